Background: an optimization exercise with open tools, aiming at small area, a short achievable clock period and few clock cycles. Do not read the settings as production practice.
At most, simulation tests tie the RTL to the original design; equivalence was not proved.
Order is by start time. A run may have started before the one above it ended, and the first run may already hold edits.
Not every run is shown, and edits may drop behaviour that the tests do not exercise.
The RTL of runs 2 to 8, 14, 16 to 22, 24, 30 to 32, 35, 37 to 40, 42, 45 to 47 and 49 was laid out without a check of its function.
Power is estimated from default activity; no workload was simulated.

## design.v

```verilog
module blank(clk,reset,x,y,clr_f);
input clk,reset;
output [7:0]x;
output [6:0]y;
output clr_f;
wire waste;
wire ofx,ofy;
wire [7:0]cx;
wire [6:0]cy;
counter8b horx(clk,reset,1'b1,cx,ofx);
counter8b #(120) hory(clk,reset,ofx,{waste,cy},ofy);
assign y = cy;
assign x = cx;
assign clr_f = ofy;
endmodule 
module counter8b #(parameter carret=160)(clk,reset,en,count,oflow);
input clk,reset,en;
output reg oflow;
output reg [7:0] count;
always @ (posedge clk, negedge reset)
begin 
	if (!reset)
		begin
		count <=0;
		oflow <=0;
		end
	else if (!en)
		begin
		end
	else if(count>=carret-1)
		begin
		count  <= 0;
		oflow <=1;
		end
	else
		begin
		oflow  <= 0;
		count <= count+1;
		end
end
endmodule 
	module bresen(xc,yc,r,xo,yo,CLK50,clearn,plot,done,idle);
	input [7:0]xc;
	input [5:0]r;
	input [6:0]yc;
	input CLK50,clearn,plot;
	output [7:0] xo;
	output [6:0] yo;
	output done;
	output idle;
	wire [10:0] x;
	wire  [7:0] y;
	reg signed [9:0] d,dn;
	reg [10:0] xn,xp;
	reg [7:0] yn,yp;
	reg [1:0] nst;
	reg [1:0] pst;
	reg enplot;
	wire holdn;
	parameter Ab=2'b00, Bb=2'b01,Cb=2'b10,Db=2'b11;
	setPixel pixplot(xc,yc,x[7:0],y[6:0],xo,yo,CLK50,clearn,enplot,holdn);
	always @(*)
	begin
	dn = d;
	xn = xp;
	yn = yp;
	enplot = 0;
	nst = Ab;
	case(pst)
	Ab: begin 
		 dn = 3 - (r << 1);
		 xn = 0;
		 yn = {2'b0,r};
		 enplot = 0;
		 if (plot) nst = Cb;
		 else nst = Ab;
		 end
	Bb: begin
	enplot = 1;
	if (xp>yp) nst = Ab;
		else 
		begin
		nst = Cb;
		xn = xp + 1;
			if (d < 0) dn = d + (xp <<< 2) + 6;
			else
				begin
					dn = d + ((xp-yp) <<< 2) + 10;
					yn = yp - 1;
				end			
	 	end
	end
	Cb:begin 
	enplot = 1;
		dn = d;
		xn = xp;
		yn = yp;
		if(holdn)
			nst = Bb;
		 else 
			nst = Cb;
		end
	default : nst=Ab;
	endcase
	end
	always @ (posedge CLK50, negedge clearn)
	begin
		if (!clearn)
		begin
		pst <= Ab;
		d <= 0;
		xp <= 0;
		yp <= 0;
		end
		else
		begin
		pst <= nst;
		d <= dn;
		xp <= xn;
		yp <= yn;	
		end
	end
	assign x = (pst == Ab) ?  0 : xp;
	assign y = (pst == Ab) ?  r : yp;
	assign done = (xn > yn);
	assign idle = (pst == Ab);
endmodule
module setPixel(xc,yc,x,y,xo,yo,CLK50,clearn,en,holdn);
input CLK50,clearn,en;
input [7:0]  xc,x;
input [6:0]  yc,y;
reg [2:0] p_state;
reg [2:0] n_state;
output reg holdn;
output reg [7:0] xo;
output reg [6:0] yo;
parameter A=3'd0,B=3'd1,C=3'd2,D=3'd3,E=3'd4,F=3'd5,G=3'd6,H=3'd7;
always @ (*)
begin
	case(p_state)
	A:
	begin
		xo = xc + x;
		yo = yc + y;
		holdn = 0;
		n_state = B;
	end
	B: 
	begin
		xo = xc - x;
		yo = yc + y;
		holdn = 0;
		n_state = C; 
	end
	C: 
	begin
		xo = xc + x;
		yo = yc - y;
		holdn = 0;
		n_state = D;
	end
	D: 
	begin
		xo = xc - x;
		yo = yc - y;
		holdn = 0;
		n_state = E; 
	end
	E: 
	begin
		xo = xc + y;
		yo = yc + x;
		holdn = 0;
		n_state = F; 
	end
	F: 
	begin
		xo = xc - y;
		yo = yc + x;
		holdn = 0;
		n_state = G; 
	end
	G: 
	begin
		xo = xc + y;
		yo = yc - x;
		holdn = 1;
		n_state = H; 
	end
	default: 
	begin
		xo = xc - y;
		yo = yc - x;
		holdn = 0;
		n_state = A;
	end
	endcase
end
always @ (posedge CLK50, negedge clearn)
begin
	if (!clearn)
		p_state <= A;
	else if (en)
		p_state<=n_state;	
end
endmodule
module circle_draw(xc,yc,rad,x,y,color,color_disp,CLK50,clearn,plot,wr,ready);
	input [7:0]xc;
	input [6:0]yc;
	input [5:0]rad;
	input CLK50,clearn,plot;
	input [2:0] color;
	output [7:0] x;
	output [6:0] y;
	output wr;
	output ready;
	output [2:0] color_disp;
	wire [7:0] xb,xf;
	wire [6:0] yb,yf;
	wire [5:0] r;
	reg [1:0] nst;
	reg [1:0] pst;
	parameter s0=2'd0,s1=2'd1,s2=2'd2;
	wire ofy;
	wire done;
	wire idle;
	assign r = ((rad > 59) || (rad == 0)) ? 59 : rad;
	blank emp(CLK50,clearn,xb,yb,ofy);
	bresen fill(xc,yc,r,xf,yf,CLK50,clearn,(pst == s2),done,idle);
	always @ (*)
	begin
		case (pst)
		s0: if(ofy) nst = s1;
			else nst = s0;
		s1: if(plot && idle) nst = s2;
			else nst = s1;
		s2: if(done) nst = s1;
			else nst = s2;
		default: nst = s0;
		endcase
	end
	always @ (posedge CLK50,negedge clearn)
	begin
	if(!clearn)
		pst <= s0;
	else 
		pst <= nst;
	end
	assign x = (pst == s0) ? xb : 
				  (pst == s1) ? 80 :
				  xf;
	assign y = (pst == s0) ? yb : 
				  (pst == s1) ? 60 :
				  yf;
	assign color_disp = (pst == s2) ? color : 0; 
	assign wr = (pst != s1);
	assign ready = (pst == s1) && idle;
endmodule
```

## run.sh

```bash
#!/bin/bash
# synth_recipe.tcl (not shown) runs the flow's synth.tcl, then flattens the netlist and writes it again
# the make line also repeats each setting of config.mk as NAME=value (left out here)
make -C /OpenROAD-flow-scripts/flow DESIGN_CONFIG=/design/flow/config.mk WORK_HOME=/design/flow/orfs CLKGATE_MAP_FILE= SYNTH_SCRIPT=/design/flow/synth_recipe.tcl finish
```

## config.mk

```make
export PLATFORM = sky130hd
export DESIGN_NAME = circle_draw
export DESIGN_NICKNAME = circle_draw
export VERILOG_FILES = /design/flow/design.v
export SDC_FILE = /design/flow/constraint.sdc
export NUM_CORES = 4
export LEC_CHECK = 0
export CAP_MARGIN = 20
export CORE_MARGIN = 2
export CORE_UTILIZATION = 40
export PLACE_DENSITY = 0.6
export SLEW_MARGIN = 20
```

## constraint.sdc

```tcl
create_clock -name core_clock -period 7.0 [get_ports {CLK50}]
set_input_delay 1.4000 -clock core_clock [delete_from_list [all_inputs] [get_ports {CLK50}]]
set_output_delay 1.4000 -clock core_clock [all_outputs]
set_load 0.01 [all_outputs]
```

==> flow_metrics.env, run 1 <==
export IMPL_fp_dieArea_um2=15500
export IMPL_finalMaxSlewViolations=0
export IMPL_timing_fmax_mhz=145
export IMPL_path_cells="clkdlybuf4s50_1 -> or4_4 -> nor2_2 -> nor3_2 -> a21oi_2 -> inv_1 -> ha_2 -> mux4_2 -> buf_4 -> ha_1 -> a21o_1 -> a21oi_1 -> o21bai_1 -> a21oi_1 -> xor2_1 -> a21oi_1 -> clkdlybuf4s50_1"
export IMPL_fin_skew_ns=0.0110
export IMPL_synth_edf_count=0
export IMPL_startpoint_type="primary input"
export IMPL_yosys_warnings=5
export IMPL_final_cell_mix="nand2_1 (66), ha_1 (66), nor2_1 (55), dfrtp_1 (53), inv_1 (43)"
export IMPL_row_count=44
export IMPL_clock_latency_ns=0.31
export IMPL_num_vias=5493
export IMPL_max_slew_worst_pin_slew_ns=0.772
export IMPL_crit_arrival_ns=5.51
export IMPL_core_area_um2=14400
export IMPL_synthArstFlopShare_pct=100
export IMPL_postCtsHoldBufs=0
export IMPL_cp_max_fo=3
export IMPL_r2r_end="pst[0]"
export IMPL_crit_path_end_kind="output pin"
export IMPL_cpPeakStageDelay_ns=0.57
export IMPL_hold_end="emp.hory.oflow"
export IMPL_die_width_um=125
export IMPL_die_height_um=125
export IMPL_antenna_cells=0
export IMPL_wirelength_um=17000
export IMPL_synthesis_area_um2=5830
export IMPL_setup_worst_path_class="primary input to output pin"
export IMPL_slowest_stage="clkdlybuf4s50_1"
export IMPL_grt_pass1_wl_um=28100
export IMPL_grt_pass1_vias=5578
export IMPL_reg2reg_setup_slack_ns=3.00
export IMPL_p_per_area_nw_per_um2=463
export IMPL_htreeDepth=2
export IMPL_antenna_left=0
export IMPL_initial_core_util_pct=40.6
export IMPL_r2r_start="fill.xp[4]"
export IMPL_finalSetupViolations=0
export IMPL_cts_tree="done"
export IMPL_cts_sinks=53
export IMPL_cap_violations=0
export IMPL_dp_worst_setup_slack_ns=-0.446
export IMPL_cpMostUsedCell="a21oi_1"
export IMPL_ioPinCount=47
export IMPL_instances_no_fill=946
export IMPL_synthCells=703
export IMPL_vias_per_cell=5.81
export IMPL_drt_iter0_markers=420
export IMPL_worst_slack_ns=0.0918
export IMPL_post_drt_wl_per_cell_um=18.0
export IMPL_cts_buffers_inserted=5
export IMPL_timing_reg2reg_worst_path_depth=13
export IMPL_finalCriticalPeriod_ns=6.91
export IMPL_relSlewSlack_pct=47.2
export IMPL_required_ns=5.60
export IMPL_io_buffers=46
export IMPL_finalPower_mw=3.19
export IMPL_min_path_type="flip-flop to flip-flop"
export IMPL_syn_area_per_cell_um2=8.29
export IMPL_holdCritStartpoint="emp.hory.oflow"
export IMPL_drive_gt1_share_pct=11.5
export IMPL_synthFlopType="dfrtp_1"
export IMPL_grt_use_total_pct=22.1
export IMPL_period_share_pct=98.7
export IMPL_cp_startpoint="rad[5]"
export IMPL_clk_pin_slew_ns=0.07
export IMPL_p_leak_nw=3.13
export IMPL_min_delay_path_depth=1
export IMPL_ys_seq_elements=53
export IMPL_synth_cell_types=83
export IMPL_status="finished clean"
export IMPL_num_nets_final=861
export IMPL_place_congestion=0.927
export IMPL_ir_worst_vdd_uv=489
export IMPL_ys_seq_area_share_pct=22.8
export IMPL_drtPass1Iterations=5
export IMPL_place_inst=935
export IMPL_hold_viol_final=0
export IMPL_cts_root_buf="clkbuf_16"
export IMPL_antenna_found_initial=0
export IMPL_syn2layout_area_growth_pct=18.2
export IMPL_grt_max_degree=54
export IMPL_hpwl_um=13100
export IMPL_globalRouteOverflowTotal=0
export IMPL_drc=0
export IMPL_ctsLongestPathBuffers=2
-- state kept, by name, summed over array words and instances, names as in the netlist, 2 cells and up --
| name | cells |
|---|---|
| emp.horx.count | 8 |
| fill.pst | 2 |
| emp.hory.count | 8 |
| pst | 2 |
| fill.d | 9 |
| fill.pixplot.p_state | 3 |
| fill.xp | 11 |
| fill.yp | 8 |
-- report_power, final --
group	switching [mW]	internal (mW)	leakage (nW)	total, mW
registers	0.127	0.367	0.676	0.494
clock network	0.132	0.136	0.0680	0.268
logic	1.31	1.11	2.39	2.43
total	1.57	1.62	3.13	3.19
-- timing repair --
action | in CTS | in global routing
setup buffers | 1 | 2
pin swaps | 1 | 5
cloned | 0 | 0
setup endpoints to repair | 3 | 6
resized for setup | 9 | 20
-- layer usage --
layer / routed length (um) / GRT usage, % / vias to the layer above
li1: - / - / 2679
met1: 7220 / 26.9 / 2643
met2: 8610 / 39.1 / 134
met3: 538 / 3.09 / 37
met4: 636 / 9.12 / 0
met5: 0 / 0 / -
-- worst max path at each step --
stage | to | slack, ns | cells after the start
after CTS | x[7] | 0.007 | 18
after global placement | y[6] | -0.30 | 19
after detailed placement | y[6] | -0.45 | 19
final | y[5] | 0.09 | 17
after global routing | y[6] | -0.08 | 19
after floorplan | x[7] | 0.61 | 17
-- synth_stat cells (4+ instances only) --
master    number  area share (%)
a211oi_1       8             1.0
a21o_1        10             1.3
a21oi_1       38             3.3
a22o_1         6            0.90
and2_1         8            0.86
and3_1        10             1.1
buf_2          6            0.52
clkbuf_1      19             1.2
dfrtp_1       53              23
fa_1           5             1.7
ha_1          68              15
inv_1         43             2.8
mux2i_1       20             3.4
mux4_2         6             2.3
nand2_1       66             4.3
nand2b_1       8            0.86
nand3_1       20             1.7
nand3b_1       5            0.64
nand4_1       12             1.3
nor2_1        56             3.6
nor2b_1       13             1.4
nor3_1        26             2.2
nor3b_1        4            0.52
o211ai_1       7            0.90
o21a_1        13             1.7
o21ai_0       42             3.6
o21ai_1        5            0.43
o21bai_1       4            0.52
o22ai_1        4            0.43
o31ai_1        4            0.52
or3_1          6            0.64
xnor2_1       17             2.6
xor2_1        17             2.6
-- cell type report --
cell class / count / area (um^2)
Fill cell: 1405 / 7480
Sequential cell: 53 / 1330
Timing Repair Buffer: 82 / 734
Clock inverter: 3 / 26.3
Inverter: 46 / 173
Multi-Input combinational cell: 573 / 4270
Tap cell: 184 / 230
Clock buffer: 5 / 125
-- through the flow --
step                cell area (um^2)  util, %  TNS, ns  hold WS [ns]
floorplan                       5830        -        0         0.459
global placement                6620     46.1   -0.578         0.483
detailed placement              6620     46.1   -0.933         0.501
CTS                             6810     47.4        0         0.518
global route                    6890     47.9   -0.116         0.552
finish                          6890     47.9        0         0.520
-- cell families after synthesis --
| logic type | Yosys count | share of synthesized area, % |
|---|---|---|
| compound gates | 179 | 21.0 |
| xor+xnor | 35 | 5.50 |
| fa+ha+maj | 73 | 16.3 |
| buf+inv | 77 | 5.41 |
| flops | 53 | 22.8 |
| mux | 29 | 6.40 |
| simple gates | 257 | 22.6 |
-- critical path: cells and delay by family --
kind	cells	cell delay, ns
buf+inv	4	1.24
xor+xnor	1	0.09
simple gates	3	0.73
fa+ha+maj	2	0.52
compound gates	6	1.00
mux	1	0.52
Testbench counts, summed over its fixed seeds: cycles 98,776.
==> run 2, diff against run 1 <==
==> design.v (replaced) <==
module circle_draw(xc,yc,rad,x,y,color,color_disp,CLK50,clearn,plot,wr,ready);
	input [7:0] xc;
	input [6:0] yc;
	input [5:0] rad;
	input CLK50,clearn,plot;
	input [2:0] color;
	output [7:0] x;
	output [6:0] y;
	output [2:0] color_disp;
	output wr;
	output ready;
	localparam IDLE = 2'b00, CLR = 2'b01, SET = 2'b10, DRW = 2'b11;
	reg [1:0] m;
	reg [7:0] xo;
	reg [6:0] yo;
	reg [2:0] col;
	reg [5:0] a, b;
	reg [7:0] e;
	reg [2:0] ph;
	wire [5:0] r = (rad == 6'd0 || rad > 6'd59) ? 6'd59 : rad;
	wire a0 = (a == 6'd0);
	wire dec = ~e[7];
	wire endpt = (ph == 3'd7) | (ph == 3'd5 & a0);
	wire done = (b < a);
	wire [5:0] xs = ph[2] ? b : a;
	wire xneg = ph[2] ? ph[0] : ph[1];
	wire [5:0] ys = ph[2] ? a : b;
	wire yneg = ph[2] ? ph[1] : ph[0];
	wire [7:0] gx = xneg ? xc - {2'b0, xs} : xc + {2'b0, xs};
	wire [6:0] gy = yneg ? yc - {1'b0, ys} : yc + {1'b0, ys};
	always @(posedge CLK50 or negedge clearn)
	begin
		if (!clearn) begin
			m <= CLR;
			xo <= 8'd0;
			yo <= 7'd0;
			col <= 3'd0;
		end else begin
			case (m)
			CLR: begin
				{yo, xo} <= {yo, xo} + 15'd1;
				if (&{yo, xo}) m <= IDLE;
			end
			IDLE: begin
				col <= color;
				if (plot) m <= SET;
			end
			SET: m <= DRW;
			default: if (done) m <= IDLE;
			endcase
			if (m[1]) begin
				xo <= gx;
				yo <= gy;
			end
		end
	end
	always @(posedge CLK50)
	begin
		if (m == IDLE) begin
			a <= 6'd0;
			b <= r;
			e <= 8'd1 - {2'b0, r};
			ph <= 3'd0;
		end else if (m[1]) begin
			if (endpt) begin
				ph <= 3'd0;
				a <= a + 6'd1;
				if (dec) begin
					b <= b - 6'd1;
					e <= e + {1'b0, a, 1'b0} - {1'b0, b, 1'b0} + 8'd5;
				end else
					e <= e + {1'b0, a, 1'b0} + 8'd3;
			end else if (ph == 3'd1 && a0)
				ph <= 3'd4;
			else
				ph <= ph + 3'd1;
		end
	end
	assign x = xo;
	assign y = yo;
	assign color_disp = col;
	assign wr = m[0];
	assign ready = ~m[1] & ~m[0];
endmodule
==> run 2 against run 1 <==
Compared with the run above: still clean; design area shrank 26%; core utilization down 1.1 points; register-to-register slack improved by 0.13 ns; routed wire length down 34%; global-route usage is 2.6 points lower; sequential share of layout area up 2.5 points; flip-flop and latch count fell by 10; area after synthesis down 24%; hold slack lost 0.0032 ns; via count down 29%; highest routed layer unchanged.
==> flow_metrics.env, run 2 <==
export IMPL_status="finished clean"
export IMPL_cts_setup_buffers=0
export IMPL_drive_gt1_share_pct=6.05
export IMPL_finalMaxSlewViolations=0
export IMPL_path_cells="ha_1 -> o21ai_0 -> nor4_1 -> nor3_1 -> inv_1 -> ha_1 -> ha_1 -> nor4bb_1 -> or3_1 -> a211oi_1 -> o41ai_2 -> xnor2_1 -> o21ai_1"
export IMPL_ctsResizeCount=0
export IMPL_top_regs="e: 8 flops, xo: 8 flops, yo: 7 flops"
export IMPL_finalCriticalPeriod_ns=3.87
export IMPL_io_buffers=46
export IMPL_postCtsHoldBufs=0
export IMPL_yosys_top_cells_area="ha_1 (15%), dfrtp_1 (11%), edfxtp_1 (9.4%)"
export IMPL_min_path_type="flip-flop to flip-flop"
export IMPL_initial_core_util_pct=41.0
export IMPL_worstPathBufferInverterCount=1
export IMPL_drtPass1Iterations=5
export IMPL_die_width_um=109
export IMPL_synthArstFlopShare_pct=46.5
export IMPL_grt_pass1_wl_um=18500
export IMPL_grt_setup_unrepaired="no"
export IMPL_multiInputGateArea_um2=3050
export IMPL_slowest_stage="dfxtp_1"
export IMPL_vias_per_cell=5.55
export IMPL_globalRouteOverflowTotal=0
export IMPL_num_vias=3898
export IMPL_cpMostUsedCell="ha_1"
export IMPL_yosys_warnings=1
export IMPL_ioPinCount=47
export IMPL_place_congestion=0.871
export IMPL_syn2layout_area_growth_pct=14.1
export IMPL_synth_cell_types=71
export IMPL_synth_top_area_share_pct=14.6
export IMPL_min_delay_path_depth=1
export IMPL_cts_buffers_inserted=5
export IMPL_yosysMostFrequentCell="ha_1"
export IMPL_setup_worst_path_class="flip-flop to flip-flop"
export IMPL_cp_max_fo=8
export IMPL_synthesis_area_um2=4450
export IMPL_synth_common_cells="ha_1 (52), nor2_1 (51), inv_1 (46)"
export IMPL_crit_arrival_ns=3.90
export IMPL_max_slew_worst_pin_slew_ns=0.979
export IMPL_cpPeakStageDelay_ns=0.53
export IMPL_row_count=38
export IMPL_antenna_cells=0
export IMPL_holdCritStartpoint="col[2]"
export IMPL_wirelength_um=11200
export IMPL_num_fill_cells=1055
export IMPL_required_ns=7.03
export IMPL_crit_family="simple AND/OR/NAND/NOR gates"
export IMPL_grt_pass1_vias=3784
export IMPL_syn_area_per_cell_um2=8.44
export IMPL_antenna_found_initial=0
export IMPL_drt_iter0_markers=305
export IMPL_finalSetupViolations=0
export IMPL_fp_dieArea_um2=12000
export IMPL_antenna_left=0
export IMPL_relSlewSlack_pct=34.5
export IMPL_cts_root_buf="clkbuf_8"
export IMPL_startpoint_type="flip-flop"
export IMPL_regArea_um2=1100
export IMPL_hpwl_um=8690
export IMPL_clock_latency_ns=0.31
export IMPL_crit_path_end_kind="flip-flop"
export IMPL_grt_use_total_pct=19.5
export IMPL_timing_fmax_mhz=259
export IMPL_grt_max_degree=38
export IMPL_reg2reg_setup_slack_ns=3.13
export IMPL_fin_tns_setup_ns=0
export IMPL_num_nets_final=644
export IMPL_core_area_um2=10800
export IMPL_drc=0
export IMPL_synth_top_area_cell="ha_1"
export IMPL_htreeDepth=2
export IMPL_mostFrequentLayoutCell="ha_1"
export IMPL_final_cell_mix="ha_1 (52), nor2_1 (51), inv_1 (46), clkdlybuf4s50_1 (46), a21oi_1 (37)"
export IMPL_ctsLongestPathBuffers=2
export IMPL_cap_violations=0
export IMPL_hold_viol_final=0
export IMPL_r2r_start="a[2]"
export IMPL_ys_seq_area_share_pct=24.8
export IMPL_synthFlopType="dfrtp_1"
export IMPL_synth_edf_count=14
export IMPL_post_drt_wl_per_cell_um=15.9
export IMPL_synthCells=527
export IMPL_cts_tree="done"
export IMPL_r2r_end="e[7]"
export IMPL_die_height_um=109
export IMPL_hold_end="col[2]"
export IMPL_ys_seq_elements=43
export IMPL_period_share_pct=55.2
export IMPL_timing_reg2reg_worst_path_depth=13
export IMPL_clk_pin_slew_ns=0.09
export IMPL_cts_sinks=43
export IMPL_fin_skew_ns=0.0171
==> run 2: cell types whose count changed after synthesis, sizes merged, moves of 14 or more <==
cell	delta
edfxtp	+14
dfrtp	-34
ha	-16
nand2	-37
xnor2	+19
o21ai	-16
==> run 2: worst reg2reg max path: cells and delay by family (launching register included) <==
family	cells	cell delay [ns]
compound gates	4	0.74
xor+xnor	1	0.17
fa+ha+maj	3	0.98
buf+inv	1	0.09
flops	1	0.53
simple gates	4	1.09
==> run 2: kinds of logic after synthesis <==
family / share of synthesized area (%)
adder cells (fa/ha/maj): 16.4
AO/OA/AOI/OAI: 20.2
XOR/XNOR: 8.46
buffers and inverters: 6.61
AND/OR/NAND/NOR: 18.5
multiplexers: 4.98
flip-flops: 24.8
==> run 2: final cells by class <==
cell class                      instances  area share [%]
Clock buffer                            6            1.43
Timing Repair Buffer                   49            9.51
Clock inverter                          2           0.271
Inverter                               47            3.48
Multi-Input combinational cell        415            60.1
Tap cell                              140            3.45
Sequential cell                        43            21.7
==> run 2: routing by layer <==
| layer | global-route usage (%) | vias to the layer above | part of all wire [%] |
|---|---|---|---|
| met3 | 2.49 | 14 | 4.2 |
| met4 | 5.70 | 0 | 1.9 |
| li1 | - | 1963 | - |
| met5 | 0 | - | 0 |
| met2 | 32.2 | 83 | 45 |
| met1 | 26.7 | 1838 | 49 |
==> run 2: worst max path at each step <==
stage / startpoint / end / cells past startpoint
after global placement: a[0] / e[7] / 15
after CTS: a[0] / e[7] / 15
after detailed placement: a[0] / e[7] / 15
after global routing: a[2] / e[7] / 13
after floorplan: a[0] / e[7] / 15
final: a[2] / e[7] / 13
==> run 2: stage by stage <==
stage | hold WS [ns] | utilization [%] | instance area [um^2] | setup WS (ns) | std cells
floorplan | 0.549 | - | 4450 | 3.53 | 527
global placement | 0.493 | 46.0 | 4990 | 3.30 | 694
detailed placement | 0.502 | 46.0 | 4990 | 3.20 | 694
CTS | 0.525 | 46.8 | 5080 | 3.17 | 702
global route | 0.548 | 46.8 | 5080 | 2.80 | 702
finish | 0.517 | 46.8 | 5080 | 3.13 | 702
Power of run 2 is not shown: the default activity estimate is doubtful for this run.
==> run 3, diff against run 2 <==
--- a/design.v
+++ b/design.v
@@ -11,2 +11,16 @@
 	output ready;
+	function [8:0] add8;
+		input [7:0] p, q;
+		input ci;
+		integer i;
+		reg c;
+		begin
+			c = ci;
+			for (i = 0; i < 8; i = i + 1) begin
+				add8[i] = p[i] ^ q[i] ^ c;
+				c = (p[i] & q[i]) | (c & (p[i] ^ q[i]));
+			end
+			add8[8] = c;
+		end
+	endfunction
 	localparam IDLE = 2'b00, CLR = 2'b01, SET = 2'b10, DRW = 2'b11;
@@ -19,3 +33,3 @@
 	reg [2:0] ph;
-	wire [5:0] r = (rad == 6'd0 || rad > 6'd59) ? 6'd59 : rad;
+	wire [5:0] r = (rad == 6'd0 || &rad[5:2]) ? 6'd59 : rad;
 	wire a0 = (a == 6'd0);
@@ -23,3 +37,4 @@
 	wire endpt = (ph == 3'd7) | (ph == 3'd5 & a0);
-	wire done = (b < a);
+	wire [8:0] bma = add8({2'b0, b}, {2'b11, ~a}, 1'b1);
+	wire done = ~bma[8];
 	wire [5:0] xs = ph[2] ? b : a;
@@ -28,4 +43,14 @@
 	wire yneg = ph[2] ? ph[1] : ph[0];
-	wire [7:0] gx = xneg ? xc - {2'b0, xs} : xc + {2'b0, xs};
-	wire [6:0] gy = yneg ? yc - {1'b0, ys} : yc + {1'b0, ys};
+	wire [8:0] gxs = add8(xc, {{2{xneg}}, xs ^ {6{xneg}}}, xneg);
+	wire [8:0] gys = add8({1'b0, yc}, {1'b0, yneg, ys ^ {6{yneg}}}, yneg);
+	wire [8:0] ai = add8({2'b0, a}, 8'd0, 1'b1);
+	wire [8:0] bd = add8({2'b0, b}, 8'hff, 1'b0);
+	wire [7:0] t1 = {1'b0, ai[5:0], 1'b1};
+	wire [7:0] t2 = dec ? {1'b1, ~bd[5:0], 1'b1} : 8'd0;
+	wire [7:0] cs_s = e ^ t1 ^ t2;
+	wire [7:0] cs_c = (e & t1) | (e & t2) | (t1 & t2);
+	wire [8:0] en = add8(cs_s, {cs_c[6:0], dec}, 1'b0);
+	wire [8:0] e0 = add8({2'b11, ~r}, 8'd1, 1'b1);
+	wire lfb = ~(yo[6] ^ yo[5]);
+	wire clr_end = ({yo, xo} == 15'h4000);
 	always @(posedge CLK50 or negedge clearn)
@@ -40,4 +65,5 @@
 			CLR: begin
-				{yo, xo} <= {yo, xo} + 15'd1;
-				if (&{yo, xo}) m <= IDLE;
+				xo <= {xo[6:0], lfb};
+				yo <= {yo[5:0], xo[7]};
+				if (clr_end) m <= IDLE;
 			end
@@ -51,4 +77,4 @@
 			if (m[1]) begin
-				xo <= gx;
-				yo <= gy;
+				xo <= gxs[7:0];
+				yo <= gys[6:0];
 			end
@@ -61,3 +87,3 @@
 			b <= r;
-			e <= 8'd1 - {2'b0, r};
+			e <= e0[7:0];
 			ph <= 3'd0;
@@ -66,8 +92,5 @@
 				ph <= 3'd0;
-				a <= a + 6'd1;
-				if (dec) begin
-					b <= b - 6'd1;
-					e <= e + {1'b0, a, 1'b0} - {1'b0, b, 1'b0} + 8'd5;
-				end else
-					e <= e + {1'b0, a, 1'b0} + 8'd3;
+				a <= ai[5:0];
+				if (dec) b <= bd[5:0];
+				e <= en[7:0];
 			end else if (ph == 3'd1 && a0)
==> run 3 against run 2 <==
Compared with the run above: sequential share of layout area increased by 5.3 points; core utilization increased by 2.6 points; die area decreased by 22%; count of clock-buffer cells in the layout unchanged; global-route usage decreased by 2.3 points; critical path depth increased by 3; register-to-register slack got worse by 0.53 ns; via count decreased by 35%.
==> flow_metrics.env, run 3 <==
export IMPL_fin_tns_setup_ns=0
export IMPL_ir_worst_vdd_uv=150
export IMPL_cts_setup_buffers=0
export IMPL_die_height_um=96.4
export IMPL_synth_cell_types=40
export IMPL_ctsResizeCount=0
export IMPL_cpMostUsedCell="fa_1"
export IMPL_final_area_um2=4080
export IMPL_htreeDepth=2
export IMPL_cts_root_buf="clkbuf_8"
export IMPL_drt_iter0_markers=86
export IMPL_startpoint_type="primary input"
export IMPL_antenna_found_initial=0
export IMPL_cts_tree="done"
export IMPL_synth_edf_count=14
export IMPL_final_cell_mix="inv_1 (47), clkdlybuf4s50_1 (46), nand2_1 (36), nor2_1 (31), ha_1 (28)"
export IMPL_ioPinCount=47
export IMPL_synth_top_area_share_pct=13.9
export IMPL_instances_no_fill=503
export IMPL_ys_seq_area_share_pct=32.2
export IMPL_dp_worst_setup_slack_ns=2.25
export IMPL_max_slew_worst_pin_slew_ns=0.986
export IMPL_row_count=33
export IMPL_worst_slack_ns=2.58
export IMPL_p_comb_share_pct=61.3
export IMPL_p_sw_mw=0.887
export IMPL_num_vias=2527
export IMPL_grt_setup_unrepaired="no"
export IMPL_yosysMostFrequentCell="inv_1"
export IMPL_pwr_share_seq_pct=28.2
export IMPL_finalSetupViolations=0
export IMPL_intPower_mw=1.15
export IMPL_period_share_pct=63.1
export IMPL_vias_per_cell=5.02
export IMPL_synthFlopType="dfrtp_1"
export IMPL_antenna_left=0
export IMPL_synth_common_cells="inv_1 (47), nand2_1 (36), nor2_1 (31)"
export IMPL_relSlewSlack_pct=34.1
export IMPL_path_cells="clkdlybuf4s50_1 -> o21ai_0 -> fa_1 -> fa_1 -> fa_1 -> inv_1 -> fa_1 -> inv_1 -> fa_1 -> inv_1 -> fa_1 -> xnor2_1 -> xnor2_1 -> nor2_1 -> a21oi_1 -> o21ai_0"
export IMPL_postCtsHoldBufs=0
export IMPL_yosys_warnings=1
export IMPL_globalRouteOverflowTotal=0
export IMPL_cts_sinks=43
export IMPL_whs_ns=0.520
export IMPL_synthesis_area_um2=3420
export IMPL_post_drt_wl_per_cell_um=14.8
export IMPL_core_area_um2=8260
export IMPL_die_width_um=96.4
export IMPL_r2r_start="ph[2]"
export IMPL_grt_use_total_pct=17.2
export IMPL_holdCritStartpoint="col[1]"
export IMPL_yosys_top_cells_area="dfrtp_1 (14%), fa_1 (13%), edfxtp_1 (12%)"
export IMPL_grt_pass1_vias=2538
export IMPL_ys_seq_elements=43
export IMPL_drive_gt1_share_pct=6.03
export IMPL_reg2reg_setup_slack_ns=2.60
export IMPL_hpwl_um=5800
export IMPL_clkPwrFrac_pct=10.5
export IMPL_hold_end="col[1]"
export IMPL_p_leak_nw=1.78
export IMPL_p_sw_share_pct=43.5
export IMPL_wirelength_um=7450
export IMPL_hold_viol_final=0
export IMPL_finalCriticalPeriod_ns=4.42
export IMPL_cp_max_fo=2
export IMPL_io_buffers=46
export IMPL_clock_latency_ns=0.32
export IMPL_num_nets_final=475
export IMPL_synthCells=358
export IMPL_crit_path_end_kind="flip-flop"
export IMPL_mostFrequentLayoutCell="inv_1"
export IMPL_finalMaxSlewViolations=0
export IMPL_grt_max_degree=40
export IMPL_place_congestion=0.821
export IMPL_setup_worst_path_class="primary input to flip-flop"
export IMPL_syn_area_per_cell_um2=9.55
export IMPL_drc=0
export IMPL_timing_reg2reg_worst_path_depth=16
export IMPL_cpPeakStageDelay_ns=0.50
export IMPL_min_path_type="flip-flop to flip-flop"
export IMPL_cts_buffers_inserted=5
export IMPL_drtPass1Iterations=4
export IMPL_synth_top_area_cell="dfrtp_1"
export IMPL_status="finished clean"
export IMPL_grt_pass1_wl_um=12100
export IMPL_slowest_stage="clkdlybuf4s50_1"
export IMPL_required_ns=7.16
export IMPL_cap_violations=0
export IMPL_top_regs="e: 8 flops, xo: 8 flops, yo: 7 flops"
export IMPL_p_per_area_nw_per_um2=500
export IMPL_fin_skew_ns=0.0169
export IMPL_syn2layout_area_growth_pct=19.4
export IMPL_initial_core_util_pct=41.4
export IMPL_r2r_end="xo[7]"
export IMPL_clk_pin_slew_ns=0.10
export IMPL_min_delay_path_depth=1
export IMPL_synthArstFlopShare_pct=46.5
export IMPL_fp_dieArea_um2=9300
export IMPL_dpl_cell_area_um2=3960
export IMPL_crit_arrival_ns=4.58
export IMPL_place_inst=495
export IMPL_antenna_cells=0
export IMPL_timing_fmax_mhz=226
export IMPL_ctsLongestPathBuffers=2
run 3: critical path: cells and delay by family:
kind / cells / cell delay, ns
adders and majority gates: 6 / 1.84
and+or+nand+nor: 1 / 0.05
buffers and inverters: 4 / 0.70
AOI/OAI and AO/OA: 3 / 0.34
xor gates and xnor gates: 2 / 0.26
run 3: metrics by stage:
stage / utilization [%] / power (mW)
after global routing: 49.4 / 2.28
after floorplan: - / 1.46
after global placement: 48.0 / 1.81
after detailed placement: 48.0 / 1.86
final: 49.4 / 2.04
after CTS: 49.4 / 2.08
run 3: cell type report:
type | count | area [um^2]
Inverter | 48 | 180
Sequential cell | 43 | 1100
Timing Repair Buffer | 48 | 475
Multi-Input combinational cell | 251 | 2070
Clock inverter | 2 | 38.8
Fill cell | 799 | 4180
Tap cell | 105 | 131
Clock buffer | 6 | 82.6
run 3: how the worst max path moves through the flow:
stage,endpoint,startpoint,cells past startpoint
final,xo[7],xc[0],16
after global routing,xo[7],ph[2],16
after CTS,xo[7],xc[0],16
after detailed placement,xo[7],xc[0],16
after global placement,xo[7],xc[0],16
after floorplan,xo[7],xc[0],15
run 3: per-layer routing:
layer | part of all wire (%) | GRT usage [%] | up-vias
li1 | - | - | 1255
met1 | 48 | 22.9 | 1217
met2 | 47 | 28.3 | 48
met3 | 4.3 | 3.34 | 7
met4 | 1.3 | 5.40 | 0
met5 | 0 | 0 | -
run 3: power groups by stage:
stage | Clock [mW] | Combinational, mW | Sequential (mW)
finish | 0.214 | 1.25 | 0.576
CTS | 0.220 | 1.28 | 0.576
global placement | 0 | 1.23 | 0.580
global route | 0.228 | 1.46 | 0.597
detailed placement | 0 | 1.28 | 0.583
floorplan | 0 | 0.918 | 0.543
run 3: cell families (layout without fill, tap and decap cells):
group | Yosys count | after routing | synth area share (%)
simple gates | 89 | 89 | 11.8
buf+inv | 64 | 104 | 7.17
compound gates | 55 | 55 | 8.75
fa+ha+maj | 51 | 51 | 23.7
flops | 43 | 43 | 32.2
xor+xnor | 28 | 28 | 7.17
mux | 28 | 28 | 9.11
==> run 4, diff against run 3 <==
==> design.v (replaced) <==
module circle_draw(xc,yc,rad,x,y,color,color_disp,CLK50,clearn,plot,wr,ready);
	input [7:0] xc;
	input [6:0] yc;
	input [5:0] rad;
	input CLK50,clearn,plot;
	input [2:0] color;
	output [7:0] x;
	output [6:0] y;
	output [2:0] color_disp;
	output wr;
	output ready;
	localparam IDLE = 2'b00, CLR = 2'b01, SET = 2'b10, DRW = 2'b11;
	reg [1:0] m;
	reg [7:0] xo;
	reg [6:0] yo;
	reg [2:0] col;
	reg [5:0] a, b;
	reg [7:0] e;
	reg [2:0] ph;
	wire [5:0] r = (rad == 6'd0 || rad > 6'd59) ? 6'd59 : rad;
	wire a0 = (a == 6'd0);
	wire dec = ~e[7];
	wire endpt = (ph == 3'd7) | (ph == 3'd5 & a0);
	wire done = (b < a);
	wire [7:0] edelta = dec ? (8'd4 - {1'b0, b, 1'b0}) : 8'd2;
	wire [5:0] xs = ph[2] ? b : a;
	wire xneg = ph[2] ? ph[0] : ph[1];
	wire [5:0] ys = ph[2] ? a : b;
	wire yneg = ph[2] ? ph[1] : ph[0];
	wire [8:0] gxs = {xc, 1'b1} + {{2'b0, xs} ^ {8{xneg}}, xneg};
	wire [7:0] gys = {yc, 1'b1} + {{1'b0, ys} ^ {7{yneg}}, yneg};
	wire [7:0] gx = gxs[8:1];
	wire [6:0] gy = gys[7:1];
	always @(posedge CLK50 or negedge clearn)
	begin
		if (!clearn) begin
			m <= CLR;
			xo <= 8'd0;
			yo <= 7'd0;
			col <= 3'd0;
		end else begin
			case (m)
			CLR: begin
				{yo, xo} <= {yo, xo} + 15'd1;
				if (&{yo, xo}) m <= IDLE;
			end
			IDLE: begin
				col <= color;
				if (plot) m <= SET;
			end
			SET: m <= DRW;
			default: if (done) m <= IDLE;
			endcase
			if (m[1]) begin
				xo <= gx;
				yo <= gy;
			end
		end
	end
	always @(posedge CLK50)
	begin
		if (m == IDLE) begin
			a <= 6'd0;
			b <= r;
			e <= 8'd1 - {2'b0, r};
			ph <= 3'd0;
		end else if (m[1]) begin
			if (endpt) begin
				ph <= 3'd0;
				a <= a + 6'd1;
				if (dec) b <= b - 6'd1;
				e <= e + {1'b0, a, 1'b1} + edelta;
			end else if (ph == 3'd1 && a0)
				ph <= 3'd4;
			else
				ph <= ph + 3'd1;
		end
	end
	assign x = xo;
	assign y = yo;
	assign color_disp = col;
	assign wr = m[0];
	assign ready = ~m[1] & ~m[0];
endmodule
==> run 4 against run 3 <==
Compared with the run above: still clean; final cell count rose by 27%; clock skew fell by 0.0071 ns; global-route usage rose by 1.1 points.
==> flow_metrics.env, run 4 <==
export IMPL_slowest_stage="dfrtp_1"
export IMPL_utilization_pct=47.6
export IMPL_antenna_found_initial=0
export IMPL_cts_sinks=43
export IMPL_cap_violations=0
export IMPL_top_regs="e: 8 flops, xo: 8 flops, yo: 7 flops"
export IMPL_place_inst=630
export IMPL_crit_family="buffers and inverters"
export IMPL_post_drt_wl_per_cell_um=15.3
export IMPL_path_cells="inv_1 -> ha_1 -> buf_4 -> clkdlybuf4s50_1"
export IMPL_instances_no_fill=638
export IMPL_syn2layout_area_growth_pct=15.8
export IMPL_hpwl_um=7430
export IMPL_synthArstFlopShare_pct=46.5
export IMPL_whs_ns=0.518
export IMPL_finalSetupViolations=0
export IMPL_clk_pin_slew_ns=0.09
export IMPL_synth_common_cells="nor2_1 (51), a21oi_1 (39), nand2_1 (39)"
export IMPL_synthesis_area_um2=4000
export IMPL_timing_fmax_mhz=249
export IMPL_wirelength_um=9770
export IMPL_grt_setup_unrepaired="no"
export IMPL_drc=0
export IMPL_required_ns=5.60
export IMPL_crit_path_end_kind="output pin"
export IMPL_io_buffers=46
export IMPL_synth_top_area_cell="dfrtp_1"
export IMPL_globalRouteOverflowTotal=0
export IMPL_mostFrequentLayoutCell="nor2_1"
export IMPL_cts_setup_buffers=0
export IMPL_die_height_um=104
export IMPL_grt_use_total_pct=18.2
export IMPL_synthFlopType="dfrtp_1"
export IMPL_ctsLongestPathBuffers=2
export IMPL_min_path_type="flip-flop to flip-flop"
export IMPL_num_nets_final=575
export IMPL_grt_pass1_wl_um=16000
export IMPL_fp_dieArea_um2=10800
export IMPL_vias_per_cell=5.28
export IMPL_cts_root_buf="clkbuf_8"
export IMPL_htreeDepth=2
export IMPL_grt_max_degree=32
export IMPL_ioPinCount=47
export IMPL_cts_buffers_inserted=5
export IMPL_startpoint_type="flip-flop"
export IMPL_drtPass1Iterations=4
export IMPL_worstPathBufferInverterCount=3
export IMPL_finalCriticalPeriod_ns=4.02
export IMPL_yosys_top_cells_area="dfrtp_1 (12%), ha_1 (12%), edfxtp_1 (11%)"
export IMPL_setup_worst_path_class="flip-flop to output pin"
export IMPL_cts_tree="done"
export IMPL_antenna_left=0
export IMPL_final_cell_mix="nor2_1 (51), clkdlybuf4s50_1 (46), nand2_1 (39), a21oi_1 (39), ha_1 (37)"
export IMPL_drt_iter0_markers=215
export IMPL_ctsResizeCount=0
export IMPL_place_congestion=0.876
export IMPL_initial_core_util_pct=41.1
export IMPL_crit_arrival_ns=2.62
export IMPL_num_vias=3371
export IMPL_synthCells=471
export IMPL_relSlewSlack_pct=38.3
export IMPL_die_width_um=104
export IMPL_ys_seq_elements=43
export IMPL_drive_gt1_share_pct=6.14
export IMPL_period_share_pct=57.4
export IMPL_yosysMostFrequentCell="nor2_1"
export IMPL_core_area_um2=9730
export IMPL_max_slew_worst_pin_slew_ns=0.917
export IMPL_yosys_warnings=1
export IMPL_synth_top_area_share_pct=11.9
export IMPL_cp_max_fo=31
export IMPL_antenna_cells=0
export IMPL_row_count=36
export IMPL_fin_tns_setup_ns=0
export IMPL_hold_viol_final=0
export IMPL_finalMaxSlewViolations=0
export IMPL_syn_area_per_cell_um2=8.49
export IMPL_ys_seq_area_share_pct=27.6
export IMPL_synth_edf_count=14
export IMPL_grt_pass1_vias=3148
export IMPL_status="finished clean"
export IMPL_clock_latency_ns=0.30
export IMPL_fin_skew_ns=0.00981
export IMPL_cpPeakStageDelay_ns=0.64
export IMPL_postCtsHoldBufs=0
export IMPL_synth_cell_types=61
-- run 4: cell families (layout without fill, tap and decap cells) --
kind of cell    Yosys count  count (layout)  share of synthesized area (%)
mux                      26              26                           7.10
compound gates          109             109                           16.6
buf+inv                  50              84                           4.94
xor+xnor                 50              50                           10.9
simple gates            149             149                           17.8
fa+ha+maj                44              44                           15.1
flops                    43              43                           27.6
-- run 4: final timing paths --
path                         from     end  slack [ns]  depth (start not counted)
setup / recovery             m[1]   ready        2.98                          4
hold / removal             col[2]  col[2]        0.52                          1
setup reg to reg             m[1]    b[5]        3.16                          6
hold reg to reg            col[2]  col[2]        0.52                          1
max in group asynchronous  clearn    m[1]        4.82                          1
min in group asynchronous  clearn   xo[5]        1.61                          1
-- run 4: layer usage --
layer,vias up,GRT usage (%),share of wire (%)
li1,1725,-,-
met1,1568,24.7,47
met2,72,30.8,48
met3,6,2.57,3.6
met4,0,4.25,0.93
met5,-,0,0
-- run 4: final cells by class --
class | instances | area [um^2]
Clock buffer | 6 | 72.6
Clock inverter | 2 | 11.3
Fill cell | 978 | 5100
Inverter | 28 | 105
Multi-Input combinational cell | 378 | 2700
Sequential cell | 43 | 1100
Tap cell | 133 | 166
Timing Repair Buffer | 48 | 475
-- run 4: per-stage QoR --
stage	area, um^2	setup WS [ns]
CTS	4630	2.97
floorplan	4000	4.00
finish	4630	2.98
global placement	4550	3.37
detailed placement	4550	3.13
global route	4630	2.79
Power of run 4 is not shown: the default activity estimate is doubtful for this run.
==> run 5, diff against run 4 <==
--- a/design.v
+++ b/design.v
@@ -11,2 +11,16 @@
 	output ready;
+	function [8:0] add8;
+		input [7:0] p, q;
+		input ci;
+		integer i;
+		reg c;
+		begin
+			c = ci;
+			for (i = 0; i < 8; i = i + 1) begin
+				add8[i] = p[i] ^ q[i] ^ c;
+				c = (p[i] & q[i]) | (c & (p[i] ^ q[i]));
+			end
+			add8[8] = c;
+		end
+	endfunction
 	localparam IDLE = 2'b00, CLR = 2'b01, SET = 2'b10, DRW = 2'b11;
@@ -19,3 +33,3 @@
 	reg [2:0] ph;
-	wire [5:0] r = (rad == 6'd0 || rad > 6'd59) ? 6'd59 : rad;
+	wire [5:0] r = (rad == 6'd0 || &rad[5:2]) ? 6'd59 : rad;
 	wire a0 = (a == 6'd0);
@@ -23,4 +37,4 @@
 	wire endpt = (ph == 3'd7) | (ph == 3'd5 & a0);
-	wire done = (b < a);
-	wire [7:0] edelta = dec ? (8'd4 - {1'b0, b, 1'b0}) : 8'd2;
+	wire [8:0] bma = add8({2'b0, b}, {2'b11, ~a}, 1'b1);
+	wire done = ~bma[8];
 	wire [5:0] xs = ph[2] ? b : a;
@@ -29,6 +43,14 @@
 	wire yneg = ph[2] ? ph[1] : ph[0];
-	wire [8:0] gxs = {xc, 1'b1} + {{2'b0, xs} ^ {8{xneg}}, xneg};
-	wire [7:0] gys = {yc, 1'b1} + {{1'b0, ys} ^ {7{yneg}}, yneg};
-	wire [7:0] gx = gxs[8:1];
-	wire [6:0] gy = gys[7:1];
+	wire [8:0] gxs = add8(xc, {{2{xneg}}, xs ^ {6{xneg}}}, xneg);
+	wire [8:0] gys = add8({1'b0, yc}, {1'b0, yneg, ys ^ {6{yneg}}}, yneg);
+	wire [8:0] ai = add8({2'b0, a}, 8'd0, 1'b1);
+	wire [8:0] bd = add8({2'b0, b}, 8'hff, 1'b0);
+	wire [7:0] t1 = {1'b0, ai[5:0], 1'b1};
+	wire [7:0] t2 = dec ? {1'b1, ~bd[5:0], 1'b1} : 8'd0;
+	wire [7:0] cs_s = e ^ t1 ^ t2;
+	wire [7:0] cs_c = (e & t1) | (e & t2) | (t1 & t2);
+	wire [8:0] en = add8(cs_s, {cs_c[6:0], dec}, 1'b0);
+	wire [8:0] e0 = add8({2'b11, ~r}, 8'd1, 1'b1);
+	wire lfb = ~(yo[6] ^ yo[5]);
+	wire clr_end = ({yo, xo} == 15'h4000);
 	always @(posedge CLK50 or negedge clearn)
@@ -43,4 +65,5 @@
 			CLR: begin
-				{yo, xo} <= {yo, xo} + 15'd1;
-				if (&{yo, xo}) m <= IDLE;
+				xo <= {xo[6:0], lfb};
+				yo <= {yo[5:0], xo[7]};
+				if (clr_end) m <= IDLE;
 			end
@@ -54,4 +77,4 @@
 			if (m[1]) begin
-				xo <= gx;
-				yo <= gy;
+				xo <= gxs[7:0];
+				yo <= gys[6:0];
 			end
@@ -64,3 +87,3 @@
 			b <= r;
-			e <= 8'd1 - {2'b0, r};
+			e <= e0[7:0];
 			ph <= 3'd0;
@@ -69,5 +92,5 @@
 				ph <= 3'd0;
-				a <= a + 6'd1;
-				if (dec) b <= b - 6'd1;
-				e <= e + {1'b0, a, 1'b1} + edelta;
+				a <= ai[5:0];
+				if (dec) b <= bd[5:0];
+				e <= en[7:0];
 			end else if (ph == 3'd1 && a0)
--- a/config.mk
+++ b/config.mk
@@ -7,2 +7,3 @@
 export LEC_CHECK = 0
+export ABC_CLOCK_PERIOD_IN_PS = 2500
 export CAP_MARGIN = 20
@@ -11,2 +12,3 @@
 export PLACE_DENSITY = 0.6
+export SETUP_SLACK_MARGIN = 3.5
 export SLEW_MARGIN = 20
==> run 5 against run 4 <==
Compared with the run above: still clean; via count decreased by 24%; core utilization increased by 4.6 points; final cell count decreased by 19%; clock skew about the same; synthesized cell count decreased by 24%; hold slack got worse by 0.0016 ns.
==> flow_metrics.env, run 5 <==
export IMPL_finalCriticalPeriod_ns=3.78
export IMPL_synth_top_area_cell="dfrtp_1"
export IMPL_required_ns=7.16
export IMPL_synth_top_area_share_pct=13.9
export IMPL_grt_setup_unrepaired="yes"
export IMPL_synthFlopType="dfrtp_1"
export IMPL_synth_edf_count=14
export IMPL_hpwl_um=5780
export IMPL_clk_pin_slew_ns=0.09
export IMPL_crit_end="xo[7]"
export IMPL_post_drt_wl_per_cell_um=14.7
export IMPL_ioPinCount=47
export IMPL_io_buffers=46
export IMPL_fp_dieArea_um2=9300
export IMPL_yosys_warnings=1
export IMPL_grt_pass1_vias=2553
export IMPL_timing_reg2reg_worst_path_depth=16
export IMPL_cts_root_buf="clkbuf_8"
export IMPL_ys_seq_area_share_pct=32.2
export IMPL_top_regs="e: 8 flops, xo: 8 flops, yo: 7 flops"
export IMPL_clock_latency_ns=0.30
export IMPL_antenna_cells=0
export IMPL_crit_arrival_ns=3.93
export IMPL_grt_max_degree=40
export IMPL_num_vias=2574
export IMPL_r2r_end="xo[7]"
export IMPL_min_path_type="flip-flop to flip-flop"
export IMPL_place_inst=495
export IMPL_row_count=33
export IMPL_syn_area_per_cell_um2=9.55
export IMPL_grt_use_total_pct=17.7
export IMPL_grt_pass1_wl_um=12500
export IMPL_final_cell_mix="nand2_1 (36), clkdlybuf4s50_1 (36), inv_1 (35), nor2_1 (30), ha_1 (25)"
export IMPL_wirelength_um=7600
export IMPL_timing_fmax_mhz=265
export IMPL_cp_startpoint="xc[0]"
export IMPL_synth_common_cells="inv_1 (47), nand2_1 (36), nor2_1 (31)"
export IMPL_die_width_um=96.4
export IMPL_setup_worst_path_class="primary input to flip-flop"
export IMPL_syn2layout_area_growth_pct=26.1
export IMPL_finalMaxSlewViolations=0
export IMPL_hold_viol_final=0
export IMPL_antenna_found_initial=0
export IMPL_globalRouteOverflowTotal=0
export IMPL_synthCells=358
export IMPL_synthSimpleGateAreaFrac_pct=11.8
export IMPL_synth_compound_area_share_pct=8.75
export IMPL_ctsLongestPathBuffers=2
export IMPL_ys_seq_elements=43
export IMPL_cp_max_fo=2
export IMPL_yosys_top_cells_area="dfrtp_1 (14%), fa_1 (13%), edfxtp_1 (12%)"
export IMPL_drt_iter0_markers=90
export IMPL_synth_xor_area_share_pct=7.17
export IMPL_fin_skew_ns=0.00944
export IMPL_die_height_um=96.4
export IMPL_yosysMostFrequentCell="inv_1"
export IMPL_finalSetupViolations=0
export IMPL_startpoint_type="primary input"
export IMPL_place_congestion=0.797
export IMPL_synthesis_area_um2=3420
export IMPL_drive_gt1_share_pct=20.6
export IMPL_drtPass1Iterations=4
export IMPL_r2r_start="ph[2]"
export IMPL_cts_sinks=43
export IMPL_cts_tree="done"
export IMPL_vias_per_cell=4.98
export IMPL_dp_worst_setup_slack_ns=2.35
export IMPL_initial_core_util_pct=41.4
export IMPL_synthArstFlopShare_pct=46.5
export IMPL_instances_no_fill=517
export IMPL_period_share_pct=54.0
export IMPL_synth_area_mux_share_pct=9.11
export IMPL_status="finished clean"
export IMPL_crit_path_end_kind="flip-flop"
export IMPL_drc=0
export IMPL_htreeDepth=2
export IMPL_worst_slack_ns=3.22
export IMPL_relSlewSlack_pct=37.8
export IMPL_synth_cell_types=40
export IMPL_cap_violations=0
export IMPL_synth_top_family_by_area="adder cells"
export IMPL_whs_ns=0.516
export IMPL_synthAdderAreaFrac_pct=23.7
export IMPL_core_area_um2=8260
export IMPL_num_nets_final=489
export IMPL_fin_tns_setup_ns=0
export IMPL_cts_buffers_inserted=5
export IMPL_reg2reg_setup_slack_ns=3.32
export IMPL_max_slew_worst_pin_slew_ns=0.931
export IMPL_antenna_left=0
## run 5: worst max-delay path, cell delays in order
cell     delay (ns)
buf_8          0.08
o21ai_4        0.05
fa_2           0.35
fa_2           0.35
fa_2           0.34
inv_2          0.06
fa_2           0.18
inv_2          0.04
fa_2           0.32
inv_2          0.07
fa_2           0.21
xnor2_2        0.12
xnor2_1        0.13
nor2_1         0.05
a21oi_1        0.12
o21ai_1        0.07
## run 5: area by class of cell
type | count | area [um^2]
well taps | 105 | 131
multi-input cells | 251 | 2180
flip-flops and latches | 43 | 1110
fillers | 757 | 3950
clock buffers | 5 | 68.8
inverters | 48 | 190
clock inverters | 3 | 43.8
repair buffers | 62 | 589
## run 5: layer usage
layer | wire [um] | part of all wire (%) | vias to the layer above | GRT usage [%]
met3 | 284 | 3.7 | 6 | 2.64
met1 | 3690 | 49 | 1244 | 24.5
li1 | - | - | 1283 | -
met4 | 73 | 0.96 | 0 | 4.34
met2 | 3550 | 47 | 41 | 29.4
met5 | 0 | 0 | - | 0
## run 5: logic make-up (layout without fill, tap and decap cells)
family	after synthesis	count (layout)
AO/OA/AOI/OAI	55	55
XOR/XNOR	28	28
adder cells (fa/ha/maj)	51	51
buffers and inverters	64	118
flip-flops	43	43
multiplexers	28	28
AND/OR/NAND/NOR	89	89
## run 5: repair_timing
item	CTS	global route
endpoints found under the hold margin	0	0
pin swaps	11	12
cloned	0	0
buffers inserted	6	8
resized for setup	37	25
setup endpoints to repair	12	9
hold buffers	0	0
## run 5: metrics by stage
| stage | instance area [um^2] | utilization [%] |
|---|---|---|
| after floorplan | 3490 | - |
| after global placement | 4030 | 48.8 |
| after detailed placement | 4030 | 48.8 |
| after CTS | 4210 | 50.9 |
| after global routing | 4310 | 52.2 |
| final | 4310 | 52.2 |
## run 5: how the worst min path moves through the flow
stage	startpoint	endpoint	slack [ns]	depth (start not counted)
final	col[1]	col[1]	0.52	1
after global routing	col[2]	col[2]	0.54	1
after CTS	col[1]	col[1]	0.52	1
after detailed placement	col[1]	col[1]	0.50	1
after global placement	col[1]	col[1]	0.49	1
after floorplan	a[1]	a[1]	0.49	2
Power of run 5 is not shown: the default activity estimate is doubtful for this run.
==> run 6, diff against run 5 <==
--- a/config.mk
+++ b/config.mk
@@ -7,3 +7,2 @@
 export LEC_CHECK = 0
-export ABC_CLOCK_PERIOD_IN_PS = 2500
 export CAP_MARGIN = 20
==> run 6 against run 5 <==
Compared with the run above: still clean on timing, DRC and antenna; final cell count did not move; critical path depth did not move; fmax did not move; routed wire length did not move; highest routed layer unchanged.
==> flow_metrics.env, run 6 <==
export IMPL_status="finished clean"
export IMPL_antenna_cells=0
export IMPL_synth_top_area_cell="dfrtp_1"
export IMPL_synthCells=358
export IMPL_num_nets_final=489
export IMPL_met1_usage_pct=24.5
export IMPL_ys_seq_elements=43
export IMPL_finalMaxSlewViolations=0
export IMPL_cpMostUsedCell="fa_2"
export IMPL_grt_setup_unrepaired="yes"
export IMPL_ys_seq_area_share_pct=32.2
export IMPL_finalSetupViolations=0
export IMPL_die_width_um=96.4
export IMPL_cts_sinks=43
export IMPL_gr_max_usage_layer="met2"
export IMPL_place_congestion=0.797
export IMPL_relSlewSlack_pct=37.8
export IMPL_multiInputGateArea_um2=2180
export IMPL_initial_core_util_pct=41.4
export IMPL_grt_use_total_pct=17.7
export IMPL_syn2layout_area_growth_pct=26.1
export IMPL_postCtsHoldBufs=0
export IMPL_grt_max_degree=40
export IMPL_hold_viol_final=0
export IMPL_yosys_warnings=1
export IMPL_instances_no_fill=517
export IMPL_timing_fmax_mhz=265
export IMPL_cpPeakStageDelay_ns=0.35
export IMPL_synthFlopType="dfrtp_1"
export IMPL_slowest_stage="fa_2"
export IMPL_synthArstFlopShare_pct=46.5
export IMPL_synth_common_cells="inv_1 (47), nand2_1 (36), nor2_1 (31)"
export IMPL_yosys_top_cells_area="dfrtp_1 (14%), fa_1 (13%), edfxtp_1 (12%)"
export IMPL_antenna_found_initial=0
export IMPL_antenna_left=0
export IMPL_cp_startpoint="xc[0]"
export IMPL_die_height_um=96.4
export IMPL_final_area_um2=4310
export IMPL_cts_buffers_inserted=5
export IMPL_io_buffers=46
export IMPL_globalRouteOverflowTotal=0
export IMPL_fin_skew_ns=0.00944
export IMPL_htreeDepth=2
export IMPL_synth_edf_count=14
export IMPL_holdCritStartpoint="col[1]"
export IMPL_synth_cell_types=40
export IMPL_top_regs="e: 8 flops, xo: 8 flops, yo: 7 flops"
export IMPL_row_count=33
export IMPL_syn_area_per_cell_um2=9.55
export IMPL_r2r_start="ph[2]"
export IMPL_cap_violations=0
export IMPL_drt_iter0_markers=90
export IMPL_max_slew_worst_pin_slew_ns=0.931
export IMPL_period_share_pct=54.0
export IMPL_crit_path_end_kind="flip-flop"
export IMPL_regArea_um2=1110
export IMPL_synth_top_area_share_pct=13.9
export IMPL_ctsLongestPathBuffers=2
export IMPL_cp_max_fo=2
export IMPL_drtPass1Iterations=4
export IMPL_vias_per_cell=4.98
export IMPL_dpl_cell_area_um2=4030
export IMPL_place_inst=495
export IMPL_synthesis_area_um2=3420
export IMPL_required_ns=7.16
export IMPL_wirelength_um=7600
export IMPL_drive_gt1_share_pct=20.6
export IMPL_setup_worst_path_class="primary input to flip-flop"
export IMPL_num_vias=2574
export IMPL_clk_pin_slew_ns=0.09
export IMPL_cts_tree="done"
export IMPL_grt_pass1_vias=2553
export IMPL_final_cell_mix="nand2_1 (36), clkdlybuf4s50_1 (36), inv_1 (35), nor2_1 (30), ha_1 (25)"
export IMPL_core_area_um2=8260
export IMPL_crit_arrival_ns=3.93
export IMPL_fp_dieArea_um2=9300
export IMPL_met2_usage_pct=29.4
export IMPL_finalCriticalPeriod_ns=3.78
export IMPL_path_cells="buf_8 -> o21ai_4 -> fa_2 -> fa_2 -> fa_2 -> inv_2 -> fa_2 -> inv_2 -> fa_2 -> inv_2 -> fa_2 -> xnor2_2 -> xnor2_1 -> nor2_1 -> a21oi_1 -> o21ai_1"
export IMPL_grt_pass1_wl_um=12500
export IMPL_num_fill_cells=757
export IMPL_startpoint_type="primary input"
export IMPL_min_path_type="flip-flop to flip-flop"
export IMPL_yosysMostFrequentCell="inv_1"
export IMPL_grt_use_met3_pct=2.64
export IMPL_drc=0
export IMPL_post_drt_wl_per_cell_um=14.7
export IMPL_ioPinCount=47
export IMPL_cts_root_buf="clkbuf_8"
export IMPL_clock_latency_ns=0.30
export IMPL_fin_tns_setup_ns=0
export IMPL_hpwl_um=5780
-- run 6: worst max-delay path, delay by kind of cell --
family | cells | cell delay, ns
AO/OA/AOI/OAI | 3 | 0.24
XOR/XNOR | 2 | 0.25
adder cells (fa/ha/maj) | 6 | 1.75
buffers and inverters | 4 | 0.25
AND/OR/NAND/NOR | 1 | 0.05
-- run 6: timing repair --
item | in CTS | in global routing
setup endpoints to repair | 12 | 9
resized for setup | 37 | 25
pin swaps | 11 | 12
buffers inserted | 6 | 8
-- run 6: path summary, 6_finish.rpt --
path / to / slack (ns) / depth (start not counted)
setup / recovery: xo[7] / 3.22 / 16
hold reg to reg: col[1] / 0.52 / 1
setup reg to reg: xo[7] / 3.32 / 16
hold / removal: col[1] / 0.52 / 1
max in group asynchronous: yo[4] / 4.82 / 1
min in group asynchronous: xo[2] / 1.61 / 1
-- run 6: kinds of logic after synthesis --
| kind of cell | after synthesis | synth area share [%] |
|---|---|---|
| and+or+nand+nor | 89 | 11.8 |
| DFF | 43 | 32.2 |
| AOI/OAI and AO/OA | 55 | 8.75 |
| adders and majority gates | 51 | 23.7 |
| buffers and inverters | 64 | 7.17 |
| muxes | 28 | 9.11 |
| xor gates and xnor gates | 28 | 7.17 |
-- run 6: metal layers --
metal  vias up  wire length (um)
met2        41              3550
met1      1244              3690
met5         -                 0
met3         6               284
met4         0                73
li1       1283                 -
-- run 6: layout make-up --
type / instances / area share, %
Multi-Input combinational cell: 251 / 50.6
Timing Repair Buffer: 62 / 13.7
Clock buffer: 5 / 1.60
Tap cell: 105 / 3.05
Inverter: 48 / 4.41
Clock inverter: 3 / 1.02
Sequential cell: 43 / 25.7
-- run 6: through the flow --
step / util, % / setup WS (ns) / hold WS, ns
2_1_floorplan: - / 3.10 / 0.488
3_3_place_gp: 48.8 / 2.40 / 0.490
3_5_place_dp: 48.8 / 2.35 / 0.500
4_1_cts: 50.9 / 3.12 / 0.522
5_1_grt: 52.2 / 3.12 / 0.544
6_report: 52.2 / 3.22 / 0.516
Power of run 6 is not shown: the default activity estimate is doubtful for this run.
==> run 7, diff against run 6 <==
--- a/design.v
+++ b/design.v
@@ -30,2 +30,3 @@
 	reg [2:0] col;
+	reg rdy;
 	reg [5:0] a, b;
@@ -43,4 +44,4 @@
 	wire yneg = ph[2] ? ph[1] : ph[0];
-	wire [8:0] gxs = add8(xc, {{2{xneg}}, xs ^ {6{xneg}}}, xneg);
-	wire [8:0] gys = add8({1'b0, yc}, {1'b0, yneg, ys ^ {6{yneg}}}, yneg);
+	wire [8:0] gxs = {xc, 1'b1} + {{2{xneg}}, xs ^ {6{xneg}}, xneg};
+	wire [7:0] gys = {yc, 1'b1} + {yneg, ys ^ {6{yneg}}, yneg};
 	wire [8:0] ai = add8({2'b0, a}, 8'd0, 1'b1);
@@ -51,3 +52,3 @@
 	wire [7:0] cs_c = (e & t1) | (e & t2) | (t1 & t2);
-	wire [8:0] en = add8(cs_s, {cs_c[6:0], dec}, 1'b0);
+	wire [7:0] en = cs_s + {cs_c[6:0], dec};
 	wire [8:0] e0 = add8({2'b11, ~r}, 8'd1, 1'b1);
@@ -59,2 +60,3 @@
 			m <= CLR;
+			rdy <= 1'b0;
 			xo <= 8'd0;
@@ -67,3 +69,6 @@
 				yo <= {yo[5:0], xo[7]};
-				if (clr_end) m <= IDLE;
+				if (clr_end) begin
+					m <= IDLE;
+					rdy <= 1'b1;
+				end
 			end
@@ -71,10 +76,16 @@
 				col <= color;
-				if (plot) m <= SET;
+				if (plot) begin
+					m <= SET;
+					rdy <= 1'b0;
+				end
 			end
 			SET: m <= DRW;
-			default: if (done) m <= IDLE;
+			default: if (done) begin
+				m <= IDLE;
+				rdy <= 1'b1;
+			end
 			endcase
 			if (m[1]) begin
-				xo <= gxs[7:0];
-				yo <= gys[6:0];
+				xo <= gxs[8:1];
+				yo <= gys[7:1];
 			end
@@ -105,3 +116,3 @@
 	assign wr = m[0];
-	assign ready = ~m[1] & ~m[0];
+	assign ready = rdy;
 endmodule
--- a/config.mk
+++ b/config.mk
@@ -11,3 +11,3 @@
 export PLACE_DENSITY = 0.6
-export SETUP_SLACK_MARGIN = 3.5
+export SETUP_SLACK_MARGIN = 4.0
 export SLEW_MARGIN = 20
==> run 7 against run 6 <==
Compared with the run above: still clean on timing, DRC and antenna; synthesized cell count rose by 17%; first-iteration DRC count rose by 23%; hold slack got worse by 0.0042 ns; largest cell class unchanged.
==> flow_metrics.env, run 7 <==
export IMPL_globalRouteOverflowTotal=0
export IMPL_cts_buffers_inserted=5
export IMPL_row_count=35
export IMPL_gr_max_usage_layer="met2"
export IMPL_crit_path_end_kind="flip-flop"
export IMPL_yosysMostFrequentCell="inv_1"
export IMPL_clk_pin_slew_ns=0.10
export IMPL_clock_latency_ns=0.31
export IMPL_ys_seq_elements=44
export IMPL_hpwl_um=6910
export IMPL_finalMaxSlewViolations=0
export IMPL_drt_iter0_markers=111
export IMPL_initial_core_util_pct=41.5
export IMPL_yosys_top_cells_area="ha_1 (15%), dfrtp_1 (13%), edfxtp_1 (11%)"
export IMPL_drtPass1Iterations=4
export IMPL_antenna_cells=0
export IMPL_max_slew_worst_pin_slew_ns=0.809
export IMPL_relSlewSlack_pct=45.0
export IMPL_io_buffers=46
export IMPL_htreeDepth=2
export IMPL_cts_sinks=44
export IMPL_grt_setup_unrepaired="yes"
export IMPL_hold_viol_final=0
export IMPL_yosys_warnings=1
export IMPL_place_inst=580
export IMPL_synth_cell_types=60
export IMPL_startpoint_type="flip-flop"
export IMPL_cts_tree="done"
export IMPL_core_area_um2=9330
export IMPL_syn_area_per_cell_um2=9.21
export IMPL_grt_pass1_wl_um=14500
export IMPL_drive_gt1_share_pct=21.5
export IMPL_cts_root_buf="clkbuf_8"
export IMPL_synthArstFlopShare_pct=47.7
export IMPL_num_vias=3137
export IMPL_synthCells=420
export IMPL_place_congestion=0.889
export IMPL_fp_dieArea_um2=10500
export IMPL_postCtsHoldBufs=0
export IMPL_wirelength_um=9230
export IMPL_crit_arrival_ns=3.04
export IMPL_period_share_pct=42.3
export IMPL_instances_no_fill=608
export IMPL_cp_max_fo=3
export IMPL_post_drt_wl_per_cell_um=15.2
export IMPL_drc=0
export IMPL_synthFlopType="dfrtp_1"
export IMPL_final_cell_mix="inv_1 (45), clkdlybuf4s50_1 (38), mux2i_1 (31), ha_1 (29), nand2_1 (28)"
export IMPL_vias_per_cell=5.16
export IMPL_grt_max_degree=36
export IMPL_finalSetupViolations=0
export IMPL_met2_usage_pct=29.6
export IMPL_final_area_um2=5060
export IMPL_status="finished clean"
export IMPL_fin_skew_ns=0.0139
export IMPL_antenna_left=0
export IMPL_antenna_found_initial=0
export IMPL_fin_tns_setup_ns=0
export IMPL_grt_use_met3_pct=2.33
export IMPL_cap_violations=0
export IMPL_finalCriticalPeriod_ns=2.96
export IMPL_synth_common_cells="inv_1 (49), ha_1 (47), mux2i_1 (32), nand2_1 (32), o21ai_0 (26)"
export IMPL_synthesis_area_um2=3870
export IMPL_die_height_um=102
export IMPL_top_regs="e: 8 flops, xo: 8 flops, yo: 7 flops"
export IMPL_dpl_cell_area_um2=4470
export IMPL_syn2layout_area_growth_pct=30.9
export IMPL_ctsLongestPathBuffers=2
export IMPL_ys_seq_area_share_pct=29.1
export IMPL_setup_worst_path_class="flip-flop to flip-flop"
export IMPL_synth_edf_count=14
export IMPL_num_fill_cells=839
export IMPL_mostFrequentLayoutCell="inv_1"
export IMPL_min_path_type="flip-flop to flip-flop"
export IMPL_die_width_um=102
export IMPL_regArea_um2=1130
export IMPL_grt_pass1_vias=2919
export IMPL_required_ns=7.07
export IMPL_timing_fmax_mhz=337
export IMPL_grt_use_total_pct=17.8
export IMPL_ioPinCount=47
export IMPL_met1_usage_pct=25.0
export IMPL_synth_top_area_cell="ha_1"
export IMPL_synth_top_area_share_pct=15.2
export IMPL_multiInputGateArea_um2=2860
export IMPL_num_nets_final=559
-- run 7: kinds of logic after synthesis --
family | after synthesis | synth area share, %
flops | 44 | 29.1
fa+ha+maj | 54 | 18.8
simple gates | 99 | 12.8
compound gates | 84 | 13.8
buf+inv | 66 | 7.15
xor+xnor | 35 | 7.92
mux | 38 | 10.4
-- run 7: final cells by class --
| cell class | count | share of cell area, % |
|---|---|---|
| Clock buffer | 5 | 1.36 |
| Tap cell | 129 | 3.19 |
| Clock inverter | 3 | 0.840 |
| Timing Repair Buffer | 67 | 12.1 |
| Multi-Input combinational cell | 310 | 56.4 |
| Sequential cell | 44 | 22.4 |
| Inverter | 50 | 3.71 |
-- run 7: critical path, stage by stage (launching register included) --
cell and delay (ns):
dfxtp_4 0.36, ha_1 0.20, ha_1 0.18, ha_1 0.18, ha_1 0.29, inv_1 0.06, fa_1 0.50, inv_1 0.06
ha_4 0.27, inv_2 0.04, o21ai_2 0.14, a31oi_4 0.11, xnor2_1 0.15, a21o_1 0.18
-- run 7: final timing paths --
check | start | to | slack [ns] | cells past startpoint
worst max-delay path | a[0] | e[7] | 4.04 | 13
worst min-delay path | col[2] | col[2] | 0.51 | 1
worst max register to register | a[0] | e[7] | 4.04 | 13
worst min register to register | col[2] | col[2] | 0.51 | 1
max in group asynchronous | clearn | m[1] | 5.61 | 1
min in group asynchronous | clearn | xo[3] | 1.04 | 1
-- run 7: routing by layer --
metal	routed length, um	up-vias	part of all wire [%]
met4	79	0	0.86
met3	262	8	2.8
met2	4440	58	48
met5	0	-	0
met1	4450	1493	48
li1	-	1578	-
-- run 7: timing repair --
| item | in CTS | in global routing |
|---|---|---|
| setup buffers | 16 | 3 |
| pin swaps | 10 | 14 |
| endpoints found under the setup margin | 31 | 19 |
| gates resized for setup | 47 | 37 |
-- run 7: per-stage QoR --
step | util [%] | hold WS, ns | worst slack [ns]
6_report | 54.3 | 0.512 | 4.04
4_1_cts | 52.4 | 0.517 | 3.96
5_1_grt | 54.3 | 0.538 | 3.91
3_5_place_dp | 47.9 | 0.495 | 2.63
2_1_floorplan | - | 0.529 | 3.99
3_3_place_gp | 47.9 | 0.494 | 2.83
Power of run 7 is not shown: the default activity estimate is doubtful for this run.
==> run 8, diff against run 7 <==
--- a/design.v
+++ b/design.v
@@ -30,3 +30,2 @@
 	reg [2:0] col;
-	reg rdy;
 	reg [5:0] a, b;
@@ -44,4 +43,4 @@
 	wire yneg = ph[2] ? ph[1] : ph[0];
-	wire [8:0] gxs = {xc, 1'b1} + {{2{xneg}}, xs ^ {6{xneg}}, xneg};
-	wire [7:0] gys = {yc, 1'b1} + {yneg, ys ^ {6{yneg}}, yneg};
+	wire [8:0] gxs = add8(xc, {{2{xneg}}, xs ^ {6{xneg}}}, xneg);
+	wire [8:0] gys = add8({1'b0, yc}, {1'b0, yneg, ys ^ {6{yneg}}}, yneg);
 	wire [8:0] ai = add8({2'b0, a}, 8'd0, 1'b1);
@@ -52,3 +51,3 @@
 	wire [7:0] cs_c = (e & t1) | (e & t2) | (t1 & t2);
-	wire [7:0] en = cs_s + {cs_c[6:0], dec};
+	wire [8:0] en = add8(cs_s, {cs_c[6:0], dec}, 1'b0);
 	wire [8:0] e0 = add8({2'b11, ~r}, 8'd1, 1'b1);
@@ -60,3 +59,2 @@
 			m <= CLR;
-			rdy <= 1'b0;
 			xo <= 8'd0;
@@ -69,6 +67,3 @@
 				yo <= {yo[5:0], xo[7]};
-				if (clr_end) begin
-					m <= IDLE;
-					rdy <= 1'b1;
-				end
+				if (clr_end) m <= IDLE;
 			end
@@ -76,16 +71,10 @@
 				col <= color;
-				if (plot) begin
-					m <= SET;
-					rdy <= 1'b0;
-				end
+				if (plot) m <= SET;
 			end
 			SET: m <= DRW;
-			default: if (done) begin
-				m <= IDLE;
-				rdy <= 1'b1;
-			end
+			default: if (done) m <= IDLE;
 			endcase
 			if (m[1]) begin
-				xo <= gxs[8:1];
-				yo <= gys[7:1];
+				xo <= gxs[7:0];
+				yo <= gys[6:0];
 			end
@@ -116,3 +105,3 @@
 	assign wr = m[0];
-	assign ready = rdy;
+	assign ready = ~m[1] & ~m[0];
 endmodule
==> run 8 against run 7 <==
Compared with the run above: still clean; clock skew down 0.0057 ns; setup slack lost 0.81 ns; synthesized cell count fell by 15%; final cell count decreased by 15%; area after synthesis is 12% lower; sequential share of layout area grew 2.8 points; count of clock-buffer cells in the layout up 1; routed wire length shrank 18%; design area down 13%; register-to-register slack worse by 0.74 ns; critical path depth grew 3; hold slack worse by 0.011 ns; largest cell class unchanged.
==> flow_metrics.env, run 8 <==
export IMPL_final_cell_mix="clkdlybuf4s50_1 (35), nand2_1 (34), inv_1 (33), nor2_1 (30), ha_1 (23)"
export IMPL_timing_fmax_mhz=265
export IMPL_hpwl_um=5760
export IMPL_clk_pin_slew_ns=0.09
export IMPL_finalSetupViolations=0
export IMPL_min_path_type="flip-flop to flip-flop"
export IMPL_multiInputGateArea_um2=2250
export IMPL_wirelength_um=7590
export IMPL_finalCriticalPeriod_ns=3.78
export IMPL_synthCells=358
export IMPL_row_count=33
export IMPL_required_ns=7.16
export IMPL_antenna_found_initial=0
export IMPL_io_buffers=46
export IMPL_synth_edf_count=14
export IMPL_hold_viol_final=0
export IMPL_syn_area_per_cell_um2=9.55
export IMPL_antenna_left=0
export IMPL_top_regs="e: 8 flops, xo: 8 flops, yo: 7 flops"
export IMPL_synthFlopType="dfrtp_1"
export IMPL_drc=0
export IMPL_relSlewSlack_pct=37.5
export IMPL_syn2layout_area_growth_pct=28.6
export IMPL_grt_setup_unrepaired="yes"
export IMPL_die_height_um=96.4
export IMPL_postCtsHoldBufs=0
export IMPL_fp_dieArea_um2=9300
export IMPL_drive_gt1_share_pct=22.6
export IMPL_grt_max_degree=40
export IMPL_ys_seq_elements=43
export IMPL_fin_skew_ns=0.00823
export IMPL_synthesis_area_um2=3420
export IMPL_post_drt_wl_per_cell_um=14.7
export IMPL_cp_max_fo=1
export IMPL_globalRouteOverflowTotal=0
export IMPL_grt_pass1_vias=2511
export IMPL_antenna_cells=0
export IMPL_place_congestion=0.777
export IMPL_num_fill_cells=759
export IMPL_grt_use_total_pct=17.8
export IMPL_status="finished clean"
export IMPL_cts_buffers_inserted=5
export IMPL_period_share_pct=53.9
export IMPL_drtPass1Iterations=4
export IMPL_ys_seq_area_share_pct=32.2
export IMPL_yosys_top_cells_area="dfrtp_1 (14%), fa_1 (13%), edfxtp_1 (12%)"
export IMPL_initial_core_util_pct=41.4
export IMPL_finalMaxSlewViolations=0
export IMPL_num_vias=2528
export IMPL_ctsLongestPathBuffers=2
export IMPL_cts_sinks=43
export IMPL_fin_tns_setup_ns=0
export IMPL_synth_common_cells="inv_1 (47), nand2_1 (36), nor2_1 (31)"
export IMPL_vias_per_cell=4.89
export IMPL_setup_worst_path_class="primary input to flip-flop"
export IMPL_yosys_warnings=1
export IMPL_cts_tree="done"
export IMPL_num_nets_final=489
export IMPL_max_slew_worst_pin_slew_ns=0.937
export IMPL_synth_top_area_cell="dfrtp_1"
export IMPL_drt_iter0_markers=80
export IMPL_startpoint_type="primary input"
export IMPL_yosysMostFrequentCell="inv_1"
export IMPL_regArea_um2=1110
export IMPL_die_width_um=96.4
export IMPL_cap_violations=0
export IMPL_cts_root_buf="clkbuf_8"
export IMPL_grt_pass1_wl_um=12600
export IMPL_crit_path_end_kind="flip-flop"
export IMPL_htreeDepth=2
export IMPL_synth_cell_types=40
export IMPL_core_area_um2=8260
export IMPL_ioPinCount=47
export IMPL_synthArstFlopShare_pct=46.5
export IMPL_clock_latency_ns=0.30
export IMPL_crit_arrival_ns=3.93
export IMPL_mostFrequentLayoutCell="clkdlybuf4s50_1"
export IMPL_synth_top_area_share_pct=13.9
## run 8: per-stage QoR
step	cell area (um^2)	hold slack [ns]	util, %	setup WS (ns)	cells
2_1_floorplan	3550	0.488	-	3.10	358
3_3_place_gp	4090	0.490	49.6	2.40	495
3_5_place_dp	4090	0.494	49.6	2.34	495
4_1_cts	4320	0.504	52.3	3.11	511
5_1_grt	4400	0.531	53.2	3.10	517
6_report	4400	0.501	53.2	3.22	517
## run 8: cell type report
class | instances | share of cell area (%)
inverters | 48 | 4.55
multi-input cells | 251 | 51.3
clock inverters | 2 | 0.256
clock buffers | 6 | 1.88
well taps | 105 | 2.99
repair buffers | 62 | 13.9
flip-flops and latches | 43 | 25.2
## run 8: critical path, stage by stage
cell	delay, ns
buf_8	0.08
inv_8	0.03
fa_2	0.38
fa_2	0.35
fa_2	0.34
inv_2	0.06
fa_2	0.18
inv_2	0.04
fa_2	0.32
inv_2	0.06
fa_2	0.21
xnor2_2	0.12
xnor2_1	0.13
nor2_1	0.05
a21oi_1	0.11
o21ai_1	0.07
## run 8: metal layers
metal / wire length [um] / GRT usage (%) / share of wire (%)
met1: 3670 / 24.5 / 48
met2: 3600 / 30.0 / 47
met3: 247 / 2.56 / 3.3
met4: 67 / 3.52 / 0.88
met5: 0 / 0 / 0
## run 8: worst paths after layout
path / start / to / slack, ns / cells past startpoint
max in group asynchronous: clearn / yo[6] / 4.82 / 1
min in group asynchronous: clearn / m[1] / 1.61 / 1
hold / removal: a[1] / a[1] / 0.50 / 2
setup / recovery: xc[1] / xo[7] / 3.22 / 16
setup reg to reg: b[0] / e[6] / 3.30 / 14
hold reg to reg: a[1] / a[1] / 0.50 / 2
## run 8: cells by family (layout without fill, tap and decap cells)
| kind of cell | count (synthesis) | in the layout | synth area share [%] |
|---|---|---|---|
| xor gates and xnor gates | 28 | 28 | 7.17 |
| muxes | 28 | 28 | 9.11 |
| adders and majority gates | 51 | 51 | 23.7 |
| AOI/OAI and AO/OA | 55 | 55 | 8.75 |
| and+or+nand+nor | 89 | 89 | 11.8 |
| buffers and inverters | 64 | 118 | 7.17 |
| DFF | 43 | 43 | 32.2 |
## run 8: timing repair
action	CTS	global route
setup buffers	8	6
endpoints found under the setup margin	17	12
pin swaps	10	11
gates resized for setup	58	8
Power of run 8 is not shown: the default activity estimate is doubtful for this run.
==> run 9, diff against run 8 <==
--- a/design.v
+++ b/design.v
@@ -27,2 +27,3 @@
 	reg [1:0] m;
+	reg rdy;
 	reg [7:0] xo;
@@ -33,6 +34,6 @@
 	reg [2:0] ph;
+	reg n1, n2, c3, c4;
 	wire [5:0] r = (rad == 6'd0 || &rad[5:2]) ? 6'd59 : rad;
 	wire a0 = (a == 6'd0);
-	wire dec = ~e[7];
-	wire endpt = (ph == 3'd7) | (ph == 3'd5 & a0);
+	wire dec = ~e[7] | (&e[6:1]);
 	wire [8:0] bma = add8({2'b0, b}, {2'b11, ~a}, 1'b1);
@@ -40,7 +41,30 @@
 	wire [5:0] xs = ph[2] ? b : a;
-	wire xneg = ph[2] ? ph[0] : ph[1];
 	wire [5:0] ys = ph[2] ? a : b;
-	wire yneg = ph[2] ? ph[1] : ph[0];
-	wire [8:0] gxs = add8(xc, {{2{xneg}}, xs ^ {6{xneg}}}, xneg);
-	wire [8:0] gys = add8({1'b0, yc}, {1'b0, yneg, ys ^ {6{yneg}}}, yneg);
+	wire xneg = ph[1];
+	wire yneg = ph[0];
+	wire [8:0] gxs = {xc, 1'b1} + {{2{xneg}}, xs ^ {6{xneg}}, xneg};
+	wire [7:0] gys = {yc, 1'b1} + {yneg, ys ^ {6{yneg}}, yneg};
+	wire [7:0] gx = gxs[8:1];
+	wire [6:0] gy = gys[7:1];
+	wire [7:0] mask = {c4 & ~a0, c4, c3 & ~a0, c3, {2{~n2 & ~a0}}, {2{~n1}}};
+	reg [2:0] nxt;
+	reg more;
+	integer k;
+	always @(*) begin
+		nxt = 3'd0;
+		more = 1'b0;
+		for (k = 7; k >= 0; k = k - 1)
+			if (k > ph && mask[k]) begin
+				nxt = k;
+				more = 1'b1;
+			end
+	end
+	wire set1 = (ph == 3'd1) & (gx == 8'd159);
+	wire set2 = ((ph == 3'd3) | ((ph == 3'd1) & a0)) & (gx == 8'd0);
+	wire xv = ~(xc[7] & (xc[6] | xc[5]));
+	wire [7:0] q = {~xc[7:5] + 3'd5, ~xc[4:0]};    
+	wire [8:0] qmb = add8(q, {2'b11, ~b}, 1'b1);
+	wire [8:0] xmb = add8(xc, {2'b11, ~b}, 1'b1);
+	wire v3 = ~xv | qmb[8];
+	wire v4 = ~xv | xmb[8];
 	wire [8:0] ai = add8({2'b0, a}, 8'd0, 1'b1);
@@ -51,4 +75,3 @@
 	wire [7:0] cs_c = (e & t1) | (e & t2) | (t1 & t2);
-	wire [8:0] en = add8(cs_s, {cs_c[6:0], dec}, 1'b0);
-	wire [8:0] e0 = add8({2'b11, ~r}, 8'd1, 1'b1);
+	wire [7:0] en = cs_s + {cs_c[6:0], dec};
 	wire lfb = ~(yo[6] ^ yo[5]);
@@ -59,2 +82,3 @@
 			m <= CLR;
+			rdy <= 1'b0;
 			xo <= 8'd0;
@@ -67,3 +91,6 @@
 				yo <= {yo[5:0], xo[7]};
-				if (clr_end) m <= IDLE;
+				if (clr_end) begin
+					m <= IDLE;
+					rdy <= 1'b1;
+				end
 			end
@@ -71,10 +98,18 @@
 				col <= color;
-				if (plot) m <= SET;
+				if (plot) begin
+					m <= SET;
+					rdy <= 1'b0;
+				end
 			end
-			SET: m <= DRW;
-			default: if (done) m <= IDLE;
+			SET: begin
+				m <= DRW;
+				end
+			default: if (done) begin
+				m <= IDLE;
+				rdy <= 1'b1;
+			end
 			endcase
 			if (m[1]) begin
-				xo <= gxs[7:0];
-				yo <= gys[6:0];
+				xo <= gx;
+				yo <= gy;
 			end
@@ -84,2 +119,4 @@
 	begin
+		c3 <= v3;
+		c4 <= v4;
 		if (m == IDLE) begin
@@ -87,14 +124,17 @@
 			b <= r;
-			e <= e0[7:0];
+			e <= {2'b11, ~r};
 			ph <= 3'd0;
+			n1 <= 1'b0;
+			n2 <= 1'b0;
 		end else if (m[1]) begin
-			if (endpt) begin
-				ph <= 3'd0;
+			if (set1) n1 <= 1'b1;
+			if (set2) n2 <= 1'b1;
+			if (more)
+				ph <= nxt;
+			else begin
+				ph <= (n1 | set1) ? 3'd2 : 3'd0;
 				a <= ai[5:0];
 				if (dec) b <= bd[5:0];
-				e <= en[7:0];
-			end else if (ph == 3'd1 && a0)
-				ph <= 3'd4;
-			else
-				ph <= ph + 3'd1;
+				e <= en;
+			end
 		end
@@ -105,3 +145,3 @@
 	assign wr = m[0];
-	assign ready = ~m[1] & ~m[0];
+	assign ready = rdy;
 endmodule
==> run 9 against run 8 <==
Compared with the run above: count of clock-buffer cells in the layout unchanged; critical path type is now flip-flop to flip-flop; flip-flop and latch count up 5; fmax grew 25%; sequential share of layout area down 3.1 points; setup slack gained 0.76 ns.
==> flow_metrics.env, run 9 <==
export IMPL_hold_viol_final=0
export IMPL_cts_tree="done"
export IMPL_crit_family="adder cells"
export IMPL_synth_edf_count=12
export IMPL_grt_max_degree=33
export IMPL_vias_per_cell=5.45
export IMPL_synth_area_mux_share_pct=8.92
export IMPL_place_congestion=0.851
export IMPL_grt_setup_unrepaired="yes"
export IMPL_grt_pass1_wl_um=17800
export IMPL_mostFrequentLayoutCell="inv_1"
export IMPL_fp_dieArea_um2=11300
export IMPL_crit_path_end_kind="flip-flop"
export IMPL_ys_seq_area_share_pct=28.3
export IMPL_finalCriticalPeriod_ns=3.02
export IMPL_globalRouteOverflowTotal=0
export IMPL_cts_sinks=48
export IMPL_die_width_um=106
export IMPL_htreeDepth=2
export IMPL_min_path_type="flip-flop to flip-flop"
export IMPL_crit_arrival_ns=3.21
export IMPL_slowest_stage="fa_1"
export IMPL_ioPinCount=47
export IMPL_post_drt_wl_per_cell_um=16.2
export IMPL_top_regs="e: 8 flops, xo: 8 flops, yo: 7 flops"
export IMPL_grt_pass1_vias=3658
export IMPL_regArea_um2=1200
export IMPL_syn2layout_area_growth_pct=29.9
export IMPL_cp_max_fo=2
export IMPL_synthArstFlopShare_pct=43.8
export IMPL_row_count=37
export IMPL_synth_top_area_cell="ha_1"
export IMPL_cts_buffers_inserted=5
export IMPL_ys_seq_elements=48
export IMPL_startpoint_type="flip-flop"
export IMPL_clock_latency_ns=0.31
export IMPL_status="finished clean"
export IMPL_whs_ns=0.487
export IMPL_num_fill_cells=956
export IMPL_max_slew_worst_pin_slew_ns=1.01
export IMPL_synth_compound_area_share_pct=17.3
export IMPL_worst_slack_ns=3.98
export IMPL_final_cell_mix="inv_1 (40), nor2_1 (38), clkdlybuf4s50_1 (37), a21oi_1 (32), ha_1 (29)"
export IMPL_dp_worst_setup_slack_ns=3.29
export IMPL_io_buffers=46
export IMPL_synthFlopType="dfrtp_1"
export IMPL_finalMaxSlewViolations=0
export IMPL_drt_iter0_markers=145
export IMPL_cap_violations=0
export IMPL_grt_use_total_pct=19.7
export IMPL_ctsLongestPathBuffers=2
export IMPL_drc=0
export IMPL_synth_common_cells="ha_1 (49), inv_1 (43), nor2_1 (40)"
export IMPL_yosys_warnings=1
export IMPL_num_vias=3653
export IMPL_fin_skew_ns=0.0117
export IMPL_multiInputGateArea_um2=3140
export IMPL_finalSetupViolations=0
export IMPL_postCtsHoldBufs=0
export IMPL_cpPeakStageDelay_ns=0.59
export IMPL_wirelength_um=10800
export IMPL_antenna_found_initial=0
export IMPL_die_height_um=106
export IMPL_synth_cell_types=63
export IMPL_syn_area_per_cell_um2=8.89
export IMPL_final_area_um2=5450
export IMPL_core_area_um2=10200
export IMPL_initial_core_util_pct=41.0
export IMPL_synthesis_area_um2=4190
export IMPL_worstPathBufferInverterCount=1
export IMPL_relSlewSlack_pct=32.5
export IMPL_synthAdderAreaFrac_pct=18.2
export IMPL_timing_fmax_mhz=331
export IMPL_cpMostUsedCell="ha_4"
export IMPL_synthSimpleGateAreaFrac_pct=14.1
export IMPL_num_nets_final=616
export IMPL_path_cells="inv_2 -> ha_4 -> ha_4 -> ha_4 -> ha_4 -> xor2_4 -> nor2_2 -> fa_1 -> ha_4 -> o21a_1 -> a21oi_2 -> xor2_2 -> mux2i_1 -> a21oi_1"
export IMPL_setup_worst_path_class="flip-flop to flip-flop"
export IMPL_fin_tns_setup_ns=0
export IMPL_synth_top_area_share_pct=14.6
export IMPL_antenna_cells=0
export IMPL_cts_root_buf="clkbuf_8"
export IMPL_yosysMostFrequentCell="ha_1"
export IMPL_clk_pin_slew_ns=0.11
export IMPL_dpl_cell_area_um2=4810
export IMPL_synthCells=472
export IMPL_required_ns=7.20
export IMPL_synth_top_family_by_area="adder cells"
export IMPL_period_share_pct=43.1
export IMPL_antenna_left=0
export IMPL_drive_gt1_share_pct=19.7
export IMPL_hpwl_um=7830
export IMPL_synth_xor_area_share_pct=7.49
export IMPL_yosys_top_cells_area="ha_1 (15%), dfrtp_1 (12%), edfxtp_1 (8.6%)"
export IMPL_drtPass1Iterations=4
[run 9: cell count changes after synthesis, sizes merged, moves of 8 or more]
| cell | delta |
|---|---|
| a21o | +11 |
| ha | +21 |
| a21oi | +17 |
| fa | -16 |
| nand2 | -9 |
| xnor2 | +8 |
| mux2i | +10 |
| nor2 | +9 |
[run 9: final timing paths]
check	startpoint	to	slack (ns)	depth (start not counted)
hold reg to reg	n2	n2	0.49	2
setup / recovery	b[1]	e[7]	3.98	14
hold / removal	n2	n2	0.49	2
setup reg to reg	b[1]	e[7]	3.98	14
max in group asynchronous	clearn	m[1]	5.57	1
min in group asynchronous	clearn	rdy	1.05	1
[run 9: through the flow]
step | instances | utilization [%]
after detailed placement | 638 | 47.0
after global routing | 670 | 53.3
final | 670 | 53.3
after global placement | 638 | 47.0
after floorplan | 472 | -
after CTS | 664 | 51.7
[run 9: kinds of logic after synthesis]
group | Yosys count
simple gates | 121
mux | 35
xor+xnor | 35
compound gates | 115
fa+ha+maj | 57
buf+inv | 61
flops | 48
[run 9: final cells by class]
type	count	area share, %
timing repair buffer	71	11.7
inverter	44	3.05
tap	136	3.12
multi-input combinational	363	57.7
clock inverter	2	0.712
clock buffer	6	1.72
sequential	48	22.1
[run 9: per-layer routing]
metal | up-vias | wire length [um] | track usage, %
met3 | 15 | 387 | 2.76
met1 | 1760 | 4830 | 25.0
met5 | - | 0 | 0
met2 | 89 | 5450 | 34.8
met4 | 0 | 168 | 5.26
li1 | 1789 | - | -
[run 9: repair_timing]
item	4_1_cts	5_1_grt
gates resized for setup	58	24
setup endpoints to repair	39	14
setup buffers	18	6
pin swaps	26	17
[run 9: worst reg2reg max path, cell delays in order, from the launching register on]
cell	delay, ns
edfxtp_1	0.39
inv_2	0.06
ha_4	0.16
ha_4	0.16
ha_4	0.16
ha_4	0.17
xor2_4	0.16
nor2_2	0.08
fa_1	0.59
ha_4	0.22
o21a_1	0.11
a21oi_2	0.18
xor2_2	0.21
mux2i_1	0.20
a21oi_1	0.07
Testbench counts for the RTL of run 9, summed over its fixed seeds: cycles 78,871.
Power of run 9 is not shown: the default activity estimate is doubtful for this run.
==> run 10, diff against run 9 <==
--- a/config.mk
+++ b/config.mk
@@ -11,3 +11,3 @@
 export PLACE_DENSITY = 0.6
-export SETUP_SLACK_MARGIN = 4.0
+export SETUP_SLACK_MARGIN = 4.3
 export SLEW_MARGIN = 20
==> run 10 against run 9 <==
Compared with the run above: via count grew 2.3%; register-to-register slack gained 0.03 ns; core utilization grew 4.3 points; die area is the same; flip-flop and latch count is the same; global-route usage shrank 0.13 points.
==> flow_metrics.env, run 10 <==
export IMPL_status="finished clean"
export IMPL_yosys_top_cells_area="ha_1 (15%), dfrtp_1 (12%), edfxtp_1 (8.6%)"
export IMPL_required_ns=7.20
export IMPL_slowest_stage="fa_1"
export IMPL_hpwl_um=8010
export IMPL_die_height_um=106
export IMPL_drtPass1Iterations=4
export IMPL_grt_pass1_wl_um=17900
export IMPL_drc=0
export IMPL_clk_pin_slew_ns=0.09
export IMPL_cp_max_fo=3
export IMPL_vias_per_cell=5.35
export IMPL_synth_top_area_share_pct=14.6
export IMPL_synthesis_area_um2=4190
export IMPL_cts_buffers_inserted=5
export IMPL_crit_path_end_kind="flip-flop"
export IMPL_fin_skew_ns=0.0131
export IMPL_synthArstFlopShare_pct=43.8
export IMPL_yosys_warnings=1
export IMPL_ioPinCount=47
export IMPL_synth_edf_count=12
export IMPL_globalRouteOverflowTotal=0
export IMPL_antenna_found_initial=0
export IMPL_period_share_pct=42.7
export IMPL_cts_tree="done"
export IMPL_synthCells=472
export IMPL_num_vias=3736
export IMPL_drive_gt1_share_pct=29.9
export IMPL_clock_latency_ns=0.31
export IMPL_antenna_cells=0
export IMPL_htreeDepth=2
export IMPL_synth_common_cells="ha_1 (49), inv_1 (43), nor2_1 (40)"
export IMPL_post_drt_wl_per_cell_um=15.9
export IMPL_startpoint_type="flip-flop"
export IMPL_max_slew_worst_pin_slew_ns=1.03
export IMPL_io_buffers=46
export IMPL_row_count=37
export IMPL_fp_dieArea_um2=11300
export IMPL_setup_worst_path_class="flip-flop to flip-flop"
export IMPL_synthFlopType="dfrtp_1"
export IMPL_grt_pass1_vias=3619
export IMPL_finalMaxSlewViolations=0
export IMPL_worst_slack_ns=4.01
export IMPL_cpPeakStageDelay_ns=0.52
export IMPL_syn2layout_area_growth_pct=40.4
export IMPL_relSlewSlack_pct=31.4
export IMPL_yosysMostFrequentCell="ha_1"
export IMPL_path_cells="inv_2 -> ha_4 -> ha_4 -> ha_4 -> ha_4 -> nand2_4 -> fa_1 -> inv_2 -> ha_4 -> o21a_1 -> a21oi_2 -> xor2_2 -> mux2i_1 -> a21oi_1"
export IMPL_finalSetupViolations=0
export IMPL_grt_setup_unrepaired="yes"
export IMPL_dp_worst_setup_slack_ns=3.37
export IMPL_top_regs="e: 8 flops, xo: 8 flops, yo: 7 flops"
export IMPL_cpMostUsedCell="ha_4"
export IMPL_fin_tns_setup_ns=0
export IMPL_ys_seq_area_share_pct=28.3
export IMPL_synth_cell_types=63
export IMPL_synth_top_area_cell="ha_1"
export IMPL_core_area_um2=10200
export IMPL_final_cell_mix="buf_4 (48), inv_1 (38), nor2_1 (35), clkdlybuf4s50_1 (28), a21oi_1 (27)"
export IMPL_hold_viol_final=0
export IMPL_place_congestion=0.799
export IMPL_min_path_type="flip-flop to flip-flop"
export IMPL_num_nets_final=644
export IMPL_ys_seq_elements=48
export IMPL_drt_iter0_markers=147
export IMPL_timing_fmax_mhz=334
export IMPL_ctsLongestPathBuffers=2
export IMPL_wirelength_um=11100
export IMPL_crit_arrival_ns=3.19
export IMPL_grt_max_degree=33
export IMPL_cts_root_buf="clkbuf_8"
export IMPL_cts_sinks=48
export IMPL_antenna_left=0
export IMPL_grt_use_total_pct=19.5
export IMPL_mostFrequentLayoutCell="buf_4"
export IMPL_finalCriticalPeriod_ns=2.99
export IMPL_syn_area_per_cell_um2=8.89
export IMPL_cap_violations=0
export IMPL_die_width_um=106
export IMPL_initial_core_util_pct=41.0
run 10: cell counts after synthesis:
No cell type changed its count.
run 10: critical path: cells and delay by family (launching register included):
family	cells	cell delay (ns)
buffers and inverters	2	0.12
XOR/XNOR	1	0.19
multiplexers	1	0.21
adder cells (fa/ha/maj)	6	1.47
AO/OA/AOI/OAI	3	0.44
flip-flops	1	0.40
AND/OR/NAND/NOR	1	0.05
run 10: area by class of cell:
cell class	count	area, um^2
clock buffers	6	72.6
clock inverters	2	11.3
fillers	925	4340
inverters	44	168
multi-input cells	363	3380
flip-flops and latches	48	1200
well taps	136	170
repair buffers	99	886
run 10: path summary, 6_finish.rpt:
kind | start | depth (start not counted) | slack, ns | to
min | n2 | 2 | 0.51 | n2
min reg2reg | n2 | 2 | 0.51 | n2
min in group asynchronous | clearn | 1 | 1.61 | yo[4]
max | b[0] | 14 | 4.01 | e[7]
max in group asynchronous | clearn | 1 | 4.75 | yo[5]
max reg2reg | b[0] | 14 | 4.01 | e[7]
run 10: kinds of logic (layout without fill, tap and decap cells):
kind of cell | Yosys count | in the layout | share of synthesized area (%)
DFF | 48 | 48 | 28.3
buffers and inverters | 61 | 151 | 5.70
muxes | 35 | 35 | 8.92
AOI/OAI and AO/OA | 115 | 115 | 17.3
adders and majority gates | 57 | 57 | 18.2
xor gates and xnor gates | 35 | 35 | 7.49
and+or+nand+nor | 121 | 121 | 14.1
run 10: per-stage QoR:
stage,instance area (um^2),hold slack (ns),utilization (%),cells
floorplan,4410,0.434,-,472
global placement,4980,0.477,48.7,639
detailed placement,4980,0.485,48.7,639
CTS,5500,0.510,53.8,678
global route,5890,0.529,57.5,698
finish,5890,0.506,57.5,698
run 10: timing repair:
action / CTS / global route
hold buffers: 0 / 0
pin swaps: 43 / 45
setup endpoints to repair: 41 / 39
buffers inserted: 31 / 20
resized for setup: 90 / 50
run 10: metal layers:
layer | track usage (%) | routed length (um)
met1 | 26.0 | 5160
met2 | 34.2 | 5370
met3 | 2.82 | 488
met4 | 2.82 | 70
met5 | 0 | 0
Power of run 10 is not shown: the default activity estimate is doubtful for this run.
==> run 11, diff against run 10 <==
--- a/config.mk
+++ b/config.mk
@@ -11,3 +11,3 @@
 export PLACE_DENSITY = 0.6
-export SETUP_SLACK_MARGIN = 4.3
+export SETUP_SLACK_MARGIN = 3.5
 export SLEW_MARGIN = 20
==> run 11 against run 10 <==
Compared with the run above: sequential share of layout area is 3.7 points higher; die area did not move; largest cell class unchanged; highest routed layer unchanged; critical path type is now primary input to flip-flop; first-iteration DRC count grew 12%; core utilization shrank 9.3 points; critical endpoint is now n1; flip-flop and latch count did not move; critical path depth is 5 lower; count of clock-buffer cells in the layout decreased by 1; register-to-register slack got worse by 0.30 ns.
==> flow_metrics.env, run 11 <==
export IMPL_status="finished clean"
export IMPL_wirelength_um=10100
export IMPL_die_width_um=106
export IMPL_final_cell_mix="ha_1 (46), inv_1 (43), clkdlybuf4s50_1 (43), nor2_1 (40), a21oi_1 (36)"
export IMPL_htreeDepth=2
export IMPL_crit_path_end_kind="flip-flop"
export IMPL_yosys_top_cells_area="ha_1 (15%), dfrtp_1 (12%), edfxtp_1 (8.6%)"
export IMPL_synthArstFlopShare_pct=43.8
export IMPL_synth_top_area_share_pct=14.6
export IMPL_io_buffers=46
export IMPL_synth_compound_area_share_pct=17.3
export IMPL_instances_no_fill=648
export IMPL_globalRouteOverflowTotal=0
export IMPL_vias_per_cell=5.27
export IMPL_grt_max_degree=33
export IMPL_grt_pass1_vias=3451
export IMPL_synthCells=472
export IMPL_synthesis_area_um2=4190
export IMPL_cts_root_buf="clkbuf_8"
export IMPL_finalCriticalPeriod_ns=3.34
export IMPL_fin_skew_ns=0.0154
export IMPL_ys_seq_area_share_pct=28.3
export IMPL_synth_area_mux_share_pct=8.92
export IMPL_grt_use_total_pct=19.0
export IMPL_wl_met1_um=5010
export IMPL_clock_latency_ns=0.32
export IMPL_synthFlopType="dfrtp_1"
export IMPL_synth_xor_area_share_pct=7.49
export IMPL_synth_top_area_cell="ha_1"
export IMPL_row_count=37
export IMPL_crit_arrival_ns=3.57
export IMPL_maxUsedRoutingLayer="met4"
export IMPL_hpwl_um=7740
export IMPL_cts_buffers_inserted=5
export IMPL_startpoint_type="primary input"
export IMPL_dr_wl_met3_um=256
export IMPL_initial_core_util_pct=41.0
export IMPL_finalSetupViolations=0
export IMPL_drc=0
export IMPL_antenna_cells=0
export IMPL_yosysMostFrequentCell="ha_1"
export IMPL_num_vias=3412
export IMPL_synth_top_family_by_area="adder cells"
export IMPL_synth_cell_types=63
export IMPL_place_congestion=0.869
export IMPL_syn2layout_area_growth_pct=17.6
export IMPL_core_area_um2=10200
export IMPL_synth_edf_count=12
export IMPL_required_ns=7.23
export IMPL_mostFrequentLayoutCell="ha_1"
export IMPL_antenna_left=0
export IMPL_yosys_warnings=1
export IMPL_max_slew_worst_pin_slew_ns=0.976
export IMPL_ioPinCount=47
export IMPL_grt_setup_unrepaired="yes"
export IMPL_grt_pass1_wl_um=17200
export IMPL_top_regs="e: 8 flops, xo: 8 flops, yo: 7 flops"
export IMPL_ys_seq_elements=48
export IMPL_drive_gt1_share_pct=7.42
export IMPL_timing_fmax_mhz=300
export IMPL_min_path_type="flip-flop to flip-flop"
export IMPL_cts_tree="done"
export IMPL_synthAdderAreaFrac_pct=18.2
export IMPL_syn_area_per_cell_um2=8.89
export IMPL_cts_sinks=48
export IMPL_die_height_um=106
export IMPL_finalMaxSlewViolations=0
export IMPL_hold_viol_final=0
export IMPL_ctsLongestPathBuffers=2
export IMPL_drtPass1Iterations=4
export IMPL_synthSimpleGateAreaFrac_pct=14.1
export IMPL_antenna_found_initial=0
export IMPL_relSlewSlack_pct=34.8
export IMPL_fp_dieArea_um2=11300
export IMPL_place_inst=638
export IMPL_dr_wl_met2_um=4710
export IMPL_drt_iter0_markers=164
export IMPL_clk_pin_slew_ns=0.11
export IMPL_cp_max_fo=6
export IMPL_period_share_pct=47.7
export IMPL_cap_violations=0
export IMPL_synth_common_cells="ha_1 (49), inv_1 (43), nor2_1 (40)"
export IMPL_post_drt_wl_per_cell_um=15.6
export IMPL_postCtsHoldBufs=0
export IMPL_fin_tns_setup_ns=0
export IMPL_setup_worst_path_class="primary input to flip-flop"
export IMPL_num_nets_final=594
## run 11: cell count changes in the layout (fill, tap and decap cells not counted), sizes merged
cell and change:
clkdlybuf4s15 -1, clkdlybuf4s50 +15, dlymetal6s2s -4, dlygate4sd2 -4
bufinv +1, buf -55, clkbuf -2
## run 11: timing repair
action / CTS / global route
gates resized for setup: 2 / 10
pin swaps: 0 / 2
setup endpoints to repair: 4 / 7
setup buffers: 1 / 1
## run 11: layer usage
layer | track usage, % | vias up
li1 | - | 1742
met1 | 26.0 | 1620
met2 | 31.5 | 41
met3 | 2.88 | 9
met4 | 4.32 | 0
met5 | 0 | -
## run 11: final cells by class
cell class                      count  area [um^2]
Clock buffer                        5         68.8
Inverter                           44          166
Timing Repair Buffer               49          483
Sequential cell                    48         1190
Multi-Input combinational cell    363         2810
Fill cell                         989         5300
Tap cell                          136          170
Clock inverter                      3         45.0
## run 11: per-stage QoR
| step | util (%) | worst slack (ns) | hold WS (ns) | area, um^2 |
|---|---|---|---|---|
| 5_1_grt | 48.2 | 3.46 | 0.516 | 4930 |
| 3_5_place_dp | 46.5 | 3.19 | 0.463 | 4760 |
| 4_1_cts | 47.7 | 3.54 | 0.480 | 4880 |
| 6_report | 48.2 | 3.66 | 0.476 | 4930 |
| 2_1_floorplan | - | 3.87 | 0.434 | 4190 |
| 3_3_place_gp | 46.5 | 3.20 | 0.451 | 4760 |
## run 11: kinds of logic (layout without fill, tap and decap cells)
logic type,after synthesis,after routing
compound gates,115,115
buf+inv,61,101
fa+ha+maj,57,57
simple gates,121,121
mux,35,35
flops,48,48
xor+xnor,35,35
## run 11: worst max-delay path: stages
cell and delay, ns:
clkdlybuf4s50_1 0.46, ha_1 0.41, o21ai_0 0.27, a21oi_1 0.07, o21ai_0 0.14, o21ai_0 0.13, and4_1 0.24, and4_1 0.20
a32o_1 0.25
## run 11: final timing paths
path | start | cells past startpoint | endpoint | slack, ns
max in group asynchronous | clearn | 1 | m[1] | 5.59
min in group asynchronous | clearn | 1 | xo[7] | 1.03
min reg2reg | n2 | 2 | n2 | 0.48
min | n2 | 2 | n2 | 0.48
max | xc[4] | 9 | n1 | 3.66
max reg2reg | b[0] | 14 | e[7] | 3.71
Power of run 11 is not shown: the default activity estimate is doubtful for this run.
==> run 12, diff against run 11 <==
--- a/config.mk
+++ b/config.mk
@@ -11,3 +11,3 @@
 export PLACE_DENSITY = 0.6
-export SETUP_SLACK_MARGIN = 3.5
+export SETUP_SLACK_MARGIN = 3.8
 export SLEW_MARGIN = 20
==> run 12 against run 11 <==
Compared with the run above: global-route usage rose by 0.27 points; core utilization rose by 3.0 points; still clean; fmax rose by 6.9%; routed wire length rose by 3.7%.
==> flow_metrics.env, run 12 <==
export IMPL_cap_violations=0
export IMPL_grt_use_total_pct=19.2
export IMPL_ys_seq_elements=48
export IMPL_synthFlopType="dfrtp_1"
export IMPL_crit_path_end_kind="flip-flop"
export IMPL_max_slew_worst_pin_slew_ns=0.748
export IMPL_drc=0
export IMPL_cts_sinks=48
export IMPL_relSlewSlack_pct=50.1
export IMPL_postCtsHoldBufs=0
export IMPL_top_regs="e: 8 flops, xo: 8 flops, yo: 7 flops"
export IMPL_status="finished clean"
export IMPL_cts_buffers_inserted=5
export IMPL_grt_setup_unrepaired="yes"
export IMPL_min_path_type="flip-flop to flip-flop"
export IMPL_final_area_um2=5240
export IMPL_syn_area_per_cell_um2=8.89
export IMPL_post_drt_wl_per_cell_um=16.0
export IMPL_crit_arrival_ns=3.35
export IMPL_cpMostUsedCell="and4_1"
export IMPL_fin_skew_ns=0.0134
export IMPL_synthesis_area_um2=4190
export IMPL_mostFrequentLayoutCell="clkdlybuf4s50_1"
export IMPL_antenna_left=0
export IMPL_drtPass1Iterations=4
export IMPL_required_ns=7.23
export IMPL_reg2reg_setup_slack_ns=3.88
export IMPL_path_cells="clkdlybuf4s50_1 -> ha_4 -> inv_1 -> nor4_1 -> a21oi_1 -> and4_1 -> and4_1 -> a32o_1"
export IMPL_fp_dieArea_um2=11300
export IMPL_drive_gt1_share_pct=15.3
export IMPL_vias_per_cell=5.31
export IMPL_synthCells=472
export IMPL_grt_pass1_vias=3516
export IMPL_slowest_stage="clkdlybuf4s50_1"
export IMPL_clock_latency_ns=0.32
export IMPL_cts_tree="done"
export IMPL_core_area_um2=10200
export IMPL_synth_cell_types=63
export IMPL_clk_pin_slew_ns=0.11
export IMPL_ctsLongestPathBuffers=2
export IMPL_cp_max_fo=6
export IMPL_num_vias=3471
export IMPL_dpl_cell_area_um2=4760
export IMPL_io_buffers=46
export IMPL_synth_top_area_cell="ha_1"
export IMPL_grt_max_degree=33
export IMPL_yosys_warnings=1
export IMPL_finalCriticalPeriod_ns=3.12
export IMPL_crit_family="simple AND/OR/NAND/NOR gates"
export IMPL_hold_viol_final=0
export IMPL_initial_core_util_pct=41.0
export IMPL_num_fill_cells=968
export IMPL_ioPinCount=47
export IMPL_die_width_um=106
export IMPL_cpPeakStageDelay_ns=0.50
export IMPL_final_cell_mix="clkdlybuf4s50_1 (41), inv_1 (40), nor2_1 (39), a21oi_1 (33), ha_1 (31)"
export IMPL_finalMaxSlewViolations=0
export IMPL_hpwl_um=7740
export IMPL_num_nets_final=600
export IMPL_timing_fmax_mhz=320
export IMPL_yosys_top_cells_area="ha_1 (15%), dfrtp_1 (12%), edfxtp_1 (8.6%)"
export IMPL_antenna_cells=0
export IMPL_antenna_found_initial=0
export IMPL_row_count=37
export IMPL_finalSetupViolations=0
export IMPL_htreeDepth=2
export IMPL_fin_tns_setup_ns=0
export IMPL_setup_worst_path_class="primary input to flip-flop"
export IMPL_ys_seq_area_share_pct=28.3
export IMPL_die_height_um=106
export IMPL_synth_edf_count=12
export IMPL_period_share_pct=44.6
export IMPL_yosysMostFrequentCell="ha_1"
export IMPL_worstPathBufferInverterCount=2
export IMPL_globalRouteOverflowTotal=0
export IMPL_synthArstFlopShare_pct=43.8
export IMPL_startpoint_type="primary input"
export IMPL_utilization_pct=51.2
export IMPL_cts_root_buf="clkbuf_8"
export IMPL_drt_iter0_markers=160
export IMPL_grt_pass1_wl_um=17500
export IMPL_syn2layout_area_growth_pct=24.9
export IMPL_synth_common_cells="ha_1 (49), inv_1 (43), nor2_1 (40)"
export IMPL_wirelength_um=10500
export IMPL_synth_top_area_share_pct=14.6
export IMPL_place_congestion=0.869
-- run 12: metal layers --
| layer | wire length [um] | share of wire [%] | global-route usage (%) | vias up |
|---|---|---|---|---|
| met5 | 0 | 0 | 0 | - |
| met4 | 146 | 1.4 | 4.32 | 0 |
| met2 | 5020 | 48 | 32.4 | 42 |
| met3 | 308 | 2.9 | 2.82 | 11 |
| met1 | 4990 | 48 | 26.1 | 1666 |
| li1 | - | - | - | 1752 |
-- run 12: cells by family after synthesis --
family / Yosys count / synth area share, %
muxes: 35 / 8.92
adders and majority gates: 57 / 18.2
xor gates and xnor gates: 35 / 7.49
and+or+nand+nor: 121 / 14.1
AOI/OAI and AO/OA: 115 / 17.3
buffers and inverters: 61 / 5.70
DFF: 48 / 28.3
-- run 12: layout make-up --
cell class	count	area, um^2	area share (%)
clock inverter	3	45.0	0.860
inverter	44	166	3.18
sequential	48	1200	22.8
tap	136	170	3.25
timing repair buffer	55	518	9.89
multi-input combinational	363	3070	58.7
clock buffer	5	68.8	1.31
-- run 12: worst paths after layout --
path / depth (start not counted) / start / to
max in group asynchronous: 1 / clearn / m[1]
min reg2reg: 2 / n2 / n2
max reg2reg: 13 / e[3] / e[7]
max: 8 / xc[6] / n1
min in group asynchronous: 1 / clearn / xo[7]
min: 2 / n2 / n2
-- run 12: worst reg2reg max path: cells and delay by family (launching register included) --
kind / cells / cell delay [ns]
AO/OA/AOI/OAI: 6 / 1.18
XOR/XNOR: 1 / 0.17
adder cells (fa/ha/maj): 2 / 0.77
buffers and inverters: 1 / 0.09
flip-flops: 1 / 0.41
AND/OR/NAND/NOR: 3 / 0.40
-- run 12: stage by stage --
stage,hold WS [ns],worst slack [ns],std cells
4_1_cts,0.480,3.80,650
5_1_grt,0.521,3.72,654
3_5_place_dp,0.463,3.19,638
3_3_place_gp,0.451,3.20,638
6_report,0.485,3.88,654
2_1_floorplan,0.434,3.87,472
-- run 12: timing repair --
item,in CTS,in global routing
pin swaps,5,16
cloned,0,0
setup buffers,4,4
resized for setup,20,45
endpoints found under the setup margin,13,8
Power of run 12 is not shown: the default activity estimate is doubtful for this run.
==> run 13, diff against run 12 <==
==> flow/run.sh (new file) <==
#!/bin/bash
# The standard layout, with plain buf_1 cells as the port buffers (the
# default choice is a slow delay buffer); each step's log stays in orfs/logs.
set -euo pipefail
bash standard.sh BUFFER_PORTS_ARGS="-buffer_cell sky130_fd_sc_hd__buf_1" finish > standard_flow.log 2>&1
==> standard.sh (new file) <==
#!/bin/bash
# synth_recipe.tcl (not shown) runs the flow's synth.tcl, then flattens the netlist and writes it again
# the make line also repeats each setting of config.mk as NAME=value (left out here)
make -C /OpenROAD-flow-scripts/flow DESIGN_CONFIG=/design/flow/config.mk WORK_HOME=/design/flow/orfs CLKGATE_MAP_FILE= SYNTH_SCRIPT=/design/flow/synth_recipe.tcl "${@:-finish}"
--- a/config.mk
+++ b/config.mk
@@ -11,3 +11,3 @@
 export PLACE_DENSITY = 0.6
-export SETUP_SLACK_MARGIN = 3.8
+export SETUP_SLACK_MARGIN = 4.0
 export SLEW_MARGIN = 20
removed: run.sh
==> run 13 against run 12 <==
Compared with the run above: core utilization decreased by 1.9 points; flip-flop and latch count unchanged; first-iteration DRC count decreased by 24%; critical path depth increased by 5; design area decreased by 3.7%; die area unchanged; register-to-register slack improved by 0.13 ns; critical path type is now flip-flop to flip-flop; highest routed layer unchanged.
==> flow_metrics.env, run 13 <==
export IMPL_synthFlopType="dfrtp_1"
export IMPL_die_width_um=106
export IMPL_crit_arrival_ns=3.19
export IMPL_num_fill_cells=989
export IMPL_worst_slack_ns=4.00
export IMPL_synth_cell_types=63
export IMPL_status="finished clean"
export IMPL_fin_tns_setup_ns=0
export IMPL_ctsLongestPathBuffers=2
export IMPL_die_height_um=106
export IMPL_grt_setup_unrepaired="yes"
export IMPL_num_nets_final=610
export IMPL_wirelength_um=10400
export IMPL_syn_area_per_cell_um2=8.89
export IMPL_ioPinCount=47
export IMPL_holdCritStartpoint="n2"
export IMPL_synth_common_cells="ha_1 (49), inv_1 (43), nor2_1 (40)"
export IMPL_core_area_um2=10200
export IMPL_postCtsHoldBufs=0
export IMPL_crit_path_end_kind="flip-flop"
export IMPL_setup_worst_path_class="flip-flop to flip-flop"
export IMPL_syn2layout_area_growth_pct=20.2
export IMPL_r2r_end="e[7]"
export IMPL_dp_worst_setup_slack_ns=3.45
export IMPL_grt_pass1_vias=3465
export IMPL_ys_seq_area_share_pct=28.3
export IMPL_cts_root_buf="clkbuf_8"
export IMPL_drc=0
export IMPL_yosys_warnings=1
export IMPL_synthesis_area_um2=4190
export IMPL_drt_iter0_markers=121
export IMPL_synth_top_area_share_pct=14.6
export IMPL_hpwl_um=7930
export IMPL_grt_use_total_pct=18.8
export IMPL_place_congestion=0.802
export IMPL_gr_max_usage_layer="met2"
export IMPL_initial_core_util_pct=41.0
export IMPL_grt_use_met3_pct=2.70
export IMPL_hold_viol_final=0
export IMPL_place_inst=639
export IMPL_met1_usage_pct=25.0
export IMPL_yosysMostFrequentCell="ha_1"
export IMPL_regArea_um2=1200
export IMPL_final_cell_mix="buf_1 (44), inv_1 (38), nor2_1 (38), a21oi_1 (32), ha_1 (30)"
export IMPL_drtPass1Iterations=4
export IMPL_synth_edf_count=12
export IMPL_timing_fmax_mhz=334
export IMPL_io_buffers=46
export IMPL_vias_per_cell=5.31
export IMPL_mostFrequentLayoutCell="buf_1"
export IMPL_antenna_cells=0
export IMPL_clock_latency_ns=0.31
export IMPL_cts_tree="done"
export IMPL_num_vias=3526
export IMPL_antenna_found_initial=0
export IMPL_startpoint_type="flip-flop"
export IMPL_finalCriticalPeriod_ns=3.00
export IMPL_top_regs="e: 8 flops, xo: 8 flops, yo: 7 flops"
export IMPL_cap_violations=0
export IMPL_post_drt_wl_per_cell_um=15.7
export IMPL_globalRouteOverflowTotal=0
export IMPL_clk_pin_slew_ns=0.10
export IMPL_finalSetupViolations=0
export IMPL_max_slew_worst_pin_slew_ns=1.02
export IMPL_drive_gt1_share_pct=18.0
export IMPL_cp_max_fo=4
export IMPL_period_share_pct=42.8
export IMPL_cts_sinks=48
export IMPL_fp_dieArea_um2=11300
export IMPL_hold_end="n2"
export IMPL_met2_usage_pct=32.8
export IMPL_multiInputGateArea_um2=3080
export IMPL_antenna_left=0
export IMPL_timing_reg2reg_worst_path_depth=13
export IMPL_cts_buffers_inserted=5
export IMPL_synth_top_area_cell="ha_1"
export IMPL_relSlewSlack_pct=31.8
export IMPL_htreeDepth=2
export IMPL_reg2reg_setup_slack_ns=4.00
export IMPL_fin_skew_ns=0.0133
export IMPL_synthCells=472
export IMPL_min_delay_path_depth=2
export IMPL_row_count=37
export IMPL_finalMaxSlewViolations=0
export IMPL_yosys_top_cells_area="ha_1 (15%), dfrtp_1 (12%), edfxtp_1 (8.6%)"
export IMPL_instances_no_fill=664
export IMPL_grt_max_degree=33
export IMPL_synthArstFlopShare_pct=43.8
export IMPL_ys_seq_elements=48
export IMPL_grt_pass1_wl_um=16900
export IMPL_required_ns=7.19
export IMPL_r2r_start="b[0]"
export IMPL_min_path_type="flip-flop to flip-flop"
run 13: worst max-delay path, stage by stage (launching register included):
cell	delay, ns
edfxtp_1	0.43
inv_2	0.10
ha_4	0.14
ha_4	0.13
ha_4	0.19
and2_4	0.14
fa_2	0.59
ha_4	0.23
a21oi_2	0.13
o211ai_1	0.11
a21oi_2	0.20
xor2_2	0.19
mux2i_1	0.21
a21oi_1	0.08
run 13: stage by stage:
stage	util [%]	hold slack (ns)	instance area (um^2)
2_1_floorplan	-	0.434	4250
3_3_place_gp	44.3	0.454	4530
3_5_place_dp	44.3	0.465	4530
4_1_cts	47.5	0.484	4860
5_1_grt	49.3	0.513	5040
6_report	49.3	0.490	5040
run 13: kinds of logic (layout without fill, tap and decap cells):
| kind of cell | after synthesis | in the layout | share of synthesized area [%] |
|---|---|---|---|
| compound gates | 115 | 115 | 17.3 |
| mux | 35 | 35 | 8.92 |
| simple gates | 121 | 121 | 14.1 |
| buf+inv | 61 | 117 | 5.70 |
| xor+xnor | 35 | 35 | 7.49 |
| fa+ha+maj | 57 | 57 | 18.2 |
| flops | 48 | 48 | 28.3 |
run 13: worst max-delay path by stage:
| stage | endpoint | cells past startpoint | slack [ns] | startpoint |
|---|---|---|---|---|
| after floorplan | e[7] | 14 | 3.97 | b[0] |
| after global placement | rdy | 8 | 3.54 | m[1] |
| after detailed placement | m[0] | 8 | 3.45 | m[1] |
| after CTS | e[7] | 13 | 3.99 | b[1] |
| after global routing | e[7] | 13 | 3.86 | e[6] |
| final | e[7] | 13 | 4.00 | b[0] |
run 13: cell type report:
class,count,area share [%]
Timing Repair Buffer,65,6.30
Sequential cell,48,23.8
Inverter,44,3.33
Tap cell,136,3.37
Multi-Input combinational cell,363,61.0
Clock inverter,3,0.844
Clock buffer,5,1.36
run 13: per-layer routing:
| layer | routed length [um] | part of all wire, % | vias to the layer above |
|---|---|---|---|
| li1 | - | - | 1780 |
| met1 | 4720 | 45 | 1673 |
| met2 | 5190 | 50 | 61 |
| met3 | 410 | 3.9 | 12 |
| met4 | 108 | 1.0 | 0 |
| met5 | 0 | 0 | - |
run 13: what timing repair did:
action | in CTS | in global routing
pin swaps | 20 | 20
endpoints found under the hold margin | 0 | 0
setup buffers | 14 | 3
setup endpoints to repair | 30 | 11
gates resized for setup | 31 | 32
cloned | 0 | 0
Power of run 13 is not shown: the default activity estimate is doubtful for this run.
==> run 14, diff against run 13 <==
--- a/design.v
+++ b/design.v
@@ -25,2 +25,25 @@
 	endfunction
+	function [8:0] sk8;
+		input [7:0] p, q;
+		input ci;
+		integer i, l;
+		reg [7:0] g, t, gg, pp;
+		begin
+			g = p & q;
+			t = p ^ q;
+			g[0] = g[0] | (t[0] & ci);
+			gg = g;
+			pp = t;
+			for (l = 0; l < 3; l = l + 1)
+				for (i = 7; i >= 0; i = i - 1)
+					if ((i >> l) & 1) begin
+						gg[i] = gg[i] | (pp[i] & gg[((i >> l) << l) - 1]);
+						pp[i] = pp[i] & pp[((i >> l) << l) - 1];
+					end
+			sk8[0] = t[0] ^ ci;
+			for (i = 1; i < 8; i = i + 1)
+				sk8[i] = t[i] ^ gg[i - 1];
+			sk8[8] = gg[7];
+		end
+	endfunction
 	localparam IDLE = 2'b00, CLR = 2'b01, SET = 2'b10, DRW = 2'b11;
@@ -44,6 +67,6 @@
 	wire yneg = ph[0];
-	wire [8:0] gxs = {xc, 1'b1} + {{2{xneg}}, xs ^ {6{xneg}}, xneg};
-	wire [7:0] gys = {yc, 1'b1} + {yneg, ys ^ {6{yneg}}, yneg};
-	wire [7:0] gx = gxs[8:1];
-	wire [6:0] gy = gys[7:1];
+	wire [8:0] gxs = sk8(xc, {{2{xneg}}, xs ^ {6{xneg}}}, xneg);
+	wire [8:0] gys = sk8({1'b0, yc}, {1'b0, yneg, ys ^ {6{yneg}}}, yneg);
+	wire [7:0] gx = gxs[7:0];
+	wire [6:0] gy = gys[6:0];
 	wire [7:0] mask = {c4 & ~a0, c4, c3 & ~a0, c3, {2{~n2 & ~a0}}, {2{~n1}}};
@@ -75,3 +98,4 @@
 	wire [7:0] cs_c = (e & t1) | (e & t2) | (t1 & t2);
-	wire [7:0] en = cs_s + {cs_c[6:0], dec};
+	wire [8:0] ens = sk8(cs_s, {cs_c[6:0], 1'b0}, dec);
+	wire [7:0] en = ens[7:0];
 	wire lfb = ~(yo[6] ^ yo[5]);
==> run.sh (new file) <==
#!/bin/bash
# synth_recipe.tcl (not shown) runs the flow's synth.tcl, then flattens the netlist and writes it again
# the make line also repeats each setting of config.mk as NAME=value (left out here)
make -C /OpenROAD-flow-scripts/flow DESIGN_CONFIG=/design/flow/config.mk WORK_HOME=/design/flow/orfs CLKGATE_MAP_FILE= SYNTH_SCRIPT=/design/flow/synth_recipe.tcl finish
removed: flow/run.sh
removed: standard.sh
==> run 14 against run 13 <==
Compared with the run above: setup slack lost 0.72 ns; die area is 3.4% lower; non-clock buffer count rose by 4; sequential share of layout area fell by 0.58 points; routed wire length decreased by 4.4%; flip-flop and latch count unchanged; register-to-register slack worse by 0.58 ns; final cell count decreased by 4.1%; largest cell class unchanged; hold slack better by 0.022 ns; synthesized cell count is 6.4% lower; core utilization grew 3.2 points; critical path depth decreased by 1.
==> flow_metrics.env, run 14 <==
export IMPL_postCtsHoldBufs=0
export IMPL_p_sw_mw=1.09
export IMPL_required_ns=7.22
export IMPL_p_leak_nw=2.19
export IMPL_fp_dieArea_um2=10900
export IMPL_r2r_start="ph[2]"
export IMPL_dpl_cell_area_um2=4690
export IMPL_fin_skew_ns=0.00915
export IMPL_antenna_left=0
export IMPL_synth_common_cells="inv_1 (49), ha_1 (43), nor2_1 (38)"
export IMPL_intPower_mw=1.39
export IMPL_min_delay_path_depth=2
export IMPL_core_area_um2=9820
export IMPL_wirelength_um=9970
export IMPL_whs_ns=0.512
export IMPL_antenna_cells=0
export IMPL_worst_slack_ns=3.29
export IMPL_ctsLongestPathBuffers=2
export IMPL_final_cell_mix="inv_1 (43), clkdlybuf4s50_1 (38), nor2_1 (36), ha_1 (35), a21oi_1 (28)"
export IMPL_grt_pass1_wl_um=16700
export IMPL_ioPinCount=47
export IMPL_p_sw_share_pct=44.0
export IMPL_period_share_pct=53.0
export IMPL_timing_reg2reg_worst_path_depth=12
export IMPL_min_path_type="flip-flop to flip-flop"
export IMPL_cts_buffers_inserted=5
export IMPL_synth_edf_count=12
export IMPL_post_drt_wl_per_cell_um=15.6
export IMPL_syn2layout_area_growth_pct=27.4
export IMPL_pwr_share_seq_pct=24.9
export IMPL_mostFrequentLayoutCell="inv_1"
export IMPL_clkPwrFrac_pct=8.3
export IMPL_initial_core_util_pct=41.2
export IMPL_synthesis_area_um2=4050
export IMPL_dr_wl_met2_um=5040
export IMPL_die_width_um=105
export IMPL_relSlewSlack_pct=33.7
export IMPL_clock_latency_ns=0.31
export IMPL_top_regs="e: 8 flops, xo: 8 flops, yo: 7 flops"
export IMPL_ys_seq_elements=48
export IMPL_cap_violations=0
export IMPL_cts_sinks=48
export IMPL_p_comb_share_pct=66.9
export IMPL_dr_wl_met3_um=295
export IMPL_vias_per_cell=5.23
export IMPL_antenna_found_initial=0
export IMPL_drive_gt1_share_pct=18.3
export IMPL_hpwl_um=7410
export IMPL_startpoint_type="primary input"
export IMPL_yosysMostFrequentCell="inv_1"
export IMPL_synth_top_area_cell="ha_1"
export IMPL_finalCriticalPeriod_ns=3.71
export IMPL_synthFlopType="dfrtp_1"
export IMPL_synth_top_area_share_pct=13.3
export IMPL_crit_arrival_ns=3.94
export IMPL_hold_end="e[6]"
export IMPL_yosys_top_cells_area="ha_1 (13%), dfrtp_1 (12%), edfxtp_1 (8.9%)"
export IMPL_num_vias=3332
export IMPL_crit_path_end_kind="flip-flop"
export IMPL_cp_startpoint="xc[0]"
export IMPL_globalRouteOverflowTotal=0
export IMPL_grt_pass1_vias=3376
export IMPL_maxUsedRoutingLayer="met4"
export IMPL_drtPass1Iterations=4
export IMPL_max_slew_worst_pin_slew_ns=0.994
export IMPL_status="finished clean"
export IMPL_ys_seq_area_share_pct=29.3
export IMPL_p_per_area_nw_per_um2=480
export IMPL_synthCells=442
export IMPL_drc=0
export IMPL_cts_tree="done"
export IMPL_num_nets_final=588
export IMPL_holdCritStartpoint="e[6]"
export IMPL_synthArstFlopShare_pct=43.8
export IMPL_wl_met1_um=4520
export IMPL_final_area_um2=5160
export IMPL_place_inst=606
export IMPL_finalPower_mw=2.48
export IMPL_yosys_warnings=1
export IMPL_utilization_pct=52.5
export IMPL_r2r_end="ph[1]"
export IMPL_grt_max_degree=33
export IMPL_cts_root_buf="clkbuf_8"
export IMPL_finalSetupViolations=0
export IMPL_cp_max_fo=2
export IMPL_dp_worst_setup_slack_ns=2.47
export IMPL_setup_worst_path_class="primary input to flip-flop"
export IMPL_drt_iter0_markers=110
export IMPL_reg2reg_setup_slack_ns=3.42
export IMPL_fin_tns_setup_ns=0
export IMPL_syn_area_per_cell_um2=9.16
export IMPL_timing_fmax_mhz=269
export IMPL_io_buffers=46
export IMPL_row_count=36
export IMPL_finalMaxSlewViolations=0
export IMPL_place_congestion=0.860
export IMPL_synth_cell_types=63
export IMPL_instances_no_fill=637
export IMPL_htreeDepth=2
export IMPL_ir_worst_vdd_uv=229
export IMPL_grt_setup_unrepaired="yes"
export IMPL_die_height_um=105
export IMPL_clk_pin_slew_ns=0.09
export IMPL_grt_use_total_pct=18.8
export IMPL_hold_viol_final=0
-- run 14: what timing repair did --
item	CTS	global route
setup buffers	16	6
resized for setup	48	19
cloned	0	1
pin swaps	27	19
setup endpoints to repair	20	22
-- run 14: layout make-up --
| class | instances | area (um^2) |
|---|---|---|
| fill | 929 | 4660 |
| timing repair inverter | 1 | 5.00 |
| tap | 133 | 166 |
| multi-input combinational | 329 | 2870 |
| timing repair buffer | 69 | 626 |
| inverter | 49 | 190 |
| sequential | 48 | 1200 |
| clock buffer | 6 | 72.6 |
| clock inverter | 2 | 35.0 |
-- run 14: per-layer routing --
metal / vias to the layer above / global-route usage (%)
li1: 1660 / -
met3: 10 / 2.62
met4: 0 / 3.24
met2: 53 / 33.5
met5: - / 0
met1: 1609 / 24.6
-- run 14: worst max-delay path, stage by stage --
cell,delay (ns)
buf_8,0.09
mux2_4,0.26
fa_2,0.35
a21oi_2,0.16
nor2b_1,0.06
nor2_1,0.12
fa_1,0.43
nand4b_1,0.21
nor3b_2,0.20
nand3_1,0.13
o311a_1,0.35
a211oi_1,0.15
-- run 14: kinds of logic after synthesis --
logic type | synth area share [%]
DFF | 29.3
xor gates and xnor gates | 6.03
muxes | 7.08
AOI/OAI and AO/OA | 16.3
and+or+nand+nor | 14.2
adders and majority gates | 20.7
buffers and inverters | 6.31
-- run 14: how the worst max path moves through the flow --
stage | to | slack [ns] | depth (start not counted)
after detailed placement | ph[1] | 2.47 | 12
after CTS | ph[1] | 3.27 | 12
final | ph[1] | 3.29 | 12
after global placement | ph[1] | 2.56 | 12
after global routing | ph[1] | 3.14 | 12
after floorplan | ph[1] | 3.21 | 11
-- run 14: power groups by stage --
| stage | clock network, mW | registers, mW | logic, mW |
|---|---|---|---|
| after detailed placement | 0 | 0.620 | 1.38 |
| after CTS | 0.209 | 0.618 | 1.57 |
| after floorplan | 0 | 0.550 | 1.03 |
| after global routing | 0.223 | 0.639 | 1.85 |
| final | 0.205 | 0.615 | 1.66 |
| after global placement | 0 | 0.616 | 1.34 |
==> run 15, diff against run 14 <==
--- a/design.v
+++ b/design.v
@@ -25,25 +25,2 @@
 	endfunction
-	function [8:0] sk8;
-		input [7:0] p, q;
-		input ci;
-		integer i, l;
-		reg [7:0] g, t, gg, pp;
-		begin
-			g = p & q;
-			t = p ^ q;
-			g[0] = g[0] | (t[0] & ci);
-			gg = g;
-			pp = t;
-			for (l = 0; l < 3; l = l + 1)
-				for (i = 7; i >= 0; i = i - 1)
-					if ((i >> l) & 1) begin
-						gg[i] = gg[i] | (pp[i] & gg[((i >> l) << l) - 1]);
-						pp[i] = pp[i] & pp[((i >> l) << l) - 1];
-					end
-			sk8[0] = t[0] ^ ci;
-			for (i = 1; i < 8; i = i + 1)
-				sk8[i] = t[i] ^ gg[i - 1];
-			sk8[8] = gg[7];
-		end
-	endfunction
 	localparam IDLE = 2'b00, CLR = 2'b01, SET = 2'b10, DRW = 2'b11;
@@ -67,6 +44,6 @@
 	wire yneg = ph[0];
-	wire [8:0] gxs = sk8(xc, {{2{xneg}}, xs ^ {6{xneg}}}, xneg);
-	wire [8:0] gys = sk8({1'b0, yc}, {1'b0, yneg, ys ^ {6{yneg}}}, yneg);
-	wire [7:0] gx = gxs[7:0];
-	wire [6:0] gy = gys[6:0];
+	wire [8:0] gxs = {xc, 1'b1} + {{2{xneg}}, xs ^ {6{xneg}}, xneg};
+	wire [7:0] gys = {yc, 1'b1} + {yneg, ys ^ {6{yneg}}, yneg};
+	wire [7:0] gx = gxs[8:1];
+	wire [6:0] gy = gys[7:1];
 	wire [7:0] mask = {c4 & ~a0, c4, c3 & ~a0, c3, {2{~n2 & ~a0}}, {2{~n1}}};
@@ -98,4 +75,3 @@
 	wire [7:0] cs_c = (e & t1) | (e & t2) | (t1 & t2);
-	wire [8:0] ens = sk8(cs_s, {cs_c[6:0], 1'b0}, dec);
-	wire [7:0] en = ens[7:0];
+	wire [7:0] en = cs_s + {cs_c[6:0], dec};
 	wire lfb = ~(yo[6] ^ yo[5]);
==> flow/run.sh (new file) <==
#!/bin/bash
# Standard synthesis, then the standard layout with plain buf_1 cells as the
# port buffers (the default pick is a slow delay buffer). Tool output goes
# to the logs below; each ORFS step also keeps its own log in orfs/logs.
set -euo pipefail
bash standard.sh synth > flow_synth.log 2>&1
bash standard.sh BUFFER_PORTS_ARGS="-buffer_cell sky130_fd_sc_hd__buf_1" finish > flow_layout.log 2>&1
==> standard.sh (new file) <==
#!/bin/bash
# synth_recipe.tcl (not shown) runs the flow's synth.tcl, then flattens the netlist and writes it again
# the make line also repeats each setting of config.mk as NAME=value (left out here)
make -C /OpenROAD-flow-scripts/flow DESIGN_CONFIG=/design/flow/config.mk WORK_HOME=/design/flow/orfs CLKGATE_MAP_FILE= SYNTH_SCRIPT=/design/flow/synth_recipe.tcl "${@:-finish}"
removed: run.sh
==> run 15 against run 14 <==
Compared with the run above: setup slack better by 0.72 ns; final cell count is 4.2% higher; count of clock-buffer cells in the layout shrank 1; critical path depth is 1 higher; area after synthesis rose by 3.6%; hold slack lost 0.022 ns; critical path type is now flip-flop to flip-flop; largest cell class unchanged; highest routed layer unchanged.
==> flow_metrics.env, run 15 <==
export IMPL_hpwl_um=7930
export IMPL_row_count=37
export IMPL_crit_end="e[7]"
export IMPL_synthSimpleGateAreaFrac_pct=14.1
export IMPL_relSlewSlack_pct=31.8
export IMPL_die_height_um=106
export IMPL_synthCells=472
export IMPL_drive_gt1_share_pct=18.0
export IMPL_startpoint_type="flip-flop"
export IMPL_top_regs="e: 8 flops, xo: 8 flops, yo: 7 flops"
export IMPL_yosys_warnings=1
export IMPL_min_path_type="flip-flop to flip-flop"
export IMPL_max_slew_worst_pin_slew_ns=1.02
export IMPL_grt_pass1_wl_um=16900
export IMPL_ioPinCount=47
export IMPL_synth_top_family_by_area="adder cells"
export IMPL_num_nets_final=610
export IMPL_fin_skew_ns=0.0133
export IMPL_r2r_start="b[0]"
export IMPL_grt_max_degree=33
export IMPL_htreeDepth=2
export IMPL_ys_seq_elements=48
export IMPL_finalCriticalPeriod_ns=3.00
export IMPL_place_congestion=0.802
export IMPL_syn2layout_area_growth_pct=20.2
export IMPL_grt_setup_unrepaired="yes"
export IMPL_fin_tns_setup_ns=0
export IMPL_ys_seq_area_share_pct=28.3
export IMPL_synthFlopType="dfrtp_1"
export IMPL_cts_sinks=48
export IMPL_synth_compound_area_share_pct=17.3
export IMPL_post_drt_wl_per_cell_um=15.7
export IMPL_syn_area_per_cell_um2=8.89
export IMPL_cp_max_fo=4
export IMPL_yosysMostFrequentCell="ha_1"
export IMPL_fp_dieArea_um2=11300
export IMPL_setup_worst_path_class="flip-flop to flip-flop"
export IMPL_antenna_cells=0
export IMPL_synthAdderAreaFrac_pct=18.2
export IMPL_cp_startpoint="b[0]"
export IMPL_synth_common_cells="ha_1 (49), inv_1 (43), nor2_1 (40)"
export IMPL_finalMaxSlewViolations=0
export IMPL_io_buffers=46
export IMPL_timing_reg2reg_worst_path_depth=13
export IMPL_cts_root_buf="clkbuf_8"
export IMPL_antenna_left=0
export IMPL_clock_latency_ns=0.31
export IMPL_num_vias=3526
export IMPL_period_share_pct=42.8
export IMPL_yosys_top_cells_area="ha_1 (15%), dfrtp_1 (12%), edfxtp_1 (8.6%)"
export IMPL_status="finished clean"
export IMPL_synth_area_mux_share_pct=8.92
export IMPL_synth_edf_count=12
export IMPL_synth_top_area_share_pct=14.6
export IMPL_vias_per_cell=5.31
export IMPL_drc=0
export IMPL_crit_path_end_kind="flip-flop"
export IMPL_core_area_um2=10200
export IMPL_ctsLongestPathBuffers=2
export IMPL_r2r_end="e[7]"
export IMPL_antenna_found_initial=0
export IMPL_postCtsHoldBufs=0
export IMPL_hold_viol_final=0
export IMPL_crit_arrival_ns=3.19
export IMPL_synth_cell_types=63
export IMPL_synthArstFlopShare_pct=43.8
export IMPL_reg2reg_setup_slack_ns=4.00
export IMPL_synth_xor_area_share_pct=7.49
export IMPL_drt_iter0_markers=121
export IMPL_clk_pin_slew_ns=0.10
export IMPL_wirelength_um=10400
export IMPL_synth_top_area_cell="ha_1"
export IMPL_grt_use_total_pct=18.8
export IMPL_initial_core_util_pct=41.0
export IMPL_drtPass1Iterations=4
export IMPL_timing_fmax_mhz=334
export IMPL_cts_buffers_inserted=5
export IMPL_cts_tree="done"
export IMPL_die_width_um=106
export IMPL_grt_pass1_vias=3465
export IMPL_final_cell_mix="buf_1 (44), inv_1 (38), nor2_1 (38), a21oi_1 (32), ha_1 (30)"
export IMPL_synthesis_area_um2=4190
export IMPL_mostFrequentLayoutCell="buf_1"
export IMPL_globalRouteOverflowTotal=0
export IMPL_required_ns=7.19
export IMPL_cap_violations=0
export IMPL_finalSetupViolations=0
run 15: cell types whose count changed in the layout (fill, tap and decap cells not counted), moves of 5 or more:
cell,previous run,this run
xnor2_1,16,25
clkdlybuf4s50_1,38,0
mux2i_1,21,26
inv_1,43,38
fa_2,6,1
o21ai_0,18,23
ha_4,8,13
ha_2,0,6
ha_1,35,30
buf_1,0,44
a21o_1,4,11
run 15: repair_timing:
action / 4_1_cts / 5_1_grt
gates cloned: 0 / 0
endpoints found under the setup margin: 30 / 11
gates resized for setup: 31 / 32
setup buffers: 14 / 3
pin swaps: 20 / 20
run 15: routing by layer:
metal | up-vias | GRT usage, % | share of wire, %
met4 | 0 | 3.38 | 1.0
met5 | - | 0 | 0
met3 | 12 | 2.70 | 3.9
met2 | 61 | 32.8 | 50
li1 | 1780 | - | -
met1 | 1673 | 25.0 | 45
run 15: cell families (layout without fill, tap and decap cells):
logic type / Yosys count / in the layout
and+or+nand+nor: 121 / 121
DFF: 48 / 48
muxes: 35 / 35
AOI/OAI and AO/OA: 115 / 115
xor gates and xnor gates: 35 / 35
adders and majority gates: 57 / 57
buffers and inverters: 61 / 117
run 15: worst min path at each step:
stage / slack [ns] / depth (start not counted) / to / from
floorplan: 0.43 / 2 / n2 / n2
CTS: 0.48 / 2 / n2 / n2
global placement: 0.45 / 2 / n2 / n2
global route: 0.51 / 2 / n2 / n2
finish: 0.49 / 2 / n2 / n2
detailed placement: 0.46 / 2 / n2 / n2
run 15: worst max-delay path, stage by stage (launching register included):
cell and delay [ns]:
edfxtp_1 0.43, inv_2 0.10, ha_4 0.14, ha_4 0.13
ha_4 0.19, and2_4 0.14, fa_2 0.59, ha_4 0.23
a21oi_2 0.13, o211ai_1 0.11, a21oi_2 0.20, xor2_2 0.19
mux2i_1 0.21, a21oi_1 0.08
run 15: area by class of cell:
class,instances,area (um^2)
multi-input cells,363,3080
clock buffers,5,68.8
fillers,989,5190
flip-flops and latches,48,1200
repair buffers,65,318
well taps,136,170
inverters,44,168
clock inverters,3,42.5
run 15: stage by stage:
stage                     setup WS (ns)  hold WS, ns  util (%)  std cells  instance area (um^2)
after global routing               3.86        0.513      49.3        664                  5040
after global placement             3.54        0.454      44.3        639                  4530
after detailed placement           3.45        0.465      44.3        639                  4530
after CTS                          3.99        0.484      47.5        661                  4860
final                              4.00        0.490      49.3        664                  5040
after floorplan                    3.97        0.434         -        472                  4250
Testbench counts for the RTL of run 15, summed over its fixed seeds: cycles 78,871.
Power of run 15 is not shown: the default activity estimate is doubtful for this run.
==> run 16, diff against run 15 <==
--- a/design.v
+++ b/design.v
@@ -134,3 +134,3 @@
 			else begin
-				ph <= (n1 | set1) ? 3'd2 : 3'd0;
+				ph <= n1 ? 3'd2 : 3'd0;
 				a <= ai[5:0];
==> run 16 against run 15 <==
Compared with the run above: setup slack got worse by 0.15 ns; via count increased by 0.74%; sequential share of layout area shrank 0.23 points; non-clock buffer count up 4; critical endpoint unchanged; still clean; routed wire length increased by 1.6%; count of clock-buffer cells in the layout is 1 higher; design area is 0.97% higher; critical path type unchanged.
==> flow_metrics.env, run 16 <==
export IMPL_grt_setup_unrepaired="yes"
export IMPL_synthFlopType="dfrtp_1"
export IMPL_reg2reg_setup_slack_ns=3.85
export IMPL_status="finished clean"
export IMPL_vias_per_cell=5.35
export IMPL_cts_tree="done"
export IMPL_post_drt_wl_per_cell_um=16.0
export IMPL_ys_seq_area_share_pct=27.8
export IMPL_cpPeakStageDelay_ns=0.57
export IMPL_min_delay_path_depth=1
export IMPL_cpMostUsedCell="ha_4"
export IMPL_num_vias=3552
export IMPL_antenna_left=0
export IMPL_die_height_um=107
export IMPL_drive_gt1_share_pct=18.6
export IMPL_place_congestion=0.825
export IMPL_antenna_cells=0
export IMPL_cts_root_buf="clkbuf_8"
export IMPL_hold_viol_final=0
export IMPL_synthArstFlopShare_pct=43.8
export IMPL_relSlewSlack_pct=31.5
export IMPL_wirelength_um=10600
export IMPL_syn_area_per_cell_um2=9.09
export IMPL_final_cell_mix="buf_1 (42), nor2_1 (36), nand2_1 (34), ha_1 (34), inv_1 (32)"
export IMPL_syn2layout_area_growth_pct=19.2
export IMPL_row_count=37
export IMPL_synthCells=470
export IMPL_num_fill_cells=1013
export IMPL_grt_use_total_pct=18.4
export IMPL_grt_pass1_vias=3481
export IMPL_crit_family="adder cells"
export IMPL_fin_tns_setup_ns=0
export IMPL_grt_pass1_wl_um=17000
export IMPL_initial_core_util_pct=41.2
export IMPL_top_regs="e: 8 flops, xo: 8 flops, yo: 7 flops"
export IMPL_synth_cell_types=68
export IMPL_multiInputGateArea_um2=3090
export IMPL_io_buffers=46
export IMPL_required_ns=7.18
export IMPL_finalMaxSlewViolations=0
export IMPL_antenna_found_initial=0
export IMPL_synth_top_area_share_pct=14.1
export IMPL_globalRouteOverflowTotal=0
export IMPL_ys_seq_elements=48
export IMPL_yosys_warnings=1
export IMPL_synth_common_cells="ha_1 (48), nor2_1 (41), inv_1 (36)"
export IMPL_r2r_start="b[0]"
export IMPL_drt_iter0_markers=109
export IMPL_slowest_stage="fa_1"
export IMPL_synthesis_area_um2=4270
export IMPL_timing_reg2reg_worst_path_depth=15
export IMPL_fin_skew_ns=0.00498
export IMPL_finalCriticalPeriod_ns=3.15
export IMPL_htreeDepth=2
export IMPL_drtPass1Iterations=4
export IMPL_finalSetupViolations=0
export IMPL_crit_path_end_kind="flip-flop"
export IMPL_crit_arrival_ns=3.33
export IMPL_min_path_type="flip-flop to flip-flop"
export IMPL_num_nets_final=609
export IMPL_period_share_pct=45.0
export IMPL_postCtsHoldBufs=0
export IMPL_ioPinCount=47
export IMPL_synth_top_area_cell="ha_1"
export IMPL_startpoint_type="flip-flop"
export IMPL_cap_violations=0
export IMPL_core_area_um2=10400
export IMPL_ctsLongestPathBuffers=2
export IMPL_clk_pin_slew_ns=0.10
export IMPL_mostFrequentLayoutCell="buf_1"
export IMPL_fp_dieArea_um2=11500
export IMPL_clock_latency_ns=0.31
export IMPL_r2r_end="e[7]"
export IMPL_regArea_um2=1200
export IMPL_cts_buffers_inserted=5
export IMPL_yosysMostFrequentCell="ha_1"
export IMPL_hpwl_um=7720
export IMPL_yosys_top_cells_area="ha_1 (14%), dfrtp_1 (12%), edfxtp_1 (8.4%)"
export IMPL_holdCritStartpoint="n2"
export IMPL_cp_max_fo=3
export IMPL_worstPathBufferInverterCount=1
export IMPL_synth_edf_count=12
export IMPL_path_cells="inv_2 -> ha_4 -> ha_4 -> ha_4 -> ha_4 -> xor2_2 -> nor2_2 -> fa_1 -> ha_4 -> a21oi_2 -> o21ai_2 -> a21oi_2 -> xor2_1 -> mux2i_1 -> a31oi_1"
export IMPL_hold_end="n2"
export IMPL_die_width_um=107
export IMPL_cts_sinks=48
export IMPL_max_slew_worst_pin_slew_ns=1.03
export IMPL_drc=0
export IMPL_grt_max_degree=33
export IMPL_timing_fmax_mhz=318
export IMPL_setup_worst_path_class="flip-flop to flip-flop"
run 16: changes by cell type after synthesis, moves of 3 or more:
cell	delta
nand2_1	+8
inv_1	-7
xnor2_1	+6
o21ai_0	-5
nand3_1	-4
clkbuf_8	+3
run 16: repair_timing:
action / 4_1_cts / 5_1_grt
pin swaps: 15 / 18
resized for setup: 23 / 27
endpoints found under the setup margin: 17 / 23
buffers inserted: 10 / 10
run 16: final cells by class:
| class | count | share of cell area (%) |
|---|---|---|
| tap | 136 | 3.34 |
| inverter | 38 | 2.92 |
| clock inverter | 2 | 0.762 |
| timing repair buffer | 69 | 6.88 |
| multi-input combinational | 365 | 60.7 |
| clock buffer | 6 | 1.84 |
| sequential | 48 | 23.5 |
run 16: worst max-delay path by stage:
stage           from     to  slack, ns  depth (start not counted)
3_3_place_gp   xc[1]  xo[7]       3.50                          9
5_1_grt         b[1]   e[7]       3.74                         15
4_1_cts         a[0]   e[7]       3.83                         14
2_1_floorplan  xc[0]     n2       3.88                          8
3_5_place_dp   xc[1]     n2       3.46                          9
6_report        b[0]   e[7]       3.85                         15
run 16: kinds of logic after synthesis:
| kind of cell | Yosys count | synth area share, % |
|---|---|---|
| buffers and inverters | 57 | 6.18 |
| AO/OA/AOI/OAI | 111 | 17.4 |
| multiplexers | 37 | 9.17 |
| XOR/XNOR | 39 | 7.99 |
| flip-flops | 48 | 27.8 |
| AND/OR/NAND/NOR | 123 | 14.1 |
| adder cells (fa/ha/maj) | 55 | 17.3 |
run 16: through the flow:
| step | utilization (%) | area, um^2 | setup slack, ns | instances | hold WS, ns |
|---|---|---|---|---|---|
| after floorplan | - | 4380 | 3.88 | 470 | 0.433 |
| after global placement | 44.5 | 4610 | 3.50 | 636 | 0.461 |
| after detailed placement | 44.5 | 4610 | 3.46 | 636 | 0.461 |
| after CTS | 47.3 | 4910 | 3.83 | 654 | 0.496 |
| after global routing | 49.1 | 5090 | 3.74 | 664 | 0.523 |
| final | 49.1 | 5090 | 3.85 | 664 | 0.503 |
run 16: per-layer routing:
layer	vias up	wire length, um	GRT usage, %
met5	-	0	0
met4	0	140	4.03
met3	12	292	2.91
met2	45	5360	32.1
met1	1718	4800	24.1
li1	1777	-	-
Power of run 16 is not shown: the default activity estimate is doubtful for this run.
==> run 17, diff against run 16 <==
--- a/design.v
+++ b/design.v
@@ -89,4 +89,2 @@
 			CLR: begin
-				xo <= {xo[6:0], lfb};
-				yo <= {yo[5:0], xo[7]};
 				if (clr_end) begin
@@ -97,3 +95,2 @@
 			IDLE: begin
-				col <= color;
 				if (plot) begin
@@ -111,5 +108,10 @@
 			endcase
-			if (m[1]) begin
+			if (m == CLR) begin
+				xo <= {xo[6:0], lfb};
+				yo <= {yo[5:0], xo[7]};
+				col <= 3'd0;
+			end else begin
 				xo <= gx;
 				yo <= gy;
+				col <= color;
 			end
@@ -128,3 +130,3 @@
 			n2 <= 1'b0;
-		end else if (m[1]) begin
+		end else begin
 			if (set1) n1 <= 1'b1;
==> run 17 against run 16 <==
Compared with the run above: die area decreased by 6.4%; non-clock buffer count decreased by 11; routed wire length decreased by 7.9%; fmax increased by 1.8%; via count decreased by 4.9%; critical endpoint unchanged; first-iteration DRC count increased by 28%.
==> flow_metrics.env, run 17 <==
export IMPL_finalMaxSlewViolations=0
export IMPL_num_vias=3378
export IMPL_num_nets_final=577
export IMPL_cts_sinks=48
export IMPL_multiInputGateArea_um2=2850
export IMPL_period_share_pct=44.2
export IMPL_worstPathBufferInverterCount=2
export IMPL_grt_pass1_vias=3184
export IMPL_synth_edf_count=12
export IMPL_hold_viol_final=0
export IMPL_max_slew_worst_pin_slew_ns=1.05
export IMPL_cp_max_fo=4
export IMPL_yosys_top_cells_area="ha_1 (14%), dfrtp_1 (13%), edfxtp_1 (9.0%)"
export IMPL_top_regs="e: 8 flops, xo: 8 flops, yo: 7 flops"
export IMPL_drc=0
export IMPL_grt_pass1_wl_um=15600
export IMPL_required_ns=7.19
export IMPL_slowest_stage="fa_2"
export IMPL_synth_top_area_cell="ha_1"
export IMPL_yosys_warnings=1
export IMPL_fp_dieArea_um2=10800
export IMPL_vias_per_cell=5.34
export IMPL_core_area_um2=9730
export IMPL_postCtsHoldBufs=0
export IMPL_fin_tns_setup_ns=0
export IMPL_yosysMostFrequentCell="ha_1"
export IMPL_clock_latency_ns=0.30
export IMPL_post_drt_wl_per_cell_um=15.4
export IMPL_ys_seq_elements=48
export IMPL_grt_setup_unrepaired="yes"
export IMPL_relSlewSlack_pct=29.8
export IMPL_crit_path_end_kind="flip-flop"
export IMPL_min_path_type="flip-flop to flip-flop"
export IMPL_crit_arrival_ns=3.28
export IMPL_utilization_pct=48.3
export IMPL_path_cells="nand4_1 -> o21ai_2 -> inv_2 -> nor2_4 -> fa_2 -> ha_4 -> nand4_1 -> o221a_4 -> o211a_1 -> nor4_2 -> buf_4 -> o211ai_1"
export IMPL_drtPass1Iterations=4
export IMPL_startpoint_type="flip-flop"
export IMPL_synth_cell_types=61
export IMPL_synth_compound_area_share_pct=18.4
export IMPL_wirelength_um=9760
export IMPL_ioPinCount=47
export IMPL_crit_family="compound AO/OA/AOI/OAI gates"
export IMPL_initial_core_util_pct=41.0
export IMPL_cts_root_buf="clkbuf_8"
export IMPL_timing_fmax_mhz=324
export IMPL_synth_xor_area_share_pct=7.69
export IMPL_drive_gt1_share_pct=14.6
export IMPL_setup_worst_path_class="flip-flop to flip-flop"
export IMPL_die_width_um=104
export IMPL_cts_buffers_inserted=5
export IMPL_synth_top_area_share_pct=13.8
export IMPL_row_count=36
export IMPL_final_cell_mix="buf_1 (44), a21oi_1 (36), inv_1 (35), nand2_1 (35), ha_1 (31)"
export IMPL_finalCriticalPeriod_ns=3.09
export IMPL_synth_top_family_by_area="compound AO/OA/AOI/OAI gates"
export IMPL_finalSetupViolations=0
export IMPL_globalRouteOverflowTotal=0
export IMPL_grt_use_total_pct=17.8
export IMPL_cpMostUsedCell="nand4_1"
export IMPL_cts_tree="done"
export IMPL_status="finished clean"
export IMPL_num_fill_cells=953
export IMPL_synthSimpleGateAreaFrac_pct=16.6
export IMPL_synth_common_cells="ha_1 (44), a21oi_1 (38), inv_1 (38)"
export IMPL_antenna_found_initial=0
export IMPL_clk_pin_slew_ns=0.09
export IMPL_drt_iter0_markers=139
export IMPL_hpwl_um=7390
export IMPL_synth_area_mux_share_pct=4.77
export IMPL_cpPeakStageDelay_ns=0.48
export IMPL_ys_seq_area_share_pct=29.8
export IMPL_antenna_left=0
export IMPL_grt_max_degree=23
export IMPL_syn_area_per_cell_um2=8.86
export IMPL_regArea_um2=1190
export IMPL_htreeDepth=2
export IMPL_synthArstFlopShare_pct=43.8
export IMPL_mostFrequentLayoutCell="buf_1"
export IMPL_syn2layout_area_growth_pct=17.8
export IMPL_synthCells=450
export IMPL_die_height_um=104
export IMPL_io_buffers=46
export IMPL_place_congestion=0.873
export IMPL_synthesis_area_um2=3990
export IMPL_synthAdderAreaFrac_pct=17.3
export IMPL_antenna_cells=0
export IMPL_cap_violations=0
export IMPL_fin_skew_ns=0.00949
export IMPL_synthFlopType="dfrtp_1"
export IMPL_ctsLongestPathBuffers=2
-- run 17: per-layer routing --
metal  track usage, %  wire, um
met1             23.5      4370
met2             31.2      4850
met3             2.77       383
met4             2.90       153
met5                0         0
-- run 17: tightest hold or removal path, delay by kind of cell, from the launching register on --
family	cells	cell delay [ns]
flip-flops	1	0.34
AO/OA/AOI/OAI	1	0.05
AND/OR/NAND/NOR	1	0.07
-- run 17: repair_timing --
action,CTS,global route
buffers inserted,4,7
endpoints found under the setup margin,15,10
resized for setup,7,44
pin swaps,1,20
-- run 17: kinds of logic (layout without fill, tap and decap cells) --
| group | after synthesis | count (layout) |
|---|---|---|
| and+or+nand+nor | 130 | 130 |
| AOI/OAI and AO/OA | 115 | 115 |
| buffers and inverters | 54 | 104 |
| adders and majority gates | 51 | 51 |
| DFF | 48 | 48 |
| xor gates and xnor gates | 35 | 35 |
| muxes | 17 | 17 |
-- run 17: worst paths after layout --
path                        start    end  slack, ns  depth (start not counted)
setup / recovery             e[6]   e[7]       3.91                         12
hold / removal                 n2     n2       0.50                          2
setup reg to reg             e[6]   e[7]       3.91                         12
hold reg to reg                n2     n2       0.50                          2
max in group asynchronous  clearn   m[0]       5.59                          1
min in group asynchronous  clearn  xo[4]       1.05                          1
-- run 17: per-stage QoR --
stage               worst slack (ns)  hold WS [ns]  cell area, um^2  instances
floorplan                       4.00         0.452             3990        450
global placement                3.65         0.481             4270        614
detailed placement              3.62         0.487             4270        614
CTS                             3.78         0.504             4400        626
global route                    3.77         0.531             4700        633
finish                          3.91         0.502             4700        633
-- run 17: area by class of cell --
type	instances	share of cell area [%]
Clock buffer	6	1.55
Inverter	38	3.04
Timing Repair Buffer	58	5.65
Clock inverter	2	0.240
Multi-Input combinational cell	348	60.6
Sequential cell	48	25.4
Tap cell	133	3.54
Power of run 17 is not shown: the default activity estimate is doubtful for this run.
==> run 18, diff against run 17 <==
--- a/design.v
+++ b/design.v
@@ -71,7 +71,11 @@
 	wire [8:0] bd = add8({2'b0, b}, 8'hff, 1'b0);
-	wire [7:0] t1 = {1'b0, ai[5:0], 1'b1};
-	wire [7:0] t2 = dec ? {1'b1, ~bd[5:0], 1'b1} : 8'd0;
-	wire [7:0] cs_s = e ^ t1 ^ t2;
-	wire [7:0] cs_c = (e & t1) | (e & t2) | (t1 & t2);
-	wire [7:0] en = cs_s + {cs_c[6:0], dec};
+	wire [7:0] t1 = {1'b0, a, 1'b1};
+	wire [7:0] t2 = dec ? {1'b1, ~b, 1'b1} : 8'd0;
+	wire [2:0] t3 = {dec, ~dec, dec};
+	wire [7:0] s1 = e ^ t1 ^ t2;
+	wire [7:0] c1 = (e & t1) | (e & t2) | (t1 & t2);
+	wire [7:0] u = {c1[6:0], 1'b0};
+	wire [7:0] s2 = s1 ^ u ^ {5'd0, t3};
+	wire [7:0] c2 = (s1 & u) | ((s1 ^ u) & {5'd0, t3});
+	wire [7:0] en = s2 + {c2[6:0], 1'b0};
 	wire lfb = ~(yo[6] ^ yo[5]);
==> run 18 against run 17 <==
Compared with the run above: critical path depth increased by 6; critical path type unchanged; routed wire length fell by 0.37%; design area increased by 1.7%; first-iteration DRC count is 13% higher; area after synthesis grew 0.88%; largest cell class unchanged; non-clock buffer count increased by 13; count of clock-buffer cells in the layout unchanged; fmax fell by 19%; setup slack worse by 0.72 ns; core utilization is 0.57 points higher; global-route usage grew 0.32 points.
==> flow_metrics.env, run 18 <==
export IMPL_status="finished clean"
export IMPL_grt_max_degree=25
export IMPL_vias_per_cell=5.22
export IMPL_die_width_um=104
export IMPL_finalMaxSlewViolations=0
export IMPL_top_regs="e: 8 flops, xo: 8 flops, yo: 7 flops"
export IMPL_post_drt_wl_per_cell_um=14.8
export IMPL_crit_family="adder cells"
export IMPL_synthArstFlopShare_pct=43.8
export IMPL_yosys_warnings=1
export IMPL_min_delay_path_depth=2
export IMPL_final_cell_mix="nor2_1 (46), ha_1 (45), inv_1 (42), buf_1 (42), nand2_1 (36)"
export IMPL_r2r_start="e[2]"
export IMPL_period_share_pct=54.5
export IMPL_ys_seq_elements=48
export IMPL_core_area_um2=9770
export IMPL_crit_end="e[7]"
export IMPL_synth_top_area_share_pct=14.9
export IMPL_synth_common_cells="ha_1 (48), nor2_1 (48), inv_1 (45)"
export IMPL_num_nets_final=606
export IMPL_syn2layout_area_growth_pct=18.7
export IMPL_synthesis_area_um2=4020
export IMPL_fin_tns_setup_ns=0
export IMPL_die_height_um=104
export IMPL_fp_dieArea_um2=10900
export IMPL_instances_no_fill=656
export IMPL_synthFlopType="dfrtp_1"
export IMPL_num_fill_cells=951
export IMPL_ys_seq_area_share_pct=29.5
export IMPL_r2r_end="e[7]"
export IMPL_clock_latency_ns=0.31
export IMPL_clk_pin_slew_ns=0.09
export IMPL_setup_worst_path_class="flip-flop to flip-flop"
export IMPL_reg2reg_setup_slack_ns=3.19
export IMPL_worstPathBufferInverterCount=4
export IMPL_initial_core_util_pct=41.2
export IMPL_cts_sinks=48
export IMPL_grt_pass1_vias=3340
export IMPL_cts_buffers_inserted=5
export IMPL_max_slew_worst_pin_slew_ns=0.943
export IMPL_grt_use_total_pct=18.1
export IMPL_regArea_um2=1190
export IMPL_required_ns=7.19
export IMPL_final_area_um2=4770
export IMPL_fin_skew_ns=0.0102
export IMPL_wirelength_um=9720
export IMPL_finalCriticalPeriod_ns=3.81
export IMPL_cp_num_cells=18
export IMPL_antenna_found_initial=0
export IMPL_drtPass1Iterations=5
export IMPL_multiInputGateArea_um2=2730
export IMPL_syn_area_per_cell_um2=8.76
export IMPL_finalSetupViolations=0
export IMPL_hpwl_um=7330
export IMPL_synth_edf_count=12
export IMPL_row_count=36
export IMPL_min_path_type="flip-flop to flip-flop"
export IMPL_utilization_pct=48.8
export IMPL_cts_tree="done"
export IMPL_synthCells=459
export IMPL_path_cells="nand4_1 -> o21ai_4 -> inv_2 -> nor2_4 -> fa_1 -> inv_2 -> fa_1 -> inv_1 -> ha_2 -> inv_2 -> fa_2 -> nor2b_2 -> o21a_1 -> o21ai_2 -> a211oi_2 -> mux2_4 -> o22ai_2 -> nand2_1"
export IMPL_globalRouteOverflowTotal=0
export IMPL_drc=0
export IMPL_yosys_top_cells_area="ha_1 (15%), dfrtp_1 (12%), edfxtp_1 (9.0%)"
export IMPL_place_inst=625
export IMPL_dpl_cell_area_um2=4370
export IMPL_cp_startpoint="e[2]"
export IMPL_grt_setup_unrepaired="yes"
export IMPL_num_vias=3422
export IMPL_hold_viol_final=0
export IMPL_slowest_stage="fa_1"
export IMPL_htreeDepth=2
export IMPL_drt_iter0_markers=157
export IMPL_ctsLongestPathBuffers=2
export IMPL_drive_gt1_share_pct=14.0
export IMPL_crit_arrival_ns=4.00
export IMPL_grt_pass1_wl_um=16100
export IMPL_io_buffers=46
export IMPL_timing_fmax_mhz=262
export IMPL_synth_cell_types=56
export IMPL_cap_violations=0
export IMPL_mostFrequentLayoutCell="nor2_1"
export IMPL_relSlewSlack_pct=37.0
export IMPL_timing_reg2reg_worst_path_depth=18
export IMPL_cts_root_buf="clkbuf_8"
export IMPL_place_congestion=0.830
export IMPL_startpoint_type="flip-flop"
export IMPL_synth_top_area_cell="ha_1"
export IMPL_crit_path_end_kind="flip-flop"
export IMPL_antenna_cells=0
export IMPL_cpPeakStageDelay_ns=0.52
export IMPL_cpMostUsedCell="inv_2"
export IMPL_cp_max_fo=3
export IMPL_ioPinCount=47
export IMPL_antenna_left=0
[run 18: changes by cell type after synthesis, moves of 4 or more]
cell	previous run	this run
inv_1	38	45
nor3_1	10	6
mux2i_1	13	17
ha_1	44	48
a211oi_1	2	6
nor2_1	26	48
o21ai_0	26	21
a21oi_1	38	29
nand3_1	12	3
a31oi_1	5	1
[run 18: area by class of cell]
class | instances | share of cell area (%)
multi-input combinational | 351 | 57.2
sequential | 48 | 25.0
timing repair buffer | 71 | 8.28
inverter | 45 | 3.54
tap | 133 | 3.49
clock buffer | 6 | 1.73
clock inverter | 2 | 0.812
[run 18: cell families after synthesis]
logic type	synth area share, %
AO/OA/AOI/OAI	16.3
AND/OR/NAND/NOR	16.5
flip-flops	29.5
buffers and inverters	5.75
adder cells (fa/ha/maj)	19.4
XOR/XNOR	7.37
multiplexers	5.23
[run 18: how the worst min path moves through the flow]
| stage | startpoint | endpoint |
|---|---|---|
| 2_1_floorplan | n2 | n2 |
| 3_3_place_gp | n2 | n2 |
| 3_5_place_dp | n2 | n2 |
| 4_1_cts | n2 | n2 |
| 5_1_grt | n2 | n2 |
| 6_report | n2 | n2 |
[run 18: layer usage]
layer	global-route usage, %	vias up	part of all wire [%]	wire length, um
met4	4.05	0	1.0	102
met1	24.6	1609	48	4710
met5	0	-	0	0
met2	30.2	74	47	4580
met3	2.94	11	3.4	331
li1	-	1728	-	-
[run 18: metrics by stage]
stage               hold WS [ns]  worst slack (ns)
CTS                        0.490              3.30
floorplan                  0.446              3.31
global placement           0.476              3.10
detailed placement         0.468              2.98
finish                     0.493              3.19
global route               0.531              3.02
[run 18: worst min-delay path, cell delays in order (launching register included)]
cell and delay (ns):
dfxtp_1 0.34, nand2_1 0.06, o31ai_1 0.06
[run 18: timing repair]
item / 4_1_cts / 5_1_grt
endpoints found under the setup margin: 13 / 10
hold buffers: 0 / 0
resized for setup: 14 / 20
pin swaps: 14 / 15
buffers inserted: 17 / 6
Power of run 18 is not shown: the default activity estimate is doubtful for this run.
==> run 19, diff against run 18 <==
--- a/design.v
+++ b/design.v
@@ -71,11 +71,7 @@
 	wire [8:0] bd = add8({2'b0, b}, 8'hff, 1'b0);
-	wire [7:0] t1 = {1'b0, a, 1'b1};
-	wire [7:0] t2 = dec ? {1'b1, ~b, 1'b1} : 8'd0;
-	wire [2:0] t3 = {dec, ~dec, dec};
-	wire [7:0] s1 = e ^ t1 ^ t2;
-	wire [7:0] c1 = (e & t1) | (e & t2) | (t1 & t2);
-	wire [7:0] u = {c1[6:0], 1'b0};
-	wire [7:0] s2 = s1 ^ u ^ {5'd0, t3};
-	wire [7:0] c2 = (s1 & u) | ((s1 ^ u) & {5'd0, t3});
-	wire [7:0] en = s2 + {c2[6:0], 1'b0};
+	wire [7:0] t1 = {1'b0, ai[5:0], 1'b1};
+	wire [7:0] t2 = dec ? {1'b1, ~bd[5:0], 1'b1} : 8'd0;
+	wire [7:0] cs_s = e ^ t1 ^ t2;
+	wire [7:0] cs_c = (e & t1) | (e & t2) | (t1 & t2);
+	wire [7:0] en = cs_s + {cs_c[6:0], dec};
 	wire lfb = ~(yo[6] ^ yo[5]);
--- a/config.mk
+++ b/config.mk
@@ -11,3 +11,3 @@
 export PLACE_DENSITY = 0.6
-export SETUP_SLACK_MARGIN = 4.0
+export SETUP_SLACK_MARGIN = 4.3
 export SLEW_MARGIN = 20
==> run 19 against run 18 <==
Compared with the run above: still clean; core utilization rose by 5.3 points; hold slack improved by 0.0082 ns; area after synthesis fell by 0.87%; die area fell by 0.83%; sequential share of layout area fell by 2.2 points; register-to-register slack improved by 0.93 ns; design area rose by 10%; routed wire length rose by 6.1%; clock skew fell by 0.0015 ns; first-iteration DRC count rose by 11%; critical path type unchanged; critical endpoint unchanged.
==> flow_metrics.env, run 19 <==
export IMPL_path_cells="inv_2 -> ha_4 -> ha_4 -> ha_4 -> ha_4 -> xor2_2 -> nor2_2 -> fa_1 -> ha_4 -> o21ai_4 -> nand3b_1 -> o311ai_2 -> nor4_4 -> o21ai_1 -> o211ai_1"
export IMPL_period_share_pct=41.2
export IMPL_slowest_stage="fa_1"
export IMPL_hold_end="n2"
export IMPL_min_delay_path_depth=2
export IMPL_maxUsedRoutingLayer="met4"
export IMPL_cap_violations=0
export IMPL_clk_pin_slew_ns=0.10
export IMPL_row_count=36
export IMPL_finalMaxSlewViolations=0
export IMPL_initial_core_util_pct=41.0
export IMPL_antenna_cells=0
export IMPL_cp_startpoint="b[1]"
export IMPL_grt_use_total_pct=18.8
export IMPL_num_fill_cells=900
export IMPL_fp_dieArea_um2=10800
export IMPL_postCtsHoldBufs=0
export IMPL_timing_reg2reg_worst_path_depth=15
export IMPL_die_width_um=104
export IMPL_grt_max_degree=23
export IMPL_crit_path_end_kind="flip-flop"
export IMPL_grt_setup_unrepaired="yes"
export IMPL_synthFlopType="dfrtp_1"
export IMPL_num_vias=3502
export IMPL_syn2layout_area_growth_pct=32.2
export IMPL_ys_seq_elements=48
export IMPL_crit_arrival_ns=3.12
export IMPL_vias_per_cell=5.26
export IMPL_hold_viol_final=0
export IMPL_cts_sinks=48
export IMPL_core_area_um2=9730
export IMPL_relSlewSlack_pct=49.7
export IMPL_max_slew_worst_pin_slew_ns=0.753
export IMPL_drive_gt1_share_pct=27.0
export IMPL_place_congestion=0.873
export IMPL_grt_pass1_wl_um=16800
export IMPL_finalSetupViolations=0
export IMPL_cts_root_buf="clkbuf_8"
export IMPL_wirelength_um=10300
export IMPL_yosys_top_cells_area="ha_1 (14%), dfrtp_1 (13%), edfxtp_1 (9.0%)"
export IMPL_synth_cell_types=61
export IMPL_post_drt_wl_per_cell_um=15.5
export IMPL_hpwl_um=7470
export IMPL_yosysMostFrequentCell="ha_1"
export IMPL_crit_family="adder cells"
export IMPL_status="finished clean"
export IMPL_ioPinCount=47
export IMPL_cpPeakStageDelay_ns=0.47
export IMPL_drt_iter0_markers=175
export IMPL_drc=0
export IMPL_die_height_um=104
export IMPL_wl_met1_um=4560
export IMPL_synth_edf_count=12
export IMPL_dr_wl_met3_um=462
export IMPL_synth_top_area_cell="ha_1"
export IMPL_finalCriticalPeriod_ns=2.88
export IMPL_min_path_type="flip-flop to flip-flop"
export IMPL_r2r_end="e[7]"
export IMPL_startpoint_type="flip-flop"
export IMPL_grt_pass1_vias=3462
export IMPL_fin_tns_setup_ns=0
export IMPL_cts_tree="done"
export IMPL_holdCritStartpoint="n2"
export IMPL_io_buffers=46
export IMPL_synthCells=450
export IMPL_ctsLongestPathBuffers=2
export IMPL_synth_common_cells="ha_1 (44), a21oi_1 (38), inv_1 (38)"
export IMPL_reg2reg_setup_slack_ns=4.12
export IMPL_synthesis_area_um2=3990
export IMPL_required_ns=7.23
export IMPL_worstPathBufferInverterCount=1
export IMPL_ys_seq_area_share_pct=29.8
export IMPL_drtPass1Iterations=4
export IMPL_antenna_left=0
export IMPL_r2r_start="b[1]"
export IMPL_top_regs="e: 8 flops, xo: 8 flops, yo: 7 flops"
export IMPL_clock_latency_ns=0.30
export IMPL_final_cell_mix="buf_1 (39), buf_4 (39), inv_1 (34), nand2_1 (34), a21oi_1 (32)"
export IMPL_synth_top_area_share_pct=13.8
export IMPL_globalRouteOverflowTotal=0
export IMPL_synthArstFlopShare_pct=43.8
export IMPL_cp_max_fo=4
export IMPL_timing_fmax_mhz=347
export IMPL_cpMostUsedCell="ha_4"
export IMPL_setup_worst_path_class="flip-flop to flip-flop"
export IMPL_fin_skew_ns=0.00861
export IMPL_yosys_warnings=1
export IMPL_antenna_found_initial=0
export IMPL_htreeDepth=2
export IMPL_cts_buffers_inserted=5
export IMPL_syn_area_per_cell_um2=8.86
export IMPL_num_nets_final=610
export IMPL_dr_wl_met2_um=5140
run 19: cell count changes after synthesis, sizes merged, moves of 3 or more:
cell	change
o31ai	-3
o22ai	-3
a21oi	+10
a211oi	-4
o21ai	+4
a31oi	+5
nand3	+9
inv	-7
ha	-4
nor3	+5
nor2	-22
mux2i	-4
run 19: metal layers:
metal,global-route usage [%],vias to the layer above
met3,2.64,15
met4,4.25,0
li1,-,1757
met1,24.5,1651
met5,0,-
met2,33.0,79
run 19: worst max path at each step:
| stage | endpoint | depth (start not counted) |
|---|---|---|
| floorplan | e[7] | 15 |
| global placement | e[7] | 15 |
| detailed placement | e[7] | 15 |
| CTS | e[7] | 15 |
| global route | e[7] | 12 |
| finish | e[7] | 15 |
run 19: area by class of cell:
class	instances	area (um^2)	share of cell area (%)
Tap cell	133	166	3.16
Inverter	38	143	2.71
Multi-Input combinational cell	348	3090	58.7
Clock buffer	6	82.6	1.57
Clock inverter	2	12.5	0.237
Timing Repair Buffer	91	572	10.8
Sequential cell	48	1200	22.8
run 19: repair_timing:
item                                    in CTS  in global routing
resized for setup                           39                 56
setup buffers                               30                 14
endpoints found under the setup margin      20                 23
pin swaps                                   19                 32
run 19: metrics by stage:
| stage | hold slack [ns] | util, % | setup WS, ns | instances | cell area, um^2 |
|---|---|---|---|---|---|
| 6_report | 0.501 | 54.2 | 4.12 | 666 | 5270 |
| 5_1_grt | 0.513 | 54.2 | 3.94 | 666 | 5270 |
| 4_1_cts | 0.499 | 50.6 | 4.01 | 652 | 4930 |
| 3_5_place_dp | 0.481 | 46.0 | 3.78 | 614 | 4470 |
| 3_3_place_gp | 0.489 | 46.0 | 3.83 | 614 | 4470 |
| 2_1_floorplan | 0.452 | - | 4.11 | 450 | 4200 |
run 19: cell families after synthesis:
group | count (synthesis) | share of synthesized area (%)
simple gates | 130 | 16.6
compound gates | 115 | 18.4
fa+ha+maj | 51 | 17.3
flops | 48 | 29.8
mux | 17 | 4.77
buf+inv | 54 | 5.37
xor+xnor | 35 | 7.69
run 19: worst register-to-register path: stages (launching register included):
cell      delay, ns
edfxtp_1       0.40
inv_2          0.07
ha_4           0.16
ha_4           0.15
ha_4           0.15
ha_4           0.15
xor2_2         0.15
nor2_2         0.12
fa_1           0.47
ha_4           0.31
o21ai_4        0.08
nand3b_1       0.10
o311ai_2       0.13
nor4_4         0.18
o21ai_1        0.11
o211ai_1       0.08
Power of run 19 is not shown: the default activity estimate is doubtful for this run.
==> run 20, diff against run 19 <==
--- a/config.mk
+++ b/config.mk
@@ -11,3 +11,3 @@
 export PLACE_DENSITY = 0.6
-export SETUP_SLACK_MARGIN = 4.3
+export SETUP_SLACK_MARGIN = 4.6
 export SLEW_MARGIN = 20
==> run 20 against run 19 <==
Compared with the run above: count of clock-buffer cells in the layout unchanged; critical path type unchanged; core utilization increased by 1.8 points; global-route usage increased by 0.42 points; die area unchanged; highest routed layer unchanged; register-to-register slack got worse by 0.06 ns; synthesized cell count unchanged; area after synthesis unchanged; critical path depth decreased by 3.
==> flow_metrics.env, run 20 <==
export IMPL_cts_tree="done"
export IMPL_synthArstFlopShare_pct=43.8
export IMPL_maxUsedRoutingLayer="met4"
export IMPL_htreeDepth=2
export IMPL_yosysMostFrequentCell="ha_1"
export IMPL_grt_setup_unrepaired="yes"
export IMPL_antenna_left=0
export IMPL_status="finished clean"
export IMPL_synthesis_area_um2=3990
export IMPL_num_fill_cells=875
export IMPL_synth_common_cells="ha_1 (44), a21oi_1 (38), inv_1 (38)"
export IMPL_wl_met1_um=4550
export IMPL_cap_violations=0
export IMPL_mostFrequentLayoutCell="buf_4"
export IMPL_core_area_um2=9730
export IMPL_cpPeakStageDelay_ns=0.46
export IMPL_cts_buffers_inserted=5
export IMPL_globalRouteOverflowTotal=0
export IMPL_finalSetupViolations=0
export IMPL_ctsLongestPathBuffers=2
export IMPL_grt_pass1_vias=3560
export IMPL_finalCriticalPeriod_ns=2.94
export IMPL_finalMaxSlewViolations=0
export IMPL_fin_tns_setup_ns=0
export IMPL_reg2reg_setup_slack_ns=4.06
export IMPL_synthFlopType="dfrtp_1"
export IMPL_crit_arrival_ns=3.17
export IMPL_cts_sinks=48
export IMPL_fin_skew_ns=0.00967
export IMPL_ioPinCount=47
export IMPL_crit_path_end_kind="flip-flop"
export IMPL_die_width_um=104
export IMPL_dr_wl_met2_um=5270
export IMPL_wirelength_um=10400
export IMPL_num_nets_final=611
export IMPL_post_drt_wl_per_cell_um=15.6
export IMPL_cts_root_buf="clkbuf_8"
export IMPL_io_buffers=46
export IMPL_drtPass1Iterations=4
export IMPL_relSlewSlack_pct=56.1
export IMPL_synth_edf_count=12
export IMPL_max_slew_worst_pin_slew_ns=0.656
export IMPL_top_regs="e: 8 flops, xo: 8 flops, yo: 7 flops"
export IMPL_vias_per_cell=5.29
export IMPL_setup_worst_path_class="flip-flop to flip-flop"
export IMPL_initial_core_util_pct=41.0
export IMPL_path_cells="nand2_1 -> o21ai_2 -> inv_2 -> nor2_2 -> fa_1 -> ha_1 -> nand4_1 -> o221a_4 -> o211a_1 -> nor4_4 -> o21ai_1 -> o211ai_1"
export IMPL_final_cell_mix="buf_4 (44), buf_1 (34), nand2_1 (32), inv_1 (31), a21oi_1 (31)"
export IMPL_place_congestion=0.841
export IMPL_grt_max_degree=23
export IMPL_dr_wl_met3_um=387
export IMPL_antenna_cells=0
export IMPL_yosys_warnings=1
export IMPL_required_ns=7.23
export IMPL_fp_dieArea_um2=10800
export IMPL_syn_area_per_cell_um2=8.86
export IMPL_synth_top_area_share_pct=13.8
export IMPL_grt_use_total_pct=19.2
export IMPL_timing_fmax_mhz=340
export IMPL_slowest_stage="fa_1"
export IMPL_yosys_top_cells_area="ha_1 (14%), dfrtp_1 (13%), edfxtp_1 (9.0%)"
export IMPL_ys_seq_elements=48
export IMPL_num_vias=3530
export IMPL_synth_cell_types=61
export IMPL_ys_seq_area_share_pct=29.8
export IMPL_drive_gt1_share_pct=32.2
export IMPL_synthCells=450
export IMPL_syn2layout_area_growth_pct=36.6
export IMPL_postCtsHoldBufs=0
export IMPL_hpwl_um=7630
export IMPL_startpoint_type="flip-flop"
export IMPL_grt_pass1_wl_um=16900
export IMPL_antenna_found_initial=0
export IMPL_row_count=36
export IMPL_drc=0
export IMPL_clk_pin_slew_ns=0.10
export IMPL_min_path_type="flip-flop to flip-flop"
export IMPL_period_share_pct=42.0
export IMPL_hold_viol_final=0
export IMPL_drt_iter0_markers=71
export IMPL_clock_latency_ns=0.30
export IMPL_synth_top_area_cell="ha_1"
export IMPL_cp_max_fo=4
export IMPL_regArea_um2=1200
export IMPL_multiInputGateArea_um2=3220
export IMPL_die_height_um=104
## run 20: changes by cell type in the layout (fill, tap and decap cells not counted), moves of 4 or more
cell and delta:
o21ai_0 -4, o21ai_1 +5, buf_4 +5, buf_1 -5
nor2_1 -4
## run 20: cell families after synthesis
kind of cell	count (synthesis)	synth area share, %
compound gates	115	18.4
xor+xnor	35	7.69
fa+ha+maj	51	17.3
buf+inv	54	5.37
flops	48	29.8
mux	17	4.77
simple gates	130	16.6
## run 20: metal layers
layer | vias to the layer above | track usage (%)
met5 | - | 0
met4 | 0 | 4.54
met3 | 16 | 3.15
met2 | 72 | 34.7
met1 | 1669 | 23.9
li1 | 1773 | -
## run 20: area by class of cell
type	count	area share, %
Clock inverter	2	0.230
Clock buffer	6	1.52
Sequential cell	48	22.0
Inverter	38	2.67
Multi-Input combinational cell	348	59.2
Timing Repair Buffer	92	11.3
Tap cell	133	3.06
## run 20: worst paths after layout
check                        from  endpoint  depth (start not counted)
setup / recovery             e[5]      e[7]                         12
hold reg to reg             xo[0]     xo[1]                          2
setup reg to reg             e[5]      e[7]                         12
min in group asynchronous  clearn     yo[5]                          1
hold / removal              xo[0]     xo[1]                          2
max in group asynchronous  clearn      m[0]                          1
## run 20: worst max-delay path: cells and delay by family (launching register included)
family	cells	cell delay (ns)
AOI/OAI and AO/OA	5	0.92
adders and majority gates	2	0.79
and+or+nand+nor	4	0.67
DFF	1	0.41
buffers and inverters	1	0.08
## run 20: timing repair
item | 4_1_cts | 5_1_grt
endpoints found under the setup margin | 42 | 41
gates resized for setup | 71 | 49
pin swaps | 48 | 43
setup buffers | 33 | 12
## run 20: per-stage QoR
step	hold WS, ns	cells	cell area (um^2)	utilization (%)	setup slack [ns]
after global routing	0.556	667	5450	56.0	3.90
after detailed placement	0.486	614	4530	46.6	3.72
after global placement	0.491	614	4530	46.6	3.73
after CTS	0.517	655	5140	52.9	3.99
final	0.517	667	5450	56.0	4.06
after floorplan	0.452	450	4260	-	4.11
Power of run 20 is not shown: the default activity estimate is doubtful for this run.
==> run 21, diff against run 20 <==
--- a/design.v
+++ b/design.v
@@ -35,2 +35,3 @@
 	reg n1, n2, c3, c4;
+	reg h, sd;
 	wire [5:0] r = (rad == 6'd0 || &rad[5:2]) ? 6'd59 : rad;
@@ -71,7 +72,7 @@
 	wire [8:0] bd = add8({2'b0, b}, 8'hff, 1'b0);
-	wire [7:0] t1 = {1'b0, ai[5:0], 1'b1};
-	wire [7:0] t2 = dec ? {1'b1, ~bd[5:0], 1'b1} : 8'd0;
+	wire [7:0] t1 = {1'b0, a, 1'b1};
+	wire [7:0] t2 = sd ? {1'b1, ~b, 1'b1} : 8'd0;
 	wire [7:0] cs_s = e ^ t1 ^ t2;
 	wire [7:0] cs_c = (e & t1) | (e & t2) | (t1 & t2);
-	wire [7:0] en = cs_s + {cs_c[6:0], dec};
+	wire [7:0] en = cs_s + {cs_c[6:0], sd};
 	wire lfb = ~(yo[6] ^ yo[5]);
@@ -130,3 +131,7 @@
 			n2 <= 1'b0;
+			h <= 1'b0;
 		end else begin
+			h <= ~more;
+			sd <= dec;
+			if (h) e <= en;
 			if (set1) n1 <= 1'b1;
@@ -139,3 +144,2 @@
 				if (dec) b <= bd[5:0];
-				e <= en;
 			end
--- a/config.mk
+++ b/config.mk
@@ -11,3 +11,3 @@
 export PLACE_DENSITY = 0.6
-export SETUP_SLACK_MARGIN = 4.6
+export SETUP_SLACK_MARGIN = 3.7
 export SLEW_MARGIN = 20
==> run 21 against run 20 <==
Compared with the run above: routed wire length decreased by 15%; flip-flop and latch count rose by 2; core utilization fell by 11 points; synthesized cell count decreased by 2.9%; hold slack got worse by 0.014 ns; critical path depth fell by 3; via count down 12%; global-route usage fell by 1.6 points; count of clock-buffer cells in the layout is 1 higher; die area is 1.4% lower; sequential share of layout area increased by 6.4 points; critical endpoint is now n2; largest cell class unchanged.
==> flow_metrics.env, run 21 <==
export IMPL_status="finished clean"
export IMPL_cts_tree="done"
export IMPL_cpPeakStageDelay_ns=0.36
export IMPL_period_share_pct=44.8
export IMPL_vias_per_cell=5.09
export IMPL_reg2reg_setup_slack_ns=4.03
export IMPL_synthAdderAreaFrac_pct=18.5
export IMPL_worstPathBufferInverterCount=1
export IMPL_synth_common_cells="ha_1 (46), inv_1 (44), nor2_1 (43)"
export IMPL_holdCritStartpoint="n2"
export IMPL_cts_root_buf="clkbuf_8"
export IMPL_hold_viol_final=0
export IMPL_mostFrequentLayoutCell="ha_1"
export IMPL_r2r_start="ph[2]"
export IMPL_wirelength_um=8810
export IMPL_io_buffers=46
export IMPL_post_drt_wl_per_cell_um=14.4
export IMPL_die_width_um=103
export IMPL_synthCells=437
export IMPL_synth_xor_area_share_pct=8.92
export IMPL_dp_worst_setup_slack_ns=3.55
export IMPL_grt_pass1_wl_um=14700
export IMPL_slowest_stage="ha_1"
export IMPL_cap_violations=0
export IMPL_antenna_left=0
export IMPL_initial_core_util_pct=40.8
export IMPL_top_regs="e: 8 flops, xo: 8 flops, yo: 7 flops"
export IMPL_ctsLongestPathBuffers=2
export IMPL_antenna_found_initial=0
export IMPL_min_path_type="flip-flop to flip-flop"
export IMPL_cts_sinks=50
export IMPL_clock_latency_ns=0.31
export IMPL_cts_buffers_inserted=5
export IMPL_synth_top_family_by_area="adder cells"
export IMPL_crit_path_end_kind="flip-flop"
export IMPL_ys_seq_elements=50
export IMPL_place_congestion=0.855
export IMPL_relSlewSlack_pct=50.6
export IMPL_grt_use_total_pct=17.6
export IMPL_yosys_top_cells_area="ha_1 (15%), dfrtp_1 (13%), edfxtp_1 (9.9%)"
export IMPL_syn2layout_area_growth_pct=10.8
export IMPL_setup_worst_path_class="primary input to flip-flop"
export IMPL_worst_slack_ns=3.86
export IMPL_cts_setup_buffers=0
export IMPL_startpoint_type="primary input"
export IMPL_grt_pass1_vias=3095
export IMPL_drt_iter0_markers=75
export IMPL_finalCriticalPeriod_ns=3.14
export IMPL_synth_top_area_cell="ha_1"
export IMPL_final_cell_mix="ha_1 (46), buf_1 (45), inv_1 (44), nor2_1 (43)"
export IMPL_path_cells="buf_1 -> ha_1 -> a21o_1 -> or3_1 -> o21ai_0 -> or2_1 -> a22o_1 -> a31oi_2 -> o41ai_2"
export IMPL_drc=0
export IMPL_synth_area_mux_share_pct=4.43
export IMPL_timing_fmax_mhz=319
export IMPL_ioPinCount=47
export IMPL_crit_arrival_ns=3.36
export IMPL_synthFlopType="dfrtp_1"
export IMPL_fin_tns_setup_ns=0
export IMPL_synth_cell_types=57
export IMPL_drtPass1Iterations=4
export IMPL_regArea_um2=1240
export IMPL_die_height_um=103
export IMPL_grt_max_degree=25
export IMPL_postCtsHoldBufs=0
export IMPL_row_count=36
export IMPL_syn_area_per_cell_um2=8.99
export IMPL_ctsResizeCount=0
export IMPL_yosys_warnings=1
export IMPL_fin_skew_ns=0.0135
export IMPL_num_nets_final=560
export IMPL_synth_top_area_share_pct=14.6
export IMPL_globalRouteOverflowTotal=0
export IMPL_num_vias=3123
export IMPL_finalMaxSlewViolations=0
export IMPL_fp_dieArea_um2=10600
export IMPL_required_ns=7.22
export IMPL_drive_gt1_share_pct=4.78
export IMPL_timing_reg2reg_worst_path_depth=10
export IMPL_htreeDepth=2
export IMPL_grt_setup_unrepaired="no"
export IMPL_synth_edf_count=13
export IMPL_clk_pin_slew_ns=0.10
export IMPL_cp_max_fo=5
export IMPL_ys_seq_area_share_pct=31.5
export IMPL_hold_end="n2"
export IMPL_finalSetupViolations=0
export IMPL_hpwl_um=7020
export IMPL_antenna_cells=0
export IMPL_yosysMostFrequentCell="ha_1"
export IMPL_num_fill_cells=983
export IMPL_synthArstFlopShare_pct=42.0
export IMPL_synthSimpleGateAreaFrac_pct=14.4
export IMPL_core_area_um2=9640
export IMPL_min_delay_path_depth=2
export IMPL_synth_compound_area_share_pct=17.0
export IMPL_r2r_end="n2"
export IMPL_multiInputGateArea_um2=2490
export IMPL_synthesis_area_um2=3930
export IMPL_max_slew_worst_pin_slew_ns=0.741
export IMPL_crit_family="compound AO/OA/AOI/OAI gates"
-- run 21: cell types whose count changed after synthesis, moves of 6 or more --
cell     change
nor2_1      +17
nand3_1      -8
inv_1        +6
o21ai_0      -6
a21oi_1      -8
-- run 21: how the worst max path moves through the flow --
stage	from	endpoint	slack, ns	cells after the start
final	xc[2]	n2	3.86	9
after global routing	xc[2]	n2	3.71	9
after CTS	ph[2]	n2	3.70	10
after detailed placement	xc[2]	n2	3.55	9
after global placement	xc[2]	n2	3.63	9
after floorplan	ph[2]	n2	3.80	12
-- run 21: worst reg2reg max path: stages, from the launching register on --
cell     delay, ns
dfxtp_2       0.66
mux2i_1       0.30
xnor2_1       0.16
ha_1          0.30
a21o_1        0.23
or3_1         0.34
o21ai_0       0.20
or2_1         0.16
a22o_1        0.15
a31oi_2       0.12
o41ai_2       0.29
-- run 21: area by class of cell --
type	count	share of cell area, %
multi-input combinational	331	57.2
sequential	50	28.4
timing repair buffer	48	4.34
tap	133	3.82
inverter	44	3.79
clock buffer	7	2.24
clock inverter	1	0.201
-- run 21: metrics by stage --
stage                     instance area (um^2)  utilization, %  hold slack (ns)  cells
after floorplan                           3930               -            0.452    437
final                                     4350            45.2            0.502    614
after CTS                                 4340            45.1            0.507    614
after global routing                      4350            45.2            0.538    614
after global placement                    4240            44.0            0.481    606
after detailed placement                  4240            44.0            0.482    606
-- run 21: per-layer routing --
| layer | wire, um | vias up | GRT usage (%) |
|---|---|---|---|
| met5 | 0 | - | 0 |
| li1 | - | 1604 | - |
| met1 | 4090 | 1450 | 22.2 |
| met3 | 380 | 10 | 3.12 |
| met2 | 4240 | 59 | 31.3 |
| met4 | 108 | 0 | 4.35 |
-- run 21: kinds of logic after synthesis --
family,Yosys count
adder cells (fa/ha/maj),54
AND/OR/NAND/NOR,119
XOR/XNOR,40
buffers and inverters,56
flip-flops,50
multiplexers,17
AO/OA/AOI/OAI,101
Power of run 21 is not shown: the default activity estimate is doubtful for this run.
==> run 22, diff against run 21 <==
--- a/config.mk
+++ b/config.mk
@@ -11,3 +11,3 @@
 export PLACE_DENSITY = 0.6
-export SETUP_SLACK_MARGIN = 3.7
+export SETUP_SLACK_MARGIN = 4.0
 export SLEW_MARGIN = 20
==> run 22 against run 21 <==
Compared with the run above: hold slack better by 0.014 ns; critical path type unchanged; highest routed layer unchanged; sequential share of layout area down 0.64 points; critical endpoint unchanged; routed wire length down 0.17%.
==> flow_metrics.env, run 22 <==
export IMPL_clock_latency_ns=0.30
export IMPL_post_drt_wl_per_cell_um=14.2
export IMPL_yosys_top_cells_area="ha_1 (15%), dfrtp_1 (13%), edfxtp_1 (9.9%)"
export IMPL_wirelength_um=8800
export IMPL_drc=0
export IMPL_initial_core_util_pct=40.8
export IMPL_timing_fmax_mhz=337
export IMPL_finalCriticalPeriod_ns=2.97
export IMPL_setup_worst_path_class="primary input to flip-flop"
export IMPL_cts_buffers_inserted=5
export IMPL_min_path_type="flip-flop to flip-flop"
export IMPL_ys_seq_elements=50
export IMPL_worst_slack_ns=4.03
export IMPL_vias_per_cell=5.02
export IMPL_cts_sinks=50
export IMPL_fin_tns_setup_ns=0
export IMPL_reg2reg_setup_slack_ns=4.22
export IMPL_synth_cell_types=57
export IMPL_hold_viol_final=0
export IMPL_syn_area_per_cell_um2=8.99
export IMPL_ctsLongestPathBuffers=2
export IMPL_cp_max_fo=4
export IMPL_syn2layout_area_growth_pct=13.8
export IMPL_clk_pin_slew_ns=0.09
export IMPL_cts_root_buf="clkbuf_8"
export IMPL_grt_use_total_pct=17.1
export IMPL_grt_pass1_vias=2974
export IMPL_postCtsHoldBufs=0
export IMPL_drtPass1Iterations=4
export IMPL_htreeDepth=2
export IMPL_die_height_um=103
export IMPL_num_vias=3104
export IMPL_crit_path_end_kind="flip-flop"
export IMPL_drt_iter0_markers=115
export IMPL_ys_seq_area_share_pct=31.5
export IMPL_fp_dieArea_um2=10600
export IMPL_num_fill_cells=961
export IMPL_regArea_um2=1240
export IMPL_num_nets_final=564
export IMPL_synth_common_cells="ha_1 (46), inv_1 (44), nor2_1 (43)"
export IMPL_grt_pass1_wl_um=14300
export IMPL_yosys_warnings=1
export IMPL_synth_top_area_share_pct=14.6
export IMPL_antenna_left=0
export IMPL_dr_wl_met3_um=284
export IMPL_ioPinCount=47
export IMPL_period_share_pct=42.4
export IMPL_antenna_found_initial=0
export IMPL_synthArstFlopShare_pct=42.0
export IMPL_yosysMostFrequentCell="ha_1"
export IMPL_max_slew_worst_pin_slew_ns=0.772
export IMPL_startpoint_type="primary input"
export IMPL_relSlewSlack_pct=48.5
export IMPL_synthesis_area_um2=3930
export IMPL_core_area_um2=9640
export IMPL_synth_top_area_cell="ha_1"
export IMPL_grt_setup_unrepaired="yes"
export IMPL_crit_arrival_ns=3.15
export IMPL_synth_edf_count=13
export IMPL_dr_wl_met2_um=4180
export IMPL_synthCells=437
export IMPL_grt_max_degree=25
export IMPL_status="finished clean"
export IMPL_cts_tree="done"
export IMPL_hpwl_um=6860
export IMPL_fin_skew_ns=0.0118
export IMPL_maxUsedRoutingLayer="met4"
export IMPL_mostFrequentLayoutCell="inv_1"
export IMPL_cap_violations=0
export IMPL_dp_worst_setup_slack_ns=3.66
export IMPL_die_width_um=103
export IMPL_final_cell_mix="inv_1 (44), nor2_1 (43), ha_1 (41), buf_1 (40)"
export IMPL_drive_gt1_share_pct=8.87
export IMPL_row_count=36
export IMPL_place_congestion=0.789
export IMPL_wl_met1_um=4310
export IMPL_io_buffers=46
export IMPL_finalMaxSlewViolations=0
export IMPL_top_regs="e: 8 flops, xo: 8 flops, yo: 7 flops"
export IMPL_required_ns=7.18
export IMPL_finalSetupViolations=0
export IMPL_antenna_cells=0
export IMPL_multiInputGateArea_um2=2570
export IMPL_synthFlopType="dfrtp_1"
export IMPL_globalRouteOverflowTotal=0
## run 22: cell types whose count changed in the layout (fill, tap and decap cells not counted), sizes merged
cell	previous run	this run
inv	44	45
clkbuf	8	12
clkinv	1	0
## run 22: kinds of logic (layout without fill, tap and decap cells)
family | Yosys count | count (layout) | synth area share [%]
AOI/OAI and AO/OA | 101 | 101 | 17.0
DFF | 50 | 50 | 31.5
muxes | 17 | 17 | 4.43
adders and majority gates | 54 | 54 | 18.5
and+or+nand+nor | 119 | 119 | 14.4
buffers and inverters | 56 | 104 | 5.35
xor gates and xnor gates | 40 | 40 | 8.92
## run 22: per-layer routing
metal	vias up	track usage, %
li1	1612	-
met1	1435	22.8
met2	55	30.2
met3	2	2.44
met4	0	2.13
met5	-	0
## run 22: metrics by stage
| stage | hold slack (ns) | area (um^2) | cells | util, % |
|---|---|---|---|---|
| 2_1_floorplan | 0.452 | 3990 | 437 | - |
| 3_3_place_gp | 0.494 | 4290 | 605 | 44.5 |
| 3_5_place_dp | 0.498 | 4290 | 605 | 44.5 |
| 4_1_cts | 0.519 | 4430 | 617 | 45.9 |
| 5_1_grt | 0.538 | 4470 | 618 | 46.4 |
| 6_report | 0.516 | 4470 | 618 | 46.4 |
## run 22: worst paths after layout
check	from	to	cells past startpoint
worst max-delay path	xc[3]	n2	9
worst min-delay path	n2	n2	2
worst max register to register	ph[2]	n2	10
worst min register to register	n2	n2	2
max in group asynchronous	clearn	m[0]	1
min in group asynchronous	clearn	col[1]	1
## run 22: what timing repair did
action,CTS,global route
gates resized for setup,2,11
pin swaps,0,3
setup endpoints to repair,6,12
setup buffers,4,1
## run 22: final cells by class
class / instances / area share [%]
Timing Repair Buffer: 52 / 5.04
Inverter: 44 / 3.69
Multi-Input combinational cell: 331 / 57.4
Sequential cell: 50 / 27.8
Tap cell: 133 / 3.72
Clock inverter: 1 / 0.140
Clock buffer: 7 / 2.18
## run 22: worst max-delay path, cell delays in order
cell and delay [ns]:
buf_2 0.13, ha_4 0.25, o21a_1 0.17, or2_2 0.29, o311a_4 0.15, or2_1 0.24
a22o_1 0.21, a31oi_2 0.22, o41ai_2 0.08
Power of run 22 is not shown: the default activity estimate is doubtful for this run.
==> run 23, diff against run 22 <==
--- a/design.v
+++ b/design.v
@@ -36,2 +36,3 @@
 	reg h, sd;
+	reg qx1, qx2;
 	wire [5:0] r = (rad == 6'd0 || &rad[5:2]) ? 6'd59 : rad;
@@ -62,4 +63,4 @@
 	end
-	wire set1 = (ph == 3'd1) & (gx == 8'd159);
-	wire set2 = ((ph == 3'd3) | ((ph == 3'd1) & a0)) & (gx == 8'd0);
+	wire set1 = qx1 & (xo == 8'd159);
+	wire set2 = qx2 & (xo == 8'd0);
 	wire xv = ~(xc[7] & (xc[6] | xc[5]));
@@ -132,4 +133,8 @@
 			h <= 1'b0;
+			qx1 <= 1'b0;
+			qx2 <= 1'b0;
 		end else begin
 			h <= ~more;
+			qx1 <= (ph[2:1] == 2'd0);
+			qx2 <= (ph[2:1] == 2'd1) | ((ph[2:1] == 2'd0) & a0);
 			sd <= dec;
==> run 23 against run 22 <==
Compared with the run above: still clean on timing, DRC and antenna; sequential share of layout area is 1.2 points higher; non-clock buffer count is 2 higher; hold slack worse by 0.034 ns; first-iteration DRC count fell by 10%; core utilization decreased by 0.87 points; die area up 0.55%; fmax is 3.6% higher; synthesized cell count rose by 0.92%; register-to-register slack lost 0.08 ns; critical path type is now flip-flop to flip-flop.
==> flow_metrics.env, run 23 <==
export IMPL_row_count=36
export IMPL_ioPinCount=47
export IMPL_fp_dieArea_um2=10700
export IMPL_drtPass1Iterations=4
export IMPL_fin_tns_setup_ns=0
export IMPL_min_delay_path_depth=2
export IMPL_final_cell_mix="ha_1 (46), buf_1 (45), inv_1 (44), nor2_1 (41), a21oi_1 (36)"
export IMPL_vias_per_cell=5.07
export IMPL_antenna_cells=0
export IMPL_finalSetupViolations=0
export IMPL_yosys_top_cells_area="ha_1 (15%), dfrtp_1 (13%), edfxtp_1 (9.9%)"
export IMPL_cts_sinks=52
export IMPL_synth_cell_types=53
export IMPL_grt_setup_unrepaired="no"
export IMPL_synth_edf_count=13
export IMPL_place_congestion=0.896
export IMPL_io_buffers=46
export IMPL_hpwl_um=6930
export IMPL_finalCriticalPeriod_ns=2.86
export IMPL_drc=0
export IMPL_antenna_left=0
export IMPL_wirelength_um=8910
export IMPL_final_area_um2=4410
export IMPL_synthFlopType="dfrtp_1"
export IMPL_initial_core_util_pct=40.8
export IMPL_die_width_um=103
export IMPL_synthCells=441
export IMPL_yosys_warnings=1
export IMPL_synth_top_area_cell="ha_1"
export IMPL_num_nets_final=569
export IMPL_required_ns=7.19
export IMPL_grt_pass1_vias=2979
export IMPL_status="finished clean"
export IMPL_num_fill_cells=961
export IMPL_ys_seq_area_share_pct=32.3
export IMPL_regArea_um2=1280
export IMPL_core_area_um2=9680
export IMPL_synth_common_cells="ha_1 (46), inv_1 (44), nor2_1 (41)"
export IMPL_period_share_pct=40.9
export IMPL_crit_path_end_kind="flip-flop"
export IMPL_grt_use_total_pct=17.2
export IMPL_top_regs="e: 8 flops, xo: 8 flops, yo: 7 flops"
export IMPL_relSlewSlack_pct=40.6
export IMPL_ctsLongestPathBuffers=2
export IMPL_yosysMostFrequentCell="ha_1"
export IMPL_cp_max_fo=9
export IMPL_synth_top_area_share_pct=14.6
export IMPL_mostFrequentLayoutCell="ha_1"
export IMPL_synthesis_area_um2=3950
export IMPL_timing_fmax_mhz=349
export IMPL_multiInputGateArea_um2=2450
export IMPL_num_vias=3157
export IMPL_cts_buffers_inserted=5
export IMPL_clk_pin_slew_ns=0.09
export IMPL_antenna_found_initial=0
export IMPL_htreeDepth=2
export IMPL_grt_max_degree=23
export IMPL_die_height_um=103
export IMPL_drt_iter0_markers=103
export IMPL_cts_tree="done"
export IMPL_dpl_cell_area_um2=4240
export IMPL_crit_arrival_ns=3.06
export IMPL_finalMaxSlewViolations=0
export IMPL_startpoint_type="flip-flop"
export IMPL_timing_reg2reg_worst_path_depth=11
export IMPL_setup_worst_path_class="flip-flop to flip-flop"
export IMPL_grt_pass1_wl_um=14500
export IMPL_fin_skew_ns=0.0140
export IMPL_drive_gt1_share_pct=5.71
export IMPL_worst_slack_ns=4.14
export IMPL_cts_root_buf="clkbuf_8"
export IMPL_dp_worst_setup_slack_ns=3.97
export IMPL_hold_viol_final=0
export IMPL_clock_latency_ns=0.31
export IMPL_max_slew_worst_pin_slew_ns=0.890
export IMPL_synthArstFlopShare_pct=40.4
export IMPL_syn_area_per_cell_um2=8.96
export IMPL_min_path_type="flip-flop to flip-flop"
export IMPL_globalRouteOverflowTotal=0
export IMPL_syn2layout_area_growth_pct=11.6
export IMPL_ys_seq_elements=52
export IMPL_utilization_pct=45.5
export IMPL_post_drt_wl_per_cell_um=14.3
export IMPL_cap_violations=0
-- run 23: critical path, cell delays in order, from the launching register on --
cell and delay [ns]:
edfxtp_1 0.55, buf_4 0.17, nand2_1 0.07, fa_1 0.49
inv_1 0.04, ha_1 0.32, nand3_1 0.10, o211ai_1 0.14
o41ai_2 0.27, xnor2_1 0.14, o21ai_0 0.13, or3b_1 0.34
-- run 23: worst paths after layout --
| path | slack (ns) | start | to |
|---|---|---|---|
| setup / recovery | 4.14 | sd | e[7] |
| hold / removal | 0.48 | e[6] | e[6] |
| setup reg to reg | 4.14 | sd | e[7] |
| hold reg to reg | 0.48 | e[6] | e[6] |
| max in group asynchronous | 5.60 | clearn | xo[0] |
| min in group asynchronous | 1.04 | clearn | yo[4] |
-- run 23: routing by layer --
metal  global-route usage [%]  wire length (um)  part of all wire, %  vias to the layer above
met5                        0                 0                    0                        -
met4                     3.74               124                  1.4                        0
met3                     3.23               385                  4.3                       12
met2                     28.2              4130                   46                       67
met1                     23.7              4270                   48                     1461
li1                         -                 -                    -                     1617
-- run 23: kinds of logic after synthesis --
family,count (synthesis),share of synthesized area [%]
adder cells (fa/ha/maj),53,18.1
multiplexers,20,5.13
AND/OR/NAND/NOR,121,14.8
AO/OA/AOI/OAI,98,15.2
buffers and inverters,58,5.79
flip-flops,52,32.3
XOR/XNOR,39,8.64
-- run 23: metrics by stage --
stage / hold WS (ns) / cells
2_1_floorplan: 0.433 / 441
3_3_place_gp: 0.442 / 608
3_5_place_dp: 0.446 / 608
4_1_cts: 0.481 / 616
5_1_grt: 0.530 / 623
6_report: 0.482 / 623
-- run 23: layout make-up --
| cell class | instances | share of cell area, % |
|---|---|---|
| Sequential cell | 52 | 29.0 |
| Timing Repair Buffer | 54 | 5.31 |
| Clock inverter | 1 | 0.199 |
| Multi-Input combinational cell | 331 | 55.6 |
| Inverter | 45 | 3.83 |
| Clock buffer | 7 | 2.21 |
| Tap cell | 133 | 3.78 |
-- run 23: timing repair --
action / 4_1_cts / 5_1_grt
resized for setup: 1 / 2
hold buffers: 0 / 0
setup endpoints to repair: 3 / 1
buffers inserted: 0 / 7
cloned: 0 / 0
hold endpoints to repair: 0 / 0
Testbench counts for the RTL of run 23, summed over its fixed seeds: cycles 78,871.
Power of run 23 is not shown: the default activity estimate is doubtful for this run.
==> run 24, diff against run 23 <==
--- a/design.v
+++ b/design.v
@@ -31,3 +31,3 @@
 	reg [2:0] col;
-	reg [5:0] a, b;
+	reg [5:0] a, bm;
 	reg [7:0] e;
@@ -36,14 +36,18 @@
 	reg h, sd;
+	reg wrq;
 	reg qx1, qx2;
-	wire [5:0] r = (rad == 6'd0 || &rad[5:2]) ? 6'd59 : rad;
+	wire big = (rad == 6'd0) | (&rad[5:2]);
+	wire [5:0] r = big ? 6'd59 : rad;
+	wire [8:0] radm = add8({2'b0, rad}, 8'hff, 1'b0);
+	wire [5:0] rm = big ? 6'd58 : radm[5:0];      
 	wire a0 = (a == 6'd0);
 	wire dec = ~e[7] | (&e[6:1]);
-	wire [8:0] bma = add8({2'b0, b}, {2'b11, ~a}, 1'b1);
-	wire done = ~bma[8];
-	wire [5:0] xs = ph[2] ? b : a;
-	wire [5:0] ys = ph[2] ? a : b;
+	wire [8:0] dd = add8({2'b0, a}, {2'b11, ~bm}, 1'b0);
+	wire done = (~dd[7] & (dd[1] | dd[0])) | (&bm);
+	wire [5:0] xs = ph[2] ? bm : a;
+	wire [5:0] ys = ph[2] ? a : bm;
 	wire xneg = ph[1];
 	wire yneg = ph[0];
-	wire [8:0] gxs = {xc, 1'b1} + {{2{xneg}}, xs ^ {6{xneg}}, xneg};
-	wire [7:0] gys = {yc, 1'b1} + {yneg, ys ^ {6{yneg}}, yneg};
+	wire [8:0] gxs = {xc, 1'b1} + {{2{xneg}}, xs ^ {6{xneg}}, xneg ^ ph[2]};
+	wire [7:0] gys = {yc, 1'b1} + {yneg, ys ^ {6{yneg}}, yneg ^ ~ph[2]};
 	wire [7:0] gx = gxs[8:1];
@@ -67,4 +71,4 @@
 	wire [7:0] q = {~xc[7:5] + 3'd5, ~xc[4:0]};    
-	wire [8:0] qmb = add8(q, {2'b11, ~b}, 1'b1);
-	wire [8:0] xmb = add8(xc, {2'b11, ~b}, 1'b1);
+	wire [8:0] qmb = add8(q, {2'b11, ~bm}, 1'b0);
+	wire [8:0] xmb = add8(xc, {2'b11, ~bm}, 1'b0);
 	wire v3 = ~xv | qmb[8];
@@ -72,8 +76,6 @@
 	wire [8:0] ai = add8({2'b0, a}, 8'd0, 1'b1);
-	wire [8:0] bd = add8({2'b0, b}, 8'hff, 1'b0);
-	wire [7:0] t1 = {1'b0, a, 1'b1};
-	wire [7:0] t2 = sd ? {1'b1, ~b, 1'b1} : 8'd0;
-	wire [7:0] cs_s = e ^ t1 ^ t2;
-	wire [7:0] cs_c = (e & t1) | (e & t2) | (t1 & t2);
-	wire [7:0] en = cs_s + {cs_c[6:0], sd};
+	wire [8:0] bd = add8({2'b0, bm}, 8'hff, 1'b0);
+	wire [7:0] eop = h ? (sd ? {1'b1, ~bm, 1'b1} : 8'd2) : {1'b0, a, 1'b1};
+	wire [8:0] ens = {e, 1'b1} + {eop, h & sd};
+	wire [7:0] en = ens[8:1];
 	wire lfb = ~(yo[6] ^ yo[5]);
@@ -85,2 +87,3 @@
 			rdy <= 1'b0;
+			wrq <= 1'b1;
 			xo <= 8'd0;
@@ -94,2 +97,3 @@
 					rdy <= 1'b1;
+					wrq <= 1'b0;
 				end
@@ -104,3 +108,4 @@
 				m <= DRW;
-				end
+				wrq <= 1'b1;
+			end
 			default: if (done) begin
@@ -108,2 +113,3 @@
 				rdy <= 1'b1;
+				wrq <= 1'b0;
 			end
@@ -127,3 +133,3 @@
 			a <= 6'd0;
-			b <= r;
+			bm <= rm;
 			e <= {2'b11, ~r};
@@ -140,3 +146,3 @@
 			sd <= dec;
-			if (h) e <= en;
+			if (h | ~more) e <= en;
 			if (set1) n1 <= 1'b1;
@@ -148,3 +154,3 @@
 				a <= ai[5:0];
-				if (dec) b <= bd[5:0];
+				if (dec) bm <= bd[5:0];
 			end
@@ -155,3 +161,3 @@
 	assign color_disp = col;
-	assign wr = m[0];
+	assign wr = wrq;
 	assign ready = rdy;
==> run 24 against run 23 <==
Compared with the run above: first-iteration DRC count rose by 42%; still clean; highest routed layer unchanged; hold slack lost 0.0072 ns; non-clock buffer count decreased by 5; largest cell class unchanged; critical path depth down 2; sequential share of layout area decreased by 0.37 points; clock skew increased by 0.0026 ns; via count rose by 6.2%.
==> flow_metrics.env, run 24 <==
export IMPL_status="finished clean"
export IMPL_relSlewSlack_pct=31.7
export IMPL_cp_max_fo=4
export IMPL_p_leak_nw=2.07
export IMPL_p_per_area_nw_per_um2=450
export IMPL_synthArstFlopShare_pct=41.5
export IMPL_synthesis_area_um2=4150
export IMPL_initial_core_util_pct=40.8
export IMPL_synth_top_area_cell="ha_1"
export IMPL_ys_seq_area_share_pct=31.4
export IMPL_finalMaxSlewViolations=0
export IMPL_synth_top_area_share_pct=16.9
export IMPL_drive_gt1_share_pct=5.84
export IMPL_globalRouteOverflowTotal=0
export IMPL_antenna_cells=0
export IMPL_regArea_um2=1310
export IMPL_die_width_um=106
export IMPL_synthCells=454
export IMPL_num_fill_cells=1029
export IMPL_min_path_type="flip-flop to flip-flop"
export IMPL_grt_max_degree=25
export IMPL_ctsLongestPathBuffers=2
export IMPL_post_drt_wl_per_cell_um=15.5
export IMPL_num_vias=3352
export IMPL_io_buffers=46
export IMPL_htreeDepth=2
export IMPL_drtPass1Iterations=6
export IMPL_synth_common_cells="ha_1 (56), inv_1 (48), a21oi_1 (33)"
export IMPL_multiInputGateArea_um2=2620
export IMPL_top_regs="e: 8 flops, xo: 8 flops, yo: 7 flops"
export IMPL_core_area_um2=10200
export IMPL_synth_cell_types=62
export IMPL_vias_per_cell=5.30
export IMPL_clock_latency_ns=0.31
export IMPL_wirelength_um=9830
export IMPL_grt_setup_unrepaired="no"
export IMPL_yosysMostFrequentCell="ha_1"
export IMPL_place_inst=624
export IMPL_cts_sinks=53
export IMPL_fin_skew_ns=0.0167
export IMPL_fp_dieArea_um2=11200
export IMPL_ys_seq_elements=53
export IMPL_ioPinCount=47
export IMPL_synth_edf_count=13
export IMPL_setup_worst_path_class="primary input to flip-flop"
export IMPL_hpwl_um=7650
export IMPL_cap_violations=0
export IMPL_fin_tns_setup_ns=0
export IMPL_required_ns=7.24
export IMPL_num_nets_final=582
export IMPL_ir_worst_vdd_uv=206
export IMPL_crit_path_end_kind="flip-flop"
export IMPL_r2r_start="ph[2]"
export IMPL_grt_pass1_wl_um=16000
export IMPL_place_congestion=0.815
export IMPL_cts_root_buf="clkbuf_8"
export IMPL_instances_no_fill=633
export IMPL_cts_buffers_inserted=5
export IMPL_mostFrequentLayoutCell="ha_1"
export IMPL_cp_startpoint="xc[0]"
export IMPL_die_height_um=106
export IMPL_syn2layout_area_growth_pct=9.94
export IMPL_hold_viol_final=0
export IMPL_period_share_pct=41.5
export IMPL_finalCriticalPeriod_ns=2.91
export IMPL_grt_use_total_pct=18.0
export IMPL_yosys_warnings=1
export IMPL_drc=0
export IMPL_synthFlopType="dfrtp_1"
export IMPL_final_cell_mix="ha_1 (56), inv_1 (48), buf_1 (45), a21oi_1 (33), nor2_1 (32)"
export IMPL_yosys_top_cells_area="ha_1 (17%), dfrtp_1 (12%), edfxtp_1 (9.4%)"
export IMPL_startpoint_type="primary input"
export IMPL_max_slew_worst_pin_slew_ns=1.02
export IMPL_antenna_left=0
export IMPL_drt_iter0_markers=146
export IMPL_cts_tree="done"
export IMPL_finalSetupViolations=0
export IMPL_clk_pin_slew_ns=0.10
export IMPL_grt_pass1_vias=3226
export IMPL_syn_area_per_cell_um2=9.15
export IMPL_row_count=37
export IMPL_holdCritStartpoint="qx2"
export IMPL_timing_fmax_mhz=344
export IMPL_crit_arrival_ns=3.14
export IMPL_antenna_found_initial=0
==> run 24: cell types whose count changed after synthesis, moves of 5 or more <==
cell | previous run | this run
a22oi_1 | 0 | 6
xnor2_1 | 27 | 21
nand2_1 | 33 | 18
nor2_1 | 41 | 32
ha_1 | 46 | 56
and3_1 | 1 | 6
nor2b_1 | 2 | 7
==> run 24: worst paths after layout <==
path / depth (start not counted) / endpoint / slack [ns]
worst max register to register: 9 / yo[6] / 4.29
worst min register to register: 2 / n2 / 0.48
worst min-delay path: 2 / n2 / 0.48
worst max-delay path: 9 / xo[7] / 4.09
min in group asynchronous: 2 / xo[6] / 1.04
max in group asynchronous: 2 / m[0] / 5.68
==> run 24: report_power, final <==
group,total [mW],internal (mW),switching (mW)
clock,0.181,0.0718,0.109
combinational,1.25,0.571,0.675
sequential,0.626,0.466,0.160
total,2.05,1.11,0.945
==> run 24: worst max-delay path, cell delays in order <==
cell,delay (ns)
clkbuf_2,0.13
inv_1,0.07
fa_1,0.46
nor2b_1,0.12
o21ai_0,0.09
a21oi_1,0.20
o21ai_0,0.18
a2111o_1,0.40
o211ai_1,0.09
==> run 24: final cells by class <==
type / count / area share, %
Timing Repair Buffer: 49 / 4.30
Sequential cell: 53 / 28.7
Multi-Input combinational cell: 339 / 57.5
Clock buffer: 6 / 1.59
Inverter: 48 / 3.95
Tap cell: 136 / 3.73
Clock inverter: 2 / 0.301
==> run 24: logic make-up after synthesis <==
logic type / synth area share (%)
DFF: 31.4
and+or+nand+nor: 14.8
muxes: 4.37
adders and majority gates: 18.3
AOI/OAI and AO/OA: 19.3
xor gates and xnor gates: 6.12
buffers and inverters: 5.66
==> run 24: timing repair <==
action / in CTS / in global routing
resized for setup: 3 / 5
setup buffers: 0 / 1
hold buffers: 0 / 0
pin swaps: 0 / 1
endpoints found under the setup margin: 20 / 16
==> run 24: metal layers <==
metal,GRT usage [%],vias up,share of wire [%]
li1,-,1729,-
met1,23.5,1567,48
met2,31.4,54,49
met3,2.51,2,2.9
met4,4.14,0,0.38
met5,0,-,0
==> run 24: stage by stage <==
step | power, mW | cell area [um^2] | utilization [%] | setup slack [ns] | hold slack [ns]
finish | 2.05 | 4570 | 44.8 | 4.09 | 0.475
global route | 2.26 | 4570 | 44.8 | 4.03 | 0.508
CTS | 2.04 | 4540 | 44.6 | 4.02 | 0.485
detailed placement | 1.85 | 4460 | 43.7 | 3.48 | 0.459
global placement | 1.82 | 4460 | 43.7 | 3.65 | 0.447
floorplan | 1.55 | 4150 | - | 4.01 | 0.432
==> run 25, diff against run 24 <==
--- a/design.v
+++ b/design.v
@@ -27,3 +27,2 @@
 	reg [1:0] m;
-	reg rdy;
 	reg [7:0] xo;
@@ -36,3 +35,2 @@
 	reg h, sd;
-	reg wrq;
 	reg qx1, qx2;
@@ -86,4 +84,2 @@
 			m <= CLR;
-			rdy <= 1'b0;
-			wrq <= 1'b1;
 			xo <= 8'd0;
@@ -94,23 +90,9 @@
 			CLR: begin
-				if (clr_end) begin
-					m <= IDLE;
-					rdy <= 1'b1;
-					wrq <= 1'b0;
-				end
+				if (clr_end) m <= IDLE;
 			end
 			IDLE: begin
-				if (plot) begin
-					m <= SET;
-					rdy <= 1'b0;
-				end
+				if (plot) m <= SET;
 			end
-			SET: begin
-				m <= DRW;
-				wrq <= 1'b1;
-			end
-			default: if (done) begin
-				m <= IDLE;
-				rdy <= 1'b1;
-				wrq <= 1'b0;
-			end
+			SET: m <= DRW;
+			default: if (done) m <= IDLE;
 			endcase
@@ -161,4 +143,4 @@
 	assign color_disp = col;
-	assign wr = wrq;
-	assign ready = rdy;
+	assign wr = m[0];
+	assign ready = ~m[1] & ~m[0];
 endmodule
==> run 25 against run 24 <==
Compared with the run above: critical path type is now flip-flop to output pin; highest routed layer unchanged; fmax is essentially flat; critical endpoint is now ready; largest cell class unchanged; core utilization is essentially flat; sequential share of layout area grew 0.082 points; first-iteration DRC count shrank 15%; non-clock buffer count shrank 3; flip-flop and latch count shrank 2; global-route usage grew 0.58 points; routed wire length shrank 5.0%; area after synthesis shrank 3.9%; clock skew shrank 0.0036 ns; setup slack lost 0.0015 ns; combinational power shrank 4%.
==> flow_metrics.env, run 25 <==
export IMPL_status="finished clean"
export IMPL_num_nets_final=562
export IMPL_synthCells=438
export IMPL_synth_top_area_cell="ha_1"
export IMPL_num_fill_cells=996
export IMPL_startpoint_type="flip-flop"
export IMPL_grt_use_total_pct=18.5
export IMPL_fin_skew_ns=0.0131
export IMPL_die_height_um=104
export IMPL_wirelength_um=9340
export IMPL_mostFrequentLayoutCell="ha_1"
export IMPL_relSlewSlack_pct=32.7
export IMPL_ir_worst_vdd_uv=181
export IMPL_hold_viol_final=0
export IMPL_setup_worst_path_class="flip-flop to output pin"
export IMPL_syn2layout_area_growth_pct=9.41
export IMPL_synth_cell_types=62
export IMPL_synth_top_area_share_pct=17.6
export IMPL_crit_end="ready"
export IMPL_finalCriticalPeriod_ns=2.91
export IMPL_post_drt_wl_per_cell_um=15.3
export IMPL_p_leak_nw=1.92
export IMPL_antenna_left=0
export IMPL_final_area_um2=4370
export IMPL_cts_buffers_inserted=5
export IMPL_intPower_mw=1.08
export IMPL_dpl_cell_area_um2=4260
export IMPL_seq_power_mw=0.609
export IMPL_clkPwrFrac_pct=9.4
export IMPL_drt_iter0_markers=124
export IMPL_p_sw_mw=0.912
export IMPL_finalSetupViolations=0
export IMPL_drive_gt1_share_pct=5.45
export IMPL_dr_wl_met2_um=4450
export IMPL_crit_arrival_ns=1.51
export IMPL_yosysMostFrequentCell="ha_1"
export IMPL_grt_pass1_wl_um=16400
export IMPL_cts_tree="done"
export IMPL_yosys_top_cells_area="ha_1 (18%), dfrtp_1 (12%), edfxtp_1 (9.8%)"
export IMPL_pg_clk_mw=0.187
export IMPL_pwr_share_seq_pct=30.6
export IMPL_antenna_cells=0
export IMPL_wl_met1_um=4400
export IMPL_ctsLongestPathBuffers=2
export IMPL_synthArstFlopShare_pct=39.2
export IMPL_cts_sinks=51
export IMPL_clock_latency_ns=0.32
export IMPL_reg2reg_setup_slack_ns=4.20
export IMPL_hpwl_um=7310
export IMPL_antenna_found_initial=0
export IMPL_synth_edf_count=13
export IMPL_htreeDepth=2
export IMPL_ys_seq_area_share_pct=31.4
export IMPL_min_path_type="flip-flop to flip-flop"
export IMPL_dr_wl_met3_um=345
export IMPL_timing_fmax_mhz=344
export IMPL_period_share_pct=41.5
export IMPL_vias_per_cell=5.30
export IMPL_p_per_area_nw_per_um2=456
export IMPL_timing_reg2reg_worst_path_depth=10
export IMPL_synthesis_area_um2=3990
export IMPL_cts_root_buf="clkbuf_8"
export IMPL_required_ns=5.60
export IMPL_grt_max_degree=31
export IMPL_synth_common_cells="ha_1 (56), nor2_1 (41), a21oi_1 (35)"
export IMPL_p_sw_share_pct=45.8
export IMPL_grt_setup_unrepaired="no"
export IMPL_maxUsedRoutingLayer="met4"
export IMPL_ys_seq_elements=51
export IMPL_clk_pin_slew_ns=0.11
export IMPL_powerComb_mw=1.20
export IMPL_p_comb_share_pct=60.0
export IMPL_r2r_start="ph[2]"
export IMPL_top_regs="e: 8 flops, xo: 8 flops, yo: 7 flops"
export IMPL_power_group_top="combinational logic"
export IMPL_initial_core_util_pct=41.0
export IMPL_drtPass1Iterations=4
export IMPL_num_vias=3233
export IMPL_drc=0
export IMPL_cp_startpoint="m[1]"
export IMPL_syn_area_per_cell_um2=9.11
export IMPL_core_area_um2=9730
export IMPL_yosys_warnings=1
export IMPL_finalMaxSlewViolations=0
export IMPL_max_slew_worst_pin_slew_ns=1.01
export IMPL_grt_pass1_vias=3340
export IMPL_globalRouteOverflowTotal=0
export IMPL_cap_violations=0
export IMPL_r2r_end="yo[6]"
export IMPL_row_count=36
export IMPL_place_congestion=0.864
export IMPL_fin_tns_setup_ns=0
export IMPL_io_buffers=46
export IMPL_synthFlopType="dfrtp_1"
export IMPL_die_width_um=104
export IMPL_ioPinCount=47
export IMPL_final_cell_mix="ha_1 (56), buf_1 (45), nor2_1 (41), a21oi_1 (35), inv_1 (34)"
export IMPL_crit_path_end_kind="output pin"
export IMPL_fp_dieArea_um2=10800
export IMPL_postCtsHoldBufs=0
export IMPL_cp_max_fo=23
run 25: cell types whose count changed after synthesis, moves of 4 or more:
| cell | previous run | this run |
|---|---|---|
| inv_1 | 48 | 34 |
| o21ai_0 | 18 | 5 |
| o21ai_1 | 2 | 14 |
| nor2_1 | 32 | 41 |
| nand2_1 | 18 | 13 |
| nor2b_1 | 7 | 12 |
| a211oi_1 | 5 | 1 |
| xnor2_1 | 21 | 25 |
run 25: how the worst min path moves through the flow:
stage | to | startpoint | depth (start not counted) | slack [ns]
after floorplan | n2 | qx2 | 2 | 0.43
after global placement | n2 | qx2 | 2 | 0.44
after detailed placement | n2 | qx2 | 2 | 0.46
after CTS | n2 | qx2 | 2 | 0.48
after global routing | n2 | qx2 | 2 | 0.50
final | n2 | qx2 | 2 | 0.47
run 25: cells by family after synthesis:
family                     synth area share, %
and+or+nand+nor                           17.1
AOI/OAI and AO/OA                         15.0
adders and majority gates                 19.1
buffers and inverters                     5.24
DFF                                       31.4
xor gates and xnor gates                  7.68
muxes                                     4.55
run 25: stage by stage:
stage | hold WS (ns) | utilization, % | setup WS [ns] | power, mW | instances
3_5_place_dp | 0.459 | 43.8 | 3.83 | 1.80 | 602
5_1_grt | 0.495 | 44.9 | 4.01 | 2.20 | 610
4_1_cts | 0.478 | 44.8 | 3.93 | 2.00 | 610
2_1_floorplan | 0.432 | - | 4.09 | 1.51 | 438
3_3_place_gp | 0.441 | 43.8 | 3.91 | 1.77 | 602
6_report | 0.471 | 44.9 | 4.09 | 1.99 | 610
run 25: worst max-delay path, cell delays in order, from the launching register on:
cell	delay (ns)
dfrtp_1	0.45
or2_4	0.35
inv_6	0.20
buf_1	0.18
run 25: final cells by class:
| cell class | count | area [um^2] | share of cell area [%] |
|---|---|---|---|
| multi-input combinational | 335 | 2530 | 58.0 |
| sequential | 51 | 1250 | 28.7 |
| timing repair buffer | 46 | 174 | 3.98 |
| tap | 133 | 166 | 3.81 |
| inverter | 37 | 144 | 3.30 |
| clock buffer | 5 | 68.8 | 1.58 |
| clock inverter | 3 | 26.3 | 0.602 |
run 25: metal layers:
metal	vias to the layer above	track usage [%]
met4	0	4.73
met3	13	2.94
met5	-	0
met1	1515	23.7
met2	72	32.6
li1	1633	-
run 25: repair_timing:
action                                  CTS  global route
setup buffers                             0             0
gates resized for setup                   5             1
pin swaps                                 0             0
endpoints found under the setup margin   14             1
hold endpoints to repair                  0             0
cloned                                    0             0
Testbench counts for the RTL of run 25, summed over its fixed seeds: cycles 78,871.
==> run 26, diff against run 25 <==
--- a/config.mk
+++ b/config.mk
@@ -11,3 +11,3 @@
 export PLACE_DENSITY = 0.6
-export SETUP_SLACK_MARGIN = 4.0
+export SETUP_SLACK_MARGIN = 4.6
 export SLEW_MARGIN = 20
==> run 26 against run 25 <==
Compared with the run above: still clean; area after synthesis stayed put; sequential share of layout area fell by 3.0 points; flip-flop and latch count unchanged; clock skew is 0.0059 ns higher; critical path type is now primary input to flip-flop; critical endpoint is now yo[6].
==> flow_metrics.env, run 26 <==
export IMPL_status="finished clean"
export IMPL_setup_worst_path_class="primary input to flip-flop"
export IMPL_final_cell_mix="ha_1 (46), nor2_1 (40), buf_1 (36), inv_1 (29), a21oi_1 (28)"
export IMPL_hpwl_um=7440
export IMPL_fp_dieArea_um2=10800
export IMPL_dr_wl_met2_um=4870
export IMPL_ys_seq_elements=51
export IMPL_path_cells="buf_6 -> ha_4 -> a21o_1 -> a21oi_2 -> nor2b_1 -> o21a_1 -> o41ai_2 -> xnor2_1 -> a21oi_1"
export IMPL_synth_edf_count=13
export IMPL_htreeDepth=2
export IMPL_core_area_um2=9730
export IMPL_wl_met1_um=4540
export IMPL_synth_cell_types=62
export IMPL_cts_tree="done"
export IMPL_die_width_um=104
export IMPL_synthCells=438
export IMPL_grt_use_met3_pct=2.44
export IMPL_antenna_cells=0
export IMPL_finalMaxSlewViolations=0
export IMPL_synthFlopType="dfrtp_1"
export IMPL_startpoint_type="primary input"
export IMPL_synth_top_area_cell="ha_1"
export IMPL_syn2layout_area_growth_pct=23.3
export IMPL_finalCriticalPeriod_ns=2.59
export IMPL_syn_area_per_cell_um2=9.11
export IMPL_crit_arrival_ns=2.75
export IMPL_vias_per_cell=5.27
export IMPL_post_drt_wl_per_cell_um=15.4
export IMPL_yosysMostFrequentCell="ha_1"
export IMPL_antenna_left=0
export IMPL_cap_violations=0
export IMPL_num_vias=3359
export IMPL_grt_setup_unrepaired="yes"
export IMPL_grt_max_degree=31
export IMPL_mostFrequentLayoutCell="ha_1"
export IMPL_crit_path_end_kind="flip-flop"
export IMPL_min_path_type="flip-flop to flip-flop"
export IMPL_drt_iter0_markers=136
export IMPL_fin_skew_ns=0.0190
export IMPL_gr_max_usage_layer="met2"
export IMPL_die_height_um=104
export IMPL_row_count=36
export IMPL_dp_worst_setup_slack_ns=3.86
export IMPL_yosys_top_cells_area="ha_1 (18%), dfrtp_1 (12%), edfxtp_1 (9.8%)"
export IMPL_relSlewSlack_pct=34.1
export IMPL_cts_root_buf="clkbuf_8"
export IMPL_num_fill_cells=945
export IMPL_initial_core_util_pct=41.0
export IMPL_maxUsedRoutingLayer="met4"
export IMPL_cts_sinks=51
export IMPL_p_leak_nw=2.12
export IMPL_clk_pin_slew_ns=0.10
export IMPL_io_buffers=46
export IMPL_wirelength_um=9810
export IMPL_slowest_stage="o41ai_2"
export IMPL_finalSetupViolations=0
export IMPL_synth_common_cells="ha_1 (56), nor2_1 (41), a21oi_1 (35)"
export IMPL_fin_tns_setup_ns=0
export IMPL_required_ns=7.16
export IMPL_ctsLongestPathBuffers=2
export IMPL_worst_slack_ns=4.41
export IMPL_p_per_area_nw_per_um2=454
export IMPL_grt_pass1_vias=3285
export IMPL_met2_usage_pct=32.8
export IMPL_antenna_found_initial=0
export IMPL_cp_max_fo=2
export IMPL_period_share_pct=37.0
export IMPL_cpPeakStageDelay_ns=0.23
export IMPL_postCtsHoldBufs=0
export IMPL_synthArstFlopShare_pct=39.2
export IMPL_synth_top_area_share_pct=17.6
export IMPL_drive_gt1_share_pct=20.0
export IMPL_max_slew_worst_pin_slew_ns=0.988
export IMPL_cts_buffers_inserted=5
export IMPL_ys_seq_area_share_pct=31.4
export IMPL_grt_pass1_wl_um=16200
export IMPL_globalRouteOverflowTotal=0
export IMPL_ir_worst_vdd_uv=231
export IMPL_yosys_warnings=1
export IMPL_drc=0
export IMPL_grt_use_total_pct=18.4
export IMPL_timing_fmax_mhz=386
export IMPL_drtPass1Iterations=6
export IMPL_clock_latency_ns=0.31
export IMPL_dr_wl_met3_um=290
export IMPL_top_regs="e: 8 flops, xo: 8 flops, yo: 7 flops"
export IMPL_hold_viol_final=0
export IMPL_met1_usage_pct=23.7
export IMPL_place_congestion=0.826
export IMPL_ioPinCount=47
export IMPL_synthesis_area_um2=3990
export IMPL_num_nets_final=589
==> run 26: cell counts after synthesis <==
No cell type changed its count.
==> run 26: critical path, delay by kind of cell <==
family                   cells  cell delay, ns
XOR/XNOR                     1            0.16
AO/OA/AOI/OAI                5            0.83
buffers and inverters        1            0.10
adder cells (fa/ha/maj)      1            0.19
AND/OR/NAND/NOR              1            0.06
==> run 26: timing repair <==
action	in CTS	in global routing
gates cloned	1	0
buffers inserted	16	10
setup endpoints to repair	44	28
pin swaps	18	10
resized for setup	38	20
==> run 26: power breakdown <==
group | total [mW] | switching, mW | leakage [nW] | internal (mW)
Sequential | 0.594 | 0.138 | 0.501 | 0.456
Combinational | 1.43 | 0.743 | 1.56 | 0.692
Clock | 0.205 | 0.111 | 0.0573 | 0.0940
==> run 26: final timing paths <==
check                       start     to  slack (ns)  depth (start not counted)
setup / recovery            yc[0]  yo[6]        4.41                          9
hold / removal                qx2     n2        0.47                          2
setup reg to reg            bm[0]  yo[6]        4.55                         10
hold reg to reg               qx2     n2        0.47                          2
max in group asynchronous  clearn   m[0]        5.61                          1
min in group asynchronous  clearn   m[1]        1.04                          1
==> run 26: layout make-up <==
| class | instances | area [um^2] | share of cell area (%) |
|---|---|---|---|
| clock buffer | 6 | 93.8 | 1.91 |
| clock inverter | 2 | 15.0 | 0.305 |
| inverter | 37 | 181 | 3.69 |
| multi-input combinational | 335 | 2750 | 55.8 |
| sequential | 51 | 1270 | 25.8 |
| tap | 133 | 166 | 3.38 |
| timing repair buffer | 72 | 442 | 8.98 |
| timing repair inverter | 1 | 6.26 | 0.127 |
==> run 26: cells by family (layout without fill, tap and decap cells) <==
| logic type | Yosys count | count (layout) | synth area share (%) |
|---|---|---|---|
| multiplexers | 18 | 18 | 4.55 |
| XOR/XNOR | 35 | 35 | 7.68 |
| AO/OA/AOI/OAI | 95 | 95 | 15.0 |
| adder cells (fa/ha/maj) | 59 | 59 | 19.1 |
| AND/OR/NAND/NOR | 128 | 128 | 17.1 |
| buffers and inverters | 52 | 118 | 5.24 |
| flip-flops | 51 | 51 | 31.4 |
==> run 26: stage by stage <==
stage,power (mW),instance area (um^2),utilization (%),std cells,hold WS (ns)
floorplan,1.58,4180,-,438,0.432
global placement,1.85,4440,45.6,602,0.444
detailed placement,1.88,4440,45.6,602,0.450
CTS,2.17,4770,49.1,627,0.473
global route,2.44,4920,50.6,637,0.517
finish,2.23,4920,50.6,637,0.467
==> run 27, diff against run 26 <==
--- a/config.mk
+++ b/config.mk
@@ -11,3 +11,3 @@
 export PLACE_DENSITY = 0.6
-export SETUP_SLACK_MARGIN = 4.6
+export SETUP_SLACK_MARGIN = 4.4
 export SLEW_MARGIN = 20
==> run 27 against run 26 <==
Compared with the run above: count of clock-buffer cells in the layout is 1 lower; sequential power about the same; synthesized cell count unchanged; register-to-register slack got worse by 0.09 ns; critical endpoint unchanged; flip-flop and latch count unchanged; fmax down 0.70%.
==> flow_metrics.env, run 27 <==
export IMPL_power_group_top="combinational logic"
export IMPL_cts_buffers_inserted=5
export IMPL_synth_edf_count=13
export IMPL_top_regs="e: 8 flops, xo: 8 flops, yo: 7 flops"
export IMPL_initial_core_util_pct=41.0
export IMPL_clk_pin_slew_ns=0.11
export IMPL_required_ns=7.17
export IMPL_clkPwrFrac_pct=8.7
export IMPL_crit_path_end_kind="flip-flop"
export IMPL_io_buffers=46
export IMPL_drt_iter0_markers=106
export IMPL_synth_cell_types=62
export IMPL_finalMaxSlewViolations=0
export IMPL_crit_family="compound AO/OA/AOI/OAI gates"
export IMPL_yosysMostFrequentCell="ha_1"
export IMPL_num_nets_final=580
export IMPL_die_width_um=104
export IMPL_ctsLongestPathBuffers=2
export IMPL_cts_root_buf="clkbuf_8"
export IMPL_grt_pass1_vias=3201
export IMPL_mostFrequentLayoutCell="ha_1"
export IMPL_cp_max_fo=2
export IMPL_grt_use_total_pct=17.7
export IMPL_cp_num_cells=9
export IMPL_timing_reg2reg_worst_path_depth=10
export IMPL_clock_latency_ns=0.31
export IMPL_status="finished clean"
export IMPL_ys_seq_elements=51
export IMPL_powerComb_mw=1.38
export IMPL_cap_violations=0
export IMPL_yosys_warnings=1
export IMPL_min_path_type="flip-flop to flip-flop"
export IMPL_p_comb_share_pct=63.7
export IMPL_intPower_mw=1.18
export IMPL_reg2reg_setup_slack_ns=4.46
export IMPL_path_cells="buf_2 -> ha_4 -> a21o_1 -> a21oi_2 -> nor2b_1 -> o21a_1 -> o41ai_2 -> xnor2_1 -> a21oi_1"
export IMPL_startpoint_type="primary input"
export IMPL_timing_fmax_mhz=384
export IMPL_seq_power_mw=0.597
export IMPL_post_drt_wl_per_cell_um=15.2
export IMPL_pg_clk_mw=0.188
export IMPL_hold_viol_final=0
export IMPL_grt_pass1_wl_um=15700
export IMPL_fin_tns_setup_ns=0
export IMPL_num_fill_cells=971
export IMPL_pwr_share_seq_pct=27.6
export IMPL_max_slew_worst_pin_slew_ns=1.01
export IMPL_finalPower_mw=2.16
export IMPL_synth_top_area_share_pct=17.6
export IMPL_antenna_found_initial=0
export IMPL_grt_setup_unrepaired="yes"
export IMPL_worstPathBufferInverterCount=1
export IMPL_r2r_start="bm[0]"
export IMPL_finalSetupViolations=0
export IMPL_fp_dieArea_um2=10800
export IMPL_ys_seq_area_share_pct=31.4
export IMPL_grt_max_degree=31
export IMPL_drive_gt1_share_pct=14.1
export IMPL_cts_tree="done"
export IMPL_ioPinCount=47
export IMPL_period_share_pct=37.2
export IMPL_num_vias=3289
export IMPL_synthCells=438
export IMPL_antenna_cells=0
export IMPL_relSlewSlack_pct=32.7
export IMPL_cts_sinks=51
export IMPL_p_per_area_nw_per_um2=465
export IMPL_p_sw_mw=0.981
export IMPL_hpwl_um=7300
export IMPL_yosys_top_cells_area="ha_1 (18%), dfrtp_1 (12%), edfxtp_1 (9.8%)"
export IMPL_setup_worst_path_class="primary input to flip-flop"
export IMPL_htreeDepth=2
export IMPL_core_area_um2=9730
export IMPL_slowest_stage="o41ai_2"
export IMPL_drtPass1Iterations=4
export IMPL_die_height_um=104
export IMPL_whs_ns=0.479
export IMPL_fin_skew_ns=0.00869
export IMPL_final_cell_mix="ha_1 (50), nor2_1 (41), buf_1 (40), inv_1 (32), a21oi_1 (29)"
export IMPL_synthArstFlopShare_pct=39.2
export IMPL_cp_startpoint="yc[0]"
export IMPL_r2r_end="yo[6]"
export IMPL_cpPeakStageDelay_ns=0.24
export IMPL_row_count=36
export IMPL_synth_common_cells="ha_1 (56), nor2_1 (41), a21oi_1 (35)"
export IMPL_wirelength_um=9550
export IMPL_drc=0
export IMPL_dpl_cell_area_um2=4330
export IMPL_antenna_left=0
export IMPL_crit_arrival_ns=2.78
export IMPL_final_area_um2=4650
export IMPL_place_congestion=0.882
export IMPL_crit_end="yo[6]"
export IMPL_globalRouteOverflowTotal=0
export IMPL_syn_area_per_cell_um2=9.11
export IMPL_synthesis_area_um2=3990
export IMPL_ir_worst_vdd_uv=170
export IMPL_synth_top_area_cell="ha_1"
export IMPL_synthFlopType="dfrtp_1"
export IMPL_finalCriticalPeriod_ns=2.61
export IMPL_p_leak_nw=2.04
export IMPL_p_sw_share_pct=45.3
export IMPL_syn2layout_area_growth_pct=16.6
export IMPL_vias_per_cell=5.24
-- run 27: cell counts after synthesis --
No cell type changed its count.
-- run 27: metrics by stage --
| stage | std cells | util (%) | setup WS [ns] |
|---|---|---|---|
| 6_report | 628 | 47.8 | 4.39 |
| 5_1_grt | 628 | 47.8 | 4.34 |
| 4_1_cts | 614 | 46.1 | 4.33 |
| 3_5_place_dp | 602 | 44.5 | 3.87 |
| 3_3_place_gp | 602 | 44.5 | 3.93 |
| 2_1_floorplan | 438 | - | 4.23 |
-- run 27: layer usage --
layer  vias up  wire (um)  global-route usage [%]
met3         9        283                    2.57
li1       1670          -                       -
met1      1556       4620                    23.5
met5         -          0                       0
met4         0         94                    2.90
met2        54       4550                    31.2
-- run 27: worst min path at each step --
stage / end / slack, ns / cells after the start / from
6_report: n2 / 0.48 / 2 / qx2
5_1_grt: n2 / 0.53 / 2 / qx2
4_1_cts: n2 / 0.49 / 2 / qx2
3_3_place_gp: n2 / 0.44 / 2 / qx2
3_5_place_dp: n2 / 0.45 / 2 / qx2
2_1_floorplan: n2 / 0.43 / 2 / qx2
-- run 27: layout make-up --
| type | count | area [um^2] | share of cell area [%] |
|---|---|---|---|
| multi-input combinational | 335 | 2640 | 56.8 |
| sequential | 51 | 1260 | 27.1 |
| timing repair buffer | 63 | 324 | 6.97 |
| tap | 133 | 166 | 3.58 |
| inverter | 37 | 154 | 3.31 |
| clock buffer | 5 | 68.8 | 1.48 |
| clock inverter | 3 | 28.8 | 0.619 |
| timing repair inverter | 1 | 6.26 | 0.135 |
-- run 27: tightest hold or removal path, delay by kind of cell, from the launching register on --
kind               cells  cell delay, ns
DFF                    1            0.32
and+or+nand+nor        1            0.08
AOI/OAI and AO/OA      1            0.05
-- run 27: cells by family after synthesis --
family / synth area share, %
AO/OA/AOI/OAI: 15.0
XOR/XNOR: 7.68
adder cells (fa/ha/maj): 19.1
buffers and inverters: 5.24
flip-flops: 31.4
multiplexers: 4.55
AND/OR/NAND/NOR: 17.1
-- run 27: what timing repair did --
item | in CTS | in global routing
pin swaps | 8 | 13
setup endpoints to repair | 29 | 24
gates resized for setup | 15 | 14
hold buffers | 0 | 0
cloned | 1 | 0
buffers inserted | 3 | 14
==> run 28, diff against run 27 <==
--- a/config.mk
+++ b/config.mk
@@ -11,3 +11,3 @@
 export PLACE_DENSITY = 0.6
-export SETUP_SLACK_MARGIN = 4.4
+export SETUP_SLACK_MARGIN = 4.2
 export SLEW_MARGIN = 20
==> run 28 against run 27 <==
Compared with the run above: non-clock buffer count down 12; first-iteration DRC count grew 7.5%; routed wire length shrank 0.63%; sequential share of layout area rose by 1.2 points; count of clock-buffer cells in the layout unchanged; global-route usage up 0.40 points; flip-flop and latch count unchanged; clock power decreased by 3%; area after synthesis did not move; highest routed layer unchanged.
==> flow_metrics.env, run 28 <==
export IMPL_synth_top_area_cell="ha_1"
export IMPL_setup_worst_path_class="primary input to flip-flop"
export IMPL_cp_max_fo=3
export IMPL_ctsLongestPathBuffers=2
export IMPL_synthCells=438
export IMPL_hpwl_um=7400
export IMPL_p_per_area_nw_per_um2=464
export IMPL_grt_use_total_pct=18.1
export IMPL_hold_viol_final=0
export IMPL_io_buffers=46
export IMPL_cp_startpoint="xc[1]"
export IMPL_finalSetupViolations=0
export IMPL_final_cell_mix="ha_1 (56), buf_1 (43), nor2_1 (41), inv_1 (34), a21oi_1 (32)"
export IMPL_cts_tree="done"
export IMPL_num_vias=3254
export IMPL_cts_buffers_inserted=5
export IMPL_timing_fmax_mhz=356
export IMPL_yosys_warnings=1
export IMPL_post_drt_wl_per_cell_um=15.4
export IMPL_synthArstFlopShare_pct=39.2
export IMPL_crit_path_end_kind="flip-flop"
export IMPL_synth_edf_count=13
export IMPL_ys_seq_area_share_pct=31.4
export IMPL_multiInputGateArea_um2=2560
export IMPL_drc=0
export IMPL_die_height_um=104
export IMPL_wirelength_um=9490
export IMPL_vias_per_cell=5.29
export IMPL_antenna_cells=0
export IMPL_ys_seq_elements=51
export IMPL_synth_cell_types=62
export IMPL_synth_top_area_share_pct=17.6
export IMPL_antenna_left=0
export IMPL_antenna_found_initial=0
export IMPL_required_ns=7.22
export IMPL_synthesis_area_um2=3990
export IMPL_syn_area_per_cell_um2=9.11
export IMPL_top_regs="e: 8 flops, xo: 8 flops, yo: 7 flops"
export IMPL_r2r_start="ph[2]"
export IMPL_worst_slack_ns=4.19
export IMPL_relSlewSlack_pct=30.8
export IMPL_whs_ns=0.476
export IMPL_grt_pass1_wl_um=16000
export IMPL_dpl_cell_area_um2=4270
export IMPL_cts_root_buf="clkbuf_8"
export IMPL_min_path_type="flip-flop to flip-flop"
export IMPL_place_inst=602
export IMPL_yosys_top_cells_area="ha_1 (18%), dfrtp_1 (12%), edfxtp_1 (9.8%)"
export IMPL_period_share_pct=40.2
export IMPL_cts_sinks=51
export IMPL_initial_core_util_pct=41.0
export IMPL_regArea_um2=1260
export IMPL_num_nets_final=567
export IMPL_max_slew_worst_pin_slew_ns=1.04
export IMPL_p_leak_nw=1.96
export IMPL_startpoint_type="primary input"
export IMPL_grt_setup_unrepaired="no"
export IMPL_dp_worst_setup_slack_ns=3.85
export IMPL_num_fill_cells=990
export IMPL_status="finished clean"
export IMPL_mostFrequentLayoutCell="ha_1"
export IMPL_finalPower_mw=2.06
export IMPL_place_congestion=0.911
export IMPL_cap_violations=0
export IMPL_grt_pass1_vias=3312
export IMPL_final_area_um2=4450
export IMPL_yosysMostFrequentCell="ha_1"
export IMPL_synth_common_cells="ha_1 (56), nor2_1 (41), a21oi_1 (35)"
export IMPL_clock_latency_ns=0.31
export IMPL_fin_tns_setup_ns=0
export IMPL_fp_dieArea_um2=10800
export IMPL_holdCritStartpoint="qx2"
export IMPL_utilization_pct=45.7
export IMPL_globalRouteOverflowTotal=0
export IMPL_htreeDepth=2
export IMPL_ir_worst_vdd_uv=248
export IMPL_drt_iter0_markers=114
export IMPL_drtPass1Iterations=5
export IMPL_finalCriticalPeriod_ns=2.81
export IMPL_synthFlopType="dfrtp_1"
export IMPL_core_area_um2=9730
export IMPL_fin_skew_ns=0.00825
export IMPL_row_count=36
export IMPL_syn2layout_area_growth_pct=11.4
export IMPL_crit_arrival_ns=3.03
export IMPL_clk_pin_slew_ns=0.11
export IMPL_finalMaxSlewViolations=0
export IMPL_ioPinCount=47
export IMPL_die_width_um=104
export IMPL_instances_no_fill=615
export IMPL_grt_max_degree=31
export IMPL_drive_gt1_share_pct=8.71
==> run 28: cell counts after synthesis <==
No cell type changed its count.
==> run 28: logic make-up (layout without fill, tap and decap cells) <==
group | Yosys count | in the layout | share of synthesized area (%)
AOI/OAI and AO/OA | 95 | 95 | 15.0
xor gates and xnor gates | 35 | 35 | 7.68
adders and majority gates | 59 | 59 | 19.1
buffers and inverters | 52 | 96 | 5.24
DFF | 51 | 51 | 31.4
muxes | 18 | 18 | 4.55
and+or+nand+nor | 128 | 128 | 17.1
==> run 28: area by class of cell <==
type,count,area share [%]
timing repair buffer,51,4.81
clock inverter,3,0.591
sequential,51,28.3
multi-input combinational,335,57.6
tap,133,3.74
clock buffer,5,1.55
inverter,37,3.41
==> run 28: repair_timing <==
item                       CTS  global route
setup endpoints to repair   21            22
setup buffers                5             0
cloned                       0             0
pin swaps                    3             0
hold endpoints to repair     0             0
hold buffers                 0             0
resized for setup           10             8
==> run 28: path summary, 6_finish.rpt <==
path | endpoint | cells after the start | slack [ns]
min | n2 | 2 | 0.48
min reg2reg | n2 | 2 | 0.48
min in group asynchronous | col[2] | 1 | 1.03
max reg2reg | xo[7] | 11 | 4.39
max in group asynchronous | m[1] | 1 | 5.60
max | xo[3] | 10 | 4.19
==> run 28: power by group <==
part / internal (mW) / switching, mW / leakage (nW) / total [mW]
clock: 0.0740 / 0.109 / 0.0506 / 0.183
combinational: 0.596 / 0.673 / 1.41 / 1.27
sequential: 0.453 / 0.156 / 0.499 / 0.609
==> run 28: critical path, stage by stage <==
cell	delay [ns]
buf_1	0.11
ha_1	0.36
nor2b_1	0.16
o21ai_1	0.19
a21oi_2	0.10
buf_4	0.14
buf_4	0.12
buf_4	0.12
buf_4	0.12
o31ai_2	0.22
==> run 28: layer usage <==
| layer | vias to the layer above | global-route usage [%] | wire length (um) |
|---|---|---|---|
| li1 | 1640 | - | - |
| met1 | 1525 | 23.2 | 4360 |
| met2 | 82 | 32.5 | 4640 |
| met3 | 7 | 2.88 | 430 |
| met4 | 0 | 3.19 | 64 |
| met5 | - | 0 | 0 |
==> run 29, diff against run 28 <==
--- a/config.mk
+++ b/config.mk
@@ -11,3 +11,3 @@
 export PLACE_DENSITY = 0.6
-export SETUP_SLACK_MARGIN = 4.2
+export SETUP_SLACK_MARGIN = 4.3
 export SLEW_MARGIN = 20
==> run 29 against run 28 <==
Compared with the run above: still clean on timing, DRC and antenna; design area up 0.62%; register-to-register slack better by 0.08 ns; combinational power about the same; sequential share of layout area down 0.15 points; sequential power about the same; fmax up 6.8%; clock skew about the same; core utilization up 0.28 points; setup slack better by 0.18 ns; non-clock buffer count down 1; critical path depth down 7; largest cell class unchanged; largest power group unchanged; highest routed layer unchanged.
==> flow_metrics.env, run 29 <==
export IMPL_ir_worst_vdd_uv=216
export IMPL_synthFlopType="dfrtp_1"
export IMPL_hold_viol_final=0
export IMPL_die_width_um=104
export IMPL_synth_top_area_cell="ha_1"
export IMPL_yosys_warnings=1
export IMPL_final_cell_mix="ha_1 (54), buf_1 (42), nor2_1 (41), inv_1 (33), a21oi_1 (32)"
export IMPL_p_per_area_nw_per_um2=457
export IMPL_clock_latency_ns=0.32
export IMPL_p_leak_nw=1.96
export IMPL_globalRouteOverflowTotal=0
export IMPL_grt_max_degree=31
export IMPL_drtPass1Iterations=5
export IMPL_num_vias=3273
export IMPL_antenna_cells=0
export IMPL_wirelength_um=9690
export IMPL_antenna_found_initial=0
export IMPL_synth_cell_types=62
export IMPL_synth_top_area_share_pct=17.6
export IMPL_syn_area_per_cell_um2=9.11
export IMPL_synth_common_cells="ha_1 (56), nor2_1 (41), a21oi_1 (35)"
export IMPL_num_nets_final=567
export IMPL_cts_sinks=51
export IMPL_fin_skew_ns=0.00783
export IMPL_cp_max_fo=4
export IMPL_fp_dieArea_um2=10800
export IMPL_min_path_type="flip-flop to flip-flop"
export IMPL_htreeDepth=2
export IMPL_crit_path_end_kind="output pin"
export IMPL_die_height_um=104
export IMPL_hpwl_um=7420
export IMPL_cts_buffers_inserted=5
export IMPL_post_drt_wl_per_cell_um=15.7
export IMPL_finalSetupViolations=0
export IMPL_mostFrequentLayoutCell="ha_1"
export IMPL_dpl_cell_area_um2=4300
export IMPL_initial_core_util_pct=41.0
export IMPL_cts_root_buf="clkbuf_8"
export IMPL_postCtsHoldBufs=0
export IMPL_drive_gt1_share_pct=9.75
export IMPL_ioPinCount=47
export IMPL_vias_per_cell=5.32
export IMPL_yosys_top_cells_area="ha_1 (18%), dfrtp_1 (12%), edfxtp_1 (9.8%)"
export IMPL_ctsLongestPathBuffers=2
export IMPL_drt_iter0_markers=174
export IMPL_final_area_um2=4470
export IMPL_place_congestion=0.890
export IMPL_setup_worst_path_class="flip-flop to output pin"
export IMPL_fin_tns_setup_ns=0
export IMPL_ys_seq_elements=51
export IMPL_finalMaxSlewViolations=0
export IMPL_grt_pass1_wl_um=16000
export IMPL_synthArstFlopShare_pct=39.2
export IMPL_relSlewSlack_pct=35.5
export IMPL_synthesis_area_um2=3990
export IMPL_cts_tree="done"
export IMPL_cap_violations=0
export IMPL_core_area_um2=9730
export IMPL_required_ns=5.60
export IMPL_drc=0
export IMPL_antenna_left=0
export IMPL_synth_edf_count=13
export IMPL_startpoint_type="flip-flop"
export IMPL_synthCells=438
export IMPL_top_regs="e: 8 flops, xo: 8 flops, yo: 7 flops"
export IMPL_timing_fmax_mhz=380
export IMPL_status="finished clean"
export IMPL_io_buffers=46
export IMPL_clk_pin_slew_ns=0.10
export IMPL_finalCriticalPeriod_ns=2.63
export IMPL_yosysMostFrequentCell="ha_1"
export IMPL_syn2layout_area_growth_pct=12.1
export IMPL_row_count=36
export IMPL_period_share_pct=37.6
export IMPL_grt_use_total_pct=18.4
export IMPL_crit_arrival_ns=1.23
export IMPL_utilization_pct=46.0
export IMPL_ys_seq_area_share_pct=31.4
export IMPL_max_slew_worst_pin_slew_ns=0.967
export IMPL_grt_pass1_vias=3320
export IMPL_grt_setup_unrepaired="yes"
[run 29: timing repair]
action | CTS | global route
setup buffers | 2 | 2
gates cloned | 0 | 1
pin swaps | 1 | 4
gates resized for setup | 9 | 11
setup endpoints to repair | 28 | 21
[run 29: cell families after synthesis]
family,share of synthesized area (%)
compound gates,15.0
mux,4.55
xor+xnor,7.68
flops,31.4
simple gates,17.1
buf+inv,5.24
fa+ha+maj,19.1
[run 29: path summary, 6_finish.rpt]
path	startpoint	end	slack (ns)	cells past startpoint
max in group asynchronous	clearn	m[0]	5.61	1
max reg2reg	bm[0]	yo[6]	4.47	10
min reg2reg	qx2	n2	0.49	2
min	qx2	n2	0.49	2
min in group asynchronous	clearn	col[1]	1.02	1
max	m[0]	ready	4.37	3
[run 29: power by group]
part	leakage, nW	internal (mW)	switching, mW
Clock	0.0494	0.0725	0.113
Sequential	0.500	0.454	0.155
Combinational	1.41	0.584	0.666
[run 29: layout make-up]
class / count / area (um^2)
fillers: 1009 / 5260
multi-input cells: 335 / 2590
flip-flops and latches: 51 / 1260
repair buffers: 50 / 208
well taps: 133 / 166
inverters: 37 / 151
clock buffers: 5 / 68.8
clock inverters: 3 / 21.3
repair inverters: 1 / 8.76
[run 29: per-layer routing]
| layer | vias up | GRT usage (%) | share of wire (%) |
|---|---|---|---|
| met5 | - | 0 | 0 |
| li1 | 1632 | - | - |
| met2 | 82 | 32.0 | 49 |
| met1 | 1542 | 23.7 | 46 |
| met4 | 0 | 5.02 | 1.7 |
| met3 | 17 | 2.88 | 4.0 |
[run 29: stage by stage]
step | power, mW | worst slack [ns] | cells | hold slack (ns)
after global placement | 1.80 | 3.98 | 602 | 0.443
after detailed placement | 1.83 | 3.95 | 602 | 0.461
after CTS | 2.02 | 4.30 | 612 | 0.491
final | 2.04 | 4.37 | 615 | 0.488
after floorplan | 1.54 | 4.23 | 438 | 0.432
after global routing | 2.25 | 4.26 | 615 | 0.545
[run 29: critical path, stage by stage (launching register included)]
cell,delay (ns)
dfstp_2,0.56
or2_4,0.17
clkinv_8,0.05
buf_2,0.14
==> run 30, diff against run 29 <==
--- a/design.v
+++ b/design.v
@@ -36,6 +36,4 @@
 	reg qx1, qx2;
-	wire big = (rad == 6'd0) | (&rad[5:2]);
-	wire [5:0] r = big ? 6'd59 : rad;
-	wire [8:0] radm = add8({2'b0, rad}, 8'hff, 1'b0);
-	wire [5:0] rm = big ? 6'd58 : radm[5:0];      
+	wire [5:0] r = (rad == 6'd0 || &rad[5:2]) ? 6'd59 : rad;
+	wire st = (m == SET);
 	wire a0 = (a == 6'd0);
@@ -49,3 +47,3 @@
 	wire [8:0] gxs = {xc, 1'b1} + {{2{xneg}}, xs ^ {6{xneg}}, xneg ^ ph[2]};
-	wire [7:0] gys = {yc, 1'b1} + {yneg, ys ^ {6{yneg}}, yneg ^ ~ph[2]};
+	wire [7:0] gys = {yc, 1'b1} + {yneg, ys ^ {6{yneg}}, yneg ^ (~ph[2] & ~st)};
 	wire [7:0] gx = gxs[8:1];
@@ -69,4 +67,4 @@
 	wire [7:0] q = {~xc[7:5] + 3'd5, ~xc[4:0]};    
-	wire [8:0] qmb = add8(q, {2'b11, ~bm}, 1'b0);
-	wire [8:0] xmb = add8(xc, {2'b11, ~bm}, 1'b0);
+	wire [8:0] qmb = add8(q, {2'b11, ~bm}, st);
+	wire [8:0] xmb = add8(xc, {2'b11, ~bm}, st);
 	wire v3 = ~xv | qmb[8];
@@ -115,3 +113,3 @@
 			a <= 6'd0;
-			bm <= rm;
+			bm <= r;
 			e <= {2'b11, ~r};
@@ -131,2 +129,3 @@
 			if (set2) n2 <= 1'b1;
+			if (st) bm <= bd[5:0];
 			if (more)
==> run 30 against run 29 <==
Compared with the run above: setup slack got worse by 0.046 ns; first-iteration DRC count is 17% higher; global-route usage up 0.47 points; fmax decreased by 1.7%; still clean; critical path depth increased by 5; die area rose by 6.7%.
==> flow_metrics.env, run 30 <==
export IMPL_yosysMostFrequentCell="ha_1"
export IMPL_clock_latency_ns=0.31
export IMPL_crit_path_end_kind="flip-flop"
export IMPL_timing_fmax_mhz=373
export IMPL_cp_max_fo=3
export IMPL_cpPeakStageDelay_ns=0.29
export IMPL_max_slew_worst_pin_slew_ns=0.997
export IMPL_num_vias=3644
export IMPL_ctsLongestPathBuffers=2
export IMPL_cts_tree="done"
export IMPL_postCtsHoldBufs=0
export IMPL_synthCells=479
export IMPL_antenna_left=0
export IMPL_top_regs="e: 8 flops, xo: 8 flops, yo: 7 flops"
export IMPL_cts_root_buf="clkbuf_8"
export IMPL_synth_top_area_share_pct=15.5
export IMPL_io_buffers=46
export IMPL_hold_end="n2"
export IMPL_min_delay_path_depth=2
export IMPL_synthesis_area_um2=4270
export IMPL_place_congestion=0.885
export IMPL_yosys_warnings=1
export IMPL_slowest_stage="ha_1"
export IMPL_relSlewSlack_pct=33.5
export IMPL_crit_arrival_ns=2.86
export IMPL_grt_setup_unrepaired="yes"
export IMPL_grt_max_degree=31
export IMPL_initial_core_util_pct=41.4
export IMPL_fin_tns_setup_ns=0
export IMPL_setup_worst_path_class="primary input to flip-flop"
export IMPL_r2r_start="h"
export IMPL_antenna_cells=0
export IMPL_synth_top_area_cell="ha_1"
export IMPL_timing_reg2reg_worst_path_depth=9
export IMPL_post_drt_wl_per_cell_um=15.9
export IMPL_synth_common_cells="ha_1 (53), a21oi_1 (42), nor2_1 (42)"
export IMPL_syn_area_per_cell_um2=8.91
export IMPL_grt_use_total_pct=18.9
export IMPL_min_path_type="flip-flop to flip-flop"
export IMPL_wirelength_um=10500
export IMPL_yosys_top_cells_area="ha_1 (16%), dfxtp_1 (11%), dfrtp_1 (11%)"
export IMPL_drt_iter0_markers=204
export IMPL_syn2layout_area_growth_pct=12.6
export IMPL_core_area_um2=10300
export IMPL_startpoint_type="primary input"
export IMPL_hold_viol_final=0
export IMPL_path_cells="buf_2 -> ha_1 -> a21o_1 -> a21oi_1 -> o21ai_0 -> a31o_2 -> nand4b_1 -> o211ai_1"
export IMPL_die_width_um=107
export IMPL_fin_skew_ns=0.00871
export IMPL_synth_cell_types=77
export IMPL_cts_sinks=51
export IMPL_drive_gt1_share_pct=11.9
export IMPL_finalMaxSlewViolations=0
export IMPL_antenna_found_initial=0
export IMPL_ioPinCount=47
export IMPL_fp_dieArea_um2=11500
export IMPL_row_count=37
export IMPL_synthArstFlopShare_pct=39.2
export IMPL_cap_violations=0
export IMPL_drtPass1Iterations=4
export IMPL_synthFlopType="dfxtp_1"
export IMPL_clk_pin_slew_ns=0.10
export IMPL_final_cell_mix="ha_1 (53), buf_1 (43), a21oi_1 (41), nor2_1 (41), inv_1 (39)"
export IMPL_vias_per_cell=5.49
export IMPL_r2r_end="e[6]"
export IMPL_status="finished clean"
export IMPL_grt_pass1_wl_um=17200
export IMPL_die_height_um=107
export IMPL_globalRouteOverflowTotal=0
export IMPL_finalCriticalPeriod_ns=2.68
export IMPL_drc=0
export IMPL_required_ns=7.19
export IMPL_synth_edf_count=7
export IMPL_period_share_pct=38.3
export IMPL_cts_buffers_inserted=5
export IMPL_num_nets_final=610
export IMPL_cp_startpoint="xc[0]"
export IMPL_grt_pass1_vias=3508
export IMPL_finalSetupViolations=0
export IMPL_htreeDepth=2
export IMPL_reg2reg_setup_slack_ns=4.44
export IMPL_mostFrequentLayoutCell="ha_1"
export IMPL_ys_seq_area_share_pct=27.9
export IMPL_ys_seq_elements=51
export IMPL_hpwl_um=8000
export IMPL_holdCritStartpoint="qx2"
[run 30: cell count changes after synthesis, moves of 4 or more]
| cell | change |
|---|---|
| inv_1 | +5 |
| buf_4 | +4 |
| dfxtp_1 | +6 |
| nand2_1 | +14 |
| nor2b_1 | -5 |
| o21ai_1 | -10 |
| edfxtp_1 | -6 |
| a22oi_1 | -5 |
| o21ai_0 | +7 |
| a21oi_1 | +7 |
| o211ai_1 | +4 |
[run 30: cell families (layout without fill, tap and decap cells)]
family	after synthesis	count (layout)	synth area share [%]
buffers and inverters	61	110	6.54
and+or+nand+nor	138	138	16.9
xor gates and xnor gates	29	29	5.95
AOI/OAI and AO/OA	124	124	20.8
adders and majority gates	56	56	16.9
muxes	20	20	5.04
DFF	51	51	27.9
[run 30: repair_timing]
action                     4_1_cts  5_1_grt
gates resized for setup         21        6
buffers inserted                 4        7
gates cloned                     1        0
pin swaps                        1        4
setup endpoints to repair       26        8
[run 30: how the worst max path moves through the flow]
stage | endpoint | slack (ns) | cells past startpoint
6_report | xo[6] | 4.32 | 8
3_5_place_dp | xo[7] | 3.86 | 10
5_1_grt | xo[5] | 4.22 | 8
4_1_cts | ready | 4.28 | 4
3_3_place_gp | xo[7] | 3.94 | 10
2_1_floorplan | e[4] | 4.18 | 4
[run 30: cell type report]
cell class,instances,area [um^2]
clock buffers,5,68.8
clock inverters,3,38.8
repair buffers,59,293
fillers,1028,5520
well taps,136,170
multi-input cells,367,2850
repair inverters,1,8.76
inverters,42,174
flip-flops and latches,51,1200
[run 30: stage by stage]
stage / area [um^2] / cells / util [%] / worst slack, ns / hold WS (ns)
floorplan: 4300 / 479 / - / 4.18 / 0.433
global placement: 4530 / 644 / 43.9 / 3.94 / 0.446
detailed placement: 4530 / 644 / 43.9 / 3.86 / 0.453
CTS: 4740 / 657 / 45.9 / 4.28 / 0.481
global route: 4810 / 664 / 46.6 / 4.22 / 0.509
finish: 4810 / 664 / 46.6 / 4.32 / 0.469
[run 30: critical path: cells and delay by family]
| kind | cells | cell delay [ns] |
|---|---|---|
| adder cells (fa/ha/maj) | 1 | 0.29 |
| AO/OA/AOI/OAI | 5 | 0.95 |
| buffers and inverters | 1 | 0.12 |
| AND/OR/NAND/NOR | 1 | 0.10 |
[run 30: metal layers]
| layer | global-route usage [%] | part of all wire, % |
|---|---|---|
| met5 | 0 | 0 |
| met4 | 4.55 | 1.1 |
| met3 | 2.60 | 4.2 |
| met2 | 31.5 | 47 |
| met1 | 25.8 | 48 |
Power of run 30 is not shown: the default activity estimate is doubtful for this run.
==> run 31, diff against run 30 <==
--- a/design.v
+++ b/design.v
@@ -30,2 +30,5 @@
 	reg [2:0] col;
+	reg [7:0] xcr;
+	reg [6:0] ycr;
+	reg rdy;
 	reg [5:0] a, bm;
@@ -36,4 +39,6 @@
 	reg qx1, qx2;
-	wire [5:0] r = (rad == 6'd0 || &rad[5:2]) ? 6'd59 : rad;
-	wire st = (m == SET);
+	wire big = (rad == 6'd0) | (&rad[5:2]);
+	wire [5:0] r = big ? 6'd59 : rad;
+	wire [8:0] radm = add8({2'b0, rad}, 8'hff, 1'b0);
+	wire [5:0] rm = big ? 6'd58 : radm[5:0];      
 	wire a0 = (a == 6'd0);
@@ -46,4 +51,4 @@
 	wire yneg = ph[0];
-	wire [8:0] gxs = {xc, 1'b1} + {{2{xneg}}, xs ^ {6{xneg}}, xneg ^ ph[2]};
-	wire [7:0] gys = {yc, 1'b1} + {yneg, ys ^ {6{yneg}}, yneg ^ (~ph[2] & ~st)};
+	wire [8:0] gxs = {xcr, 1'b1} + {{2{xneg}}, xs ^ {6{xneg}}, xneg ^ ph[2]};
+	wire [7:0] gys = {ycr, 1'b1} + {yneg, ys ^ {6{yneg}}, yneg ^ ~ph[2]};
 	wire [7:0] gx = gxs[8:1];
@@ -65,6 +70,6 @@
 	wire set2 = qx2 & (xo == 8'd0);
-	wire xv = ~(xc[7] & (xc[6] | xc[5]));
-	wire [7:0] q = {~xc[7:5] + 3'd5, ~xc[4:0]};    
-	wire [8:0] qmb = add8(q, {2'b11, ~bm}, st);
-	wire [8:0] xmb = add8(xc, {2'b11, ~bm}, st);
+	wire xv = ~(xcr[7] & (xcr[6] | xcr[5]));
+	wire [7:0] q = {~xcr[7:5] + 3'd5, ~xcr[4:0]};    
+	wire [8:0] qmb = add8(q, {2'b11, ~bm}, 1'b0);
+	wire [8:0] xmb = add8(xcr, {2'b11, ~bm}, 1'b0);
 	wire v3 = ~xv | qmb[8];
@@ -82,2 +87,3 @@
 			m <= CLR;
+			rdy <= 1'b0;
 			xo <= 8'd0;
@@ -88,9 +94,18 @@
 			CLR: begin
-				if (clr_end) m <= IDLE;
+				if (clr_end) begin
+					m <= IDLE;
+					rdy <= 1'b1;
+				end
 			end
 			IDLE: begin
-				if (plot) m <= SET;
+				if (plot) begin
+					m <= SET;
+					rdy <= 1'b0;
+				end
 			end
 			SET: m <= DRW;
-			default: if (done) m <= IDLE;
+			default: if (done) begin
+				m <= IDLE;
+				rdy <= 1'b1;
+			end
 			endcase
@@ -109,2 +124,4 @@
 	begin
+		xcr <= xc;
+		ycr <= yc;
 		c3 <= v3;
@@ -113,3 +130,3 @@
 			a <= 6'd0;
-			bm <= r;
+			bm <= rm;
 			e <= {2'b11, ~r};
@@ -129,3 +146,2 @@
 			if (set2) n2 <= 1'b1;
-			if (st) bm <= bd[5:0];
 			if (more)
@@ -143,3 +159,3 @@
 	assign wr = m[0];
-	assign ready = ~m[1] & ~m[0];
+	assign ready = rdy;
 endmodule
--- a/config.mk
+++ b/config.mk
@@ -11,3 +11,3 @@
 export PLACE_DENSITY = 0.6
-export SETUP_SLACK_MARGIN = 4.3
+export SETUP_SLACK_MARGIN = 4.5
 export SLEW_MARGIN = 20
==> run 31 against run 30 <==
Compared with the run above: design area up 9.6%; fmax up 9.1%; register-to-register slack better by 0.11 ns; critical path depth up 2; non-clock buffer count up 11; final cell count up 2.6%; global-route usage up 0.12 points; core utilization up 1.8 points; critical path type is now flip-flop to flip-flop; largest cell class unchanged.
==> flow_metrics.env, run 31 <==
export IMPL_finalMaxSlewViolations=0
export IMPL_fp_dieArea_um2=12000
export IMPL_setup_worst_path_class="flip-flop to flip-flop"
export IMPL_row_count=38
export IMPL_synthArstFlopShare_pct=31.3
export IMPL_fin_skew_ns=0.0118
export IMPL_place_congestion=0.873
export IMPL_startpoint_type="flip-flop"
export IMPL_min_path_type="flip-flop to flip-flop"
export IMPL_hpwl_um=7760
export IMPL_postCtsHoldBufs=0
export IMPL_relSlewSlack_pct=32.6
export IMPL_drc=0
export IMPL_hold_viol_final=0
export IMPL_synth_top_area_share_pct=15.7
export IMPL_multiInputGateArea_um2=2790
export IMPL_htreeDepth=3
export IMPL_die_height_um=110
export IMPL_antenna_cells=0
export IMPL_syn_area_per_cell_um2=9.50
export IMPL_cap_violations=0
export IMPL_reg2reg_setup_slack_ns=4.55
export IMPL_yosys_warnings=1
export IMPL_finalPower_mw=2.55
export IMPL_grt_pass1_vias=3591
export IMPL_status="finished clean"
export IMPL_io_buffers=46
export IMPL_initial_core_util_pct=41.1
export IMPL_finalSetupViolations=0
export IMPL_cts_tree="done"
export IMPL_required_ns=7.20
export IMPL_clkPwrFrac_pct=11.0
export IMPL_p_sw_share_pct=45.1
export IMPL_p_leak_nw=2.26
export IMPL_vias_per_cell=5.32
export IMPL_antenna_found_initial=0
export IMPL_final_cell_mix="ha_1 (52), nor2_1 (42), buf_1 (42), inv_1 (33), dfxtp_1 (28)"
export IMPL_synth_top_area_cell="ha_1"
export IMPL_worst_slack_ns=4.55
export IMPL_yosys_top_cells_area="ha_1 (16%), dfxtp_1 (15%), dfrtp_1 (11%)"
export IMPL_p_per_area_nw_per_um2=484
export IMPL_timing_fmax_mhz=407
export IMPL_grt_setup_unrepaired="yes"
export IMPL_utilization_pct=48.4
export IMPL_ioPinCount=47
export IMPL_ys_seq_area_share_pct=35.3
export IMPL_num_vias=3624
export IMPL_grt_max_degree=32
export IMPL_num_fill_cells=1034
export IMPL_instances_no_fill=681
export IMPL_globalRouteOverflowTotal=0
export IMPL_drtPass1Iterations=4
export IMPL_max_slew_worst_pin_slew_ns=1.01
export IMPL_yosysMostFrequentCell="ha_1"
export IMPL_ir_worst_vdd_uv=202
export IMPL_synth_common_cells="ha_1 (56), nor2_1 (42), inv_1 (39)"
export IMPL_dr_wl_met2_um=5310
export IMPL_regArea_um2=1590
export IMPL_clock_latency_ns=0.36
export IMPL_syn2layout_area_growth_pct=17.7
export IMPL_wl_met1_um=5070
export IMPL_synth_cell_types=72
export IMPL_synthFlopType="dfxtp_1"
export IMPL_core_area_um2=10900
export IMPL_synth_edf_count=13
export IMPL_period_share_pct=35.1
export IMPL_ctsLongestPathBuffers=2
export IMPL_clk_pin_slew_ns=0.08
export IMPL_wirelength_um=10900
export IMPL_fin_tns_setup_ns=0
export IMPL_ys_seq_elements=67
export IMPL_place_inst=642
export IMPL_pwr_share_seq_pct=28.4
export IMPL_cp_max_fo=8
export IMPL_intPower_mw=1.40
export IMPL_cts_sinks=67
export IMPL_crit_arrival_ns=2.66
export IMPL_p_comb_share_pct=60.6
export IMPL_cts_buffers_inserted=9
export IMPL_drive_gt1_share_pct=16.3
export IMPL_top_regs="e: 8 flops, xcr: 8 flops, xo: 8 flops"
export IMPL_synthesis_area_um2=4470
export IMPL_cts_root_buf="clkbuf_8"
export IMPL_crit_path_end_kind="flip-flop"
export IMPL_dr_wl_met3_um=387
export IMPL_mostFrequentLayoutCell="ha_1"
export IMPL_maxUsedRoutingLayer="met4"
export IMPL_finalCriticalPeriod_ns=2.45
export IMPL_dp_worst_setup_slack_ns=3.51
export IMPL_die_width_um=110
export IMPL_antenna_left=0
export IMPL_post_drt_wl_per_cell_um=15.9
export IMPL_grt_use_total_pct=19.0
export IMPL_p_sw_mw=1.15
export IMPL_synthCells=471
export IMPL_num_nets_final=622
export IMPL_grt_pass1_wl_um=17500
export IMPL_drt_iter0_markers=207
==> run 31: power groups by stage <==
stage / Sequential, mW / Combinational, mW / Clock, mW
floorplan: 0.696 / 1.07 / 0
global placement: 0.747 / 1.33 / 0
detailed placement: 0.754 / 1.35 / 0
CTS: 0.731 / 1.42 / 0.289
global route: 0.740 / 1.73 / 0.307
finish: 0.724 / 1.54 / 0.281
==> run 31: worst paths after layout <==
kind | depth (start not counted) | to | start
max in group asynchronous | 1 | m[0] | clearn
worst max-delay path | 10 | yo[6] | ph[2]
worst min register to register | 2 | n2 | qx2
worst max register to register | 10 | yo[6] | ph[2]
min in group asynchronous | 1 | col[0] | clearn
worst min-delay path | 2 | n2 | qx2
==> run 31: stage by stage <==
step                      hold slack, ns  cell area [um^2]
after floorplan                    0.433              4550
after CTS                          0.479              5090
after detailed placement           0.458              4820
after global routing               0.527              5270
final                              0.474              5270
after global placement             0.448              4820
==> run 31: critical path, stage by stage (launching register included) <==
cell and delay, ns:
dfxtp_4 0.43, buf_4 0.14, buf_4 0.10, mux2i_1 0.32, xnor2_1 0.18, ha_1 0.29
nand2_1 0.09, o22ai_2 0.10, o41ai_2 0.38, xnor2_1 0.18, a21oi_1 0.09
==> run 31: layout make-up <==
class	instances	area share, %
multi-input cells	348	53.0
clock inverters	7	0.855
inverters	40	3.25
well taps	140	3.33
flip-flops and latches	67	30.2
clock buffers	9	2.35
repair buffers	70	7.03
==> run 31: what timing repair did <==
| action | CTS | global route |
|---|---|---|
| endpoints found under the setup margin | 42 | 21 |
| setup buffers | 8 | 15 |
| pin swaps | 1 | 13 |
| resized for setup | 12 | 20 |
==> run 31: logic make-up after synthesis <==
family / Yosys count / synth area share [%]
xor+xnor: 33 / 6.46
compound gates: 107 / 16.6
mux: 18 / 4.05
simple gates: 131 / 15.3
flops: 67 / 35.3
fa+ha+maj: 59 / 17.0
buf+inv: 56 / 5.31
==> run 31: routing by layer <==
layer  vias up  GRT usage [%]
li1       1817              -
met1      1726           25.1
met2        75           30.6
met3         6           3.91
met4         0           6.78
met5         -              0
==> run 32, diff against run 31 <==
--- a/config.mk
+++ b/config.mk
@@ -11,3 +11,3 @@
 export PLACE_DENSITY = 0.6
-export SETUP_SLACK_MARGIN = 4.5
+export SETUP_SLACK_MARGIN = 4.7
 export SLEW_MARGIN = 20
==> run 32 against run 31 <==
Compared with the run above: final cell count is 4.6% higher; design area is 9.5% higher; hold slack better by 0.0024 ns; core utilization is 4.6 points higher; global-route usage is 0.63 points higher; sequential share of layout area is 2.5 points lower; combinational power is 18% higher; routed wire length is 4.0% higher; die area stayed put; setup slack better by 0.030 ns.
==> flow_metrics.env, run 32 <==
export IMPL_antenna_left=0
export IMPL_relSlewSlack_pct=31.7
export IMPL_fin_tns_setup_ns=0
export IMPL_crit_family="flip-flops"
export IMPL_ir_worst_vdd_uv=268
export IMPL_grt_pass1_vias=3597
export IMPL_clk_pin_slew_ns=0.08
export IMPL_synth_top_area_cell="ha_1"
export IMPL_antenna_cells=0
export IMPL_p_leak_nw=2.53
export IMPL_grt_setup_unrepaired="yes"
export IMPL_wl_met1_um=4990
export IMPL_finalCriticalPeriod_ns=2.42
export IMPL_die_height_um=110
export IMPL_vias_per_cell=5.33
export IMPL_yosys_warnings=1
export IMPL_io_buffers=46
export IMPL_slowest_stage="dfstp_2"
export IMPL_wirelength_um=11300
export IMPL_required_ns=5.60
export IMPL_core_area_um2=10900
export IMPL_drc=0
export IMPL_yosys_top_cells_area="ha_1 (16%), dfxtp_1 (15%), dfrtp_1 (11%)"
export IMPL_period_share_pct=34.6
export IMPL_status="finished clean"
export IMPL_synthesis_area_um2=4470
export IMPL_antenna_found_initial=0
export IMPL_reg2reg_setup_slack_ns=4.64
export IMPL_dr_wl_met3_um=521
export IMPL_max_slew_worst_pin_slew_ns=1.02
export IMPL_post_drt_wl_per_cell_um=15.9
export IMPL_num_nets_final=653
export IMPL_syn_area_per_cell_um2=9.50
export IMPL_syn2layout_area_growth_pct=28.9
export IMPL_globalRouteOverflowTotal=0
export IMPL_synth_cell_types=72
export IMPL_worst_slack_ns=4.58
export IMPL_min_path_type="flip-flop to flip-flop"
export IMPL_dp_worst_setup_slack_ns=3.59
export IMPL_final_cell_mix="ha_1 (49), buf_4 (49), nor2_1 (39), inv_1 (33), dfxtp_1 (26)"
export IMPL_synthArstFlopShare_pct=31.3
export IMPL_ys_seq_area_share_pct=35.3
export IMPL_setup_worst_path_class="flip-flop to output pin"
export IMPL_crit_path_end_kind="output pin"
export IMPL_path_cells="buf_6"
export IMPL_yosysMostFrequentCell="ha_1"
export IMPL_finalMaxSlewViolations=0
export IMPL_startpoint_type="flip-flop"
export IMPL_maxUsedRoutingLayer="met4"
export IMPL_die_width_um=110
export IMPL_fp_dieArea_um2=12000
export IMPL_synthCells=471
export IMPL_hpwl_um=7890
export IMPL_drt_iter0_markers=203
export IMPL_synth_edf_count=13
export IMPL_dr_wl_met2_um=5580
export IMPL_cts_tree="done"
export IMPL_drtPass1Iterations=5
export IMPL_instances_no_fill=712
export IMPL_synth_common_cells="ha_1 (56), nor2_1 (42), inv_1 (39)"
export IMPL_cts_root_buf="clkbuf_8"
export IMPL_place_congestion=0.864
export IMPL_finalSetupViolations=0
export IMPL_cpPeakStageDelay_ns=0.56
export IMPL_finalPower_mw=2.87
export IMPL_synth_top_area_share_pct=15.7
export IMPL_clock_latency_ns=0.36
export IMPL_ioPinCount=47
export IMPL_cts_sinks=67
export IMPL_fin_skew_ns=0.0116
export IMPL_drive_gt1_share_pct=29.0
export IMPL_grt_pass1_wl_um=17800
export IMPL_htreeDepth=3
export IMPL_num_vias=3793
export IMPL_utilization_pct=53.0
export IMPL_postCtsHoldBufs=0
export IMPL_cap_violations=0
export IMPL_ctsLongestPathBuffers=2
export IMPL_initial_core_util_pct=41.1
export IMPL_grt_max_degree=32
export IMPL_hold_viol_final=0
export IMPL_crit_arrival_ns=1.02
export IMPL_cp_max_fo=2
export IMPL_ys_seq_elements=67
export IMPL_timing_fmax_mhz=412
export IMPL_place_inst=642
export IMPL_cts_buffers_inserted=9
export IMPL_grt_use_total_pct=19.6
export IMPL_top_regs="e: 8 flops, xcr: 8 flops, xo: 8 flops"
export IMPL_worstPathBufferInverterCount=1
export IMPL_synthFlopType="dfxtp_1"
export IMPL_p_per_area_nw_per_um2=498
export IMPL_row_count=38
-- run 32: cell counts after synthesis --
Identical to the previous run, type by type.
-- run 32: cell families (layout without fill, tap and decap cells) --
| group | count (synthesis) | count (layout) | synth area share [%] |
|---|---|---|---|
| flops | 67 | 67 | 35.3 |
| simple gates | 131 | 131 | 15.3 |
| compound gates | 107 | 107 | 16.6 |
| fa+ha+maj | 59 | 59 | 17.0 |
| mux | 18 | 18 | 4.05 |
| xor+xnor | 33 | 33 | 6.46 |
| buf+inv | 56 | 157 | 5.31 |
-- run 32: what timing repair did --
item	CTS	global route
pin swaps	17	13
buffers inserted	35	19
endpoints found under the hold margin	0	0
setup endpoints to repair	68	59
resized for setup	53	47
-- run 32: worst paths after layout --
check / startpoint / end / cells past startpoint
setup / recovery: m[0] / wr / 1
hold / removal: qx2 / n2 / 2
setup reg to reg: ph[2] / yo[5] / 11
hold reg to reg: qx2 / n2 / 2
max in group asynchronous: clearn / m[0] / 1
min in group asynchronous: clearn / yo[0] / 1
-- run 32: tightest hold or removal path, stage by stage (launching register included) --
cell and delay, ns:
dfxtp_1 0.31, a21oi_1 0.06, nor2_1 0.08
-- run 32: power breakdown --
group / total, mW / internal (mW) / switching, mW
registers: 0.714 / 0.576 / 0.138
clock network: 0.348 / 0.188 / 0.160
logic: 1.81 / 0.885 / 0.928
-- run 32: per-stage QoR --
stage / hold WS [ns] / area (um^2)
after CTS: 0.489 / 5450
after floorplan: 0.433 / 4590
after detailed placement: 0.454 / 4840
final: 0.477 / 5770
after global placement: 0.449 / 4840
after global routing: 0.533 / 5770
-- run 32: per-layer routing --
metal / global-route usage [%] / vias to the layer above
li1: - / 1874
met1: 24.6 / 1809
met2: 33.6 / 95
met3: 4.21 / 15
met4: 6.06 / 0
met5: 0 / -
-- run 32: area by class of cell --
class	count	area [um^2]
clock buffer	10	149
inverter	40	171
clock inverter	6	71.3
tap	140	175
fill	995	5120
sequential	67	1600
multi-input combinational	348	2940
timing repair buffer	101	668
==> run 33, diff against run 32 <==
--- a/design.v
+++ b/design.v
@@ -30,5 +30,2 @@
 	reg [2:0] col;
-	reg [7:0] xcr;
-	reg [6:0] ycr;
-	reg rdy;
 	reg [5:0] a, bm;
@@ -51,4 +48,4 @@
 	wire yneg = ph[0];
-	wire [8:0] gxs = {xcr, 1'b1} + {{2{xneg}}, xs ^ {6{xneg}}, xneg ^ ph[2]};
-	wire [7:0] gys = {ycr, 1'b1} + {yneg, ys ^ {6{yneg}}, yneg ^ ~ph[2]};
+	wire [8:0] gxs = {xc, 1'b1} + {{2{xneg}}, xs ^ {6{xneg}}, xneg ^ ph[2]};
+	wire [7:0] gys = {yc, 1'b1} + {yneg, ys ^ {6{yneg}}, yneg ^ ~ph[2]};
 	wire [7:0] gx = gxs[8:1];
@@ -70,6 +67,6 @@
 	wire set2 = qx2 & (xo == 8'd0);
-	wire xv = ~(xcr[7] & (xcr[6] | xcr[5]));
-	wire [7:0] q = {~xcr[7:5] + 3'd5, ~xcr[4:0]};    
+	wire xv = ~(xc[7] & (xc[6] | xc[5]));
+	wire [7:0] q = {~xc[7:5] + 3'd5, ~xc[4:0]};    
 	wire [8:0] qmb = add8(q, {2'b11, ~bm}, 1'b0);
-	wire [8:0] xmb = add8(xcr, {2'b11, ~bm}, 1'b0);
+	wire [8:0] xmb = add8(xc, {2'b11, ~bm}, 1'b0);
 	wire v3 = ~xv | qmb[8];
@@ -87,3 +84,2 @@
 			m <= CLR;
-			rdy <= 1'b0;
 			xo <= 8'd0;
@@ -94,18 +90,9 @@
 			CLR: begin
-				if (clr_end) begin
-					m <= IDLE;
-					rdy <= 1'b1;
-				end
+				if (clr_end) m <= IDLE;
 			end
 			IDLE: begin
-				if (plot) begin
-					m <= SET;
-					rdy <= 1'b0;
-				end
+				if (plot) m <= SET;
 			end
 			SET: m <= DRW;
-			default: if (done) begin
-				m <= IDLE;
-				rdy <= 1'b1;
-			end
+			default: if (done) m <= IDLE;
 			endcase
@@ -124,4 +111,2 @@
 	begin
-		xcr <= xc;
-		ycr <= yc;
 		c3 <= v3;
@@ -159,3 +144,3 @@
 	assign wr = m[0];
-	assign ready = rdy;
+	assign ready = ~m[1] & ~m[0];
 endmodule
--- a/config.mk
+++ b/config.mk
@@ -9,5 +9,5 @@
 export CORE_MARGIN = 2
-export CORE_UTILIZATION = 40
-export PLACE_DENSITY = 0.6
-export SETUP_SLACK_MARGIN = 4.7
+export CORE_UTILIZATION = 60
+export PLACE_DENSITY = 0.75
+export SETUP_SLACK_MARGIN = 4.3
 export SLEW_MARGIN = 20
==> run 33 against run 32 <==
Compared with the run above: design area decreased by 23%; non-clock buffer count is 48 lower; area after synthesis is 11% lower; combinational power decreased by about 30%; die area decreased by 39%; critical path type unchanged; via count is 12% lower; clock skew fell by 0.0017 ns; first-iteration DRC count increased by 26%; sequential share of layout area is 0.75 points higher.
==> flow_metrics.env, run 33 <==
export IMPL_synth_common_cells="ha_1 (56), nor2_1 (41), a21oi_1 (35)"
export IMPL_globalRouteOverflowTotal=0
export IMPL_ioPinCount=47
export IMPL_num_fill_cells=539
export IMPL_wirelength_um=8970
export IMPL_hpwl_um=6930
export IMPL_synth_cell_types=62
export IMPL_antenna_found_initial=0
export IMPL_startpoint_type="flip-flop"
export IMPL_yosys_warnings=1
export IMPL_grt_setup_unrepaired="yes"
export IMPL_timing_fmax_mhz=355
export IMPL_ys_seq_elements=51
export IMPL_synthesis_area_um2=3990
export IMPL_htreeDepth=2
export IMPL_required_ns=5.60
export IMPL_relSlewSlack_pct=32.3
export IMPL_cts_sinks=51
export IMPL_row_count=29
export IMPL_fp_dieArea_um2=7320
export IMPL_max_slew_worst_pin_slew_ns=1.02
export IMPL_ir_worst_vdd_uv=244
export IMPL_min_path_type="flip-flop to flip-flop"
export IMPL_synthArstFlopShare_pct=39.2
export IMPL_setup_worst_path_class="flip-flop to output pin"
export IMPL_die_height_um=85.6
export IMPL_post_drt_wl_per_cell_um=16.0
export IMPL_cts_buffers_inserted=5
export IMPL_clock_latency_ns=0.32
export IMPL_syn_area_per_cell_um2=9.11
export IMPL_cts_root_buf="clkbuf_8"
export IMPL_multiInputGateArea_um2=2610
export IMPL_cap_violations=0
export IMPL_instances_no_fill=561
export IMPL_die_width_um=85.6
export IMPL_mostFrequentLayoutCell="ha_1"
export IMPL_drtPass1Iterations=4
export IMPL_vias_per_cell=5.93
export IMPL_grt_max_degree=31
export IMPL_cts_tree="done"
export IMPL_synth_top_area_cell="ha_1"
export IMPL_ctsLongestPathBuffers=2
export IMPL_status="finished clean"
export IMPL_postCtsHoldBufs=0
export IMPL_syn2layout_area_growth_pct=11.0
export IMPL_io_buffers=46
export IMPL_antenna_left=0
export IMPL_num_vias=3328
export IMPL_final_cell_mix="ha_1 (53), buf_1 (43), nor2_1 (41), inv_1 (33), a21oi_1 (31)"
export IMPL_yosys_top_cells_area="ha_1 (18%), dfrtp_1 (12%), edfxtp_1 (9.8%)"
export IMPL_yosysMostFrequentCell="ha_1"
export IMPL_hold_viol_final=0
export IMPL_cp_max_fo=23
export IMPL_drt_iter0_markers=255
export IMPL_place_inst=546
export IMPL_grt_pass1_wl_um=15200
export IMPL_period_share_pct=40.3
export IMPL_clk_pin_slew_ns=0.10
export IMPL_place_congestion=0.832
export IMPL_drive_gt1_share_pct=10.3
export IMPL_initial_core_util_pct=62.5
export IMPL_finalSetupViolations=0
export IMPL_core_area_um2=6390
export IMPL_drc=0
export IMPL_p_leak_nw=1.96
export IMPL_timing_reg2reg_worst_path_depth=12
export IMPL_crit_arrival_ns=1.42
export IMPL_grt_pass1_vias=3273
export IMPL_ys_seq_area_share_pct=31.4
export IMPL_finalMaxSlewViolations=0
export IMPL_synthCells=438
export IMPL_finalCriticalPeriod_ns=2.82
export IMPL_synthFlopType="dfrtp_1"
export IMPL_fin_tns_setup_ns=0
export IMPL_num_nets_final=569
export IMPL_regArea_um2=1260
export IMPL_min_delay_path_depth=2
export IMPL_grt_use_total_pct=25.8
export IMPL_antenna_cells=0
export IMPL_synth_edf_count=13
export IMPL_reg2reg_setup_slack_ns=4.43
export IMPL_p_per_area_nw_per_um2=464
export IMPL_fin_skew_ns=0.00994
export IMPL_crit_path_end_kind="output pin"
export IMPL_top_regs="e: 8 flops, xo: 8 flops, yo: 7 flops"
export IMPL_synth_top_area_share_pct=17.6
-- run 33: cell count changes in the layout (fill, tap and decap cells not counted), sizes merged, moves of 4 or more --
cell and delta:
buf -42, dfxtp -15, o22ai -5, o21a -4, nand3 +4, clkbuf -11
nand2 -8, a21oi +6
-- run 33: layout make-up --
type / count / area share (%)
clock inverter: 3 / 0.537
tap: 77 / 2.17
clock buffer: 5 / 1.55
sequential: 51 / 28.5
timing repair buffer: 53 / 5.17
inverter: 37 / 3.30
multi-input combinational: 335 / 58.8
-- run 33: through the flow --
| stage | utilization (%) | worst slack (ns) | area, um^2 | power (mW) | hold slack, ns |
|---|---|---|---|---|---|
| 6_report | 69.4 | 4.18 | 4430 | 2.06 | 0.466 |
| 2_1_floorplan | - | 4.23 | 4030 | 1.54 | 0.432 |
| 3_5_place_dp | 66.2 | 3.93 | 4230 | 1.81 | 0.457 |
| 3_3_place_gp | 66.2 | 4.02 | 4230 | 1.77 | 0.445 |
| 4_1_cts | 67.9 | 4.11 | 4330 | 2.00 | 0.474 |
| 5_1_grt | 69.4 | 4.12 | 4430 | 2.25 | 0.520 |
-- run 33: worst max-delay path, cell delays in order (launching register included) --
cell and delay (ns):
dfrtp_1 0.46, or2_4 0.32, inv_8 0.14, buf_1 0.18
-- run 33: path summary, 6_finish.rpt --
kind	start	endpoint
max in group asynchronous	clearn	m[0]
setup / recovery	m[1]	ready
hold / removal	qx2	n2
hold reg to reg	qx2	n2
min in group asynchronous	clearn	xo[2]
setup reg to reg	bm[0]	xo[7]
-- run 33: metal layers --
metal	share of wire [%]	global-route usage (%)	wire length [um]	vias to the layer above
met1	44	33.6	3980	1568
met4	2.4	8.23	215	0
li1	-	-	-	1646
met3	4.5	3.08	407	19
met5	0	0	0	-
met2	49	44.9	4370	95
-- run 33: repair_timing --
item                                    CTS  global route
pin swaps                                 1            12
setup buffers                             0             7
endpoints found under the setup margin   22            22
resized for setup                         7            13
endpoints found under the hold margin     0             0
-- run 33: power by group --
| part | total [mW] | internal (mW) | switching [mW] | leakage (nW) |
|---|---|---|---|---|
| logic | 1.27 | 0.606 | 0.661 | 1.41 |
| clock network | 0.181 | 0.0721 | 0.109 | 0.0486 |
| registers | 0.608 | 0.454 | 0.154 | 0.500 |
-- run 33: cell families after synthesis --
family          Yosys count  synth area share, %
flops                    51                 31.4
xor+xnor                 35                 7.68
compound gates           95                 15.0
simple gates            128                 17.1
buf+inv                  52                 5.24
mux                      18                 4.55
fa+ha+maj                59                 19.1
Testbench counts for the RTL of run 33, summed over its fixed seeds: cycles 78,871.
==> run 34, diff against run 33 <==
--- a/config.mk
+++ b/config.mk
@@ -9,4 +9,4 @@
 export CORE_MARGIN = 2
-export CORE_UTILIZATION = 60
-export PLACE_DENSITY = 0.75
+export CORE_UTILIZATION = 75
+export PLACE_DENSITY = 0.9
 export SETUP_SLACK_MARGIN = 4.3
==> run 34 against run 33 <==
Compared with the run above: combinational power is essentially flat; global-route usage rose by 6.9 points; synthesized cell count stayed put; total power up 0.26%; register-to-register slack worse by 0.06 ns; clock power down 7%; critical path depth stayed put; via count rose by 4.4%; critical path type unchanged; highest routed layer unchanged.
==> flow_metrics.env, run 34 <==
export IMPL_p_per_area_nw_per_um2=471
export IMPL_intPower_mw=1.11
export IMPL_ctsLongestPathBuffers=2
export IMPL_antenna_cells=0
export IMPL_instances_no_fill=551
export IMPL_setup_worst_path_class="flip-flop to output pin"
export IMPL_ir_worst_vdd_uv=283
export IMPL_synthFlopType="dfrtp_1"
export IMPL_cts_buffers_inserted=5
export IMPL_mostFrequentLayoutCell="ha_1"
export IMPL_clk_pin_slew_ns=0.09
export IMPL_timing_reg2reg_worst_path_depth=11
export IMPL_ioPinCount=47
export IMPL_reg2reg_setup_slack_ns=4.37
export IMPL_fin_tns_setup_ns=0
export IMPL_min_path_type="flip-flop to flip-flop"
export IMPL_fin_skew_ns=0.00543
export IMPL_row_count=26
export IMPL_relSlewSlack_pct=34.0
export IMPL_hpwl_um=7150
export IMPL_yosysMostFrequentCell="ha_1"
export IMPL_grt_setup_unrepaired="yes"
export IMPL_p_sw_share_pct=46.1
export IMPL_dp_worst_setup_slack_ns=3.90
export IMPL_top_regs="e: 8 flops, xo: 8 flops, yo: 7 flops"
export IMPL_r2r_end="xo[7]"
export IMPL_synthCells=438
export IMPL_required_ns=5.60
export IMPL_status="finished clean"
export IMPL_cts_tree="done"
export IMPL_finalSetupViolations=0
export IMPL_finalMaxSlewViolations=0
export IMPL_die_height_um=76.9
export IMPL_synth_common_cells="ha_1 (56), nor2_1 (41), a21oi_1 (35)"
export IMPL_synth_cell_types=62
export IMPL_synthArstFlopShare_pct=39.2
export IMPL_vias_per_cell=6.30
export IMPL_drtPass1Iterations=5
export IMPL_clkPwrFrac_pct=8.2
export IMPL_final_cell_mix="ha_1 (53), buf_1 (43), nor2_1 (41), inv_1 (33), a21oi_1 (32)"
export IMPL_finalCriticalPeriod_ns=2.78
export IMPL_ys_seq_elements=51
export IMPL_yosys_top_cells_area="ha_1 (18%), dfrtp_1 (12%), edfxtp_1 (9.8%)"
export IMPL_period_share_pct=39.7
export IMPL_drt_iter0_markers=265
export IMPL_synth_top_area_share_pct=17.6
export IMPL_place_inst=539
export IMPL_htreeDepth=2
export IMPL_syn_area_per_cell_um2=9.11
export IMPL_timing_fmax_mhz=360
export IMPL_clock_latency_ns=0.31
export IMPL_globalRouteOverflowTotal=0
export IMPL_drive_gt1_share_pct=9.15
export IMPL_synthesis_area_um2=3990
export IMPL_cts_root_buf="clkbuf_8"
export IMPL_synth_top_area_cell="ha_1"
export IMPL_worst_slack_ns=4.22
export IMPL_synth_edf_count=13
export IMPL_max_slew_worst_pin_slew_ns=0.989
export IMPL_post_drt_wl_per_cell_um=17.4
export IMPL_fp_dieArea_um2=5920
export IMPL_initial_core_util_pct=78.1
export IMPL_holdCritStartpoint="qx2"
export IMPL_antenna_left=0
export IMPL_postCtsHoldBufs=0
export IMPL_pwr_share_seq_pct=29.7
export IMPL_r2r_start="ph[1]"
export IMPL_core_area_um2=5110
export IMPL_num_vias=3474
export IMPL_grt_use_total_pct=32.7
export IMPL_wirelength_um=9600
export IMPL_min_delay_path_depth=2
export IMPL_hold_viol_final=0
export IMPL_grt_max_degree=31
export IMPL_cp_max_fo=23
export IMPL_startpoint_type="flip-flop"
export IMPL_io_buffers=46
export IMPL_syn2layout_area_growth_pct=9.78
export IMPL_yosys_warnings=1
export IMPL_die_width_um=76.9
export IMPL_antenna_found_initial=0
export IMPL_drc=0
export IMPL_hold_end="n2"
export IMPL_cap_violations=0
export IMPL_crit_path_end_kind="output pin"
export IMPL_num_nets_final=566
export IMPL_ys_seq_area_share_pct=31.4
export IMPL_place_congestion=0.898
export IMPL_p_comb_share_pct=62.1
export IMPL_cts_sinks=51
export IMPL_grt_pass1_vias=3294
export IMPL_p_sw_mw=0.950
export IMPL_p_leak_nw=1.94
export IMPL_num_fill_cells=318
export IMPL_grt_pass1_wl_um=15400
export IMPL_crit_arrival_ns=1.38
==> run 34: kinds of logic after synthesis <==
family | after synthesis | synth area share, %
AO/OA/AOI/OAI | 95 | 15.0
AND/OR/NAND/NOR | 128 | 17.1
XOR/XNOR | 35 | 7.68
flip-flops | 51 | 31.4
buffers and inverters | 52 | 5.24
multiplexers | 18 | 4.55
adder cells (fa/ha/maj) | 59 | 19.1
==> run 34: worst max path at each step <==
stage | start | to | slack [ns] | cells past startpoint
3_3_place_gp | yc[0] | yo[6] | 4.01 | 9
2_1_floorplan | yc[0] | yo[6] | 4.23 | 8
6_report | m[1] | ready | 4.22 | 3
4_1_cts | m[1] | ready | 4.14 | 3
5_1_grt | m[1] | ready | 4.17 | 3
3_5_place_dp | yc[0] | yo[6] | 3.90 | 9
==> run 34: area by class of cell <==
cell class | instances | area, um^2 | area share, %
clock buffer | 6 | 72.6 | 1.66
inverter | 37 | 146 | 3.34
timing repair buffer | 50 | 206 | 4.71
tap | 70 | 87.6 | 2.00
clock inverter | 2 | 11.3 | 0.257
sequential | 51 | 1260 | 28.7
multi-input combinational | 335 | 2600 | 59.3
==> run 34: metrics by stage <==
| stage | power (mW) | util (%) | instance area [um^2] | hold slack [ns] |
|---|---|---|---|---|
| final | 2.06 | 85.8 | 4380 | 0.484 |
| after global routing | 2.22 | 85.8 | 4380 | 0.492 |
| after CTS | 2.00 | 84.6 | 4320 | 0.480 |
| after detailed placement | 1.82 | 82.6 | 4220 | 0.446 |
| after global placement | 1.75 | 82.6 | 4220 | 0.443 |
| after floorplan | 1.54 | - | 4030 | 0.432 |
==> run 34: power by group through the flow <==
stage                     clock, mW  sequential (mW)  combinational (mW)
after global placement            0            0.603                1.15
after global routing          0.180            0.625                1.42
after CTS                     0.168            0.607                1.23
after floorplan                   0            0.553               0.983
final                         0.169            0.612                1.28
after detailed placement          0            0.609                1.21
==> run 34: timing repair <==
item	4_1_cts	5_1_grt
gates resized for setup	9	8
pin swaps	1	5
setup buffers	0	4
endpoints found under the setup margin	24	20
==> run 34: critical path: stages, from the launching register on <==
cell	delay [ns]
dfrtp_1	0.44
or2_4	0.32
inv_8	0.14
buf_1	0.17
==> run 34: routing by layer <==
layer	up-vias	global-route usage [%]	wire [um]
met5	-	0	0
met4	0	10.9	225
met3	30	5.41	610
met2	162	60.5	5040
met1	1641	38.0	3730
li1	1641	-	-
==> run 35, diff against run 34 <==
--- a/design.v
+++ b/design.v
@@ -30,2 +30,3 @@
 	reg [2:0] col;
+	reg rdy;
 	reg [5:0] a, bm;
@@ -84,2 +85,3 @@
 			m <= CLR;
+			rdy <= 1'b0;
 			xo <= 8'd0;
@@ -90,9 +92,18 @@
 			CLR: begin
-				if (clr_end) m <= IDLE;
+				if (clr_end) begin
+					m <= IDLE;
+					rdy <= 1'b1;
+				end
 			end
 			IDLE: begin
-				if (plot) m <= SET;
+				if (plot) begin
+					m <= SET;
+					rdy <= 1'b0;
+				end
 			end
 			SET: m <= DRW;
-			default: if (done) m <= IDLE;
+			default: if (done) begin
+				m <= IDLE;
+				rdy <= 1'b1;
+			end
 			endcase
@@ -144,3 +155,3 @@
 	assign wr = m[0];
-	assign ready = ~m[1] & ~m[0];
+	assign ready = rdy;
 endmodule
--- a/config.mk
+++ b/config.mk
@@ -9,4 +9,4 @@
 export CORE_MARGIN = 2
-export CORE_UTILIZATION = 75
-export PLACE_DENSITY = 0.9
+export CORE_UTILIZATION = 40
+export PLACE_DENSITY = 0.6
 export SETUP_SLACK_MARGIN = 4.3
==> run 35 against run 34 <==
Compared with the run above: global-route usage is 14 points lower; final cell count is 17% higher; largest cell class unchanged; register-to-register slack better by 0.10 ns; non-clock buffer count is 7 higher; clock skew is 0.0055 ns higher; die area is 91% higher; still clean on timing, DRC and antenna; highest routed layer unchanged; fmax is 6.0% higher; critical path depth is 6 higher; flip-flop and latch count is 1 higher; critical path type is now primary input to flip-flop; sequential share of layout area is 1.5 points lower; hold slack better by 0.0085 ns.
==> flow_metrics.env, run 35 <==
export IMPL_status="finished clean"
export IMPL_yosys_top_cells_area="ha_1 (17%), dfrtp_1 (12%), edfxtp_1 (9.3%)"
export IMPL_vias_per_cell=5.31
export IMPL_cp_startpoint="yc[0]"
export IMPL_io_buffers=46
export IMPL_fin_skew_ns=0.0109
export IMPL_place_congestion=0.859
export IMPL_ioPinCount=47
export IMPL_dp_worst_setup_slack_ns=3.65
export IMPL_final_area_um2=4720
export IMPL_finalCriticalPeriod_ns=2.62
export IMPL_crit_end="yo[5]"
export IMPL_startpoint_type="primary input"
export IMPL_crit_arrival_ns=2.85
export IMPL_r2r_end="e[7]"
export IMPL_htreeDepth=2
export IMPL_synth_xor_area_share_pct=6.91
export IMPL_worst_slack_ns=4.38
export IMPL_ys_seq_elements=52
export IMPL_grt_setup_unrepaired="no"
export IMPL_synthSimpleGateAreaFrac_pct=16.4
export IMPL_fin_tns_setup_ns=0
export IMPL_num_vias=3412
export IMPL_clock_latency_ns=0.31
export IMPL_top_regs="e: 8 flops, xo: 8 flops, yo: 7 flops"
export IMPL_ctsLongestPathBuffers=2
export IMPL_period_share_pct=37.5
export IMPL_drive_gt1_share_pct=11.3
export IMPL_cts_root_buf="clkbuf_8"
export IMPL_initial_core_util_pct=40.9
export IMPL_min_path_type="flip-flop to flip-flop"
export IMPL_synthAdderAreaFrac_pct=18.2
export IMPL_grt_pass1_wl_um=16400
export IMPL_grt_max_degree=33
export IMPL_cts_buffers_inserted=5
export IMPL_required_ns=7.23
export IMPL_antenna_cells=0
export IMPL_synthFlopType="dfrtp_1"
export IMPL_ys_seq_area_share_pct=30.5
export IMPL_synth_edf_count=13
export IMPL_timing_reg2reg_worst_path_depth=9
export IMPL_drtPass1Iterations=5
export IMPL_yosysMostFrequentCell="ha_1"
export IMPL_hold_viol_final=0
export IMPL_crit_path_end_kind="flip-flop"
export IMPL_cpPeakStageDelay_ns=0.40
export IMPL_row_count=37
export IMPL_grt_pass1_vias=3280
export IMPL_clk_pin_slew_ns=0.10
export IMPL_timing_fmax_mhz=381
export IMPL_num_nets_final=591
export IMPL_cts_tree="done"
export IMPL_yosys_warnings=1
export IMPL_wirelength_um=10000
export IMPL_max_slew_worst_pin_slew_ns=1.02
export IMPL_synth_area_mux_share_pct=4.42
export IMPL_final_cell_mix="ha_1 (56), buf_1 (43), inv_1 (41), nor2_1 (40), a21oi_1 (28)"
export IMPL_post_drt_wl_per_cell_um=15.6
export IMPL_postCtsHoldBufs=0
export IMPL_synthesis_area_um2=4190
export IMPL_slowest_stage="fa_2"
export IMPL_synth_top_area_share_pct=16.7
export IMPL_synth_top_family_by_area="adder cells"
export IMPL_dpl_cell_area_um2=4460
export IMPL_path_cells="buf_1 -> inv_1 -> fa_2 -> nor2b_1 -> o21ai_0 -> a21oi_1 -> o21ai_1 -> nor4b_2 -> nor3_1"
export IMPL_finalSetupViolations=0
export IMPL_cts_sinks=52
export IMPL_synthCells=456
export IMPL_die_width_um=106
export IMPL_r2r_start="sd"
export IMPL_antenna_left=0
export IMPL_hpwl_um=7720
export IMPL_syn_area_per_cell_um2=9.18
export IMPL_cp_max_fo=2
export IMPL_cap_violations=0
export IMPL_worstPathBufferInverterCount=2
export IMPL_globalRouteOverflowTotal=0
export IMPL_synth_cell_types=66
export IMPL_die_height_um=106
export IMPL_grt_use_total_pct=18.2
export IMPL_fp_dieArea_um2=11300
export IMPL_antenna_found_initial=0
export IMPL_core_area_um2=10200
export IMPL_num_fill_cells=1009
export IMPL_synth_top_area_cell="ha_1"
export IMPL_setup_worst_path_class="primary input to flip-flop"
export IMPL_drt_iter0_markers=240
export IMPL_whs_ns=0.492
export IMPL_cp_num_cells=9
export IMPL_synthArstFlopShare_pct=40.4
export IMPL_drc=0
export IMPL_mostFrequentLayoutCell="ha_1"
export IMPL_syn2layout_area_growth_pct=12.7
export IMPL_synth_compound_area_share_pct=17.7
export IMPL_crit_family="compound AO/OA/AOI/OAI gates"
export IMPL_finalMaxSlewViolations=0
export IMPL_synth_common_cells="ha_1 (56), inv_1 (43), nor2_1 (40)"
export IMPL_reg2reg_setup_slack_ns=4.47
export IMPL_relSlewSlack_pct=32.1
run 35: changes by cell type after synthesis, sizes merged, moves of 4 or more:
cell	previous run	this run
inv	37	43
nand2	13	19
o21a	2	7
o22ai	4	9
nand2b	7	3
nand3	10	6
nor2b	12	8
run 35: area by class of cell:
class                   instances  area, um^2  share of cell area, %
repair buffers                 57         265                   5.62
inverters                      43         161                   3.42
flip-flops and latches         52        1290                   27.3
well taps                     136         170                   3.61
clock inverters                 2        38.8                  0.822
multi-input cells             346        2710                   57.5
clock buffers                   6        82.6                   1.75
run 35: stage by stage:
stage | util [%] | cells
floorplan | - | 456
CTS | 45.0 | 634
global placement | 43.6 | 624
detailed placement | 43.6 | 624
finish | 46.1 | 642
global route | 46.1 | 642
run 35: layer usage:
| layer | routed length (um) | GRT usage, % |
|---|---|---|
| met5 | 0 | 0 |
| met4 | 107 | 4.42 |
| met3 | 283 | 2.27 |
| met2 | 4760 | 30.4 |
| met1 | 4880 | 25.1 |
run 35: worst min-delay path, stage by stage, from the launching register on:
cell and delay (ns):
dfxtp_1 0.32, a21oi_1 0.05, nor2_1 0.08
run 35: logic make-up after synthesis:
| family | count (synthesis) |
|---|---|
| muxes | 18 |
| buffers and inverters | 58 |
| adders and majority gates | 59 |
| DFF | 52 |
| and+or+nand+nor | 126 |
| AOI/OAI and AO/OA | 110 |
| xor gates and xnor gates | 33 |
run 35: what timing repair did:
action	CTS	global route
pin swaps	1	10
setup endpoints to repair	30	26
setup buffers	2	8
gates resized for setup	5	17
run 35: worst min-delay path by stage:
| stage | from | end | slack, ns | cells after the start |
|---|---|---|---|---|
| CTS | qx2 | n2 | 0.51 | 2 |
| global placement | qx2 | n2 | 0.45 | 2 |
| finish | qx2 | n2 | 0.49 | 2 |
| global route | n1 | ph[1] | 0.59 | 2 |
| floorplan | qx2 | n2 | 0.43 | 2 |
| detailed placement | qx2 | n2 | 0.47 | 2 |
Power of run 35 is not shown: the default activity estimate is doubtful for this run.
==> run 36, diff against run 35 <==
--- a/design.v
+++ b/design.v
@@ -30,3 +30,2 @@
 	reg [2:0] col;
-	reg rdy;
 	reg [5:0] a, bm;
@@ -85,3 +84,2 @@
 			m <= CLR;
-			rdy <= 1'b0;
 			xo <= 8'd0;
@@ -92,18 +90,9 @@
 			CLR: begin
-				if (clr_end) begin
-					m <= IDLE;
-					rdy <= 1'b1;
-				end
+				if (clr_end) m <= IDLE;
 			end
 			IDLE: begin
-				if (plot) begin
-					m <= SET;
-					rdy <= 1'b0;
-				end
+				if (plot) m <= SET;
 			end
 			SET: m <= DRW;
-			default: if (done) begin
-				m <= IDLE;
-				rdy <= 1'b1;
-			end
+			default: if (done) m <= IDLE;
 			endcase
@@ -155,3 +144,3 @@
 	assign wr = m[0];
-	assign ready = rdy;
+	assign ready = ~m[1] & ~m[0];
 endmodule
--- a/config.mk
+++ b/config.mk
@@ -10,2 +10,4 @@
 export CORE_UTILIZATION = 40
+export CTS_CLUSTER_DIAMETER = 300
+export CTS_CLUSTER_SIZE = 60
 export PLACE_DENSITY = 0.6
==> run 36 against run 35 <==
Compared with the run above: area after synthesis shrank 4.7%; via count shrank 4.1%; fmax shrank 0.33%; final cell count shrank 4.2%; global-route usage grew 0.17 points; non-clock buffer count shrank 7; design area shrank 5.1%; count of clock-buffer cells in the layout shrank 1; first-iteration DRC count shrank 28%; critical path depth shrank 6; flip-flop and latch count shrank 1; routed wire length shrank 3.4%.
==> flow_metrics.env, run 36 <==
export IMPL_vias_per_cell=5.32
export IMPL_fin_tns_setup_ns=0
export IMPL_slowest_stage="dfstp_2"
export IMPL_fin_skew_ns=0.00783
export IMPL_die_width_um=104
export IMPL_drtPass1Iterations=5
export IMPL_post_drt_wl_per_cell_um=15.7
export IMPL_place_inst=602
export IMPL_hpwl_um=7420
export IMPL_synth_top_area_cell="ha_1"
export IMPL_synth_compound_area_share_pct=15.0
export IMPL_antenna_left=0
export IMPL_wirelength_um=9690
export IMPL_cts_sinks=51
export IMPL_status="finished clean"
export IMPL_synth_common_cells="ha_1 (56), nor2_1 (41), a21oi_1 (35)"
export IMPL_synthesis_area_um2=3990
export IMPL_top_regs="e: 8 flops, xo: 8 flops, yo: 7 flops"
export IMPL_grt_max_degree=31
export IMPL_period_share_pct=37.6
export IMPL_ir_worst_vdd_uv=216
export IMPL_synth_top_family_by_area="adder cells"
export IMPL_synth_edf_count=13
export IMPL_yosys_top_cells_area="ha_1 (18%), dfrtp_1 (12%), edfxtp_1 (9.8%)"
export IMPL_drive_gt1_share_pct=9.75
export IMPL_p_leak_nw=1.96
export IMPL_utilization_pct=46.0
export IMPL_path_cells="or2_4 -> clkinv_8 -> buf_2"
export IMPL_grt_setup_unrepaired="yes"
export IMPL_synth_xor_area_share_pct=7.68
export IMPL_yosysMostFrequentCell="ha_1"
export IMPL_num_nets_final=567
export IMPL_mostFrequentLayoutCell="ha_1"
export IMPL_num_fill_cells=1009
export IMPL_syn2layout_area_growth_pct=12.1
export IMPL_ioPinCount=47
export IMPL_drc=0
export IMPL_cap_violations=0
export IMPL_instances_no_fill=615
export IMPL_cts_tree="done"
export IMPL_crit_path_end_kind="output pin"
export IMPL_synth_cell_types=62
export IMPL_initial_core_util_pct=41.0
export IMPL_final_cell_mix="ha_1 (54), buf_1 (42), nor2_1 (41), inv_1 (33), a21oi_1 (32)"
export IMPL_cpPeakStageDelay_ns=0.56
export IMPL_startpoint_type="flip-flop"
export IMPL_htreeDepth=2
export IMPL_synthArstFlopShare_pct=39.2
export IMPL_finalMaxSlewViolations=0
export IMPL_relSlewSlack_pct=35.5
export IMPL_row_count=36
export IMPL_max_slew_worst_pin_slew_ns=0.967
export IMPL_clk_pin_slew_ns=0.10
export IMPL_antenna_found_initial=0
export IMPL_num_vias=3273
export IMPL_antenna_cells=0
export IMPL_setup_worst_path_class="flip-flop to output pin"
export IMPL_globalRouteOverflowTotal=0
export IMPL_synth_top_area_share_pct=17.6
export IMPL_cts_root_buf="clkbuf_8"
export IMPL_core_area_um2=9730
export IMPL_ys_seq_area_share_pct=31.4
export IMPL_finalSetupViolations=0
export IMPL_synth_area_mux_share_pct=4.55
export IMPL_finalCriticalPeriod_ns=2.63
export IMPL_worstPathBufferInverterCount=2
export IMPL_die_height_um=104
export IMPL_crit_family="flip-flops"
export IMPL_grt_use_total_pct=18.4
export IMPL_grt_pass1_wl_um=16000
export IMPL_crit_arrival_ns=1.23
export IMPL_hold_viol_final=0
export IMPL_cp_max_fo=4
export IMPL_p_per_area_nw_per_um2=457
export IMPL_synthFlopType="dfrtp_1"
export IMPL_postCtsHoldBufs=0
export IMPL_place_congestion=0.890
export IMPL_syn_area_per_cell_um2=9.11
export IMPL_required_ns=5.60
export IMPL_synthCells=438
export IMPL_cts_buffers_inserted=5
export IMPL_drt_iter0_markers=174
export IMPL_yosys_warnings=1
export IMPL_ys_seq_elements=51
export IMPL_io_buffers=46
export IMPL_fp_dieArea_um2=10800
export IMPL_synthSimpleGateAreaFrac_pct=17.1
export IMPL_grt_pass1_vias=3320
export IMPL_clock_latency_ns=0.32
export IMPL_finalPower_mw=2.04
export IMPL_ctsLongestPathBuffers=2
export IMPL_synthAdderAreaFrac_pct=19.1
export IMPL_timing_fmax_mhz=380
export IMPL_min_path_type="flip-flop to flip-flop"
## run 36: changes by cell type after synthesis, moves of 4 or more
| cell | before | now |
|---|---|---|
| nand2_1 | 19 | 13 |
| o22ai_1 | 9 | 4 |
| o21a_1 | 7 | 2 |
| nand2b_1 | 3 | 7 |
| a21oi_1 | 31 | 35 |
| nand3_1 | 6 | 10 |
| o21ai_1 | 1 | 14 |
| o21ai_0 | 17 | 5 |
| nor2b_1 | 8 | 12 |
| inv_1 | 43 | 34 |
## run 36: power breakdown
| part | internal [mW] | switching [mW] | leakage (nW) |
|---|---|---|---|
| clock | 0.0725 | 0.113 | 0.0494 |
| sequential | 0.454 | 0.155 | 0.500 |
| combinational | 0.584 | 0.666 | 1.41 |
## run 36: tightest hold or removal path, cell delays in order (launching register included)
cell	delay (ns)
dfxtp_1	0.32
a21oi_1	0.06
nor2_1	0.08
## run 36: layout make-up
class	instances	area (um^2)	area share [%]
clock buffers	5	68.8	1.54
multi-input cells	335	2590	57.8
clock inverters	3	21.3	0.476
repair inverters	1	8.76	0.196
flip-flops and latches	51	1260	28.2
repair buffers	50	208	4.64
well taps	133	166	3.72
inverters	37	151	3.38
## run 36: path summary, 6_finish.rpt
kind                          end  slack (ns)  cells past startpoint    from
max                         ready        4.37                      3    m[0]
min                            n2        0.49                      2     qx2
max reg2reg                 yo[6]        4.47                     10   bm[0]
min reg2reg                    n2        0.49                      2     qx2
max in group asynchronous    m[0]        5.61                      1  clearn
min in group asynchronous  col[1]        1.02                      1  clearn
## run 36: logic make-up (layout without fill, tap and decap cells)
logic type | count (synthesis) | after routing
AOI/OAI and AO/OA | 95 | 95
xor gates and xnor gates | 35 | 35
adders and majority gates | 59 | 59
buffers and inverters | 52 | 96
DFF | 51 | 51
muxes | 18 | 18
and+or+nand+nor | 128 | 128
## run 36: timing repair
item	in CTS	in global routing
pin swaps	1	4
setup buffers	2	2
gates resized for setup	9	11
setup endpoints to repair	28	21
gates cloned	0	1
## run 36: through the flow
step | cell area (um^2) | setup slack [ns] | hold WS [ns]
CTS | 4420 | 4.30 | 0.491
global route | 4470 | 4.26 | 0.545
detailed placement | 4300 | 3.95 | 0.461
finish | 4470 | 4.37 | 0.488
global placement | 4300 | 3.98 | 0.443
floorplan | 4030 | 4.23 | 0.432
## run 36: layer usage
metal,vias up,GRT usage (%),part of all wire (%)
met5,-,0,0
met4,0,5.02,1.7
met3,17,2.88,4.0
met2,82,32.0,49
met1,1542,23.7,46
li1,1632,-,-
Testbench counts for the RTL of run 36, summed over its fixed seeds: cycles 78,871.
==> run 37, diff against run 36 <==
--- a/design.v
+++ b/design.v
@@ -35,3 +35,5 @@
 	reg h, sd;
-	reg qx1, qx2;
+	reg [2:0] pph;
+	wire qx1 = (pph[2:1] == 2'd0);
+	wire qx2 = (pph[2:1] == 2'd1) | ((pph[2:1] == 2'd0) & a0);
 	wire big = (rad == 6'd0) | (&rad[5:2]);
@@ -52,3 +54,6 @@
 	wire [6:0] gy = gys[7:1];
-	wire [7:0] mask = {c4 & ~a0, c4, c3 & ~a0, c3, {2{~n2 & ~a0}}, {2{~n1}}};
+	wire band = &yo[6:3];
+	wire [7:0] yskip = {band & (pph == 3'd5), band & (pph == 3'd4), 2'b00,
+	                    band & (pph == 3'd1), band & (pph == 3'd0), 2'b00};
+	wire [7:0] mask = {c4 & ~a0, c4, c3 & ~a0, c3, {2{~n2 & ~a0}}, {2{~n1}}} & ~yskip;
 	reg [2:0] nxt;
@@ -113,2 +118,3 @@
 		c4 <= v4;
+		pph <= ph | {3{m == IDLE}};
 		if (m == IDLE) begin
@@ -121,8 +127,4 @@
 			h <= 1'b0;
-			qx1 <= 1'b0;
-			qx2 <= 1'b0;
 		end else begin
 			h <= ~more;
-			qx1 <= (ph[2:1] == 2'd0);
-			qx2 <= (ph[2:1] == 2'd1) | ((ph[2:1] == 2'd0) & a0);
 			sd <= dec;
--- a/config.mk
+++ b/config.mk
@@ -10,4 +10,2 @@
 export CORE_UTILIZATION = 40
-export CTS_CLUSTER_DIAMETER = 300
-export CTS_CLUSTER_SIZE = 60
 export PLACE_DENSITY = 0.6
==> run 37 against run 36 <==
Compared with the run above: setup slack lost 0.041 ns; first-iteration DRC count shrank 14%; global-route usage grew 0.35 points; design area grew 5.1%; non-clock buffer count grew 10; final cell count grew 3.6%; synthesized cell count grew 3.2%; flip-flop and latch count grew 1; register-to-register slack lost 0.06 ns; fmax shrank 1.5%; count of clock-buffer cells in the layout grew 2; critical path type is now primary input to flip-flop.
==> flow_metrics.env, run 37 <==
export IMPL_status="finished clean"
export IMPL_synth_common_cells="ha_1 (56), nor2_1 (36), inv_1 (34)"
export IMPL_cts_buffers_inserted=5
export IMPL_globalRouteOverflowTotal=0
export IMPL_required_ns=7.18
export IMPL_drtPass1Iterations=4
export IMPL_die_width_um=105
export IMPL_r2r_start="h"
export IMPL_final_cell_mix="ha_1 (54), buf_1 (42), nor2_1 (36), inv_1 (33), nand2_1 (26)"
export IMPL_mostFrequentLayoutCell="ha_1"
export IMPL_maxUsedRoutingLayer="met4"
export IMPL_cp_startpoint="yc[0]"
export IMPL_num_nets_final=589
export IMPL_cap_violations=0
export IMPL_ioPinCount=47
export IMPL_grt_pass1_wl_um=16600
export IMPL_postCtsHoldBufs=0
export IMPL_synth_top_area_share_pct=17.1
export IMPL_die_height_um=105
export IMPL_wl_met1_um=4820
export IMPL_setup_worst_path_class="primary input to flip-flop"
export IMPL_path_cells="buf_1 -> ha_4 -> a21o_1 -> a21oi_2 -> nor2b_1 -> o21a_1 -> o41ai_2 -> xnor2_1 -> a21oi_1"
export IMPL_dr_wl_met2_um=4490
export IMPL_relSlewSlack_pct=41.4
export IMPL_synth_top_area_cell="ha_1"
export IMPL_clock_latency_ns=0.31
export IMPL_synthArstFlopShare_pct=38.5
export IMPL_initial_core_util_pct=41.5
export IMPL_antenna_cells=0
export IMPL_worst_slack_ns=4.33
export IMPL_synth_cell_types=66
export IMPL_hold_end="n1"
export IMPL_crit_family="compound AO/OA/AOI/OAI gates"
export IMPL_cp_max_fo=2
export IMPL_cts_root_buf="clkbuf_8"
export IMPL_period_share_pct=38.2
export IMPL_regArea_um2=1280
export IMPL_worstPathBufferInverterCount=1
export IMPL_r2r_end="e[7]"
export IMPL_reg2reg_setup_slack_ns=4.41
export IMPL_min_path_type="flip-flop to flip-flop"
export IMPL_yosys_top_cells_area="ha_1 (17%), dfrtp_1 (12%), edfxtp_1 (9.5%)"
export IMPL_max_slew_worst_pin_slew_ns=0.879
export IMPL_antenna_left=0
export IMPL_top_regs="e: 8 flops, xo: 8 flops, yo: 7 flops"
export IMPL_crit_arrival_ns=2.85
export IMPL_cts_sinks=52
export IMPL_grt_setup_unrepaired="yes"
export IMPL_finalMaxSlewViolations=0
export IMPL_io_buffers=46
export IMPL_antenna_found_initial=0
export IMPL_htreeDepth=2
export IMPL_hpwl_um=7760
export IMPL_yosysMostFrequentCell="ha_1"
export IMPL_cpPeakStageDelay_ns=0.26
export IMPL_slowest_stage="o41ai_2"
export IMPL_ys_seq_area_share_pct=31.1
export IMPL_grt_max_degree=28
export IMPL_core_area_um2=9860
export IMPL_fin_skew_ns=0.0114
export IMPL_crit_path_end_kind="flip-flop"
export IMPL_num_fill_cells=962
export IMPL_grt_pass1_vias=3360
export IMPL_ys_seq_elements=52
export IMPL_fin_tns_setup_ns=0
export IMPL_dr_wl_met3_um=377
export IMPL_num_vias=3407
export IMPL_finalCriticalPeriod_ns=2.67
export IMPL_post_drt_wl_per_cell_um=15.6
export IMPL_synth_edf_count=13
export IMPL_synthFlopType="dfxtp_1"
export IMPL_holdCritStartpoint="n1"
export IMPL_timing_reg2reg_worst_path_depth=10
export IMPL_timing_fmax_mhz=374
export IMPL_whs_ns=0.510
export IMPL_vias_per_cell=5.35
export IMPL_syn_area_per_cell_um2=9.06
export IMPL_synthCells=452
export IMPL_synthesis_area_um2=4090
export IMPL_clk_pin_slew_ns=0.10
export IMPL_dp_worst_setup_slack_ns=3.87
export IMPL_grt_use_total_pct=18.7
export IMPL_multiInputGateArea_um2=2690
export IMPL_drc=0
export IMPL_wirelength_um=9970
export IMPL_finalSetupViolations=0
export IMPL_hold_viol_final=0
export IMPL_ctsLongestPathBuffers=2
export IMPL_place_congestion=0.861
export IMPL_row_count=36
export IMPL_syn2layout_area_growth_pct=14.9
export IMPL_startpoint_type="primary input"
export IMPL_drt_iter0_markers=150
export IMPL_cts_tree="done"
export IMPL_yosys_warnings=1
export IMPL_fp_dieArea_um2=11100
export IMPL_drive_gt1_share_pct=12.1
export IMPL_min_delay_path_depth=2
==> run 37: changes by cell type after synthesis, moves of 4 or more <==
cell,change
a21oi_1,-5
nor2_1,-5
o21ai_1,-11
nand2_1,+13
a21o_1,+4
o21ai_0,+10
nor3_1,-5
==> run 37: timing repair <==
item,4_1_cts,5_1_grt
resized for setup,8,18
endpoints found under the setup margin,29,20
buffers inserted,1,13
pin swaps,2,5
==> run 37: through the flow <==
step / cells / cell area [um^2] / utilization, %
finish: 637 / 4700 / 47.7
global route: 637 / 4700 / 47.7
CTS: 624 / 4560 / 46.2
detailed placement: 615 / 4400 / 44.6
global placement: 615 / 4400 / 44.6
floorplan: 452 / 4140 / -
==> run 37: worst min-delay path, delay by kind of cell, from the launching register on <==
| family | cells | cell delay [ns] |
|---|---|---|
| flops | 1 | 0.34 |
| simple gates | 2 | 0.14 |
==> run 37: layout make-up <==
| class | instances | area share [%] |
|---|---|---|
| repair buffers | 60 | 6.15 |
| flip-flops and latches | 52 | 27.2 |
| well taps | 133 | 3.54 |
| multi-input cells | 347 | 57.1 |
| inverters | 37 | 3.22 |
| clock buffers | 7 | 2.08 |
| clock inverters | 1 | 0.638 |
==> run 37: cells by family (layout without fill, tap and decap cells) <==
| group | after synthesis | after routing | synth area share [%] |
|---|---|---|---|
| buf+inv | 53 | 105 | 5.13 |
| xor+xnor | 35 | 35 | 7.49 |
| flops | 52 | 52 | 31.1 |
| fa+ha+maj | 59 | 59 | 18.6 |
| mux | 14 | 14 | 3.42 |
| simple gates | 133 | 133 | 16.7 |
| compound gates | 106 | 106 | 17.5 |
==> run 37: worst max path at each step <==
stage	slack (ns)	cells after the start	endpoint
final	4.33	9	yo[6]
after global routing	4.20	10	e[7]
after CTS	4.22	3	ready
after detailed placement	3.87	10	yo[6]
after global placement	3.97	10	xo[7]
after floorplan	4.23	8	yo[6]
==> run 37: layer usage <==
layer | GRT usage, % | vias up
li1 | - | 1714
met1 | 25.2 | 1588
met2 | 30.3 | 86
met3 | 3.12 | 19
met4 | 6.76 | 0
met5 | 0 | -
Power of run 37 is not shown: the default activity estimate is doubtful for this run.
==> run 38, diff against run 37 <==
--- a/design.v
+++ b/design.v
@@ -35,5 +35,4 @@
 	reg h, sd;
+	reg qx1, qx2;
 	reg [2:0] pph;
-	wire qx1 = (pph[2:1] == 2'd0);
-	wire qx2 = (pph[2:1] == 2'd1) | ((pph[2:1] == 2'd0) & a0);
 	wire big = (rad == 6'd0) | (&rad[5:2]);
@@ -118,3 +117,2 @@
 		c4 <= v4;
-		pph <= ph | {3{m == IDLE}};
 		if (m == IDLE) begin
@@ -127,4 +125,9 @@
 			h <= 1'b0;
+			qx1 <= 1'b0;
+			qx2 <= 1'b0;
 		end else begin
 			h <= ~more;
+			pph <= ph;
+			qx1 <= (ph[2:1] == 2'd0);
+			qx2 <= (ph[2:1] == 2'd1) | ((ph[2:1] == 2'd0) & a0);
 			sd <= dec;
==> run 38 against run 37 <==
Compared with the run above: register-to-register slack improved by 0.03 ns; area after synthesis rose by 2.9%; routed wire length up 1.4%; core utilization down 1.6 points; non-clock buffer count shrank 6; critical path depth down 1; via count rose by 1.9%; largest cell class unchanged; final cell count increased by 0.94%; die area rose by 2.8%; fmax grew 0.55%; setup slack improved by 0.015 ns.
==> flow_metrics.env, run 38 <==
export IMPL_yosysMostFrequentCell="ha_1"
export IMPL_antenna_left=0
export IMPL_clk_pin_slew_ns=0.10
export IMPL_yosys_warnings=1
export IMPL_status="finished clean"
export IMPL_crit_path_end_kind="flip-flop"
export IMPL_htreeDepth=2
export IMPL_wirelength_um=10100
export IMPL_r2r_end="e[7]"
export IMPL_timing_reg2reg_worst_path_depth=8
export IMPL_reg2reg_setup_slack_ns=4.44
export IMPL_synth_top_area_share_pct=16.6
export IMPL_fp_dieArea_um2=11400
export IMPL_max_slew_worst_pin_slew_ns=0.949
export IMPL_synth_compound_area_share_pct=17.4
export IMPL_ioPinCount=47
export IMPL_die_height_um=107
export IMPL_syn_area_per_cell_um2=9.16
export IMPL_post_drt_wl_per_cell_um=15.7
export IMPL_hpwl_um=7850
export IMPL_finalMaxSlewViolations=0
export IMPL_synthArstFlopShare_pct=37.0
export IMPL_clock_latency_ns=0.31
export IMPL_final_cell_mix="ha_1 (56), buf_1 (43), nor2_1 (40), inv_1 (36), a21oi_1 (26)"
export IMPL_fin_skew_ns=0.00789
export IMPL_relSlewSlack_pct=36.8
export IMPL_postCtsHoldBufs=0
export IMPL_min_path_type="flip-flop to flip-flop"
export IMPL_core_area_um2=10300
export IMPL_timing_fmax_mhz=376
export IMPL_period_share_pct=38.0
export IMPL_synth_edf_count=16
export IMPL_drive_gt1_share_pct=9.66
export IMPL_grt_pass1_vias=3374
export IMPL_top_regs="e: 8 flops, xo: 8 flops, yo: 7 flops"
export IMPL_required_ns=7.16
export IMPL_io_buffers=46
export IMPL_hold_end="n2"
export IMPL_num_vias=3471
export IMPL_place_congestion=0.859
export IMPL_startpoint_type="primary input"
export IMPL_ys_seq_area_share_pct=31.9
export IMPL_cts_tree="done"
export IMPL_grt_pass1_wl_um=16700
export IMPL_synthAdderAreaFrac_pct=18.1
export IMPL_hold_viol_final=0
export IMPL_setup_worst_path_class="primary input to flip-flop"
export IMPL_finalCriticalPeriod_ns=2.66
export IMPL_synth_area_mux_share_pct=4.31
export IMPL_grt_max_degree=30
export IMPL_drc=0
export IMPL_cap_violations=0
export IMPL_min_delay_path_depth=2
export IMPL_antenna_found_initial=0
export IMPL_cts_buffers_inserted=5
export IMPL_drt_iter0_markers=158
export IMPL_ctsLongestPathBuffers=2
export IMPL_fin_tns_setup_ns=0
export IMPL_yosys_top_cells_area="ha_1 (17%), edfxtp_1 (11%), dfrtp_1 (11%)"
export IMPL_synth_top_area_cell="ha_1"
export IMPL_synth_common_cells="ha_1 (56), nor2_1 (40), inv_1 (36)"
export IMPL_synthesis_area_um2=4210
export IMPL_holdCritStartpoint="qx2"
export IMPL_die_width_um=107
export IMPL_num_nets_final=592
export IMPL_crit_arrival_ns=2.82
export IMPL_drtPass1Iterations=4
export IMPL_r2r_start="a[1]"
export IMPL_initial_core_util_pct=41.0
export IMPL_cp_max_fo=2
export IMPL_cpPeakStageDelay_ns=0.31
export IMPL_globalRouteOverflowTotal=0
export IMPL_grt_use_total_pct=18.3
export IMPL_row_count=37
export IMPL_vias_per_cell=5.40
export IMPL_path_cells="buf_1 -> ha_1 -> a21o_1 -> a21oi_2 -> o22ai_2 -> o41ai_2 -> xnor2_1 -> a21oi_1"
export IMPL_cts_sinks=54
export IMPL_synth_xor_area_share_pct=6.45
export IMPL_synth_top_family_by_area="adder cells"
export IMPL_antenna_cells=0
export IMPL_synth_cell_types=66
export IMPL_mostFrequentLayoutCell="ha_1"
export IMPL_finalSetupViolations=0
export IMPL_syn2layout_area_growth_pct=12.5
export IMPL_synthCells=460
export IMPL_slowest_stage="o41ai_2"
export IMPL_ys_seq_elements=54
export IMPL_cts_root_buf="clkbuf_8"
export IMPL_synthSimpleGateAreaFrac_pct=16.8
export IMPL_synthFlopType="dfrtp_1"
export IMPL_grt_setup_unrepaired="no"
[run 38: changes by cell type after synthesis, sizes merged, moves of 4 or more]
| cell | delta |
|---|---|
| nor2 | +5 |
| nand2 | -6 |
| clkbuf | +4 |
| o21a | +4 |
| nor3 | +7 |
| buf | -4 |
| nand2b | -5 |
| nand3 | -4 |
[run 38: logic make-up after synthesis]
family	count (synthesis)
compound gates	110
xor+xnor	31
fa+ha+maj	59
buf+inv	56
flops	54
mux	18
simple gates	132
[run 38: worst max path at each step]
stage	from	to	slack (ns)
finish	yc[0]	yo[6]	4.34
global route	yc[0]	yo[6]	4.30
CTS	m[1]	ready	4.27
detailed placement	m[0]	ready	3.78
global placement	m[0]	ready	3.85
floorplan	yc[0]	yo[6]	4.31
[run 38: worst max-delay path, delay by kind of cell]
kind	cells	cell delay, ns
AOI/OAI and AO/OA	5	0.85
xor gates and xnor gates	1	0.18
buffers and inverters	1	0.10
adders and majority gates	1	0.30
[run 38: layout make-up]
| cell class | count | area, um^2 |
|---|---|---|
| timing repair buffer | 54 | 236 |
| multi-input combinational | 350 | 2710 |
| timing repair inverter | 1 | 6.26 |
| inverter | 40 | 159 |
| tap | 136 | 170 |
| clock inverter | 1 | 6.26 |
| sequential | 54 | 1350 |
| clock buffer | 7 | 97.6 |
| fill | 1049 | 5540 |
[run 38: repair_timing]
item                       in CTS  in global routing
pin swaps                       2                  8
gates resized for setup        11                 10
setup endpoints to repair      29                 26
gates cloned                    1                  0
setup buffers                   1                  6
[run 38: per-layer routing]
metal	up-vias	GRT usage (%)	wire, um
met5	-	0	0
met4	0	3.62	84
met3	6	2.19	328
met2	59	31.2	4870
met1	1663	25.0	4820
li1	1743	-	-
[run 38: through the flow]
| stage | setup slack (ns) | cells | hold slack, ns | instance area, um^2 | utilization, % |
|---|---|---|---|---|---|
| after CTS | 4.27 | 637 | 0.483 | 4650 | 45.3 |
| after detailed placement | 3.78 | 627 | 0.459 | 4510 | 43.9 |
| after floorplan | 4.31 | 460 | 0.433 | 4230 | - |
| final | 4.34 | 643 | 0.475 | 4740 | 46.1 |
| after global placement | 3.85 | 627 | 0.444 | 4510 | 43.9 |
| after global routing | 4.30 | 643 | 0.525 | 4740 | 46.1 |
Power of run 38 is not shown: the default activity estimate is doubtful for this run.
==> run 39, diff against run 38 <==
--- a/design.v
+++ b/design.v
@@ -35,4 +35,5 @@
 	reg h, sd;
-	reg qx1, qx2;
 	reg [2:0] pph;
+	wire qx1 = (pph[2:1] == 2'd0);
+	wire qx2 = (pph[2:1] == 2'd1) | ((pph[2:1] == 2'd0) & a0);
 	wire big = (rad == 6'd0) | (&rad[5:2]);
@@ -117,2 +118,3 @@
 		c4 <= v4;
+		pph <= ph | {3{m == IDLE}};
 		if (m == IDLE) begin
@@ -125,9 +127,4 @@
 			h <= 1'b0;
-			qx1 <= 1'b0;
-			qx2 <= 1'b0;
 		end else begin
 			h <= ~more;
-			pph <= ph;
-			qx1 <= (ph[2:1] == 2'd0);
-			qx2 <= (ph[2:1] == 2'd1) | ((ph[2:1] == 2'd0) & a0);
 			sd <= dec;
--- a/config.mk
+++ b/config.mk
@@ -11,3 +11,3 @@
 export PLACE_DENSITY = 0.6
-export SETUP_SLACK_MARGIN = 4.3
+export SETUP_SLACK_MARGIN = 4.2
 export SLEW_MARGIN = 20
==> run 39 against run 38 <==
Compared with the run above: core utilization up 0.078 points; sequential share of layout area down 0.42 points; synthesized cell count down 1.7%; hold slack better by 0.048 ns; critical endpoint is now ready; area after synthesis down 2.8%; highest routed layer unchanged; critical path type is now flip-flop to output pin; clock skew up 0.00063 ns; die area down 2.7%; still clean on timing, DRC and antenna; design area down 3.9%; final cell count down 2.3%; register-to-register slack about the same; via count down 3.3%; critical path depth down 5.
==> flow_metrics.env, run 39 <==
export IMPL_dp_worst_setup_slack_ns=3.81
export IMPL_num_vias=3358
export IMPL_num_fill_cells=982
export IMPL_relSlewSlack_pct=39.6
export IMPL_place_congestion=0.845
export IMPL_drc=0
export IMPL_wirelength_um=9770
export IMPL_top_regs="e: 8 flops, xo: 8 flops, yo: 7 flops"
export IMPL_ys_seq_elements=52
export IMPL_fin_skew_ns=0.00852
export IMPL_cp_num_cells=3
export IMPL_setup_worst_path_class="flip-flop to output pin"
export IMPL_syn2layout_area_growth_pct=11.3
export IMPL_crit_family="flip-flops"
export IMPL_final_cell_mix="ha_1 (56), buf_1 (43), nor2_1 (36), inv_1 (34)"
export IMPL_cts_root_buf="clkbuf_8"
export IMPL_drt_iter0_markers=94
export IMPL_drtPass1Iterations=4
export IMPL_fin_tns_setup_ns=0
export IMPL_worstPathBufferInverterCount=2
export IMPL_reg2reg_setup_slack_ns=4.43
export IMPL_antenna_found_initial=0
export IMPL_max_slew_worst_pin_slew_ns=0.906
export IMPL_synthAdderAreaFrac_pct=18.6
export IMPL_core_area_um2=9860
export IMPL_synth_edf_count=13
export IMPL_r2r_start="ph[0]"
export IMPL_cts_buffers_inserted=5
export IMPL_synthFlopType="dfxtp_1"
export IMPL_place_inst=615
export IMPL_cts_tree="done"
export IMPL_period_share_pct=40.5
export IMPL_synth_xor_area_share_pct=7.49
export IMPL_timing_reg2reg_worst_path_depth=9
export IMPL_drive_gt1_share_pct=8.28
export IMPL_instances_no_fill=628
export IMPL_startpoint_type="flip-flop"
export IMPL_synth_top_area_share_pct=17.1
export IMPL_status="finished clean"
export IMPL_io_buffers=46
export IMPL_grt_use_total_pct=17.7
export IMPL_grt_max_degree=28
export IMPL_required_ns=5.60
export IMPL_hpwl_um=7700
export IMPL_finalSetupViolations=0
export IMPL_crit_arrival_ns=1.44
export IMPL_cp_max_fo=19
export IMPL_synthSimpleGateAreaFrac_pct=16.7
export IMPL_postCtsHoldBufs=0
export IMPL_synth_cell_types=66
export IMPL_globalRouteOverflowTotal=0
export IMPL_yosys_warnings=1
export IMPL_grt_pass1_wl_um=15700
export IMPL_cp_startpoint="m[0]"
export IMPL_synth_area_mux_share_pct=3.42
export IMPL_clk_pin_slew_ns=0.10
export IMPL_syn_area_per_cell_um2=9.06
export IMPL_die_height_um=105
export IMPL_row_count=36
export IMPL_ioPinCount=47
export IMPL_num_nets_final=580
export IMPL_yosysMostFrequentCell="ha_1"
export IMPL_grt_setup_unrepaired="yes"
export IMPL_crit_end="ready"
export IMPL_ys_seq_area_share_pct=31.1
export IMPL_finalCriticalPeriod_ns=2.84
export IMPL_synth_top_family_by_area="adder cells"
export IMPL_grt_pass1_vias=3129
export IMPL_fp_dieArea_um2=11100
export IMPL_yosys_top_cells_area="ha_1 (17%), dfrtp_1 (12%), edfxtp_1 (9.5%)"
export IMPL_timing_fmax_mhz=353
export IMPL_path_cells="or2_4 -> clkinv_4 -> buf_1"
export IMPL_crit_path_end_kind="output pin"
export IMPL_hold_viol_final=0
export IMPL_cap_violations=0
export IMPL_mostFrequentLayoutCell="ha_1"
export IMPL_r2r_end="yo[6]"
export IMPL_cpPeakStageDelay_ns=0.59
export IMPL_cts_sinks=52
export IMPL_clock_latency_ns=0.31
export IMPL_synth_common_cells="ha_1 (56), nor2_1 (36), inv_1 (34)"
export IMPL_finalMaxSlewViolations=0
export IMPL_synthArstFlopShare_pct=38.5
export IMPL_synthCells=452
export IMPL_synth_top_area_cell="ha_1"
export IMPL_synthesis_area_um2=4090
export IMPL_worst_slack_ns=4.16
export IMPL_slowest_stage="dfstp_2"
export IMPL_initial_core_util_pct=41.5
export IMPL_vias_per_cell=5.35
export IMPL_post_drt_wl_per_cell_um=15.6
export IMPL_antenna_left=0
export IMPL_ctsLongestPathBuffers=2
export IMPL_htreeDepth=2
export IMPL_min_path_type="flip-flop to flip-flop"
export IMPL_antenna_cells=0
export IMPL_synth_compound_area_share_pct=17.5
export IMPL_die_width_um=105
## run 39: logic make-up after synthesis
family / Yosys count
DFF: 52
buffers and inverters: 53
AOI/OAI and AO/OA: 106
muxes: 14
and+or+nand+nor: 133
adders and majority gates: 59
xor gates and xnor gates: 35
## run 39: per-stage QoR
step                      utilization (%)  area, um^2  hold slack [ns]
after floorplan                         -        4110            0.457
after global placement               44.4        4380            0.492
after detailed placement             44.4        4380            0.503
after CTS                            45.7        4510            0.517
after global routing                 46.2        4560            0.568
final                                46.2        4560            0.523
## run 39: cell type report
class / count / area (um^2) / area share, %
inverter: 37 / 144 / 3.16
tap: 133 / 166 / 3.65
multi-input combinational: 347 / 2640 / 58.0
sequential: 52 / 1280 / 28.1
clock inverter: 2 / 38.8 / 0.851
timing repair buffer: 51 / 214 / 4.70
clock buffer: 6 / 72.6 / 1.59
## run 39: timing repair
item                       in CTS  in global routing
gates resized for setup         6                  8
setup buffers                   1                  4
setup endpoints to repair      23                 19
pin swaps                       1                  9
## run 39: how the worst min path moves through the flow
stage | depth (start not counted) | end | start | slack (ns)
after floorplan | 2 | n1 | n1 | 0.46
after global placement | 2 | n1 | n1 | 0.49
after detailed placement | 2 | n1 | n1 | 0.50
after CTS | 2 | n1 | n1 | 0.52
after global routing | 2 | n1 | n1 | 0.57
final | 2 | n1 | n1 | 0.52
## run 39: per-layer routing
layer | global-route usage [%] | wire [um]
met5 | 0 | 0
met2 | 27.9 | 4440
met1 | 25.8 | 4830
met3 | 2.25 | 380
met4 | 4.10 | 115
## run 39: worst register-to-register path: stages, from the launching register on
cell     delay, ns
dfxtp_1       0.78
xnor2_1       0.20
ha_1          0.32
a21o_1        0.17
a21oi_2       0.14
nor2b_1       0.07
o21a_1        0.21
o41ai_2       0.31
xnor2_1       0.16
a21oi_1       0.08
Power of run 39 is not shown: the default activity estimate is doubtful for this run.
==> run 40, diff against run 39 <==
--- a/config.mk
+++ b/config.mk
@@ -11,3 +11,3 @@
 export PLACE_DENSITY = 0.6
-export SETUP_SLACK_MARGIN = 4.2
+export SETUP_SLACK_MARGIN = 4.4
 export SLEW_MARGIN = 20
==> run 40 against run 39 <==
Compared with the run above: still clean on timing, DRC and antenna; die area did not move; global-route usage rose by 0.93 points; core utilization rose by 3.2 points; count of clock-buffer cells in the layout rose by 1; flip-flop and latch count did not move; hold slack got worse by 0.0040 ns; non-clock buffer count rose by 18; routed wire length rose by 4.0%; via count rose by 1.5%; critical path depth did not move; first-iteration DRC count rose by 38%; clock skew rose by 0.0022 ns; largest cell class unchanged; highest routed layer unchanged.
==> flow_metrics.env, run 40 <==
export IMPL_drtPass1Iterations=4
export IMPL_yosys_warnings=1
export IMPL_synth_compound_area_share_pct=17.5
export IMPL_io_buffers=46
export IMPL_wl_met1_um=4980
export IMPL_max_slew_worst_pin_slew_ns=0.936
export IMPL_crit_arrival_ns=1.21
export IMPL_syn_area_per_cell_um2=9.06
export IMPL_ctsLongestPathBuffers=2
export IMPL_yosys_top_cells_area="ha_1 (17%), dfrtp_1 (12%), edfxtp_1 (9.5%)"
export IMPL_synthArstFlopShare_pct=38.5
export IMPL_finalMaxSlewViolations=0
export IMPL_dr_wl_met2_um=4710
export IMPL_synthFlopType="dfxtp_1"
export IMPL_place_congestion=0.835
export IMPL_fin_tns_setup_ns=0
export IMPL_cts_buffers_inserted=5
export IMPL_yosysMostFrequentCell="ha_1"
export IMPL_cap_violations=0
export IMPL_setup_worst_path_class="flip-flop to output pin"
export IMPL_initial_core_util_pct=41.5
export IMPL_synthesis_area_um2=4090
export IMPL_synth_cell_types=66
export IMPL_core_area_um2=9860
export IMPL_grt_setup_unrepaired="yes"
export IMPL_cts_sinks=52
export IMPL_reg2reg_setup_slack_ns=4.51
export IMPL_ys_seq_elements=52
export IMPL_die_height_um=105
export IMPL_hpwl_um=7790
export IMPL_required_ns=5.60
export IMPL_mostFrequentLayoutCell="ha_1"
export IMPL_hold_viol_final=0
export IMPL_crit_path_end_kind="output pin"
export IMPL_post_drt_wl_per_cell_um=15.7
export IMPL_antenna_cells=0
export IMPL_synth_common_cells="ha_1 (56), nor2_1 (36), inv_1 (34)"
export IMPL_antenna_left=0
export IMPL_cts_tree="done"
export IMPL_status="finished clean"
export IMPL_synth_area_mux_share_pct=3.42
export IMPL_dr_wl_met3_um=317
export IMPL_finalSetupViolations=0
export IMPL_ioPinCount=47
export IMPL_vias_per_cell=5.28
export IMPL_synthCells=452
export IMPL_globalRouteOverflowTotal=0
export IMPL_synth_xor_area_share_pct=7.49
export IMPL_grt_max_degree=28
export IMPL_drive_gt1_share_pct=16.0
export IMPL_synthSimpleGateAreaFrac_pct=16.7
export IMPL_synth_top_family_by_area="adder cells"
export IMPL_timing_reg2reg_worst_path_depth=10
export IMPL_r2r_start="bm[0]"
export IMPL_cts_root_buf="clkbuf_8"
export IMPL_synth_edf_count=13
export IMPL_synthAdderAreaFrac_pct=18.6
export IMPL_maxUsedRoutingLayer="met4"
export IMPL_fin_skew_ns=0.0107
export IMPL_grt_pass1_wl_um=16600
export IMPL_clock_latency_ns=0.31
export IMPL_min_path_type="flip-flop to flip-flop"
export IMPL_htreeDepth=2
export IMPL_num_vias=3409
export IMPL_drc=0
export IMPL_synth_top_area_cell="ha_1"
export IMPL_top_regs="e: 8 flops, xo: 8 flops, yo: 7 flops"
export IMPL_grt_pass1_vias=3285
export IMPL_relSlewSlack_pct=37.6
export IMPL_r2r_end="yo[6]"
export IMPL_timing_fmax_mhz=384
export IMPL_row_count=36
export IMPL_synth_top_area_share_pct=17.1
export IMPL_startpoint_type="flip-flop"
export IMPL_fp_dieArea_um2=11100
export IMPL_cp_startpoint="m[0]"
export IMPL_grt_use_total_pct=18.7
export IMPL_die_width_um=105
export IMPL_clk_pin_slew_ns=0.10
export IMPL_syn2layout_area_growth_pct=19.0
export IMPL_finalCriticalPeriod_ns=2.61
export IMPL_drt_iter0_markers=130
export IMPL_final_cell_mix="ha_1 (49), buf_1 (40), nor2_1 (36), inv_1 (31), nand2_1 (26)"
export IMPL_period_share_pct=37.2
export IMPL_ys_seq_area_share_pct=31.1
export IMPL_crit_end="ready"
export IMPL_wirelength_um=10200
export IMPL_cp_max_fo=2
export IMPL_antenna_found_initial=0
export IMPL_num_nets_final=598
-- run 40: changes by cell type in the layout (fill, tap and decap cells not counted), moves of 3 or more --
| cell | delta |
|---|---|
| o21ai_0 | -4 |
| o21ai_1 | +4 |
| buf_6 | +4 |
| dfxtp_1 | -4 |
| buf_1 | -3 |
| ha_1 | -7 |
| inv_1 | -3 |
| ha_4 | +5 |
| buf_4 | +17 |
-- run 40: stage by stage --
step | setup WS (ns) | hold slack, ns | util (%) | area (um^2) | instances
4_1_cts | 4.38 | 0.523 | 47.1 | 4650 | 627
5_1_grt | 4.31 | 0.559 | 49.4 | 4870 | 646
3_3_place_gp | 3.91 | 0.514 | 45.0 | 4440 | 615
2_1_floorplan | 4.23 | 0.457 | - | 4170 | 452
3_5_place_dp | 3.86 | 0.508 | 45.0 | 4440 | 615
6_report | 4.39 | 0.519 | 49.4 | 4870 | 646
-- run 40: how the worst min path moves through the flow --
| stage | cells past startpoint | from | endpoint |
|---|---|---|---|
| detailed placement | 2 | n1 | n1 |
| finish | 2 | n1 | n1 |
| floorplan | 2 | n1 | n1 |
| global placement | 2 | n1 | n1 |
| global route | 2 | n1 | n1 |
| CTS | 2 | n1 | n1 |
-- run 40: layout make-up --
class | instances | area [um^2]
clock inverters | 1 | 30.0
fillers | 947 | 4990
inverters | 37 | 159
well taps | 133 | 166
repair buffers | 69 | 375
clock buffers | 7 | 97.6
flip-flops and latches | 52 | 1290
multi-input cells | 347 | 2760
-- run 40: routing by layer --
layer,vias up,global-route usage (%)
met1,1590,26.5
met2,74,30.2
met4,0,4.57
met5,-,0
met3,10,2.00
li1,1735,-
-- run 40: cells by family (layout without fill, tap and decap cells) --
family	Yosys count	in the layout
simple gates	133	133
buf+inv	53	114
fa+ha+maj	59	59
flops	52	52
mux	14	14
xor+xnor	35	35
compound gates	106	106
-- run 40: timing repair --
action,in CTS,in global routing
hold buffers,0,0
setup endpoints to repair,37,26
setup buffers,4,19
gates resized for setup,19,19
pin swaps,9,15
-- run 40: critical path: stages (launching register included) --
cell      delay, ns
dfstp_2        0.54
or2_4          0.18
clkinv_8       0.06
buf_6          0.11
Power of run 40 is not shown: the default activity estimate is doubtful for this run.
==> run 41, diff against run 40 <==
--- a/design.v
+++ b/design.v
@@ -35,5 +35,3 @@
 	reg h, sd;
-	reg [2:0] pph;
-	wire qx1 = (pph[2:1] == 2'd0);
-	wire qx2 = (pph[2:1] == 2'd1) | ((pph[2:1] == 2'd0) & a0);
+	reg qx1, qx2;
 	wire big = (rad == 6'd0) | (&rad[5:2]);
@@ -54,6 +52,3 @@
 	wire [6:0] gy = gys[7:1];
-	wire band = &yo[6:3];
-	wire [7:0] yskip = {band & (pph == 3'd5), band & (pph == 3'd4), 2'b00,
-	                    band & (pph == 3'd1), band & (pph == 3'd0), 2'b00};
-	wire [7:0] mask = {c4 & ~a0, c4, c3 & ~a0, c3, {2{~n2 & ~a0}}, {2{~n1}}} & ~yskip;
+	wire [7:0] mask = {c4 & ~a0, c4, c3 & ~a0, c3, {2{~n2 & ~a0}}, {2{~n1}}};
 	reg [2:0] nxt;
@@ -118,3 +113,2 @@
 		c4 <= v4;
-		pph <= ph | {3{m == IDLE}};
 		if (m == IDLE) begin
@@ -127,4 +121,8 @@
 			h <= 1'b0;
+			qx1 <= 1'b0;
+			qx2 <= 1'b0;
 		end else begin
 			h <= ~more;
+			qx1 <= (ph[2:1] == 2'd0);
+			qx2 <= (ph[2:1] == 2'd1) | ((ph[2:1] == 2'd0) & a0);
 			sd <= dec;
--- a/config.mk
+++ b/config.mk
@@ -7,3 +7,3 @@
 export LEC_CHECK = 0
-export CAP_MARGIN = 20
+export CAP_MARGIN = 5
 export CORE_MARGIN = 2
@@ -11,3 +11,3 @@
 export PLACE_DENSITY = 0.6
-export SETUP_SLACK_MARGIN = 4.4
-export SLEW_MARGIN = 20
+export SETUP_SLACK_MARGIN = 4.3
+export SLEW_MARGIN = 5
==> run 41 against run 40 <==
Compared with the run above: synthesized cell count is 3.1% lower; via count fell by 4.0%; fmax fell by 1.0%; design area fell by 8.2%; count of clock-buffer cells in the layout shrank 2; core utilization decreased by 3.4 points; hold slack got worse by 0.030 ns; clock skew about the same; die area shrank 2.4%; register-to-register slack lost 0.02 ns; flip-flop and latch count shrank 1.
==> flow_metrics.env, run 41 <==
export IMPL_status="finished clean"
export IMPL_synthArstFlopShare_pct=39.2
export IMPL_drtPass1Iterations=5
export IMPL_dp_worst_setup_slack_ns=3.95
export IMPL_grt_max_degree=31
export IMPL_clk_pin_slew_ns=0.11
export IMPL_synthCells=438
export IMPL_dr_wl_met3_um=404
export IMPL_ys_seq_elements=51
export IMPL_synth_cell_types=62
export IMPL_vias_per_cell=5.32
export IMPL_core_area_um2=9730
export IMPL_worst_slack_ns=4.37
export IMPL_min_path_type="flip-flop to flip-flop"
export IMPL_syn2layout_area_growth_pct=12.1
export IMPL_finalSetupViolations=0
export IMPL_globalRouteOverflowTotal=0
export IMPL_synth_top_area_cell="ha_1"
export IMPL_maxUsedRoutingLayer="met4"
export IMPL_drc=0
export IMPL_antenna_cells=0
export IMPL_p_sw_mw=0.934
export IMPL_dpl_cell_area_um2=4300
export IMPL_crit_path_end_kind="flip-flop"
export IMPL_antenna_left=0
export IMPL_place_congestion=0.890
export IMPL_whs_ns=0.489
export IMPL_grt_setup_unrepaired="yes"
export IMPL_grt_pass1_wl_um=16000
export IMPL_yosys_warnings=1
export IMPL_drt_iter0_markers=149
export IMPL_drive_gt1_share_pct=9.54
export IMPL_wl_met1_um=4450
export IMPL_cts_root_buf="clkbuf_8"
export IMPL_post_drt_wl_per_cell_um=15.7
export IMPL_pwr_share_seq_pct=29.8
export IMPL_row_count=36
export IMPL_relSlewSlack_pct=28.8
export IMPL_synthesis_area_um2=3990
export IMPL_final_cell_mix="ha_1 (54), buf_1 (43), nor2_1 (41), inv_1 (33), a21oi_1 (32)"
export IMPL_synthFlopType="dfrtp_1"
export IMPL_antenna_found_initial=0
export IMPL_die_height_um=104
export IMPL_p_sw_share_pct=45.7
export IMPL_max_slew_worst_pin_slew_ns=1.07
export IMPL_crit_arrival_ns=2.81
export IMPL_cts_tree="done"
export IMPL_startpoint_type="primary input"
export IMPL_die_width_um=104
export IMPL_hpwl_um=7420
export IMPL_top_regs="e: 8 flops, xo: 8 flops, yo: 7 flops"
export IMPL_clkPwrFrac_pct=9.0
export IMPL_utilization_pct=46.0
export IMPL_yosysMostFrequentCell="ha_1"
export IMPL_grt_pass1_vias=3320
export IMPL_cap_violations=0
export IMPL_ioPinCount=47
export IMPL_wirelength_um=9660
export IMPL_synth_common_cells="ha_1 (56), nor2_1 (41), a21oi_1 (35)"
export IMPL_hold_viol_final=0
export IMPL_ys_seq_area_share_pct=31.4
export IMPL_instances_no_fill=615
export IMPL_syn_area_per_cell_um2=9.11
export IMPL_timing_fmax_mhz=380
export IMPL_fin_tns_setup_ns=0
export IMPL_dr_wl_met2_um=4670
export IMPL_ir_worst_vdd_uv=217
export IMPL_cp_max_fo=3
export IMPL_fin_skew_ns=0.0104
export IMPL_synth_top_area_share_pct=17.6
export IMPL_num_vias=3272
export IMPL_grt_use_total_pct=18.4
export IMPL_htreeDepth=2
export IMPL_finalPower_mw=2.04
export IMPL_mostFrequentLayoutCell="ha_1"
export IMPL_place_inst=602
export IMPL_clock_latency_ns=0.32
export IMPL_final_area_um2=4470
export IMPL_fp_dieArea_um2=10800
export IMPL_initial_core_util_pct=41.0
export IMPL_intPower_mw=1.11
export IMPL_io_buffers=46
export IMPL_p_comb_share_pct=61.2
export IMPL_finalCriticalPeriod_ns=2.63
export IMPL_finalMaxSlewViolations=0
export IMPL_cts_sinks=51
export IMPL_num_fill_cells=1006
export IMPL_synth_edf_count=13
export IMPL_setup_worst_path_class="primary input to flip-flop"
export IMPL_required_ns=7.18
export IMPL_num_nets_final=567
export IMPL_period_share_pct=37.6
export IMPL_yosys_top_cells_area="ha_1 (18%), dfrtp_1 (12%), edfxtp_1 (9.8%)"
export IMPL_p_leak_nw=1.96
export IMPL_ctsLongestPathBuffers=2
export IMPL_cts_buffers_inserted=5
export IMPL_p_per_area_nw_per_um2=457
run 41: cell count changes after synthesis, sizes merged, moves of 4 or more:
cell | before | now
a21o | 8 | 4
nor3 | 3 | 8
nor2 | 36 | 41
nor4 | 5 | 1
nand2 | 26 | 13
run 41: kinds of logic (layout without fill, tap and decap cells):
family / after synthesis / after routing / share of synthesized area, %
compound gates: 95 / 95 / 15.0
xor+xnor: 35 / 35 / 7.68
fa+ha+maj: 59 / 59 / 19.1
buf+inv: 52 / 96 / 5.24
flops: 51 / 51 / 31.4
mux: 18 / 18 / 4.55
simple gates: 128 / 128 / 17.1
run 41: final cells by class:
class                           count  area (um^2)  area share, %
Timing Repair Buffer               50          206           4.62
Multi-Input combinational cell    335         2590           57.9
Tap cell                          133          166           3.72
Clock buffer                        5         68.8           1.54
Clock inverter                      3         21.3          0.476
Timing Repair inverter              1         8.76          0.196
Sequential cell                    51         1260           28.2
Inverter                           37          151           3.39
run 41: power by group through the flow:
stage	sequential [mW]	clock, mW	combinational (mW)
finish	0.609	0.185	1.25
detailed placement	0.613	0	1.22
global placement	0.609	0	1.19
global route	0.630	0.201	1.42
floorplan	0.553	0	0.983
CTS	0.606	0.187	1.23
run 41: worst paths after layout:
check,start,to,slack (ns),cells past startpoint
max,xc[0],xo[7],4.37,10
min,qx2,n2,0.49,2
max reg2reg,bm[0],yo[6],4.49,10
min reg2reg,qx2,n2,0.49,2
max in group asynchronous,clearn,xo[2],5.12,1
min in group asynchronous,clearn,col[1],1.24,1
run 41: what timing repair did:
item,in CTS,in global routing
cloned,0,1
setup buffers,2,2
pin swaps,1,4
gates resized for setup,9,11
setup endpoints to repair,28,21
hold buffers,0,0
run 41: worst max-delay path, cell delays in order:
cell,delay (ns)
buf_1,0.15
inv_2,0.07
fa_2,0.36
nor2b_2,0.13
o21ai_2,0.07
a21oi_2,0.14
o21ai_1,0.10
a21oi_1,0.18
xnor2_1,0.14
a21oi_1,0.08
run 41: layer usage:
metal,track usage [%],vias to the layer above
met5,0,-
met4,5.02,0
met3,2.88,12
met2,32.0,93
met1,23.7,1530
li1,-,1637
Testbench counts for the RTL of run 41, summed over its fixed seeds: cycles 78,871.
==> run 42, diff against run 41 <==
--- a/design.v
+++ b/design.v
@@ -25,2 +25,25 @@
 	endfunction
+	function [8:0] sk8;
+		input [7:0] p, q;
+		input ci;
+		integer i, l;
+		reg [7:0] g, t, gg, pp;
+		begin
+			g = p & q;
+			t = p ^ q;
+			g[0] = g[0] | (t[0] & ci);
+			gg = g;
+			pp = t;
+			for (l = 0; l < 3; l = l + 1)
+				for (i = 7; i >= 0; i = i - 1)
+					if ((i >> l) & 1) begin
+						gg[i] = gg[i] | (pp[i] & gg[((i >> l) << l) - 1]);
+						pp[i] = pp[i] & pp[((i >> l) << l) - 1];
+					end
+			sk8[0] = t[0] ^ ci;
+			for (i = 1; i < 8; i = i + 1)
+				sk8[i] = t[i] ^ gg[i - 1];
+			sk8[8] = gg[7];
+		end
+	endfunction
 	localparam IDLE = 2'b00, CLR = 2'b01, SET = 2'b10, DRW = 2'b11;
@@ -48,6 +71,6 @@
 	wire yneg = ph[0];
-	wire [8:0] gxs = {xc, 1'b1} + {{2{xneg}}, xs ^ {6{xneg}}, xneg ^ ph[2]};
-	wire [7:0] gys = {yc, 1'b1} + {yneg, ys ^ {6{yneg}}, yneg ^ ~ph[2]};
-	wire [7:0] gx = gxs[8:1];
-	wire [6:0] gy = gys[7:1];
+	wire [8:0] gxs = sk8(xc, {{2{xneg}}, xs ^ {6{xneg}}}, xneg ^ ph[2]);
+	wire [8:0] gys = sk8({1'b0, yc}, {1'b0, yneg, ys ^ {6{yneg}}}, yneg ^ ~ph[2]);
+	wire [7:0] gx = gxs[7:0];
+	wire [6:0] gy = gys[6:0];
 	wire [7:0] mask = {c4 & ~a0, c4, c3 & ~a0, c3, {2{~n2 & ~a0}}, {2{~n1}}};
--- a/config.mk
+++ b/config.mk
@@ -7,3 +7,3 @@
 export LEC_CHECK = 0
-export CAP_MARGIN = 5
+export CAP_MARGIN = 20
 export CORE_MARGIN = 2
@@ -12,2 +12,2 @@
 export SETUP_SLACK_MARGIN = 4.3
-export SLEW_MARGIN = 5
+export SLEW_MARGIN = 20
==> run 42 against run 41 <==
Compared with the run above: setup slack got worse by 0.29 ns; non-clock buffer count increased by 12; sequential power increased by 2%; die area increased by 1.7%; global-route usage about the same; routed wire length decreased by 0.52%; final cell count increased by 0.49%; highest routed layer unchanged.
==> flow_metrics.env, run 42 <==
export IMPL_grt_use_total_pct=18.4
export IMPL_finalPower_mw=2.21
export IMPL_synthFlopType="dfrtp_1"
export IMPL_initial_core_util_pct=41.3
export IMPL_place_congestion=0.823
export IMPL_cts_root_buf="clkbuf_8"
export IMPL_required_ns=7.17
export IMPL_clk_pin_slew_ns=0.11
export IMPL_finalCriticalPeriod_ns=2.92
export IMPL_syn_area_per_cell_um2=9.44
export IMPL_drtPass1Iterations=4
export IMPL_finalSetupViolations=0
export IMPL_period_share_pct=41.8
export IMPL_crit_arrival_ns=3.10
export IMPL_whs_ns=0.476
export IMPL_ioPinCount=47
export IMPL_antenna_found_initial=0
export IMPL_die_width_um=105
export IMPL_cts_buffers_inserted=5
export IMPL_synth_common_cells="ha_1 (52), inv_1 (45), nor2_1 (36)"
export IMPL_row_count=36
export IMPL_synthArstFlopShare_pct=39.2
export IMPL_slowest_stage="fa_2"
export IMPL_cpMostUsedCell="fa_2"
export IMPL_drive_gt1_share_pct=12.6
export IMPL_synth_top_area_share_pct=16.0
export IMPL_min_path_type="flip-flop to flip-flop"
export IMPL_crit_path_end_kind="flip-flop"
export IMPL_core_area_um2=9820
export IMPL_drt_iter0_markers=117
export IMPL_fin_skew_ns=0.00858
export IMPL_cts_tree="done"
export IMPL_ys_seq_area_share_pct=30.8
export IMPL_synthesis_area_um2=4060
export IMPL_path_cells="buf_8 -> inv_8 -> fa_2 -> fa_2 -> nor2b_1 -> o21a_1 -> nor2_2 -> fa_2 -> a21oi_2"
export IMPL_postCtsHoldBufs=0
export IMPL_finalMaxSlewViolations=0
export IMPL_top_regs="e: 8 flops, xo: 8 flops, yo: 7 flops"
export IMPL_grt_pass1_wl_um=16200
export IMPL_startpoint_type="primary input"
export IMPL_io_buffers=46
export IMPL_num_nets_final=572
export IMPL_antenna_left=0
export IMPL_grt_max_degree=32
export IMPL_synth_cell_types=68
export IMPL_post_drt_wl_per_cell_um=15.5
export IMPL_setup_worst_path_class="primary input to flip-flop"
export IMPL_utilization_pct=47.6
export IMPL_globalRouteOverflowTotal=0
export IMPL_p_per_area_nw_per_um2=473
export IMPL_reg2reg_setup_slack_ns=4.19
export IMPL_synth_edf_count=13
export IMPL_syn2layout_area_growth_pct=15.2
export IMPL_timing_fmax_mhz=342
export IMPL_vias_per_cell=5.24
export IMPL_ctsLongestPathBuffers=2
export IMPL_grt_setup_unrepaired="yes"
export IMPL_fin_tns_setup_ns=0
export IMPL_drc=0
export IMPL_yosys_top_cells_area="ha_1 (16%), dfrtp_1 (12%), edfxtp_1 (9.6%)"
export IMPL_fp_dieArea_um2=11000
export IMPL_wirelength_um=9610
export IMPL_antenna_cells=0
export IMPL_cp_max_fo=2
export IMPL_status="finished clean"
export IMPL_relSlewSlack_pct=33.4
export IMPL_cpPeakStageDelay_ns=0.52
export IMPL_max_slew_worst_pin_slew_ns=0.999
export IMPL_grt_pass1_vias=3217
export IMPL_p_leak_nw=2.09
export IMPL_synth_top_area_cell="ha_1"
export IMPL_cts_sinks=51
export IMPL_final_cell_mix="ha_1 (52), buf_1 (42), inv_1 (41), nor2_1 (35), a21oi_1 (26)"
export IMPL_num_vias=3238
export IMPL_synthCells=430
export IMPL_cap_violations=0
export IMPL_yosys_warnings=1
export IMPL_htreeDepth=2
export IMPL_yosysMostFrequentCell="ha_1"
export IMPL_clock_latency_ns=0.31
export IMPL_die_height_um=105
export IMPL_mostFrequentLayoutCell="ha_1"
export IMPL_hpwl_um=7280
export IMPL_ir_worst_vdd_uv=216
export IMPL_hold_viol_final=0
export IMPL_ys_seq_elements=51
-- run 42: cell count changes after synthesis, moves of 4 or more --
cell / before / now
nand3_1: 10 / 5
o21ai_1: 14 / 0
xnor2_1: 25 / 17
o21a_1: 2 / 9
nor2_1: 41 / 36
fa_1: 3 / 9
inv_1: 34 / 45
ha_1: 56 / 52
nand2b_1: 7 / 3
buf_2: 5 / 1
a21oi_1: 35 / 27
buf_4: 0 / 4
o21ai_0: 5 / 16
-- run 42: cells by family after synthesis --
family | share of synthesized area [%]
xor gates and xnor gates | 5.82
adders and majority gates | 20.5
muxes | 4.71
DFF | 30.8
AOI/OAI and AO/OA | 17.8
buffers and inverters | 6.32
and+or+nand+nor | 14.1
-- run 42: repair_timing --
item                       4_1_cts  5_1_grt
setup endpoints to repair       35       32
resized for setup               23        9
pin swaps                       13        3
gates cloned                     1        0
setup buffers                    9        5
-- run 42: stage by stage --
step	setup WS, ns	instance area (um^2)	cells
floorplan	3.87	4090	430
global placement	3.51	4350	595
detailed placement	3.48	4350	595
CTS	4.11	4610	613
global route	3.98	4680	618
finish	4.08	4680	618
-- run 42: worst max-delay path, delay by kind of cell --
family | cells | cell delay [ns]
buffers and inverters | 2 | 0.12
adder cells (fa/ha/maj) | 3 | 1.18
AO/OA/AOI/OAI | 2 | 0.21
AND/OR/NAND/NOR | 2 | 0.19
-- run 42: where the power goes --
| group | switching [mW] | internal, mW | total [mW] |
|---|---|---|---|
| Sequential | 0.154 | 0.468 | 0.622 |
| Clock | 0.112 | 0.0739 | 0.186 |
| Combinational | 0.746 | 0.658 | 1.40 |
-- run 42: worst paths after layout --
| kind | depth (start not counted) | start | endpoint |
|---|---|---|---|
| max | 9 | xc[0] | xo[4] |
| min | 2 | qx2 | n2 |
| max reg2reg | 10 | ph[1] | xo[4] |
| min reg2reg | 2 | qx2 | n2 |
| max in group asynchronous | 1 | clearn | m[0] |
| min in group asynchronous | 1 | clearn | col[2] |
-- run 42: final cells by class --
type                    count  area [um^2]
clock buffers               5         68.8
clock inverters             3         26.3
fillers                   980         5140
inverters                  45          186
multi-input cells         319         2590
flip-flops and latches     51         1260
well taps                 133          166
repair buffers             62          369
-- run 42: layer usage --
layer / GRT usage (%) / part of all wire (%) / routed length (um)
met5: 0 / 0 / 0
met4: 4.10 / 0.81 / 78
met3: 3.49 / 4.0 / 388
met2: 30.8 / 48 / 4660
met1: 24.6 / 47 / 4480
==> run 43, diff against run 42 <==
--- a/design.v
+++ b/design.v
@@ -25,25 +25,2 @@
 	endfunction
-	function [8:0] sk8;
-		input [7:0] p, q;
-		input ci;
-		integer i, l;
-		reg [7:0] g, t, gg, pp;
-		begin
-			g = p & q;
-			t = p ^ q;
-			g[0] = g[0] | (t[0] & ci);
-			gg = g;
-			pp = t;
-			for (l = 0; l < 3; l = l + 1)
-				for (i = 7; i >= 0; i = i - 1)
-					if ((i >> l) & 1) begin
-						gg[i] = gg[i] | (pp[i] & gg[((i >> l) << l) - 1]);
-						pp[i] = pp[i] & pp[((i >> l) << l) - 1];
-					end
-			sk8[0] = t[0] ^ ci;
-			for (i = 1; i < 8; i = i + 1)
-				sk8[i] = t[i] ^ gg[i - 1];
-			sk8[8] = gg[7];
-		end
-	endfunction
 	localparam IDLE = 2'b00, CLR = 2'b01, SET = 2'b10, DRW = 2'b11;
@@ -71,6 +48,6 @@
 	wire yneg = ph[0];
-	wire [8:0] gxs = sk8(xc, {{2{xneg}}, xs ^ {6{xneg}}}, xneg ^ ph[2]);
-	wire [8:0] gys = sk8({1'b0, yc}, {1'b0, yneg, ys ^ {6{yneg}}}, yneg ^ ~ph[2]);
-	wire [7:0] gx = gxs[7:0];
-	wire [6:0] gy = gys[6:0];
+	wire [8:0] gxs = {xc, 1'b1} + {{2{xneg}}, xs ^ {6{xneg}}, xneg ^ ph[2]};
+	wire [7:0] gys = {yc, 1'b1} + {yneg, ys ^ {6{yneg}}, yneg ^ ~ph[2]};
+	wire [7:0] gx = gxs[8:1];
+	wire [6:0] gy = gys[7:1];
 	wire [7:0] mask = {c4 & ~a0, c4, c3 & ~a0, c3, {2{~n2 & ~a0}}, {2{~n1}}};
--- a/flow/run.sh
+++ b/flow/run.sh
@@ -6,2 +6,2 @@
 bash standard.sh synth > flow_synth.log 2>&1
-bash standard.sh BUFFER_PORTS_ARGS="-buffer_cell sky130_fd_sc_hd__buf_1" finish > flow_layout.log 2>&1
+bash standard.sh BUFFER_PORTS_ARGS="-buffer_cell sky130_fd_sc_hd__buf_1" REMOVE_ABC_BUFFERS=1 finish > flow_layout.log 2>&1
==> run 43 against run 42 <==
Compared with the run above: critical path depth is 6 lower; total power is 6.6% lower; via count is 1.0% higher; flip-flop and latch count stayed put.
==> flow_metrics.env, run 43 <==
export IMPL_status="finished clean"
export IMPL_slowest_stage="dfrtp_2"
export IMPL_ys_seq_elements=51
export IMPL_whs_ns=0.463
export IMPL_num_vias=3271
export IMPL_clock_latency_ns=0.32
export IMPL_synthFlopType="dfrtp_1"
export IMPL_instances_no_fill=615
export IMPL_syn_area_per_cell_um2=9.11
export IMPL_grt_pass1_vias=3212
export IMPL_finalCriticalPeriod_ns=2.78
export IMPL_cpPeakStageDelay_ns=0.46
export IMPL_final_cell_mix="ha_1 (55), buf_1 (43), nor2_1 (41), inv_1 (33), a21oi_1 (31)"
export IMPL_ir_worst_vdd_uv=211
export IMPL_worst_slack_ns=4.22
export IMPL_drt_iter0_markers=116
export IMPL_synth_edf_count=13
export IMPL_max_slew_worst_pin_slew_ns=0.982
export IMPL_antenna_found_initial=0
export IMPL_die_width_um=104
export IMPL_path_cells="or2_4 -> clkinv_8 -> buf_1"
export IMPL_cts_tree="done"
export IMPL_grt_max_degree=31
export IMPL_syn2layout_area_growth_pct=12.1
export IMPL_globalRouteOverflowTotal=0
export IMPL_core_area_um2=9730
export IMPL_vias_per_cell=5.32
export IMPL_num_nets_final=567
export IMPL_initial_core_util_pct=41.0
export IMPL_clk_pin_slew_ns=0.11
export IMPL_synthCells=438
export IMPL_mostFrequentLayoutCell="ha_1"
export IMPL_cts_root_buf="clkbuf_8"
export IMPL_cp_max_fo=23
export IMPL_grt_pass1_wl_um=15600
export IMPL_relSlewSlack_pct=34.5
export IMPL_drtPass1Iterations=5
export IMPL_setup_worst_path_class="flip-flop to output pin"
export IMPL_antenna_cells=0
export IMPL_cts_buffers_inserted=5
export IMPL_final_area_um2=4470
export IMPL_top_regs="e: 8 flops, xo: 8 flops, yo: 7 flops"
export IMPL_cap_violations=0
export IMPL_timing_fmax_mhz=360
export IMPL_synth_top_area_share_pct=17.6
export IMPL_ys_seq_area_share_pct=31.4
export IMPL_crit_arrival_ns=1.38
export IMPL_synthArstFlopShare_pct=39.2
export IMPL_ioPinCount=47
export IMPL_worstPathBufferInverterCount=2
export IMPL_drc=0
export IMPL_p_per_area_nw_per_um2=462
export IMPL_crit_path_end_kind="output pin"
export IMPL_grt_setup_unrepaired="yes"
export IMPL_yosys_top_cells_area="ha_1 (18%), dfrtp_1 (12%), edfxtp_1 (9.8%)"
export IMPL_fin_tns_setup_ns=0
export IMPL_antenna_left=0
export IMPL_min_path_type="flip-flop to flip-flop"
export IMPL_place_inst=602
export IMPL_drive_gt1_share_pct=9.75
export IMPL_yosys_warnings=1
export IMPL_io_buffers=46
export IMPL_htreeDepth=2
export IMPL_period_share_pct=39.7
export IMPL_startpoint_type="flip-flop"
export IMPL_synth_cell_types=62
export IMPL_post_drt_wl_per_cell_um=15.4
export IMPL_place_congestion=0.868
export IMPL_row_count=36
export IMPL_synthesis_area_um2=3990
export IMPL_finalSetupViolations=0
export IMPL_fin_skew_ns=0.0155
export IMPL_ctsLongestPathBuffers=2
export IMPL_die_height_um=104
export IMPL_yosysMostFrequentCell="ha_1"
export IMPL_crit_family="flip-flops"
export IMPL_finalMaxSlewViolations=0
export IMPL_hold_viol_final=0
export IMPL_cts_sinks=51
export IMPL_synth_top_area_cell="ha_1"
export IMPL_dp_worst_setup_slack_ns=3.83
export IMPL_grt_use_total_pct=17.8
export IMPL_wirelength_um=9450
export IMPL_dpl_cell_area_um2=4260
export IMPL_hpwl_um=7270
export IMPL_fp_dieArea_um2=10800
export IMPL_p_leak_nw=1.96
export IMPL_synth_common_cells="ha_1 (56), nor2_1 (41), a21oi_1 (35)"
export IMPL_required_ns=5.60
==> run 43: where the power goes <==
part	switching (mW)	internal, mW
clock network	0.116	0.0741
registers	0.156	0.453
logic	0.670	0.597
==> run 43: routing by layer <==
| metal | track usage (%) | vias to the layer above | wire length [um] |
|---|---|---|---|
| li1 | - | 1640 | - |
| met1 | 22.7 | 1555 | 4340 |
| met2 | 31.1 | 66 | 4580 |
| met3 | 3.26 | 10 | 384 |
| met4 | 4.15 | 0 | 138 |
| met5 | 0 | - | 0 |
==> run 43: kinds of logic after synthesis <==
group,count (synthesis),share of synthesized area [%]
and+or+nand+nor,128,17.1
AOI/OAI and AO/OA,95,15.0
adders and majority gates,59,19.1
buffers and inverters,52,5.24
DFF,51,31.4
xor gates and xnor gates,35,7.68
muxes,18,4.55
==> run 43: repair_timing <==
item | 4_1_cts | 5_1_grt
buffers inserted | 0 | 5
hold buffers | 0 | 0
endpoints found under the setup margin | 21 | 19
resized for setup | 10 | 15
pin swaps | 2 | 12
==> run 43: worst reg2reg max path: cells and delay by family (launching register included) <==
kind            cells  cell delay, ns
simple gates        1            0.06
xor+xnor            2            0.35
fa+ha+maj           1            0.24
mux                 1            0.30
flops               1            0.56
compound gates      5            0.90
==> run 43: path summary, 6_finish.rpt <==
path / startpoint / end / slack (ns) / cells past startpoint
setup reg to reg: bm[0] / yo[6] / 4.45 / 10
max in group asynchronous: clearn / m[1] / 5.62 / 1
setup / recovery: m[1] / ready / 4.22 / 3
hold / removal: qx2 / n2 / 0.46 / 2
hold reg to reg: qx2 / n2 / 0.46 / 2
min in group asynchronous: clearn / col[2] / 1.01 / 1
==> run 43: cell type report <==
cell class / count / area [um^2]
clock inverters: 3 / 26.3
clock buffers: 5 / 68.8
multi-input cells: 335 / 2580
well taps: 133 / 166
repair buffers: 51 / 214
flip-flops and latches: 51 / 1260
fillers: 1024 / 5260
inverters: 37 / 151
==> run 43: stage by stage <==
stage | utilization (%) | power (mW)
floorplan | - | 1.49
global placement | 43.8 | 1.77
detailed placement | 43.8 | 1.80
CTS | 45.0 | 2.01
global route | 46.0 | 2.27
finish | 46.0 | 2.07
Testbench counts for the RTL of run 43, summed over its fixed seeds: cycles 78,871.
==> run 44, diff against run 43 <==
==> flow/run.sh (replaced) <==
#!/bin/bash
# Standard synthesis, then the standard layout with plain buf_1 cells as the
# port buffers (the default pick is a slow delay buffer). Tool output goes
# to the logs below; CTS adds no dummy clock loads; each ORFS step also keeps its own log in orfs/logs.
set -euo pipefail
bash standard.sh synth > flow_synth.log 2>&1
bash standard.sh BUFFER_PORTS_ARGS="-buffer_cell sky130_fd_sc_hd__buf_1" CTS_ARGS="-sink_clustering_enable -repair_clock_nets -dont_use_dummy_load" finish > flow_layout.log 2>&1
==> run 44 against run 43 <==
Compared with the run above: critical path depth up 7; fmax up 5.6%; setup slack better by 0.15 ns; die area unchanged; largest power group unchanged; first-iteration DRC count up 32%; still clean on timing, DRC and antenna; largest cell class unchanged; synthesized cell count unchanged; combinational power about the same; count of clock-buffer cells in the layout unchanged.
==> flow_metrics.env, run 44 <==
export IMPL_startpoint_type="primary input"
export IMPL_grt_max_degree=31
export IMPL_final_area_um2=4440
export IMPL_synth_top_area_share_pct=17.6
export IMPL_synth_common_cells="ha_1 (56), nor2_1 (41), a21oi_1 (35)"
export IMPL_cts_root_buf="clkbuf_8"
export IMPL_pwr_share_seq_pct=30.2
export IMPL_synth_cell_types=62
export IMPL_drc=0
export IMPL_htreeDepth=2
export IMPL_grt_setup_unrepaired="yes"
export IMPL_die_height_um=104
export IMPL_io_buffers=46
export IMPL_intPower_mw=1.10
export IMPL_synthCells=438
export IMPL_syn2layout_area_growth_pct=11.3
export IMPL_core_area_um2=9730
export IMPL_ctsLongestPathBuffers=2
export IMPL_synthFlopType="dfrtp_1"
export IMPL_vias_per_cell=5.34
export IMPL_relSlewSlack_pct=35.9
export IMPL_status="finished clean"
export IMPL_num_nets_final=566
export IMPL_p_per_area_nw_per_um2=454
export IMPL_mostFrequentLayoutCell="ha_1"
export IMPL_max_slew_worst_pin_slew_ns=0.961
export IMPL_grt_pass1_vias=3313
export IMPL_wirelength_um=9610
export IMPL_finalPower_mw=2.02
export IMPL_clk_pin_slew_ns=0.11
export IMPL_drive_gt1_share_pct=9.21
export IMPL_finalCriticalPeriod_ns=2.63
export IMPL_synth_top_area_cell="ha_1"
export IMPL_timing_fmax_mhz=380
export IMPL_crit_arrival_ns=2.81
export IMPL_cap_violations=0
export IMPL_antenna_cells=0
export IMPL_clkPwrFrac_pct=7.9
export IMPL_antenna_left=0
export IMPL_globalRouteOverflowTotal=0
export IMPL_ir_worst_vdd_uv=212
export IMPL_p_sw_share_pct=45.3
export IMPL_drt_iter0_markers=153
export IMPL_synthArstFlopShare_pct=39.2
export IMPL_hold_viol_final=0
export IMPL_hpwl_um=7420
export IMPL_top_regs="e: 8 flops, xo: 8 flops, yo: 7 flops"
export IMPL_utilization_pct=45.6
export IMPL_fp_dieArea_um2=10800
export IMPL_ys_seq_elements=51
export IMPL_final_cell_mix="ha_1 (54), buf_1 (42), nor2_1 (41), inv_1 (33), a21oi_1 (31)"
export IMPL_cts_tree="done"
export IMPL_finalSetupViolations=0
export IMPL_p_comb_share_pct=61.9
export IMPL_postCtsHoldBufs=0
export IMPL_required_ns=7.18
export IMPL_yosys_warnings=1
export IMPL_p_leak_nw=1.94
export IMPL_ioPinCount=47
export IMPL_setup_worst_path_class="primary input to flip-flop"
export IMPL_ys_seq_area_share_pct=31.4
export IMPL_crit_path_end_kind="flip-flop"
export IMPL_place_congestion=0.890
export IMPL_grt_pass1_wl_um=16100
export IMPL_antenna_found_initial=0
export IMPL_drtPass1Iterations=6
export IMPL_p_sw_mw=0.914
export IMPL_dpl_cell_area_um2=4300
export IMPL_synthesis_area_um2=3990
export IMPL_fin_tns_setup_ns=0
export IMPL_yosys_top_cells_area="ha_1 (18%), dfrtp_1 (12%), edfxtp_1 (9.8%)"
export IMPL_syn_area_per_cell_um2=9.11
export IMPL_synth_edf_count=13
export IMPL_clock_latency_ns=0.31
export IMPL_yosysMostFrequentCell="ha_1"
export IMPL_cp_max_fo=3
export IMPL_cts_sinks=51
export IMPL_fin_skew_ns=0.0277
export IMPL_row_count=36
export IMPL_grt_use_total_pct=18.5
export IMPL_num_vias=3261
export IMPL_die_width_um=104
export IMPL_initial_core_util_pct=41.0
export IMPL_post_drt_wl_per_cell_um=15.7
export IMPL_min_path_type="flip-flop to flip-flop"
export IMPL_period_share_pct=37.6
export IMPL_cts_buffers_inserted=5
export IMPL_finalMaxSlewViolations=0
run 44: cell counts after synthesis:
No cell type changed its count.
run 44: logic make-up (layout without fill, tap and decap cells):
| family | Yosys count | after routing | synth area share [%] |
|---|---|---|---|
| buffers and inverters | 52 | 92 | 5.24 |
| XOR/XNOR | 35 | 35 | 7.68 |
| AO/OA/AOI/OAI | 95 | 95 | 15.0 |
| flip-flops | 51 | 51 | 31.4 |
| adder cells (fa/ha/maj) | 59 | 59 | 19.1 |
| AND/OR/NAND/NOR | 128 | 128 | 17.1 |
| multiplexers | 18 | 18 | 4.55 |
run 44: stage by stage:
stage               setup slack (ns)  instances  hold slack (ns)
global placement                3.98        602            0.443
CTS                             4.31        610            0.486
detailed placement              3.95        602            0.461
finish                          4.37        611            0.487
global route                    4.25        611            0.540
floorplan                       4.23        438            0.432
run 44: cell type report:
cell class              count  area (um^2)
clock buffers               5         68.8
fillers                  1015         5290
inverters                  37          146
multi-input cells         335         2590
flip-flops and latches     51         1260
well taps                 133          166
repair buffers             49          200
repair inverters            1         6.26
run 44: metal layers:
layer	part of all wire (%)	vias up	global-route usage, %
met4	1.5	0	5.02
met3	3.9	15	2.94
li1	-	1630	-
met2	48	87	32.0
met5	0	-	0
met1	47	1529	24.0
run 44: worst paths after layout:
| path | from | endpoint | slack (ns) | cells past startpoint |
|---|---|---|---|---|
| min | qx2 | n2 | 0.49 | 2 |
| min in group asynchronous | clearn | col[1] | 1.03 | 1 |
| max in group asynchronous | clearn | m[0] | 5.59 | 1 |
| max | xc[0] | xo[7] | 4.37 | 10 |
| min reg2reg | qx2 | n2 | 0.49 | 2 |
| max reg2reg | bm[0] | yo[6] | 4.48 | 10 |
run 44: power by group through the flow:
stage | sequential [mW] | clock (mW) | combinational, mW
global placement | 0.609 | 0 | 1.19
detailed placement | 0.613 | 0 | 1.22
global route | 0.630 | 0.178 | 1.41
finish | 0.609 | 0.160 | 1.25
CTS | 0.608 | 0.163 | 1.23
floorplan | 0.553 | 0 | 0.983
run 44: what timing repair did:
| item | 4_1_cts | 5_1_grt |
|---|---|---|
| gates cloned | 1 | 0 |
| buffers inserted | 2 | 1 |
| endpoints found under the setup margin | 23 | 15 |
| gates resized for setup | 10 | 10 |
| pin swaps | 1 | 4 |
run 44: critical path: stages:
cell     delay [ns]
buf_1          0.15
inv_2          0.07
fa_2           0.36
nor2b_2        0.13
o21ai_2        0.07
a21oi_2        0.14
o21ai_1        0.10
a21oi_1        0.18
xnor2_1        0.14
a21oi_1        0.08
==> run 45, diff against run 44 <==
--- a/design.v
+++ b/design.v
@@ -52,14 +52,26 @@
 	wire [6:0] gy = gys[7:1];
-	wire [7:0] mask = {c4 & ~a0, c4, c3 & ~a0, c3, {2{~n2 & ~a0}}, {2{~n1}}};
 	reg [2:0] nxt;
 	reg more;
-	integer k;
 	always @(*) begin
 		nxt = 3'd0;
-		more = 1'b0;
-		for (k = 7; k >= 0; k = k - 1)
-			if (k > ph && mask[k]) begin
-				nxt = k;
-				more = 1'b1;
-			end
+		more = 1'b1;
+		case (ph)
+		3'd0: nxt = 3'd1;
+		3'd1: if (~n2 & ~a0) nxt = 3'd2;
+			else if (c3) nxt = 3'd4;
+			else if (c4) nxt = 3'd6;
+			else more = 1'b0;
+		3'd2: nxt = 3'd3;
+		3'd3: if (c3) nxt = 3'd4;
+			else if (c4) nxt = 3'd6;
+			else more = 1'b0;
+		3'd4: if (~a0) nxt = 3'd5;
+			else if (c4) nxt = 3'd6;
+			else more = 1'b0;
+		3'd5: if (c4) nxt = 3'd6;
+			else more = 1'b0;
+		3'd6: if (~a0) nxt = 3'd7;
+			else more = 1'b0;
+		default: more = 1'b0;
+		endcase
 	end
==> run 45 against run 44 <==
Compared with the run above: still clean on timing, DRC and antenna; critical path depth down 7; fmax is 3.3% lower; sequential share of layout area decreased by 0.29 points; non-clock buffer count is 1 higher; core utilization up 0.17 points; critical endpoint is now ready.
==> flow_metrics.env, run 45 <==
export IMPL_cts_buffers_inserted=5
export IMPL_finalSetupViolations=0
export IMPL_synthArstFlopShare_pct=39.2
export IMPL_yosys_warnings=1
export IMPL_startpoint_type="flip-flop"
export IMPL_min_path_type="flip-flop to flip-flop"
export IMPL_mostFrequentLayoutCell="ha_1"
export IMPL_io_buffers=46
export IMPL_vias_per_cell=5.44
export IMPL_final_cell_mix="ha_1 (52), inv_1 (45), buf_1 (42), nor2_1 (32), xnor2_1 (21)"
export IMPL_cts_sinks=51
export IMPL_fin_tns_setup_ns=0
export IMPL_grt_pass1_vias=3204
export IMPL_die_width_um=104
export IMPL_yosys_top_cells_area="ha_1 (16%), dfrtp_1 (12%), edfxtp_1 (9.7%)"
export IMPL_slowest_stage="dfstp_2"
export IMPL_grt_use_total_pct=18.5
export IMPL_yosysMostFrequentCell="ha_1"
export IMPL_antenna_left=0
export IMPL_globalRouteOverflowTotal=0
export IMPL_relSlewSlack_pct=47.8
export IMPL_place_congestion=0.850
export IMPL_grt_setup_unrepaired="yes"
export IMPL_drive_gt1_share_pct=8.92
export IMPL_cap_violations=0
export IMPL_fp_dieArea_um2=10900
export IMPL_required_ns=5.60
export IMPL_synthFlopType="dfrtp_1"
export IMPL_hpwl_um=7580
export IMPL_die_height_um=104
export IMPL_post_drt_wl_per_cell_um=15.9
export IMPL_crit_path_end_kind="output pin"
export IMPL_synth_top_area_share_pct=16.4
export IMPL_path_cells="or2_4 -> clkinvlp_4 -> buf_6"
export IMPL_num_vias=3346
export IMPL_syn2layout_area_growth_pct=10.9
export IMPL_grt_max_degree=23
export IMPL_postCtsHoldBufs=0
export IMPL_synth_edf_count=13
export IMPL_status="finished clean"
export IMPL_htreeDepth=2
export IMPL_cp_max_fo=5
export IMPL_drtPass1Iterations=4
export IMPL_cts_root_buf="clkbuf_8"
export IMPL_syn_area_per_cell_um2=9.20
export IMPL_hold_viol_final=0
export IMPL_ctsLongestPathBuffers=2
export IMPL_period_share_pct=38.9
export IMPL_crit_family="flip-flops"
export IMPL_synth_top_area_cell="ha_1"
export IMPL_cpPeakStageDelay_ns=0.58
export IMPL_clock_latency_ns=0.31
export IMPL_fin_skew_ns=0.0264
export IMPL_ioPinCount=47
export IMPL_finalCriticalPeriod_ns=2.72
export IMPL_row_count=36
export IMPL_synthesis_area_um2=4040
export IMPL_initial_core_util_pct=41.3
export IMPL_core_area_um2=9770
export IMPL_setup_worst_path_class="flip-flop to output pin"
export IMPL_synth_common_cells="ha_1 (53), inv_1 (46), nor2_1 (33)"
export IMPL_drt_iter0_markers=166
export IMPL_synth_cell_types=69
export IMPL_num_fill_cells=984
export IMPL_cts_tree="done"
export IMPL_antenna_cells=0
export IMPL_num_nets_final=567
export IMPL_antenna_found_initial=0
export IMPL_synthCells=439
export IMPL_finalMaxSlewViolations=0
export IMPL_crit_arrival_ns=1.32
export IMPL_wirelength_um=9750
export IMPL_ys_seq_area_share_pct=31.0
export IMPL_ys_seq_elements=51
export IMPL_worstPathBufferInverterCount=2
export IMPL_max_slew_worst_pin_slew_ns=0.783
export IMPL_drc=0
export IMPL_grt_pass1_wl_um=16200
export IMPL_clk_pin_slew_ns=0.09
export IMPL_timing_fmax_mhz=367
export IMPL_top_regs="e: 8 flops, xo: 8 flops, yo: 7 flops"
[run 45: cell types whose count changed after synthesis, moves of 8 or more]
cell     before  now
a21oi_1      35   20
inv_1        34   46
nand2_1      13   21
nor2_1       41   33
nor2b_1      12    3
o21ai_0       5   16
o21ai_1      14    4
[run 45: cell families (layout without fill, tap and decap cells)]
family,count (synthesis),after routing,share of synthesized area (%)
buffers and inverters,60,103,6.51
AO/OA/AOI/OAI,109,109,18.8
multiplexers,20,20,4.99
XOR/XNOR,27,27,5.86
flip-flops,51,51,31.0
adder cells (fa/ha/maj),56,56,17.9
AND/OR/NAND/NOR,116,116,14.9
[run 45: layer usage]
metal	wire, um	GRT usage (%)
met1	4500	24.6
met2	4710	31.4
met3	417	2.94
met4	133	4.15
met5	0	0
[run 45: repair_timing]
| action | in CTS | in global routing |
|---|---|---|
| setup endpoints to repair | 8 | 16 |
| pin swaps | 1 | 7 |
| cloned | 1 | 0 |
| setup buffers | 2 | 2 |
| resized for setup | 6 | 18 |
[run 45: worst paths after layout]
kind | slack [ns] | to | depth (start not counted) | start
max in group asynchronous | 5.60 | m[0] | 1 | clearn
worst min register to register | 0.47 | n2 | 2 | qx2
min in group asynchronous | 1.03 | xo[4] | 1 | clearn
worst max-delay path | 4.28 | ready | 3 | m[0]
worst max register to register | 4.48 | xo[5] | 10 | ph[1]
worst min-delay path | 0.47 | n2 | 2 | qx2
[run 45: metrics by stage]
stage	util [%]	cells	hold slack [ns]	cell area, um^2	setup slack, ns
after floorplan	-	439	0.431	4070	4.22
after global placement	44.2	605	0.444	4320	3.82
after detailed placement	44.2	605	0.461	4320	3.80
after CTS	45.2	613	0.474	4420	4.25
after global routing	45.8	615	0.496	4480	4.21
final	45.8	615	0.470	4480	4.28
[run 45: worst min-delay path, delay by kind of cell, from the launching register on]
kind,cells,cell delay [ns]
and+or+nand+nor,1,0.07
DFF,1,0.31
AOI/OAI and AO/OA,1,0.05
[run 45: cell type report]
class	instances	area [um^2]	area share (%)
multi-input cells	328	2580	57.6
flip-flops and latches	51	1260	28.1
repair buffers	50	216	4.83
inverters	47	184	4.11
well taps	133	166	3.72
clock buffers	5	68.8	1.54
repair inverters	1	5.00	0.112
Power of run 45 is not shown: the default activity estimate is doubtful for this run.
==> run 46, diff against run 45 <==
--- a/design.v
+++ b/design.v
@@ -30,2 +30,3 @@
 	reg [2:0] col;
+	reg rdy;
 	reg [5:0] a, bm;
@@ -52,26 +53,14 @@
 	wire [6:0] gy = gys[7:1];
+	wire [7:0] mask = {c4 & ~a0, c4, c3 & ~a0, c3, {2{~n2 & ~a0}}, {2{~n1}}};
 	reg [2:0] nxt;
 	reg more;
+	integer k;
 	always @(*) begin
 		nxt = 3'd0;
-		more = 1'b1;
-		case (ph)
-		3'd0: nxt = 3'd1;
-		3'd1: if (~n2 & ~a0) nxt = 3'd2;
-			else if (c3) nxt = 3'd4;
-			else if (c4) nxt = 3'd6;
-			else more = 1'b0;
-		3'd2: nxt = 3'd3;
-		3'd3: if (c3) nxt = 3'd4;
-			else if (c4) nxt = 3'd6;
-			else more = 1'b0;
-		3'd4: if (~a0) nxt = 3'd5;
-			else if (c4) nxt = 3'd6;
-			else more = 1'b0;
-		3'd5: if (c4) nxt = 3'd6;
-			else more = 1'b0;
-		3'd6: if (~a0) nxt = 3'd7;
-			else more = 1'b0;
-		default: more = 1'b0;
-		endcase
+		more = 1'b0;
+		for (k = 7; k >= 0; k = k - 1)
+			if (k > ph && mask[k]) begin
+				nxt = k;
+				more = 1'b1;
+			end
 	end
@@ -96,2 +85,3 @@
 			m <= CLR;
+			rdy <= 1'b0;
 			xo <= 8'd0;
@@ -102,9 +92,18 @@
 			CLR: begin
-				if (clr_end) m <= IDLE;
+				if (clr_end) begin
+					m <= IDLE;
+					rdy <= 1'b1;
+				end
 			end
 			IDLE: begin
-				if (plot) m <= SET;
+				if (plot) begin
+					m <= SET;
+					rdy <= 1'b0;
+				end
 			end
 			SET: m <= DRW;
-			default: if (done) m <= IDLE;
+			default: if (done) begin
+				m <= IDLE;
+				rdy <= 1'b1;
+			end
 			endcase
@@ -156,3 +155,3 @@
 	assign wr = m[0];
-	assign ready = ~m[1] & ~m[0];
+	assign ready = rdy;
 endmodule
==> run 46 against run 45 <==
Compared with the run above: via count increased by 1.7%; highest routed layer unchanged; routed wire length increased by 2.0%; flip-flop and latch count increased by 1; clock skew decreased by 0.0056 ns; final cell count increased by 3.7%; register-to-register slack about the same; still clean on timing, DRC and antenna; die area increased by 3.5%; synthesized cell count increased by 3.9%.
==> flow_metrics.env, run 46 <==
export IMPL_num_nets_final=590
export IMPL_yosys_warnings=1
export IMPL_initial_core_util_pct=40.9
export IMPL_fin_tns_setup_ns=0
export IMPL_synth_top_area_cell="ha_1"
export IMPL_wirelength_um=9950
export IMPL_status="finished clean"
export IMPL_cp_max_fo=2
export IMPL_min_path_type="flip-flop to flip-flop"
export IMPL_cap_violations=0
export IMPL_mostFrequentLayoutCell="ha_1"
export IMPL_period_share_pct=37.3
export IMPL_cts_buffers_inserted=5
export IMPL_grt_use_total_pct=18.3
export IMPL_htreeDepth=2
export IMPL_drtPass1Iterations=5
export IMPL_die_height_um=106
export IMPL_grt_pass1_vias=3277
export IMPL_synthFlopType="dfrtp_1"
export IMPL_grt_pass1_wl_um=16400
export IMPL_synthArstFlopShare_pct=40.4
export IMPL_synth_top_area_share_pct=16.7
export IMPL_die_width_um=106
export IMPL_crit_end="yo[5]"
export IMPL_synthesis_area_um2=4190
export IMPL_relSlewSlack_pct=32.4
export IMPL_grt_setup_unrepaired="no"
export IMPL_ioPinCount=47
export IMPL_vias_per_cell=5.33
export IMPL_clk_pin_slew_ns=0.10
export IMPL_r2r_start="sd"
export IMPL_syn2layout_area_growth_pct=11.1
export IMPL_hpwl_um=7720
export IMPL_finalCriticalPeriod_ns=2.61
export IMPL_yosysMostFrequentCell="ha_1"
export IMPL_hold_viol_final=0
export IMPL_cts_root_buf="clkbuf_8"
export IMPL_synth_cell_types=66
export IMPL_startpoint_type="primary input"
export IMPL_drive_gt1_share_pct=10.6
export IMPL_fin_skew_ns=0.0208
export IMPL_grt_max_degree=33
export IMPL_row_count=37
export IMPL_finalSetupViolations=0
export IMPL_top_regs="e: 8 flops, xo: 8 flops, yo: 7 flops"
export IMPL_cts_sinks=52
export IMPL_drt_iter0_markers=254
export IMPL_max_slew_worst_pin_slew_ns=1.01
export IMPL_final_cell_mix="ha_1 (56), buf_1 (43), inv_1 (41), nor2_1 (40), a21oi_1 (28)"
export IMPL_post_drt_wl_per_cell_um=15.6
export IMPL_cts_tree="done"
export IMPL_drc=0
export IMPL_core_area_um2=10200
export IMPL_setup_worst_path_class="primary input to flip-flop"
export IMPL_reg2reg_setup_slack_ns=4.48
export IMPL_crit_path_end_kind="flip-flop"
export IMPL_antenna_left=0
export IMPL_ys_seq_elements=52
export IMPL_timing_fmax_mhz=383
export IMPL_antenna_found_initial=0
export IMPL_synthCells=456
export IMPL_ys_seq_area_share_pct=30.5
export IMPL_antenna_cells=0
export IMPL_place_congestion=0.859
export IMPL_synth_edf_count=13
export IMPL_required_ns=7.23
export IMPL_cp_startpoint="yc[0]"
export IMPL_timing_reg2reg_worst_path_depth=9
export IMPL_r2r_end="e[7]"
export IMPL_fp_dieArea_um2=11300
export IMPL_syn_area_per_cell_um2=9.18
export IMPL_finalMaxSlewViolations=0
export IMPL_yosys_top_cells_area="ha_1 (17%), dfrtp_1 (12%), edfxtp_1 (9.3%)"
export IMPL_num_vias=3403
export IMPL_synth_common_cells="ha_1 (56), inv_1 (43), nor2_1 (40)"
export IMPL_globalRouteOverflowTotal=0
export IMPL_io_buffers=46
export IMPL_crit_arrival_ns=2.84
export IMPL_clock_latency_ns=0.31
export IMPL_ctsLongestPathBuffers=2
-- run 46: critical path: stages --
cell,delay (ns)
buf_1,0.10
inv_1,0.07
fa_2,0.40
nor2b_1,0.11
o21ai_0,0.11
a21oi_1,0.24
o21ai_1,0.11
nor4b_2,0.16
nor3_1,0.14
-- run 46: worst min-delay path by stage --
| stage | cells past startpoint | slack [ns] | endpoint | from |
|---|---|---|---|---|
| final | 2 | 0.51 | n2 | qx2 |
| after global routing | 2 | 0.59 | ph[1] | n1 |
| after CTS | 2 | 0.52 | n2 | qx2 |
| after detailed placement | 2 | 0.47 | n2 | qx2 |
| after global placement | 2 | 0.45 | n2 | qx2 |
| after floorplan | 2 | 0.43 | n2 | qx2 |
-- run 46: stage by stage --
step           utilization (%)  instance area (um^2)  setup slack (ns)  hold WS (ns)  instances
3_5_place_dp              43.6                  4460              3.65         0.468        624
5_1_grt                   45.4                  4650              4.29         0.585        638
6_report                  45.4                  4650              4.39         0.507        638
3_3_place_gp              43.6                  4460              3.83         0.453        624
4_1_cts                   44.5                  4550              4.31         0.523        631
2_1_floorplan                -                  4200              4.26         0.433        456
-- run 46: metal layers --
layer,vias up,track usage (%),part of all wire [%]
met5,-,0,0
met3,7,2.45,3.5
met1,1607,25.1,48
li1,1715,-,-
met2,74,30.3,48
met4,0,4.42,0.93
-- run 46: repair_timing --
action | 4_1_cts | 5_1_grt
setup buffers | 2 | 7
hold buffers | 0 | 0
pin swaps | 1 | 9
setup endpoints to repair | 29 | 20
cloned | 0 | 0
gates resized for setup | 5 | 18
-- run 46: final cells by class --
type | count | area (um^2)
timing repair buffer | 56 | 251
multi-input combinational | 346 | 2710
clock buffer | 5 | 68.8
tap | 136 | 170
fill | 1013 | 5580
sequential | 52 | 1290
inverter | 43 | 161
-- run 46: kinds of logic after synthesis --
family	count (synthesis)	synth area share (%)
compound gates	110	17.7
buf+inv	58	5.89
xor+xnor	33	6.91
fa+ha+maj	59	18.2
simple gates	126	16.4
flops	52	30.5
mux	18	4.42
Power of run 46 is not shown: the default activity estimate is doubtful for this run.
==> run 47, diff against run 46 <==
--- a/config.mk
+++ b/config.mk
@@ -11,3 +11,3 @@
 export PLACE_DENSITY = 0.6
-export SETUP_SLACK_MARGIN = 4.3
+export SETUP_SLACK_MARGIN = 4.5
 export SLEW_MARGIN = 20
==> run 47 against run 46 <==
Compared with the run above: highest routed layer unchanged; routed wire length is 1.1% higher; core utilization up 3.5 points; die area unchanged; clock skew is 0.0074 ns lower; flip-flop and latch count unchanged.
==> flow_metrics.env, run 47 <==
export IMPL_place_congestion=0.858
export IMPL_syn2layout_area_growth_pct=19.7
export IMPL_die_height_um=106
export IMPL_max_slew_worst_pin_slew_ns=1.04
export IMPL_antenna_found_initial=0
export IMPL_cts_buffers_inserted=5
export IMPL_post_drt_wl_per_cell_um=15.5
export IMPL_synth_top_area_cell="ha_1"
export IMPL_cts_tree="done"
export IMPL_startpoint_type="primary input"
export IMPL_postCtsHoldBufs=0
export IMPL_setup_worst_path_class="primary input to flip-flop"
export IMPL_finalCriticalPeriod_ns=2.53
export IMPL_hold_end="n2"
export IMPL_drt_iter0_markers=168
export IMPL_hpwl_um=7730
export IMPL_drive_gt1_share_pct=19.7
export IMPL_slowest_stage="o41ai_2"
export IMPL_finalSetupViolations=0
export IMPL_synth_edf_count=13
export IMPL_finalMaxSlewViolations=0
export IMPL_yosys_warnings=1
export IMPL_yosys_top_cells_area="ha_1 (17%), dfrtp_1 (12%), edfxtp_1 (9.3%)"
export IMPL_grt_use_total_pct=17.9
export IMPL_synthAdderAreaFrac_pct=18.2
export IMPL_die_width_um=106
export IMPL_synth_xor_area_share_pct=6.91
export IMPL_path_cells="buf_8 -> ha_4 -> a21o_1 -> a21oi_2 -> o22ai_2 -> o41ai_2 -> xnor2_1 -> a21oi_1"
export IMPL_synth_top_area_share_pct=16.7
export IMPL_grt_max_degree=33
export IMPL_reg2reg_setup_slack_ns=4.58
export IMPL_num_vias=3455
export IMPL_crit_path_end_kind="flip-flop"
export IMPL_synth_top_family_by_area="adder cells"
export IMPL_clk_pin_slew_ns=0.10
export IMPL_cpPeakStageDelay_ns=0.25
export IMPL_period_share_pct=36.2
export IMPL_initial_core_util_pct=40.9
export IMPL_synth_area_mux_share_pct=4.42
export IMPL_min_path_type="flip-flop to flip-flop"
export IMPL_cap_violations=0
export IMPL_syn_area_per_cell_um2=9.18
export IMPL_ys_seq_area_share_pct=30.5
export IMPL_final_cell_mix="ha_1 (45), nor2_1 (40), buf_1 (37), inv_1 (36), a21oi_1 (25)"
export IMPL_io_buffers=46
export IMPL_mostFrequentLayoutCell="ha_1"
export IMPL_top_regs="e: 8 flops, xo: 8 flops, yo: 7 flops"
export IMPL_antenna_cells=0
export IMPL_r2r_start="ph[1]"
export IMPL_holdCritStartpoint="qx2"
export IMPL_synthArstFlopShare_pct=40.4
export IMPL_num_fill_cells=977
export IMPL_relSlewSlack_pct=31.0
export IMPL_status="finished clean"
export IMPL_clock_latency_ns=0.31
export IMPL_ioPinCount=47
export IMPL_drtPass1Iterations=4
export IMPL_ys_seq_elements=52
export IMPL_vias_per_cell=5.32
export IMPL_synthFlopType="dfrtp_1"
export IMPL_regArea_um2=1290
export IMPL_grt_pass1_wl_um=16000
export IMPL_synth_cell_types=66
export IMPL_crit_family="compound AO/OA/AOI/OAI gates"
export IMPL_cts_sinks=52
export IMPL_cts_root_buf="clkbuf_8"
export IMPL_fin_skew_ns=0.0134
export IMPL_core_area_um2=10200
export IMPL_timing_fmax_mhz=395
export IMPL_cp_max_fo=2
export IMPL_min_delay_path_depth=2
export IMPL_multiInputGateArea_um2=2900
export IMPL_synth_common_cells="ha_1 (56), inv_1 (43), nor2_1 (40)"
export IMPL_grt_setup_unrepaired="yes"
export IMPL_hold_viol_final=0
export IMPL_synth_compound_area_share_pct=17.7
export IMPL_fp_dieArea_um2=11300
export IMPL_worstPathBufferInverterCount=1
export IMPL_cp_num_cells=8
export IMPL_whs_ns=0.479
export IMPL_synthCells=456
export IMPL_wirelength_um=10100
export IMPL_required_ns=7.16
export IMPL_ctsLongestPathBuffers=2
export IMPL_synthSimpleGateAreaFrac_pct=16.4
export IMPL_yosysMostFrequentCell="ha_1"
export IMPL_row_count=37
export IMPL_synthesis_area_um2=4190
export IMPL_num_nets_final=601
export IMPL_r2r_end="xo[7]"
export IMPL_drc=0
export IMPL_crit_arrival_ns=2.69
export IMPL_antenna_left=0
export IMPL_htreeDepth=2
export IMPL_timing_reg2reg_worst_path_depth=10
export IMPL_grt_pass1_vias=3172
export IMPL_fin_tns_setup_ns=0
export IMPL_globalRouteOverflowTotal=0
[run 47: cell counts after synthesis]
No cell type changed its count.
[run 47: cell families after synthesis]
group           Yosys count
fa+ha+maj                59
flops                    52
mux                      18
simple gates            126
xor+xnor                 33
compound gates          110
buf+inv                  58
[run 47: worst max-delay path by stage]
stage | startpoint | end | slack (ns)
final | yc[0] | yo[6] | 4.47
after global routing | yc[0] | yo[6] | 4.35
after CTS | yc[0] | yo[6] | 4.47
after detailed placement | ph[2] | bm[4] | 3.72
after global placement | ph[2] | bm[3] | 3.80
after floorplan | yc[0] | yo[6] | 4.37
[run 47: layout make-up]
cell class                 instances  share of cell area [%]
timing repair buffer              67                    7.49
multi-input combinational        346                    57.9
inverter                          43                    4.02
tap                              136                    3.40
sequential                        52                    25.8
clock buffer                       5                    1.37
[run 47: metrics by stage]
stage	cells	utilization, %	area (um^2)	setup slack, ns
4_1_cts	638	47.4	4850	4.47
6_report	649	49.0	5010	4.47
2_1_floorplan	456	-	4380	4.37
3_5_place_dp	624	45.4	4640	3.72
3_3_place_gp	624	45.4	4640	3.80
5_1_grt	649	49.0	5010	4.35
[run 47: per-layer routing]
metal,track usage (%),vias to the layer above,share of wire (%)
met5,0,-,0
met4,3.48,0,0.72
met3,2.27,8,4.0
met2,29.4,66,48
met1,25.2,1633,47
li1,-,1748,-
[run 47: worst min-delay path: cells and delay by family (launching register included)]
kind            cells  cell delay (ns)
compound gates      1             0.06
flops               1             0.32
simple gates        1             0.07
[run 47: timing repair]
| action | CTS | global route |
|---|---|---|
| endpoints found under the setup margin | 46 | 33 |
| setup buffers | 9 | 11 |
| pin swaps | 6 | 14 |
| gates resized for setup | 26 | 25 |
Power of run 47 is not shown: the default activity estimate is doubtful for this run.
==> run 48, diff against run 47 <==
--- a/design.v
+++ b/design.v
@@ -30,3 +30,2 @@
 	reg [2:0] col;
-	reg rdy;
 	reg [5:0] a, bm;
@@ -85,3 +84,2 @@
 			m <= CLR;
-			rdy <= 1'b0;
 			xo <= 8'd0;
@@ -92,18 +90,9 @@
 			CLR: begin
-				if (clr_end) begin
-					m <= IDLE;
-					rdy <= 1'b1;
-				end
+				if (clr_end) m <= IDLE;
 			end
 			IDLE: begin
-				if (plot) begin
-					m <= SET;
-					rdy <= 1'b0;
-				end
+				if (plot) m <= SET;
 			end
 			SET: m <= DRW;
-			default: if (done) begin
-				m <= IDLE;
-				rdy <= 1'b1;
-			end
+			default: if (done) m <= IDLE;
 			endcase
@@ -155,3 +144,3 @@
 	assign wr = m[0];
-	assign ready = rdy;
+	assign ready = ~m[1] & ~m[0];
 endmodule
--- a/flow/run.sh
+++ b/flow/run.sh
@@ -6,2 +6,2 @@
 bash standard.sh synth > flow_synth.log 2>&1
-bash standard.sh BUFFER_PORTS_ARGS="-buffer_cell sky130_fd_sc_hd__buf_1" CTS_ARGS="-sink_clustering_enable -repair_clock_nets -dont_use_dummy_load" finish > flow_layout.log 2>&1
+bash standard.sh BUFFER_PORTS_ARGS="-buffer_cell sky130_fd_sc_hd__buf_1" CTS_ARGS="-sink_clustering_enable -repair_clock_nets -dont_use_dummy_load -sink_clustering_size 30 -sink_clustering_max_diameter 150" finish > flow_layout.log 2>&1
--- a/config.mk
+++ b/config.mk
@@ -11,3 +11,3 @@
 export PLACE_DENSITY = 0.6
-export SETUP_SLACK_MARGIN = 4.5
+export SETUP_SLACK_MARGIN = 4.3
 export SLEW_MARGIN = 20
==> run 48 against run 47 <==
Compared with the run above: hold slack improved by 0.0075 ns; first-iteration DRC count fell by 8.9%; global-route usage rose by 0.64 points; fmax fell by 3.8%; synthesized cell count fell by 3.9%; routed wire length fell by 4.5%; highest routed layer unchanged; register-to-register slack got worse by 0.10 ns; clock skew rose by 0.014 ns.
==> flow_metrics.env, run 48 <==
export IMPL_startpoint_type="primary input"
export IMPL_slowest_stage="fa_2"
export IMPL_mostFrequentLayoutCell="ha_1"
export IMPL_p_leak_nw=1.94
export IMPL_max_slew_worst_pin_slew_ns=0.961
export IMPL_finalMaxSlewViolations=0
export IMPL_num_fill_cells=1015
export IMPL_synth_cell_types=62
export IMPL_initial_core_util_pct=41.0
export IMPL_syn2layout_area_growth_pct=11.3
export IMPL_wirelength_um=9610
export IMPL_p_per_area_nw_per_um2=454
export IMPL_final_area_um2=4440
export IMPL_regArea_um2=1260
export IMPL_ioPinCount=47
export IMPL_grt_max_degree=31
export IMPL_fp_dieArea_um2=10800
export IMPL_cpMostUsedCell="a21oi_1"
export IMPL_antenna_cells=0
export IMPL_r2r_end="yo[6]"
export IMPL_die_height_um=104
export IMPL_ctsLongestPathBuffers=2
export IMPL_whs_ns=0.487
export IMPL_num_nets_final=566
export IMPL_finalCriticalPeriod_ns=2.63
export IMPL_antenna_found_initial=0
export IMPL_vias_per_cell=5.34
export IMPL_utilization_pct=45.6
export IMPL_row_count=36
export IMPL_synth_edf_count=13
export IMPL_crit_path_end_kind="flip-flop"
export IMPL_antenna_left=0
export IMPL_finalPower_mw=2.02
export IMPL_synth_common_cells="ha_1 (56), nor2_1 (41), a21oi_1 (35)"
export IMPL_drt_iter0_markers=153
export IMPL_synthArstFlopShare_pct=39.2
export IMPL_ys_seq_elements=51
export IMPL_status="finished clean"
export IMPL_clk_pin_slew_ns=0.11
export IMPL_globalRouteOverflowTotal=0
export IMPL_die_width_um=104
export IMPL_drive_gt1_share_pct=9.21
export IMPL_grt_pass1_wl_um=16100
export IMPL_fin_skew_ns=0.0277
export IMPL_p_sw_share_pct=45.3
export IMPL_yosys_warnings=1
export IMPL_min_path_type="flip-flop to flip-flop"
export IMPL_dp_worst_setup_slack_ns=3.95
export IMPL_intPower_mw=1.10
export IMPL_p_comb_share_pct=61.9
export IMPL_cp_max_fo=3
export IMPL_holdCritStartpoint="qx2"
export IMPL_dpl_cell_area_um2=4300
export IMPL_worst_slack_ns=4.37
export IMPL_cts_tree="done"
export IMPL_synthesis_area_um2=3990
export IMPL_core_area_um2=9730
export IMPL_timing_reg2reg_worst_path_depth=10
export IMPL_period_share_pct=37.6
export IMPL_top_regs="e: 8 flops, xo: 8 flops, yo: 7 flops"
export IMPL_synth_top_area_cell="ha_1"
export IMPL_hold_viol_final=0
export IMPL_ir_worst_vdd_uv=212
export IMPL_place_inst=602
export IMPL_setup_worst_path_class="primary input to flip-flop"
export IMPL_grt_pass1_vias=3313
export IMPL_synthCells=438
export IMPL_cts_buffers_inserted=5
export IMPL_clkPwrFrac_pct=7.9
export IMPL_p_sw_mw=0.914
export IMPL_syn_area_per_cell_um2=9.11
export IMPL_crit_arrival_ns=2.81
export IMPL_io_buffers=46
export IMPL_crit_family="compound AO/OA/AOI/OAI gates"
export IMPL_num_vias=3261
export IMPL_instances_no_fill=611
export IMPL_cap_violations=0
export IMPL_cpPeakStageDelay_ns=0.36
export IMPL_post_drt_wl_per_cell_um=15.7
export IMPL_cts_root_buf="clkbuf_8"
export IMPL_min_delay_path_depth=2
export IMPL_cts_sinks=51
export IMPL_final_cell_mix="ha_1 (54), buf_1 (42), nor2_1 (41), inv_1 (33), a21oi_1 (31)"
export IMPL_grt_use_total_pct=18.5
export IMPL_clock_latency_ns=0.31
export IMPL_pwr_share_seq_pct=30.2
export IMPL_synthFlopType="dfrtp_1"
export IMPL_drc=0
export IMPL_timing_fmax_mhz=380
export IMPL_ys_seq_area_share_pct=31.4
export IMPL_place_congestion=0.890
export IMPL_drtPass1Iterations=6
export IMPL_relSlewSlack_pct=35.9
export IMPL_htreeDepth=2
export IMPL_finalSetupViolations=0
export IMPL_grt_setup_unrepaired="yes"
export IMPL_r2r_start="bm[0]"
export IMPL_yosysMostFrequentCell="ha_1"
export IMPL_hpwl_um=7420
export IMPL_path_cells="buf_1 -> inv_2 -> fa_2 -> nor2b_2 -> o21ai_2 -> a21oi_2 -> o21ai_1 -> a21oi_1 -> xnor2_1 -> a21oi_1"
export IMPL_reg2reg_setup_slack_ns=4.48
export IMPL_fin_tns_setup_ns=0
export IMPL_hold_end="n2"
export IMPL_required_ns=7.18
export IMPL_worstPathBufferInverterCount=2
export IMPL_yosys_top_cells_area="ha_1 (18%), dfrtp_1 (12%), edfxtp_1 (9.8%)"
export IMPL_multiInputGateArea_um2=2590
export IMPL_synth_top_area_share_pct=17.6
-- run 48: changes by cell type in the layout (fill, tap and decap cells not counted), moves of 4 or more --
cell	previous run	this run
a21oi_1	25	31
buf_1	37	42
buf_4	21	3
dfxtp_1	11	15
ha_1	45	54
ha_4	10	2
nand2_1	19	13
nand2b_1	3	7
nand3_1	6	10
o21a_1	7	2
o21ai_0	9	5
o21ai_1	6	13
o22ai_1	8	4
-- run 48: cell families (layout without fill, tap and decap cells) --
family | count (synthesis) | in the layout | synth area share [%]
compound gates | 95 | 95 | 15.0
xor+xnor | 35 | 35 | 7.68
fa+ha+maj | 59 | 59 | 19.1
buf+inv | 52 | 92 | 5.24
flops | 51 | 51 | 31.4
mux | 18 | 18 | 4.55
simple gates | 128 | 128 | 17.1
-- run 48: power by group through the flow --
stage / clock (mW) / sequential, mW / combinational [mW]
CTS: 0.163 / 0.608 / 1.23
global placement: 0 / 0.609 / 1.19
global route: 0.178 / 0.630 / 1.41
detailed placement: 0 / 0.613 / 1.22
floorplan: 0 / 0.553 / 0.983
finish: 0.160 / 0.609 / 1.25
-- run 48: final cells by class --
| type | count | share of cell area [%] |
|---|---|---|
| Multi-Input combinational cell | 335 | 58.4 |
| Sequential cell | 51 | 28.4 |
| Timing Repair Buffer | 49 | 4.51 |
| Tap cell | 133 | 3.75 |
| Inverter | 37 | 3.30 |
| Clock buffer | 5 | 1.55 |
| Timing Repair inverter | 1 | 0.141 |
-- run 48: metal layers --
metal	vias up	part of all wire [%]	track usage, %
met5	-	0	0
met4	0	1.5	5.02
met3	15	3.9	2.94
met1	1529	47	24.0
met2	87	48	32.0
li1	1630	-	-
-- run 48: worst max path at each step --
stage | startpoint | to | slack [ns] | depth (start not counted)
after floorplan | yc[0] | yo[6] | 4.23 | 8
after global placement | xc[0] | xo[7] | 3.98 | 10
after detailed placement | yc[0] | yo[6] | 3.95 | 9
after CTS | yc[0] | yo[6] | 4.31 | 9
after global routing | xc[0] | xo[7] | 4.25 | 10
final | xc[0] | xo[7] | 4.37 | 10
-- run 48: tightest hold or removal path, stage by stage (launching register included) --
cell,delay [ns]
dfxtp_1,0.31
a21oi_1,0.06
nor2_1,0.08
-- run 48: timing repair --
item | in CTS | in global routing
setup endpoints to repair | 23 | 15
gates resized for setup | 10 | 10
setup buffers | 2 | 1
hold buffers | 0 | 0
pin swaps | 1 | 4
gates cloned | 1 | 0
Testbench counts for the RTL of run 48, summed over its fixed seeds: cycles 78,871.
==> run 49, diff against run 48 <==
--- a/design.v
+++ b/design.v
@@ -35,3 +35,5 @@
 	reg h, sd;
-	reg qx1, qx2;
+	reg [2:0] pph;
+	wire qx1 = (pph[2:1] == 2'd0);
+	wire qx2 = (pph[2:1] == 2'd1) | ((pph[2:1] == 2'd0) & a0);
 	wire big = (rad == 6'd0) | (&rad[5:2]);
@@ -52,3 +54,6 @@
 	wire [6:0] gy = gys[7:1];
-	wire [7:0] mask = {c4 & ~a0, c4, c3 & ~a0, c3, {2{~n2 & ~a0}}, {2{~n1}}};
+	wire band = &yo[6:3];
+	wire [7:0] yskip = {band & (pph == 3'd5), band & (pph == 3'd4), 2'b00,
+	                    band & (pph == 3'd1), band & (pph == 3'd0), 2'b00};
+	wire [7:0] mask = {c4 & ~a0, c4, c3 & ~a0, c3, {2{~n2 & ~a0}}, {2{~n1}}} & ~yskip;
 	reg [2:0] nxt;
@@ -113,2 +118,3 @@
 		c4 <= v4;
+		pph <= ph | {3{m == IDLE}};
 		if (m == IDLE) begin
@@ -121,8 +127,4 @@
 			h <= 1'b0;
-			qx1 <= 1'b0;
-			qx2 <= 1'b0;
 		end else begin
 			h <= ~more;
-			qx1 <= (ph[2:1] == 2'd0);
-			qx2 <= (ph[2:1] == 2'd1) | ((ph[2:1] == 2'd0) & a0);
 			sd <= dec;
==> flow/run.sh (replaced) <==
#!/bin/bash
# Standard synthesis, then the standard layout with plain buf_1 cells as the
# port buffers (the default pick is a slow delay buffer). Tool output goes
# to the logs below; CTS adds no dummy clock loads; each ORFS step also keeps its own log in orfs/logs.
set -euo pipefail
bash standard.sh synth > flow_synth.log 2>&1
bash standard.sh BUFFER_PORTS_ARGS="-buffer_cell sky130_fd_sc_hd__buf_1" CTS_ARGS="-sink_clustering_enable -repair_clock_nets -dont_use_dummy_load" finish > flow_layout.log 2>&1
==> run 49 against run 48 <==
Compared with the run above: critical path type unchanged; hold slack better by 0.014 ns; sequential share of layout area shrank 1.1 points; core utilization grew 2.1 points; design area grew 6.1%; first-iteration DRC count fell by 21%; still clean on timing, DRC and antenna; area after synthesis rose by 2.6%; routed wire length grew 4.2%.
==> flow_metrics.env, run 49 <==
export IMPL_num_nets_final=595
export IMPL_io_buffers=46
export IMPL_ctsLongestPathBuffers=2
export IMPL_yosys_warnings=1
export IMPL_antenna_cells=0
export IMPL_die_height_um=105
export IMPL_hold_viol_final=0
export IMPL_yosysMostFrequentCell="ha_1"
export IMPL_place_congestion=0.861
export IMPL_grt_use_total_pct=18.6
export IMPL_min_path_type="flip-flop to flip-flop"
export IMPL_finalCriticalPeriod_ns=2.67
export IMPL_num_fill_cells=956
export IMPL_synth_top_area_cell="ha_1"
export IMPL_drc=0
export IMPL_cts_sinks=52
export IMPL_synth_edf_count=13
export IMPL_top_regs="e: 8 flops, xo: 8 flops, yo: 7 flops"
export IMPL_slowest_stage="o41ai_2"
export IMPL_syn2layout_area_growth_pct=15.0
export IMPL_syn_area_per_cell_um2=9.06
export IMPL_antenna_left=0
export IMPL_cts_buffers_inserted=5
export IMPL_cap_violations=0
export IMPL_core_area_um2=9860
export IMPL_grt_setup_unrepaired="yes"
export IMPL_drt_iter0_markers=121
export IMPL_crit_family="compound AO/OA/AOI/OAI gates"
export IMPL_vias_per_cell=5.36
export IMPL_grt_max_degree=28
export IMPL_final_cell_mix="ha_1 (53), buf_1 (42), nor2_1 (36), inv_1 (32), nand2_1 (26)"
export IMPL_fin_skew_ns=0.0232
export IMPL_worstPathBufferInverterCount=1
export IMPL_row_count=36
export IMPL_ioPinCount=47
export IMPL_synthesis_area_um2=4090
export IMPL_fin_tns_setup_ns=0
export IMPL_yosys_top_cells_area="ha_1 (17%), dfrtp_1 (12%), edfxtp_1 (9.5%)"
export IMPL_required_ns=7.18
export IMPL_period_share_pct=38.2
export IMPL_synthFlopType="dfxtp_1"
export IMPL_synth_common_cells="ha_1 (56), nor2_1 (36), inv_1 (34)"
export IMPL_drive_gt1_share_pct=13.6
export IMPL_synthArstFlopShare_pct=38.5
export IMPL_num_vias=3433
export IMPL_wirelength_um=10000
export IMPL_cp_max_fo=2
export IMPL_cts_root_buf="clkbuf_8"
export IMPL_startpoint_type="primary input"
export IMPL_path_cells="buf_1 -> ha_4 -> a21o_1 -> a21oi_2 -> nor2b_1 -> o21a_1 -> o41ai_2 -> xnor2_1 -> a21oi_1"
export IMPL_timing_fmax_mhz=374
export IMPL_mostFrequentLayoutCell="ha_1"
export IMPL_die_width_um=105
export IMPL_synthCells=452
export IMPL_grt_pass1_vias=3341
export IMPL_setup_worst_path_class="primary input to flip-flop"
export IMPL_clk_pin_slew_ns=0.10
export IMPL_globalRouteOverflowTotal=0
export IMPL_finalMaxSlewViolations=0
export IMPL_fp_dieArea_um2=11100
export IMPL_finalSetupViolations=0
export IMPL_synth_cell_types=66
export IMPL_reg2reg_setup_slack_ns=4.43
export IMPL_grt_pass1_wl_um=16500
export IMPL_postCtsHoldBufs=0
export IMPL_max_slew_worst_pin_slew_ns=0.872
export IMPL_hpwl_um=7760
export IMPL_htreeDepth=2
export IMPL_ys_seq_area_share_pct=31.1
export IMPL_crit_path_end_kind="flip-flop"
export IMPL_cts_tree="done"
export IMPL_cpPeakStageDelay_ns=0.26
export IMPL_ys_seq_elements=52
export IMPL_synth_top_area_share_pct=17.1
export IMPL_relSlewSlack_pct=41.9
export IMPL_status="finished clean"
export IMPL_drtPass1Iterations=5
export IMPL_clock_latency_ns=0.31
export IMPL_post_drt_wl_per_cell_um=15.6
export IMPL_antenna_found_initial=0
export IMPL_crit_arrival_ns=2.85
export IMPL_initial_core_util_pct=41.5
-- run 49: per-layer routing --
| metal | GRT usage [%] | up-vias | share of wire (%) |
|---|---|---|---|
| li1 | - | 1721 | - |
| met1 | 25.1 | 1607 | 49 |
| met2 | 30.1 | 91 | 45 |
| met3 | 3.62 | 14 | 4.3 |
| met4 | 5.14 | 0 | 2.0 |
| met5 | 0 | - | 0 |
-- run 49: cell type report --
type | instances | area, um^2 | area share (%)
clock buffer | 5 | 68.8 | 1.46
inverter | 37 | 154 | 3.27
multi-input combinational | 347 | 2700 | 57.3
sequential | 52 | 1290 | 27.3
tap | 133 | 166 | 3.53
timing repair buffer | 66 | 334 | 7.09
-- run 49: path summary, 6_finish.rpt --
path | start | end | cells after the start
max reg2reg | ph[2] | yo[6] | 10
max | yc[0] | yo[6] | 9
min reg2reg | n1 | n1 | 2
min in group asynchronous | clearn | xo[4] | 1
min | n1 | n1 | 2
max in group asynchronous | clearn | m[1] | 1
-- run 49: kinds of logic after synthesis --
logic type	after synthesis	synth area share [%]
mux	14	3.42
buf+inv	53	5.13
xor+xnor	35	7.49
flops	52	31.1
compound gates	106	17.5
simple gates	133	16.7
fa+ha+maj	59	18.6
-- run 49: repair_timing --
action | in CTS | in global routing
buffers inserted | 1 | 19
endpoints found under the setup margin | 29 | 20
gates resized for setup | 8 | 23
pin swaps | 2 | 8
-- run 49: metrics by stage --
step / std cells / instance area [um^2] / hold WS, ns / setup slack (ns) / util (%)
floorplan: 452 / 4140 / 0.457 / 4.23 / -
global placement: 615 / 4400 / 0.489 / 3.97 / 44.6
finish: 640 / 4710 / 0.500 / 4.33 / 47.7
global route: 640 / 4710 / 0.525 / 4.23 / 47.7
detailed placement: 615 / 4400 / 0.492 / 3.87 / 44.6
CTS: 621 / 4500 / 0.506 / 4.24 / 45.6
-- run 49: worst reg2reg max path: stages (launching register included) --
cell and delay, ns:
dfxtp_4 0.53, mux2i_1 0.32, xnor2_1 0.24, ha_4 0.26, a21o_1 0.16, a21oi_2 0.16, nor2b_1 0.06, o21a_1 0.21
o41ai_2 0.26, xnor2_1 0.17, a21oi_1 0.08
Power of run 49 is not shown: the default activity estimate is doubtful for this run.
==> run 50, diff against run 49 <==
--- a/design.v
+++ b/design.v
@@ -35,5 +35,3 @@
 	reg h, sd;
-	reg [2:0] pph;
-	wire qx1 = (pph[2:1] == 2'd0);
-	wire qx2 = (pph[2:1] == 2'd1) | ((pph[2:1] == 2'd0) & a0);
+	reg qx1, qx2;
 	wire big = (rad == 6'd0) | (&rad[5:2]);
@@ -54,6 +52,3 @@
 	wire [6:0] gy = gys[7:1];
-	wire band = &yo[6:3];
-	wire [7:0] yskip = {band & (pph == 3'd5), band & (pph == 3'd4), 2'b00,
-	                    band & (pph == 3'd1), band & (pph == 3'd0), 2'b00};
-	wire [7:0] mask = {c4 & ~a0, c4, c3 & ~a0, c3, {2{~n2 & ~a0}}, {2{~n1}}} & ~yskip;
+	wire [7:0] mask = {c4 & ~a0, c4, c3 & ~a0, c3, {2{~n2 & ~a0}}, {2{~n1}}};
 	reg [2:0] nxt;
@@ -118,3 +113,2 @@
 		c4 <= v4;
-		pph <= ph | {3{m == IDLE}};
 		if (m == IDLE) begin
@@ -127,4 +121,8 @@
 			h <= 1'b0;
+			qx1 <= 1'b0;
+			qx2 <= 1'b0;
 		end else begin
 			h <= ~more;
+			qx1 <= (ph[2:1] == 2'd0);
+			qx2 <= (ph[2:1] == 2'd1) | ((ph[2:1] == 2'd0) & a0);
 			sd <= dec;
--- a/config.mk
+++ b/config.mk
@@ -11,3 +11,3 @@
 export PLACE_DENSITY = 0.6
-export SETUP_SLACK_MARGIN = 4.3
+export SETUP_SLACK_MARGIN = 4.25
 export SLEW_MARGIN = 20
==> run 50 against run 49 <==
Compared with the run above: count of clock-buffer cells in the layout unchanged; die area decreased by 2.4%; design area decreased by 5.9%; area after synthesis decreased by 2.5%; first-iteration DRC count increased by 21%; register-to-register slack improved by 0.04 ns; non-clock buffer count decreased by 17; hold slack got worse by 0.018 ns; flip-flop and latch count decreased by 1; critical path depth decreased by 6; core utilization decreased by 2.2 points; synthesized cell count decreased by 3.1%; critical endpoint is now ready; largest cell class unchanged; highest routed layer unchanged.
==> flow_metrics.env, run 50 <==
export IMPL_status="finished clean"
export IMPL_synthArstFlopShare_pct=39.2
export IMPL_crit_path_end_kind="output pin"
export IMPL_fin_skew_ns=0.0176
export IMPL_yosysMostFrequentCell="ha_1"
export IMPL_die_width_um=104
export IMPL_post_drt_wl_per_cell_um=15.2
export IMPL_relSlewSlack_pct=37.3
export IMPL_gr_max_usage_layer="met2"
export IMPL_utilization_pct=45.5
export IMPL_timing_fmax_mhz=363
export IMPL_grt_use_total_pct=17.6
export IMPL_path_cells="or2_4 -> clkinv_8 -> buf_1"
export IMPL_top_regs="e: 8 flops, xo: 8 flops, yo: 7 flops"
export IMPL_grt_pass1_vias=3174
export IMPL_num_fill_cells=988
export IMPL_synth_top_area_cell="ha_1"
export IMPL_period_share_pct=39.3
export IMPL_clock_latency_ns=0.30
export IMPL_die_height_um=104
export IMPL_hold_viol_final=0
export IMPL_synth_top_area_share_pct=17.6
export IMPL_ioPinCount=47
export IMPL_row_count=36
export IMPL_ys_seq_elements=51
export IMPL_drt_iter0_markers=147
export IMPL_syn2layout_area_growth_pct=11.0
export IMPL_synth_cell_types=62
export IMPL_finalPower_mw=2.01
export IMPL_antenna_found_initial=0
export IMPL_htreeDepth=2
export IMPL_antenna_cells=0
export IMPL_clk_pin_slew_ns=0.08
export IMPL_yosys_top_cells_area="ha_1 (18%), dfrtp_1 (12%), edfxtp_1 (9.8%)"
export IMPL_grt_max_degree=31
export IMPL_dpl_cell_area_um2=4300
export IMPL_cts_sinks=51
export IMPL_cts_tree="done"
export IMPL_grt_pass1_wl_um=15500
export IMPL_finalCriticalPeriod_ns=2.75
export IMPL_startpoint_type="flip-flop"
export IMPL_cp_max_fo=23
export IMPL_grt_use_met3_pct=2.51
export IMPL_synthesis_area_um2=3990
export IMPL_mostFrequentLayoutCell="ha_1"
export IMPL_max_slew_worst_pin_slew_ns=0.941
export IMPL_num_nets_final=565
export IMPL_grt_setup_unrepaired="yes"
export IMPL_met1_usage_pct=23.8
export IMPL_synth_edf_count=13
export IMPL_io_buffers=46
export IMPL_synth_common_cells="ha_1 (56), nor2_1 (41), a21oi_1 (35)"
export IMPL_cts_root_buf="clkbuf_8"
export IMPL_cts_buffers_inserted=5
export IMPL_synthFlopType="dfrtp_1"
export IMPL_yosys_warnings=1
export IMPL_setup_worst_path_class="flip-flop to output pin"
export IMPL_antenna_left=0
export IMPL_synthCells=438
export IMPL_initial_core_util_pct=41.0
export IMPL_p_per_area_nw_per_um2=453
export IMPL_met2_usage_pct=30.2
export IMPL_cpPeakStageDelay_ns=0.44
export IMPL_finalMaxSlewViolations=0
export IMPL_wirelength_um=9300
export IMPL_core_area_um2=9730
export IMPL_globalRouteOverflowTotal=0
export IMPL_fp_dieArea_um2=10800
export IMPL_final_cell_mix="ha_1 (54), buf_1 (44), nor2_1 (41), inv_1 (34), a21oi_1 (33)"
export IMPL_ys_seq_area_share_pct=31.4
export IMPL_p_leak_nw=1.93
export IMPL_drc=0
export IMPL_crit_arrival_ns=1.35
export IMPL_fin_tns_setup_ns=0
export IMPL_final_area_um2=4430
export IMPL_slowest_stage="dfrtp_2"
export IMPL_ir_worst_vdd_uv=229
export IMPL_whs_ns=0.482
export IMPL_drive_gt1_share_pct=8.39
export IMPL_place_congestion=0.896
export IMPL_finalSetupViolations=0
export IMPL_cap_violations=0
export IMPL_syn_area_per_cell_um2=9.11
export IMPL_min_path_type="flip-flop to flip-flop"
export IMPL_drtPass1Iterations=4
export IMPL_hpwl_um=7400
export IMPL_num_vias=3204
export IMPL_ctsLongestPathBuffers=2
export IMPL_vias_per_cell=5.25
export IMPL_required_ns=5.60
==> run 50: per-layer routing <==
| layer | wire [um] | part of all wire [%] |
|---|---|---|
| met1 | 4440 | 48 |
| met2 | 4480 | 48 |
| met3 | 304 | 3.3 |
| met4 | 74 | 0.80 |
| met5 | 0 | 0 |
==> run 50: logic make-up (layout without fill, tap and decap cells) <==
| kind of cell | Yosys count | in the layout | synth area share (%) |
|---|---|---|---|
| adders and majority gates | 59 | 59 | 19.1 |
| xor gates and xnor gates | 35 | 35 | 7.68 |
| AOI/OAI and AO/OA | 95 | 95 | 15.0 |
| and+or+nand+nor | 128 | 128 | 17.1 |
| buffers and inverters | 52 | 91 | 5.24 |
| muxes | 18 | 18 | 4.55 |
| DFF | 51 | 51 | 31.4 |
==> run 50: what timing repair did <==
item / 4_1_cts / 5_1_grt
buffers inserted: 0 / 3
pin swaps: 0 / 5
hold buffers: 0 / 0
gates resized for setup: 6 / 12
setup endpoints to repair: 19 / 19
hold endpoints to repair: 0 / 0
==> run 50: power by group <==
| part | internal (mW) | switching, mW |
|---|---|---|
| clock network | 0.0648 | 0.0881 |
| logic | 0.582 | 0.666 |
| registers | 0.454 | 0.154 |
| total | 1.10 | 0.908 |
==> run 50: worst paths after layout <==
| kind | depth (start not counted) | start | endpoint | slack, ns |
|---|---|---|---|---|
| min in group asynchronous | 1 | clearn | col[0] | 1.04 |
| max in group asynchronous | 1 | clearn | m[1] | 5.57 |
| worst min register to register | 2 | qx2 | n2 | 0.48 |
| worst min-delay path | 2 | qx2 | n2 | 0.48 |
| worst max register to register | 10 | a[0] | yo[6] | 4.47 |
| worst max-delay path | 3 | m[1] | ready | 4.25 |
==> run 50: cell type report <==
cell class	instances	area, um^2	area share, %
Sequential cell	51	1260	28.4
Tap cell	133	166	3.76
Multi-Input combinational cell	335	2590	58.4
Clock buffer	5	68.8	1.55
Inverter	37	151	3.42
Timing Repair Buffer	49	198	4.46
==> run 50: critical path: cells and delay by family, from the launching register on <==
kind / cells / cell delay (ns)
buf+inv: 2 / 0.29
flops: 1 / 0.44
simple gates: 1 / 0.32
==> run 50: per-stage QoR <==
stage / worst slack (ns) / cells
2_1_floorplan: 4.23 / 438
3_3_place_gp: 4.00 / 602
3_5_place_dp: 3.94 / 602
4_1_cts: 4.11 / 607
5_1_grt: 4.19 / 610
6_report: 4.25 / 610
Testbench counts for the RTL of run 50, summed over its fixed seeds: cycles 78,871.
==> run 51, diff against run 50 <==
--- a/config.mk
+++ b/config.mk
@@ -11,3 +11,3 @@
 export PLACE_DENSITY = 0.6
-export SETUP_SLACK_MARGIN = 4.25
+export SETUP_SLACK_MARGIN = 4.35
 export SLEW_MARGIN = 20
==> run 51 against run 50 <==
Compared with the run above: core utilization is 0.64 points higher; via count increased by 1.8%; hold slack got worse by 0.0044 ns; register-to-register slack improved by 0.05 ns; critical path type is now primary input to flip-flop; highest routed layer unchanged.
==> flow_metrics.env, run 51 <==
export IMPL_antenna_left=0
export IMPL_fin_skew_ns=0.0274
export IMPL_top_regs="e: 8 flops, xo: 8 flops, yo: 7 flops"
export IMPL_drtPass1Iterations=4
export IMPL_r2r_start="bm[0]"
export IMPL_synth_common_cells="ha_1 (56), nor2_1 (41), a21oi_1 (35)"
export IMPL_ys_seq_elements=51
export IMPL_die_height_um=104
export IMPL_reg2reg_setup_slack_ns=4.52
export IMPL_pwr_share_seq_pct=29.9
export IMPL_final_cell_mix="ha_1 (54), nor2_1 (40), buf_1 (40), inv_1 (33), a21oi_1 (30)"
export IMPL_antenna_cells=0
export IMPL_ioPinCount=47
export IMPL_cts_buffers_inserted=5
export IMPL_hpwl_um=7360
export IMPL_cts_root_buf="clkbuf_8"
export IMPL_drc=0
export IMPL_post_drt_wl_per_cell_um=15.4
export IMPL_hold_viol_final=0
export IMPL_p_leak_nw=1.97
export IMPL_ys_seq_area_share_pct=31.4
export IMPL_worst_slack_ns=4.40
export IMPL_holdCritStartpoint="qx2"
export IMPL_finalCriticalPeriod_ns=2.60
export IMPL_dp_worst_setup_slack_ns=3.87
export IMPL_synth_edf_count=13
export IMPL_synth_top_area_share_pct=17.6
export IMPL_ctsLongestPathBuffers=2
export IMPL_min_path_type="flip-flop to flip-flop"
export IMPL_finalPower_mw=2.04
export IMPL_p_sw_mw=0.921
export IMPL_dpl_cell_area_um2=4310
export IMPL_grt_pass1_wl_um=16000
export IMPL_yosys_top_cells_area="ha_1 (18%), dfrtp_1 (12%), edfxtp_1 (9.8%)"
export IMPL_mostFrequentLayoutCell="ha_1"
export IMPL_core_area_um2=9730
export IMPL_grt_setup_unrepaired="yes"
export IMPL_synthFlopType="dfrtp_1"
export IMPL_setup_worst_path_class="primary input to flip-flop"
export IMPL_period_share_pct=37.2
export IMPL_wirelength_um=9400
export IMPL_slowest_stage="o41ai_2"
export IMPL_p_comb_share_pct=62.4
export IMPL_clkPwrFrac_pct=7.7
export IMPL_finalMaxSlewViolations=0
export IMPL_cp_max_fo=2
export IMPL_antenna_found_initial=0
export IMPL_clk_pin_slew_ns=0.10
export IMPL_num_nets_final=567
export IMPL_r2r_end="yo[6]"
export IMPL_utilization_pct=46.2
export IMPL_cts_tree="done"
export IMPL_crit_family="compound AO/OA/AOI/OAI gates"
export IMPL_yosys_warnings=1
export IMPL_synthCells=438
export IMPL_fp_dieArea_um2=10800
export IMPL_p_per_area_nw_per_um2=453
export IMPL_synthArstFlopShare_pct=39.2
export IMPL_vias_per_cell=5.33
export IMPL_yosysMostFrequentCell="ha_1"
export IMPL_grt_use_total_pct=18.1
export IMPL_synth_cell_types=62
export IMPL_hold_end="n2"
export IMPL_synth_top_area_cell="ha_1"
export IMPL_drive_gt1_share_pct=10.9
export IMPL_timing_reg2reg_worst_path_depth=10
export IMPL_ir_worst_vdd_uv=233
export IMPL_clock_latency_ns=0.31
export IMPL_grt_pass1_vias=3303
export IMPL_whs_ns=0.478
export IMPL_io_buffers=46
export IMPL_required_ns=7.17
export IMPL_row_count=36
export IMPL_initial_core_util_pct=41.0
export IMPL_p_sw_share_pct=45.2
export IMPL_final_area_um2=4490
export IMPL_max_slew_worst_pin_slew_ns=0.999
export IMPL_path_cells="clkbuf_2 -> ha_4 -> a21o_1 -> a21oi_2 -> nor2b_1 -> o21a_1 -> o41ai_2 -> xnor2_1 -> a21oi_1"
export IMPL_worstPathBufferInverterCount=1
export IMPL_startpoint_type="primary input"
export IMPL_intPower_mw=1.12
export IMPL_die_width_um=104
export IMPL_globalRouteOverflowTotal=0
export IMPL_cpPeakStageDelay_ns=0.25
export IMPL_drt_iter0_markers=164
export IMPL_cap_violations=0
export IMPL_num_vias=3263
export IMPL_finalSetupViolations=0
export IMPL_postCtsHoldBufs=0
export IMPL_synthesis_area_um2=3990
export IMPL_relSlewSlack_pct=33.4
export IMPL_timing_fmax_mhz=384
export IMPL_grt_max_degree=31
export IMPL_crit_arrival_ns=2.77
export IMPL_crit_path_end_kind="flip-flop"
export IMPL_syn2layout_area_growth_pct=12.6
export IMPL_htreeDepth=2
export IMPL_syn_area_per_cell_um2=9.11
export IMPL_instances_no_fill=612
export IMPL_place_congestion=0.860
export IMPL_fin_tns_setup_ns=0
export IMPL_status="finished clean"
export IMPL_cts_sinks=51
export IMPL_min_delay_path_depth=2
export IMPL_place_inst=602
[run 51: kinds of logic (layout without fill, tap and decap cells)]
logic type / count (synthesis) / in the layout / share of synthesized area [%]
DFF: 51 / 51 / 31.4
adders and majority gates: 59 / 59 / 19.1
and+or+nand+nor: 128 / 128 / 17.1
muxes: 18 / 18 / 4.55
AOI/OAI and AO/OA: 95 / 95 / 15.0
buffers and inverters: 52 / 93 / 5.24
xor gates and xnor gates: 35 / 35 / 7.68
[run 51: worst max path at each step]
stage	from	to	slack, ns	depth (start not counted)
final	yc[0]	yo[6]	4.40	9
after CTS	m[1]	ready	4.30	3
after detailed placement	xc[0]	xo[7]	3.87	10
after global routing	yc[0]	yo[6]	4.29	9
after floorplan	yc[0]	yo[6]	4.23	8
after global placement	xc[0]	xo[7]	3.92	10
[run 51: cell type report]
cell class	instances	area [um^2]
Timing Repair Buffer	50	216
Sequential cell	51	1260
Multi-Input combinational cell	335	2610
Clock buffer	5	68.8
Inverter	37	159
Tap cell	133	166
Timing Repair inverter	1	6.26
Fill cell	967	5240
[run 51: timing repair]
action                                  in CTS  in global routing
gates cloned                                 1                  0
endpoints found under the setup margin      26                 18
pin swaps                                    4                 11
gates resized for setup                     13                 16
buffers inserted                             1                  3
[run 51: power groups by stage]
stage / clock [mW] / sequential, mW / combinational [mW]
5_1_grt: 0.173 / 0.628 / 1.44
6_report: 0.158 / 0.609 / 1.27
2_1_floorplan: 0 / 0.553 / 0.989
4_1_cts: 0.163 / 0.608 / 1.24
3_5_place_dp: 0 / 0.611 / 1.22
3_3_place_gp: 0 / 0.609 / 1.20
[run 51: routing by layer]
metal	wire (um)	vias up	GRT usage [%]	part of all wire (%)
met4	133	0	5.02	1.4
met1	4240	1542	23.8	45
met3	460	10	2.76	4.9
li1	-	1632	-	-
met2	4570	79	31.0	49
met5	0	-	0	0
[run 51: tightest hold or removal path: stages, from the launching register on]
cell and delay (ns):
dfxtp_1 0.31, a21oi_1 0.05, nor2_1 0.08
==> run 52, diff against run 51 <==
--- a/config.mk
+++ b/config.mk
@@ -7,2 +7,3 @@
 export LEC_CHECK = 0
+export ABC_AREA = 1
 export CAP_MARGIN = 20
@@ -11,3 +12,3 @@
 export PLACE_DENSITY = 0.6
-export SETUP_SLACK_MARGIN = 4.35
+export SETUP_SLACK_MARGIN = 4.3
 export SLEW_MARGIN = 20
==> run 52 against run 51 <==
Compared with the run above: still clean; synthesized cell count up 30%; fmax shrank 0.59%; hold slack lost 0.0033 ns; non-clock buffer count unchanged; flip-flop and latch count is the same; design area rose by 3.5%; sequential share of layout area shrank 1.1 points; routed wire length is 5.9% higher; critical path type is now flip-flop to output pin.
==> flow_metrics.env, run 52 <==
export IMPL_fp_dieArea_um2=11500
export IMPL_synth_cell_types=45
export IMPL_cts_sinks=51
export IMPL_crit_path_end_kind="output pin"
export IMPL_wirelength_um=9960
export IMPL_die_width_um=107
export IMPL_min_path_type="flip-flop to flip-flop"
export IMPL_drive_gt1_share_pct=6.06
export IMPL_synthFlopType="dfrtp_1"
export IMPL_globalRouteOverflowTotal=0
export IMPL_fin_skew_ns=0.0368
export IMPL_synthCells=569
export IMPL_cts_tree="done"
export IMPL_synthesis_area_um2=4270
export IMPL_die_height_um=107
export IMPL_antenna_cells=0
export IMPL_hpwl_um=8080
export IMPL_ctsLongestPathBuffers=2
export IMPL_relSlewSlack_pct=58.5
export IMPL_antenna_found_initial=0
export IMPL_cp_max_fo=4
export IMPL_grt_use_total_pct=17.8
export IMPL_drtPass1Iterations=4
export IMPL_drc=0
export IMPL_ys_seq_area_share_pct=29.4
export IMPL_synth_common_cells="nand2_1 (132), inv_1 (93), ha_1 (56)"
export IMPL_period_share_pct=37.4
export IMPL_synth_top_area_cell="ha_1"
export IMPL_synth_top_area_share_pct=16.4
export IMPL_slowest_stage="dfstp_2"
export IMPL_cts_buffers_inserted=5
export IMPL_status="finished clean"
export IMPL_finalMaxSlewViolations=0
export IMPL_yosys_warnings=1
export IMPL_final_cell_mix="nand2_1 (132), inv_1 (93), ha_1 (56), buf_1 (44), nor2_1 (35)"
export IMPL_clock_latency_ns=0.31
export IMPL_place_inst=739
export IMPL_utilization_pct=45.0
export IMPL_required_ns=5.60
export IMPL_instances_no_fill=747
export IMPL_timing_fmax_mhz=382
export IMPL_vias_per_cell=4.88
export IMPL_num_nets_final=699
export IMPL_ioPinCount=47
export IMPL_finalSetupViolations=0
export IMPL_grt_max_degree=32
export IMPL_grt_pass1_wl_um=16300
export IMPL_io_buffers=46
export IMPL_final_area_um2=4650
export IMPL_synthArstFlopShare_pct=39.2
export IMPL_antenna_left=0
export IMPL_crit_arrival_ns=1.22
export IMPL_mostFrequentLayoutCell="nand2_1"
export IMPL_htreeDepth=2
export IMPL_yosys_top_cells_area="ha_1 (16%), nand2_1 (12%), dfrtp_1 (11%)"
export IMPL_cpPeakStageDelay_ns=0.61
export IMPL_holdCritStartpoint="qx2"
export IMPL_top_regs="e: 8 flops, xo: 8 flops, yo: 7 flops"
export IMPL_grt_setup_unrepaired="no"
export IMPL_cts_root_buf="clkbuf_8"
export IMPL_setup_worst_path_class="flip-flop to output pin"
export IMPL_syn_area_per_cell_um2=7.50
export IMPL_yosysMostFrequentCell="nand2_1"
export IMPL_initial_core_util_pct=41.3
export IMPL_drt_iter0_markers=162
export IMPL_r2r_start="ph[2]"
export IMPL_row_count=37
export IMPL_clk_pin_slew_ns=0.11
export IMPL_finalCriticalPeriod_ns=2.62
export IMPL_syn2layout_area_growth_pct=9.00
export IMPL_ys_seq_elements=51
export IMPL_fin_tns_setup_ns=0
export IMPL_cp_startpoint="m[0]"
export IMPL_num_vias=3642
export IMPL_path_cells="nor2_4 -> buf_8 -> clkbuf_2"
export IMPL_post_drt_wl_per_cell_um=13.3
export IMPL_dpl_cell_area_um2=4540
export IMPL_cap_violations=0
export IMPL_synth_edf_count=13
export IMPL_startpoint_type="flip-flop"
export IMPL_grt_pass1_vias=3483
export IMPL_core_area_um2=10300
export IMPL_max_slew_worst_pin_slew_ns=0.621
export IMPL_hold_viol_final=0
export IMPL_place_congestion=0.864
[run 52: cell types whose count changed after synthesis, sizes merged, moves of 10 or more]
cell | previous run | this run
nand2 | 13 | 135
inv | 37 | 94
nand3 | 10 | 35
a21oi | 35 | 16
xnor2 | 25 | 7
mux2i | 17 | 0
nor2b | 12 | 0
o21ai | 19 | 31
o22ai | 4 | 14
[run 52: path summary, 6_finish.rpt]
| check | to | slack (ns) | cells past startpoint |
|---|---|---|---|
| min reg2reg | n2 | 0.47 | 2 |
| min in group asynchronous | col[1] | 1.03 | 1 |
| min | n2 | 0.47 | 2 |
| max | ready | 4.38 | 3 |
| max in group asynchronous | m[1] | 5.59 | 1 |
| max reg2reg | bm[3] | 4.58 | 10 |
[run 52: cell type report]
class,instances,area [um^2]
Fill cell,1093,5670
Multi-Input combinational cell,409,2580
Sequential cell,51,1250
Inverter,96,363
Timing Repair Buffer,50,210
Tap cell,136,170
Clock buffer,5,68.8
[run 52: timing repair]
item	4_1_cts	5_1_grt
resized for setup	2	6
hold endpoints to repair	0	0
hold buffers	0	0
endpoints found under the setup margin	8	10
buffers inserted	0	2
cloned	0	1
[run 52: worst max-delay path: cells and delay by family (launching register included)]
family / cells / cell delay (ns)
flip-flops: 1 / 0.61
buffers and inverters: 2 / 0.24
AND/OR/NAND/NOR: 1 / 0.07
[run 52: routing by layer]
layer | track usage (%) | share of wire, % | vias up
met2 | 31.9 | 48 | 62
met3 | 2.48 | 3.5 | 8
li1 | - | - | 1957
met5 | 0 | 0 | -
met4 | 3.99 | 1.2 | 0
met1 | 22.5 | 47 | 1615
[run 52: cell families after synthesis]
kind of cell             share of synthesized area, %
flip-flops                                       29.4
buffers and inverters                            10.3
AO/OA/AOI/OAI                                    13.1
adder cells (fa/ha/maj)                          17.8
XOR/XNOR                                         5.13
AND/OR/NAND/NOR                                  24.2
[run 52: per-stage QoR]
| stage | hold slack, ns | setup slack, ns |
|---|---|---|
| after floorplan | 0.424 | 4.39 |
| after global placement | 0.441 | 4.18 |
| after detailed placement | 0.446 | 4.14 |
| after CTS | 0.460 | 4.33 |
| after global routing | 0.490 | 4.32 |
| final | 0.475 | 4.38 |
Power of run 52 is not shown: the default activity estimate is doubtful for this run.

[re-timing with driven ports]
Ports are ideal in the flow. The routed layouts listed here were re-timed in OpenROAD.
Step 1 assumes that a clkbuf_16 drives the clock port and a buf_2 every other input.
Step 2 also shifts input and output timing later by t, the mid clock arrival at the registers, as if the neighbouring blocks saw the same clock.
a / b / c = ideal ports / drivers / drivers and shift; a / b = the first two.
run	t, ns	setup WS [ns]	latest minus earliest clock arrival (ns)
run 1	0.344	0.092 / 0.061 / 0.061	0.012 / 0.012
run 2	0.333	3.133 / 3.133 / 3.133	0.017 / 0.017
run 3	0.342	2.585 / 2.590 / 2.248	0.018 / 0.018
run 4	0.324	2.982 / 2.948 / 3.163	0.010 / 0.010
run 5	0.329	3.222 / 3.200 / 2.871	0.009 / 0.010
run 6	0.329	3.222 / 3.200 / 2.871	0.009 / 0.010
run 7	0.332	4.036 / 4.036 / 3.718	0.014 / 0.014
run 8	0.326	3.225 / 3.202 / 2.877	0.008 / 0.009
run 9	0.339	3.982 / 3.982 / 3.691	0.012 / 0.012
run 10	0.338	4.010 / 4.010 / 3.868	0.013 / 0.013
run 11	0.348	3.661 / 3.671 / 3.323	0.015 / 0.016
run 12	0.349	3.876 / 3.882 / 3.537	0.013 / 0.013
run 13	0.337	4.004 / 4.004 / 3.751	0.013 / 0.014
run 14	0.334	3.287 / 3.280 / 2.946	0.010 / 0.010
run 15	0.337	4.004 / 4.004 / 3.751	0.013 / 0.014
run 16	0.341	3.853 / 3.853 / 3.701	0.005 / 0.005
run 17	0.326	3.909 / 3.909 / 3.774	0.009 / 0.010
run 18	0.333	3.186 / 3.186 / 3.186	0.010 / 0.010
run 19	0.329	4.116 / 4.116 / 3.974	0.009 / 0.009
run 20	0.326	4.058 / 4.058 / 3.958	0.009 / 0.010
run 21	0.334	3.864 / 3.876 / 3.542	0.013 / 0.014
run 22	0.325	4.034 / 4.044 / 3.719	0.012 / 0.012
run 23	0.337	4.138 / 4.138 / 3.961	0.014 / 0.014
run 24	0.338	4.094 / 4.063 / 3.725	0.016 / 0.017
run 25	0.342	4.093 / 4.061 / 3.844	0.013 / 0.013
run 26	0.338	4.411 / 4.404 / 4.073	0.019 / 0.019
run 27	0.339	4.393 / 4.375 / 4.062	0.009 / 0.008
run 28	0.338	4.189 / 4.200 / 3.862	0.008 / 0.008
run 29	0.346	4.368 / 4.336 / 4.028	0.008 / 0.008
run 30	0.337	4.322 / 4.314 / 3.991	0.009 / 0.009
run 31	0.380	4.545 / 4.524 / 4.218	0.012 / 0.012
run 32	0.391	4.576 / 4.538 / 4.318	0.012 / 0.012
run 33	0.341	4.182 / 4.152 / 3.988	0.010 / 0.010
run 34	0.335	4.219 / 4.188 / 4.020	0.005 / 0.005
run 35	0.337	4.377 / 4.379 / 4.043	0.011 / 0.011
run 36	0.346	4.368 / 4.336 / 4.028	0.008 / 0.008
run 37	0.340	4.327 / 4.309 / 3.991	0.011 / 0.011
run 38	0.334	4.342 / 4.337 / 4.018	0.008 / 0.007
run 39	0.337	4.163 / 4.131 / 3.943	0.008 / 0.009
run 40	0.339	4.394 / 4.362 / 4.058	0.011 / 0.010
run 41	0.344	4.367 / 4.336 / 4.029	0.010 / 0.010
run 42	0.346	4.075 / 4.054 / 3.708	0.009 / 0.008
run 43	0.346	4.220 / 4.188 / 4.006	0.016 / 0.016
run 44	0.334	4.369 / 4.349 / 4.041	0.028 / 0.027
run 45	0.334	4.278 / 4.243 / 4.027	0.026 / 0.027
run 46	0.334	4.387 / 4.389 / 4.056	0.021 / 0.021
run 47	0.329	4.468 / 4.456 / 4.127	0.014 / 0.013
run 48	0.334	4.369 / 4.349 / 4.041	0.028 / 0.027
run 49	0.333	4.327 / 4.324 / 3.998	0.023 / 0.023
run 50	0.327	4.247 / 4.212 / 4.038	0.017 / 0.017
run 51	0.332	4.396 / 4.371 / 4.076	0.027 / 0.027
run 52	0.326	4.380 / 4.347 / 4.130	0.037 / 0.037
After both steps every run listed still meets setup and hold. For run 24, which loses most, drivers alone change the setup slack by -0.031 ns; drivers and shift together by -0.369 ns.
